Background: an optimization exercise with open tools, aiming at a short achievable clock period and few clock cycles. Do not read the settings as production practice.
RTL that was checked went through simulation tests only; none was proved equivalent to the original.
Runs are listed by start time; runs that overlapped did not see each other's results, and the first one shown may already differ from the original design.
Not every run is shown, and edits may drop behaviour that the tests do not exercise.
The RTL of runs 5 to 7, 13, 16 to 18, 20 to 22 and 24 to 27 was laid out without a check of its function.
No activity file was given, so power comes from the tool's default toggle rates.

==> design/flow/design.v <==
module main(clk, rst, mem_rdata, mem_addr, mem_wdata, mem_we);
	input clk, rst;
	input [15:0] mem_rdata;       
	output [7:0] mem_addr;
	output [7:0] mem_wdata;
	output mem_we;
	wire PCWrite, IRWrite, S, AdrSrc, MemWrite, RegSrc1, ExtenderShift, RegWrite;
	wire [1:0] RegSrc0, ALUSrcA, ALUSrcB, ResultSrc, ImmSrc;
	wire [3:0] ALUControl;
	wire [3:0] FLAGS;
	wire [15:0] Instr;
	wire [2:0] IMM_VAL_7;
	wire [7:0] IMM_VAL_1;
	assign ImmSrc = Instr[15:14];
	assign IMM_VAL_7 = 7;
	assign IMM_VAL_1 = 1;
	assign mem_we = MemWrite;
	controller CTRL(
		.clk(clk),
		.rst(rst),
		.FLAGS(FLAGS),
		.Instr(Instr),
		.PCWrite(PCWrite),
		.IRWrite(IRWrite),
		.S(S),
		.AdrSrc(AdrSrc),
		.MemWrite(MemWrite),
		.RegSrc1(RegSrc1),
		.ExtenderShift(ExtenderShift),
		.RegWrite(RegWrite),
		.RegSrc0(RegSrc0),
		.ALUSrcA(ALUSrcA),
		.ALUSrcB(ALUSrcB),
		.ResultSrc(ResultSrc),
		.ALUControl(ALUControl)
	);
	datapath DUT(
		AdrSrc,
		PCWrite,
		MemWrite,
		IRWrite,
		RegSrc1,
		ExtenderShift,
		RegWrite,
		clk,
		rst,
		S,
		ALUControl,
		ALUSrcA,
		ALUSrcB,
		IMM_VAL_1,
		IMM_VAL_7,
		ImmSrc,
		RegSrc0,
		ResultSrc,
		mem_rdata,
		FLAGS,
		Instr,
		mem_addr,
		mem_wdata
	);
endmodule
module controller(clk, rst, FLAGS, Instr, PCWrite, IRWrite, S, AdrSrc, MemWrite, RegSrc1, ExtenderShift, RegWrite, RegSrc0, ALUSrcA, ALUSrcB, ResultSrc, ALUControl);
	input clk, rst;
	input [3:0] FLAGS;
	input [15:0] Instr;
	reg [4:0] current_state, next_state;
	output reg PCWrite, IRWrite, S, AdrSrc, MemWrite, RegSrc1, ExtenderShift, RegWrite;
	output reg [1:0] RegSrc0, ALUSrcA, ALUSrcB, ResultSrc;
	output reg [3:0] ALUControl;
	wire [1:0] OP, CMD_00, B_type, B_flag;
	wire [2:0] CMD_01;
	wire logic_op;
	assign OP = Instr[15:14];
	assign CMD_00 = Instr[13:12];  
	assign CMD_01 = Instr[13:11];  
	assign B_type = Instr[13:12];
	assign B_flag = Instr[11:10];
	assign logic_op = (CMD_01 == 3'b000 | CMD_01 == 3'b001 | CMD_01 == 3'b010);
	parameter Fetch = 0;
	parameter Decode = 1;
	parameter MemAdr = 2;
	parameter MemRead = 3;
	parameter MemWB = 4;
	parameter MemW = 5;
	parameter ExecuteR = 6;
	parameter ExecuteI = 7;
	parameter ALUWB = 8;
	parameter Branch = 9;
	parameter BL = 10;
	parameter BI_MemAdr = 11;
	parameter BI_MemRead = 12;
	parameter BI_WritePC = 13;
	parameter BranchWithCondition = 14;
	always @(posedge clk)
	begin: STATE_MEMORY
		if (rst)
			current_state <= Fetch;
		else
			current_state <= next_state;
	end
	always @(*)
	begin: REGSRC_LOGIC
		RegSrc0 = 0;
		RegSrc1 = 0;
		ExtenderShift = 0;
		case (OP)
			2'b00: begin  
				if (Instr[11] == 1) begin
					RegSrc0 = 2;  
					ExtenderShift = 1;
				end
			end
			2'b01: begin  
				if (!logic_op) begin  
					RegSrc0 = 2;  
					ExtenderShift = 1;
				end
			end
			2'b10: begin  
				RegSrc1 = 1;  
			end
			2'b11: begin  
				RegSrc1 = 1;  
			end
		endcase
	end
	always @(*)
	begin: WRITE_CONTROLLER
		IRWrite = 0;
		PCWrite = 0;
		MemWrite = 0;
		RegWrite = 0;
		S = 0;
		case (current_state)
			Fetch: begin
				IRWrite = 1;
				PCWrite = 1;
			end
			Decode: begin
				PCWrite = 1;
				if (OP == 2'b11 && B_type == 2'b01)  
					RegWrite = 1;
			end
			ExecuteR: S = 1;
			ExecuteI: S = 1;
			ALUWB: RegWrite = 1;
			MemW: MemWrite = 1;
			MemWB: RegWrite = 1;
			Branch: PCWrite = 1;
			BL: PCWrite = 1;
			BI_WritePC: PCWrite = 1;
			BranchWithCondition: begin
				case (B_flag)
					2'b00: PCWrite = (FLAGS[2] == 1);  
					2'b01: PCWrite = (FLAGS[2] == 0);  
					2'b10: PCWrite = (FLAGS[1] == 1);  
					2'b11: PCWrite = (FLAGS[1] == 0);  
				endcase
			end
			default: ;
		endcase
	end
	always @(*)
	begin: OUTPUT_LOGIC
		AdrSrc = 0;
		ALUSrcA = 2'b01;
		ALUSrcB = 2'b10;
		ALUControl = 4'b0000;
		ResultSrc = 2'b10;
		case (current_state)
			Fetch: ;  
			Decode: ;  
			ExecuteR: begin 
				ALUSrcA = 0;  
				ALUSrcB = 2'b00;  
				if (OP == 2'b00) begin  
					if (CMD_00 == 2'b01)
						ALUControl = 4'b0001;  
					if (CMD_00 == 2'b10)
						ALUControl = 4'b0001;  
				end
				if (OP == 2'b01) begin  
					if (CMD_01 == 3'b000)  
						ALUControl = 4'b0100;
					if (CMD_01 == 3'b001)  
						ALUControl = 4'b0101;
					if (CMD_01 == 3'b010)  
						ALUControl = 4'b0110;
				end
			end
			ExecuteI: begin
				ALUSrcB = 2'b01;  
				ALUSrcA = 0;  
				if (OP == 2'b00) begin 
					if (CMD_00 == 2'b11)  
						ALUSrcA = 2'b10;  
					if (CMD_00 == 2'b01)
						ALUControl = 4'b0001;  
					if (CMD_00 == 2'b10)
						ALUControl = 4'b0001;  
				end
				if (OP == 2'b01) begin  
					if (CMD_01 == 3'b011)  
						ALUControl = 4'b1000;
					if (CMD_01 == 3'b100)  
						ALUControl = 4'b1001;
					if (CMD_01 == 3'b101)  
						ALUControl = 4'b1010;
					if (CMD_01 == 3'b110)  
						ALUControl = 4'b1011;
					if (CMD_01 == 3'b111)  
						ALUControl = 4'b1100;
				end
			end	
			ALUWB: ResultSrc = 2'b00;
			MemAdr: begin
				if (Instr[12] == 0)  
					ALUSrcA = 2'b00;	 
				else  
					ALUSrcA = 2'b10;	 
				ALUSrcB = 2'b01;
			end
			MemRead: begin
				ResultSrc = 2'b00;
				AdrSrc = 1;
			end
			MemW: begin
				ResultSrc = 2'b00;
				AdrSrc = 1;
			end
			MemWB: ResultSrc = 2'b01;
			Branch, BL, BI_MemAdr, BranchWithCondition: begin
				ALUSrcA = 2'b10;  
				ALUSrcB = 2'b01;  
			end
			BI_MemRead: begin
				ResultSrc = 2'b00;
				AdrSrc = 1;
			end
			BI_WritePC: ResultSrc = 2'b01;
			default: ;
		endcase
	end
	always @(*)
	begin: NEXT_STATE_LOGIC
		next_state = Fetch;
		case (current_state)
			Fetch: next_state = Decode;
			Decode: begin
				case (OP)
					2'b00: next_state = Instr[11] ? ExecuteI : ExecuteR;  
					2'b01: next_state = logic_op ? ExecuteR : ExecuteI;   
					2'b10: next_state = MemAdr;                           
					2'b11: begin  
						case (B_type)
							2'b00: next_state = Branch;
							2'b01: next_state = BL;
							2'b10: next_state = BI_MemAdr;
							2'b11: next_state = BranchWithCondition;
						endcase
					end
				endcase
			end
			ExecuteR, ExecuteI: begin
				if (OP == 2'b00 && CMD_00 == 2'b10)  
					next_state = Fetch;
				else
					next_state = ALUWB;
			end
			MemAdr: next_state = Instr[13] ? MemRead : MemW;
			MemRead: next_state = MemWB;
			BI_MemAdr: next_state = BI_MemRead;
			BI_MemRead: next_state = BI_WritePC;
			default: next_state = Fetch;
		endcase
	end
endmodule
module datapath(
	AdrSrc,
	PcWrite,
	MemWrite,
	IRWrite,
	RegSrc1,
	ExtenderShift,
	RegWrite,
	clk,
	rst,
	S,
	ALUControl,
	ALUSrcA,
	ALUSrcB,
	IMM_VAL_1,
	IMM_VAL_7,
	ImmSrc,
	RegSrc0,
	ResultSrc,
	M,
	FLAGS,
	Instr,
	MemAddr,
	WrittenData
);
input wire	AdrSrc;
input wire	PcWrite;
input wire	MemWrite;
input wire	IRWrite;
input wire	RegSrc1;
input wire	ExtenderShift;
input wire	RegWrite;
input wire	clk;
input wire	rst;
input wire	S;
input wire	[3:0] ALUControl;
input wire	[1:0] ALUSrcA;
input wire	[1:0] ALUSrcB;
input wire	[7:0] IMM_VAL_1;
input wire	[2:0] IMM_VAL_7;
input wire	[1:0] ImmSrc;
input wire	[1:0] RegSrc0;
input wire	[1:0] ResultSrc;
input wire	[15:0] M;
output wire	[3:0] FLAGS;
output wire	[15:0] Instr;
output wire	[7:0] MemAddr;
output wire	[7:0] WrittenData;
wire	[3:0] F;
wire	[3:3] FL;
wire	[15:0] Instr_ALTERA_SYNTHESIZED;
wire	[7:0] SYNTHESIZED_WIRE_0;
wire	[7:0] SYNTHESIZED_WIRE_1;
wire	[7:0] SYNTHESIZED_WIRE_27;
wire	[7:0] SYNTHESIZED_WIRE_3;
wire	[7:0] SYNTHESIZED_WIRE_4;
wire	[7:0] SYNTHESIZED_WIRE_28;
wire	[7:0] SYNTHESIZED_WIRE_29;
wire	[2:0] SYNTHESIZED_WIRE_8;
wire	[2:0] SYNTHESIZED_WIRE_9;
wire	[7:0] SYNTHESIZED_WIRE_12;
wire	[7:0] SYNTHESIZED_WIRE_30;
wire	[7:0] SYNTHESIZED_WIRE_31;
wire	[7:0] SYNTHESIZED_WIRE_16;
wire	[7:0] SYNTHESIZED_WIRE_32;
wire	[7:0] SYNTHESIZED_WIRE_18;
wire	[7:0] SYNTHESIZED_WIRE_22;
wire	[0:7] SYNTHESIZED_WIRE_24;
wire	[0:7] SYNTHESIZED_WIRE_25;
wire	[0:2] SYNTHESIZED_WIRE_26;
assign	WrittenData = SYNTHESIZED_WIRE_32;
assign	SYNTHESIZED_WIRE_24 = 0;
assign	SYNTHESIZED_WIRE_25 = 0;
assign	SYNTHESIZED_WIRE_26 = 0;
alu_with_shifter #(.W(8))	b2v_inst(
	.A(SYNTHESIZED_WIRE_0),
	.B(SYNTHESIZED_WIRE_1),
	.control(ALUControl),
	.N(F[3]),
	.Z(F[2]),
	.CO(F[1]),
	.OVF(F[0]),
	.out(SYNTHESIZED_WIRE_28));
mux_2x1 #(.W(3))	b2v_inst10(
	.sel(RegSrc1),
	.in0(Instr_ALTERA_SYNTHESIZED[2:0]),
	.in1(Instr_ALTERA_SYNTHESIZED[10:8]),
	.out(SYNTHESIZED_WIRE_9));
reg_w_rst_en #(.W(8))	b2v_inst12(
	.clk(clk),
	.rst(rst),
	.en(PcWrite),
	.inp(SYNTHESIZED_WIRE_27),
	.out(SYNTHESIZED_WIRE_29));
reg_w_rst_en #(.W(4))	b2v_inst13(
	.clk(clk),
	.rst(rst),
	.en(S),
	.inp(F),
	.out(FLAGS));
reg_w_res #(.W(8))	b2v_inst14(
	.clk(clk),
	.rst(rst),
	.inp(SYNTHESIZED_WIRE_3),
	.out(SYNTHESIZED_WIRE_22));
reg_w_res #(.W(8))	b2v_inst15(
	.clk(clk),
	.rst(rst),
	.inp(SYNTHESIZED_WIRE_4),
	.out(SYNTHESIZED_WIRE_32));
reg_w_res #(.W(8))	b2v_inst16(
	.clk(clk),
	.rst(rst),
	.inp(SYNTHESIZED_WIRE_28),
	.out(SYNTHESIZED_WIRE_12));
reg_w_res #(.W(8))	b2v_inst18(
	.clk(clk),
	.rst(rst),
	.inp(M[7:0]),
	.out(SYNTHESIZED_WIRE_30));
mux_2x1 #(.W(8))	b2v_inst19(
	.sel(AdrSrc),
	.in0(SYNTHESIZED_WIRE_29),
	.in1(SYNTHESIZED_WIRE_27),
	.out(SYNTHESIZED_WIRE_16));
reg_file_8	b2v_inst2(
	.clk(clk),
	.rst(rst),
	.WE3(RegWrite),
	.A1(SYNTHESIZED_WIRE_8),
	.A2(SYNTHESIZED_WIRE_9),
	.A3(Instr_ALTERA_SYNTHESIZED[10:8]),
	.R7_in(SYNTHESIZED_WIRE_27),
	.WD3(SYNTHESIZED_WIRE_27),
	.RD1(SYNTHESIZED_WIRE_3),
	.RD2(SYNTHESIZED_WIRE_4));
reg_w_rst_en #(.W(16))	b2v_inst20(
	.clk(clk),
	.rst(rst),
	.en(IRWrite),
	.inp(M),
	.out(Instr_ALTERA_SYNTHESIZED));
mux_4x1 #(.W(8))	b2v_inst22(
	.in0(SYNTHESIZED_WIRE_12),
	.in1(SYNTHESIZED_WIRE_30),
	.in2(SYNTHESIZED_WIRE_28),
	.in3(SYNTHESIZED_WIRE_31),
	.sel(ResultSrc),
	.out(SYNTHESIZED_WIRE_27));
assign	MemAddr = SYNTHESIZED_WIRE_16;
extend	b2v_inst4(
	.ImmSrc(ImmSrc),
	.inp(Instr_ALTERA_SYNTHESIZED[11:0]),
	.out(SYNTHESIZED_WIRE_18));
left_shifter	b2v_inst5(
	.en(ExtenderShift),
	.inp(SYNTHESIZED_WIRE_18),
	.rot(Instr_ALTERA_SYNTHESIZED[7:5]),
	.out(SYNTHESIZED_WIRE_31));
mux_4x1 #(.W(8))	b2v_inst7(
	.in0(SYNTHESIZED_WIRE_32),
	.in1(SYNTHESIZED_WIRE_31),
	.in2(IMM_VAL_1),
	.in3(SYNTHESIZED_WIRE_30),
	.sel(ALUSrcB),
	.out(SYNTHESIZED_WIRE_1));
mux_4x1 #(.W(8))	b2v_inst8(
	.in0(SYNTHESIZED_WIRE_22),
	.in1(SYNTHESIZED_WIRE_29),
	.in2(SYNTHESIZED_WIRE_24),
	.in3(SYNTHESIZED_WIRE_25),
	.sel(ALUSrcA),
	.out(SYNTHESIZED_WIRE_0));
mux_4x1 #(.W(3))	b2v_inst9(
	.in0(Instr_ALTERA_SYNTHESIZED[7:5]),
	.in1(IMM_VAL_7),
	.in2(Instr_ALTERA_SYNTHESIZED[10:8]),
	.in3(SYNTHESIZED_WIRE_26),
	.sel(RegSrc0),
	.out(SYNTHESIZED_WIRE_8));
assign	Instr = Instr_ALTERA_SYNTHESIZED;
endmodule
module dec_3x8(inp, out);
	input [2:0] inp;
	output [7:0] out;
	assign out[7] = (inp[2]) & (inp[1]) & (inp[0]);
	assign out[6] = (inp[2]) & (inp[1]) & (~inp[0]);
	assign out[5] = (inp[2]) & (~inp[1]) & (inp[0]);
	assign out[4] = (inp[2]) & (~inp[1]) & (~inp[0]);
	assign out[3] = (~inp[2]) & (inp[1]) & (inp[0]);
	assign out[2] = (~inp[2]) & (inp[1]) & (~inp[0]);
	assign out[1] = (~inp[2]) & (~inp[1]) & (inp[0]);
	assign out[0] = (~inp[2]) & (~inp[1]) & (~inp[0]);
endmodule
module mux_2x1 #(parameter W=8)(in0, in1, sel, out);
	input [W-1:0] in0, in1;
	input sel;
	output reg [W-1:0] out;
	always @(in0, in1, sel)
		case(sel)
			1'b0: out = in0;
			1'b1: out = in1;
		endcase
endmodule
module mux_4x1 #(parameter W=8)(in0, in1, in2, in3, sel, out);
	input [W-1:0] in0, in1, in2, in3;
	input [1:0] sel;
	output reg [W-1:0] out;
	always @(in0, in1, in2, in3, sel)
		case(sel)
			2'b00: out = in0;
			2'b01: out = in1;
			2'b10: out = in2;
			2'b11: out = in3;
		endcase
endmodule
module mux_8x1 #(parameter W=8)(in0, in1, in2, in3, in4, in5, in6, in7, sel, out);
	input [W-1:0] in0, in1, in2, in3, in4, in5, in6, in7;
	input [2:0] sel;
	wire [W-1:0] middle_out0, middle_out1;
	output [W-1:0] out;
	mux_4x1 #(W) mux1 (in0, in1, in2, in3, sel[1:0], middle_out0);
	mux_4x1 #(W) mux2 (in4, in5, in6, in7, sel[1:0], middle_out1);
	mux_2x1 #(W) mux3 (middle_out0, middle_out1, sel[2], out);
endmodule
module reg_w_res #(parameter W=8) (clk, rst, inp, out);
	input clk, rst;
	input [W-1:0] inp;
	output reg [W-1:0] out;
	always @(posedge clk)
	begin
		if (rst) begin
			out <= 0;
		end else begin
			out <= inp;
		end
	end
endmodule
module reg_w_rst_en #(parameter W=8) (clk, rst, en, inp, out);
	input clk, rst, en;
	input [W-1:0] inp;
	output reg [W-1:0] out;
	always @(posedge clk)
	begin
		if (rst) begin
			out <= 0;
		end else if (en) begin
			out <= inp;
		end
	end
endmodule
module bit_8_reg_w_rst_en #(parameter D=0) (clk, rst, en, inp, out);
	input clk, rst, en;
	input [7:0] inp;
	output reg [7:0] out;
	always @(posedge clk)
	begin
		if (rst) begin
			out <= D;
		end else if (en) begin
			out <= inp;
		end
	end
endmodule
module reg_file_8(clk, rst, A1, A2, A3, WD3, R7_in, RD1, RD2, WE3);
	input clk, rst, WE3;
	input[2:0] A1, A2, A3;
	input[7:0] WD3, R7_in;
	output [7:0] RD1, RD2;
	wire [7:0] R_OUT[7:0];
	wire [7:0] DEC_WR_OUT, WRITE_SELECT;
	dec_3x8 dec_write_en(.inp(A3), .out(DEC_WR_OUT));
	assign WRITE_SELECT[0] = DEC_WR_OUT[0] & WE3;
	assign WRITE_SELECT[1] = DEC_WR_OUT[1] & WE3;
	assign WRITE_SELECT[2] = DEC_WR_OUT[2] & WE3;
	assign WRITE_SELECT[3] = DEC_WR_OUT[3] & WE3;
	assign WRITE_SELECT[4] = DEC_WR_OUT[4] & WE3;
	assign WRITE_SELECT[5] = DEC_WR_OUT[5] & WE3;
	assign WRITE_SELECT[6] = DEC_WR_OUT[6] & WE3;
	assign WRITE_SELECT[7] = DEC_WR_OUT[7] & WE3;
	bit_8_reg_w_rst_en #(0) R0(.clk(clk), .rst(rst), .en(WRITE_SELECT[0]), .inp(WD3), .out(R_OUT[0]));
	bit_8_reg_w_rst_en #(1) R1(.clk(clk), .rst(rst), .en(WRITE_SELECT[1]), .inp(WD3), .out(R_OUT[1]));
	bit_8_reg_w_rst_en #(2) R2(.clk(clk), .rst(rst), .en(WRITE_SELECT[2]), .inp(WD3), .out(R_OUT[2]));
	bit_8_reg_w_rst_en #(3) R3(.clk(clk), .rst(rst), .en(WRITE_SELECT[3]), .inp(WD3), .out(R_OUT[3]));
	bit_8_reg_w_rst_en #(4) R4(.clk(clk), .rst(rst), .en(WRITE_SELECT[4]), .inp(WD3), .out(R_OUT[4]));
	bit_8_reg_w_rst_en #(5) R5(.clk(clk), .rst(rst), .en(WRITE_SELECT[5]), .inp(WD3), .out(R_OUT[5]));
	bit_8_reg_w_rst_en #(6) R6(.clk(clk), .rst(rst), .en(WRITE_SELECT[6]), .inp(WD3), .out(R_OUT[6]));
	bit_8_reg_w_rst_en #(0) R7(.clk(clk), .rst(rst), .en(WRITE_SELECT[7]), .inp(R7_in), .out(R_OUT[7]));
	mux_8x1 #(8) mux_A1(R_OUT[0], R_OUT[1], R_OUT[2], R_OUT[3],
								 R_OUT[4], R_OUT[5], R_OUT[6], R_OUT[7],
								 A1, RD1);
	mux_8x1 #(8) mux_A2(R_OUT[0], R_OUT[1], R_OUT[2], R_OUT[3],
								 R_OUT[4], R_OUT[5], R_OUT[6], R_OUT[7],
								 A2, RD2);
endmodule
module extend(inp, out, ImmSrc);
	input [11:0] inp;
	input [1:0] ImmSrc;
	output reg [7:0] out;
	always @(inp, ImmSrc)
	begin
		case (ImmSrc)
			2'b10: out = {2'b0, inp[11], inp[4:0]};  
			2'b11: out = {2'b0, inp[5:0]};           
			default: out = {3'b0, inp[4:0]};         
		endcase
	end
endmodule
module left_shifter(inp, rot, en, out);
	input [7:0] inp;
	input [2:0] rot;
	input en;
	output reg [7:0] out;
	always @(*)
	begin
	if (en)
	begin
		out = inp << rot;
	end
	else
		out = inp;
	end
endmodule
module alu_with_shifter #(parameter W=8)(A, B, out, control, N, Z, CO, OVF);
	input [W-1:0] A, B;
	input [3:0] control;
	output reg N,Z,CO,OVF;
	output reg [W-1:0] out;
	reg [2*W-1:0] A_A;
	always @(*)
	begin
		CO = 0;
		OVF = 0;
		out = 0;
		A_A = 0;
		case(control)
		4'b0000:	begin  
					{CO, out} = A + B;
					OVF = (A[W-1] ~^ B[W-1]) & (A[W-1] ^ out[W-1]);
					end
		4'b0001:	begin  
					{CO, out} = A - B;
					OVF = (A[W-1] ^ out[W-1]) & (A[W-1] ^ B[W-1]);
					end
		4'b0010:	begin  
					{CO, out} = B - A;
					OVF = (B[W-1] ^ out[W-1]) & (A[W-1] ^ B[W-1]);
					end
		4'b0011:	out = A & (~B);
		4'b0100:	out = A & B;   
		4'b0101:	out = A | B;   
		4'b0110:	out = A ^ B;   
		4'b0111:	out = A ~^ B;
		4'b1000: begin  
					A_A = {A,A};
					A_A = A_A << B;
					out = A_A[2*W-1:W];
					end
		4'b1001: begin  
					A_A = {A,A};
					A_A = A_A >> B;
					out = A_A[W-1:0];
					end
		4'b1010: out = A << B;    
		4'b1011: out = A >> B;    
		4'b1100: out = A >>> B;   
		default: out = 0;
		endcase
		N = out[W-1];
		Z = (out == 0);
	end
endmodule
==> design/flow/run.sh <==
#!/bin/bash
# synth_recipe.tcl (not shown) runs the flow's synth.tcl, then flattens the netlist and writes it again
# the make line also repeats each setting of config.mk as NAME=value (left out here)
make -C /OpenROAD-flow-scripts/flow DESIGN_CONFIG=/design/flow/config.mk WORK_HOME=/design/flow/orfs CLKGATE_MAP_FILE= SYNTH_SCRIPT=/design/flow/synth_recipe.tcl finish
==> design/flow/config.mk <==
export PLATFORM = sky130hd
export DESIGN_NAME = main
export DESIGN_NICKNAME = main
export VERILOG_FILES = /design/flow/design.v
export SDC_FILE = /design/flow/constraint.sdc
export NUM_CORES = 4
export LEC_CHECK = 0
export CAP_MARGIN = 20
export CORE_MARGIN = 2
export CORE_UTILIZATION = 40
export SLEW_MARGIN = 20
==> design/flow/constraint.sdc <==
create_clock -name core_clock -period 5.5 [get_ports {clk}]
set_input_delay 1.1000 -clock core_clock [delete_from_list [all_inputs] [get_ports {clk}]]
set_output_delay 1.1000 -clock core_clock [all_outputs]
set_load 0.01 [all_outputs]
==> results_dict.tcl, run 1 <==
set metrics [dict create \
    r2r_start "DUT.b2v_inst20.out[12]" \
    numClockSinks 126 \
    h-tree-depth 4 \
    crit_chain "and3b_2 -> a21o_1 -> mux2_4 -> a21oi_4 -> ha_1 -> nand2b_4 -> a221oi_2 -> o21ai_1 -> and4_1 -> o31ai_4 -> o311ai_4 -> a311oi_2 -> o211ai_1 -> nor2b_4 -> a221oi_4 -> mux2i_1 -> buf_2" \
    die_height_um 154 \
    ys_ff_latch 126 \
    seqPwrFrac_pct 24.3 \
    synth_edf_count 0 \
    syn_avg_cell_area_um2 7.29 \
    synth_area_leader_cell "dfxtp_1" \
    cts_made_buffers 17 \
    dieArea_um2 23800 \
    ys_top_cells_by_count "nand2_1 (193), dfxtp_1 (126), nor2_1 (107)" \
    r2r-end "DUT.b2v_inst2.R3.out[3]" \
    slew_violations 0 \
    worstSetupPathType "register to primary output" \
    fin_ws_ns 0.0637 \
    min_delay_path_depth 2 \
    p_clk_share_pct 22.6 \
    p_comb_share_pct 53.1 \
    ff2ff_setup_slack_ns 0.22 \
    min_path_type "register to register" \
    clockBufferDepth 2 \
    p_sw_share_pct 42.5 \
    synthesis.area_um2 9040 \
    grt.total_usage_pct 29.5 \
    maxCapViolations 0 \
    wl_per_cell_um 21.4 \
    synth_top_area_share_pct 27.9 \
    initialDrtViolationCount 1038 \
    regArea_um2 2540 \
    hpwl_um 26500 \
    worst_slew_pin_slew_ns 1.11 \
    final_layout_size_suffix_gt1_share_pct 20.9 \
    synth_area_leaders "dfxtp_1 (28%), nand2_1 (8.0%), a21oi_1 (5.4%)" \
    overflow 0 \
    synth_top_flop_cell "dfxtp_1" \
    cp_slowest_stage_delay_ns 0.34 \
    fin_util_pct 51.5 \
    crit_slowest_cell "dfxtp_2" \
    rsz0062_at_grt "yes" \
    power.net_switching_mw 2.03 \
    largest-register "DUT.b2v_inst20.out" \
    min_to "DUT.b2v_inst20.out[12]" \
    grt_pass1_vias 9578 \
    first_pass_iters 7 \
    synth-seq-area-share_pct 27.9 \
    power.density_nw_per_um2 413 \
    wirelength_um 35900 \
    hold_violations 0 \
    row_count 55 \
    cts.clk_slew.worst_paths_ns 0.06 \
    crit_family "compound AO/OA/AOI/OAI gates" \
    die_w_um 154 \
    clockRootBuffer "clkbuf_16" \
    finalSetupViolCount 0 \
    async_flop_share_pct 0 \
    cts_tree "yes" \
    io_pins 35 \
    gp_congestion 1.00 \
    grt_pass1_wl_um 55100 \
    vias 10162 \
    finalCritPeriodShare_pct 98.8 \
    fill_cells 2188 \
    finClkSkew_ns 0.00785 \
    post-place-ws_ns -0.125 \
    cp.required_ns 4.40 \
    start_kind "register" \
    drc 0 \
    design.core.area_um2 22400 \
    reg2reg_depth 32 \
    worstHoldStart "DUT.b2v_inst20.out[12]" \
    antenna_found_initial 0 \
    worstSkewPairLatency_ns 0.42 \
    crit_fanout 4 \
    final_nets 1435 \
    p_int_mw 2.75 \
    peakVddDrop_uv 206 \
    status "finished clean" \
    viasPerCell 6.06 \
    initial_core_util_pct 40.3 \
    grt_max_degree 53 \
    synth.distinct_cells 85 \
    yosys.cell_count.top_type "nand2_1" \
    max_freq_mhz 184 \
    portBuffers 34 \
    period_needed_ns 5.44 \
    power_leakage_nw 4.46 \
    end_kind "primary output" \
    multi_input_area_um2 6260 \
    largest_reg_flops 16 \
    cp_data_arrival_time_ns 4.34 \
    syn_inst 1240 \
    postRouteAntennaNets 0 \
    syn2layout_area_growth_pct 27.8 \
    antennaDiodeCount 0 \
    path_buf_inv 1 \
    ys_warn_count 20 \
    slew-limit-headroom_pct 26.1 \
]
[area by class of cell]
type                            count  area share, %
Multi-Input combinational cell    982           54.2
Sequential cell                   126           22.0
Timing Repair Buffer              212           14.5
Clock buffer                       18           3.80
Tap cell                          285           3.08
Inverter                           40           1.30
Clock inverter                     14           1.15
[cells by family after synthesis]
group	after synthesis	synth area share (%)
AOI/OAI and AO/OA	425	31.8
adders and majority gates	38	5.51
xor gates and xnor gates	5	0.484
and+or+nand+nor	480	24.7
DFF	126	27.9
buffers and inverters	132	5.77
muxes	34	3.94
[power by group through the flow]
stage                     sequential (mW)  clock, mW  combinational (mW)
after floorplan                      1.11          0                1.31
after global placement               1.17          0                2.18
after detailed placement             1.17          0                2.18
after CTS                            1.15       1.09                2.35
after global routing                 1.17       1.13                2.72
final                                1.16       1.08                2.54
[repair_timing]
item,in CTS,in global routing
pin swaps,7,19
hold buffers,0,0
setup buffers,15,9
endpoints found under the setup margin,4,14
gates resized for setup,31,46
[worst reg2reg max path: cells and delay by family, from the launching register on]
| family | cells | cell delay, ns |
|---|---|---|
| buffers and inverters | 18 | 1.90 |
| adder cells (fa/ha/maj) | 1 | 0.16 |
| flip-flops | 1 | 0.32 |
| AND/OR/NAND/NOR | 3 | 0.90 |
| AO/OA/AOI/OAI | 10 | 1.85 |
[cell usage in the layout (no fill, tap or decap), drive strengths merged, types with 10 or more instances in the layout]
| cell type | n |
|---|---|
| a211oi | 53 |
| a21o | 10 |
| a21oi | 98 |
| a221oi | 12 |
| a311oi | 16 |
| a31oi | 22 |
| a32o | 11 |
| and3 | 15 |
| buf | 182 |
| clkbuf | 19 |
| clkdlybuf4s50 | 29 |
| dfxtp | 126 |
| ha | 35 |
| inv | 44 |
| mux2 | 10 |
| mux2i | 24 |
| nand2 | 193 |
| nand2b | 18 |
| nand3 | 44 |
| nor2 | 107 |
| nor2b | 21 |
| nor3 | 29 |
| o211ai | 32 |
| o21a | 10 |
| o21ai | 87 |
| o22ai | 10 |
[per-stage QoR]
| step | instance area (µm²) | TNS (ns) | instances | hold slack, ns | power [mW] |
|---|---|---|---|---|---|
| after global routing | 11600 | -0.140 | 1677 | 0.482 | 5.02 |
| after floorplan | 9060 | 0 | 1240 | 0.440 | 2.42 |
| final | 11600 | 0 | 1677 | 0.464 | 4.78 |
| after CTS | 11300 | -0.0208 | 1669 | 0.475 | 4.60 |
| after detailed placement | 10600 | -0.215 | 1622 | 0.466 | 3.35 |
| after global placement | 10600 | -0.0103 | 1621 | 0.469 | 3.34 |
[how the worst max path moves through the flow]
stage | start | to | slack, ns | cells after the start
finish | DUT.b2v_inst20.out[15] | mem_addr[5] | 0.06 | 17
global placement | CTRL.current_state[0] | mem_addr[2] | -0.01 | 18
global route | DUT.b2v_inst20.out[15] | mem_addr[5] | -0.09 | 17
floorplan | DUT.b2v_inst20.out[12] | mem_addr[5] | 0.05 | 20
CTS | DUT.b2v_inst20.out[12] | mem_addr[5] | -0.02 | 18
detailed placement | DUT.b2v_inst20.out[14] | mem_addr[2] | -0.12 | 20
[routing by layer]
metal	vias to the layer above	GRT usage, %	wire length [µm]
li1	4844	-	-
met1	4756	36.3	14800
met2	453	48.8	16700
met3	109	5.35	2300
met4	0	16.3	2070
met5	-	0	0
Testbench counts, summed over its fixed seeds: cycles 248,895.
==> run 2: changes to the inputs <==
==> design/flow/design.v (replaced) <==
module main(clk, rst, mem_rdata, mem_addr, mem_wdata, mem_we);
	input clk, rst;
	input [15:0] mem_rdata;       
	output [7:0] mem_addr;
	output [7:0] mem_wdata;
	output mem_we;
	reg k_fetch, k_ld, k_st, k_bip;    
	reg [7:0] addr_q, wdata_q;
	reg we_q;
	reg [7:0] fpc;                     
	reg fpc_bip;                       
	reg [7:0] sfa;                     
	reg [2:0] ld_rd;
	reg [63:0] rf;
	reg [7:0] res_q;                   
	reg fz, fc;
	reg v;
	reg e_wr, e_setf, e_arith, e_sub, e_and, e_or, e_xor, e_shf, e_passb;
	reg e_ld, e_st, e_bc, e_pred;
	reg [1:0] e_cc;
	reg [2:0] e_rd;
	reg [7:0] e_alt;
	reg [7:0] opA, opB, opS;
	reg fwdA, fwdB, fwdS;
	reg [2:0] iA, iB, iS;
	reg uA, uB, uS;
	reg [2:0] ramt;
	reg [7:0] smask;
	assign mem_addr = addr_q;
	assign mem_wdata = wdata_q;
	assign mem_we = we_q;
	wire exec = v & k_fetch;
	wire [7:0] A = fwdA ? res_q : opA;
	wire [7:0] B = fwdB ? (e_sub ? ~res_q : res_q) : opB;
	wire [7:0] S = fwdS ? res_q : opS;
	wire [8:0] sum = {1'b0, A} + {1'b0, B} + {8'b0, e_sub};
	wire [7:0] pg = A ^ B;
	wire [7:0] cz = {A[6:0] | B[6:0], e_sub};
	wire z_add = &(~(pg ^ cz));
	wire [7:0] rot1 = ramt[0] ? {A[6:0], A[7]} : A;
	wire [7:0] rot2 = ramt[1] ? {rot1[5:0], rot1[7:6]} : rot1;
	wire [7:0] rot4 = ramt[2] ? {rot2[3:0], rot2[7:4]} : rot2;
	wire [7:0] r_oth = ({8{e_and}} & (A & B)) | ({8{e_or}} & (A | B)) | ({8{e_xor}} & (A ^ B)) |
	                   ({8{e_shf}} & rot4 & smask) | ({8{e_passb}} & B);
	wire [7:0] result = e_arith ? sum[7:0] : r_oth;
	wire z_new = e_arith ? z_add : ~|r_oth;
	wire c_new = e_arith & (sum[8] ^ e_sub);
	reg taken_e;
	always @(*)
		case (e_cc)
			2'b00: taken_e = fz;
			2'b01: taken_e = ~fz;
			2'b10: taken_e = fc;
			default: taken_e = ~fc;
		endcase
	wire mispred = exec & e_bc & (taken_e ^ e_pred);
	wire e_mem = exec & (e_ld | e_st);
	wire [15:0] I = mem_rdata;
	wire d_alu0 = (I[15:14] == 2'b00);
	wire d_alu1 = (I[15:14] == 2'b01);
	wire d_mem  = (I[15:14] == 2'b10);
	wire d_br   = (I[15:14] == 2'b11);
	wire d_imm  = I[11];
	wire d_mov  = d_alu0 & (I[13:12] == 2'b11) & d_imm;
	wire d_sub  = d_alu0 & (I[13:12] == 2'b01 || I[13:12] == 2'b10);
	wire d_cmp  = d_alu0 & (I[13:12] == 2'b10);
	wire d_logic = d_alu1 & (I[13:11] <= 3'd2);
	wire d_shift = d_alu1 & (I[13:11] >= 3'd3);
	wire d_b    = d_br & (I[13:12] == 2'b00);
	wire d_bl   = d_br & (I[13:12] == 2'b01);
	wire d_bi   = d_br & (I[13:12] == 2'b10);
	wire d_bc   = d_br & (I[13:12] == 2'b11);
	wire [7:0] fa = addr_q;
	wire [7:0] fa2 = {addr_q[7:1] + 7'd1, addr_q[0]};
	wire [7:0] target = {2'b00, I[5:0]};
	wire d_back = (target <= fa);               
	wire d_taken = d_b | d_bl | d_bi | (d_bc & d_back);
	wire [7:0] succ = d_taken ? target : fa2;
	wire [7:0] ext = {3'b000, I[4:0]} << I[7:5];
	wire [7:0] rRn = rf[I[7:5]*8 +: 8];
	wire [7:0] rRd = rf[I[10:8]*8 +: 8];
	wire [7:0] rRm = rf[I[2:0]*8 +: 8];
	wire selA_rd = (d_alu0 & d_imm) | d_shift;
	wire selA_0  = d_mem & I[12];
	wire [2:0] d_iA = selA_rd ? I[10:8] : I[7:5];
	wire d_uA = (d_alu0 & ~d_mov) | d_alu1 | (d_mem & ~I[12]);
	wire d_uB = (d_alu0 & ~d_imm) | d_logic;
	wire d_uS = d_mem & ~I[13];
	wire [7:0] d_opA = selA_0 ? 8'd0 : (selA_rd ? rRd : rRn);
	wire [7:0] d_opB0 = d_mem ? {2'b00, I[11], I[4:0]} :
	                    d_br  ? fa2 :
	                    (d_alu0 & d_imm) ? ext : rRm;
	wire [7:0] d_opB = d_sub ? ~d_opB0 : d_opB0;
	wire d_right = (I[13:11] == 3'b100) | (I[13:11] == 3'b110) | (I[13:11] == 3'b111);
	wire d_rotop = (I[13:11] == 3'b011) | (I[13:11] == 3'b100);
	wire [2:0] d_ramt = d_right ? (3'd0 - ext[2:0]) : ext[2:0];
	wire d_zero = d_rotop ? (ext[7:4] != 4'd0) : (ext[7:3] != 5'd0);
	wire d_full = d_rotop & ~ext[3] & (ext[7:4] == 4'd0);
	wire [7:0] d_mask = d_zero ? 8'h00 : d_full ? 8'hFF :
	                    d_right ? (8'hFF >> ext[2:0]) : (8'hFF << ext[2:0]);
	wire fwd_en = exec & e_wr;
	wire smc = (addr_q == sfa) | (addr_q == sfa + 8'd1);
	wire [7:0] ld_data = mem_rdata[7:0];
	wire rf_we_e = exec & e_wr;
	wire rf_we_l = k_ld;
	wire [2:0] rf_wa = k_ld ? ld_rd : e_rd;
	wire [7:0] rf_wd = k_ld ? ld_data : result;
	integer i;
	always @(posedge clk) begin
		if (rst) begin
			k_fetch <= 1'b1; k_ld <= 1'b0; k_st <= 1'b0; k_bip <= 1'b0;
			addr_q <= 8'd0;
			we_q <= 1'b0;
			v <= 1'b0;
			fpc_bip <= 1'b0;
			fz <= 1'b0; fc <= 1'b0;
			rf <= {8'd0, 8'd6, 8'd5, 8'd4, 8'd3, 8'd2, 8'd1, 8'd0};
		end else begin
			if (rf_we_e | rf_we_l) begin
				for (i = 0; i < 8; i = i + 1)
					if (rf_wa == i) rf[i*8 +: 8] <= rf_wd;
				res_q <= rf_wd;
			end
			if (exec & e_setf) begin
				fz <= z_new;
				fc <= c_new;
			end
			we_q <= 1'b0;
			if (k_fetch) begin
				if (mispred) begin
					addr_q <= e_alt;
					v <= 1'b0;
					k_fetch <= 1'b1; k_ld <= 1'b0; k_st <= 1'b0; k_bip <= 1'b0;
				end else begin
					v <= ~(d_b | d_bi);
					e_wr <= (d_alu0 & ~d_cmp) | d_alu1 | d_bl;
					e_setf <= d_alu0 | d_alu1;
					e_arith <= (d_alu0 & ~d_mov) | d_mem;
					e_sub <= d_sub;
					e_and <= d_alu1 & (I[13:11] == 3'b000);
					e_or  <= d_alu1 & (I[13:11] == 3'b001);
					e_xor <= d_alu1 & (I[13:11] == 3'b010);
					e_shf <= d_shift;
					e_passb <= d_mov | d_bl;
					e_ld <= d_mem & I[13];
					e_st <= d_mem & ~I[13];
					e_bc <= d_bc;
					e_pred <= d_back;
					e_cc <= I[11:10];
					e_rd <= I[10:8];
					e_alt <= d_back ? fa2 : target;
					opA <= d_opA;
					opB <= d_opB;
					opS <= rRd;
					iA <= d_iA; iB <= I[2:0]; iS <= I[10:8];
					uA <= d_uA; uB <= d_uB; uS <= d_uS;
					fwdA <= fwd_en & d_uA & (e_rd == d_iA);
					fwdB <= fwd_en & d_uB & (e_rd == I[2:0]);
					fwdS <= fwd_en & d_uS & (e_rd == I[10:8]);
					ramt <= d_ramt;
					smask <= d_mask;
					if (e_mem) begin
						addr_q <= sum[7:0];
						we_q <= e_st;
						wdata_q <= S;
						ld_rd <= e_rd;
						fpc <= succ;
						fpc_bip <= d_bi;
						sfa <= fa;
						k_fetch <= 1'b0; k_ld <= e_ld; k_st <= e_st; k_bip <= 1'b0;
					end else begin
						addr_q <= succ;
						k_fetch <= ~d_bi; k_ld <= 1'b0; k_st <= 1'b0; k_bip <= d_bi;
					end
				end
			end else if (k_bip) begin
				addr_q <= ld_data;
				k_fetch <= 1'b1; k_ld <= 1'b0; k_st <= 1'b0; k_bip <= 1'b0;
			end else begin
				if (k_ld) begin
					fwdA <= uA & (iA == ld_rd);
					fwdB <= uB & (iB == ld_rd);
					fwdS <= uS & (iS == ld_rd);
				end
				if (k_st & smc) begin
					v <= 1'b0;
					addr_q <= sfa;
					k_fetch <= 1'b1; k_ld <= 1'b0; k_st <= 1'b0; k_bip <= 1'b0;
				end else begin
					addr_q <= fpc;
					k_fetch <= ~fpc_bip; k_ld <= 1'b0; k_st <= 1'b0; k_bip <= fpc_bip;
				end
			end
		end
	end
endmodule
==> run 2 against run 1 <==
  * Still clean on timing, DRC and antenna
  * Via count is 8.5% lower
  * Non-clock buffer count is 160 lower
  * Worst hold slack better by 0.0070 ns
  * Clock skew is 0.016 ns higher
  * Design area is 14% higher
  * Combinational power is 48% lower
  * Utilization is 6.8 points lower
  * Sequential cell count is 60 higher
  * Sequential power is 59% higher
  * Die area is 31% higher
  * Largest power group is now registers
==> results_dict.tcl, run 2 <==
set metrics [dict create \
    synth_top_area_share_pct 26.7 \
    final_common_cell "edfxtp_1" \
    largest_reg_flops 64 \
    die_w_um 177 \
    synth_top_flop_cell "edfxtp_1" \
    hold_slack_ns 0.471 \
    dpl_cell_area_um2 12500 \
    fin_area_um2 13200 \
    grt_pass1_vias 9055 \
    p_comb_share_pct 29.1 \
    power.net_switching_mw 1.60 \
    ctsHoldBuffers 0 \
    vias 9297 \
    wirelength_um 35500 \
    ys_top_cells_by_count "edfxtp_1 (106), nor2_1 (100), nand2_1 (90)" \
    post-place-ws_ns 1.24 \
    row_count 63 \
    synth_edf_count 106 \
    final_layout_size_suffix_gt1_share_pct 14.1 \
    cp.required_ns 5.68 \
    syn_avg_cell_area_um2 10.1 \
    yosys.cell_count.top_type "edfxtp_1" \
    synth_area_leader_cell "edfxtp_1" \
    worstSkewPairLatency_ns 0.45 \
    clockRootBuffer "clkbuf_16" \
    worstSetupPathType "register to register" \
    grt_pass1_wl_um 54900 \
    syn2layout_area_growth_pct 10.6 \
    design.core.area_um2 29500 \
    gp_congestion 0.884 \
    synthesis.area_um2 11900 \
    status "finished clean" \
    ys_warn_count 1 \
    initialDrtViolationCount 1144 \
    slew-limit-headroom_pct 24.9 \
    cts_made_buffers 17 \
    period_needed_ns 3.89 \
    clockBufferDepth 2 \
    peakVddDrop_uv 263 \
    viasPerCell 5.95 \
    tns_ns 0 \
    hpwl_um 25400 \
    cp_data_arrival_time_ns 4.08 \
    antennaDiodeCount 0 \
    h-tree-depth 4 \
    post_cts_resized 0 \
    slew_violations 0 \
    io_pins 35 \
    synth-seq-area-share_pct 40.2 \
    min_path_type "register to register" \
    postRouteAntennaNets 0 \
    final_nets 1213 \
    hold_violations 0 \
    overflow 0 \
    p_int_mw 2.95 \
    ys_ff_latch 186 \
    wl_per_cell_um 22.7 \
    drc 0 \
    p_total_mw 4.54 \
    power_leakage_nw 4.81 \
    dieArea_um2 31200 \
    p_sw_share_pct 35.1 \
    power.density_nw_per_um2 345 \
    max_freq_mhz 257 \
    cts.clk_slew.worst_paths_ns 0.08 \
    fin_ws_ns 1.61 \
    finalCritPeriodShare_pct 70.7 \
    p_clk_share_pct 30.3 \
    portBuffers 34 \
    worst_slew_pin_slew_ns 1.12 \
    first_pass_iters 5 \
    grt_max_degree 50 \
    finClkSkew_ns 0.0234 \
    final_cell_mix "edfxtp_1 (106), nor2_1 (98), nand2_1 (90)" \
    antenna_found_initial 0 \
    largest-register "rf" \
    grt.total_usage_pct 23.3 \
    post-cts-setup-buffers 0 \
    crit_fanout 11 \
    syn_inst 1178 \
    async_flop_share_pct 0 \
    synth_area_leaders "edfxtp_1 (27%), dfxtp_1 (13%), mux4_2 (10%)" \
    rsz0062_at_grt "no" \
    maxCapViolations 0 \
    start_kind "register" \
    initial_core_util_pct 40.4 \
    finalSetupViolCount 0 \
    die_height_um 177 \
    end_kind "register" \
    seqPwrFrac_pct 40.6 \
    synth.distinct_cells 78 \
    numClockSinks 186 \
    cts_tree "yes" \
]
-- run 2: cell count changes after synthesis, moves of 14 or more --
| cell | before | now |
|---|---|---|
| o211ai_1 | 31 | 10 |
| xor2_1 | 1 | 31 |
| nor2b_1 | 21 | 7 |
| mux4_2 | 0 | 54 |
| edfxtp_1 | 0 | 106 |
| mux2i_1 | 24 | 40 |
| nand2_1 | 193 | 90 |
| a21oi_1 | 97 | 73 |
| xnor2_1 | 4 | 30 |
| a211oi_1 | 53 | 32 |
| o21ai_0 | 81 | 66 |
| dfxtp_1 | 126 | 80 |
| inv_1 | 36 | 61 |
| mux2_2 | 9 | 44 |
-- run 2: critical path, stage by stage (launching register included) --
cell and delay, ns:
edfxtp_1 0.77, xnor2_1 0.19, a21oi_1 0.17, fa_1 0.48, fa_1 0.44, a21o_1 0.18, a21oi_1 0.21, o21ai_0 0.18
a211o_1 0.29, o221a_2 0.14, mux2i_2 0.52, inv_1 0.08
-- run 2: final timing paths --
kind / from / to / slack (ns) / depth (start not counted)
setup / recovery: e_sub / res_q[6] / 1.61 / 11
hold / removal: fz / fz / 0.47 / 2
setup reg to reg: e_sub / res_q[6] / 1.61 / 11
hold reg to reg: fz / fz / 0.47 / 2
-- run 2: power groups by stage --
| stage | logic, mW | clock network, mW | registers, mW |
|---|---|---|---|
| CTS | 1.31 | 1.39 | 1.84 |
| global placement | 1.29 | 0 | 1.87 |
| detailed placement | 1.30 | 0 | 1.87 |
| global route | 1.43 | 1.45 | 1.86 |
| floorplan | 0.951 | 0 | 1.77 |
| finish | 1.32 | 1.38 | 1.84 |
-- run 2: kinds of logic (layout without fill, tap and decap cells) --
group	after synthesis	in the layout	share of synthesized area, %
AND/OR/NAND/NOR	311	311	11.9
AO/OA/AOI/OAI	290	290	16.1
flip-flops	186	186	40.2
buffers and inverters	152	147	5.09
multiplexers	143	143	18.5
XOR/XNOR	61	61	4.49
adder cells (fa/ha/maj)	35	35	3.80
-- run 2: final cells by class --
cell class              count  area, µm²
multi-input cells         840       6540
repair buffers             52        460
inverters                  63        236
clock inverters            15        248
well taps                 390        488
fillers                  2829      16300
flip-flops and latches    186       4780
clock buffers              17        425
-- run 2: metrics by stage --
| stage | std cells | util [%] |
|---|---|---|
| 2_1_floorplan | 1178 | - |
| 3_3_place_gp | 1531 | 42.4 |
| 3_5_place_dp | 1531 | 42.4 |
| 4_1_cts | 1563 | 44.7 |
| 5_1_grt | 1563 | 44.7 |
| 6_report | 1563 | 44.7 |
-- run 2: metal layers --
| metal | wire, µm | up-vias | global-route usage (%) | part of all wire [%] |
|---|---|---|---|---|
| met4 | 606 | 0 | 6.75 | 1.7 |
| met5 | 0 | - | 0 | 0 |
| met3 | 2260 | 41 | 3.23 | 6.3 |
| met2 | 17000 | 369 | 37.4 | 48 |
| li1 | - | 4348 | - | - |
| met1 | 15700 | 4539 | 32.8 | 44 |
Testbench counts for the RTL of run 2, summed over its fixed seeds: cycles 89,804.
==> run 3: changes to the inputs <==
--- a/design/flow/config.mk
+++ b/design/flow/config.mk
@@ -6,6 +6,10 @@
 export NUM_CORES = 4
 export LEC_CHECK = 0
+export ABC_CLOCK_PERIOD_IN_PS = 1800
 export CAP_MARGIN = 20
 export CORE_MARGIN = 2
 export CORE_UTILIZATION = 40
+export GPL_TIMING_DRIVEN = 1
+export SETUP_SLACK_MARGIN = 3.6
 export SLEW_MARGIN = 20
+export TNS_END_PERCENT = 100
==> run 3 against run 2 <==
  * Synthesized cell count unchanged
  * Non-clock buffer count increased by 197
  * Via count increased by 18%
  * Critical path depth increased by 2
  * Area after synthesis unchanged
  * First-iteration DRC count increased by 7.3%
  * Utilization increased by 14 points
  * Worst hold slack improved by 0.010 ns
  * Critical path type unchanged
  * Highest routed layer unchanged
==> results_dict.tcl, run 3 <==
set metrics [dict create \
    ys_top_cells_by_count "edfxtp_1 (106), nor2_1 (100), nand2_1 (90)" \
    io_pins 35 \
    min_path_type "register to register" \
    cts_tree "yes" \
    crit_slowest_cell "edfxtp_1" \
    cts.clk_slew.worst_paths_ns 0.09 \
    synth_top_flop_cell "edfxtp_1" \
    dpl.cell_count 1533 \
    viasPerCell 6.24 \
    hold_violations 0 \
    top_usage_layer "met2" \
    ctsHoldBuffers 0 \
    tns_ns 0 \
    worstSetupPathType "register to register" \
    cp_slowest_stage_delay_ns 0.43 \
    grt.total_usage_pct 27.2 \
    end_kind "register" \
    wl_per_cell_um 25.3 \
    first_pass_iters 6 \
    clockRootBuffer "clkbuf_16" \
    gp_congestion 0.884 \
    slew-limit-headroom_pct 36.8 \
    synth_top_area_share_pct 26.7 \
    grt_pass1_wl_um 63300 \
    regArea_um2 4820 \
    synthesis.area_um2 11900 \
    drc 0 \
    fin_ws_ns 2.40 \
    synth_edf_count 106 \
    initial_core_util_pct 40.4 \
    antenna_found_initial 2 \
    power.net_switching_mw 2.03 \
    status "finished clean" \
    die_height_um 177 \
    wirelength_um 44600 \
    largest-register "rf" \
    power_leakage_nw 6.46 \
    finalCritPeriodShare_pct 56.3 \
    dpl_cell_area_um2 12900 \
    p_comb_share_pct 44.2 \
    period_needed_ns 3.10 \
    p_sw_share_pct 36.8 \
    multi_input_area_um2 8240 \
    grt_use_met2_pct 44.6 \
    synth-seq-area-share_pct 40.2 \
    async_flop_share_pct 0 \
    cp.required_ns 5.80 \
    syn_avg_cell_area_um2 10.1 \
    grt_max_degree 30 \
    h-tree-depth 4 \
    p_clk_share_pct 22.9 \
    synth.distinct_cells 78 \
    portBuffers 34 \
    clockBufferDepth 2 \
    crit_fanout 8 \
    postRouteAntennaNets 0 \
    largest_reg_flops 64 \
    max_freq_mhz 323 \
    die_w_um 177 \
    path_buf_inv 3 \
    worst_slew_pin_slew_ns 0.946 \
    worstSkewPairLatency_ns 0.44 \
    ys_ff_latch 186 \
    seqPwrFrac_pct 32.8 \
    numClockSinks 186 \
    finClkSkew_ns 0.0196 \
    vias 11002 \
    rsz0062_at_grt "yes" \
    synth_area_leaders "edfxtp_1 (27%), dfxtp_1 (13%), mux4_2 (10%)" \
    post-place-ws_ns 1.11 \
    final_layout_size_suffix_gt1_share_pct 47.0 \
    cts_made_buffers 17 \
    overflow 0 \
    layout.cells.non_filler 1764 \
    fill_cells 2330 \
    hpwl_um 25300 \
    grt_use_met3_pct 3.75 \
    syn2layout_area_growth_pct 45.6 \
    final_nets 1412 \
    final_cell_mix "buf_4 (127), edfxtp_1 (106), nand2_1 (81)" \
    peakVddDrop_uv 188 \
    maxCapViolations 0 \
    finalSetupViolCount 0 \
    crit_chain "buf_12 -> mux2i_4 -> inv_2 -> fa_2 -> fa_2 -> a21o_1 -> a21oi_2 -> o21ai_2 -> a211o_1 -> o221a_4 -> mux2i_4 -> buf_6 -> a211oi_1" \
    fin_area_um2 17300 \
    final_common_cell "buf_4" \
    crit_family "compound AO/OA/AOI/OAI gates" \
    row_count 63 \
    grt_pass1_vias 10610 \
    synth_area_leader_cell "edfxtp_1" \
    slew_violations 0 \
    design.core.area_um2 29500 \
    p_int_mw 3.49 \
    syn_inst 1178 \
    initialDrtViolationCount 1227 \
    yosys.cell_count.top_type "edfxtp_1" \
    power.density_nw_per_um2 318 \
    dieArea_um2 31200 \
    start_kind "register" \
    cp_data_arrival_time_ns 3.39 \
    ys_warn_count 1 \
    grt_use_met1_pct 34.9 \
]
run 3: cell counts after synthesis:
Identical to the previous run, type by type.
run 3: layer usage:
metal  routed length (µm)  part of all wire [%]
met5                    0                     0
met4                 2640                   5.9
met3                 3520                   7.9
met2                21500                    48
met1                16900                    38
run 3: stage by stage:
step	hold WS [ns]	util, %	power (mW)
2_1_floorplan	0.424	-	2.87
3_3_place_gp	0.462	43.8	3.25
3_5_place_dp	0.469	43.8	3.26
4_1_cts	0.481	55.1	5.18
5_1_grt	0.514	58.8	5.71
6_report	0.481	58.8	5.52
run 3: power groups by stage:
stage / sequential (mW) / combinational (mW) / clock (mW)
final: 1.81 / 2.44 / 1.27
after global routing: 1.83 / 2.55 / 1.33
after CTS: 1.80 / 2.11 / 1.27
after detailed placement: 1.87 / 1.39 / 0
after global placement: 1.87 / 1.38 / 0
after floorplan: 1.77 / 1.10 / 0
run 3: area by class of cell:
class                   instances  area share [%]
flip-flops and latches        186            27.8
repair buffers                249            16.8
multi-input cells             842            47.5
well taps                     390            2.81
clock inverters                15            1.02
diodes                          2          0.0289
clock buffers                  17            2.45
inverters                      63            1.57
run 3: timing repair:
item                       in CTS  in global routing
setup buffers                 128                 47
resized for setup             426                135
setup endpoints to repair     278                263
cloned                         17                  5
pin swaps                      67                 56
run 3: logic make-up after synthesis:
family                     after synthesis  share of synthesized area, %
AOI/OAI and AO/OA                      290                          16.1
adders and majority gates               35                          3.80
and+or+nand+nor                        311                          11.9
DFF                                    186                          40.2
muxes                                  143                          18.5
buffers and inverters                  152                          5.09
xor gates and xnor gates                61                          4.49
run 3: path summary, 6_finish.rpt:
check                           startpoint  endpoint  slack [ns]  cells past startpoint
worst max-delay path                  fwdA    rf[46]        2.40                     13
worst min-delay path               fpc_bip   fpc_bip        0.48                      2
worst max register to register        fwdA    rf[46]        2.40                     13
worst min register to register     fpc_bip   fpc_bip        0.48                      2
run 3: worst register-to-register path: stages, from the launching register on:
cell,delay (ns)
edfxtp_1,0.43
buf_12,0.16
mux2i_4,0.21
inv_2,0.07
fa_2,0.38
fa_2,0.37
a21o_1,0.19
a21oi_2,0.17
o21ai_2,0.09
a211o_1,0.29
o221a_4,0.15
mux2i_4,0.17
buf_6,0.18
a211oi_1,0.08
==> run 4: changes to the inputs <==
--- a/design/flow/design.v
+++ b/design/flow/design.v
@@ -22,5 +22,6 @@
 	reg [7:0] e_alt;
 	reg [7:0] opA, opB, opS;
-	reg fwdA, fwdB, fwdS;
+	reg fwdA, fwdBp, fwdBn, fwdS;
+	reg [5:0] e_off;
 	reg [2:0] iA, iB, iS;
 	reg uA, uB, uS;
@@ -32,7 +33,13 @@
 	wire exec = v & k_fetch;
 	wire [7:0] A = fwdA ? res_q : opA;
-	wire [7:0] B = fwdB ? (e_sub ? ~res_q : res_q) : opB;
+	wire [7:0] B = ({8{fwdBp}} & res_q) | ({8{fwdBn}} & ~res_q) | ({8{~(fwdBp | fwdBn)}} & opB);
 	wire [7:0] S = fwdS ? res_q : opS;
-	wire [8:0] sum = {1'b0, A} + {1'b0, B} + {8'b0, e_sub};
+	wire [8:0] sum;
+	wire co;
+	cla8 alu_add(.a(A), .b(B), .cin(e_sub), .s(sum[7:0]), .co(co));
+	assign sum[8] = co;
+	wire [7:0] mar;
+	wire mar_co;
+	cla8 adr_add(.a(A), .b({2'b00, e_off}), .cin(1'b0), .s(mar), .co(mar_co));
 	wire [7:0] pg = A ^ B;
 	wire [7:0] cz = {A[6:0] | B[6:0], e_sub};
@@ -156,10 +163,12 @@
 					uA <= d_uA; uB <= d_uB; uS <= d_uS;
 					fwdA <= fwd_en & d_uA & (e_rd == d_iA);
-					fwdB <= fwd_en & d_uB & (e_rd == I[2:0]);
+					fwdBp <= fwd_en & d_uB & ~d_sub & (e_rd == I[2:0]);
+					fwdBn <= fwd_en & d_uB & d_sub & (e_rd == I[2:0]);
+					e_off <= {I[11], I[4:0]};
 					fwdS <= fwd_en & d_uS & (e_rd == I[10:8]);
 					ramt <= d_ramt;
 					smask <= d_mask;
 					if (e_mem) begin
-						addr_q <= sum[7:0];
+						addr_q <= mar;
 						we_q <= e_st;
 						wdata_q <= S;
@@ -180,5 +189,6 @@
 				if (k_ld) begin
 					fwdA <= uA & (iA == ld_rd);
-					fwdB <= uB & (iB == ld_rd);
+					fwdBp <= uB & ~e_sub & (iB == ld_rd);
+					fwdBn <= uB & e_sub & (iB == ld_rd);
 					fwdS <= uS & (iS == ld_rd);
 				end
@@ -195,2 +205,42 @@
 	end
 endmodule
+module cla8(a, b, cin, s, co);
+	input [7:0] a, b;
+	input cin;
+	output [7:0] s;
+	output co;
+	wire [7:0] p = a ^ b;
+	wire [7:0] g = {a[7:1] & b[7:1], (a[0] & b[0]) | (p[0] & cin)};
+	wire [7:0] g1, p1;
+	assign g1[0] = g[0];
+	assign p1[0] = 1'b0;
+	genvar i;
+	generate
+		for (i = 1; i < 8; i = i + 1) begin : l1
+			assign g1[i] = g[i] | (p[i] & g[i-1]);
+			assign p1[i] = p[i] & p[i-1];
+		end
+	endgenerate
+	wire [7:0] g2, p2;
+	assign g2[0] = g1[0];
+	assign p2[0] = 1'b0;
+	assign g2[1] = g1[1] | (p1[1] & g1[0]);
+	assign p2[1] = 1'b0;
+	generate
+		for (i = 2; i < 8; i = i + 1) begin : l2
+			assign g2[i] = g1[i] | (p1[i] & g1[i-2]);
+			assign p2[i] = p1[i] & p1[i-2];
+		end
+	endgenerate
+	wire [7:0] g3;
+	generate
+		for (i = 0; i < 4; i = i + 1) begin : l3a
+			assign g3[i] = g2[i];
+		end
+		for (i = 4; i < 8; i = i + 1) begin : l3b
+			assign g3[i] = g2[i] | (p2[i] & g2[i-4]);
+		end
+	endgenerate
+	assign s = p ^ {g3[6:0], cin};
+	assign co = g3[7];
+endmodule
==> run 4 against run 3 <==
  * Via count down 2.8%
  * Maximum frequency down 0.89%
  * Wire length down 3.6%
  * Clock skew down 0.010 ns
  * Sequential share of layout area up 1.2 points
  * Total power about the same
  * Final cell count down 1.3%
  * Critical path depth unchanged
  * Register-to-register slack worse by 0.03 ns
  * First-iteration DRC count up 3.1%
  * Critical path type unchanged
  * Critical endpoint is now rf[6]
  * Highest routed layer unchanged
==> results_dict.tcl, run 4 <==
set metrics [dict create \
    status "finished clean" \
    synth-seq-area-share_pct 40.1 \
    finClkSkew_ns 0.00955 \
    power.density_nw_per_um2 325 \
    power_leakage_nw 6.30 \
    min_path_type "register to register" \
    io_pins 35 \
    synth_area_leader_cell "edfxtp_1" \
    antenna_found_initial 0 \
    async_flop_share_pct 0 \
    synth_edf_count 109 \
    syn_avg_cell_area_um2 10.3 \
    die_w_um 178 \
    portBuffers 34 \
    syn2layout_area_growth_pct 39.8 \
    fill_cells 2427 \
    ys_warn_count 1 \
    peakVddDrop_uv 224 \
    gp_congestion 0.883 \
    cp_slowest_stage_delay_ns 0.43 \
    worstSetupPathType "register to register" \
    grt_pass1_wl_um 63300 \
    h-tree-depth 4 \
    cts_made_buffers 17 \
    wirelength_um 43000 \
    finalCritPeriodShare_pct 56.8 \
    worstHoldStart "fz" \
    yosys.cell_count.top_type "edfxtp_1" \
    ys_ff_latch 189 \
    top_usage_layer "met2" \
    rsz0062_at_grt "yes" \
    synth.distinct_cells 69 \
    cts_tree "yes" \
    crit_fanout 8 \
    cp.required_ns 5.84 \
    final_nets 1398 \
    maxCapViolations 0 \
    synthSimpleGateAreaFrac_pct 11.8 \
    synth_compound_area_share_pct 15.1 \
    synth_top_flop_cell "edfxtp_1" \
    vias 10694 \
    max_freq_mhz 320 \
    cts.clk_slew.worst_paths_ns 0.07 \
    design.core.area_um2 29800 \
    final_layout_size_suffix_gt1_share_pct 44.2 \
    numClockSinks 189 \
    worst_slew_pin_slew_ns 1.01 \
    syn_inst 1184 \
    largest_reg_flops 64 \
    drc 0 \
    ctsHoldBuffers 0 \
    synth_top_family_by_area "multiplexers" \
    ys_top_cells_by_count "edfxtp_1 (109), nand2_1 (88), nor2_1 (82)" \
    crit_slowest_cell "fa_2" \
    r2r_start "fwdA" \
    wl_per_cell_um 24.7 \
    crit_chain "buf_12 -> mux2i_4 -> inv_2 -> fa_2 -> fa_2 -> a31oi_4 -> o21bai_2 -> a41oi_2 -> xor2_1 -> and2_4 -> o32ai_4 -> buf_12 -> a21o_1" \
    finalSetupViolCount 0 \
    synthXorXnorAreaFrac_pct 4.33 \
    hold_violations 0 \
    end_kind "register" \
    period_needed_ns 3.12 \
    row_count 63 \
    synthesis.area_um2 12100 \
    initialDrtViolationCount 1265 \
    die_height_um 178 \
    grt_pass1_vias 10265 \
    hpwl_um 26200 \
    cp_data_arrival_time_ns 3.46 \
    dieArea_um2 31800 \
    viasPerCell 6.14 \
    fin_util_pct 56.9 \
    antennaDiodeCount 0 \
    crit_start "fwdA" \
    synth_area_leaders "edfxtp_1 (27%), dfxtp_1 (13%), mux4_2 (11%)" \
    final_cell_mix "buf_4 (114), edfxtp_1 (109), nand2_1 (77)" \
    postRouteAntennaNets 0 \
    slew_violations 0 \
    initial_core_util_pct 40.7 \
    grt_use_met3_pct 3.96 \
    final_common_cell "buf_4" \
    grt_max_degree 46 \
    synthMuxAreaShare_pct 19.2 \
    overflow 0 \
    first_pass_iters 7 \
    synth_top_area_share_pct 27.0 \
    clockRootBuffer "clkbuf_16" \
    post_synth_fa_ha_maj_area_fraction_pct 4.51 \
    start_kind "register" \
    worstSkewPairLatency_ns 0.44 \
    grt.total_usage_pct 27.0 \
    slew-limit-headroom_pct 32.3 \
    largest-register "rf" \
    tns_ns 0 \
    grt_use_met2_pct 43.8 \
    clockBufferDepth 2 \
    grt_use_met1_pct 36.2 \
]
==> run 4: cell types whose count changed after synthesis, sizes merged, moves of 6 or more <==
cell,delta
nor2,-18
mux2i,+15
mux2,-11
a211oi,-10
clkbuf,+8
o21ai,+8
xor2,-8
nor3b,+7
o31a,-7
xnor2,+7
buf,-6
ha,+6
o21a,-6
==> run 4: metrics by stage <==
| step | cell area [µm²] | setup slack, ns | total power [mW] | std cells | hold WS [ns] |
|---|---|---|---|---|---|
| after global placement | 13200 | 1.32 | 3.34 | 1540 | 0.453 |
| after CTS | 16300 | 2.46 | 5.23 | 1712 | 0.464 |
| final | 17000 | 2.38 | 5.52 | 1741 | 0.472 |
| after floorplan | 13000 | 2.32 | 2.93 | 1184 | 0.424 |
| after global routing | 17000 | 2.30 | 5.72 | 1741 | 0.487 |
| after detailed placement | 13200 | 1.29 | 3.36 | 1541 | 0.454 |
==> run 4: logic make-up (layout without fill, tap and decap cells) <==
group           count (synthesis)  after routing
compound gates                286            288
xor+xnor                       60             60
fa+ha+maj                      42             42
buf+inv                       154            318
flops                         189            189
mux                           152            152
simple gates                  301            302
==> run 4: cell type report <==
cell class                      instances  area (µm²)  share of cell area, %
Clock inverter                          9        73.8                  0.435
Timing Repair Buffer                  223        2350                   13.9
Clock buffer                           23         510                   3.01
Multi-Input combinational cell        844        8360                   49.3
Sequential cell                       189        4910                   28.9
Inverter                               63         275                   1.62
Tap cell                              390         488                   2.88
==> run 4: where the power goes <==
group	switching, mW	leakage (nW)	internal (mW)
clock network	0.565	0.290	0.666
registers	0.157	1.71	1.70
logic	1.26	4.30	1.16
total	1.99	6.30	3.53
==> run 4: timing repair <==
item,in CTS,in global routing
gates cloned,11,1
setup buffers,128,28
setup endpoints to repair,280,270
pin swaps,84,52
gates resized for setup,427,94
hold endpoints to repair,0,0
==> run 4: layer usage <==
layer	wire length (µm)	vias to the layer above
met5	0	-
met4	1930	0
met3	3170	119
met2	20400	522
met1	17500	5303
li1	-	4750
==> run 4: worst paths after layout <==
| path | end | slack [ns] | depth (start not counted) |
|---|---|---|---|
| hold reg to reg | fz | 0.47 | 2 |
| hold / removal | fz | 0.47 | 2 |
| setup / recovery | rf[6] | 2.38 | 13 |
| setup reg to reg | rf[6] | 2.38 | 13 |
==> run 4: worst max-delay path: cells and delay by family (launching register included) <==
family                     cells  cell delay [ns]
adders and majority gates      2             0.81
AOI/OAI and AO/OA              5             0.71
buffers and inverters          3             0.44
DFF                            1             0.38
muxes                          1             0.30
and+or+nand+nor                1             0.20
xor gates and xnor gates       1             0.17
Testbench counts for the RTL of run 4, summed over its fixed seeds: cycles 89,804.
==> run 5: changes to the inputs <==
--- a/design/flow/design.v
+++ b/design/flow/design.v
@@ -5,15 +5,19 @@
 	output [7:0] mem_wdata;
 	output mem_we;
-	reg k_fetch, k_ld, k_st, k_bip;    
+	reg k_fetch, k_ld, k_st, k_bip;
 	reg [7:0] addr_q, wdata_q;
 	reg we_q;
 	reg [7:0] fpc;                     
 	reg fpc_bip;                       
-	reg [7:0] sfa;                     
 	reg [2:0] ld_rd;
 	reg [63:0] rf;
 	reg [7:0] res_q;                   
 	reg fz, fc;
+	reg dv;
+	reg [15:0] ir;
+	reg [7:0] d_fa;
+	reg d_pred;
 	reg v;
+	reg [7:0] e_fa;
 	reg e_wr, e_setf, e_arith, e_sub, e_and, e_or, e_xor, e_shf, e_passb;
 	reg e_ld, e_st, e_bc, e_pred;
@@ -21,7 +25,7 @@
 	reg [2:0] e_rd;
 	reg [7:0] e_alt;
+	reg [5:0] e_off;
 	reg [7:0] opA, opB, opS;
 	reg fwdA, fwdBp, fwdBn, fwdS;
-	reg [5:0] e_off;
 	reg [2:0] iA, iB, iS;
 	reg uA, uB, uS;
@@ -31,5 +35,6 @@
 	assign mem_wdata = wdata_q;
 	assign mem_we = we_q;
-	wire exec = v & k_fetch;
+	wire adv = ~(k_ld | k_st);
+	wire exec = v & adv;
 	wire [7:0] A = fwdA ? res_q : opA;
 	wire [7:0] B = ({8{fwdBp}} & res_q) | ({8{fwdBn}} & ~res_q) | ({8{~(fwdBp | fwdBn)}} & opB);
@@ -63,5 +68,5 @@
 	wire mispred = exec & e_bc & (taken_e ^ e_pred);
 	wire e_mem = exec & (e_ld | e_st);
-	wire [15:0] I = mem_rdata;
+	wire [15:0] I = ir;
 	wire d_alu0 = (I[15:14] == 2'b00);
 	wire d_alu1 = (I[15:14] == 2'b01);
@@ -74,14 +79,9 @@
 	wire d_logic = d_alu1 & (I[13:11] <= 3'd2);
 	wire d_shift = d_alu1 & (I[13:11] >= 3'd3);
-	wire d_b    = d_br & (I[13:12] == 2'b00);
 	wire d_bl   = d_br & (I[13:12] == 2'b01);
-	wire d_bi   = d_br & (I[13:12] == 2'b10);
 	wire d_bc   = d_br & (I[13:12] == 2'b11);
-	wire [7:0] fa = addr_q;
-	wire [7:0] fa2 = {addr_q[7:1] + 7'd1, addr_q[0]};
-	wire [7:0] target = {2'b00, I[5:0]};
-	wire d_back = (target <= fa);               
-	wire d_taken = d_b | d_bl | d_bi | (d_bc & d_back);
-	wire [7:0] succ = d_taken ? target : fa2;
+	wire d_st   = d_mem & ~I[13];
+	wire [7:0] d_fa2 = {d_fa[7:1] + 7'd1, d_fa[0]};
+	wire [7:0] d_target = {2'b00, I[5:0]};
 	wire [7:0] ext = {3'b000, I[4:0]} << I[7:5];
 	wire [7:0] rRn = rf[I[7:5]*8 +: 8];
@@ -93,8 +93,8 @@
 	wire d_uA = (d_alu0 & ~d_mov) | d_alu1 | (d_mem & ~I[12]);
 	wire d_uB = (d_alu0 & ~d_imm) | d_logic;
-	wire d_uS = d_mem & ~I[13];
+	wire d_uS = d_st;
 	wire [7:0] d_opA = selA_0 ? 8'd0 : (selA_rd ? rRd : rRn);
 	wire [7:0] d_opB0 = d_mem ? {2'b00, I[11], I[4:0]} :
-	                    d_br  ? fa2 :
+	                    d_br  ? d_fa2 :
 	                    (d_alu0 & d_imm) ? ext : rRm;
 	wire [7:0] d_opB = d_sub ? ~d_opB0 : d_opB0;
@@ -107,8 +107,30 @@
 	                    d_right ? (8'hFF >> ext[2:0]) : (8'hFF << ext[2:0]);
 	wire fwd_en = exec & e_wr;
-	wire smc = (addr_q == sfa) | (addr_q == sfa + 8'd1);
+	wire [15:0] M = mem_rdata;
+	wire f_br = (M[15:14] == 2'b11);
+	wire f_bi = f_br & (M[13:12] == 2'b10);
+	wire f_bc = f_br & (M[13:12] == 2'b11);
+	wire [7:0] fa2 = {addr_q[7:1] + 7'd1, addr_q[0]};
+	wire f_back = (addr_q[7:6] != 2'b00) | (M[5:0] <= addr_q[5:0]);
+	wire f_taken = f_br & ~f_bi & (~f_bc | f_back);
+	reg [7:0] own_a;
+	reg own_bip;
+	always @(*) begin
+		if (k_fetch) begin
+			own_a = f_taken | f_bi ? {2'b00, M[5:0]} : fa2;
+			own_bip = f_bi;
+		end else if (k_bip) begin
+			own_a = M[7:0];
+			own_bip = 1'b0;
+		end else begin
+			own_a = fpc;
+			own_bip = fpc_bip;
+		end
+	end
+	wire next_e_st = adv ? (dv & (ir[15:13] == 3'b100)) : (v & e_st);
+	wire hitE = v & ((addr_q == e_fa) | (addr_q == e_fa + 8'd1));
+	wire hitD = dv & ((addr_q == d_fa) | (addr_q == d_fa + 8'd1));
 	wire [7:0] ld_data = mem_rdata[7:0];
-	wire rf_we_e = exec & e_wr;
-	wire rf_we_l = k_ld;
+	wire rf_we = (exec & e_wr) | k_ld;
 	wire [2:0] rf_wa = k_ld ? ld_rd : e_rd;
 	wire [7:0] rf_wd = k_ld ? ld_data : result;
@@ -120,9 +142,10 @@
 			we_q <= 1'b0;
 			v <= 1'b0;
+			dv <= 1'b0;
 			fpc_bip <= 1'b0;
 			fz <= 1'b0; fc <= 1'b0;
 			rf <= {8'd0, 8'd6, 8'd5, 8'd4, 8'd3, 8'd2, 8'd1, 8'd0};
 		end else begin
-			if (rf_we_e | rf_we_l) begin
+			if (rf_we) begin
 				for (i = 0; i < 8; i = i + 1)
 					if (rf_wa == i) rf[i*8 +: 8] <= rf_wd;
@@ -134,56 +157,58 @@
 			end
 			we_q <= 1'b0;
-			if (k_fetch) begin
+			if (adv) begin
+				v <= dv & ~mispred;
+				e_fa <= d_fa;
+				e_wr <= (d_alu0 & ~d_cmp) | d_alu1 | d_bl;
+				e_setf <= d_alu0 | d_alu1;
+				e_arith <= (d_alu0 & ~d_mov) | d_mem;
+				e_sub <= d_sub;
+				e_and <= d_alu1 & (I[13:11] == 3'b000);
+				e_or  <= d_alu1 & (I[13:11] == 3'b001);
+				e_xor <= d_alu1 & (I[13:11] == 3'b010);
+				e_shf <= d_shift;
+				e_passb <= d_mov | d_bl;
+				e_ld <= d_mem & I[13];
+				e_st <= d_st;
+				e_bc <= d_bc;
+				e_pred <= d_pred;
+				e_cc <= I[11:10];
+				e_rd <= I[10:8];
+				e_alt <= d_pred ? d_fa2 : d_target;
+				e_off <= {I[11], I[4:0]};
+				opA <= d_opA;
+				opB <= d_opB;
+				opS <= rRd;
+				iA <= d_iA; iB <= I[2:0]; iS <= I[10:8];
+				uA <= d_uA; uB <= d_uB; uS <= d_uS;
+				fwdA <= fwd_en & d_uA & (e_rd == d_iA);
+				fwdBp <= fwd_en & d_uB & ~d_sub & (e_rd == I[2:0]);
+				fwdBn <= fwd_en & d_uB & d_sub & (e_rd == I[2:0]);
+				fwdS <= fwd_en & d_uS & (e_rd == I[10:8]);
+				ramt <= d_ramt;
+				smask <= d_mask;
+				dv <= k_fetch & ~mispred;
+				ir <= M;
+				d_fa <= addr_q;
+				d_pred <= f_bc & f_back;
 				if (mispred) begin
 					addr_q <= e_alt;
-					v <= 1'b0;
 					k_fetch <= 1'b1; k_ld <= 1'b0; k_st <= 1'b0; k_bip <= 1'b0;
+				end else if (e_mem) begin
+					addr_q <= mar;
+					we_q <= e_st;
+					wdata_q <= S;
+					ld_rd <= e_rd;
+					fpc <= own_a;
+					fpc_bip <= own_bip;
+					k_fetch <= 1'b0; k_ld <= e_ld; k_st <= e_st; k_bip <= 1'b0;
+				end else if (own_bip & next_e_st) begin
+					fpc <= own_a;
+					fpc_bip <= 1'b1;
+					k_fetch <= 1'b0; k_ld <= 1'b0; k_st <= 1'b0; k_bip <= 1'b0;
 				end else begin
-					v <= ~(d_b | d_bi);
-					e_wr <= (d_alu0 & ~d_cmp) | d_alu1 | d_bl;
-					e_setf <= d_alu0 | d_alu1;
-					e_arith <= (d_alu0 & ~d_mov) | d_mem;
-					e_sub <= d_sub;
-					e_and <= d_alu1 & (I[13:11] == 3'b000);
-					e_or  <= d_alu1 & (I[13:11] == 3'b001);
-					e_xor <= d_alu1 & (I[13:11] == 3'b010);
-					e_shf <= d_shift;
-					e_passb <= d_mov | d_bl;
-					e_ld <= d_mem & I[13];
-					e_st <= d_mem & ~I[13];
-					e_bc <= d_bc;
-					e_pred <= d_back;
-					e_cc <= I[11:10];
-					e_rd <= I[10:8];
-					e_alt <= d_back ? fa2 : target;
-					opA <= d_opA;
-					opB <= d_opB;
-					opS <= rRd;
-					iA <= d_iA; iB <= I[2:0]; iS <= I[10:8];
-					uA <= d_uA; uB <= d_uB; uS <= d_uS;
-					fwdA <= fwd_en & d_uA & (e_rd == d_iA);
-					fwdBp <= fwd_en & d_uB & ~d_sub & (e_rd == I[2:0]);
-					fwdBn <= fwd_en & d_uB & d_sub & (e_rd == I[2:0]);
-					e_off <= {I[11], I[4:0]};
-					fwdS <= fwd_en & d_uS & (e_rd == I[10:8]);
-					ramt <= d_ramt;
-					smask <= d_mask;
-					if (e_mem) begin
-						addr_q <= mar;
-						we_q <= e_st;
-						wdata_q <= S;
-						ld_rd <= e_rd;
-						fpc <= succ;
-						fpc_bip <= d_bi;
-						sfa <= fa;
-						k_fetch <= 1'b0; k_ld <= e_ld; k_st <= e_st; k_bip <= 1'b0;
-					end else begin
-						addr_q <= succ;
-						k_fetch <= ~d_bi; k_ld <= 1'b0; k_st <= 1'b0; k_bip <= d_bi;
-					end
+					addr_q <= own_a;
+					k_fetch <= ~own_bip; k_ld <= 1'b0; k_st <= 1'b0; k_bip <= own_bip;
 				end
-			end else if (k_bip) begin
-				addr_q <= ld_data;
-				k_fetch <= 1'b1; k_ld <= 1'b0; k_st <= 1'b0; k_bip <= 1'b0;
 			end else begin
 				if (k_ld) begin
@@ -193,8 +218,11 @@
 					fwdS <= uS & (iS == ld_rd);
 				end
-				if (k_st & smc) begin
-					v <= 1'b0;
-					addr_q <= sfa;
+				if (k_st & (hitE | hitD)) begin
+					v <= v & ~hitE;
+					dv <= 1'b0;
+					addr_q <= hitE ? e_fa : d_fa;
 					k_fetch <= 1'b1; k_ld <= 1'b0; k_st <= 1'b0; k_bip <= 1'b0;
+				end else if (fpc_bip & next_e_st) begin
+					k_fetch <= 1'b0; k_ld <= 1'b0; k_st <= 1'b0; k_bip <= 1'b0;
 				end else begin
 					addr_q <= fpc;
==> run 5 against run 4 <==
  * Still clean on timing, DRC and antenna
  * Sequential share of layout area is 0.77 points higher
  * First-iteration DRC count rose by 11%
  * Maximum frequency fell by 4.7%
  * Setup slack worse by 0.15 ns
  * Clock power up 28%
  * Critical path type unchanged
  * Critical endpoint is now rf[63]
  * Highest routed layer is now met5
==> results_dict.tcl, run 5 <==
set metrics [dict create \
    numClockSinks 215 \
    layout.cells.non_filler 1959 \
    cp_data_arrival_time_ns 3.69 \
    ctsHoldBuffers 0 \
    yosys.cell_count.top_type "edfxtp_1" \
    postRouteAntennaNets 0 \
    synth_top_area_share_pct 29.7 \
    tns_ns 0 \
    p_sw_share_pct 32.1 \
    viasPerCell 6.20 \
    p_int_mw 3.54 \
    crit_start "fwdBn" \
    worst_slew_pin_slew_ns 0.815 \
    period_needed_ns 3.28 \
    h-tree-depth 1 \
    overflow 0 \
    maxCapViolations 0 \
    first_pass_iters 6 \
    syn2layout_area_growth_pct 41.2 \
    hpwl_um 29700 \
    initial_core_util_pct 40.5 \
    io_pins 35 \
    drc 0 \
    path_buf_inv 3 \
    worstSkewPairLatency_ns 0.54 \
    final_layout_size_suffix_gt1_share_pct 44.3 \
    min_path_type "register to register" \
    design.core.area_um2 33400 \
    cts_tree "yes" \
    p_clk_share_pct 30.1 \
    finalSetupViolCount 0 \
    synth_area_leaders "edfxtp_1 (30%), dfxtp_1 (12%), mux4_2 (9.3%)" \
    dieArea_um2 35400 \
    syn_avg_cell_area_um2 10.5 \
    grt.total_usage_pct 26.3 \
    top_regs "rf (64), ir (16)" \
    start_kind "register" \
    crit_fanout 8 \
    synth-seq-area-share_pct 41.7 \
    hold_violations 0 \
    max_freq_mhz 305 \
    slew_violations 0 \
    wirelength_um 49300 \
    ys_ff_latch 215 \
    row_count 67 \
    power.density_nw_per_um2 272 \
    initialDrtViolationCount 1398 \
    synthesis.area_um2 13600 \
    cp_slowest_stage_delay_ns 0.46 \
    finalCritPeriodShare_pct 59.6 \
    end_kind "register" \
    finClkSkew_ns 0.0253 \
    grt_max_degree 80 \
    syn_inst 1289 \
    largest-register "rf" \
    async_flop_share_pct 0 \
    antennaDiodeCount 0 \
    gp_congestion 0.879 \
    clockBufferDepth 3 \
    synth_edf_count 134 \
    power.net_switching_mw 1.67 \
    seqPwrFrac_pct 37.7 \
    rsz0062_at_grt "yes" \
    final_cell_mix "buf_4 (152), edfxtp_1 (134), nand2_1 (84), nor2_1 (84), mux2i_1 (73)" \
    wl_per_cell_um 25.2 \
    status "finished clean" \
    crit_chain "buf_6 -> a211oi_2 -> a21o_1 -> inv_2 -> fa_2 -> buf_4 -> a21o_1 -> a21oi_2 -> o21ba_4 -> o21ai_2 -> a21o_1 -> a311oi_4 -> a211o_4 -> mux2i_1" \
    die_height_um 188 \
    grt_pass1_wl_um 71000 \
    portBuffers 34 \
    final_nets 1554 \
    synth.distinct_cells 79 \
    power_leakage_nw 7.15 \
    crit_family "compound AO/OA/AOI/OAI gates" \
    p_comb_share_pct 32.2 \
    cp.required_ns 5.91 \
    cts.clk_slew.worst_paths_ns 0.06 \
    synth_area_leader_cell "edfxtp_1" \
    clockRootBuffer "clkbuf_16" \
    synth_top_flop_cell "edfxtp_1" \
    dpl.cell_count 1698 \
    ys_warn_count 1 \
    antenna_found_initial 1 \
    crit_slowest_cell "edfxtp_1" \
    peakVddDrop_uv 230 \
    crit_path_frequent_cell "a21o_1" \
    worstHoldStart "rf[6]" \
    r2r_start "fwdBn" \
    final_common_cell "buf_4" \
    ys_top_cells_by_count "edfxtp_1 (134), nand2_1 (96), nor2_1 (95)" \
    worstSetupPathType "register to register" \
    cts_made_buffers 24 \
    slew-limit-headroom_pct 45.6 \
    grt_pass1_vias 11286 \
    vias 12149 \
    largest_reg_flops 64 \
    die_w_um 188 \
]
-- run 5: worst paths after layout --
check | endpoint | depth (start not counted) | slack (ns)
max | rf[63] | 14 | 2.22
min reg2reg | rf[6] | 2 | 0.48
max reg2reg | rf[63] | 14 | 2.22
min | rf[6] | 2 | 0.48
-- run 5: area by class of cell --
cell class	count	area [µm²]
Sequential cell	215	5680
Fill cell	2683	14300
Timing Repair Buffer	265	2600
Clock buffer	28	616
Clock inverter	16	139
Tap cell	448	561
Multi-Input combinational cell	930	9310
Inverter	57	225
-- run 5: power by group through the flow --
stage	clock (mW)	combinational (mW)	sequential, mW
floorplan	0	0.770	1.92
global placement	0	0.973	2.02
detailed placement	0	0.980	2.03
CTS	1.58	1.43	1.96
global route	1.64	1.75	1.97
finish	1.57	1.68	1.97
-- run 5: kinds of logic (layout without fill, tap and decap cells) --
group,count (synthesis),in the layout,share of synthesized area (%)
compound gates,297,298,14.7
xor+xnor,76,76,4.91
buf+inv,146,366,4.20
fa+ha+maj,43,43,4.14
simple gates,331,332,11.6
mux,181,181,18.8
flops,215,215,41.7
-- run 5: metal layers --
metal  share of wire, %  up-vias  track usage (%)
li1                   -     5253                -
met1                 40     6062             36.7
met2                 46      673             41.6
met3                9.5      159             4.12
met4                4.3        2             9.27
met5              0.022        -                0
-- run 5: timing repair --
item                       in CTS  in global routing
buffers inserted              150                 56
gates cloned                    7                  4
setup endpoints to repair     278                186
pin swaps                      80                 79
resized for setup             409                130
-- run 5: through the flow --
step           util, %  hold slack, ns  setup WS [ns]  power (mW)  instance area (µm²)
3_3_place_gp      43.8           0.463           1.03        3.00                14700
3_5_place_dp      43.8           0.477          0.955        3.01                14700
6_report          57.2           0.483           2.22        5.21                19100
5_1_grt           57.2           0.518           2.11        5.37                19100
4_1_cts           53.8           0.485           2.34        4.97                18000
2_1_floorplan        -           0.421           2.03        2.69                14100
-- run 5: worst register-to-register path: stages (launching register included) --
cell	delay, ns
edfxtp_1	0.46
buf_6	0.16
a211oi_2	0.16
a21o_1	0.16
inv_2	0.06
fa_2	0.36
buf_4	0.15
a21o_1	0.17
a21oi_2	0.23
o21ba_4	0.18
o21ai_2	0.07
a21o_1	0.19
a311oi_4	0.45
a211o_4	0.26
mux2i_1	0.10
==> run 6: changes to the inputs <==
--- a/design/flow/design.v
+++ b/design/flow/design.v
@@ -12,5 +12,4 @@
 	reg [2:0] ld_rd;
 	reg [63:0] rf;
-	reg [7:0] res_q;                   
 	reg fz, fc;
 	reg dv;
@@ -27,5 +26,4 @@
 	reg [5:0] e_off;
 	reg [7:0] opA, opB, opS;
-	reg fwdA, fwdBp, fwdBn, fwdS;
 	reg [2:0] iA, iB, iS;
 	reg uA, uB, uS;
@@ -37,7 +35,7 @@
 	wire adv = ~(k_ld | k_st);
 	wire exec = v & adv;
-	wire [7:0] A = fwdA ? res_q : opA;
-	wire [7:0] B = ({8{fwdBp}} & res_q) | ({8{fwdBn}} & ~res_q) | ({8{~(fwdBp | fwdBn)}} & opB);
-	wire [7:0] S = fwdS ? res_q : opS;
+	wire [7:0] A = opA;
+	wire [7:0] B = opB;
+	wire [7:0] S = opS;
 	wire [8:0] sum;
 	wire co;
@@ -94,9 +92,16 @@
 	wire d_uB = (d_alu0 & ~d_imm) | d_logic;
 	wire d_uS = d_st;
-	wire [7:0] d_opA = selA_0 ? 8'd0 : (selA_rd ? rRd : rRn);
+	wire fwd_en = exec & e_wr;
+	wire bpA = fwd_en & (e_rd == d_iA);
+	wire bpB = fwd_en & (e_rd == I[2:0]);
+	wire bpS = fwd_en & (e_rd == I[10:8]);
+	wire [7:0] vA = bpA ? result : (selA_rd ? rRd : rRn);
+	wire [7:0] vB = bpB ? result : rRm;
+	wire [7:0] d_opA = selA_0 ? 8'd0 : vA;
 	wire [7:0] d_opB0 = d_mem ? {2'b00, I[11], I[4:0]} :
 	                    d_br  ? d_fa2 :
-	                    (d_alu0 & d_imm) ? ext : rRm;
+	                    (d_alu0 & d_imm) ? ext : vB;
 	wire [7:0] d_opB = d_sub ? ~d_opB0 : d_opB0;
+	wire [7:0] d_opS = bpS ? result : rRd;
 	wire d_right = (I[13:11] == 3'b100) | (I[13:11] == 3'b110) | (I[13:11] == 3'b111);
 	wire d_rotop = (I[13:11] == 3'b011) | (I[13:11] == 3'b100);
@@ -106,5 +111,4 @@
 	wire [7:0] d_mask = d_zero ? 8'h00 : d_full ? 8'hFF :
 	                    d_right ? (8'hFF >> ext[2:0]) : (8'hFF << ext[2:0]);
-	wire fwd_en = exec & e_wr;
 	wire [15:0] M = mem_rdata;
 	wire f_br = (M[15:14] == 2'b11);
@@ -112,6 +116,6 @@
 	wire f_bc = f_br & (M[13:12] == 2'b11);
 	wire [7:0] fa2 = {addr_q[7:1] + 7'd1, addr_q[0]};
-	wire f_back = (addr_q[7:6] != 2'b00) | (M[5:0] <= addr_q[5:0]);
-	wire f_taken = f_br & ~f_bi & (~f_bc | f_back);
+	wire f_pbne = f_bc & (M[11:10] == 2'b01);
+	wire f_taken = f_br & ~f_bi & (~f_bc | f_pbne);
 	reg [7:0] own_a;
 	reg own_bip;
@@ -150,5 +154,4 @@
 				for (i = 0; i < 8; i = i + 1)
 					if (rf_wa == i) rf[i*8 +: 8] <= rf_wd;
-				res_q <= rf_wd;
 			end
 			if (exec & e_setf) begin
@@ -179,11 +182,7 @@
 				opA <= d_opA;
 				opB <= d_opB;
-				opS <= rRd;
+				opS <= d_opS;
 				iA <= d_iA; iB <= I[2:0]; iS <= I[10:8];
 				uA <= d_uA; uB <= d_uB; uS <= d_uS;
-				fwdA <= fwd_en & d_uA & (e_rd == d_iA);
-				fwdBp <= fwd_en & d_uB & ~d_sub & (e_rd == I[2:0]);
-				fwdBn <= fwd_en & d_uB & d_sub & (e_rd == I[2:0]);
-				fwdS <= fwd_en & d_uS & (e_rd == I[10:8]);
 				ramt <= d_ramt;
 				smask <= d_mask;
@@ -191,5 +190,5 @@
 				ir <= M;
 				d_fa <= addr_q;
-				d_pred <= f_bc & f_back;
+				d_pred <= f_pbne;
 				if (mispred) begin
 					addr_q <= e_alt;
@@ -213,8 +212,7 @@
 			end else begin
 				if (k_ld) begin
-					fwdA <= uA & (iA == ld_rd);
-					fwdBp <= uB & ~e_sub & (iB == ld_rd);
-					fwdBn <= uB & e_sub & (iB == ld_rd);
-					fwdS <= uS & (iS == ld_rd);
+					if (uA & (iA == ld_rd)) opA <= ld_data;
+					if (uB & (iB == ld_rd)) opB <= e_sub ? ~ld_data : ld_data;
+					if (uS & (iS == ld_rd)) opS <= ld_data;
 				end
 				if (k_st & (hitE | hitD)) begin
==> run 6 against run 5 <==
  * Final cell count is 1.5% lower
  * Critical endpoint is now opB[7]
  * Synthesized cell count is 2.5% higher
  * Clock skew is 0.013 ns lower
  * Combinational power is 14% lower
  * Non-clock buffer count is 50 lower
  * Critical path type unchanged
  * Design area is 8.1% lower
==> results_dict.tcl, run 6 <==
set metrics [dict create \
    initialDrtViolationCount 1169 \
    peakVddDrop_uv 231 \
    final_layout_size_suffix_gt1_share_pct 37.0 \
    slew_violations 0 \
    first_pass_iters 7 \
    row_count 66 \
    synth_area_leaders "edfxtp_1 (27%), dfxtp_1 (12%), mux4_2 (9.4%)" \
    synth-seq-area-share_pct 39.5 \
    cts_made_buffers 24 \
    crit_family "compound AO/OA/AOI/OAI gates" \
    reg2reg_depth 9 \
    p_total_mw 4.95 \
    synth_edf_count 122 \
    cp_slowest_stage_delay_ns 0.54 \
    synth.distinct_cells 86 \
    layout.cells.non_filler 1929 \
    overflow 0 \
    drc 0 \
    worstSkewPairLatency_ns 0.53 \
    crit_chain "inv_1 -> ha_1 -> a211o_1 -> a2111o_1 -> a21o_1 -> a311o_1 -> a21oi_2 -> xor2_1 -> a21oi_1" \
    finalCritPeriodShare_pct 54.1 \
    clockRootBuffer "clkbuf_16" \
    design.core.area_um2 32700 \
    r2r_start "opA[2]" \
    crit_fanout 7 \
    min_path_type "register to register" \
    power_leakage_nw 6.66 \
    synthesis.area_um2 13400 \
    die_height_um 187 \
    status "finished clean" \
    finalSetupViolCount 0 \
    worst_slew_pin_slew_ns 1.07 \
    antenna_found_initial 0 \
    ff2ff_setup_slack_ns 2.52 \
    end_kind "register" \
    antennaDiodeCount 0 \
    synth_top_area_share_pct 27.4 \
    tns_ns 0 \
    rsz0062_at_grt "yes" \
    wl_per_cell_um 23.1 \
    largest_reg_flops 64 \
    maxCapViolations 0 \
    initial_core_util_pct 40.9 \
    grt_pass1_wl_um 67000 \
    power.density_nw_per_um2 281 \
    crit_slowest_cell "edfxtp_1" \
    syn2layout_area_growth_pct 31.5 \
    io_pins 35 \
    period_needed_ns 2.98 \
    gp_congestion 0.946 \
    die_w_um 187 \
    h-tree-depth 1 \
    ys_ff_latch 203 \
    min_to "wdata_q[0]" \
    final_cell_mix "buf_4 (133), edfxtp_1 (122), nand2_1 (103)" \
    final_common_cell "buf_4" \
    top_regs "rf (64), ir (16)" \
    largest-register "rf" \
    finClkSkew_ns 0.0121 \
    portBuffers 34 \
    path_buf_inv 1 \
    vias 11590 \
    crit_start "opA[2]" \
    viasPerCell 6.01 \
    dieArea_um2 34900 \
    hpwl_um 28700 \
    syn_inst 1321 \
    slew-limit-headroom_pct 28.4 \
    cts_tree "yes" \
    synth_top_flop_cell "edfxtp_1" \
    grt_pass1_vias 11211 \
    grt_max_degree 58 \
    syn_avg_cell_area_um2 10.1 \
    grt.total_usage_pct 24.8 \
    ys_warn_count 1 \
    numClockSinks 203 \
    ctsHoldBuffers 0 \
    ys_top_cells_by_count "edfxtp_1 (122), nand2_1 (122), nor2_1 (105)" \
    clockBufferDepth 3 \
    wirelength_um 44500 \
    cp.required_ns 5.77 \
    max_freq_mhz 336 \
    hold_violations 0 \
    async_flop_share_pct 0 \
    worstHoldStart "opS[0]" \
    final_nets 1524 \
    worstSetupPathType "register to register" \
    postRouteAntennaNets 0 \
    min_delay_path_depth 0 \
    dpl.cell_count 1719 \
    synth_area_leader_cell "edfxtp_1" \
    start_kind "register" \
    cp_data_arrival_time_ns 3.25 \
    r2r-end "opB[7]" \
    cts.clk_slew.worst_paths_ns 0.06 \
]
run 6: changes by cell type after synthesis, moves of 7 or more:
cell and delta:
nor2_1 +10, nand2_1 +26, a211oi_1 -10, inv_1 -8, nor2b_1 +9, a311oi_1 -7, edfxtp_1 -12, or4_1 +7
mux2_2 -9, o21ai_1 +9
run 6: cell families (layout without fill, tap and decap cells):
logic type | Yosys count | after routing | synth area share [%]
mux | 168 | 168 | 18.0
flops | 203 | 203 | 39.5
buf+inv | 141 | 306 | 4.41
xor+xnor | 83 | 83 | 5.49
simple gates | 378 | 379 | 13.5
compound gates | 311 | 311 | 15.5
fa+ha+maj | 37 | 37 | 3.63
run 6: where the power goes:
group	switching (mW)	total (mW)	internal [mW]
Sequential	0.133	1.86	1.73
Combinational	0.766	1.44	0.675
Clock	0.663	1.64	0.982
run 6: worst max path at each step:
stage | endpoint | slack (ns) | cells past startpoint
2_1_floorplan | opA[1] | 2.62 | 10
3_3_place_gp | addr_q[0] | 1.79 | 8
3_5_place_dp | addr_q[0] | 1.95 | 9
4_1_cts | opB[7] | 2.54 | 9
5_1_grt | rf[32] | 2.44 | 12
6_report | opB[7] | 2.52 | 9
run 6: repair_timing:
item	in CTS	in global routing
gates resized for setup	272	94
pin swaps	59	63
buffers inserted	144	20
gates cloned	2	0
setup endpoints to repair	268	182
run 6: metrics by stage:
| step | util (%) | cell area [µm²] | worst slack [ns] | hold WS (ns) |
|---|---|---|---|---|
| 2_1_floorplan | - | 14000 | 2.62 | 0.400 |
| 3_3_place_gp | 44.0 | 14400 | 1.79 | 0.407 |
| 3_5_place_dp | 44.0 | 14400 | 1.95 | 0.413 |
| 4_1_cts | 52.0 | 17000 | 2.54 | 0.423 |
| 5_1_grt | 53.8 | 17600 | 2.44 | 0.426 |
| 6_report | 53.8 | 17600 | 2.52 | 0.419 |
run 6: per-layer routing:
layer  track usage (%)  part of all wire [%]
met1              33.0                    41
met4              10.3                   4.7
met3              3.40                   7.6
met5                 0                     0
met2              40.5                    47
run 6: cell type report:
class                      count  area, µm²
clock buffer                  32        696
clock inverter                12        120
fill                        2852      15100
inverter                      47        191
multi-input combinational    978       8770
sequential                   203       5330
tap                          442        553
timing repair buffer         215       1930
==> run 7: changes to the inputs <==
--- a/design/flow/design.v
+++ b/design/flow/design.v
@@ -13,4 +13,7 @@
 	reg [63:0] rf;
 	reg fz, fc;
+	reg [7:0] res_q;                   
+	reg [2:0] res_wa;
+	reg res_we;
 	reg dv;
 	reg [15:0] ir;
@@ -45,7 +48,6 @@
 	wire mar_co;
 	cla8 adr_add(.a(A), .b({2'b00, e_off}), .cin(1'b0), .s(mar), .co(mar_co));
-	wire [7:0] pg = A ^ B;
 	wire [7:0] cz = {A[6:0] | B[6:0], e_sub};
-	wire z_add = &(~(pg ^ cz));
+	wire z_add = &(~((A ^ cz) ^ B));
 	wire [7:0] rot1 = ramt[0] ? {A[6:0], A[7]} : A;
 	wire [7:0] rot2 = ramt[1] ? {rot1[5:0], rot1[7:6]} : rot1;
@@ -83,7 +85,7 @@
 	wire [7:0] d_target = {2'b00, I[5:0]};
 	wire [7:0] ext = {3'b000, I[4:0]} << I[7:5];
-	wire [7:0] rRn = rf[I[7:5]*8 +: 8];
-	wire [7:0] rRd = rf[I[10:8]*8 +: 8];
-	wire [7:0] rRm = rf[I[2:0]*8 +: 8];
+	wire [7:0] rRn = (res_we & (res_wa == I[7:5])) ? res_q : rf[I[7:5]*8 +: 8];
+	wire [7:0] rRd = (res_we & (res_wa == I[10:8])) ? res_q : rf[I[10:8]*8 +: 8];
+	wire [7:0] rRm = (res_we & (res_wa == I[2:0])) ? res_q : rf[I[2:0]*8 +: 8];
 	wire selA_rd = (d_alu0 & d_imm) | d_shift;
 	wire selA_0  = d_mem & I[12];
@@ -136,7 +138,16 @@
 	wire hitD = dv & ((addr_q == d_fa) | (addr_q == d_fa + 8'd1));
 	wire [7:0] ld_data = mem_rdata[7:0];
-	wire rf_we = (exec & e_wr) | k_ld;
-	wire [2:0] rf_wa = k_ld ? ld_rd : e_rd;
-	wire [7:0] rf_wd = k_ld ? ld_data : result;
+	wire hit_any = k_st & (hitE | hitD);
+	wire [7:0] oth_a = mispred ? e_alt :
+	                   e_mem ? mar :
+	                   hit_any ? (hitE ? e_fa : d_fa) :
+	                   k_fetch ? fa2 : fpc;
+	wire f_jump = f_br & ~(M[13] & M[12] & ~f_pbne);    
+	wire no_ovr = ~mispred & ~e_mem;
+	wire useM6 = k_fetch & no_ovr & f_jump;
+	wire useM8 = k_bip & no_ovr;
+	wire [7:0] addr_nx;
+	assign addr_nx[5:0] = (useM6 | useM8) ? M[5:0] : oth_a[5:0];
+	assign addr_nx[7:6] = useM8 ? M[7:6] : useM6 ? 2'b00 : oth_a[7:6];
 	integer i;
 	always @(posedge clk) begin
@@ -148,11 +159,16 @@
 			dv <= 1'b0;
 			fpc_bip <= 1'b0;
+			res_we <= 1'b0;
 			fz <= 1'b0; fc <= 1'b0;
 			rf <= {8'd0, 8'd6, 8'd5, 8'd4, 8'd3, 8'd2, 8'd1, 8'd0};
 		end else begin
-			if (rf_we) begin
+			if (res_we) begin
 				for (i = 0; i < 8; i = i + 1)
-					if (rf_wa == i) rf[i*8 +: 8] <= rf_wd;
-			end
+					if (res_wa == i) rf[i*8 +: 8] <= res_q;
+			end
+			res_we <= (exec & e_wr) | k_ld;
+			res_wa <= k_ld ? ld_rd : e_rd;
+			res_q <= k_ld ? ld_data : result;
+			addr_q <= addr_nx;
 			if (exec & e_setf) begin
 				fz <= z_new;
@@ -192,8 +208,6 @@
 				d_pred <= f_pbne;
 				if (mispred) begin
-					addr_q <= e_alt;
 					k_fetch <= 1'b1; k_ld <= 1'b0; k_st <= 1'b0; k_bip <= 1'b0;
 				end else if (e_mem) begin
-					addr_q <= mar;
 					we_q <= e_st;
 					wdata_q <= S;
@@ -207,5 +221,4 @@
 					k_fetch <= 1'b0; k_ld <= 1'b0; k_st <= 1'b0; k_bip <= 1'b0;
 				end else begin
-					addr_q <= own_a;
 					k_fetch <= ~own_bip; k_ld <= 1'b0; k_st <= 1'b0; k_bip <= own_bip;
 				end
@@ -219,10 +232,8 @@
 					v <= v & ~hitE;
 					dv <= 1'b0;
-					addr_q <= hitE ? e_fa : d_fa;
 					k_fetch <= 1'b1; k_ld <= 1'b0; k_st <= 1'b0; k_bip <= 1'b0;
 				end else if (fpc_bip & next_e_st) begin
 					k_fetch <= 1'b0; k_ld <= 1'b0; k_st <= 1'b0; k_bip <= 1'b0;
 				end else begin
-					addr_q <= fpc;
 					k_fetch <= ~fpc_bip; k_ld <= 1'b0; k_st <= 1'b0; k_bip <= fpc_bip;
 				end
@@ -236,37 +247,35 @@
 	output [7:0] s;
 	output co;
-	wire [7:0] p = a ^ b;
-	wire [7:0] g = {a[7:1] & b[7:1], (a[0] & b[0]) | (p[0] & cin)};
-	wire [7:0] g1, p1;
-	assign g1[0] = g[0];
-	assign p1[0] = 1'b0;
+	wire [7:0] g0 = a & b;
+	wire [7:0] t0 = a | b;
+	wire [7:0] g1, t1, g2, t2, g3, t3;
 	genvar i;
 	generate
-		for (i = 1; i < 8; i = i + 1) begin : l1
-			assign g1[i] = g[i] | (p[i] & g[i-1]);
-			assign p1[i] = p[i] & p[i-1];
+		for (i = 0; i < 8; i = i + 1) begin : pre
+			if (i >= 1) begin : l1
+				assign g1[i] = g0[i] | (t0[i] & g0[i-1]);
+				assign t1[i] = t0[i] & t0[i-1];
+			end else begin : l1z
+				assign g1[i] = g0[i];
+				assign t1[i] = t0[i];
+			end
+			if (i >= 2) begin : l2
+				assign g2[i] = g1[i] | (t1[i] & g1[i-2]);
+				assign t2[i] = t1[i] & t1[i-2];
+			end else begin : l2z
+				assign g2[i] = g1[i];
+				assign t2[i] = t1[i];
+			end
+			if (i >= 4) begin : l3
+				assign g3[i] = g2[i] | (t2[i] & g2[i-4]);
+				assign t3[i] = t2[i] & t2[i-4];
+			end else begin : l3z
+				assign g3[i] = g2[i];
+				assign t3[i] = t2[i];
+			end
 		end
 	endgenerate
-	wire [7:0] g2, p2;
-	assign g2[0] = g1[0];
-	assign p2[0] = 1'b0;
-	assign g2[1] = g1[1] | (p1[1] & g1[0]);
-	assign p2[1] = 1'b0;
-	generate
-		for (i = 2; i < 8; i = i + 1) begin : l2
-			assign g2[i] = g1[i] | (p1[i] & g1[i-2]);
-			assign p2[i] = p1[i] & p1[i-2];
-		end
-	endgenerate
-	wire [7:0] g3;
-	generate
-		for (i = 0; i < 4; i = i + 1) begin : l3a
-			assign g3[i] = g2[i];
-		end
-		for (i = 4; i < 8; i = i + 1) begin : l3b
-			assign g3[i] = g2[i] | (p2[i] & g2[i-4]);
-		end
-	endgenerate
-	assign s = p ^ {g3[6:0], cin};
-	assign co = g3[7];
+	wire [8:0] c = {g3 | (t3 & {8{cin}}), cin};
+	assign s = (a ^ c[7:0]) ^ b;
+	assign co = c[8];
 endmodule
==> run 7 against run 6 <==
  * Maximum frequency grew 1.3%
  * Via count up 6.3%
  * Wire length increased by 11%
  * Critical path depth rose by 3
  * Clock power barely moved
  * Register-to-register slack gained 0.04 ns
  * Non-clock buffer count up 34
  * Final cell count rose by 6.0%
  * Critical endpoint is now opA[6]
==> results_dict.tcl, run 7 <==
set metrics [dict create \
    status "finished clean" \
    io_pins 35 \
    synth_top_area_share_pct 29.1 \
    ctsHoldBuffers 0 \
    postRouteAntennaNets 0 \
    wirelength_um 49200 \
    finClkSkew_ns 0.0241 \
    synth.distinct_cells 84 \
    die_height_um 189 \
    initial_core_util_pct 40.8 \
    synth_top_family_by_area "multiplexers" \
    end_kind "register" \
    synth_edf_count 133 \
    period_needed_ns 2.94 \
    cts_made_buffers 25 \
    wl_per_cell_um 24.1 \
    max_freq_mhz 340 \
    path_buf_inv 3 \
    post-place-ws_ns 2.12 \
    synth_area_leaders "edfxtp_1 (29%), dfxtp_1 (12%), mux4_2 (9.2%)" \
    finalSetupViolCount 0 \
    syn2layout_area_growth_pct 34.4 \
    synth_area_leader_cell "edfxtp_1" \
    async_flop_share_pct 0 \
    first_pass_iters 5 \
    initialDrtViolationCount 1186 \
    slew-limit-headroom_pct 21.9 \
    synthesis.area_um2 13700 \
    rsz0062_at_grt "yes" \
    dieArea_um2 35900 \
    power_leakage_nw 6.91 \
    ys_ff_latch 215 \
    fin_ws_ns 2.56 \
    crit_family "multiplexers" \
    antennaDiodeCount 0 \
    vias 12318 \
    crit_path_frequent_cell "buf_6" \
    start_kind "register" \
    final_layout_size_suffix_gt1_share_pct 36.0 \
    synthXorXnorAreaFrac_pct 6.44 \
    worstSetupPathType "register to register" \
    largest_reg_flops 64 \
    antenna_found_initial 1 \
    finalCritPeriodShare_pct 53.4 \
    final_cell_mix "nand2_1 (210), buf_4 (144), edfxtp_1 (133)" \
    post_synth_fa_ha_maj_area_fraction_pct 3.30 \
    syn_avg_cell_area_um2 9.85 \
    peakVddDrop_uv 261 \
    cts_tree "yes" \
    gp_congestion 0.937 \
    grt.total_usage_pct 26.9 \
    cp_data_arrival_time_ns 3.18 \
    tns_ns 0 \
    row_count 67 \
    h-tree-depth 1 \
    synthMuxAreaShare_pct 17.0 \
    ys_top_cells_by_count "nand2_1 (215), edfxtp_1 (133), a21oi_1 (95)" \
    drc 0 \
    crit_fanout 6 \
    synth_compound_area_share_pct 13.4 \
    worst_slew_pin_slew_ns 1.16 \
    design.core.area_um2 33700 \
    crit_slowest_cell "edfxtp_1" \
    top_regs "rf (64), ir (16)" \
    cts.clk_slew.worst_paths_ns 0.06 \
    synthSimpleGateAreaFrac_pct 14.7 \
    hold_violations 0 \
    grt_pass1_vias 11801 \
    power.density_nw_per_um2 277 \
    hold_slack_ns 0.415 \
    die_w_um 189 \
    cp_slowest_stage_delay_ns 0.41 \
    largest-register "rf" \
    clockBufferDepth 3 \
    hpwl_um 30900 \
    synth_top_flop_cell "edfxtp_1" \
    grt_pass1_wl_um 73400 \
    viasPerCell 6.03 \
    overflow 0 \
    synth-seq-area-share_pct 41.0 \
    portBuffers 34 \
    slew_violations 0 \
    cp.required_ns 5.74 \
    min_path_type "register to register" \
    ys_warn_count 1 \
    worstSkewPairLatency_ns 0.54 \
    maxCapViolations 0 \
    yosys.cell_count.top_type "nand2_1" \
    clockRootBuffer "clkbuf_16" \
    final_nets 1626 \
    syn_inst 1395 \
    numClockSinks 215 \
    crit_chain "inv_2 -> ha_4 -> o21a_1 -> nor2_2 -> o31ai_2 -> buf_6 -> mux2_4 -> xor2_2 -> nor4_4 -> buf_6 -> mux2i_1 -> o21ai_1" \
    final_common_cell "nand2_1" \
    grt_max_degree 80 \
]
run 7: layout make-up:
type                    instances  area (µm²)
repair buffers                249        2340
clock buffers                  34         689
repair inverters                2        18.8
well taps                     448         561
multi-input cells            1037        8870
fillers                      2930       15200
clock inverters                12         116
flip-flops and latches        215        5670
inverters                      47         205
run 7: cell families (layout without fill, tap and decap cells):
group	count (synthesis)	count (layout)
AOI/OAI and AO/OA	298	299
xor gates and xnor gates	101	101
adders and majority gates	36	36
buffers and inverters	145	344
DFF	215	215
muxes	159	159
and+or+nand+nor	441	442
run 7: worst paths after layout:
path	from	endpoint	slack, ns	cells past startpoint
worst min-delay path	opS[2]	wdata_q[2]	0.42	0
worst max register to register	ir[13]	opA[6]	2.56	12
worst min register to register	opS[2]	wdata_q[2]	0.42	0
worst max-delay path	ir[13]	opA[6]	2.56	12
run 7: per-stage QoR:
step / util [%] / power (mW) / instances / instance area, µm²
floorplan: - / 2.68 / 1395 / 14300
global placement: 43.7 / 2.97 / 1799 / 14700
detailed placement: 43.7 / 2.99 / 1799 / 14700
CTS: 52.8 / 4.95 / 2003 / 17800
global route: 54.8 / 5.29 / 2044 / 18500
finish: 54.8 / 5.11 / 2044 / 18500
run 7: what timing repair did:
item | in CTS | in global routing
setup endpoints to repair | 239 | 149
gates cloned | 9 | 0
hold endpoints to repair | 0 | 0
gates resized for setup | 333 | 78
pin swaps | 91 | 54
buffers inserted | 149 | 41
run 7: layer usage:
layer	global-route usage [%]	vias up	share of wire, %	wire, µm
li1	-	5491	-	-
met1	36.0	6052	40	19900
met2	42.9	632	46	22900
met3	4.21	143	7.9	3890
met4	12.7	0	5.2	2560
met5	0	-	0	0
run 7: power breakdown:
| group | internal, mW | switching (mW) |
|---|---|---|
| combinational | 0.683 | 0.765 |
| sequential | 1.85 | 0.160 |
| clock | 0.971 | 0.682 |
| total | 3.50 | 1.61 |
==> run 8: changes to the inputs <==
--- a/design/flow/design.v
+++ b/design/flow/design.v
@@ -6,9 +6,13 @@
 	output mem_we;
 	reg k_fetch, k_ld, k_st, k_bip;
-	reg [7:0] addr_q, wdata_q;
+	reg [7:0] a_oth, a_m;
+	reg a_selm;
+	reg [7:0] wdata_q;
 	reg we_q;
-	reg [7:0] fpc;                     
+	reg [7:0] fpc_oth, fpc_m;
+	reg fpc_selm;
 	reg fpc_bip;                       
 	reg [2:0] ld_rd;
+	reg hitE_q, hitD_q;                
 	reg [63:0] rf;
 	reg fz, fc;
@@ -20,4 +24,5 @@
 	reg [7:0] d_fa;
 	reg d_pred;
+	reg mE_n, mE_d, mE_m, mR_n, mR_d, mR_m;
 	reg v;
 	reg [7:0] e_fa;
@@ -33,5 +38,7 @@
 	reg [2:0] ramt;
 	reg [7:0] smask;
-	assign mem_addr = addr_q;
+	wire [7:0] addr = a_selm ? a_m : a_oth;
+	wire [7:0] fpc = fpc_selm ? fpc_m : fpc_oth;
+	assign mem_addr = addr;
 	assign mem_wdata = wdata_q;
 	assign mem_we = we_q;
@@ -82,10 +89,14 @@
 	wire d_bc   = d_br & (I[13:12] == 2'b11);
 	wire d_st   = d_mem & ~I[13];
+	wire d_wr   = (d_alu0 & ~d_cmp) | d_alu1 | d_bl;
 	wire [7:0] d_fa2 = {d_fa[7:1] + 7'd1, d_fa[0]};
 	wire [7:0] d_target = {2'b00, I[5:0]};
 	wire [7:0] ext = {3'b000, I[4:0]} << I[7:5];
-	wire [7:0] rRn = (res_we & (res_wa == I[7:5])) ? res_q : rf[I[7:5]*8 +: 8];
-	wire [7:0] rRd = (res_we & (res_wa == I[10:8])) ? res_q : rf[I[10:8]*8 +: 8];
-	wire [7:0] rRm = (res_we & (res_wa == I[2:0])) ? res_q : rf[I[2:0]*8 +: 8];
+	wire [7:0] rRn = mR_n ? res_q : rf[I[7:5]*8 +: 8];
+	wire [7:0] rRd = mR_d ? res_q : rf[I[10:8]*8 +: 8];
+	wire [7:0] rRm = mR_m ? res_q : rf[I[2:0]*8 +: 8];
+	wire [7:0] vRn = (exec & mE_n) ? result : rRn;
+	wire [7:0] vRd = (exec & mE_d) ? result : rRd;
+	wire [7:0] vRm = (exec & mE_m) ? result : rRm;
 	wire selA_rd = (d_alu0 & d_imm) | d_shift;
 	wire selA_0  = d_mem & I[12];
@@ -94,16 +105,10 @@
 	wire d_uB = (d_alu0 & ~d_imm) | d_logic;
 	wire d_uS = d_st;
-	wire fwd_en = exec & e_wr;
-	wire bpA = fwd_en & (e_rd == d_iA);
-	wire bpB = fwd_en & (e_rd == I[2:0]);
-	wire bpS = fwd_en & (e_rd == I[10:8]);
-	wire [7:0] vA = bpA ? result : (selA_rd ? rRd : rRn);
-	wire [7:0] vB = bpB ? result : rRm;
-	wire [7:0] d_opA = selA_0 ? 8'd0 : vA;
+	wire [7:0] d_opA = selA_0 ? 8'd0 : (selA_rd ? vRd : vRn);
 	wire [7:0] d_opB0 = d_mem ? {2'b00, I[11], I[4:0]} :
 	                    d_br  ? d_fa2 :
-	                    (d_alu0 & d_imm) ? ext : vB;
+	                    (d_alu0 & d_imm) ? ext : vRm;
 	wire [7:0] d_opB = d_sub ? ~d_opB0 : d_opB0;
-	wire [7:0] d_opS = bpS ? result : rRd;
+	wire [7:0] d_opS = vRd;
 	wire d_right = (I[13:11] == 3'b100) | (I[13:11] == 3'b110) | (I[13:11] == 3'b111);
 	wire d_rotop = (I[13:11] == 3'b011) | (I[13:11] == 3'b100);
@@ -117,42 +122,22 @@
 	wire f_bi = f_br & (M[13:12] == 2'b10);
 	wire f_bc = f_br & (M[13:12] == 2'b11);
-	wire [7:0] fa2 = {addr_q[7:1] + 7'd1, addr_q[0]};
 	wire f_pbne = f_bc & (M[11:10] == 2'b01);
-	wire f_taken = f_br & ~f_bi & (~f_bc | f_pbne);
-	reg [7:0] own_a;
-	reg own_bip;
-	always @(*) begin
-		if (k_fetch) begin
-			own_a = f_taken | f_bi ? {2'b00, M[5:0]} : fa2;
-			own_bip = f_bi;
-		end else if (k_bip) begin
-			own_a = M[7:0];
-			own_bip = 1'b0;
-		end else begin
-			own_a = fpc;
-			own_bip = fpc_bip;
-		end
-	end
+	wire f_jump = f_br & ~(M[13] & M[12] & ~f_pbne);    
+	wire [7:0] fa2 = {addr[7:1] + 7'd1, addr[0]};
+	wire [7:0] m_a = {M[7:6] & {2{k_bip}}, M[5:0]};
+	wire own_selm = (k_fetch & f_jump) | k_bip;
+	wire [7:0] own_oth = k_fetch ? fa2 : fpc;
+	wire own_bip = k_fetch ? f_bi : (~k_bip & fpc_bip);
 	wire next_e_st = adv ? (dv & (ir[15:13] == 3'b100)) : (v & e_st);
-	wire hitE = v & ((addr_q == e_fa) | (addr_q == e_fa + 8'd1));
-	wire hitD = dv & ((addr_q == d_fa) | (addr_q == d_fa + 8'd1));
+	wire hitE = v & hitE_q;
+	wire hitD = dv & hitD_q;
+	wire hit_any = k_st & (hitE | hitD);
 	wire [7:0] ld_data = mem_rdata[7:0];
-	wire hit_any = k_st & (hitE | hitD);
-	wire [7:0] oth_a = mispred ? e_alt :
-	                   e_mem ? mar :
-	                   hit_any ? (hitE ? e_fa : d_fa) :
-	                   k_fetch ? fa2 : fpc;
-	wire f_jump = f_br & ~(M[13] & M[12] & ~f_pbne);    
-	wire no_ovr = ~mispred & ~e_mem;
-	wire useM6 = k_fetch & no_ovr & f_jump;
-	wire useM8 = k_bip & no_ovr;
-	wire [7:0] addr_nx;
-	assign addr_nx[5:0] = (useM6 | useM8) ? M[5:0] : oth_a[5:0];
-	assign addr_nx[7:6] = useM8 ? M[7:6] : useM6 ? 2'b00 : oth_a[7:6];
 	integer i;
 	always @(posedge clk) begin
 		if (rst) begin
 			k_fetch <= 1'b1; k_ld <= 1'b0; k_st <= 1'b0; k_bip <= 1'b0;
-			addr_q <= 8'd0;
+			a_oth <= 8'd0;
+			a_selm <= 1'b0;
 			we_q <= 1'b0;
 			v <= 1'b0;
@@ -170,5 +155,4 @@
 			res_wa <= k_ld ? ld_rd : e_rd;
 			res_q <= k_ld ? ld_data : result;
-			addr_q <= addr_nx;
 			if (exec & e_setf) begin
 				fz <= z_new;
@@ -176,8 +160,9 @@
 			end
 			we_q <= 1'b0;
+			a_m <= m_a;
 			if (adv) begin
 				v <= dv & ~mispred;
 				e_fa <= d_fa;
-				e_wr <= (d_alu0 & ~d_cmp) | d_alu1 | d_bl;
+				e_wr <= d_wr;
 				e_setf <= d_alu0 | d_alu1;
 				e_arith <= (d_alu0 & ~d_mov) | d_mem;
@@ -205,23 +190,46 @@
 				dv <= k_fetch & ~mispred;
 				ir <= M;
-				d_fa <= addr_q;
+				d_fa <= addr;
 				d_pred <= f_pbne;
+				mE_n <= d_wr & (I[10:8] == M[7:5]);
+				mE_d <= d_wr & (I[10:8] == M[10:8]);
+				mE_m <= d_wr & (I[10:8] == M[2:0]);
+				mR_n <= exec & e_wr & (e_rd == M[7:5]);
+				mR_d <= exec & e_wr & (e_rd == M[10:8]);
+				mR_m <= exec & e_wr & (e_rd == M[2:0]);
+				hitE_q <= (mar == d_fa) | (mar == d_fa + 8'd1);
+				hitD_q <= (mar == addr) | (mar == addr + 8'd1);
 				if (mispred) begin
+					a_oth <= e_alt;
+					a_selm <= 1'b0;
 					k_fetch <= 1'b1; k_ld <= 1'b0; k_st <= 1'b0; k_bip <= 1'b0;
 				end else if (e_mem) begin
+					a_oth <= mar;
+					a_selm <= 1'b0;
 					we_q <= e_st;
 					wdata_q <= S;
 					ld_rd <= e_rd;
-					fpc <= own_a;
+					fpc_oth <= own_oth;
+					fpc_m <= m_a;
+					fpc_selm <= own_selm;
 					fpc_bip <= own_bip;
 					k_fetch <= 1'b0; k_ld <= e_ld; k_st <= e_st; k_bip <= 1'b0;
-				end else if (own_bip & next_e_st) begin
-					fpc <= own_a;
-					fpc_bip <= 1'b1;
-					k_fetch <= 1'b0; k_ld <= 1'b0; k_st <= 1'b0; k_bip <= 1'b0;
 				end else begin
-					k_fetch <= ~own_bip; k_ld <= 1'b0; k_st <= 1'b0; k_bip <= own_bip;
+					a_oth <= own_oth;
+					a_selm <= own_selm;
+					if (own_bip & next_e_st) begin
+						fpc_oth <= own_oth;
+						fpc_m <= m_a;
+						fpc_selm <= own_selm;
+						fpc_bip <= 1'b1;
+						k_fetch <= 1'b0; k_ld <= 1'b0; k_st <= 1'b0; k_bip <= 1'b0;
+					end else begin
+						k_fetch <= ~own_bip; k_ld <= 1'b0; k_st <= 1'b0; k_bip <= own_bip;
+					end
 				end
 			end else begin
+				mR_n <= k_ld & (ld_rd == ir[7:5]);
+				mR_d <= k_ld & (ld_rd == ir[10:8]);
+				mR_m <= k_ld & (ld_rd == ir[2:0]);
 				if (k_ld) begin
 					if (uA & (iA == ld_rd)) opA <= ld_data;
@@ -229,12 +237,17 @@
 					if (uS & (iS == ld_rd)) opS <= ld_data;
 				end
-				if (k_st & (hitE | hitD)) begin
+				a_selm <= 1'b0;
+				if (hit_any) begin
 					v <= v & ~hitE;
 					dv <= 1'b0;
+					a_oth <= hitE ? e_fa : d_fa;
 					k_fetch <= 1'b1; k_ld <= 1'b0; k_st <= 1'b0; k_bip <= 1'b0;
-				end else if (fpc_bip & next_e_st) begin
-					k_fetch <= 1'b0; k_ld <= 1'b0; k_st <= 1'b0; k_bip <= 1'b0;
 				end else begin
-					k_fetch <= ~fpc_bip; k_ld <= 1'b0; k_st <= 1'b0; k_bip <= fpc_bip;
+					a_oth <= fpc;
+					if (fpc_bip & next_e_st) begin
+						k_fetch <= 1'b0; k_ld <= 1'b0; k_st <= 1'b0; k_bip <= 1'b0;
+					end else begin
+						k_fetch <= ~fpc_bip; k_ld <= 1'b0; k_st <= 1'b0; k_bip <= fpc_bip;
+					end
 				end
 			end
==> run 8 against run 7 <==
  * Design area up 5.4%
  * Synthesized cell count up 5.2%
  * Setup slack better by 0.069 ns
  * Final cell count up 3.4%
  * First-iteration DRC count down 4.0%
  * Sequential share of layout area up 2.3 points
  * Critical endpoint is now opB[5]
  * Largest power group unchanged
==> results_dict.tcl, run 8 <==
set metrics [dict create \
    clockRootBuffer "clkbuf_16" \
    finalSetupViolCount 0 \
    start_kind "register" \
    final_cell_mix "nand2_1 (203), edfxtp_1 (158), buf_4 (120)" \
    async_flop_share_pct 0 \
    overflow 0 \
    clockBufferDepth 3 \
    drc 0 \
    largest-register "rf" \
    final_layout_size_suffix_gt1_share_pct 35.4 \
    cp.required_ns 5.79 \
    top_regs "rf (64), ir (16)" \
    h-tree-depth 1 \
    cts_tree "yes" \
    synth_area_leaders "edfxtp_1 (32%), dfxtp_1 (11%), mux4_2 (8.9%)" \
    hpwl_um 32000 \
    row_count 70 \
    finClkSkew_ns 0.0169 \
    syn2layout_area_growth_pct 32.0 \
    wirelength_um 51400 \
    post-place-ws_ns 2.30 \
    grt_max_degree 61 \
    gp_congestion 0.929 \
    end_kind "register" \
    vias 12725 \
    period_needed_ns 2.87 \
    dieArea_um2 38400 \
    grt.total_usage_pct 26.1 \
    worstSkewPairLatency_ns 0.56 \
    wl_per_cell_um 24.3 \
    viasPerCell 6.02 \
    synth-seq-area-share_pct 43.4 \
    fin_area_um2 19500 \
    die_w_um 196 \
    synth_top_flop_cell "edfxtp_1" \
    synthesis.area_um2 14700 \
    slew_violations 0 \
    syn_avg_cell_area_um2 10.0 \
    rsz0062_at_grt "yes" \
    synth.distinct_cells 77 \
    synth_edf_count 158 \
    cts_made_buffers 28 \
    ys_top_cells_by_count "nand2_1 (214), edfxtp_1 (158), a21oi_1 (121)" \
    fin_ws_ns 2.63 \
    yosys.cell_count.top_type "nand2_1" \
    initialDrtViolationCount 1139 \
    grt_pass1_vias 12223 \
    status "finished clean" \
    ys_ff_latch 241 \
    cts.clk_slew.worst_paths_ns 0.06 \
    ys_warn_count 1 \
    power_leakage_nw 7.13 \
    fill_cells 3096 \
    peakVddDrop_uv 284 \
    synth_top_area_share_pct 32.2 \
    worstSetupPathType "register to register" \
    final_nets 1672 \
    dpl_cell_area_um2 15800 \
    slew-limit-headroom_pct 27.1 \
    largest_reg_flops 64 \
    syn_inst 1468 \
    final_common_cell "nand2_1" \
    portBuffers 34 \
    synth_area_leader_cell "edfxtp_1" \
    postRouteAntennaNets 0 \
    finalCritPeriodShare_pct 52.2 \
    fin_util_pct 53.4 \
    hold_violations 0 \
    cp_data_arrival_time_ns 3.16 \
    tns_ns 0 \
    initial_core_util_pct 40.5 \
    die_height_um 196 \
    crit_fanout 4 \
    worst_slew_pin_slew_ns 1.09 \
    io_pins 35 \
    numClockSinks 241 \
    first_pass_iters 7 \
    ctsHoldBuffers 0 \
    antennaDiodeCount 0 \
    power.density_nw_per_um2 304 \
    design.core.area_um2 36400 \
    maxCapViolations 0 \
    max_freq_mhz 349 \
    grt_pass1_wl_um 75700 \
    min_path_type "register to register" \
    antenna_found_initial 0 \
]
==> run 8: metal layers <==
layer	part of all wire (%)	GRT usage, %
met1	39	33.4
met2	47	42.9
met3	7.8	3.85
met4	6.5	13.7
met5	0	0
==> run 8: power by group <==
part	total [mW]	internal [mW]	switching [mW]
combinational	1.78	0.854	0.928
clock	1.87	1.07	0.792
sequential	2.27	2.09	0.179
total	5.91	4.02	1.90
==> run 8: stage by stage <==
stage                     power (mW)  cells  hold WS (ns)
after floorplan                 3.13   1468         0.400
final                           5.91   2113         0.429
after detailed placement        3.48   1880         0.416
after global placement          3.47   1880         0.412
after global routing            6.12   2113         0.447
after CTS                       5.70   2071         0.431
==> run 8: worst paths after layout <==
| path | start | end | slack [ns] | cells after the start |
|---|---|---|---|---|
| worst max-delay path | opA[0] | opB[5] | 2.63 | 12 |
| worst min-delay path | opS[3] | wdata_q[3] | 0.43 | 0 |
| worst max register to register | opA[0] | opB[5] | 2.63 | 12 |
| worst min register to register | opS[3] | wdata_q[3] | 0.43 | 0 |
==> run 8: cells by family (layout without fill, tap and decap cells) <==
family	Yosys count	after routing	synth area share, %
DFF	241	241	43.4
buffers and inverters	157	330	4.20
xor gates and xnor gates	113	113	6.91
and+or+nand+nor	462	466	13.9
AOI/OAI and AO/OA	302	302	12.7
adders and majority gates	31	31	2.73
muxes	162	162	16.2
==> run 8: cell type report <==
cell class	count	area [µm²]	area share (%)
Inverter	49	199	1.02
Clock buffer	33	751	3.86
Multi-Input combinational cell	1074	9120	46.9
Timing Repair Buffer	229	2210	11.4
Tap cell	468	586	3.01
Sequential cell	241	6420	33.0
Clock inverter	19	169	0.868
==> run 8: worst max-delay path, cell delays in order (launching register included) <==
cell,delay [ns]
edfxtp_1,0.43
inv_1,0.07
ha_2,0.17
nand2b_4,0.15
a2111o_1,0.49
buf_6,0.16
a31oi_2,0.13
xnor2_1,0.17
mux2i_2,0.10
buf_4,0.20
a311o_1,0.29
mux2i_1,0.15
a22oi_1,0.08
==> run 8: repair_timing <==
| action | CTS | global route |
|---|---|---|
| cloned | 4 | 2 |
| resized for setup | 265 | 131 |
| setup endpoints to repair | 302 | 139 |
| pin swaps | 75 | 57 |
| setup buffers | 135 | 40 |
Testbench counts for the RTL of run 8, summed over its fixed seeds: cycles 92,371.
==> run 9: changes to the inputs <==
--- a/design/flow/design.v
+++ b/design/flow/design.v
@@ -14,5 +14,6 @@
 	reg fpc_bip;                       
 	reg [2:0] ld_rd;
-	reg hitE_q, hitD_q;                
+	reg smc_q;                         
+	reg [7:0] smc_a;                   
 	reg [63:0] rf;
 	reg fz, fc;
@@ -44,5 +45,5 @@
 	assign mem_we = we_q;
 	wire adv = ~(k_ld | k_st);
-	wire exec = v & adv;
+	wire exec = v & adv & ~smc_q;
 	wire [7:0] A = opA;
 	wire [7:0] B = opB;
@@ -124,5 +125,15 @@
 	wire f_pbne = f_bc & (M[11:10] == 2'b01);
 	wire f_jump = f_br & ~(M[13] & M[12] & ~f_pbne);    
-	wire [7:0] fa2 = {addr[7:1] + 7'd1, addr[0]};
+	function [7:0] inc8;
+		input [7:0] x;
+		integer k;
+		begin
+			for (k = 0; k < 8; k = k + 1)
+				inc8[k] = x[k] ^ ((x & ((8'd1 << k) - 8'd1)) == ((8'd1 << k) - 8'd1));
+		end
+	endfunction
+	wire [7:0] a_oth2 = {inc8({1'b0, a_oth[7:1]}), a_oth[0]};
+	wire [7:0] a_m2 = {inc8({1'b0, a_m[7:1]}), a_m[0]};
+	wire [7:0] fa2 = a_selm ? a_m2 : a_oth2;
 	wire [7:0] m_a = {M[7:6] & {2{k_bip}}, M[5:0]};
 	wire own_selm = (k_fetch & f_jump) | k_bip;
@@ -130,7 +141,6 @@
 	wire own_bip = k_fetch ? f_bi : (~k_bip & fpc_bip);
 	wire next_e_st = adv ? (dv & (ir[15:13] == 3'b100)) : (v & e_st);
-	wire hitE = v & hitE_q;
-	wire hitD = dv & hitD_q;
-	wire hit_any = k_st & (hitE | hitD);
+	wire hitE = v & ((a_oth == e_fa) | (a_oth == inc8(e_fa)));
+	wire hitD = dv & ((a_oth == d_fa) | (a_oth == inc8(d_fa)));
 	wire [7:0] ld_data = mem_rdata[7:0];
 	integer i;
@@ -140,4 +150,5 @@
 			a_oth <= 8'd0;
 			a_selm <= 1'b0;
+			smc_q <= 1'b0;
 			we_q <= 1'b0;
 			v <= 1'b0;
@@ -147,4 +158,7 @@
 			fz <= 1'b0; fc <= 1'b0;
 			rf <= {8'd0, 8'd6, 8'd5, 8'd4, 8'd3, 8'd2, 8'd1, 8'd0};
+			opA <= 8'd0; opB <= 8'd0; opS <= 8'd0;
+			e_arith <= 1'b0; e_sub <= 1'b0; e_and <= 1'b0; e_or <= 1'b0; e_xor <= 1'b0; e_shf <= 1'b0; e_passb <= 1'b0;
+			ramt <= 3'd0; smask <= 8'd0;
 		end else begin
 			if (res_we) begin
@@ -162,4 +176,5 @@
 			a_m <= m_a;
 			if (adv) begin
+				smc_q <= 1'b0;
 				v <= dv & ~mispred;
 				e_fa <= d_fa;
@@ -198,7 +213,15 @@
 				mR_d <= exec & e_wr & (e_rd == M[10:8]);
 				mR_m <= exec & e_wr & (e_rd == M[2:0]);
-				hitE_q <= (mar == d_fa) | (mar == d_fa + 8'd1);
-				hitD_q <= (mar == addr) | (mar == addr + 8'd1);
-				if (mispred) begin
+				fpc_oth <= own_oth;
+				fpc_m <= m_a;
+				fpc_selm <= own_selm;
+				fpc_bip <= own_bip;
+				if (smc_q) begin
+					v <= 1'b0;
+					dv <= 1'b0;
+					a_oth <= smc_a;
+					a_selm <= 1'b0;
+					k_fetch <= 1'b1; k_ld <= 1'b0; k_st <= 1'b0; k_bip <= 1'b0;
+				end else if (mispred) begin
 					a_oth <= e_alt;
 					a_selm <= 1'b0;
@@ -210,8 +233,4 @@
 					wdata_q <= S;
 					ld_rd <= e_rd;
-					fpc_oth <= own_oth;
-					fpc_m <= m_a;
-					fpc_selm <= own_selm;
-					fpc_bip <= own_bip;
 					k_fetch <= 1'b0; k_ld <= e_ld; k_st <= e_st; k_bip <= 1'b0;
 				end else begin
@@ -219,8 +238,4 @@
 					a_selm <= own_selm;
 					if (own_bip & next_e_st) begin
-						fpc_oth <= own_oth;
-						fpc_m <= m_a;
-						fpc_selm <= own_selm;
-						fpc_bip <= 1'b1;
 						k_fetch <= 1'b0; k_ld <= 1'b0; k_st <= 1'b0; k_bip <= 1'b0;
 					end else begin
@@ -238,16 +253,11 @@
 				end
 				a_selm <= 1'b0;
-				if (hit_any) begin
-					v <= v & ~hitE;
-					dv <= 1'b0;
-					a_oth <= hitE ? e_fa : d_fa;
-					k_fetch <= 1'b1; k_ld <= 1'b0; k_st <= 1'b0; k_bip <= 1'b0;
+				smc_q <= k_st & (hitE | hitD);
+				smc_a <= v ? e_fa : d_fa;       
+				a_oth <= fpc;
+				if (fpc_bip & next_e_st) begin
+					k_fetch <= 1'b0; k_ld <= 1'b0; k_st <= 1'b0; k_bip <= 1'b0;
 				end else begin
-					a_oth <= fpc;
-					if (fpc_bip & next_e_st) begin
-						k_fetch <= 1'b0; k_ld <= 1'b0; k_st <= 1'b0; k_bip <= 1'b0;
-					end else begin
-						k_fetch <= ~fpc_bip; k_ld <= 1'b0; k_st <= 1'b0; k_bip <= fpc_bip;
-					end
+					k_fetch <= ~fpc_bip; k_ld <= 1'b0; k_st <= 1'b0; k_bip <= fpc_bip;
 				end
 			end
==> run 9 against run 8 <==
  * Still clean on timing, DRC and antenna
  * Die area increased by 0.45%
  * Area after synthesis up 0.46%
  * Design area down 1.6%
  * Clock power down 3%
  * Combinational power shrank 27%
  * Via count up 2.1%
  * Register-to-register slack better by 0.15 ns
  * Critical path depth down 1
  * Highest routed layer unchanged
==> results_dict.tcl, run 9 <==
set metrics [dict create \
    status "finished clean" \
    h-tree-depth 1 \
    crit_path_frequent_cell "maj3_2" \
    slew-limit-headroom_pct 31.1 \
    period_needed_ns 2.72 \
    min_to "wdata_q[7]" \
    gp_congestion 0.932 \
    cp.required_ns 5.89 \
    fin_ws_ns 2.78 \
    synth.distinct_cells 73 \
    numClockSinks 242 \
    wl_per_cell_um 24.3 \
    synth_area_leader_cell "edfxtp_1" \
    grt_pass1_vias 12390 \
    r2r-end "a_oth[6]" \
    min_delay_path_depth 0 \
    slew_violations 0 \
    hpwl_um 32400 \
    crit_family "adder cells" \
    final_nets 1698 \
    synthesis.area_um2 14800 \
    synth_area_leaders "edfxtp_1 (24%), dfxtp_1 (17%), mux4_2 (8.2%)" \
    ys_warn_count 1 \
    rsz0062_at_grt "yes" \
    portBuffers 34 \
    p_total_mw 5.34 \
    async_flop_share_pct 0 \
    final_cell_mix "nand2_1 (216), buf_4 (122), edfxtp_1 (116)" \
    syn2layout_area_growth_pct 29.3 \
    worstSetupPathType "register to register" \
    initial_core_util_pct 40.6 \
    wirelength_um 51700 \
    min_path_type "register to register" \
    worstSkewPairLatency_ns 0.56 \
    final_layout_size_suffix_gt1_share_pct 34.1 \
    initialDrtViolationCount 1325 \
    post-place-ws_ns 2.00 \
    drc 0 \
    yosys.cell_count.top_type "nand2_1" \
    dieArea_um2 38600 \
    first_pass_iters 7 \
    die_height_um 196 \
    tns_ns 0 \
    design.core.area_um2 36500 \
    power_leakage_nw 7.14 \
    crit_chain "ha_2 -> inv_2 -> fa_2 -> inv_2 -> maj3_2 -> maj3_2 -> maj3_2 -> maj3_2 -> xnor2_2 -> o21ai_1 -> o2bb2ai_1" \
    antenna_found_initial 1 \
    io_pins 35 \
    cp_data_arrival_time_ns 3.11 \
    grt.total_usage_pct 25.8 \
    crit_fanout 2 \
    grt_max_degree 83 \
    postRouteAntennaNets 0 \
    clockBufferDepth 3 \
    worstHoldStart "opS[7]" \
    crit_slowest_cell "edfxtp_1" \
    viasPerCell 6.10 \
    ff2ff_setup_slack_ns 2.78 \
    final_common_cell "nand2_1" \
    ys_ff_latch 242 \
    top_regs "rf (64), ir (10)" \
    r2r_start "iB[0]" \
    power.density_nw_per_um2 279 \
    worst_slew_pin_slew_ns 1.03 \
    peakVddDrop_uv 254 \
    fin_area_um2 19200 \
    finalCritPeriodShare_pct 49.4 \
    synth-seq-area-share_pct 40.5 \
    syn_avg_cell_area_um2 9.82 \
    largest-register "rf" \
    syn_inst 1508 \
    overflow 0 \
    synth_top_flop_cell "dfxtp_1" \
    start_kind "register" \
    dpl_cell_area_um2 15600 \
    max_freq_mhz 368 \
    vias 12993 \
    cts_tree "yes" \
    synth_edf_count 116 \
    die_w_um 196 \
    maxCapViolations 0 \
    ys_top_cells_by_count "nand2_1 (222), dfxtp_1 (126), edfxtp_1 (116)" \
    path_buf_inv 2 \
    finClkSkew_ns 0.0292 \
    finalSetupViolCount 0 \
    fin_util_pct 52.4 \
    clockRootBuffer "clkbuf_16" \
    end_kind "register" \
    reg2reg_depth 11 \
    synth_top_area_share_pct 23.5 \
    hold_violations 0 \
    largest_reg_flops 64 \
    cts_made_buffers 28 \
    cts.clk_slew.worst_paths_ns 0.06 \
    row_count 70 \
    cp_slowest_stage_delay_ns 0.41 \
    grt_pass1_wl_um 76100 \
]
[run 9: changes by cell type after synthesis, sizes merged, moves of 11 or more]
cell	before	now
a21oi	121	106
clkbuf	79	90
a211oi	10	28
xnor2	70	57
nor2	107	89
dfxtp	83	126
o211ai	17	5
xor2	42	62
mux2i	74	85
edfxtp	158	116
[run 9: stage by stage]
step	hold slack, ns	cells
2_1_floorplan	0.401	1508
3_3_place_gp	0.418	1913
3_5_place_dp	0.422	1913
4_1_cts	0.438	2082
5_1_grt	0.438	2131
6_report	0.436	2131
[run 9: worst reg2reg max path: stages, from the launching register on]
cell	delay, ns
edfxtp_1	0.41
ha_2	0.22
inv_2	0.05
fa_2	0.20
inv_2	0.04
maj3_2	0.29
maj3_2	0.33
maj3_2	0.30
maj3_2	0.33
xnor2_2	0.18
o21ai_1	0.08
o2bb2ai_1	0.13
[run 9: routing by layer]
| metal | part of all wire [%] | global-route usage (%) | vias to the layer above |
|---|---|---|---|
| met3 | 8.0 | 3.92 | 149 |
| met5 | 0 | 0 | - |
| met1 | 41 | 34.6 | 6410 |
| met2 | 47 | 41.7 | 683 |
| met4 | 4.6 | 11.2 | 0 |
| li1 | - | - | 5751 |
[run 9: logic make-up after synthesis]
logic type	after synthesis	share of synthesized area (%)
DFF	242	40.5
and+or+nand+nor	451	13.6
AOI/OAI and AO/OA	308	12.8
buffers and inverters	158	4.17
muxes	182	17.8
xor gates and xnor gates	119	7.04
adders and majority gates	48	4.05
[run 9: power by group]
part | leakage, nW | total, mW | switching [mW] | internal [mW]
sequential | 2.18 | 2.23 | 0.194 | 2.03
clock | 0.421 | 1.81 | 0.792 | 1.02
combinational | 4.54 | 1.30 | 0.687 | 0.613
[run 9: worst max-delay path by stage]
stage,from,endpoint,cells past startpoint
3_3_place_gp,k_ld,opA[4],11
3_5_place_dp,rst,wdata_q[7],6
5_1_grt,iB[0],a_oth[6],11
2_1_floorplan,rst,opA[7],7
6_report,iB[0],a_oth[6],11
4_1_cts,iB[0],a_oth[6],11
[run 9: final cells by class]
| type | count | area (µm²) |
|---|---|---|
| clock buffers | 36 | 752 |
| diodes | 1 | 2.50 |
| well taps | 468 | 586 |
| multi-input cells | 1111 | 9350 |
| fillers | 3074 | 17400 |
| clock inverters | 16 | 124 |
| inverters | 42 | 178 |
| repair buffers | 214 | 2070 |
| repair inverters | 1 | 7.51 |
| flip-flops and latches | 242 | 6080 |
[run 9: repair_timing]
| action | CTS | global route |
|---|---|---|
| pin swaps | 70 | 68 |
| gates resized for setup | 326 | 100 |
| endpoints found under the setup margin | 192 | 166 |
| cloned | 7 | 2 |
| hold buffers | 0 | 0 |
| buffers inserted | 110 | 46 |
Testbench counts for the RTL of run 9, summed over its fixed seeds: cycles 92,371.
==> run 10: changes to the inputs <==
--- a/design/flow/design.v
+++ b/design/flow/design.v
@@ -53,7 +53,5 @@
 	cla8 alu_add(.a(A), .b(B), .cin(e_sub), .s(sum[7:0]), .co(co));
 	assign sum[8] = co;
-	wire [7:0] mar;
-	wire mar_co;
-	cla8 adr_add(.a(A), .b({2'b00, e_off}), .cin(1'b0), .s(mar), .co(mar_co));
+	wire [7:0] mar = sum[7:0];
 	wire [7:0] cz = {A[6:0] | B[6:0], e_sub};
 	wire z_add = &(~((A ^ cz) ^ B));
==> run 10 against run 9 <==
  * Count of clock-buffer cells in the layout down 3
  * Non-clock buffer count up 10
  * Setup slack better by 0.019 ns
  * Combinational power up 8%
  * Highest routed layer unchanged
  * Clock power up 8%
  * Critical path depth down 7
==> results_dict.tcl, run 10 <==
set metrics [dict create \
    status "finished clean" \
    finalCritPeriodShare_pct 49.1 \
    cts_made_buffers 26 \
    first_pass_iters 7 \
    gp_congestion 0.948 \
    ys_ff_latch 240 \
    grt_use_met1_pct 36.9 \
    cp_data_arrival_time_ns 1.60 \
    antenna_found_initial 0 \
    overflow 0 \
    wirelength_um 53400 \
    slew_violations 0 \
    initialDrtViolationCount 1410 \
    postRouteAntennaNets 0 \
    grt_max_degree 84 \
    worstSkewPairLatency_ns 0.58 \
    synth_area_leader_cell "edfxtp_1" \
    die_height_um 197 \
    crit_fanout 6 \
    initial_core_util_pct 40.6 \
    period_needed_ns 2.70 \
    clockRootBuffer "clkbuf_16" \
    min_to "wdata_q[3]" \
    r2r-end "d_fa[0]" \
    io_pins 35 \
    synth-seq-area-share_pct 40.0 \
    synth_edf_count 114 \
    h-tree-depth 1 \
    synth_top_area_share_pct 23.0 \
    crit_family "buffers and inverters" \
    antennaDiodeCount 0 \
    end_kind "primary output" \
    cts.clk_slew.worst_paths_ns 0.06 \
    die_w_um 197 \
    syn_avg_cell_area_um2 9.77 \
    rsz0062_at_grt "yes" \
    post-place-ws_ns 2.13 \
    synthesis.area_um2 14900 \
    worstHoldStart "opS[3]" \
    start_kind "register" \
    final_nets 1717 \
    power_leakage_nw 7.26 \
    crit_path_frequent_cell "buf_12" \
    yosys.cell_count.top_type "nand2_1" \
    top_regs "rf (64), ir (10)" \
    power.density_nw_per_um2 284 \
    hold_violations 0 \
    largest-register "rf" \
    row_count 70 \
    fin_ws_ns 2.80 \
    grt.total_usage_pct 27.1 \
    reg2reg_depth 17 \
    portBuffers 34 \
    worstSetupPathType "register to primary output" \
    numClockSinks 240 \
    fill_cells 3162 \
    vias 13203 \
    maxCapViolations 0 \
    cp_slowest_stage_delay_ns 0.35 \
    wl_per_cell_um 24.9 \
    finClkSkew_ns 0.0234 \
    ctsHoldBuffers 0 \
    grt_pass1_wl_um 79700 \
    largest_reg_flops 64 \
    async_flop_share_pct 0 \
    peakVddDrop_uv 243 \
    min_path_type "register to register" \
    dieArea_um2 38700 \
    drc 0 \
    design.core.area_um2 36600 \
    synth_top_flop_cell "dfxtp_1" \
    crit_slowest_cell "dfxtp_4" \
    cts_tree "yes" \
    finalSetupViolCount 0 \
    syn2layout_area_growth_pct 31.7 \
    crit_start "a_selm" \
    min_delay_path_depth 0 \
    ff2ff_setup_slack_ns 2.86 \
    cp.required_ns 4.40 \
    final_common_cell "nand2_1" \
    slew-limit-headroom_pct 35.7 \
    grt_pass1_vias 12659 \
    ys_warn_count 1 \
    r2r_start "a_selm" \
    grt_use_met3_pct 4.43 \
    worst_slew_pin_slew_ns 0.962 \
    syn_inst 1522 \
    synth_area_leaders "edfxtp_1 (23%), dfxtp_1 (17%), mux4_2 (8.0%)" \
    clockBufferDepth 3 \
    tns_ns 0 \
    path_buf_inv 3 \
    grt_use_met2_pct 43.2 \
    max_freq_mhz 370 \
    final_layout_size_suffix_gt1_share_pct 35.3 \
    top_usage_layer "met2" \
    viasPerCell 6.14 \
    crit_chain "buf_12 -> buf_12 -> mux2_4 -> buf_6" \
    ys_top_cells_by_count "nand2_1 (217), dfxtp_1 (126), a21oi_1 (121)" \
    synth.distinct_cells 80 \
    hpwl_um 32800 \
    final_cell_mix "nand2_1 (208), buf_4 (129), edfxtp_1 (114)" \
]
==> run 10: cell count changes after synthesis, moves of 6 or more <==
cell and delta:
a221oi_1 -8, nand4_1 -8, a21oi_1 +15, and3_1 +6, xnor2_1 -12, inv_1 +7, nand2b_1 +6
==> run 10: how the worst max path moves through the flow <==
stage,cells past startpoint,slack (ns),endpoint
2_1_floorplan,5,2.78,opB[5]
3_3_place_gp,7,2.17,a_oth[5]
3_5_place_dp,7,2.13,a_oth[5]
4_1_cts,3,2.89,mem_addr[6]
5_1_grt,4,2.78,mem_addr[4]
6_report,4,2.80,mem_addr[6]
==> run 10: cell type report <==
| type | instances | area [µm²] | area share, % |
|---|---|---|---|
| Inverter | 50 | 234 | 1.19 |
| Sequential cell | 240 | 6030 | 30.8 |
| Tap cell | 468 | 586 | 2.99 |
| Clock inverter | 15 | 191 | 0.978 |
| Multi-Input combinational cell | 1114 | 9540 | 48.7 |
| Timing Repair inverter | 5 | 40.0 | 0.204 |
| Timing Repair Buffer | 224 | 2200 | 11.2 |
| Clock buffer | 33 | 761 | 3.88 |
==> run 10: kinds of logic (layout without fill, tap and decap cells) <==
| kind of cell | count (synthesis) | in the layout | synth area share [%] |
|---|---|---|---|
| AOI/OAI and AO/OA | 341 | 342 | 14.7 |
| DFF | 240 | 240 | 40.0 |
| muxes | 180 | 180 | 17.7 |
| buffers and inverters | 170 | 327 | 4.64 |
| adders and majority gates | 38 | 38 | 3.25 |
| xor gates and xnor gates | 102 | 102 | 6.01 |
| and+or+nand+nor | 451 | 452 | 13.8 |
==> run 10: power breakdown <==
part / leakage [nW] / internal [mW] / switching (mW) / total, mW
sequential: 2.16 / 2.02 / 0.191 / 2.21
clock: 0.467 / 1.17 / 0.788 / 1.96
combinational: 4.63 / 0.661 / 0.743 / 1.40
==> run 10: routing by layer <==
metal | part of all wire (%) | vias to the layer above
met5 | 0 | -
met4 | 4.7 | 0
met3 | 8.3 | 174
met2 | 46 | 679
met1 | 41 | 6498
li1 | - | 5852
==> run 10: stage by stage <==
| step | total power [mW] | cell area, µm² | hold slack, ns | cells | utilization [%] |
|---|---|---|---|---|---|
| after floorplan | 2.90 | 15400 | 0.404 | 1522 | - |
| after global placement | 3.19 | 15800 | 0.415 | 1925 | 43.2 |
| after detailed placement | 3.20 | 15800 | 0.425 | 1925 | 43.2 |
| after CTS | 5.43 | 18900 | 0.440 | 2114 | 51.6 |
| after global routing | 5.75 | 19600 | 0.457 | 2149 | 53.5 |
| final | 5.57 | 19600 | 0.441 | 2149 | 53.5 |
==> run 10: what timing repair did <==
item / in CTS / in global routing
setup buffers: 130 / 34
gates resized for setup: 325 / 94
cloned: 11 / 1
endpoints found under the setup margin: 181 / 106
pin swaps: 77 / 68
Testbench counts for the RTL of run 10, summed over its fixed seeds: cycles 92,371.
==> run 11: changes to the inputs <==
--- a/design/flow/design.v
+++ b/design/flow/design.v
@@ -39,5 +39,6 @@
 	reg [2:0] ramt;
 	reg [7:0] smask;
-	wire [7:0] addr = a_selm ? a_m : a_oth;
+	reg [7:0] am_o, ao_o;
+	wire [7:0] addr = am_o | ao_o;
 	wire [7:0] fpc = fpc_selm ? fpc_m : fpc_oth;
 	assign mem_addr = addr;
@@ -142,10 +143,20 @@
 	wire hitD = dv & ((a_oth == d_fa) | (a_oth == inc8(d_fa)));
 	wire [7:0] ld_data = mem_rdata[7:0];
+	wire [7:0] n_oth = rst ? 8'd0 :
+	                   ~adv ? fpc :
+	                   smc_q ? smc_a :
+	                   mispred ? e_alt :
+	                   e_mem ? mar : own_oth;
+	wire n_selm = ~rst & adv & ~smc_q & ~mispred & ~e_mem & own_selm;
+	always @(posedge clk) begin
+		a_oth <= n_oth;
+		a_selm <= n_selm;
+		ao_o <= n_selm ? 8'd0 : n_oth;
+		am_o <= n_selm ? m_a : 8'd0;
+	end
 	integer i;
 	always @(posedge clk) begin
 		if (rst) begin
 			k_fetch <= 1'b1; k_ld <= 1'b0; k_st <= 1'b0; k_bip <= 1'b0;
-			a_oth <= 8'd0;
-			a_selm <= 1'b0;
 			smc_q <= 1'b0;
 			we_q <= 1'b0;
@@ -218,14 +229,8 @@
 					v <= 1'b0;
 					dv <= 1'b0;
-					a_oth <= smc_a;
-					a_selm <= 1'b0;
 					k_fetch <= 1'b1; k_ld <= 1'b0; k_st <= 1'b0; k_bip <= 1'b0;
 				end else if (mispred) begin
-					a_oth <= e_alt;
-					a_selm <= 1'b0;
 					k_fetch <= 1'b1; k_ld <= 1'b0; k_st <= 1'b0; k_bip <= 1'b0;
 				end else if (e_mem) begin
-					a_oth <= mar;
-					a_selm <= 1'b0;
 					we_q <= e_st;
 					wdata_q <= S;
@@ -233,6 +238,4 @@
 					k_fetch <= 1'b0; k_ld <= e_ld; k_st <= e_st; k_bip <= 1'b0;
 				end else begin
-					a_oth <= own_oth;
-					a_selm <= own_selm;
 					if (own_bip & next_e_st) begin
 						k_fetch <= 1'b0; k_ld <= 1'b0; k_st <= 1'b0; k_bip <= 1'b0;
@@ -250,8 +253,6 @@
 					if (uS & (iS == ld_rd)) opS <= ld_data;
 				end
-				a_selm <= 1'b0;
 				smc_q <= k_st & (hitE | hitD);
 				smc_a <= v ? e_fa : d_fa;       
-				a_oth <= fpc;
 				if (fpc_bip & next_e_st) begin
 					k_fetch <= 1'b0; k_ld <= 1'b0; k_st <= 1'b0; k_bip <= 1'b0;
==> run 11 against run 10 <==
  * Via count shrank 0.21%
  * Final cell count up 3.1%
  * Combinational power shrank 5%
  * Global-route usage down 0.58 points
  * Non-clock buffer count down 27
  * Sequential share of layout area up 1.7 points
  * Utilization is 1.1 points lower
  * Worst hold slack got worse by 0.014 ns
  * Die area is 1.4% higher
  * Critical path type is now register to register
  * Critical endpoint is now opA[5]
  * Largest power group unchanged
==> results_dict.tcl, run 11 <==
set metrics [dict create \
    synthesis.area_um2 15100 \
    reg2reg_depth 11 \
    slew_violations 0 \
    grt_pass1_wl_um 78500 \
    status "finished clean" \
    syn_inst 1561 \
    finalSetupViolCount 0 \
    synth_edf_count 114 \
    worst_setup_path_endpoint "opA[5]" \
    final_layout_size_suffix_gt1_share_pct 33.6 \
    synth.distinct_cells 74 \
    first_pass_iters 7 \
    cp_data_arrival_time_ns 3.01 \
    start_kind "register" \
    top_regs "rf (64), ir (10)" \
    power.density_nw_per_um2 298 \
    crit_start "opA[4]" \
    drc 0 \
    worstSetupPathType "register to register" \
    maxCapViolations 0 \
    end_kind "register" \
    design.core.area_um2 37400 \
    synth_top_area_share_pct 22.7 \
    antennaDiodeCount 0 \
    cts_made_buffers 29 \
    period_needed_ns 2.54 \
    die_w_um 198 \
    crit_chain "inv_4 -> ha_4 -> buf_6 -> or3_4 -> a211oi_4 -> o311a_1 -> a211oi_4 -> buf_6 -> mux2_4 -> a22oi_2 -> o21ai_1" \
    max_freq_mhz 394 \
    dieArea_um2 39300 \
    wirelength_um 52700 \
    yosys.cell_count.top_type "nand2_1" \
    syn2layout_area_growth_pct 29.9 \
    synth_top_flop_cell "dfxtp_1" \
    ff2ff_setup_slack_ns 2.96 \
    fill_cells 3279 \
    min_path_type "register to register" \
    worstSkewPairLatency_ns 0.59 \
    overflow 0 \
    largest-register "rf" \
    largest_reg_flops 64 \
    rsz0062_at_grt "yes" \
    crit_slowest_cell "dfxtp_4" \
    crit_fanout 4 \
    viasPerCell 5.95 \
    synth_area_leader_cell "edfxtp_1" \
    cts.clk_slew.worst_paths_ns 0.07 \
    hold_violations 0 \
    clockRootBuffer "clkbuf_16" \
    clockBufferDepth 3 \
    cp_slowest_stage_delay_ns 0.42 \
    ys_warn_count 1 \
    io_pins 35 \
    final_common_cell "nand2_1" \
    cts_tree "yes" \
    portBuffers 34 \
    wl_per_cell_um 23.8 \
    initial_core_util_pct 40.3 \
    die_height_um 198 \
    vias 13175 \
    async_flop_share_pct 0 \
    synth-seq-area-share_pct 41.6 \
    finalCritPeriodShare_pct 46.2 \
    worst_slew_pin_slew_ns 0.930 \
    r2r-end "opA[5]" \
    grt_pass1_vias 12660 \
    finClkSkew_ns 0.0219 \
    slew-limit-headroom_pct 38.0 \
    grt_max_degree 65 \
    postRouteAntennaNets 0 \
    final_cell_mix "nand2_1 (227), buf_4 (115), edfxtp_1 (114)" \
    grt.total_usage_pct 26.5 \
    initialDrtViolationCount 1476 \
    hpwl_um 33900 \
    r2r_start "opA[4]" \
    gp_congestion 0.947 \
    numClockSinks 256 \
    h-tree-depth 1 \
    row_count 71 \
    ys_top_cells_by_count "nand2_1 (234), dfxtp_1 (142), edfxtp_1 (114)" \
    tns_ns 0 \
    power_leakage_nw 7.13 \
    cp.required_ns 5.97 \
    final_nets 1737 \
    synth_area_leaders "edfxtp_1 (23%), dfxtp_1 (19%), mux4_2 (8.1%)" \
    antenna_found_initial 0 \
    dpl.cell_count 2018 \
    peakVddDrop_uv 323 \
    ys_ff_latch 256 \
    layout.cells.non_filler 2215 \
    syn_avg_cell_area_um2 9.66 \
]
-- run 11: cell types whose count changed after synthesis, sizes merged, moves of 11 or more --
cell | previous run | this run
dfxtp | 126 | 142
clkbuf | 91 | 79
o21ai | 79 | 94
nand2 | 217 | 234
or2 | 3 | 14
-- run 11: timing repair --
action / 4_1_cts / 5_1_grt
hold buffers: 0 / 0
cloned: 4 / 0
setup endpoints to repair: 206 / 113
buffers inserted: 91 / 48
pin swaps: 69 / 86
resized for setup: 297 / 126
-- run 11: area by class of cell --
cell class | instances | area, µm² | share of cell area, %
repair inverters | 2 | 16.3 | 0.0830
multi-input cells | 1154 | 9500 | 48.5
flip-flops and latches | 256 | 6360 | 32.5
clock inverters | 18 | 283 | 1.44
repair buffers | 197 | 1810 | 9.23
well taps | 511 | 639 | 3.26
inverters | 41 | 189 | 0.964
clock buffers | 36 | 792 | 4.04
-- run 11: per-layer routing --
layer	share of wire (%)	track usage, %	vias up
met5	0	0	-
met4	4.6	10.5	0
met3	8.3	4.72	154
met2	46	43.2	657
met1	41	35.1	6438
li1	-	-	5926
-- run 11: where the power goes --
| part | leakage [nW] | switching (mW) | internal (mW) |
|---|---|---|---|
| Clock | 0.522 | 0.841 | 1.35 |
| Combinational | 4.31 | 0.716 | 0.610 |
| Sequential | 2.29 | 0.184 | 2.14 |
-- run 11: worst min-delay path by stage --
stage            from         end  slack [ns]  cells past startpoint
2_1_floorplan  opS[0]  wdata_q[0]        0.41                      0
3_3_place_gp   opS[0]  wdata_q[0]        0.41                      0
3_5_place_dp   opS[7]  wdata_q[7]        0.42                      0
4_1_cts        opS[7]  wdata_q[7]        0.43                      0
5_1_grt        opS[7]  wdata_q[7]        0.44                      0
6_report       opS[7]  wdata_q[7]        0.43                      0
-- run 11: per-stage QoR --
step	power, mW	setup slack [ns]	util (%)	cell area, µm²	hold WS, ns
after floorplan	2.99	2.47	-	15500	0.408
after global placement	3.29	1.95	43.1	16100	0.415
after detailed placement	3.30	1.91	43.1	16100	0.417
after CTS	5.68	2.95	49.9	18700	0.432
after global routing	6.03	2.89	52.4	19600	0.436
final	5.84	2.96	52.4	19600	0.427
-- run 11: worst max-delay path, delay by kind of cell (launching register included) --
| kind | cells | cell delay, ns |
|---|---|---|
| compound gates | 5 | 0.85 |
| fa+ha+maj | 1 | 0.16 |
| buf+inv | 3 | 0.32 |
| flops | 1 | 0.42 |
| mux | 1 | 0.29 |
| simple gates | 1 | 0.37 |
-- run 11: kinds of logic (layout without fill, tap and decap cells) --
group                    after synthesis  in the layout  share of synthesized area, %
AND/OR/NAND/NOR                      519            519                          16.0
adder cells (fa/ha/maj)               38             38                          3.20
multiplexers                         159            159                          15.6
buffers and inverters                151            294                          3.98
AO/OA/AOI/OAI                        336            336                          13.8
flip-flops                           256            256                          41.6
XOR/XNOR                             102            102                          5.93
Testbench counts for the RTL of run 11, summed over its fixed seeds: cycles 92,371.
==> run 12: changes to the inputs <==
--- a/design/flow/design.v
+++ b/design/flow/design.v
@@ -105,10 +105,18 @@
 	wire d_uB = (d_alu0 & ~d_imm) | d_logic;
 	wire d_uS = d_st;
-	wire [7:0] d_opA = selA_0 ? 8'd0 : (selA_rd ? vRd : vRn);
-	wire [7:0] d_opB0 = d_mem ? {2'b00, I[11], I[4:0]} :
-	                    d_br  ? d_fa2 :
-	                    (d_alu0 & d_imm) ? ext : vRm;
-	wire [7:0] d_opB = d_sub ? ~d_opB0 : d_opB0;
-	wire [7:0] d_opS = vRd;
+	wire bpA = exec & (selA_rd ? mE_d : mE_n) & ~selA_0;
+	wire bpB = exec & mE_m & ~d_mem & ~d_br & ~(d_alu0 & d_imm);
+	wire bpS = exec & mE_d;
+	wire [7:0] rA = selA_rd ? rRd : rRn;
+	wire [7:0] oB0 = d_mem ? {2'b00, I[11], I[4:0]} :
+	                 d_br  ? d_fa2 :
+	                 (d_alu0 & d_imm) ? ext : rRm;
+	wire [7:0] oB = d_sub ? ~oB0 : oB0;
+	wire [7:0] d_opA = ({8{bpA & e_arith}} & sum[7:0]) | ({8{bpA & ~e_arith}} & r_oth) |
+	                   ({8{~bpA & ~selA_0}} & rA);
+	wire [7:0] d_opB = ({8{bpB & e_arith & ~d_sub}} & sum[7:0]) | ({8{bpB & e_arith & d_sub}} & ~sum[7:0]) |
+	                   ({8{bpB & ~e_arith & ~d_sub}} & r_oth) | ({8{bpB & ~e_arith & d_sub}} & ~r_oth) |
+	                   ({8{~bpB}} & oB);
+	wire [7:0] d_opS = ({8{bpS & e_arith}} & sum[7:0]) | ({8{bpS & ~e_arith}} & r_oth) | ({8{~bpS}} & rRd);
 	wire d_right = (I[13:11] == 3'b100) | (I[13:11] == 3'b110) | (I[13:11] == 3'b111);
 	wire d_rotop = (I[13:11] == 3'b011) | (I[13:11] == 3'b100);
==> run 12 against run 11 <==
  * Clock power is 11% lower
  * Still clean on timing, DRC and antenna
  * Largest cell class unchanged
  * Register-to-register slack better by 0.17 ns
  * Non-clock buffer count is 35 higher
  * Setup slack better by 0.17 ns
  * Total power is 4.6% lower
  * Die area is 3.4% higher
  * Worst hold slack better by 0.017 ns
  * Design area is 6.0% higher
  * Sequential power hardly changed
  * Critical path type is now register to primary output
==> results_dict.tcl, run 12 <==
set metrics [dict create \
    status "finished clean" \
    grt_pass1_vias 13589 \
    syn_avg_cell_area_um2 9.79 \
    crit_slowest_cell "dfxtp_1" \
    drc 0 \
    grt.total_usage_pct 27.5 \
    min_delay_path_depth 0 \
    min_path_type "register to register" \
    dpl.cell_count 2048 \
    finClkSkew_ns 0.0137 \
    gp_congestion 0.989 \
    end_kind "primary output" \
    synthesis.area_um2 15600 \
    cp.required_ns 4.40 \
    postRouteAntennaNets 0 \
    row_count 72 \
    final_nets 1807 \
    final_common_cell "nand2_1" \
    reg2reg_depth 6 \
    cp_data_arrival_time_ns 1.27 \
    final_layout_size_suffix_gt1_share_pct 38.2 \
    numClockSinks 256 \
    design.core.area_um2 38600 \
    die_w_um 201 \
    worst_slew_pin_slew_ns 0.952 \
    syn2layout_area_growth_pct 33.2 \
    period_needed_ns 2.37 \
    fin_ws_ns 3.13 \
    initialDrtViolationCount 1730 \
    layout.cells.non_filler 2292 \
    slew-limit-headroom_pct 36.5 \
    fill_cells 3384 \
    start_kind "register" \
    ys_top_cells_by_count "nand2_1 (219), dfxtp_1 (142), edfxtp_1 (114)" \
    dieArea_um2 40600 \
    ctsHoldBuffers 0 \
    maxCapViolations 0 \
    antennaDiodeCount 0 \
    antenna_found_initial 0 \
    syn_inst 1594 \
    portBuffers 34 \
    wl_per_cell_um 25.7 \
    largest_reg_flops 64 \
    fin_area_um2 20800 \
    cp_slowest_stage_delay_ns 0.30 \
    dpl_cell_area_um2 16400 \
    viasPerCell 6.15 \
    slew_violations 0 \
    p_total_mw 5.58 \
    grt_max_degree 82 \
    tns_ns 0 \
    min_to "wdata_q[2]" \
    finalSetupViolCount 0 \
    die_height_um 201 \
    max_freq_mhz 422 \
    cts_made_buffers 29 \
    peakVddDrop_uv 231 \
    crit_chain "or2_4 -> buf_6" \
    synth_area_leader_cell "edfxtp_1" \
    synth_edf_count 114 \
    ff2ff_setup_slack_ns 3.13 \
    initial_core_util_pct 40.5 \
    hold_violations 0 \
    finalCritPeriodShare_pct 43.1 \
    power_leakage_nw 7.63 \
    r2r_start "ir[7]" \
    first_pass_iters 5 \
    io_pins 35 \
    crit_fanout 2 \
    synth_top_flop_cell "dfxtp_1" \
    wirelength_um 59000 \
    worstHoldStart "opS[2]" \
    r2r-end "opB[6]" \
    post-place-ws_ns 2.02 \
    ys_ff_latch 256 \
    power.density_nw_per_um2 268 \
    synth_top_area_share_pct 21.9 \
    ys_warn_count 1 \
    clockBufferDepth 3 \
    cts.clk_slew.worst_paths_ns 0.06 \
    vias 14090 \
    synth_area_leaders "edfxtp_1 (22%), dfxtp_1 (18%), mux4_2 (7.1%)" \
    worstSetupPathType "register to primary output" \
    largest-register "rf" \
    final_cell_mix "nand2_1 (208), buf_4 (124), edfxtp_1 (114)" \
    hold_slack_ns 0.443 \
    yosys.cell_count.top_type "nand2_1" \
    rsz0062_at_grt "yes" \
    fin_util_pct 53.9 \
    synth-seq-area-share_pct 40.2 \
    clockRootBuffer "clkbuf_16" \
    hpwl_um 36300 \
    overflow 0 \
    async_flop_share_pct 0 \
    h-tree-depth 1 \
    synth.distinct_cells 96 \
    grt_pass1_wl_um 85300 \
    cts_tree "yes" \
    top_regs "rf (64), ir (10)" \
    worstSkewPairLatency_ns 0.59 \
]
==> run 12: where the power goes <==
part / internal (mW) / switching, mW / leakage, nW / total [mW]
clock network: 1.11 / 0.839 / 0.469 / 1.95
logic: 0.602 / 0.717 / 4.86 / 1.32
registers: 2.13 / 0.182 / 2.29 / 2.31
==> run 12: cell families after synthesis <==
kind of cell / synth area share [%]
fa+ha+maj: 3.10
compound gates: 14.8
mux: 15.8
buf+inv: 4.65
simple gates: 15.7
xor+xnor: 5.73
flops: 40.2
==> run 12: what timing repair did <==
item | 4_1_cts | 5_1_grt
setup buffers | 123 | 54
pin swaps | 86 | 85
gates cloned | 8 | 5
resized for setup | 417 | 170
endpoints found under the setup margin | 219 | 156
==> run 12: cell type report <==
type	instances	area, µm²	area share, %
sequential	256	6350	30.6
timing repair inverter	5	43.8	0.211
timing repair buffer	232	2240	10.8
clock buffer	42	836	4.02
inverter	48	246	1.19
clock inverter	12	103	0.494
multi-input combinational	1179	10300	49.6
tap	518	648	3.12
==> run 12: worst max path at each step <==
| stage | startpoint | end | slack (ns) | cells past startpoint |
|---|---|---|---|---|
| 6_report | ao_o[6] | mem_addr[6] | 3.13 | 2 |
| 5_1_grt | d_fa[1] | smc_q | 3.10 | 10 |
| 4_1_cts | ao_o[6] | mem_addr[6] | 3.13 | 2 |
| 3_5_place_dp | rst | ao_o[5] | 2.02 | 8 |
| 3_3_place_gp | rst | ao_o[5] | 2.06 | 8 |
| 2_1_floorplan | rst | ao_o[5] | 3.31 | 7 |
==> run 12: routing by layer <==
metal,vias up,wire length (µm),track usage (%)
met2,809,26900,44.8
li1,6153,-,-
met4,0,3750,13.2
met3,217,4860,4.66
met1,6911,23400,35.6
met5,-,0,0
==> run 12: critical path, delay by kind of cell (launching register included) <==
kind / cells / cell delay (ns)
flip-flops: 1 / 0.30
AND/OR/NAND/NOR: 1 / 0.27
buffers and inverters: 1 / 0.13
Testbench counts for the RTL of run 12, summed over its fixed seeds: cycles 92,371.
==> run 13: changes to the inputs <==
--- a/design/flow/design.v
+++ b/design/flow/design.v
@@ -175,4 +175,12 @@
 			fz <= 1'b0; fc <= 1'b0;
 			rf <= {8'd0, 8'd6, 8'd5, 8'd4, 8'd3, 8'd2, 8'd1, 8'd0};
+			wdata_q <= 8'd0; fpc_oth <= 8'd0; fpc_m <= 8'd0; fpc_selm <= 1'b0;
+			ld_rd <= 3'd0; smc_a <= 8'd0; res_q <= 8'd0; res_wa <= 3'd0;
+			ir <= 16'd0; d_fa <= 8'd0; d_pred <= 1'b0;
+			mE_n <= 1'b0; mE_d <= 1'b0; mE_m <= 1'b0; mR_n <= 1'b0; mR_d <= 1'b0; mR_m <= 1'b0;
+			e_fa <= 8'd0; e_wr <= 1'b0; e_setf <= 1'b0; e_ld <= 1'b0; e_st <= 1'b0; e_bc <= 1'b0;
+			e_pred <= 1'b0; e_cc <= 2'd0; e_rd <= 3'd0; e_alt <= 8'd0;
+			iA <= 3'd0; iB <= 3'd0; iS <= 3'd0; uA <= 1'b0; uB <= 1'b0; uS <= 1'b0;
+			a_m <= 8'd0;
 			opA <= 8'd0; opB <= 8'd0; opS <= 8'd0;
 			e_arith <= 1'b0; e_sub <= 1'b0; e_and <= 1'b0; e_or <= 1'b0; e_xor <= 1'b0; e_shf <= 1'b0; e_passb <= 1'b0;
==> run 13 against run 12 <==
  * Sequential power shrank 12%
  * Still clean
  * Non-clock buffer count shrank 28
  * Combinational power shrank 32%
  * Critical path type is now register to register
  * First-iteration DRC count shrank 11%
==> results_dict.tcl, run 13 <==
set metrics [dict create \
    synthesis.area_um2 15500 \
    min_to "e_wr" \
    synth_area_leader_cell "dfxtp_1" \
    top_regs "rf (64), ir (10)" \
    power.net_switching_mw 1.46 \
    rsz0062_at_grt "yes" \
    dpl.cell_count 2266 \
    slew-limit-headroom_pct 38.2 \
    antenna_found_initial 0 \
    ys_ff_latch 256 \
    gp_congestion 0.930 \
    clockBufferDepth 3 \
    synth-seq-area-share_pct 33.1 \
    multi_input_area_um2 11100 \
    grt_pass1_wl_um 86900 \
    syn2layout_area_growth_pct 31.2 \
    synth_top_area_share_pct 33.1 \
    worstSkewPairLatency_ns 0.59 \
    hpwl_um 36500 \
    peakVddDrop_uv 244 \
    cp_data_arrival_time_ns 2.87 \
    postRouteAntennaNets 0 \
    maxCapViolations 0 \
    p_comb_share_pct 17.7 \
    finalCritPeriodShare_pct 44.3 \
    crit_start "fpc_m[5]" \
    grt.total_usage_pct 27.9 \
    cts_made_buffers 28 \
    min_delay_path_depth 1 \
    dpl_cell_area_um2 16300 \
    clockRootBuffer "clkbuf_16" \
    numClockSinks 256 \
    synth.distinct_cells 83 \
    slew_violations 0 \
    final_layout_size_suffix_gt1_share_pct 32.8 \
    finalSetupViolCount 0 \
    seqPwrFrac_pct 40.2 \
    final_nets 1983 \
    die_w_um 201 \
    ys_top_cells_by_count "nand2_1 (302), dfxtp_1 (256), a21oi_1 (161)" \
    status "finished clean" \
    start_kind "register" \
    p_total_mw 5.07 \
    cp.required_ns 5.94 \
    post_synth_fa_ha_maj_area_fraction_pct 3.18 \
    worstHoldStart "e_wr" \
    wl_per_cell_um 23.8 \
    power.density_nw_per_um2 250 \
    synth_area_leaders "dfxtp_1 (33%), nand2_1 (7.3%), mux4_2 (6.8%)" \
    vias 14919 \
    final_cell_mix "nand2_1 (296), dfxtp_1 (192), a21oi_1 (144)" \
    synthMuxAreaShare_pct 15.3 \
    overflow 0 \
    worstSetupPathType "register to register" \
    ys_warn_count 1 \
    async_flop_share_pct 0 \
    final_common_cell "nand2_1" \
    drc 0 \
    reg2reg_depth 8 \
    synth_top_flop_cell "dfxtp_1" \
    syn_avg_cell_area_um2 8.38 \
    synthSimpleGateAreaFrac_pct 20.3 \
    first_pass_iters 6 \
    ff2ff_setup_slack_ns 3.06 \
    wirelength_um 58600 \
    p_clk_share_pct 42.1 \
    synthXorXnorAreaFrac_pct 6.11 \
    regArea_um2 5280 \
    portBuffers 34 \
    hold_violations 0 \
    largest_reg_flops 64 \
    finClkSkew_ns 0.0247 \
    ctsHoldBuffers 0 \
    cts.clk_slew.worst_paths_ns 0.07 \
    grt_pass1_vias 14079 \
    dieArea_um2 40300 \
    yosys.cell_count.top_type "nand2_1" \
    worst_slew_pin_slew_ns 0.927 \
    io_pins 35 \
    design.core.area_um2 38500 \
    die_height_um 201 \
    p_int_mw 3.61 \
    p_sw_share_pct 28.8 \
    synth_compound_area_share_pct 16.6 \
    grt_max_degree 95 \
    synth_top_family_by_area "simple AND/OR/NAND/NOR gates" \
    fill_cells 3411 \
    h-tree-depth 1 \
    hold_slack_ns 0.451 \
    syn_inst 1848 \
    largest-register "rf" \
    min_path_type "register to register" \
    post-place-ws_ns 2.24 \
    synth_edf_count 0 \
    viasPerCell 6.05 \
    initial_core_util_pct 40.2 \
    power_leakage_nw 7.28 \
    max_freq_mhz 411 \
    cts_tree "yes" \
    period_needed_ns 2.44 \
    fin_area_um2 20300 \
    r2r-end "opB[7]" \
    end_kind "register" \
    antennaDiodeCount 0 \
    layout.cells.non_filler 2467 \
    initialDrtViolationCount 1536 \
    fin_util_pct 52.8 \
    tns_ns 0 \
    fin_ws_ns 3.06 \
    r2r_start "fpc_m[5]" \
    crit_fanout 14 \
    row_count 72 \
]
## run 13: cell count changes in the layout (fill, tap and decap cells not counted), sizes merged, moves of 19 or more
cell | previous run | this run
nand2 | 219 | 302
xnor2 | 51 | 72
buf | 213 | 186
dfxtp | 142 | 256
nor2 | 101 | 149
nor3 | 20 | 40
nor2b | 15 | 34
a21oi | 103 | 161
edfxtp | 114 | 0
## run 13: cells by family after synthesis
logic type,after synthesis
flops,256
simple gates,682
mux,162
fa+ha+maj,39
xor+xnor,108
compound gates,405
buf+inv,196
## run 13: final cells by class
class	instances	area share (%)
clock buffers	35	3.78
clock inverters	17	1.32
inverters	38	0.782
multi-input cells	1399	54.8
flip-flops and latches	256	26.0
well taps	518	3.19
repair buffers	204	10.1
## run 13: power by group through the flow
stage	logic (mW)	clock network, mW	registers (mW)
2_1_floorplan	0.501	0	2.00
3_3_place_gp	0.599	0	2.09
3_5_place_dp	0.605	0	2.09
4_1_cts	0.800	2.14	2.04
5_1_grt	0.945	2.21	2.05
6_report	0.898	2.13	2.04
## run 13: timing repair
action	4_1_cts	5_1_grt
gates cloned	7	2
pin swaps	89	80
endpoints found under the hold margin	0	0
buffers inserted	107	33
endpoints found under the setup margin	245	120
resized for setup	420	132
## run 13: worst max path at each step
| stage | slack [ns] | cells after the start | end |
|---|---|---|---|
| floorplan | 3.19 | 6 | e_xor |
| global placement | 2.25 | 7 | ao_o[3] |
| detailed placement | 2.24 | 7 | ao_o[0] |
| CTS | 3.09 | 6 | opB[7] |
| global route | 3.02 | 8 | opB[7] |
| finish | 3.06 | 8 | opB[7] |
## run 13: critical path: stages, from the launching register on
cell      delay (ns)
dfxtp_4         0.37
buf_12          0.17
mux2_2          0.39
a21oi_2         0.21
nor2b_1         0.09
o311a_4         0.32
a221o_1         0.31
a311oi_1        0.29
a221oi_1        0.13
## run 13: metal layers
layer,routed length [µm],up-vias,track usage (%)
li1,-,6705,-
met1,24100,7245,37.8
met2,26200,796,43.1
met3,5380,173,4.89
met4,2920,0,13.2
met5,0,-,0
==> run 14: changes to the inputs <==
--- a/design/flow/design.v
+++ b/design/flow/design.v
@@ -175,12 +175,4 @@
 			fz <= 1'b0; fc <= 1'b0;
 			rf <= {8'd0, 8'd6, 8'd5, 8'd4, 8'd3, 8'd2, 8'd1, 8'd0};
-			wdata_q <= 8'd0; fpc_oth <= 8'd0; fpc_m <= 8'd0; fpc_selm <= 1'b0;
-			ld_rd <= 3'd0; smc_a <= 8'd0; res_q <= 8'd0; res_wa <= 3'd0;
-			ir <= 16'd0; d_fa <= 8'd0; d_pred <= 1'b0;
-			mE_n <= 1'b0; mE_d <= 1'b0; mE_m <= 1'b0; mR_n <= 1'b0; mR_d <= 1'b0; mR_m <= 1'b0;
-			e_fa <= 8'd0; e_wr <= 1'b0; e_setf <= 1'b0; e_ld <= 1'b0; e_st <= 1'b0; e_bc <= 1'b0;
-			e_pred <= 1'b0; e_cc <= 2'd0; e_rd <= 3'd0; e_alt <= 8'd0;
-			iA <= 3'd0; iB <= 3'd0; iS <= 3'd0; uA <= 1'b0; uB <= 1'b0; uS <= 1'b0;
-			a_m <= 8'd0;
 			opA <= 8'd0; opB <= 8'd0; opS <= 8'd0;
 			e_arith <= 1'b0; e_sub <= 1'b0; e_and <= 1'b0; e_or <= 1'b0; e_xor <= 1'b0; e_shf <= 1'b0; e_passb <= 1'b0;
--- a/design/flow/config.mk
+++ b/design/flow/config.mk
@@ -9,6 +9,7 @@
 export CAP_MARGIN = 20
 export CORE_MARGIN = 2
-export CORE_UTILIZATION = 40
+export CORE_UTILIZATION = 25
 export GPL_TIMING_DRIVEN = 1
+export PLACE_DENSITY = 0.5
 export SETUP_SLACK_MARGIN = 3.6
 export SLEW_MARGIN = 20
==> run 14 against run 13 <==
  * Still clean on timing, DRC and antenna
  * Final cell count is 7.9% higher
  * Clock skew is 0.0061 ns lower
  * Total power is 13% higher
  * Non-clock buffer count is 81 higher
  * Setup slack better by 0.040 ns
  * Critical path type is now register to primary output
  * Largest power group is now registers
  * Highest routed layer is now met5
==> results_dict.tcl, run 14 <==
set metrics [dict create \
    initial_core_util_pct 25.3 \
    grt_max_degree 84 \
    h-tree-depth 1 \
    async_flop_share_pct 0 \
    initialDrtViolationCount 1533 \
    clockRootBuffer "clkbuf_16" \
    hold_violations 0 \
    die_w_um 254 \
    synth_edf_count 114 \
    min_delay_path_depth 0 \
    design.core.area_um2 61700 \
    synth_area_leader_cell "edfxtp_1" \
    wirelength_um 61200 \
    min_path_type "register to register" \
    worst_slew_pin_slew_ns 1.03 \
    reg2reg_depth 10 \
    cp_slowest_stage_delay_ns 0.51 \
    final_cell_mix "nand2_1 (204), buf_4 (158), edfxtp_1 (114)" \
    viasPerCell 5.27 \
    die_height_um 254 \
    dieArea_um2 64400 \
    r2r-end "opB[3]" \
    slew-limit-headroom_pct 31.1 \
    cp_data_arrival_time_ns 1.30 \
    ff2ff_setup_slack_ns 3.18 \
    largest-register "rf" \
    final_nets 1860 \
    status "finished clean" \
    synth.distinct_cells 96 \
    ys_warn_count 1 \
    antennaDiodeCount 0 \
    drc 0 \
    fill_cells 6169 \
    hpwl_um 37900 \
    max_freq_mhz 417 \
    period_needed_ns 2.40 \
    top_regs "rf (64), ir (10)" \
    grt_pass1_vias 13420 \
    start_kind "register" \
    final_common_cell "nand2_1" \
    worstSkewPairLatency_ns 0.58 \
    crit_family "flip-flops" \
    grt.total_usage_pct 18.2 \
    overflow 0 \
    syn2layout_area_growth_pct 40.7 \
    syn_avg_cell_area_um2 9.79 \
    ys_ff_latch 256 \
    numClockSinks 256 \
    cts_made_buffers 29 \
    finClkSkew_ns 0.0186 \
    rsz0062_at_grt "yes" \
    finalCritPeriodShare_pct 43.6 \
    finalSetupViolCount 0 \
    power_leakage_nw 8.00 \
    antenna_found_initial 4 \
    ctsHoldBuffers 0 \
    largest_reg_flops 64 \
    peakVddDrop_uv 216 \
    maxCapViolations 0 \
    ys_top_cells_by_count "nand2_1 (219), dfxtp_1 (142), edfxtp_1 (114)" \
    crit_chain "buf_2" \
    cp.required_ns 4.40 \
    synth_top_area_share_pct 21.9 \
    first_pass_iters 6 \
    r2r_start "fpc_m[0]" \
    cp.depth 1 \
    min_to "wdata_q[7]" \
    yosys.cell_count.top_type "nand2_1" \
    clockBufferDepth 3 \
    syn_inst 1594 \
    synth-seq-area-share_pct 40.2 \
    portBuffers 34 \
    gp_congestion 0.926 \
    end_kind "primary output" \
    grt_pass1_wl_um 88400 \
    synth_area_leaders "edfxtp_1 (22%), dfxtp_1 (18%), mux4_2 (7.1%)" \
    cts_tree "yes" \
    final_layout_size_suffix_gt1_share_pct 41.1 \
    cts.clk_slew.worst_paths_ns 0.07 \
    tns_ns 0 \
    power.density_nw_per_um2 261 \
    fin_util_pct 35.6 \
    row_count 91 \
    io_pins 35 \
    postRouteAntennaNets 0 \
    crit_slowest_cell "edfxtp_1" \
    slew_violations 0 \
    synthesis.area_um2 15600 \
    wl_per_cell_um 23.0 \
    crit_fanout 1 \
    hold_slack_ns 0.428 \
    vias 14042 \
    worstHoldStart "opS[7]" \
    worstSetupPathType "register to primary output" \
    path_buf_inv 1 \
    synth_top_flop_cell "dfxtp_1" \
]
run 14: cell count changes after synthesis, moves of 21 or more:
cell and delta:
xnor2_1 -21, edfxtp_1 +114, nor2_1 -48, nand2_1 -83, a21oi_1 -59, dfxtp_1 -114
clkbuf_1 -42
run 14: logic make-up (layout without fill, tap and decap cells):
kind of cell	after synthesis	in the layout	synth area share [%]
AOI/OAI and AO/OA	348	348	14.8
xor gates and xnor gates	102	102	5.73
adders and majority gates	38	38	3.10
buffers and inverters	161	391	4.65
DFF	256	256	40.2
muxes	172	172	15.8
and+or+nand+nor	517	519	15.7
run 14: metal layers:
metal	wire length, µm	global-route usage, %
met2	28200	29.5
met3	4840	2.89
met1	25500	24.5
met5	38	0
met4	2660	6.72
run 14: area by class of cell:
class / instances / area, µm² / area share (%)
Timing Repair Buffer: 285 / 2770 / 12.6
Clock inverter: 10 / 91.3 / 0.416
Sequential cell: 256 / 6350 / 28.9
Multi-Input combinational cell: 1179 / 10500 / 47.8
Inverter: 48 / 243 / 1.11
Timing Repair inverter: 5 / 46.3 / 0.211
Clock buffer: 43 / 903 / 4.12
Tap cell: 837 / 1050 / 4.77
run 14: repair_timing:
action,CTS,global route
endpoints found under the hold margin,0,0
pin swaps,113,107
setup buffers,141,84
resized for setup,421,218
setup endpoints to repair,215,149
cloned,11,4
run 14: through the flow:
| stage | instances | cell area [µm²] | power (mW) | worst slack [ns] |
|---|---|---|---|---|
| 5_1_grt | 2663 | 21900 | 5.92 | 3.09 |
| 3_3_place_gp | 2370 | 16800 | 3.22 | 1.94 |
| 4_1_cts | 2575 | 20300 | 5.53 | 3.09 |
| 6_report | 2663 | 21900 | 5.73 | 3.10 |
| 2_1_floorplan | 1594 | 15900 | 2.91 | 3.31 |
| 3_5_place_dp | 2370 | 16800 | 3.23 | 1.92 |
run 14: worst max-delay path by stage:
stage               startpoint      endpoint  slack (ns)
finish              wdata_q[6]  mem_wdata[6]        3.10
global route           ao_o[5]   mem_addr[5]        3.09
CTS                 wdata_q[6]  mem_wdata[6]        3.09
detailed placement         rst       ao_o[5]        1.92
global placement           rst       ao_o[5]        1.94
floorplan                  rst       ao_o[5]        3.31
run 14: power by group:
group | switching (mW) | leakage (nW) | internal, mW
logic | 0.736 | 5.22 | 0.650
clock network | 0.851 | 0.495 | 1.18
registers | 0.174 | 2.29 | 2.13
total | 1.76 | 8.00 | 3.97
Testbench counts for the RTL of run 14, summed over its fixed seeds: cycles 92,371.
==> run 15: changes to the inputs <==
--- a/design/flow/design.v
+++ b/design/flow/design.v
@@ -23,4 +23,5 @@
 	reg dv;
 	reg [15:0] ir;
+	reg [7:0] ext_q;                   
 	reg [7:0] d_fa;
 	reg d_pred;
@@ -92,5 +93,5 @@
 	wire [7:0] d_fa2 = {d_fa[7:1] + 7'd1, d_fa[0]};
 	wire [7:0] d_target = {2'b00, I[5:0]};
-	wire [7:0] ext = {3'b000, I[4:0]} << I[7:5];
+	wire [7:0] ext = ext_q;
 	wire [7:0] rRn = mR_n ? res_q : rf[I[7:5]*8 +: 8];
 	wire [7:0] rRd = mR_d ? res_q : rf[I[10:8]*8 +: 8];
@@ -222,4 +223,5 @@
 				dv <= k_fetch & ~mispred;
 				ir <= M;
+				ext_q <= {3'b000, M[4:0]} << M[7:5];
 				d_fa <= addr;
 				d_pred <= f_pbne;
--- a/design/flow/config.mk
+++ b/design/flow/config.mk
@@ -9,7 +9,6 @@
 export CAP_MARGIN = 20
 export CORE_MARGIN = 2
-export CORE_UTILIZATION = 25
+export CORE_UTILIZATION = 40
 export GPL_TIMING_DRIVEN = 1
-export PLACE_DENSITY = 0.5
 export SETUP_SLACK_MARGIN = 3.6
 export SLEW_MARGIN = 20
==> run 15 against run 14 <==
  * Synthesized cell count rose by 0.44%
  * Total power is 1.6% higher
  * Sequential power grew 4%
  * Die area decreased by 36%
  * Worst hold slack better by 0.0033 ns
  * Combinational power hardly changed
  * Largest cell class unchanged
  * Largest power group unchanged
  * Highest routed layer unchanged
==> results_dict.tcl, run 15 <==
set metrics [dict create \
    async_flop_share_pct 0 \
    min_to "wdata_q[3]" \
    synth.distinct_cells 91 \
    cp.required_ns 4.40 \
    wl_per_cell_um 25.1 \
    ff2ff_setup_slack_ns 3.18 \
    r2r_start "fpc_m[0]" \
    dpl.cell_count 2060 \
    ys_warn_count 1 \
    min_path_type "register to register" \
    syn2layout_area_growth_pct 34.4 \
    largest-register "rf" \
    final_cell_mix "nand2_1 (223), buf_4 (144), edfxtp_1 (122)" \
    ys_top_cells_by_count "nand2_1 (236), dfxtp_1 (142), edfxtp_1 (122)" \
    syn_inst 1601 \
    postRouteAntennaNets 0 \
    crit_fanout 2 \
    grt_max_degree 80 \
    synth-seq-area-share_pct 41.3 \
    portBuffers 34 \
    start_kind "register" \
    hold_slack_ns 0.432 \
    syn_avg_cell_area_um2 9.84 \
    cts_made_buffers 29 \
    slew_violations 0 \
    period_needed_ns 2.36 \
    cp_data_arrival_time_ns 1.26 \
    hpwl_um 36000 \
    h-tree-depth 1 \
    tns_ns 0 \
    numClockSinks 264 \
    synth_area_leader_cell "edfxtp_1" \
    final_nets 1826 \
    wirelength_um 58000 \
    clockBufferDepth 3 \
    synthesis.area_um2 15800 \
    viasPerCell 6.11 \
    finalSetupViolCount 0 \
    synth_top_area_share_pct 23.3 \
    vias 14129 \
    synth_edf_count 122 \
    design.core.area_um2 38700 \
    largest_reg_flops 64 \
    dieArea_um2 41000 \
    grt_pass1_wl_um 85600 \
    layout.cells.non_filler 2312 \
    r2r-end "opB[6]" \
    yosys.cell_count.top_type "nand2_1" \
    gp_congestion 0.938 \
    grt.total_usage_pct 27.5 \
    final_layout_size_suffix_gt1_share_pct 37.3 \
    rsz0062_at_grt "yes" \
    hold_violations 0 \
    maxCapViolations 0 \
    ys_ff_latch 264 \
    worstSetupPathType "register to primary output" \
    antenna_found_initial 3 \
    fill_cells 3289 \
    row_count 72 \
    worstHoldStart "opS[3]" \
    cp_slowest_stage_delay_ns 0.32 \
    worstSkewPairLatency_ns 0.58 \
    min_delay_path_depth 0 \
    die_w_um 202 \
    power_leakage_nw 7.76 \
    final_common_cell "nand2_1" \
    end_kind "primary output" \
    max_freq_mhz 424 \
    status "finished clean" \
    peakVddDrop_uv 219 \
    initial_core_util_pct 40.7 \
    die_height_um 202 \
    crit_slowest_cell "dfxtp_2" \
    overflow 0 \
    slew-limit-headroom_pct 36.2 \
    synth_area_leaders "edfxtp_1 (23%), dfxtp_1 (18%), mux4_2 (8.0%)" \
    ctsHoldBuffers 0 \
    clockRootBuffer "clkbuf_16" \
    crit_chain "or2_4 -> buf_6" \
    first_pass_iters 5 \
    p_total_mw 5.82 \
    drc 0 \
    worst_slew_pin_slew_ns 0.954 \
    initialDrtViolationCount 1481 \
    cts_tree "yes" \
    grt_pass1_vias 13793 \
    finClkSkew_ns 0.0128 \
    top_regs "rf (64), ir (10)" \
    reg2reg_depth 8 \
    power.density_nw_per_um2 275 \
    synth_top_flop_cell "dfxtp_1" \
    io_pins 35 \
    finalCritPeriodShare_pct 42.9 \
    cts.clk_slew.worst_paths_ns 0.06 \
]
==> run 15: per-layer routing <==
| layer | track usage, % | routed length [µm] |
|---|---|---|
| met1 | 35.1 | 22500 |
| met2 | 44.7 | 27000 |
| met3 | 5.03 | 5160 |
| met4 | 14.0 | 3390 |
| met5 | 0 | 7 |
==> run 15: repair_timing <==
item / 4_1_cts / 5_1_grt
cloned: 9 / 1
setup buffers: 145 / 42
pin swaps: 104 / 66
endpoints found under the setup margin: 222 / 151
resized for setup: 415 / 108
==> run 15: cell type report <==
class | instances | area [µm²] | share of cell area (%)
Multi-Input combinational cell | 1175 | 10200 | 48.4
Sequential cell | 264 | 6600 | 31.2
Timing Repair Buffer | 249 | 2410 | 11.4
Clock buffer | 37 | 807 | 3.81
Tap cell | 518 | 648 | 3.06
Inverter | 47 | 239 | 1.13
Clock inverter | 17 | 171 | 0.810
Timing Repair inverter | 4 | 53.8 | 0.254
Antenna cell | 1 | 2.50 | 0.0118
==> run 15: logic make-up (layout without fill, tap and decap cells) <==
kind of cell / count (synthesis) / in the layout / synth area share (%)
AO/OA/AOI/OAI: 338 / 338 / 14.3
XOR/XNOR: 96 / 96 / 5.34
adder cells (fa/ha/maj): 38 / 38 / 3.07
buffers and inverters: 164 / 354 / 4.42
flip-flops: 264 / 264 / 41.3
multiplexers: 174 / 174 / 15.8
other: 0 / 1 / 0
AND/OR/NAND/NOR: 527 / 529 / 15.8
==> run 15: how the worst max path moves through the flow <==
stage,slack (ns),cells past startpoint,end,startpoint
after floorplan,3.22,5,ld_rd[0],rst
after global placement,2.32,5,ext_q[7],mem_rdata[5]
after detailed placement,2.30,5,ext_q[7],mem_rdata[5]
after CTS,3.14,2,mem_addr[6],ao_o[6]
after global routing,3.12,2,mem_addr[6],ao_o[6]
final,3.14,2,mem_addr[6],ao_o[6]
==> run 15: worst max-delay path, delay by kind of cell (launching register included) <==
kind / cells / cell delay [ns]
flip-flops: 1 / 0.32
AND/OR/NAND/NOR: 1 / 0.24
buffers and inverters: 1 / 0.12
==> run 15: power by group <==
| group | switching [mW] | leakage, nW | internal (mW) |
|---|---|---|---|
| combinational | 0.739 | 4.91 | 0.666 |
| clock | 0.847 | 0.478 | 1.18 |
| sequential | 0.183 | 2.37 | 2.20 |
==> run 15: per-stage QoR <==
stage,util (%),setup WS [ns],instance area [µm²]
CTS,52.6,3.14,20400
detailed placement,43.3,2.30,16800
global route,54.7,3.12,21200
global placement,43.3,2.32,16800
finish,54.7,3.14,21200
floorplan,-,3.22,16300
Testbench counts for the RTL of run 15, summed over its fixed seeds: cycles 92,371.
==> run 16: changes to the inputs <==
--- a/design/flow/design.v
+++ b/design/flow/design.v
@@ -43,5 +43,6 @@
 	wire [7:0] addr = am_o | ao_o;
 	wire [7:0] fpc = fpc_selm ? fpc_m : fpc_oth;
-	assign mem_addr = addr;
+	reg [7:0] addr_o;                  
+	assign mem_addr = addr_o;
 	assign mem_wdata = wdata_q;
 	assign mem_we = we_q;
@@ -163,4 +164,6 @@
 		ao_o <= n_selm ? 8'd0 : n_oth;
 		am_o <= n_selm ? m_a : 8'd0;
+		addr_o <= n_selm ? m_a : n_oth;
+		wdata_q <= S;
 	end
 	integer i;
@@ -244,5 +247,4 @@
 				end else if (e_mem) begin
 					we_q <= e_st;
-					wdata_q <= S;
 					ld_rd <= e_rd;
 					k_fetch <= 1'b0; k_ld <= e_ld; k_st <= e_st; k_bip <= 1'b0;
==> run 16 against run 15 <==
  * Clock skew decreased by 0.00076 ns
  * Final cell count decreased by 2.2%
  * Via count decreased by 3.4%
  * Worst hold slack got worse by 0.087 ns
  * Total power increased by 1.6%
  * Setup slack got worse by 0.026 ns
  * Non-clock buffer count decreased by 19
  * Sequential power increased by 3%
  * Sequential cell count increased by 8
  * Die area decreased by 2.3%
  * Global-route usage decreased by 1.2 points
  * Largest cell class unchanged
  * Largest power group unchanged
  * Highest routed layer is now met4
==> results_dict.tcl, run 16 <==
set metrics [dict create \
    p_total_mw 5.91 \
    yosys.cell_count.top_type "nand2_1" \
    post-place-ws_ns 2.32 \
    hold_slack_ns 0.344 \
    start_kind "register" \
    synth_area_leader_cell "edfxtp_1" \
    peakVddDrop_uv 259 \
    syn_inst 1570 \
    period_needed_ns 2.38 \
    hold_violations 0 \
    largest-register "rf" \
    clockRootBuffer "clkbuf_16" \
    largest_reg_flops 64 \
    final_layout_size_suffix_gt1_share_pct 36.3 \
    hpwl_um 35000 \
    finalSetupViolCount 0 \
    synth-seq-area-share_pct 42.8 \
    worst_slew_pin_slew_ns 0.942 \
    initialDrtViolationCount 1476 \
    drc 0 \
    viasPerCell 6.03 \
    synth.distinct_cells 82 \
    io_pins 35 \
    initial_core_util_pct 40.7 \
    power_leakage_nw 7.65 \
    maxCapViolations 0 \
    synth_edf_count 114 \
    grt_max_degree 53 \
    min_path_type "register to register" \
    multi_input_area_um2 9640 \
    regArea_um2 6690 \
    cts.clk_slew.worst_paths_ns 0.06 \
    fin_ws_ns 3.12 \
    top_regs "rf (64), ir (10)" \
    fill_cells 3248 \
    ys_top_cells_by_count "nand2_1 (228), dfxtp_1 (158), a21oi_1 (123)" \
    cp.required_ns 5.97 \
    synth_area_leaders "edfxtp_1 (22%), dfxtp_1 (21%), mux4_2 (7.2%)" \
    gp_congestion 0.925 \
    tns_ns 0 \
    finalCritPeriodShare_pct 43.4 \
    synthesis.area_um2 15400 \
    ctsHoldBuffers 0 \
    cts_made_buffers 30 \
    worstSkewPairLatency_ns 0.59 \
    async_flop_share_pct 0 \
    first_pass_iters 6 \
    grt.total_usage_pct 26.3 \
    portBuffers 34 \
    wirelength_um 55200 \
    final_cell_mix "nand2_1 (216), buf_4 (127), dfxtp_1 (117)" \
    grt_pass1_wl_um 81000 \
    postRouteAntennaNets 0 \
    power.density_nw_per_um2 288 \
    antennaDiodeCount 0 \
    wl_per_cell_um 24.4 \
    end_kind "register" \
    design.core.area_um2 37800 \
    synth_top_area_share_pct 22.3 \
    slew_violations 0 \
    rsz0062_at_grt "yes" \
    clockBufferDepth 3 \
    grt_pass1_vias 12890 \
    slew-limit-headroom_pct 37.0 \
    overflow 0 \
    final_nets 1783 \
    crit_fanout 3 \
    cts_tree "yes" \
    syn_avg_cell_area_um2 9.80 \
    die_height_um 200 \
    row_count 71 \
    status "finished clean" \
    numClockSinks 272 \
    dieArea_um2 40000 \
    ys_ff_latch 272 \
    die_w_um 200 \
    synth_top_flop_cell "dfxtp_1" \
    cp_data_arrival_time_ns 2.85 \
    antenna_found_initial 0 \
    finClkSkew_ns 0.0120 \
    vias 13643 \
    ys_warn_count 1 \
    max_freq_mhz 419 \
    syn2layout_area_growth_pct 33.5 \
    h-tree-depth 1 \
    final_common_cell "nand2_1" \
    worstSetupPathType "register to register" \
]
-- run 16: cell count changes after synthesis, sizes merged, moves of 7 or more --
cell	change
a211oi	+8
a21oi	+20
a31oi	-13
and2	-7
and3	+7
buf	-7
dfxtp	+16
edfxtp	-8
mux2i	-7
nand2	-7
nor2	+7
o22ai	+8
xor2	+9
-- run 16: stage by stage --
stage               utilization [%]  area, µm²  cells
finish                         54.4      20500   2262
global route                   54.4      20500   2262
CTS                            52.1      19700   2219
detailed placement             43.3      16300   2030
global placement               43.3      16300   2030
floorplan                         -      15800   1570
-- run 16: kinds of logic after synthesis --
family	Yosys count	share of synthesized area, %
fa+ha+maj	38	3.14
mux	158	14.7
flops	272	42.8
xor+xnor	110	6.26
compound gates	340	14.0
simple gates	500	15.0
buf+inv	152	4.02
-- run 16: final timing paths --
kind                 to  slack [ns]   start  cells past startpoint
max              opB[4]        3.12  opA[3]                      9
min          wdata_q[1]        0.34  opS[1]                      0
max reg2reg      opB[4]        3.12  opA[3]                      9
min reg2reg  wdata_q[1]        0.34  opS[1]                      0
-- run 16: critical path: stages, from the launching register on --
cell and delay (ns):
dfxtp_4 0.38, buf_6 0.12, buf_6 0.11, mux4_2 0.46, a32o_2 0.29, or3_4 0.35, o31ai_4 0.10, a2bb2oi_2 0.22
xor2_1 0.16, o22ai_1 0.09
-- run 16: final cells by class --
cell class / instances / area share [%]
timing repair buffer: 230 / 11.3
inverter: 46 / 0.956
tap: 511 / 3.11
multi-input combinational: 1147 / 46.9
sequential: 272 / 32.5
clock inverter: 13 / 0.615
clock buffer: 43 / 4.56
-- run 16: metal layers --
metal  global-route usage, %  vias to the layer above  wire length [µm]
li1                        -                     6027                 -
met1                    35.3                     6739             22600
met2                    42.6                      727             26000
met3                    4.38                      150              4530
met4                    9.94                        0              2100
met5                       0                        -                 0
-- run 16: what timing repair did --
item,CTS,global route
cloned,4,0
pin swaps,88,63
setup buffers,129,43
endpoints found under the setup margin,226,132
gates resized for setup,377,123
-- run 16: where the power goes --
part,switching (mW),total (mW),leakage [nW],internal (mW)
clock network,0.877,2.16,0.528,1.28
registers,0.186,2.45,2.43,2.26
logic,0.692,1.31,4.68,0.615
total,1.75,5.91,7.65,4.16
==> run 17: changes to the inputs <==
--- a/design/flow/design.v
+++ b/design/flow/design.v
@@ -38,5 +38,5 @@
 	reg [2:0] iA, iB, iS;
 	reg uA, uB, uS;
-	reg [2:0] ramt;
+	reg [7:0] rsel;
 	reg [7:0] smask;
 	reg [7:0] am_o, ao_o;
@@ -59,7 +59,12 @@
 	wire [7:0] cz = {A[6:0] | B[6:0], e_sub};
 	wire z_add = &(~((A ^ cz) ^ B));
-	wire [7:0] rot1 = ramt[0] ? {A[6:0], A[7]} : A;
-	wire [7:0] rot2 = ramt[1] ? {rot1[5:0], rot1[7:6]} : rot1;
-	wire [7:0] rot4 = ramt[2] ? {rot2[3:0], rot2[7:4]} : rot2;
+	reg [7:0] rot4;
+	integer ri, rj;
+	always @(*)
+		for (ri = 0; ri < 8; ri = ri + 1) begin
+			rot4[ri] = 1'b0;
+			for (rj = 0; rj < 8; rj = rj + 1)
+				rot4[ri] = rot4[ri] | (rsel[rj] & A[(ri - rj + 8) % 8]);
+		end
 	wire [7:0] r_oth = ({8{e_and}} & (A & B)) | ({8{e_or}} & (A | B)) | ({8{e_xor}} & (A ^ B)) |
 	                   ({8{e_shf}} & rot4 & smask) | ({8{e_passb}} & B);
@@ -181,5 +186,5 @@
 			opA <= 8'd0; opB <= 8'd0; opS <= 8'd0;
 			e_arith <= 1'b0; e_sub <= 1'b0; e_and <= 1'b0; e_or <= 1'b0; e_xor <= 1'b0; e_shf <= 1'b0; e_passb <= 1'b0;
-			ramt <= 3'd0; smask <= 8'd0;
+			rsel <= 8'd0; smask <= 8'd0;
 		end else begin
 			if (res_we) begin
@@ -222,5 +227,5 @@
 				iA <= d_iA; iB <= I[2:0]; iS <= I[10:8];
 				uA <= d_uA; uB <= d_uB; uS <= d_uS;
-				ramt <= d_ramt;
+				rsel <= 8'd1 << d_ramt;
 				smask <= d_mask;
 				dv <= k_fetch & ~mispred;
==> run 17 against run 16 <==
  * Total power is 1.0% higher
  * Largest power group unchanged
  * Wire length increased by 3.1%
  * Area after synthesis is 2.6% higher
  * Still clean
  * First-iteration DRC count grew 3.7%
  * Count of clock-buffer cells in the layout is 2 lower
==> results_dict.tcl, run 17 <==
set metrics [dict create \
    status "finished clean" \
    cp.required_ns 5.99 \
    syn_avg_cell_area_um2 9.61 \
    cp.depth 8 \
    design.core.area_um2 38800 \
    synth_area_leaders "edfxtp_1 (22%), dfxtp_1 (21%), nand2_1 (5.5%)" \
    slew-limit-headroom_pct 44.7 \
    syn2layout_area_growth_pct 35.3 \
    power_leakage_nw 7.91 \
    ff2ff_setup_slack_ns 3.08 \
    first_pass_iters 6 \
    reg2reg_depth 8 \
    row_count 72 \
    slew_violations 0 \
    antenna_found_initial 0 \
    rsz0062_at_grt "yes" \
    gp_congestion 0.891 \
    path_buf_inv 1 \
    synth_top_area_share_pct 21.7 \
    worstSkewPairLatency_ns 0.61 \
    yosys.cell_count.top_type "nand2_1" \
    ctsHoldBuffers 0 \
    worst_setup_path_endpoint "opB[7]" \
    syn_inst 1643 \
    synthesis.area_um2 15800 \
    finalCritPeriodShare_pct 44.1 \
    p_int_mw 4.15 \
    crit_slowest_cell "mux4_2" \
    wirelength_um 56900 \
    grt.total_usage_pct 26.5 \
    ys_top_cells_by_count "nand2_1 (230), dfxtp_1 (163), a21oi_1 (119)" \
    initialDrtViolationCount 1530 \
    clockRootBuffer "clkbuf_16" \
    drc 0 \
    postRouteAntennaNets 0 \
    period_needed_ns 2.42 \
    synth_area_leader_cell "edfxtp_1" \
    r2r_start "ir[0]" \
    p_sw_share_pct 30.5 \
    hold_violations 0 \
    cts.clk_slew.worst_paths_ns 0.07 \
    finClkSkew_ns 0.0333 \
    p_total_mw 5.97 \
    min_path_type "register to register" \
    grt_pass1_wl_um 83700 \
    wl_per_cell_um 24.3 \
    h-tree-depth 1 \
    async_flop_share_pct 0 \
    clockBufferDepth 3 \
    start_kind "register" \
    ys_ff_latch 277 \
    cts_made_buffers 31 \
    maxCapViolations 0 \
    synth_edf_count 114 \
    die_height_um 203 \
    fin_area_um2 21400 \
    grt_pass1_vias 13561 \
    seqPwrFrac_pct 41.6 \
    final_cell_mix "nand2_1 (214), buf_4 (132), dfxtp_1 (125)" \
    hold_slack_ns 0.351 \
    crit_fanout 8 \
    power.density_nw_per_um2 280 \
    p_comb_share_pct 23.0 \
    dieArea_um2 41100 \
    worstSetupPathType "register to register" \
    largest_reg_flops 64 \
    synth-seq-area-share_pct 42.4 \
    tns_ns 0 \
    viasPerCell 6.08 \
    power.net_switching_mw 1.82 \
    finalSetupViolCount 0 \
    hpwl_um 34400 \
    end_kind "register" \
    final_nets 1862 \
    ys_warn_count 1 \
    final_layout_size_suffix_gt1_share_pct 35.9 \
    portBuffers 34 \
    dpl_cell_area_um2 16700 \
    grt_max_degree 58 \
    final_common_cell "nand2_1" \
    max_freq_mhz 413 \
    initial_core_util_pct 40.7 \
    crit_start "ir[0]" \
    r2r-end "opB[7]" \
    cts_tree "yes" \
    p_clk_share_pct 35.4 \
    crit_chain "buf_12 -> mux4_2 -> mux2i_2 -> a2111oi_1 -> a311oi_1 -> mux2i_1 -> a41oi_1 -> o31ai_1" \
    numClockSinks 277 \
    cp_slowest_stage_delay_ns 0.52 \
    io_pins 35 \
    die_w_um 203 \
    synth_top_flop_cell "dfxtp_1" \
    overflow 0 \
    crit_family "multiplexers" \
    worst_slew_pin_slew_ns 0.827 \
    peakVddDrop_uv 238 \
    largest-register "rf" \
    antennaDiodeCount 0 \
    vias 14273 \
    top_regs "rf (64), ir (16)" \
    cp_data_arrival_time_ns 2.92 \
    synth.distinct_cells 85 \
]
[run 17: cell types whose count changed after synthesis, sizes merged, moves of 6 or more]
cell	delta
o211ai	-6
mux2i	-18
and3	-7
a31oi	+12
o21ai	-7
a22oi	+31
clkbuf	+19
nor2	+9
nand3	+10
nand2b	+7
[run 17: through the flow]
step           util, %  setup WS, ns  std cells
6_report          55.0          3.08       2346
5_1_grt           55.0          3.01       2346
4_1_cts           51.8          3.12       2279
3_5_place_dp      42.9          1.81       2086
3_3_place_gp      42.9          1.85       2084
2_1_floorplan        -          3.09       1643
[run 17: cell families after synthesis]
| family | after synthesis | synth area share, % |
|---|---|---|
| compound gates | 376 | 15.4 |
| xor+xnor | 107 | 6.02 |
| fa+ha+maj | 40 | 3.22 |
| buf+inv | 172 | 4.43 |
| flops | 277 | 42.4 |
| mux | 133 | 12.7 |
| simple gates | 538 | 15.9 |
[run 17: how the worst min path moves through the flow]
stage                       from          to  slack, ns  depth (start not counted)
after floorplan           opS[0]  wdata_q[0]       0.33                          0
final                     opS[6]  wdata_q[6]       0.35                          0
after global placement    opS[6]  wdata_q[6]       0.34                          0
after detailed placement  opS[6]  wdata_q[6]       0.34                          0
after CTS                 opS[3]  wdata_q[3]       0.35                          0
after global routing      opS[3]  wdata_q[3]       0.35                          0
[run 17: what timing repair did]
| item | 4_1_cts | 5_1_grt |
|---|---|---|
| pin swaps | 104 | 90 |
| setup endpoints to repair | 271 | 180 |
| gates resized for setup | 394 | 163 |
| gates cloned | 12 | 4 |
| buffers inserted | 124 | 63 |
[run 17: worst reg2reg max path, delay by kind of cell, from the launching register on]
| kind | cells | cell delay [ns] |
|---|---|---|
| mux | 3 | 0.86 |
| flops | 1 | 0.45 |
| compound gates | 4 | 0.81 |
| buf+inv | 1 | 0.18 |
[run 17: area by class of cell]
type / instances / area [µm²]
Sequential cell: 277 / 6780
Multi-Input combinational cell: 1199 / 10000
Inverter: 45 / 251
Clock inverter: 16 / 163
Timing Repair inverter: 4 / 78.8
Fill cell: 3210 / 17500
Clock buffer: 41 / 865
Timing Repair Buffer: 246 / 2560
Tap cell: 518 / 648
[run 17: power by group through the flow]
stage	Clock, mW	Combinational, mW	Sequential, mW
floorplan	0	0.702	2.41
global placement	0	0.846	2.54
detailed placement	0	0.858	2.54
CTS	2.13	1.19	2.48
global route	2.21	1.44	2.50
finish	2.12	1.37	2.48
[run 17: metal layers]
| metal | vias up | track usage, % | wire, µm |
|---|---|---|---|
| met5 | - | 0 | 0 |
| met1 | 6965 | 34.6 | 22100 |
| met4 | 0 | 11.7 | 3350 |
| met2 | 750 | 43.5 | 26700 |
| met3 | 216 | 4.06 | 4760 |
| li1 | 6342 | - | - |
==> run 18: changes to the inputs <==
--- a/design/flow/design.v
+++ b/design/flow/design.v
@@ -23,4 +23,6 @@
 	reg dv;
 	reg [15:0] ir;
+	reg [7:0] d_fa2_q;                 
+	reg [7:0] oh_n, oh_d, oh_m;        
 	reg [7:0] ext_q;                   
 	reg [7:0] d_fa;
@@ -97,10 +99,20 @@
 	wire d_st   = d_mem & ~I[13];
 	wire d_wr   = (d_alu0 & ~d_cmp) | d_alu1 | d_bl;
-	wire [7:0] d_fa2 = {d_fa[7:1] + 7'd1, d_fa[0]};
+	wire [7:0] d_fa2 = d_fa2_q;
 	wire [7:0] d_target = {2'b00, I[5:0]};
 	wire [7:0] ext = ext_q;
-	wire [7:0] rRn = mR_n ? res_q : rf[I[7:5]*8 +: 8];
-	wire [7:0] rRd = mR_d ? res_q : rf[I[10:8]*8 +: 8];
-	wire [7:0] rRm = mR_m ? res_q : rf[I[2:0]*8 +: 8];
+	function [7:0] rf_read;
+		input [7:0] oh;
+		input [63:0] r;
+		integer k;
+		begin
+			rf_read = 8'd0;
+			for (k = 0; k < 8; k = k + 1)
+				rf_read = rf_read | ({8{oh[k]}} & r[k*8 +: 8]);
+		end
+	endfunction
+	wire [7:0] rRn = mR_n ? res_q : rf_read(oh_n, rf);
+	wire [7:0] rRd = mR_d ? res_q : rf_read(oh_d, rf);
+	wire [7:0] rRm = mR_m ? res_q : rf_read(oh_m, rf);
 	wire [7:0] vRn = (exec & mE_n) ? result : rRn;
 	wire [7:0] vRd = (exec & mE_d) ? result : rRd;
@@ -184,4 +196,6 @@
 			fz <= 1'b0; fc <= 1'b0;
 			rf <= {8'd0, 8'd6, 8'd5, 8'd4, 8'd3, 8'd2, 8'd1, 8'd0};
+			ir <= 16'd0; d_fa <= 8'd0; d_fa2_q <= 8'd0; ext_q <= 8'd0;
+			oh_n <= 8'd0; oh_d <= 8'd0; oh_m <= 8'd0;
 			opA <= 8'd0; opB <= 8'd0; opS <= 8'd0;
 			e_arith <= 1'b0; e_sub <= 1'b0; e_and <= 1'b0; e_or <= 1'b0; e_xor <= 1'b0; e_shf <= 1'b0; e_passb <= 1'b0;
@@ -231,4 +245,8 @@
 				dv <= k_fetch & ~mispred;
 				ir <= M;
+				d_fa2_q <= fa2;
+				oh_n <= 8'd1 << M[7:5];
+				oh_d <= 8'd1 << M[10:8];
+				oh_m <= 8'd1 << M[2:0];
 				ext_q <= {3'b000, M[4:0]} << M[7:5];
 				d_fa <= addr;
==> run 18 against run 17 <==
  * Sequential power grew 12%
  * Die area grew 8.0%
  * Largest power group unchanged
  * Clock skew is 0.017 ns lower
  * Via count up 14%
  * Largest cell class unchanged
  * Synthesized cell count grew 18%
  * Non-clock buffer count shrank 15
==> results_dict.tcl, run 18 <==
set metrics [dict create \
    status "finished clean" \
    max_freq_mhz 425 \
    synth_top_flop_cell "dfxtp_1" \
    grt_max_degree 73 \
    syn2layout_area_growth_pct 31.0 \
    worstSkewPairLatency_ns 0.54 \
    post-place-ws_ns 2.05 \
    power_leakage_nw 8.29 \
    finalCritPeriodShare_pct 42.8 \
    synth_top_family_by_area "compound AO/OA/AOI/OAI gates" \
    grt.total_usage_pct 29.3 \
    worstHoldStart "opS[1]" \
    synthesis.area_um2 17100 \
    min_path_type "register to register" \
    worst_slew_pin_slew_ns 0.798 \
    dpl.cell_count 2353 \
    fin_area_um2 22400 \
    final_common_cell "nand2_1" \
    wl_per_cell_um 25.3 \
    async_flop_share_pct 0 \
    end_kind "register" \
    dieArea_um2 44400 \
    slew-limit-headroom_pct 46.4 \
    initial_core_util_pct 40.6 \
    antenna_found_initial 0 \
    grt_pass1_wl_um 99000 \
    crit_chain "inv_4 -> ha_4 -> nor2b_4 -> a211o_1 -> o211ai_1 -> mux2i_4 -> buf_6 -> a311o_1 -> a31oi_1" \
    yosys.cell_count.top_type "nand2_1" \
    rsz0062_at_grt "yes" \
    slew_violations 0 \
    overflow 0 \
    synth_area_leaders "dfxtp_1 (27%), edfxtp_1 (15%), nand2_1 (5.9%)" \
    cts_tree "yes" \
    maxCapViolations 0 \
    synth.distinct_cells 95 \
    dpl_cell_area_um2 18000 \
    ys_ff_latch 315 \
    ys_top_cells_by_count "nand2_1 (267), dfxtp_1 (227), a21oi_1 (153)" \
    start_kind "register" \
    fin_ws_ns 3.15 \
    final_cell_mix "nand2_1 (254), dfxtp_1 (184), a21oi_1 (146)" \
    post_synth_fa_ha_maj_area_fraction_pct 2.90 \
    peakVddDrop_uv 215 \
    portBuffers 34 \
    finalSetupViolCount 0 \
    die_height_um 211 \
    synth_top_area_share_pct 26.6 \
    r2r_start "opA[1]" \
    crit_fanout 4 \
    cp_slowest_stage_delay_ns 0.40 \
    fin_util_pct 53.2 \
    largest-register "rf" \
    ctsHoldBuffers 0 \
    synthXorXnorAreaFrac_pct 5.51 \
    ys_warn_count 1 \
    postRouteAntennaNets 0 \
    synthSimpleGateAreaFrac_pct 17.5 \
    wirelength_um 65900 \
    initialDrtViolationCount 1833 \
    hold_violations 0 \
    crit_slowest_cell "dfxtp_4" \
    io_pins 35 \
    numClockSinks 315 \
    viasPerCell 6.25 \
    hpwl_um 40100 \
    syn_inst 1931 \
    cts_made_buffers 36 \
    die_w_um 211 \
    power.density_nw_per_um2 296 \
    synth-seq-area-share_pct 42.1 \
    cp_data_arrival_time_ns 2.77 \
    cp.required_ns 5.91 \
    h-tree-depth 2 \
    design.core.area_um2 42000 \
    clockBufferDepth 3 \
    drc 0 \
    grt_pass1_vias 15667 \
    period_needed_ns 2.35 \
    final_layout_size_suffix_gt1_share_pct 29.0 \
    synth_compound_area_share_pct 20.2 \
    gp_congestion 0.979 \
    top_regs "rf (64), ir (16)" \
    synthMuxAreaShare_pct 6.63 \
    tns_ns 0 \
    vias 16276 \
    largest_reg_flops 64 \
    crit_start "opA[1]" \
    clockRootBuffer "clkbuf_16" \
    layout.cells.non_filler 2605 \
    worstSetupPathType "register to register" \
    syn_avg_cell_area_um2 8.85 \
    finClkSkew_ns 0.0158 \
    p_total_mw 6.62 \
    final_nets 2094 \
    synth_edf_count 88 \
    synth_area_leader_cell "dfxtp_1" \
    cts.clk_slew.worst_paths_ns 0.06 \
    hold_slack_ns 0.350 \
    row_count 75 \
    first_pass_iters 6 \
]
==> run 18: cell families after synthesis <==
kind of cell | Yosys count
xor+xnor | 105
mux | 108
simple gates | 634
flops | 315
fa+ha+maj | 39
compound gates | 509
buf+inv | 221
==> run 18: metal layers <==
layer | part of all wire (%) | global-route usage (%) | vias to the layer above
met5 | 0 | 0.111 | -
met4 | 5.3 | 13.7 | 0
met3 | 8.4 | 5.20 | 238
met2 | 46 | 48.1 | 940
met1 | 40 | 37.4 | 7879
li1 | - | - | 7219
==> run 18: worst max-delay path: cells and delay by family, from the launching register on <==
kind,cells,cell delay [ns]
mux,1,0.40
buf+inv,2,0.21
fa+ha+maj,1,0.16
flops,1,0.40
simple gates,1,0.14
compound gates,4,0.92
==> run 18: final timing paths <==
path,endpoint,slack [ns],cells past startpoint
worst max-delay path,addr_o[7],3.15,9
worst min-delay path,wdata_q[1],0.35,0
worst max register to register,addr_o[7],3.15,9
worst min register to register,wdata_q[1],0.35,0
==> run 18: area by class of cell <==
type	count	area, µm²
repair inverters	5	43.8
diodes	1	2.50
inverters	50	259
fillers	3711	19700
repair buffers	231	2400
well taps	539	674
clock buffers	56	1110
multi-input cells	1398	10500
flip-flops and latches	315	7300
clock inverters	10	113
==> run 18: repair_timing <==
action / CTS / global route
endpoints found under the setup margin: 304 / 148
gates cloned: 17 / 0
setup buffers: 139 / 29
resized for setup: 383 / 94
endpoints found under the hold margin: 0 / 0
pin swaps: 91 / 45
==> run 18: where the power goes <==
group	internal [mW]	switching (mW)
logic	0.631	0.739
clock network	1.49	0.997
registers	2.56	0.211
==> run 19: changes to the inputs <==
--- a/design/flow/design.v
+++ b/design/flow/design.v
@@ -170,16 +170,22 @@
 	wire hitD = dv & ((a_oth == d_fa) | (a_oth == inc8(d_fa)));
 	wire [7:0] ld_data = mem_rdata[7:0];
-	wire [7:0] n_oth = rst ? 8'd0 :
-	                   ~adv ? fpc :
-	                   smc_q ? smc_a :
-	                   mispred ? e_alt :
-	                   e_mem ? mar : own_oth;
-	wire n_selm = ~rst & adv & ~smc_q & ~mispred & ~e_mem & own_selm;
+	wire [7:0] n_oth_e = ~adv ? fpc :
+	                     smc_q ? smc_a :
+	                     mispred ? e_alt : own_oth;
+	wire n_selm = adv & ~smc_q & ~mispred & ~e_mem & own_selm;
 	always @(posedge clk) begin
-		a_oth <= n_oth;
-		a_selm <= n_selm;
-		ao_o <= n_selm ? 8'd0 : n_oth;
-		am_o <= n_selm ? m_a : 8'd0;
-		addr_o <= n_selm ? m_a : n_oth;
+		if (rst) begin
+			a_oth <= 8'd0;
+			a_selm <= 1'b0;
+			ao_o <= 8'd0;
+			am_o <= 8'd0;
+			addr_o <= 8'd0;
+		end else begin
+			a_oth <= e_mem ? mar : n_oth_e;
+			a_selm <= n_selm;
+			ao_o <= e_mem ? mar : (n_selm ? 8'd0 : n_oth_e);
+			am_o <= n_selm ? m_a : 8'd0;
+			addr_o <= e_mem ? mar : (n_selm ? m_a : n_oth_e);
+		end
 		wdata_q <= S;
 	end
==> run 19 against run 18 <==
  * Global-route usage down 1.4 points
  * Register-to-register slack improved by 0.08 ns
  * Total power shrank 0.34%
  * Critical endpoint is now smc_q
  * Via count fell by 0.78%
  * Maximum frequency is 3.5% higher
  * First-iteration DRC count grew 17%
  * Critical path depth is 1 lower
  * Clock power down 4%
  * Area after synthesis fell by 2.1%
==> results_dict.tcl, run 19 <==
set metrics [dict create \
    ys_warn_count 1 \
    die_height_um 208 \
    async_flop_share_pct 0 \
    worstHoldStart "opS[2]" \
    clockBufferDepth 3 \
    largest_reg_flops 64 \
    cts_made_buffers 36 \
    synth_area_leaders "dfxtp_1 (27%), edfxtp_1 (16%), a22oi_1 (5.7%)" \
    wl_per_cell_um 25.0 \
    die_w_um 208 \
    start_kind "register" \
    r2r-end "smc_q" \
    hpwl_um 39100 \
    r2r_start "e_fa[0]" \
    initial_core_util_pct 40.8 \
    top_regs "rf (64), ir (16)" \
    final_cell_mix "nand2_1 (237), dfxtp_1 (171), a21oi_1 (145)" \
    crit_slowest_cell "edfxtp_1" \
    cts_tree "yes" \
    syn_inst 1896 \
    path_buf_inv 0 \
    min_to "wdata_q[2]" \
    crit_chain "ha_2 -> and3_4 -> ha_4 -> xor2_1 -> or4_1 -> a2111oi_2 -> o21ai_1 -> a21oi_1" \
    numClockSinks 315 \
    period_needed_ns 2.27 \
    grt_max_degree 91 \
    worstSetupPathType "register to register" \
    wirelength_um 64700 \
    finalSetupViolCount 0 \
    ff2ff_setup_slack_ns 3.23 \
    grt_pass1_vias 14923 \
    power.density_nw_per_um2 292 \
    fin_util_pct 55.2 \
    antennaDiodeCount 0 \
    cp_data_arrival_time_ns 2.78 \
    synth.distinct_cells 77 \
    postRouteAntennaNets 0 \
    dpl.cell_count 2315 \
    slew-limit-headroom_pct 53.8 \
    portBuffers 34 \
    crit_family "simple AND/OR/NAND/NOR gates" \
    drc 0 \
    tns_ns 0 \
    initialDrtViolationCount 2152 \
    power_leakage_nw 8.14 \
    row_count 74 \
    io_pins 35 \
    finClkSkew_ns 0.0433 \
    antenna_found_initial 0 \
    clockRootBuffer "clkbuf_16" \
    cp_slowest_stage_delay_ns 0.44 \
    largest-register "rf" \
    ys_ff_latch 315 \
    finalCritPeriodShare_pct 41.3 \
    grt_pass1_wl_um 93800 \
    h-tree-depth 2 \
    vias 16149 \
    rsz0062_at_grt "yes" \
    dieArea_um2 43500 \
    max_freq_mhz 440 \
    grt.total_usage_pct 27.9 \
    first_pass_iters 6 \
    overflow 0 \
    gp_congestion 0.922 \
    final_layout_size_suffix_gt1_share_pct 32.8 \
    synth_top_area_share_pct 27.2 \
    yosys.cell_count.top_type "nand2_1" \
    ys_top_cells_by_count "nand2_1 (248), dfxtp_1 (227), a21oi_1 (167)" \
    synth-seq-area-share_pct 43.0 \
    syn_avg_cell_area_um2 8.82 \
    synth_edf_count 88 \
    viasPerCell 6.25 \
    final_nets 2079 \
    synth_top_flop_cell "dfxtp_1" \
    fill_cells 3440 \
    crit_fanout 3 \
    worst_slew_pin_slew_ns 0.692 \
    hold_violations 0 \
    layout.cells.non_filler 2582 \
    final_common_cell "nand2_1" \
    min_path_type "register to register" \
    cts.clk_slew.worst_paths_ns 0.07 \
    maxCapViolations 0 \
    synthesis.area_um2 16700 \
    min_delay_path_depth 0 \
    worstSkewPairLatency_ns 0.59 \
    syn2layout_area_growth_pct 35.3 \
    synth_area_leader_cell "dfxtp_1" \
    p_total_mw 6.60 \
    reg2reg_depth 8 \
    end_kind "register" \
    cp.required_ns 6.01 \
    slew_violations 0 \
    design.core.area_um2 41000 \
    status "finished clean" \
    peakVddDrop_uv 277 \
]
## run 19: cell families (layout without fill, tap and decap cells)
family                   after synthesis  count (layout)  synth area share, %
multiplexers                         100             100                 6.25
AO/OA/AOI/OAI                        491             491                 19.5
buffers and inverters                212             360                 5.00
XOR/XNOR                             114             114                 6.01
AND/OR/NAND/NOR                      625             631                 17.3
flip-flops                           315             315                 43.0
adder cells (fa/ha/maj)               39              39                 2.96
## run 19: routing by layer
layer | global-route usage (%) | routed length, µm | up-vias
met2 | 46.1 | 30400 | 943
met1 | 36.0 | 25200 | 7839
met4 | 12.5 | 3590 | 0
met5 | 0 | 0 | -
li1 | - | - | 7130
met3 | 4.20 | 5440 | 237
## run 19: final cells by class
type	instances	area [µm²]	share of cell area, %
Multi-Input combinational cell	1375	10600	47.0
Sequential cell	315	7330	32.4
Timing Repair Buffer	246	2570	11.4
Clock buffer	48	1020	4.49
Tap cell	532	666	2.94
Inverter	44	218	0.962
Clock inverter	18	164	0.724
Timing Repair inverter	4	31.3	0.138
## run 19: timing repair
action	4_1_cts	5_1_grt
pin swaps	94	94
resized for setup	480	180
setup endpoints to repair	273	174
buffers inserted	124	57
cloned	13	7
hold buffers	0	0
## run 19: worst max-delay path by stage
| stage | cells after the start | start | to | slack, ns |
|---|---|---|---|---|
| floorplan | 7 | rst | opA[4] | 2.64 |
| global placement | 8 | mem_rdata[10] | addr_o[5] | 2.00 |
| detailed placement | 8 | mem_rdata[10] | addr_o[5] | 1.98 |
| CTS | 8 | e_fa[0] | smc_q | 3.22 |
| global route | 11 | opB[0] | res_q[7] | 3.15 |
| finish | 8 | e_fa[0] | smc_q | 3.23 |
## run 19: power breakdown
group	switching, mW	total, mW	internal [mW]	leakage [nW]
combinational	0.760	1.43	0.670	4.81
clock	1.05	2.38	1.33	0.572
sequential	0.229	2.79	2.56	2.76
## run 19: metrics by stage
step           cell area (µm²)  worst slack, ns  hold WS (ns)
2_1_floorplan            17200             2.64         0.326
3_3_place_gp             17500             2.00         0.349
3_5_place_dp             17500             1.98         0.347
4_1_cts                  21200             3.22         0.355
5_1_grt                  22600             3.15         0.359
6_report                 22600             3.23         0.354
Testbench counts for the RTL of run 19, summed over its fixed seeds: cycles 92,371.
==> run 20: changes to the inputs <==
--- a/design/flow/design.v
+++ b/design/flow/design.v
@@ -23,4 +23,5 @@
 	reg dv;
 	reg [15:0] ir;
+	reg [7:0] d_fa1, e_fa1;             
 	reg [7:0] d_fa2_q;                 
 	reg [7:0] oh_n, oh_d, oh_m;        
@@ -167,6 +168,6 @@
 	wire own_bip = k_fetch ? f_bi : (~k_bip & fpc_bip);
 	wire next_e_st = adv ? (dv & (ir[15:13] == 3'b100)) : (v & e_st);
-	wire hitE = v & ((a_oth == e_fa) | (a_oth == inc8(e_fa)));
-	wire hitD = dv & ((a_oth == d_fa) | (a_oth == inc8(d_fa)));
+	wire hitE = v & ((a_oth == e_fa) | (a_oth == e_fa1));
+	wire hitD = dv & ((a_oth == d_fa) | (a_oth == d_fa1));
 	wire [7:0] ld_data = mem_rdata[7:0];
 	wire [7:0] n_oth_e = ~adv ? fpc :
@@ -202,4 +203,5 @@
 			fz <= 1'b0; fc <= 1'b0;
 			rf <= {8'd0, 8'd6, 8'd5, 8'd4, 8'd3, 8'd2, 8'd1, 8'd0};
+			res_q <= 8'd0; res_wa <= 3'd0; e_fa <= 8'd0; e_fa1 <= 8'd0; d_fa1 <= 8'd0;
 			ir <= 16'd0; d_fa <= 8'd0; d_fa2_q <= 8'd0; ext_q <= 8'd0;
 			oh_n <= 8'd0; oh_d <= 8'd0; oh_m <= 8'd0;
@@ -225,4 +227,5 @@
 				v <= dv & ~mispred;
 				e_fa <= d_fa;
+				e_fa1 <= d_fa1;
 				e_wr <= d_wr;
 				e_setf <= d_alu0 | d_alu1;
@@ -252,4 +255,5 @@
 				ir <= M;
 				d_fa2_q <= fa2;
+				d_fa1 <= a_selm ? inc8(a_m) : inc8(a_oth);
 				oh_n <= 8'd1 << M[7:5];
 				oh_d <= 8'd1 << M[10:8];
==> run 20 against run 19 <==
  * Sequential share of layout area fell by 0.33 points
  * Count of clock-buffer cells in the layout rose by 9
  * Synthesized cell count rose by 8.3%
  * Sequential power rose by 5%
  * Worst hold slack got worse by 0.0033 ns
  * Clock skew fell by 0.018 ns
  * Utilization fell by 2.2 points
  * Highest routed layer unchanged
  * Largest power group unchanged
  * Non-clock buffer count fell by 2
  * Largest cell class unchanged
==> results_dict.tcl, run 20 <==
set metrics [dict create \
    status "finished clean" \
    synth_top_area_share_pct 29.6 \
    yosys.cell_count.top_type "nand2_1" \
    grt.total_usage_pct 28.6 \
    vias 17232 \
    clockBufferDepth 3 \
    worstSkewPairLatency_ns 0.58 \
    io_pins 35 \
    dieArea_um2 46000 \
    cts.clk_slew.worst_paths_ns 0.06 \
    fin_area_um2 23300 \
    max_freq_mhz 436 \
    clockRootBuffer "clkbuf_16" \
    fill_cells 3881 \
    h-tree-depth 2 \
    cp.required_ns 5.95 \
    peakVddDrop_uv 217 \
    postRouteAntennaNets 0 \
    slew-limit-headroom_pct 45.7 \
    power.density_nw_per_um2 307 \
    overflow 0 \
    ys_top_cells_by_count "nand2_1 (292), dfxtp_1 (262), a21oi_1 (175)" \
    gp_congestion 0.944 \
    async_flop_share_pct 0 \
    hold_violations 0 \
    slew_violations 0 \
    largest_reg_flops 64 \
    finalCritPeriodShare_pct 41.7 \
    finalSetupViolCount 0 \
    antennaDiodeCount 0 \
    ctsHoldBuffers 0 \
    synth-seq-area-share_pct 41.3 \
    final_nets 2211 \
    fin_ws_ns 3.21 \
    ys_ff_latch 331 \
    period_needed_ns 2.29 \
    final_common_cell "nand2_1" \
    die_w_um 214 \
    initialDrtViolationCount 2239 \
    final_cell_mix "nand2_1 (279), dfxtp_1 (201), a21oi_1 (157)" \
    end_kind "register" \
    numClockSinks 331 \
    post-place-ws_ns 2.24 \
    cts_made_buffers 38 \
    ys_warn_count 1 \
    antenna_found_initial 0 \
    wirelength_um 69500 \
    synth_edf_count 69 \
    syn_inst 2053 \
    grt_pass1_wl_um 102000 \
    cp_data_arrival_time_ns 2.74 \
    top_regs "rf (64), ir (16)" \
    regArea_um2 7460 \
    syn2layout_area_growth_pct 31.5 \
    r2r_start "ir[13]" \
    maxCapViolations 0 \
    viasPerCell 6.21 \
    synth_area_leaders "dfxtp_1 (30%), edfxtp_1 (12%), nand2_1 (6.2%)" \
    worstSetupPathType "register to register" \
    design.core.area_um2 43900 \
    rsz0062_at_grt "yes" \
    grt_pass1_vias 16303 \
    synth.distinct_cells 88 \
    synth_area_leader_cell "dfxtp_1" \
    synth_top_flop_cell "dfxtp_1" \
    worst_slew_pin_slew_ns 0.814 \
    start_kind "register" \
    synthesis.area_um2 17700 \
    worstHoldStart "opS[3]" \
    power_leakage_nw 8.32 \
    crit_fanout 7 \
    crit_start "ir[13]" \
    tns_ns 0 \
    grt_max_degree 84 \
    p_total_mw 7.15 \
    die_height_um 214 \
    initial_core_util_pct 40.3 \
    finClkSkew_ns 0.0258 \
    first_pass_iters 7 \
    row_count 77 \
    min_path_type "register to register" \
    largest-register "rf" \
    portBuffers 34 \
    drc 0 \
    dpl_cell_area_um2 18500 \
    multi_input_area_um2 11000 \
    final_layout_size_suffix_gt1_share_pct 28.4 \
    cts_tree "yes" \
    hpwl_um 42700 \
    wl_per_cell_um 25.0 \
    syn_avg_cell_area_um2 8.63 \
]
-- run 20: changes by cell type after synthesis, moves of 9 or more --
cell / before / now
nand2_1: 248 / 292
dfxtp_1: 227 / 262
xnor2_1: 57 / 78
buf_2: 17 / 36
edfxtp_1: 88 / 69
xor2_1: 56 / 39
o21ai_0: 47 / 61
mux2_2: 36 / 26
a311oi_1: 3 / 12
mux2i_1: 64 / 73
-- run 20: stage by stage --
step,hold WS [ns],instances,util (%)
after floorplan,0.326,2053,-
after global placement,0.354,2514,42.0
after detailed placement,0.352,2514,42.1
after CTS,0.355,2729,50.5
after global routing,0.363,2776,53.0
final,0.351,2776,53.0
-- run 20: worst max-delay path, cell delays in order (launching register included) --
cell        delay (ns)
dfxtp_4           0.39
clkinvlp_4        0.12
ha_4              0.17
or3b_4            0.36
a22oi_2           0.26
or2_4             0.22
a311oi_4          0.09
buf_6             0.17
buf_6             0.11
a221o_1           0.28
-- run 20: worst paths after layout --
path | endpoint | slack [ns] | depth (start not counted)
setup / recovery | opA[0] | 3.21 | 9
hold / removal | wdata_q[3] | 0.35 | 0
setup reg to reg | opA[0] | 3.21 | 9
hold reg to reg | wdata_q[3] | 0.35 | 0
-- run 20: logic make-up after synthesis --
| group | share of synthesized area, % |
|---|---|
| AO/OA/AOI/OAI | 20.3 |
| XOR/XNOR | 6.12 |
| adder cells (fa/ha/maj) | 2.80 |
| buffers and inverters | 5.28 |
| flip-flops | 41.3 |
| multiplexers | 5.86 |
| AND/OR/NAND/NOR | 18.3 |
-- run 20: what timing repair did --
action	in CTS	in global routing
buffers inserted	138	43
hold endpoints to repair	0	0
resized for setup	409	156
pin swaps	90	65
cloned	7	4
endpoints found under the setup margin	255	134
-- run 20: routing by layer --
layer	global-route usage, %	part of all wire (%)	vias up
met5	0	0	-
li1	-	-	7597
met3	4.62	8.5	253
met4	14.0	5.6	0
met2	46.7	46	1044
met1	36.8	40	8338
-- run 20: power breakdown --
| group | switching (mW) | internal [mW] | total, mW |
|---|---|---|---|
| registers | 0.262 | 2.67 | 2.93 |
| clock network | 1.10 | 1.53 | 2.63 |
| logic | 0.850 | 0.740 | 1.59 |
| total | 2.21 | 4.94 | 7.15 |
-- run 20: area by class of cell --
type,instances,share of cell area [%]
timing repair buffer,244,11.1
multi-input combinational,1496,47.1
inverter,43,0.994
sequential,331,32.0
clock inverter,13,0.575
clock buffer,57,5.01
tap,592,3.18
==> run 21: changes to the inputs <==
--- a/design/flow/config.mk
+++ b/design/flow/config.mk
@@ -11,5 +11,5 @@
 export CORE_UTILIZATION = 40
 export GPL_TIMING_DRIVEN = 1
-export SETUP_SLACK_MARGIN = 3.6
+export SETUP_SLACK_MARGIN = 3.3
 export SLEW_MARGIN = 20
 export TNS_END_PERCENT = 100
==> run 21 against run 20 <==
  * Still clean
  * Sequential share of layout area grew 2.4 points
  * Final cell count decreased by 2.5%
  * Count of clock-buffer cells in the layout unchanged
  * Utilization shrank 4.0 points
  * Via count fell by 4.3%
  * Synthesized cell count stayed put
  * Maximum frequency grew 1.9%
  * Combinational power fell by 18%
  * Sequential cell count unchanged
  * Non-clock buffer count shrank 70
  * Critical path type unchanged
==> results_dict.tcl, run 21 <==
set metrics [dict create \
    finalCritPeriodShare_pct 40.9 \
    crit_fanout 6 \
    reg2reg_depth 9 \
    cts_made_buffers 39 \
    drc 0 \
    post_synth_fa_ha_maj_area_fraction_pct 2.80 \
    portBuffers 34 \
    largest_reg_flops 64 \
    wirelength_um 65800 \
    initialDrtViolationCount 1953 \
    r2r-end "opA[4]" \
    peakVddDrop_uv 211 \
    viasPerCell 6.10 \
    tns_ns 0 \
    synthesis.area_um2 17700 \
    synthXorXnorAreaFrac_pct 6.12 \
    gp_congestion 0.940 \
    crit_family "compound AO/OA/AOI/OAI gates" \
    hpwl_um 42100 \
    power_leakage_nw 7.64 \
    worst_slew_pin_slew_ns 0.971 \
    ys_warn_count 1 \
    syn_avg_cell_area_um2 8.63 \
    row_count 77 \
    synth_top_flop_cell "dfxtp_1" \
    finalSetupViolCount 0 \
    met3_length_um 5000 \
    top_layer_used "met4" \
    cts.clk_slew.worst_paths_ns 0.06 \
    top_regs "rf (64), ir (16)" \
    period_needed_ns 2.25 \
    final_cell_mix "nand2_1 (287), dfxtp_1 (229), a21oi_1 (171)" \
    clockRootBuffer "clkbuf_16" \
    largest-register "rf" \
    synth-seq-area-share_pct 41.3 \
    slew_violations 0 \
    slew-limit-headroom_pct 34.8 \
    grt.total_usage_pct 27.3 \
    ys_top_cells_by_count "nand2_1 (292), dfxtp_1 (262), a21oi_1 (175)" \
    cp_slowest_stage_delay_ns 0.52 \
    io_pins 35 \
    status "finished clean" \
    cp_data_arrival_time_ns 2.69 \
    synthMuxAreaShare_pct 5.86 \
    cts_tree "yes" \
    synthSimpleGateAreaFrac_pct 18.3 \
    die_w_um 214 \
    wl_per_cell_um 24.3 \
    synth_compound_area_share_pct 20.3 \
    min_delay_path_depth 0 \
    p_total_mw 6.96 \
    grt_pass1_wl_um 97200 \
    final_nets 2142 \
    antenna_found_initial 0 \
    start_kind "register" \
    syn2layout_area_growth_pct 21.4 \
    postRouteAntennaNets 0 \
    synth_top_area_share_pct 29.6 \
    synth_edf_count 69 \
    async_flop_share_pct 0 \
    r2r_start "opA[2]" \
    die_height_um 214 \
    rsz0062_at_grt "yes" \
    synth_top_family_by_area "compound AO/OA/AOI/OAI gates" \
    first_pass_iters 8 \
    grt_pass1_vias 15648 \
    final_common_cell "nand2_1" \
    crit_slowest_cell "o31ai_2" \
    finClkSkew_ns 0.0174 \
    ys_ff_latch 331 \
    maxCapViolations 0 \
    min_path_type "register to register" \
    min_to "wdata_q[3]" \
    hold_violations 0 \
    antennaDiodeCount 0 \
    h-tree-depth 2 \
    initial_core_util_pct 40.3 \
    final_layout_size_suffix_gt1_share_pct 19.1 \
    end_kind "register" \
    yosys.cell_count.top_type "nand2_1" \
    worstSetupPathType "register to register" \
    path_buf_inv 3 \
    fill_cells 4117 \
    cp.required_ns 5.94 \
    worstSkewPairLatency_ns 0.56 \
    worstHoldStart "opS[3]" \
    grt_max_degree 75 \
    syn_inst 2053 \
    synth.distinct_cells 88 \
    synth_area_leaders "dfxtp_1 (30%), edfxtp_1 (12%), nand2_1 (6.2%)" \
    ff2ff_setup_slack_ns 3.25 \
    ctsHoldBuffers 0 \
    power.density_nw_per_um2 323 \
    dieArea_um2 46000 \
    overflow 0 \
    design.core.area_um2 43900 \
    numClockSinks 331 \
    cp.depth 9 \
    synth_area_leader_cell "dfxtp_1" \
    wl_met1_um 27100 \
    clockBufferDepth 3 \
    vias 16497 \
    crit_chain "inv_1 -> ha_4 -> nand2b_1 -> a21oi_1 -> o31ai_2 -> a31oi_4 -> buf_4 -> buf_12 -> a221o_1" \
    max_freq_mhz 444 \
    met2_length_um 30400 \
]
run 21: cell counts after synthesis:
Identical to the previous run, type by type.
run 21: layer usage:
metal | GRT usage, % | vias up
li1 | - | 7475
met1 | 35.6 | 7953
met3 | 3.80 | 183
met5 | 0 | -
met4 | 12.4 | 0
met2 | 44.9 | 886
run 21: logic make-up (layout without fill, tap and decap cells):
family / after synthesis / count (layout)
AOI/OAI and AO/OA: 538 / 538
xor gates and xnor gates: 120 / 120
adders and majority gates: 39 / 39
buffers and inverters: 229 / 289
DFF: 331 / 331
muxes: 100 / 100
and+or+nand+nor: 696 / 697
run 21: area by class of cell:
type | instances | area (µm²) | share of cell area, %
multi-input combinational | 1494 | 10100 | 47.0
sequential | 331 | 7410 | 34.5
timing repair buffer | 174 | 1650 | 7.65
clock buffer | 57 | 1150 | 5.33
tap | 592 | 741 | 3.44
inverter | 43 | 233 | 1.08
clock inverter | 13 | 195 | 0.908
timing repair inverter | 2 | 18.8 | 0.0873
run 21: where the power goes:
group	internal [mW]	leakage [nW]	total, mW	switching, mW
clock network	1.68	0.657	2.74	1.06
registers	2.66	2.84	2.91	0.244
logic	0.577	4.15	1.31	0.736
run 21: how the worst max path moves through the flow:
stage / from / end / slack, ns
after detailed placement: rst / opB[5] / 2.05
final: opA[2] / opA[4] / 3.25
after CTS: v / opA[4] / 3.24
after global placement: rst / opB[2] / 2.10
after floorplan: rst / opA[4] / 3.26
after global routing: k_ld / opB[1] / 3.21
run 21: per-stage QoR:
stage | area (µm²) | hold slack [ns] | std cells | utilization (%) | worst slack, ns
finish | 21500 | 0.362 | 2706 | 49.0 | 3.25
global route | 21500 | 0.370 | 2706 | 49.0 | 3.21
CTS | 20600 | 0.363 | 2651 | 46.9 | 3.24
detailed placement | 18300 | 0.354 | 2518 | 41.6 | 2.05
global placement | 18300 | 0.355 | 2518 | 41.6 | 2.10
floorplan | 17800 | 0.326 | 2053 | - | 3.26
run 21: repair_timing:
action | CTS | global route
endpoints found under the setup margin | 218 | 75
hold endpoints to repair | 0 | 0
pin swaps | 27 | 39
gates resized for setup | 212 | 109
cloned | 3 | 5
buffers inserted | 60 | 50
==> run 22: changes to the inputs <==
--- a/design/flow/config.mk
+++ b/design/flow/config.mk
@@ -11,5 +11,5 @@
 export CORE_UTILIZATION = 40
 export GPL_TIMING_DRIVEN = 1
-export SETUP_SLACK_MARGIN = 3.3
+export SETUP_SLACK_MARGIN = 4.2
 export SLEW_MARGIN = 20
 export TNS_END_PERCENT = 100
==> run 22 against run 21 <==
  * Still clean
  * Area after synthesis unchanged
  * Combinational power increased by 66%
  * Clock power about the same
  * Critical endpoint is now opA[0]
  * Sequential power increased by 2%
  * Synthesized cell count unchanged
  * Global-route usage increased by 6.2 points
  * Final cell count increased by 8.9%
==> results_dict.tcl, run 22 <==
set metrics [dict create \
    final_cell_mix "nand2_1 (226), dfxtp_1 (194), buf_4 (191)" \
    top_regs "rf (64), ir (16)" \
    largest-register "rf" \
    grt.total_usage_pct 33.5 \
    cp.required_ns 5.97 \
    async_flop_share_pct 0 \
    wl_per_cell_um 30.7 \
    start_kind "register" \
    h-tree-depth 2 \
    finClkSkew_ns 0.0353 \
    hold_violations 0 \
    power_leakage_nw 10.1 \
    maxCapViolations 0 \
    min_path_type "register to register" \
    rsz0062_at_grt "yes" \
    die_height_um 214 \
    syn2layout_area_growth_pct 53.5 \
    syn_avg_cell_area_um2 8.63 \
    power.density_nw_per_um2 289 \
    cts_tree "yes" \
    cts.clk_slew.worst_paths_ns 0.06 \
    first_pass_iters 14 \
    clockBufferDepth 3 \
    design.core.area_um2 43900 \
    clockRootBuffer "clkbuf_16" \
    ys_ff_latch 331 \
    post-place-ws_ns 2.21 \
    crit_slowest_cell "a22oi_2" \
    grt_max_degree 53 \
    largest_reg_flops 64 \
    synth_area_leader_cell "dfxtp_1" \
    hpwl_um 43000 \
    syn_inst 2053 \
    status "finished clean" \
    end_kind "register" \
    cts_made_buffers 39 \
    finalCritPeriodShare_pct 46.3 \
    max_freq_mhz 393 \
    synth_area_leaders "dfxtp_1 (30%), edfxtp_1 (12%), nand2_1 (6.2%)" \
    gp_congestion 0.929 \
    final_layout_size_suffix_gt1_share_pct 43.1 \
    vias 19829 \
    viasPerCell 6.73 \
    finalSetupViolCount 0 \
    hold_slack_ns 0.357 \
    grt_pass1_vias 18087 \
    postRouteAntennaNets 0 \
    fin_ws_ns 2.95 \
    die_w_um 214 \
    synth_edf_count 69 \
    synth.distinct_cells 88 \
    cp_data_arrival_time_ns 3.01 \
    drc 0 \
    slew_violations 0 \
    wirelength_um 90400 \
    worst_slew_pin_slew_ns 0.825 \
    yosys.cell_count.top_type "nand2_1" \
    synth-seq-area-share_pct 41.3 \
    crit_fanout 6 \
    tns_ns 0 \
    peakVddDrop_uv 243 \
    worstSkewPairLatency_ns 0.60 \
    fill_cells 3190 \
    ys_top_cells_by_count "nand2_1 (292), dfxtp_1 (262), a21oi_1 (175)" \
    row_count 77 \
    numClockSinks 331 \
    multi_input_area_um2 12500 \
    portBuffers 34 \
    initial_core_util_pct 40.3 \
    synth_top_area_share_pct 29.6 \
    ys_warn_count 1 \
    ctsHoldBuffers 0 \
    crit_chain "inv_6 -> ha_4 -> or3b_4 -> a22oi_2 -> or2_4 -> buf_6 -> buf_12 -> mux2i_1 -> a221o_1" \
    regArea_um2 7490 \
    grt_pass1_wl_um 116000 \
    cp_slowest_stage_delay_ns 0.45 \
    synthesis.area_um2 17700 \
    final_nets 2381 \
    period_needed_ns 2.55 \
    io_pins 35 \
    antenna_found_initial 3 \
    slew-limit-headroom_pct 45.0 \
    initialDrtViolationCount 2954 \
    final_common_cell "nand2_1" \
    dieArea_um2 46000 \
    worstSetupPathType "register to register" \
    overflow 0 \
    synth_top_flop_cell "dfxtp_1" \
]
## run 22: cell counts after synthesis
Identical to the previous run, type by type.
## run 22: path summary, 6_finish.rpt
kind               start          to  slack, ns  cells after the start
setup / recovery  ir[13]      opA[0]       2.95                      9
hold / removal    opS[1]  wdata_q[1]       0.36                      0
setup reg to reg  ir[13]      opA[0]       2.95                      9
hold reg to reg   opS[1]  wdata_q[1]       0.36                      0
## run 22: cell families (layout without fill, tap and decap cells)
family / Yosys count / in the layout / share of synthesized area, %
flops: 331 / 331 / 41.3
compound gates: 538 / 538 / 20.3
buf+inv: 229 / 521 / 5.28
xor+xnor: 120 / 120 / 6.12
other cells: 0 / 2 / 0
fa+ha+maj: 39 / 39 / 2.80
simple gates: 696 / 704 / 18.3
mux: 100 / 100 / 5.86
## run 22: repair_timing
item	4_1_cts	5_1_grt
setup buffers	224	88
gates cloned	39	11
resized for setup	730	301
pin swaps	169	162
setup endpoints to repair	389	336
## run 22: report_power, final
| part | total (mW) | internal (mW) | leakage [nW] | switching (mW) |
|---|---|---|---|---|
| clock | 2.73 | 1.58 | 0.631 | 1.15 |
| sequential | 2.96 | 2.67 | 2.85 | 0.296 |
| combinational | 2.17 | 1.03 | 6.66 | 1.14 |
| total | 7.86 | 5.28 | 10.1 | 2.58 |
## run 22: worst max-delay path, delay by kind of cell (launching register included)
kind,cells,cell delay (ns)
AOI/OAI and AO/OA,2,0.81
and+or+nand+nor,2,0.65
DFF,1,0.39
buffers and inverters,3,0.26
adders and majority gates,1,0.16
muxes,1,0.12
## run 22: area by class of cell
| type | instances | share of cell area (%) |
|---|---|---|
| timing repair inverter | 9 | 0.506 |
| clock buffer | 51 | 3.87 |
| multi-input combinational | 1501 | 45.9 |
| tap | 592 | 2.73 |
| sequential | 331 | 27.6 |
| timing repair buffer | 399 | 17.7 |
| clock inverter | 19 | 0.842 |
| antenna | 2 | 0.0184 |
| inverter | 43 | 0.888 |
## run 22: stage by stage
| step | cell area [µm²] | power (mW) | utilization (%) | cells |
|---|---|---|---|---|
| after floorplan | 18800 | 3.70 | - | 2053 |
| after global placement | 18700 | 4.02 | 42.7 | 2513 |
| after detailed placement | 18700 | 4.03 | 42.7 | 2513 |
| after CTS | 25000 | 7.31 | 56.9 | 2846 |
| after global routing | 27200 | 8.00 | 61.9 | 2945 |
| final | 27200 | 7.86 | 61.9 | 2947 |
## run 22: layer usage
metal	up-vias	global-route usage, %	wire, µm
met1	9417	39.6	30600
li1	7977	-	-
met4	2	24.4	9180
met3	668	9.12	11800
met2	1765	52.3	38800
met5	-	0.417	12
==> run 23: changes to the inputs <==
--- a/design/flow/design.v
+++ b/design/flow/design.v
@@ -30,4 +30,5 @@
 	reg d_pred;
 	reg mE_n, mE_d, mE_m, mR_n, mR_d, mR_m;
+	reg q_selA_rd, q_selA_0, q_sub, q_mem, q_br, q_aimm, q_bA, q_bB;
 	reg v;
 	reg [7:0] e_fa;
@@ -119,22 +120,22 @@
 	wire [7:0] vRd = (exec & mE_d) ? result : rRd;
 	wire [7:0] vRm = (exec & mE_m) ? result : rRm;
-	wire selA_rd = (d_alu0 & d_imm) | d_shift;
-	wire selA_0  = d_mem & I[12];
+	wire selA_rd = q_selA_rd;
+	wire selA_0  = q_selA_0;
 	wire [2:0] d_iA = selA_rd ? I[10:8] : I[7:5];
 	wire d_uA = (d_alu0 & ~d_mov) | d_alu1 | (d_mem & ~I[12]);
 	wire d_uB = (d_alu0 & ~d_imm) | d_logic;
 	wire d_uS = d_st;
-	wire bpA = exec & (selA_rd ? mE_d : mE_n) & ~selA_0;
-	wire bpB = exec & mE_m & ~d_mem & ~d_br & ~(d_alu0 & d_imm);
+	wire bpA = exec & q_bA;
+	wire bpB = exec & q_bB;
 	wire bpS = exec & mE_d;
 	wire [7:0] rA = selA_rd ? rRd : rRn;
-	wire [7:0] oB0 = d_mem ? {2'b00, I[11], I[4:0]} :
-	                 d_br  ? d_fa2 :
-	                 (d_alu0 & d_imm) ? ext : rRm;
-	wire [7:0] oB = d_sub ? ~oB0 : oB0;
+	wire [7:0] oB0 = q_mem ? {2'b00, I[11], I[4:0]} :
+	                 q_br  ? d_fa2 :
+	                 q_aimm ? ext : rRm;
+	wire [7:0] oB = q_sub ? ~oB0 : oB0;
 	wire [7:0] d_opA = ({8{bpA & e_arith}} & sum[7:0]) | ({8{bpA & ~e_arith}} & r_oth) |
 	                   ({8{~bpA & ~selA_0}} & rA);
-	wire [7:0] d_opB = ({8{bpB & e_arith & ~d_sub}} & sum[7:0]) | ({8{bpB & e_arith & d_sub}} & ~sum[7:0]) |
-	                   ({8{bpB & ~e_arith & ~d_sub}} & r_oth) | ({8{bpB & ~e_arith & d_sub}} & ~r_oth) |
+	wire [7:0] d_opB = ({8{bpB & e_arith & ~q_sub}} & sum[7:0]) | ({8{bpB & e_arith & q_sub}} & ~sum[7:0]) |
+	                   ({8{bpB & ~e_arith & ~q_sub}} & r_oth) | ({8{bpB & ~e_arith & q_sub}} & ~r_oth) |
 	                   ({8{~bpB}} & oB);
 	wire [7:0] d_opS = ({8{bpS & e_arith}} & sum[7:0]) | ({8{bpS & ~e_arith}} & r_oth) | ({8{~bpS}} & rRd);
@@ -163,4 +164,7 @@
 	wire [7:0] a_m2 = {inc8({1'b0, a_m[7:1]}), a_m[0]};
 	wire [7:0] fa2 = a_selm ? a_m2 : a_oth2;
+	wire f_aimm = (M[15:14] == 2'b00) & M[11];
+	wire f_selA_rd = f_aimm | ((M[15:14] == 2'b01) & (M[13:11] >= 3'd3));
+	wire f_selA_0 = (M[15:14] == 2'b10) & M[12];
 	wire [7:0] m_a = {M[7:6] & {2{k_bip}}, M[5:0]};
 	wire own_selm = (k_fetch & f_jump) | k_bip;
@@ -204,4 +208,6 @@
 			rf <= {8'd0, 8'd6, 8'd5, 8'd4, 8'd3, 8'd2, 8'd1, 8'd0};
 			res_q <= 8'd0; res_wa <= 3'd0; e_fa <= 8'd0; e_fa1 <= 8'd0; d_fa1 <= 8'd0;
+			q_selA_rd <= 1'b0; q_selA_0 <= 1'b0; q_sub <= 1'b0; q_mem <= 1'b0; q_br <= 1'b0;
+			q_aimm <= 1'b0; q_bA <= 1'b0; q_bB <= 1'b0;
 			ir <= 16'd0; d_fa <= 8'd0; d_fa2_q <= 8'd0; ext_q <= 8'd0;
 			oh_n <= 8'd0; oh_d <= 8'd0; oh_m <= 8'd0;
@@ -262,4 +268,12 @@
 				d_fa <= addr;
 				d_pred <= f_pbne;
+				q_selA_rd <= f_selA_rd;
+				q_selA_0 <= f_selA_0;
+				q_sub <= (M[15:14] == 2'b00) & (M[13:12] == 2'b01 || M[13:12] == 2'b10);
+				q_mem <= (M[15:14] == 2'b10);
+				q_br <= (M[15:14] == 2'b11);
+				q_aimm <= f_aimm;
+				q_bA <= d_wr & (I[10:8] == (f_selA_rd ? M[10:8] : M[7:5])) & ~f_selA_0;
+				q_bB <= d_wr & (I[10:8] == M[2:0]) & ~M[15] & ~f_aimm;
 				mE_n <= d_wr & (I[10:8] == M[7:5]);
 				mE_d <= d_wr & (I[10:8] == M[10:8]);
--- a/design/flow/config.mk
+++ b/design/flow/config.mk
@@ -11,5 +11,5 @@
 export CORE_UTILIZATION = 40
 export GPL_TIMING_DRIVEN = 1
-export SETUP_SLACK_MARGIN = 4.2
+export SETUP_SLACK_MARGIN = 3.6
 export SLEW_MARGIN = 20
 export TNS_END_PERCENT = 100
==> run 23 against run 22 <==
  * Clock skew is 0.011 ns lower
  * Largest power group unchanged
  * Global-route usage is 5.1 points lower
  * Sequential power hardly changed
  * Die area is 0.47% higher
  * Sequential share of layout area is 5.2 points higher
  * Worst hold slack worse by 0.0023 ns
==> results_dict.tcl, run 23 <==
set metrics [dict create \
    synth_area_leader_cell "dfxtp_1" \
    cp_data_arrival_time_ns 2.74 \
    worstSkewPairLatency_ns 0.59 \
    slew_violations 0 \
    finalCritPeriodShare_pct 41.0 \
    synth_area_leaders "dfxtp_1 (30%), edfxtp_1 (11%), nand2_1 (6.0%)" \
    initial_core_util_pct 40.4 \
    dieArea_um2 46200 \
    p_clk_share_pct 37.3 \
    post_synth_fa_ha_maj_area_fraction_pct 2.99 \
    synth_compound_area_share_pct 20.4 \
    layout.cells.non_filler 2733 \
    final_cell_mix "nand2_1 (279), dfxtp_1 (231), a21oi_1 (158)" \
    hold_slack_ns 0.354 \
    ys_warn_count 1 \
    final_common_cell "nand2_1" \
    synthesis.area_um2 17800 \
    async_flop_share_pct 0 \
    tns_ns 0 \
    synth_top_flop_cell "dfxtp_1" \
    max_freq_mhz 444 \
    worstSetupPathType "register to register" \
    status "finished clean" \
    die_height_um 215 \
    finClkSkew_ns 0.0241 \
    largest_reg_flops 64 \
    grt.total_usage_pct 28.3 \
    hold_violations 0 \
    synthSimpleGateAreaFrac_pct 17.9 \
    cts.clk_slew.worst_paths_ns 0.06 \
    period_needed_ns 2.25 \
    die_w_um 215 \
    gp_congestion 0.932 \
    dpl.cell_count 2513 \
    top_regs "rf (64), ir (16)" \
    numClockSinks 337 \
    clockBufferDepth 3 \
    cp.required_ns 5.99 \
    io_pins 35 \
    ff2ff_setup_slack_ns 3.25 \
    slew-limit-headroom_pct 24.7 \
    r2r_start "opA[0]" \
    vias 16846 \
    synthMuxAreaShare_pct 6.05 \
    start_kind "register" \
    power.net_switching_mw 2.13 \
    synthXorXnorAreaFrac_pct 5.88 \
    crit_fanout 3 \
    overflow 0 \
    min_path_type "register to register" \
    finalSetupViolCount 0 \
    p_sw_share_pct 30.8 \
    post-place-ws_ns 2.02 \
    h-tree-depth 2 \
    antenna_found_initial 0 \
    power_leakage_nw 8.26 \
    worst_slew_pin_slew_ns 1.12 \
    seqPwrFrac_pct 42.6 \
    synth_top_family_by_area "compound AO/OA/AOI/OAI gates" \
    fin_util_pct 52.1 \
    row_count 77 \
    peakVddDrop_uv 262 \
    worstHoldStart "opS[0]" \
    grt_pass1_vias 16200 \
    final_nets 2173 \
    p_comb_share_pct 20.1 \
    r2r-end "opS[4]" \
    p_total_mw 6.91 \
    ys_top_cells_by_count "nand2_1 (286), dfxtp_1 (270), a21oi_1 (170)" \
    fin_ws_ns 3.25 \
    synth_top_area_share_pct 30.4 \
    synth-seq-area-share_pct 41.7 \
    synth.distinct_cells 83 \
    portBuffers 34 \
    power.density_nw_per_um2 301 \
    wirelength_um 68000 \
    maxCapViolations 0 \
    reg2reg_depth 9 \
    syn2layout_area_growth_pct 28.8 \
    drc 0 \
    synth_edf_count 67 \
    end_kind "register" \
    ctsHoldBuffers 0 \
    viasPerCell 6.16 \
    min_to "wdata_q[0]" \
    dpl_cell_area_um2 18600 \
    cts_made_buffers 39 \
    min_delay_path_depth 0 \
    p_int_mw 4.78 \
    fin_area_um2 22900 \
    final_layout_size_suffix_gt1_share_pct 25.3 \
    initialDrtViolationCount 1795 \
    hpwl_um 42600 \
    antennaDiodeCount 0 \
    wl_per_cell_um 24.9 \
    ys_ff_latch 337 \
    syn_avg_cell_area_um2 8.68 \
    first_pass_iters 8 \
    rsz0062_at_grt "yes" \
    cts_tree "yes" \
    clockRootBuffer "clkbuf_16" \
    grt_pass1_wl_um 101000 \
    yosys.cell_count.top_type "nand2_1" \
    design.core.area_um2 44000 \
    postRouteAntennaNets 0 \
    largest-register "rf" \
    syn_inst 2050 \
    grt_max_degree 69 \
]
run 23: cell count changes after synthesis, sizes merged, moves of 8 or more:
cell    delta
clkbuf    +19
o21ai     -17
a22oi     +16
a221oi    +17
dfxtp      +8
buf       -18
run 23: final cells by class:
class                           count  area, µm²
Tap cell                          592        741
Timing Repair inverter              1       8.76
Clock buffer                       54       1120
Clock inverter                     15        158
Fill cell                        3878      21100
Timing Repair Buffer              204       2220
Sequential cell                   337       7510
Multi-Input combinational cell   1484      10900
Inverter                           46        214
run 23: worst max-delay path by stage:
stage / from / end / slack, ns / cells after the start
detailed placement: mem_rdata[10] / ao_o[1] / 2.02 / 7
floorplan: rst / opA[0] / 2.63 / 7
CTS: opA[0] / opS[4] / 3.26 / 9
global placement: mem_rdata[10] / ao_o[1] / 2.06 / 7
finish: opA[0] / opS[4] / 3.25 / 9
global route: a_m[1] / a_oth[6] / 3.15 / 9
run 23: logic make-up (layout without fill, tap and decap cells):
| group | after synthesis | in the layout |
|---|---|---|
| and+or+nand+nor | 684 | 688 |
| AOI/OAI and AO/OA | 535 | 535 |
| DFF | 337 | 337 |
| buffers and inverters | 233 | 320 |
| xor gates and xnor gates | 115 | 115 |
| muxes | 104 | 104 |
| adders and majority gates | 42 | 42 |
run 23: routing by layer:
layer,vias up,track usage [%],share of wire (%)
met3,245,5.32,7.9
met2,875,47.0,47
li1,7533,-,-
met1,8193,35.1,40
met5,-,0,0
met4,0,14.7,6.0
run 23: what timing repair did:
action,CTS,global route
setup buffers,115,24
pin swaps,111,64
setup endpoints to repair,317,183
cloned,11,1
endpoints found under the hold margin,0,0
gates resized for setup,432,87
run 23: power groups by stage:
stage                     Clock, mW  Sequential, mW  Combinational, mW
after floorplan                   0            2.83              0.765
after global placement            0            2.99              0.939
after detailed placement          0            2.99              0.953
after CTS                      2.59            2.93               1.28
after global routing           2.71            2.96               1.47
final                          2.58            2.94               1.39
run 23: worst max-delay path: stages, from the launching register on:
cell       delay, ns
dfxtp_4         0.39
inv_4           0.04
ha_4            0.15
nand2b_4        0.13
a221o_2         0.39
a21o_1          0.23
a221oi_4        0.36
buf_6           0.17
a21oi_4         0.08
a2111oi_4       0.19
Testbench counts for the RTL of run 23, summed over its fixed seeds: cycles 92,371.
==> run 24: changes to the inputs <==
--- a/design/flow/design.v
+++ b/design/flow/design.v
@@ -151,5 +151,5 @@
 	wire f_bi = f_br & (M[13:12] == 2'b10);
 	wire f_bc = f_br & (M[13:12] == 2'b11);
-	wire f_pbne = f_bc & (M[11:10] == 2'b01);
+	wire f_pbne = f_bc & M[10];                         
 	wire f_jump = f_br & ~(M[13] & M[12] & ~f_pbne);    
 	function [7:0] inc8;
==> run 24 against run 23 <==
  * Via count shrank 4.2%
  * Global-route usage decreased by 1.7 points
  * Wire length decreased by 5.6%
  * Highest routed layer unchanged
  * Sequential power is essentially flat
  * First-iteration DRC count down 0.22%
  * Critical path type unchanged
  * Clock power increased by 8.9%
  * Synthesized cell count is 0.59% lower
  * Clock skew increased by 0.0044 ns
==> results_dict.tcl, run 24 <==
set metrics [dict create \
    synth_top_area_share_pct 30.7 \
    postRouteAntennaNets 0 \
    ys_ff_latch 337 \
    power_leakage_nw 7.93 \
    synth_area_leaders "dfxtp_1 (31%), edfxtp_1 (11%), nand2_1 (6.5%)" \
    cts_made_buffers 39 \
    viasPerCell 6.01 \
    hold_violations 0 \
    hold_slack_ns 0.348 \
    start_kind "register" \
    slew-limit-headroom_pct 50.0 \
    synth_edf_count 67 \
    rsz0062_at_grt "yes" \
    numClockSinks 337 \
    syn_avg_cell_area_um2 8.65 \
    io_pins 35 \
    p_total_mw 7.02 \
    r2r_start "opA[0]" \
    design.core.area_um2 43300 \
    min_path_type "register to register" \
    fin_area_um2 22000 \
    top_regs "rf (64), ir (16)" \
    wl_per_cell_um 23.9 \
    final_common_cell "nand2_1" \
    largest_reg_flops 64 \
    die_w_um 214 \
    clockRootBuffer "clkbuf_16" \
    power.net_switching_mw 2.04 \
    layout.cells.non_filler 2684 \
    p_clk_share_pct 39.9 \
    period_needed_ns 2.40 \
    p_sw_share_pct 29.0 \
    crit_fanout 4 \
    seqPwrFrac_pct 42.1 \
    largest-register "rf" \
    syn2layout_area_growth_pct 25.1 \
    synth_area_leader_cell "dfxtp_1" \
    syn_inst 2038 \
    crit_chain "inv_4 -> ha_4 -> nand2b_4 -> a2111o_1 -> and2_4 -> o41ai_4 -> xor2_2 -> a222oi_1 -> buf_4 -> o21bai_1" \
    vias 16142 \
    grt_pass1_vias 15314 \
    h-tree-depth 2 \
    power.density_nw_per_um2 319 \
    yosys.cell_count.top_type "nand2_1" \
    synth.distinct_cells 79 \
    final_layout_size_suffix_gt1_share_pct 23.7 \
    finClkSkew_ns 0.0285 \
    worstSetupPathType "register to register" \
    ys_warn_count 1 \
    first_pass_iters 7 \
    ys_top_cells_by_count "nand2_1 (304), dfxtp_1 (270), a21oi_1 (174)" \
    final_cell_mix "nand2_1 (297), dfxtp_1 (221), a21oi_1 (161)" \
    fill_cells 3910 \
    grt_pass1_wl_um 95000 \
    tns_ns 0 \
    async_flop_share_pct 0 \
    drc 0 \
    dpl_cell_area_um2 18400 \
    maxCapViolations 0 \
    final_nets 2129 \
    crit_start "opA[0]" \
    grt_max_degree 82 \
    worstHoldStart "opS[0]" \
    synthesis.area_um2 17600 \
    synth_top_flop_cell "dfxtp_1" \
    end_kind "register" \
    slew_violations 0 \
    clockBufferDepth 3 \
    dpl.cell_count 2496 \
    dieArea_um2 45800 \
    worst_slew_pin_slew_ns 0.750 \
    gp_congestion 0.956 \
    hpwl_um 40900 \
    cp_slowest_stage_delay_ns 0.39 \
    regArea_um2 7530 \
    grt.total_usage_pct 26.7 \
    multi_input_area_um2 10400 \
    die_height_um 214 \
    peakVddDrop_uv 214 \
    p_comb_share_pct 18.0 \
    synth-seq-area-share_pct 42.1 \
    row_count 76 \
    cp_data_arrival_time_ns 2.85 \
    cts_tree "yes" \
    initialDrtViolationCount 1791 \
    portBuffers 34 \
    overflow 0 \
    worstSkewPairLatency_ns 0.57 \
    antennaDiodeCount 0 \
    finalSetupViolCount 0 \
    initial_core_util_pct 40.7 \
    max_freq_mhz 417 \
    cts.clk_slew.worst_paths_ns 0.06 \
    wirelength_um 64200 \
    crit_slowest_cell "dfxtp_4" \
    antenna_found_initial 1 \
    status "finished clean" \
    finalCritPeriodShare_pct 43.6 \
    p_int_mw 4.98 \
    cp.required_ns 5.95 \
]
run 24: worst paths after layout:
check	cells after the start	to	slack, ns
setup / recovery	10	addr_o[7]	3.10
hold / removal	0	wdata_q[0]	0.35
setup reg to reg	10	addr_o[7]	3.10
hold reg to reg	0	wdata_q[0]	0.35
run 24: routing by layer:
metal | track usage [%] | share of wire, % | up-vias
met5 | 0 | 0 | -
met4 | 13.4 | 5.0 | 0
met3 | 4.79 | 7.7 | 206
met2 | 44.1 | 47 | 770
met1 | 33.4 | 40 | 7769
li1 | - | - | 7397
run 24: cell families after synthesis:
logic type,share of synthesized area (%)
AO/OA/AOI/OAI,19.8
XOR/XNOR,5.95
adder cells (fa/ha/maj),3.02
buffers and inverters,4.99
flip-flops,42.1
multiplexers,6.41
AND/OR/NAND/NOR,17.8
run 24: timing repair:
action                                  CTS  global route
hold buffers                              0             0
hold endpoints to repair                  0             0
pin swaps                                58            36
endpoints found under the setup margin  306           160
setup buffers                            76            32
resized for setup                       346            92
cloned                                    5             4
run 24: area by class of cell:
type	count	area share, %
timing repair inverter	1	0.0397
multi-input combinational	1475	47.0
clock buffer	49	4.93
inverter	45	1.00
tap	585	3.32
sequential	337	34.2
clock inverter	22	1.34
timing repair buffer	170	8.17
run 24: critical path: cells and delay by family, from the launching register on:
kind            cells  cell delay, ns
compound gates      4            1.05
simple gates        2            0.32
buf+inv             2            0.22
fa+ha+maj           1            0.15
xor+xnor            1            0.18
flops               1            0.39
run 24: through the flow:
stage	utilization (%)	setup WS (ns)
2_1_floorplan	-	2.91
3_3_place_gp	42.6	2.08
3_5_place_dp	42.6	2.05
4_1_cts	49.4	3.03
5_1_grt	51.0	2.99
6_report	51.0	3.10
run 24: power by group through the flow:
stage	Sequential [mW]	Clock (mW)	Combinational, mW
floorplan	2.84	0	0.769
detailed placement	3.01	0	0.937
CTS	2.95	2.84	1.14
finish	2.96	2.81	1.26
global placement	3.01	0	0.922
global route	2.97	2.95	1.34
==> run 25: changes to the inputs <==
--- a/design/flow/design.v
+++ b/design/flow/design.v
@@ -60,5 +60,7 @@
 	cla8 alu_add(.a(A), .b(B), .cin(e_sub), .s(sum[7:0]), .co(co));
 	assign sum[8] = co;
-	wire [7:0] mar = sum[7:0];
+	wire [7:0] mar;
+	wire mar_co;
+	cla8 adr_add(.a(A), .b(B), .cin(1'b0), .s(mar), .co(mar_co));
 	wire [7:0] cz = {A[6:0] | B[6:0], e_sub};
 	wire z_add = &(~((A ^ cz) ^ B));
==> run 25 against run 24 <==
  * Area after synthesis rose by 0.28%
  * Worst hold slack improved by 0.0063 ns
  * Critical endpoint is now opS[5]
  * Still clean on timing, DRC and antenna
  * Combinational power fell by 7%
  * Clock power fell by 12%
  * Wire length rose by 10%
  * Design area rose by 2.6%
  * Highest routed layer is now met5
  * Setup slack got worse by 0.053 ns
==> results_dict.tcl, run 25 <==
set metrics [dict create \
    tns_ns 0 \
    dpl.cell_count 2527 \
    finalSetupViolCount 0 \
    min_path_type "register to register" \
    row_count 77 \
    worst_slew_pin_slew_ns 1.08 \
    drc 0 \
    antenna_found_initial 2 \
    slew_violations 0 \
    fin_util_pct 51.5 \
    h-tree-depth 2 \
    syn_inst 2068 \
    max_freq_mhz 408 \
    peakVddDrop_uv 208 \
    overflow 0 \
    clockRootBuffer "clkbuf_16" \
    r2r_start "opB[0]" \
    synth_edf_count 67 \
    crit_fanout 5 \
    maxCapViolations 0 \
    cp_data_arrival_time_ns 2.88 \
    power.density_nw_per_um2 290 \
    ys_top_cells_by_count "nand2_1 (308), dfxtp_1 (270), a21oi_1 (174)" \
    synth_area_leaders "dfxtp_1 (31%), edfxtp_1 (11%), nand2_1 (6.5%)" \
    postRouteAntennaNets 0 \
    ys_ff_latch 337 \
    power_leakage_nw 8.14 \
    die_w_um 214 \
    worstSkewPairLatency_ns 0.58 \
    wirelength_um 70700 \
    async_flop_share_pct 0 \
    ctsHoldBuffers 0 \
    cp.required_ns 5.93 \
    grt.total_usage_pct 28.6 \
    synth.distinct_cells 79 \
    largest-register "rf" \
    largest_reg_flops 64 \
    yosys.cell_count.top_type "nand2_1" \
    grt_max_degree 72 \
    layout.cells.non_filler 2759 \
    top_regs "rf (64), ir (16)" \
    hpwl_um 42500 \
    syn_avg_cell_area_um2 8.55 \
    end_kind "register" \
    final_layout_size_suffix_gt1_share_pct 26.1 \
    dieArea_um2 45900 \
    worstHoldStart "opS[7]" \
    cts.clk_slew.worst_paths_ns 0.07 \
    min_delay_path_depth 0 \
    hold_violations 0 \
    fin_area_um2 22600 \
    status "finished clean" \
    initialDrtViolationCount 2367 \
    design.core.area_um2 43900 \
    rsz0062_at_grt "yes" \
    wl_per_cell_um 25.6 \
    numClockSinks 337 \
    synthesis.area_um2 17700 \
    reg2reg_depth 9 \
    dpl_cell_area_um2 18500 \
    first_pass_iters 7 \
    hold_slack_ns 0.355 \
    synth_top_flop_cell "dfxtp_1" \
    syn2layout_area_growth_pct 27.9 \
    synth_top_area_share_pct 30.6 \
    r2r-end "opS[5]" \
    vias 16988 \
    p_total_mw 6.55 \
    slew-limit-headroom_pct 27.8 \
    viasPerCell 6.16 \
    portBuffers 34 \
    final_cell_mix "nand2_1 (296), dfxtp_1 (220), a21oi_1 (154)" \
    ff2ff_setup_slack_ns 3.05 \
    initial_core_util_pct 40.2 \
    post-place-ws_ns 2.03 \
    die_height_um 214 \
    period_needed_ns 2.45 \
    cts_made_buffers 38 \
    finClkSkew_ns 0.0306 \
    clockBufferDepth 3 \
    final_common_cell "nand2_1" \
    final_nets 2198 \
    synth_area_leader_cell "dfxtp_1" \
    fin_ws_ns 3.05 \
    io_pins 35 \
    min_to "wdata_q[7]" \
    cts_tree "yes" \
    grt_pass1_vias 16037 \
    antennaDiodeCount 0 \
    start_kind "register" \
    finalCritPeriodShare_pct 44.6 \
    synth-seq-area-share_pct 42.0 \
    grt_pass1_wl_um 101000 \
    gp_congestion 0.943 \
    ys_warn_count 1 \
    worstSetupPathType "register to register" \
]
[run 25: cell count changes after synthesis, sizes merged, moves of 5 or more]
cell    before  now
nand4       42   36
nor3        53   66
nand3       45   34
o211ai      12   20
inv         43   50
a41oi        9   14
mux2        36   25
nor2       143  157
a22oi      135  123
o21ai       52   62
xor2        40   46
nor4         8   14
[run 25: metal layers]
| layer | vias to the layer above | track usage, % | wire, µm |
|---|---|---|---|
| met1 | 8094 | 36.1 | 27400 |
| met5 | - | 0 | 17 |
| li1 | 7576 | - | - |
| met3 | 313 | 4.71 | 6040 |
| met2 | 1003 | 45.9 | 32100 |
| met4 | 2 | 17.4 | 5140 |
[run 25: cell type report]
class,instances,area [µm²]
clock inverter,20,148
tap,592,741
fill,3924,21300
timing repair buffer,212,2250
timing repair inverter,2,13.8
inverter,52,246
multi-input combinational,1494,10600
clock buffer,50,1050
sequential,337,7540
[run 25: critical path, stage by stage (launching register included)]
cell,delay [ns]
dfxtp_4,0.41
inv_2,0.06
ha_4,0.16
or4b_4,0.54
a311o_1,0.33
xor2_2,0.25
a21oi_2,0.12
buf_4,0.18
a211oi_4,0.20
nor4_1,0.06
[run 25: what timing repair did]
item	in CTS	in global routing
endpoints found under the hold margin	0	0
resized for setup	371	146
buffers inserted	88	58
gates cloned	9	7
endpoints found under the setup margin	323	126
pin swaps	56	60
[run 25: kinds of logic (layout without fill, tap and decap cells)]
group | Yosys count | in the layout | synth area share, %
AOI/OAI and AO/OA | 533 | 533 | 20.0
xor gates and xnor gates | 121 | 121 | 6.00
adders and majority gates | 43 | 43 | 3.13
buffers and inverters | 240 | 336 | 5.23
DFF | 337 | 337 | 42.0
muxes | 100 | 100 | 5.84
and+or+nand+nor | 694 | 697 | 17.8
[run 25: how the worst max path moves through the flow]
stage,start,end,slack [ns],depth (start not counted)
6_report,opB[0],opS[5],3.05,9
3_3_place_gp,rst,e_xor,2.09,6
3_5_place_dp,rst,e_xor,2.03,6
2_1_floorplan,rst,opB[5],2.98,6
4_1_cts,opB[1],opS[5],3.04,9
5_1_grt,opA[0],opB[6],3.00,11
[run 25: report_power, final]
part	leakage, nW	internal, mW	switching (mW)
logic	4.68	0.522	0.646
registers	2.89	2.68	0.235
clock network	0.569	1.36	1.11
total	8.14	4.56	1.99
==> run 26: changes to the inputs <==
--- a/design/flow/config.mk
+++ b/design/flow/config.mk
@@ -13,3 +13,5 @@
 export SETUP_SLACK_MARGIN = 3.6
 export SLEW_MARGIN = 20
+export SYNTH_HIERARCHICAL = 1
+export SYNTH_MINIMUM_KEEP_SIZE = 0
 export TNS_END_PERCENT = 100
==> run 26 against run 25 <==
  * Synthesized cell count is 1.6% higher
  * Sequential power grew 2%
  * Global-route usage fell by 1.6 points
  * Area after synthesis grew 2.6%
  * Non-clock buffer count shrank 14
  * Setup slack improved by 0.029 ns
  * Register-to-register slack better by 0.03 ns
  * Utilization fell by 1.2 points
  * Combinational power increased by 21%
  * Design area increased by 0.16%
  * Critical path type unchanged
  * Largest cell class unchanged
  * Highest routed layer is now met4
==> results_dict.tcl, run 26 <==
set metrics [dict create \
    h-tree-depth 2 \
    end_kind "register" \
    first_pass_iters 6 \
    hpwl_um 41300 \
    cts.clk_slew.worst_paths_ns 0.06 \
    worst_slew_pin_slew_ns 0.991 \
    numClockSinks 337 \
    antennaDiodeCount 0 \
    viasPerCell 5.98 \
    start_kind "register" \
    vias 16648 \
    grt_pass1_wl_um 98500 \
    power.density_nw_per_um2 312 \
    path_buf_inv 1 \
    die_w_um 217 \
    syn_inst 2101 \
    fin_util_pct 50.2 \
    largest-register "rf" \
    row_count 78 \
    hold_violations 0 \
    final_cell_mix "nand2_1 (286), dfxtp_1 (224), a21oi_1 (165)" \
    die_height_um 217 \
    finClkSkew_ns 0.0223 \
    slew-limit-headroom_pct 33.4 \
    grt_pass1_vias 16185 \
    gp_congestion 0.916 \
    final_layout_size_suffix_gt1_share_pct 23.4 \
    crit_slowest_cell "nor4_4" \
    slew_violations 0 \
    synthesis.area_um2 18100 \
    worstSkewPairLatency_ns 0.59 \
    cts_tree "yes" \
    finalSetupViolCount 0 \
    antenna_found_initial 0 \
    syn2layout_area_growth_pct 24.8 \
    peakVddDrop_uv 212 \
    grt.total_usage_pct 27.0 \
    top_regs "rf (64), ir (16)" \
    io_pins 35 \
    cp_data_arrival_time_ns 2.90 \
    syn_avg_cell_area_um2 8.64 \
    overflow 0 \
    power_leakage_nw 8.21 \
    cp.required_ns 5.98 \
    dieArea_um2 47100 \
    portBuffers 34 \
    period_needed_ns 2.42 \
    crit_chain "maj3_2 -> o21ai_4 -> a21oi_4 -> a31o_1 -> nor4_4 -> inv_1 -> a21oi_2 -> a211oi_1 -> a2111oi_1" \
    rsz0062_at_grt "yes" \
    cts_made_buffers 39 \
    initialDrtViolationCount 1991 \
    drc 0 \
    crit_fanout 5 \
    largest_reg_flops 64 \
    ctsHoldBuffers 0 \
    maxCapViolations 0 \
    grt_max_degree 96 \
    status "finished clean" \
    crit_family "compound AO/OA/AOI/OAI gates" \
    cp_slowest_stage_delay_ns 0.39 \
    tns_ns 0 \
    wl_per_cell_um 23.4 \
    finalCritPeriodShare_pct 44.0 \
    min_path_type "register to register" \
    fin_ws_ns 3.08 \
    final_common_cell "nand2_1" \
    postRouteAntennaNets 0 \
    final_nets 2216 \
    design.core.area_um2 45100 \
    max_freq_mhz 413 \
    clockRootBuffer "clkbuf_16" \
    ys_warn_count 7 \
    clockBufferDepth 3 \
    wirelength_um 65100 \
    post-place-ws_ns 2.25 \
    fill_cells 4149 \
    initial_core_util_pct 40.2 \
    worstSetupPathType "register to register" \
]
==> run 26: per-stage QoR <==
step           instance area, µm²  power, mW  cells  hold WS, ns
2_1_floorplan               18600       3.72   2102        0.331
3_3_place_gp                19000       4.06   2573        0.347
3_5_place_dp                19000       4.08   2573        0.351
4_1_cts                     22000       6.98   2750        0.359
5_1_grt                     22600       7.33   2786        0.364
6_report                    22600       7.06   2786        0.351
==> run 26: power breakdown <==
part	switching (mW)	leakage, nW	internal, mW
clock	1.13	0.658	1.54
sequential	0.259	2.89	2.71
combinational	0.769	4.66	0.645
==> run 26: cell type report <==
| type | count | area (µm²) | share of cell area [%] |
|---|---|---|---|
| Multi-Input combinational cell | 1520 | 10900 | 48.2 |
| Sequential cell | 337 | 7530 | 33.3 |
| Timing Repair Buffer | 198 | 1880 | 8.29 |
| Clock buffer | 55 | 1120 | 4.93 |
| Tap cell | 600 | 751 | 3.31 |
| Inverter | 59 | 245 | 1.08 |
| Clock inverter | 17 | 213 | 0.939 |
==> run 26: what timing repair did <==
| item | 4_1_cts | 5_1_grt |
|---|---|---|
| cloned | 5 | 1 |
| setup endpoints to repair | 299 | 174 |
| resized for setup | 327 | 99 |
| setup buffers | 100 | 35 |
| hold endpoints to repair | 0 | 0 |
| pin swaps | 74 | 55 |
==> run 26: final timing paths <==
kind	start	to	slack (ns)	depth (start not counted)
min	opS[3]	wdata_q[3]	0.35	0
min reg2reg	opS[3]	wdata_q[3]	0.35	0
max reg2reg	opA[0]	opS[7]	3.08	9
max	opA[0]	opS[7]	3.08	9
==> run 26: worst reg2reg max path, stage by stage, from the launching register on <==
cell       delay (ns)
dfxtp_4          0.36
maj3_2           0.35
o21ai_4          0.20
a21oi_4          0.11
a31o_1           0.21
nor4_4           0.39
inv_1            0.10
a21oi_2          0.18
a211oi_1         0.10
a2111oi_1        0.31
==> run 26: routing by layer <==
layer / part of all wire (%) / GRT usage, % / wire length, µm / vias up
li1: - / - / - / 7664
met1: 41 / 33.5 / 26800 / 8126
met3: 5.6 / 3.77 / 3670 / 183
met5: 0 / 0 / 0 / -
met2: 49 / 46.6 / 31600 / 675
met4: 4.5 / 11.8 / 2910 / 0
==> run 27: changes to the inputs <==
--- a/design/flow/design.v
+++ b/design/flow/design.v
@@ -60,7 +60,5 @@
 	cla8 alu_add(.a(A), .b(B), .cin(e_sub), .s(sum[7:0]), .co(co));
 	assign sum[8] = co;
-	wire [7:0] mar;
-	wire mar_co;
-	cla8 adr_add(.a(A), .b(B), .cin(1'b0), .s(mar), .co(mar_co));
+	wire [7:0] mar = sum[7:0];
 	wire [7:0] cz = {A[6:0] | B[6:0], e_sub};
 	wire z_add = &(~((A ^ cz) ^ B));
==> run 27 against run 26 <==
  * Setup slack got worse by 0.11 ns
  * Clock power decreased by 7%
  * Sequential cell count unchanged
  * Largest cell class unchanged
  * Wire length decreased by 2.8%
  * Still clean
  * Sequential power decreased by 2%
  * Die area decreased by 2.4%
  * Global-route usage decreased by 0.74 points
  * Register-to-register slack got worse by 0.11 ns
  * First-iteration DRC count decreased by 17%
==> results_dict.tcl, run 27 <==
set metrics [dict create \
    ys_ff_latch 337 \
    dieArea_um2 46000 \
    r2r_start "opA[3]" \
    first_pass_iters 6 \
    wl_per_cell_um 23.3 \
    finClkSkew_ns 0.0164 \
    p_int_mw 4.66 \
    async_flop_share_pct 0 \
    fill_cells 4057 \
    crit_fanout 6 \
    overflow 0 \
    largest-register "rf" \
    start_kind "register" \
    slew-limit-headroom_pct 35.5 \
    ys_top_cells_by_count "nand2_1 (294), dfxtp_1 (270), a21oi_1 (175)" \
    peakVddDrop_uv 206 \
    hpwl_um 40800 \
    cp.depth 10 \
    crit_family "compound AO/OA/AOI/OAI gates" \
    viasPerCell 6.02 \
    multi_input_area_um2 10700 \
    min_path_type "register to register" \
    p_clk_share_pct 37.9 \
    cp_slowest_stage_delay_ns 0.45 \
    grt_max_degree 91 \
    fin_area_um2 22200 \
    cp_data_arrival_time_ns 2.97 \
    p_sw_share_pct 28.8 \
    worstSkewPairLatency_ns 0.57 \
    antennaDiodeCount 0 \
    gp_congestion 0.932 \
    ff2ff_setup_slack_ns 2.97 \
    postRouteAntennaNets 0 \
    top_regs "rf (64), ir (16)" \
    cp.required_ns 5.94 \
    grt_pass1_vias 15220 \
    ys_warn_count 7 \
    cts_tree "yes" \
    finalSetupViolCount 0 \
    power.net_switching_mw 1.89 \
    worst_setup_path_endpoint "opS[7]" \
    grt.total_usage_pct 26.3 \
    initialDrtViolationCount 1660 \
    seqPwrFrac_pct 44.4 \
    dpl_cell_area_um2 18600 \
    worst_slew_pin_slew_ns 0.963 \
    largest_reg_flops 64 \
    status "finished clean" \
    period_needed_ns 2.53 \
    crit_slowest_cell "a211oi_4" \
    cts_made_buffers 37 \
    numClockSinks 337 \
    grt_pass1_wl_um 94000 \
    power.density_nw_per_um2 295 \
    clockRootBuffer "clkbuf_16" \
    die_w_um 214 \
    final_cell_mix "nand2_1 (290), dfxtp_1 (225), a21oi_1 (163)" \
    slew_violations 0 \
    synth_edf_count 67 \
    power_leakage_nw 7.89 \
    yosys.cell_count.top_type "nand2_1" \
    final_nets 2160 \
    syn2layout_area_growth_pct 25.3 \
    reg2reg_depth 10 \
    worstSetupPathType "register to register" \
    syn_inst 2059 \
    regArea_um2 7520 \
    initial_core_util_pct 40.3 \
    synth-seq-area-share_pct 41.9 \
    synthesis.area_um2 17700 \
    max_freq_mhz 395 \
    drc 0 \
    final_common_cell "nand2_1" \
    path_buf_inv 0 \
    syn_avg_cell_area_um2 8.60 \
    die_height_um 214 \
    end_kind "register" \
    vias 16368 \
    p_comb_share_pct 17.6 \
    final_layout_size_suffix_gt1_share_pct 23.1 \
    design.core.area_um2 43900 \
    synth_area_leaders "dfxtp_1 (31%), edfxtp_1 (11%), a22oi_1 (6.2%)" \
    rsz0062_at_grt "yes" \
    r2r-end "opS[7]" \
    hold_slack_ns 0.342 \
    crit_chain "nor2_4 -> or3_4 -> a21oi_4 -> a31o_1 -> nor4_4 -> and2_4 -> a211oi_4 -> nor2_1 -> o21ai_2 -> a31oi_1" \
    finalCritPeriodShare_pct 46.0 \
    io_pins 35 \
    synth.distinct_cells 85 \
    tns_ns 0 \
    synth_top_flop_cell "dfxtp_1" \
    antenna_found_initial 1 \
    synth_area_leader_cell "dfxtp_1" \
    portBuffers 34 \
    synth_top_area_share_pct 30.5 \
    wirelength_um 63200 \
    fin_util_pct 50.5 \
    row_count 77 \
    hold_violations 0 \
    cts.clk_slew.worst_paths_ns 0.06 \
    crit_start "opA[3]" \
    clockBufferDepth 3 \
    h-tree-depth 2 \
    maxCapViolations 0 \
]
-- run 27: cell families (layout without fill, tap and decap cells) --
group                    count (synthesis)  in the layout  share of synthesized area, %
flip-flops                             337            337                          41.9
multiplexers                            98             98                          5.69
adder cells (fa/ha/maj)                 44             44                          3.13
buffers and inverters                  217            284                          4.80
AO/OA/AOI/OAI                          561            561                          20.8
AND/OR/NAND/NOR                        681            682                          17.7
XOR/XNOR                               121            121                          5.99
-- run 27: cell type report --
cell class                 count  area share [%]
clock buffer                  55            4.95
clock inverter                11           0.401
inverter                      42            1.11
multi-input combinational   1506            48.2
sequential                   337            33.9
tap                          592            3.34
timing repair buffer         175            8.02
timing repair inverter         1          0.0733
-- run 27: worst min path at each step --
| stage | from | slack [ns] | to | cells past startpoint |
|---|---|---|---|---|
| CTS | opS[5] | 0.34 | wdata_q[5] | 0 |
| floorplan | opS[0] | 0.33 | wdata_q[0] | 0 |
| detailed placement | opS[5] | 0.34 | wdata_q[5] | 0 |
| global placement | opS[3] | 0.34 | wdata_q[3] | 0 |
| finish | opS[5] | 0.34 | wdata_q[5] | 0 |
| global route | opS[1] | 0.36 | wdata_q[1] | 0 |
-- run 27: per-stage QoR --
stage / worst slack [ns] / total power [mW] / cells
final: 2.97 / 6.55 / 2719
after global routing: 2.94 / 6.77 / 2719
after CTS: 3.02 / 6.46 / 2676
after detailed placement: 2.03 / 3.79 / 2530
after global placement: 2.07 / 3.77 / 2530
after floorplan: 3.01 / 3.49 / 2059
-- run 27: Yosys stat by module (local to each module, per instance) --
module,cells inside,flip-flops and latches
cla8,55,0
main,2004,337
-- run 27: what timing repair did --
item | CTS | global route
setup endpoints to repair | 338 | 192
gates resized for setup | 340 | 117
setup buffers | 75 | 41
pin swaps | 61 | 64
hold buffers | 0 | 0
gates cloned | 5 | 2
-- run 27: worst reg2reg max path: stages, from the launching register on --
cell      delay [ns]
dfxtp_4         0.38
nor2_4          0.05
or3_4           0.37
a21oi_4         0.27
a31o_1          0.24
nor4_4          0.07
and2_4          0.18
a211oi_4        0.45
nor2_1          0.12
o21ai_2         0.17
a31oi_1         0.10
-- run 27: power by group through the flow --
stage	logic (mW)	registers (mW)	clock network, mW
after floorplan	0.677	2.82	0
after global placement	0.808	2.97	0
after detailed placement	0.818	2.97	0
after CTS	1.05	2.90	2.51
after global routing	1.23	2.93	2.60
final	1.16	2.91	2.48
-- run 27: per-layer routing --
layer	global-route usage, %	routed length, µm	up-vias
met1	33.9	25800	7882
met2	43.4	29700	792
met3	3.33	4200	216
met4	13.0	3460	0
met5	0	0	-
li1	-	-	7478
==> run 28: changes to the inputs <==
--- a/design/flow/design.v
+++ b/design/flow/design.v
@@ -153,4 +153,14 @@
 	wire f_pbne = f_bc & M[10];                         
 	wire f_jump = f_br & ~(M[13] & M[12] & ~f_pbne);    
+	function all_ones;
+		input [7:0] x;
+		input integer n;
+		integer j;
+		begin
+			all_ones = 1'b1;
+			for (j = n - 1; j >= 0; j = j - 1)
+				all_ones = all_ones & x[j];
+		end
+	endfunction
 	function [7:0] inc8;
 		input [7:0] x;
@@ -158,5 +168,5 @@
 		begin
 			for (k = 0; k < 8; k = k + 1)
-				inc8[k] = x[k] ^ ((x & ((8'd1 << k) - 8'd1)) == ((8'd1 << k) - 8'd1));
+				inc8[k] = all_ones(x, k) ? ~x[k] : x[k];
 		end
 	endfunction
--- a/design/flow/config.mk
+++ b/design/flow/config.mk
@@ -13,5 +13,3 @@
 export SETUP_SLACK_MARGIN = 3.6
 export SLEW_MARGIN = 20
-export SYNTH_HIERARCHICAL = 1
-export SYNTH_MINIMUM_KEEP_SIZE = 0
 export TNS_END_PERCENT = 100
==> run 28 against run 27 <==
  * Still clean
  * Sequential power grew 2%
  * Area after synthesis shrank 0.23%
  * Count of clock-buffer cells in the layout grew 2
==> results_dict.tcl, run 28 <==
set metrics [dict create \
    cp_slowest_stage_delay_ns 0.40 \
    hold_violations 0 \
    wl_per_cell_um 23.6 \
    slew-limit-headroom_pct 37.0 \
    largest_reg_flops 64 \
    synth_edf_count 67 \
    maxCapViolations 0 \
    final_common_cell "nand2_1" \
    fill_cells 3931 \
    die_height_um 214 \
    peakVddDrop_uv 213 \
    grt_max_degree 97 \
    cts_tree "yes" \
    min_path_type "register to register" \
    ys_warn_count 1 \
    clockRootBuffer "clkbuf_16" \
    rsz0062_at_grt "yes" \
    p_total_mw 7.04 \
    synth_top_area_share_pct 30.6 \
    power_leakage_nw 7.80 \
    synthesis.area_um2 17700 \
    crit_family "compound AO/OA/AOI/OAI gates" \
    clockBufferDepth 3 \
    numClockSinks 337 \
    crit_chain "inv_2 -> ha_4 -> nor3b_4 -> o31ai_4 -> a31oi_4 -> xnor2_2 -> buf_6 -> o311ai_4 -> xnor2_1 -> o22ai_1" \
    hold_slack_ns 0.357 \
    post_synth_fa_ha_maj_area_fraction_pct 2.45 \
    finalSetupViolCount 0 \
    grt_pass1_wl_um 95600 \
    hpwl_um 40700 \
    worst_slew_pin_slew_ns 0.943 \
    die_w_um 214 \
    ys_top_cells_by_count "nand2_1 (300), dfxtp_1 (270), a21oi_1 (188)" \
    row_count 76 \
    finalCritPeriodShare_pct 40.9 \
    fin_ws_ns 3.25 \
    path_buf_inv 2 \
    async_flop_share_pct 0 \
    max_freq_mhz 445 \
    cp.required_ns 5.92 \
    post-place-ws_ns 2.23 \
    grt_pass1_vias 15446 \
    wirelength_um 63900 \
    cp.depth 10 \
    cp_data_arrival_time_ns 2.67 \
    start_kind "register" \
    worstHoldStart "opS[6]" \
    syn_inst 2047 \
    initial_core_util_pct 40.7 \
    synth_area_leaders "dfxtp_1 (31%), edfxtp_1 (11%), nand2_1 (6.4%)" \
    syn_avg_cell_area_um2 8.63 \
    h-tree-depth 2 \
    synth_top_flop_cell "dfxtp_1" \
    vias 16333 \
    finClkSkew_ns 0.0325 \
    design.core.area_um2 43400 \
    gp_congestion 0.939 \
    synth.distinct_cells 86 \
    synth_area_leader_cell "dfxtp_1" \
    power.density_nw_per_um2 315 \
    yosys.cell_count.top_type "nand2_1" \
    antennaDiodeCount 0 \
    overflow 0 \
    end_kind "register" \
    syn2layout_area_growth_pct 26.4 \
    ys_ff_latch 337 \
    grt.total_usage_pct 26.6 \
    worstSkewPairLatency_ns 0.57 \
    final_layout_size_suffix_gt1_share_pct 25.9 \
    portBuffers 34 \
    reg2reg_depth 10 \
    first_pass_iters 8 \
    drc 0 \
    crit_slowest_cell "o31ai_4" \
    status "finished clean" \
    cts_made_buffers 39 \
    synthSimpleGateAreaFrac_pct 17.6 \
    synthXorXnorAreaFrac_pct 6.44 \
    min_delay_path_depth 0 \
    r2r_start "opA[1]" \
    largest-register "rf" \
    final_cell_mix "nand2_1 (295), dfxtp_1 (204), a21oi_1 (169)" \
    ff2ff_setup_slack_ns 3.25 \
    cts.clk_slew.worst_paths_ns 0.06 \
    io_pins 35 \
    top_regs "rf (64), ir (16)" \
    final_nets 2147 \
    worstSetupPathType "register to register" \
    synth_compound_area_share_pct 20.1 \
    crit_start "opA[1]" \
    synthMuxAreaShare_pct 6.08 \
    postRouteAntennaNets 0 \
    crit_fanout 5 \
    antenna_found_initial 0 \
    dieArea_um2 45900 \
    viasPerCell 6.03 \
    initialDrtViolationCount 1863 \
    synth_top_family_by_area "compound AO/OA/AOI/OAI gates" \
    period_needed_ns 2.25 \
    tns_ns 0 \
    slew_violations 0 \
    ctsHoldBuffers 0 \
    fin_util_pct 51.5 \
    synth-seq-area-share_pct 42.0 \
]
run 28: changes by cell type after synthesis, moves of 12 or more:
cell      before  now
o21ai_0       68   45
a31oi_1       28   14
and2_1        28   16
buf_2         13   25
nand3_1       47   34
a21oi_1      175  188
a221oi_1       6   20
a22oi_1      147  134
inv_1         38   50
run 28: layer usage:
| metal | up-vias | track usage [%] | share of wire, % |
|---|---|---|---|
| met5 | - | 0 | 0 |
| met4 | 0 | 12.3 | 5.0 |
| met3 | 204 | 3.67 | 6.9 |
| met2 | 808 | 44.4 | 48 |
| met1 | 7918 | 34.1 | 41 |
| li1 | 7403 | - | - |
run 28: logic make-up after synthesis:
group / Yosys count
and+or+nand+nor: 671
AOI/OAI and AO/OA: 533
DFF: 337
buffers and inverters: 239
xor gates and xnor gates: 129
muxes: 104
adders and majority gates: 34
run 28: per-stage QoR:
step | cell area (µm²) | std cells
after global routing | 22300 | 2709
after detailed placement | 18300 | 2494
after global placement | 18300 | 2492
after floorplan | 18000 | 2047
final | 22300 | 2709
after CTS | 21600 | 2677
run 28: what timing repair did:
action | 4_1_cts | 5_1_grt
endpoints found under the setup margin | 278 | 98
resized for setup | 420 | 114
pin swaps | 83 | 51
gates cloned | 7 | 0
setup buffers | 106 | 32
run 28: final timing paths:
path / to
setup / recovery: opB[7]
hold / removal: wdata_q[6]
setup reg to reg: opB[7]
hold reg to reg: wdata_q[6]
run 28: worst reg2reg max path: cells and delay by family (launching register included):
| kind | cells | cell delay, ns |
|---|---|---|
| DFF | 1 | 0.37 |
| xor gates and xnor gates | 2 | 0.35 |
| AOI/OAI and AO/OA | 4 | 0.93 |
| and+or+nand+nor | 1 | 0.06 |
| adders and majority gates | 1 | 0.18 |
| buffers and inverters | 2 | 0.22 |
run 28: cell type report:
type                    instances  area [µm²]  area share [%]
flip-flops and latches        337        7570            33.9
multi-input cells            1474       10600            47.6
well taps                     585         732            3.28
inverters                      50         220           0.986
repair inverters                3        22.5           0.101
repair buffers                190        1830            8.22
clock buffers                  57        1130            5.08
clock inverters                13         178           0.796
run 28: power breakdown:
group	internal [mW]	total, mW	switching (mW)
logic	0.642	1.38	0.743
clock network	1.62	2.68	1.06
registers	2.71	2.97	0.260
Testbench counts for the RTL of run 28, summed over its fixed seeds: cycles 91,487.
==> run 29: changes to the inputs <==
--- a/design/flow/config.mk
+++ b/design/flow/config.mk
@@ -9,5 +9,5 @@
 export CAP_MARGIN = 20
 export CORE_MARGIN = 2
-export CORE_UTILIZATION = 40
+export CORE_UTILIZATION = 30
 export GPL_TIMING_DRIVEN = 1
 export SETUP_SLACK_MARGIN = 3.6
==> run 29 against run 28 <==
  * Still clean on timing, DRC and antenna
  * Register-to-register slack worse by 0.02 ns
  * Utilization is 12 points lower
  * Clock skew is 0.011 ns lower
  * Worst hold slack better by 0.0084 ns
  * Combinational power is 4% higher
  * Total power is 0.25% higher
  * Synthesized cell count stayed put
  * Die area is 33% higher
  * Largest power group unchanged
==> results_dict.tcl, run 29 <==
set metrics [dict create \
    row_count 88 \
    crit_slowest_cell "dfxtp_4" \
    power_leakage_nw 7.95 \
    overflow 0 \
    syn_inst 2047 \
    grt_pass1_vias 15844 \
    status "finished clean" \
    wl_per_cell_um 23.0 \
    grt.total_usage_pct 21.3 \
    viasPerCell 5.69 \
    synth.distinct_cells 86 \
    synth_top_area_share_pct 30.6 \
    cts_made_buffers 38 \
    cts.clk_slew.worst_paths_ns 0.06 \
    syn_avg_cell_area_um2 8.63 \
    maxCapViolations 0 \
    largest_reg_flops 64 \
    worstSkewPairLatency_ns 0.55 \
    tns_ns 0 \
    synth_area_leaders "dfxtp_1 (31%), edfxtp_1 (11%), nand2_1 (6.4%)" \
    start_kind "register" \
    peakVddDrop_uv 260 \
    drc 0 \
    worst_slew_pin_slew_ns 0.950 \
    crit_chain "inv_4 -> ha_4 -> nor3b_4 -> buf_6 -> nor3_4 -> xnor2_2 -> mux2i_4 -> a21oi_2 -> xor2_1 -> a21oi_1" \
    finalSetupViolCount 0 \
    cts_tree "yes" \
    design.core.area_um2 57900 \
    ys_warn_count 1 \
    final_common_cell "nand2_1" \
    synthesis.area_um2 17700 \
    period_needed_ns 2.27 \
    syn2layout_area_growth_pct 29.1 \
    gp_congestion 0.922 \
    cp_slowest_stage_delay_ns 0.41 \
    dpl_cell_area_um2 18600 \
    io_pins 35 \
    yosys.cell_count.top_type "nand2_1" \
    final_nets 2175 \
    slew-limit-headroom_pct 36.6 \
    crit_fanout 4 \
    vias 16592 \
    worstSetupPathType "register to register" \
    ctsHoldBuffers 0 \
    portBuffers 34 \
    synth_edf_count 67 \
    min_path_type "register to register" \
    end_kind "register" \
    synth-seq-area-share_pct 42.0 \
    wirelength_um 67200 \
    antenna_found_initial 1 \
    initial_core_util_pct 30.5 \
    rsz0062_at_grt "yes" \
    top_regs "rf (64), ir (16)" \
    path_buf_inv 2 \
    h-tree-depth 2 \
    finalCritPeriodShare_pct 41.3 \
    grt_pass1_wl_um 98800 \
    cp_data_arrival_time_ns 2.70 \
    clockRootBuffer "clkbuf_16" \
    cp.required_ns 5.93 \
    first_pass_iters 8 \
    hold_violations 0 \
    ys_ff_latch 337 \
    postRouteAntennaNets 0 \
    hpwl_um 40900 \
    max_freq_mhz 440 \
    slew_violations 0 \
    synth_top_flop_cell "dfxtp_1" \
    fin_area_um2 22800 \
    final_layout_size_suffix_gt1_share_pct 25.8 \
    clockBufferDepth 3 \
    largest-register "rf" \
    power.density_nw_per_um2 309 \
    die_w_um 247 \
    ys_top_cells_by_count "nand2_1 (300), dfxtp_1 (270), a21oi_1 (188)" \
    async_flop_share_pct 0 \
    initialDrtViolationCount 1682 \
    grt_max_degree 88 \
    final_cell_mix "nand2_1 (293), dfxtp_1 (208), a21oi_1 (169)" \
    dieArea_um2 60800 \
    finClkSkew_ns 0.0218 \
    die_height_um 247 \
    synth_area_leader_cell "dfxtp_1" \
    numClockSinks 337 \
    crit_family "XOR/XNOR gates" \
]
## run 29: cell counts after synthesis
No cell type changed its count.
## run 29: where the power goes
part | internal, mW | switching, mW
Clock | 1.57 | 1.08
Combinational | 0.666 | 0.763
Sequential | 2.71 | 0.263
## run 29: path summary, 6_finish.rpt
check	slack (ns)	startpoint	endpoint	cells after the start
setup / recovery	3.23	opA[0]	opB[2]	10
hold / removal	0.37	opS[6]	wdata_q[6]	0
hold reg to reg	0.37	opS[6]	wdata_q[6]	0
setup reg to reg	3.23	opA[0]	opB[2]	10
## run 29: final cells by class
cell class	instances	area, µm²
timing repair inverter	3	22.5
antenna	1	2.50
inverter	50	230
clock inverter	16	194
timing repair buffer	216	2190
clock buffer	52	1080
fill	5651	35100
tap	765	957
multi-input combinational	1477	10600
sequential	337	7570
## run 29: what timing repair did
action / CTS / global route
pin swaps: 76 / 40
setup endpoints to repair: 309 / 192
gates resized for setup: 419 / 113
buffers inserted: 121 / 38
cloned: 12 / 1
## run 29: per-layer routing
metal  vias up  GRT usage [%]  wire, µm
li1       7476              -         -
met1      8003           27.0     27200
met2       902           35.0     31200
met3       211           3.57      5450
met4         0           10.1      3350
met5         -              0         0
## run 29: cell families after synthesis
family | Yosys count | synth area share [%]
AO/OA/AOI/OAI | 533 | 20.1
XOR/XNOR | 129 | 6.44
adder cells (fa/ha/maj) | 34 | 2.45
buffers and inverters | 239 | 5.39
flip-flops | 337 | 42.0
multiplexers | 104 | 6.08
AND/OR/NAND/NOR | 671 | 17.6
## run 29: stage by stage
step           util (%)  hold WS (ns)  power (mW)  cells  setup slack [ns]
5_1_grt            39.4         0.378        7.28   2916              3.15
2_1_floorplan         -         0.330        3.65   2047              3.00
3_3_place_gp       32.0         0.371        3.98   2676              2.18
6_report           39.4         0.365        7.05   2917              3.23
3_5_place_dp       32.0         0.366        4.00   2676              2.12
4_1_cts            38.1         0.374        6.93   2877              3.31
==> run 30: changes to the inputs <==
--- a/design/flow/config.mk
+++ b/design/flow/config.mk
@@ -9,5 +9,5 @@
 export CAP_MARGIN = 20
 export CORE_MARGIN = 2
-export CORE_UTILIZATION = 30
+export CORE_UTILIZATION = 55
 export GPL_TIMING_DRIVEN = 1
 export SETUP_SLACK_MARGIN = 3.6
==> run 30 against run 29 <==
  * Area after synthesis is the same
  * Clock skew shrank 0.00068 ns
  * Sequential cell count is the same
  * Global-route usage grew 16 points
==> results_dict.tcl, run 30 <==
set metrics [dict create \
    status "finished clean" \
    synth.distinct_cells 86 \
    crit_slowest_cell "dfxtp_4" \
    synth_edf_count 67 \
    rsz0062_at_grt "yes" \
    vias 16608 \
    worstSetupPathType "register to register" \
    tns_ns 0 \
    hpwl_um 40800 \
    async_flop_share_pct 0 \
    die_height_um 183 \
    synth_area_leaders "dfxtp_1 (31%), edfxtp_1 (11%), nand2_1 (6.4%)" \
    slew_violations 0 \
    cp_slowest_stage_delay_ns 0.36 \
    initialDrtViolationCount 2133 \
    wl_per_cell_um 25.7 \
    cp_data_arrival_time_ns 2.59 \
    cts_made_buffers 38 \
    viasPerCell 6.56 \
    ys_ff_latch 337 \
    numClockSinks 337 \
    final_common_cell "nand2_1" \
    portBuffers 34 \
    dpl_cell_area_um2 18100 \
    ys_warn_count 1 \
    cts_tree "yes" \
    design.core.area_um2 31600 \
    finalCritPeriodShare_pct 39.8 \
    io_pins 35 \
    postRouteAntennaNets 0 \
    met3_length_um 6170 \
    synth_top_area_share_pct 30.6 \
    syn2layout_area_growth_pct 25.3 \
    largest_reg_flops 64 \
    row_count 65 \
    largest-register "rf" \
    synth_top_flop_cell "dfxtp_1" \
    wirelength_um 65100 \
    finClkSkew_ns 0.0211 \
    met2_length_um 29700 \
    clockRootBuffer "clkbuf_16" \
    crit_chain "ha_2 -> nor2b_2 -> o31ai_4 -> a31oi_4 -> xnor2_2 -> buf_6 -> o311ai_4 -> xnor2_1 -> o22ai_1" \
    syn_inst 2047 \
    final_cell_mix "nand2_1 (292), dfxtp_1 (207), a21oi_1 (166)" \
    peakVddDrop_uv 244 \
    cp.required_ns 5.90 \
    cts.clk_slew.worst_paths_ns 0.06 \
    hold_violations 0 \
    worst_slew_pin_slew_ns 0.958 \
    start_kind "register" \
    synth_area_leader_cell "dfxtp_1" \
    first_pass_iters 8 \
    max_freq_mhz 457 \
    antennaDiodeCount 0 \
    top_layer_used "met4" \
    fin_area_um2 22100 \
    grt_pass1_vias 15359 \
    final_nets 2152 \
    overflow 0 \
    final_layout_size_suffix_gt1_share_pct 26.4 \
    finalSetupViolCount 0 \
    drc 0 \
    synth-seq-area-share_pct 42.0 \
    dieArea_um2 33600 \
    synthesis.area_um2 17700 \
    dpl.cell_count 2310 \
    top_regs "rf (64), ir (16)" \
    gp_congestion 0.959 \
    yosys.cell_count.top_type "nand2_1" \
    slew-limit-headroom_pct 36.0 \
    layout.cells.non_filler 2531 \
    grt_max_degree 83 \
    min_path_type "register to register" \
    antenna_found_initial 0 \
    initial_core_util_pct 56.0 \
    crit_fanout 5 \
    maxCapViolations 0 \
    grt_pass1_wl_um 96400 \
    period_needed_ns 2.19 \
    syn_avg_cell_area_um2 8.63 \
    power.density_nw_per_um2 316 \
    end_kind "register" \
    worstSkewPairLatency_ns 0.53 \
    wl_met1_um 25900 \
    die_w_um 183 \
    power_leakage_nw 7.85 \
    grt.total_usage_pct 37.7 \
    clockBufferDepth 3 \
    ys_top_cells_by_count "nand2_1 (300), dfxtp_1 (270), a21oi_1 (188)" \
    h-tree-depth 2 \
]
## run 30: worst max-delay path: cells and delay by family (launching register included)
| kind | cells | cell delay [ns] |
|---|---|---|
| adders and majority gates | 1 | 0.21 |
| AOI/OAI and AO/OA | 4 | 0.83 |
| buffers and inverters | 1 | 0.15 |
| DFF | 1 | 0.36 |
| and+or+nand+nor | 1 | 0.19 |
| xor gates and xnor gates | 2 | 0.32 |
## run 30: final timing paths
check | start | to | slack, ns | cells past startpoint
hold reg to reg | opS[5] | wdata_q[5] | 0.34 | 0
hold / removal | opS[5] | wdata_q[5] | 0.34 | 0
setup / recovery | opA[0] | opB[7] | 3.31 | 9
setup reg to reg | opA[0] | opB[7] | 3.31 | 9
## run 30: final cells by class
class | instances | area [µm²]
timing repair inverter | 4 | 31.3
fill | 2438 | 9430
tap | 402 | 503
timing repair buffer | 196 | 1910
clock inverter | 17 | 176
inverter | 50 | 228
multi-input combinational | 1473 | 10600
clock buffer | 52 | 1120
sequential | 337 | 7570
## run 30: where the power goes
part,internal [mW],total (mW),switching (mW)
sequential,2.71,2.97,0.266
combinational,0.627,1.38,0.751
clock,1.57,2.64,1.07
## run 30: logic make-up after synthesis
family                   count (synthesis)  synth area share, %
AO/OA/AOI/OAI                          533                 20.1
XOR/XNOR                               129                 6.44
AND/OR/NAND/NOR                        671                 17.6
buffers and inverters                  239                 5.39
flip-flops                             337                 42.0
adder cells (fa/ha/maj)                 34                 2.45
multiplexers                           104                 6.08
## run 30: metrics by stage
step           hold slack [ns]  utilization [%]  power (mW)  setup WS [ns]
2_1_floorplan            0.330                -        3.65           3.00
3_3_place_gp             0.342             57.3        3.97           2.11
3_5_place_dp             0.340             57.3        3.99           2.08
4_1_cts                  0.344             67.3        6.82           3.35
5_1_grt                  0.351             70.1        7.20           3.24
6_report                 0.344             70.1        6.99           3.31
## run 30: what timing repair did
action / CTS / global route
hold buffers: 0 / 0
endpoints found under the setup margin: 331 / 141
setup buffers: 92 / 48
cloned: 9 / 2
pin swaps: 76 / 55
resized for setup: 417 / 116
## run 30: layer usage
metal | vias up | track usage [%]
li1 | 7432 | -
met1 | 7924 | 51.1
met2 | 999 | 60.0
met3 | 253 | 5.70
met4 | 0 | 16.5
met5 | - | 0
==> run 31: changes to the inputs <==
--- a/design/flow/config.mk
+++ b/design/flow/config.mk
@@ -9,5 +9,5 @@
 export CAP_MARGIN = 20
 export CORE_MARGIN = 2
-export CORE_UTILIZATION = 55
+export CORE_UTILIZATION = 70
 export GPL_TIMING_DRIVEN = 1
 export SETUP_SLACK_MARGIN = 3.6
==> run 31 against run 30 <==
  * The run now fails in global routing
  * Area after synthesis unchanged
  * Synthesized cell count unchanged
==> results_dict.tcl, run 31 <==
set metrics [dict create \
    status "did not finish" \
    lastStage "global routing" \
    toolErrorMsg "[ERROR GRT-0232] Routing congestion too high. Check the congestion heatmap in the GUI." \
    numClockSinks 337 \
    dpl.cell_count 2240 \
    overflow 60 \
    synth_edf_count 67 \
    clockBufferDepth 3 \
    initial_core_util_pct 70.7 \
    synth.distinct_cells 86 \
    ys_ff_latch 337 \
    row_count 58 \
    antenna_found_initial 20 \
    synth_top_flop_cell "dfxtp_1" \
    worst_endpoint "opB[6]$_SDFFE_PP0P_/D" \
    async_flop_share_pct 0 \
    synth_top_area_share_pct 30.6 \
    synth_area_leaders "dfxtp_1 (31%), edfxtp_1 (11%), nand2_1 (6.4%)" \
    grt.total_usage_pct 85.1 \
    die_height_um 163 \
    ys_warn_count 1 \
    ctsHoldBuffers 0 \
    synth-seq-area-share_pct 42.0 \
    endpoint_type "sequential cell input" \
    cts_made_buffers 37 \
    synth_area_leader_cell "dfxtp_1" \
    gp_congestion 1.00 \
    die_w_um 163 \
    hpwl_um 38700 \
    synthesis.area_um2 17700 \
    ys_top_cells_by_count "nand2_1 (300), dfxtp_1 (270), a21oi_1 (188)" \
    io_pins 35 \
    syn_inst 2047 \
    syn_avg_cell_area_um2 8.63 \
    portBuffers 34 \
    clockRootBuffer "clkbuf_16" \
    yosys.cell_count.top_type "nand2_1" \
    h-tree-depth 2 \
    grt_max_degree 98 \
]
run 31: cell counts after synthesis:
No cell type changed its count.
run 31: cells by family after synthesis:
family                   Yosys count  share of synthesized area (%)
multiplexers                     104                           6.08
adder cells (fa/ha/maj)           34                           2.45
AO/OA/AOI/OAI                    533                           20.1
AND/OR/NAND/NOR                  671                           17.6
XOR/XNOR                         129                           6.44
buffers and inverters            239                           5.39
flip-flops                       337                           42.0
run 31: power by group through the flow:
stage / clock [mW] / sequential (mW) / combinational (mW)
after floorplan: 0 / 2.84 / 0.804
after global placement: 0 / 3.01 / 0.927
after detailed placement: 0 / 3.02 / 0.951
after CTS: 2.43 / 2.96 / 1.28
run 31: metrics by stage:
step | instance area (µm²) | setup slack [ns]
2_1_floorplan | 18000 | 3.00
3_3_place_gp | 18000 | 2.22
3_5_place_dp | 18000 | 2.20
4_1_cts | 21400 | 3.35
run 31: worst max path at each step:
stage	slack, ns	end	depth (start not counted)
detailed placement	2.20	ext_q[4]	6
global placement	2.22	ext_q[7]	6
CTS	3.35	opB[3]	11
floorplan	3.00	d_pred	5
run 31: per-layer routing:
layer | overflow | GRT usage [%]
met1 | 5 | 85.5
met2 | 19 | 94.2
met3 | 3 | 76.1
met4 | 31 | 83.5
met5 | 2 | 64.4
run 31: timing repair:
action,CTS
pin swaps,75
gates resized for setup,414
hold endpoints to repair,0
endpoints found under the setup margin,299
gates cloned,10
buffers inserted,124
==> run 32: changes to the inputs <==
--- a/design/flow/config.mk
+++ b/design/flow/config.mk
@@ -9,5 +9,5 @@
 export CAP_MARGIN = 20
 export CORE_MARGIN = 2
-export CORE_UTILIZATION = 70
+export CORE_UTILIZATION = 62
 export GPL_TIMING_DRIVEN = 1
 export SETUP_SLACK_MARGIN = 3.6
==> run 32 against run 31 <==
  * Now clean on timing, DRC and antenna
  * Area after synthesis unchanged
  * Synthesized cell count unchanged
==> results_dict.tcl, run 32 <==
set metrics [dict create \
    row_count 61 \
    final_nets 2177 \
    synth_top_area_share_pct 30.6 \
    final_cell_mix "nand2_1 (288), dfxtp_1 (212), a21oi_1 (169)" \
    layout.cells.non_filler 2531 \
    ctsHoldBuffers 0 \
    syn_inst 2047 \
    maxCapViolations 0 \
    grt.total_usage_pct 41.7 \
    drc 0 \
    numClockSinks 337 \
    peakVddDrop_uv 271 \
    design.core.area_um2 27900 \
    clockRootBuffer "clkbuf_16" \
    clockBufferDepth 3 \
    first_pass_iters 12 \
    hpwl_um 39800 \
    wirelength_um 70400 \
    status "finished clean" \
    portBuffers 34 \
    dieArea_um2 29900 \
    cts_made_buffers 37 \
    io_pins 35 \
    synth_edf_count 67 \
    die_w_um 173 \
    ys_ff_latch 337 \
    rsz0062_at_grt "yes" \
    slew-limit-headroom_pct 34.0 \
    grt_pass1_vias 15996 \
    async_flop_share_pct 0 \
    cts.clk_slew.worst_paths_ns 0.06 \
    final_common_cell "nand2_1" \
    power_leakage_nw 7.97 \
    cts_tree "yes" \
    period_needed_ns 2.46 \
    h-tree-depth 2 \
    end_kind "register" \
    synthesis.area_um2 17700 \
    power.density_nw_per_um2 312 \
    synth_top_flop_cell "dfxtp_1" \
    synth.distinct_cells 86 \
    tns_ns 0 \
    syn_avg_cell_area_um2 8.63 \
    syn2layout_area_growth_pct 26.8 \
    die_height_um 173 \
    hold_violations 0 \
    finalCritPeriodShare_pct 44.7 \
    yosys.cell_count.top_type "nand2_1" \
    vias 17957 \
    antenna_found_initial 5 \
    worstSkewPairLatency_ns 0.55 \
    worstSetupPathType "register to register" \
    crit_fanout 3 \
    postRouteAntennaNets 0 \
    synth_area_leaders "dfxtp_1 (31%), edfxtp_1 (11%), nand2_1 (6.4%)" \
    synth-seq-area-share_pct 42.0 \
    initialDrtViolationCount 3156 \
    min_path_type "register to register" \
    initial_core_util_pct 63.2 \
    overflow 0 \
    top_regs "rf (64), ir (16)" \
    finClkSkew_ns 0.0262 \
    final_layout_size_suffix_gt1_share_pct 26.3 \
    slew_violations 0 \
    largest_reg_flops 64 \
    grt_max_degree 83 \
    dpl.cell_count 2287 \
    gp_congestion 0.944 \
    max_freq_mhz 407 \
    cp.required_ns 5.87 \
    finalSetupViolCount 0 \
    grt_pass1_wl_um 96900 \
    wl_per_cell_um 27.8 \
    largest-register "rf" \
    synth_area_leader_cell "dfxtp_1" \
    ys_top_cells_by_count "nand2_1 (300), dfxtp_1 (270), a21oi_1 (188)" \
    cp_data_arrival_time_ns 2.83 \
    start_kind "register" \
    ys_warn_count 1 \
    viasPerCell 7.09 \
    worst_slew_pin_slew_ns 0.986 \
]
run 32: cell counts after synthesis:
Identical to the previous run, type by type.
run 32: final timing paths:
check,startpoint,endpoint,slack (ns),cells past startpoint
worst min-delay path,opS[6],wdata_q[6],0.35,0
worst min register to register,opS[6],wdata_q[6],0.35,0
worst max-delay path,opA[1],opA[1],3.04,11
worst max register to register,opA[1],opA[1],3.04,11
run 32: layout make-up:
| cell class | count | area (µm²) |
|---|---|---|
| diodes | 1 | 2.50 |
| clock buffers | 51 | 1040 |
| clock inverters | 15 | 145 |
| fillers | 1694 | 5540 |
| inverters | 50 | 230 |
| multi-input cells | 1476 | 10700 |
| flip-flops and latches | 337 | 7550 |
| well taps | 378 | 473 |
| repair buffers | 220 | 2260 |
| repair inverters | 3 | 22.5 |
run 32: report_power, final:
group	total, mW	leakage, nW	internal, mW	switching, mW
logic	1.50	4.51	0.675	0.828
registers	2.99	2.89	2.71	0.284
clock network	2.48	0.573	1.43	1.05
run 32: kinds of logic (layout without fill, tap and decap cells):
group	Yosys count	after routing	share of synthesized area, %
adders and majority gates	34	34	2.45
muxes	104	104	6.08
other	0	1	0
AOI/OAI and AO/OA	533	534	20.1
and+or+nand+nor	671	675	17.6
DFF	337	337	42.0
buffers and inverters	239	339	5.39
xor gates and xnor gates	129	129	6.44
run 32: layer usage:
layer	vias up	wire length, µm	track usage [%]
met4	6	6140	24.6
li1	7496	-	-
met2	1595	30300	65.1
met5	-	34	0
met1	8378	25000	54.6
met3	482	8880	7.15
run 32: what timing repair did:
action | CTS | global route
endpoints found under the setup margin | 330 | 190
hold endpoints to repair | 0 | 0
pin swaps | 69 | 70
buffers inserted | 105 | 56
gates resized for setup | 397 | 138
gates cloned | 12 | 3
run 32: worst max-delay path, cell delays in order, from the launching register on:
cell and delay [ns]:
dfxtp_4 0.40, inv_4 0.05, ha_4 0.18, buf_6 0.12, buf_6 0.11, buf_6 0.12, o211ai_1 0.27, a31oi_2 0.10
mux2_4 0.35, nor2_1 0.10, a21oi_1 0.08, o22ai_1 0.41
run 32: stage by stage:
step | total power [mW] | cell area, µm² | util [%] | setup slack [ns] | hold slack [ns]
2_1_floorplan | 3.65 | 18000 | - | 3.00 | 0.330
3_3_place_gp | 3.95 | 18000 | 64.6 | 2.19 | 0.343
3_5_place_dp | 3.98 | 18100 | 64.6 | 2.16 | 0.342
4_1_cts | 6.66 | 21300 | 76.2 | 3.28 | 0.357
5_1_grt | 7.12 | 22400 | 80.2 | 3.07 | 0.360
6_report | 6.98 | 22400 | 80.2 | 3.04 | 0.354
==> run 33: changes to the inputs <==
--- a/design/flow/config.mk
+++ b/design/flow/config.mk
@@ -9,5 +9,5 @@
 export CAP_MARGIN = 20
 export CORE_MARGIN = 2
-export CORE_UTILIZATION = 62
+export CORE_UTILIZATION = 48
 export GPL_TIMING_DRIVEN = 1
 export SETUP_SLACK_MARGIN = 3.6
==> run 33 against run 32 <==
  * Sequential share of layout area is 0.51 points lower
  * Largest power group unchanged
  * Total power is 3.8% higher
  * Area after synthesis stayed put
==> results_dict.tcl, run 33 <==
set metrics [dict create \
    syn_inst 2047 \
    ctsHoldBuffers 0 \
    wirelength_um 65300 \
    finClkSkew_ns 0.0258 \
    async_flop_share_pct 0 \
    cp.required_ns 5.94 \
    synth_area_leader_cell "dfxtp_1" \
    antennaDiodeCount 0 \
    finalSetupViolCount 0 \
    vias 16668 \
    die_w_um 196 \
    final_cell_mix "nand2_1 (293), dfxtp_1 (213), a21oi_1 (167)" \
    io_pins 35 \
    h-tree-depth 2 \
    yosys.cell_count.top_type "nand2_1" \
    start_kind "register" \
    power_leakage_nw 8.11 \
    antenna_found_initial 0 \
    drc 0 \
    syn_avg_cell_area_um2 8.63 \
    min_path_type "register to register" \
    dpl.cell_count 2378 \
    final_common_cell "nand2_1" \
    finalCritPeriodShare_pct 41.4 \
    final_layout_size_suffix_gt1_share_pct 27.5 \
    worstSkewPairLatency_ns 0.59 \
    rsz0062_at_grt "yes" \
    first_pass_iters 8 \
    synth_top_flop_cell "dfxtp_1" \
    hpwl_um 40700 \
    grt_pass1_wl_um 96600 \
    synth_top_area_share_pct 30.6 \
    ys_ff_latch 337 \
    synth_area_leaders "dfxtp_1 (31%), edfxtp_1 (11%), nand2_1 (6.4%)" \
    synth-seq-area-share_pct 42.0 \
    max_freq_mhz 440 \
    portBuffers 34 \
    gp_congestion 0.935 \
    wl_per_cell_um 24.7 \
    cts_made_buffers 38 \
    crit_fanout 5 \
    cp_data_arrival_time_ns 2.72 \
    slew-limit-headroom_pct 23.4 \
    period_needed_ns 2.27 \
    dieArea_um2 38300 \
    multi_input_area_um2 10700 \
    initial_core_util_pct 48.5 \
    tns_ns 0 \
    viasPerCell 6.32 \
    power.density_nw_per_um2 318 \
    cp_slowest_stage_delay_ns 0.37 \
    crit_slowest_cell "o31ai_4" \
    largest_reg_flops 64 \
    crit_chain "inv_2 -> ha_4 -> nor2b_4 -> o31ai_4 -> a31oi_4 -> xnor2_4 -> buf_12 -> o311ai_4 -> xnor2_2 -> o22ai_1" \
    design.core.area_um2 36400 \
    worstSetupPathType "register to register" \
    largest-register "rf" \
    end_kind "register" \
    grt_max_degree 201 \
    clockRootBuffer "clkbuf_16" \
    maxCapViolations 0 \
    grt_pass1_vias 15691 \
    regArea_um2 7550 \
    row_count 70 \
    layout.cells.non_filler 2639 \
    grt.total_usage_pct 32.9 \
    die_height_um 196 \
    synth_edf_count 67 \
    synth.distinct_cells 86 \
    ys_warn_count 1 \
    syn2layout_area_growth_pct 28.9 \
    postRouteAntennaNets 0 \
    peakVddDrop_uv 196 \
    overflow 0 \
    synthesis.area_um2 17700 \
    cts.clk_slew.worst_paths_ns 0.06 \
    initialDrtViolationCount 1748 \
    status "finished clean" \
    cts_tree "yes" \
    clockBufferDepth 3 \
    final_nets 2194 \
    slew_violations 0 \
    top_regs "rf (64), ir (16)" \
    numClockSinks 337 \
    fill_cells 2968 \
    hold_violations 0 \
    worst_slew_pin_slew_ns 1.15 \
    ys_top_cells_by_count "nand2_1 (300), dfxtp_1 (270), a21oi_1 (188)" \
]
run 33: cell counts after synthesis:
No cell type changed its count.
run 33: area by class of cell:
cell class                      instances  area share (%)
Multi-Input combinational cell       1475            47.0
Sequential cell                       337            33.2
Timing Repair Buffer                  237            10.1
Clock buffer                           51            4.88
Tap cell                              468            2.57
Clock inverter                         18            1.21
Inverter                               50           0.984
Timing Repair inverter                  3          0.0990
run 33: stage by stage:
step                      total power [mW]  cell area (µm²)  hold slack [ns]  utilization (%)  setup WS (ns)
final                                 7.25            22800            0.341             62.5           3.23
after global routing                  7.48            22800            0.346             62.5           3.12
after CTS                             7.08            21700            0.344             59.4           3.31
after detailed placement              3.99            18200            0.352             49.9           2.27
after global placement                3.98            18200            0.354             49.9           2.29
after floorplan                       3.65            18000            0.330                -           3.00
run 33: critical path, delay by kind of cell, from the launching register on:
family / cells / cell delay, ns
compound gates: 4 / 0.94
flops: 1 / 0.36
xor+xnor: 2 / 0.35
buf+inv: 2 / 0.24
fa+ha+maj: 1 / 0.19
simple gates: 1 / 0.06
run 33: repair_timing:
action / in CTS / in global routing
gates cloned: 8 / 2
setup endpoints to repair: 279 / 116
gates resized for setup: 419 / 116
setup buffers: 118 / 64
pin swaps: 89 / 59
run 33: layer usage:
layer / track usage [%] / vias up / wire [µm]
met4: 15.9 / 0 / 3870
li1: - / 7525 / -
met2: 54.1 / 888 / 30500
met5: 0 / - / 0
met3: 5.04 / 218 / 5220
met1: 42.4 / 8037 / 25700
run 33: power breakdown:
part | internal (mW) | leakage, nW | switching, mW
logic | 0.699 | 4.54 | 0.780
clock network | 1.68 | 0.677 | 1.13
registers | 2.71 | 2.89 | 0.258
total | 5.08 | 8.11 | 2.16
run 33: path summary, 6_finish.rpt:
kind | from | end | slack (ns) | cells after the start
worst min-delay path | opS[7] | wdata_q[7] | 0.34 | 0
worst max-delay path | opB[1] | opB[7] | 3.23 | 10
worst min register to register | opS[7] | wdata_q[7] | 0.34 | 0
worst max register to register | opB[1] | opB[7] | 3.23 | 10
run 33: kinds of logic (layout without fill, tap and decap cells):
kind of cell	count (synthesis)	in the layout	synth area share (%)
buf+inv	239	359	5.39
flops	337	337	42.0
xor+xnor	129	129	6.44
compound gates	533	533	20.1
mux	104	104	6.08
fa+ha+maj	34	34	2.45
simple gates	671	675	17.6

separate check: timing with driven ports:
In the flow no input, the clock included, has a driving cell. The finished layouts below were timed again as built, in two steps.
Step 1: set_driving_cell puts a clkbuf_16 on clk and a buf_2 on each other input, an assumption about the parent block.
Step 2, shift: input delay + t, output delay - t, t = (earliest + latest rising clock arrival at the registers) / 2. This alone moves slack from input paths to output paths.
a / b / c = ideal / step 1 / step 2; a / b = the first two.
run	t (ns)	slack for setup (ns)	clock arrival spread, ns	worst register clock-pin slew, ns	cell pins on the clock port's net
run 1	0.459	0.064 / 0.024 / 0.223	0.008 / 0.007	0.06 / 0.06	1
run 2	0.487	1.609 / 1.609 / 1.143	0.023 / 0.023	0.08 / 0.08	1
run 3	0.486	2.405 / 2.405 / 2.197	0.019 / 0.020	0.09 / 0.09	1
run 4	0.485	2.377 / 2.377 / 2.052	0.009 / 0.010	0.07 / 0.07	1
run 5	0.581	2.223 / 2.223 / 2.009	0.027 / 0.027	0.06 / 0.06	1
run 6	0.575	2.524 / 2.524 / 2.524	0.013 / 0.013	0.06 / 0.06	1
run 7	0.575	2.562 / 2.562 / 2.562	0.025 / 0.025	0.06 / 0.06	1
run 8	0.608	2.631 / 2.631 / 2.631	0.018 / 0.018	0.07 / 0.07	1
run 9	0.606	2.781 / 2.781 / 2.781	0.029 / 0.030	0.07 / 0.07	1
run 10	0.617	2.800 / 2.748 / 2.780	0.023 / 0.024	0.07 / 0.07	1
run 11	0.632	2.962 / 2.962 / 2.776	0.023 / 0.022	0.07 / 0.07	1
run 12	0.635	3.129 / 3.077 / 2.669	0.015 / 0.015	0.07 / 0.07	1
run 13	0.635	3.065 / 3.058 / 2.773	0.024 / 0.025	0.07 / 0.07	1
run 14	0.633	3.105 / 3.043 / 2.770	0.019 / 0.019	0.07 / 0.07	1
run 15	0.627	3.141 / 3.086 / 2.906	0.013 / 0.013	0.07 / 0.07	1
run 16	0.639	3.115 / 3.115 / 2.798	0.013 / 0.013	0.07 / 0.07	1
run 17	0.653	3.076 / 3.076 / 2.449	0.035 / 0.034	0.07 / 0.07	1
run 18	0.589	3.147 / 3.147 / 2.718	0.018 / 0.017	0.07 / 0.07	1
run 19	0.617	3.226 / 3.205 / 2.824	0.044 / 0.043	0.07 / 0.07	1
run 20	0.623	3.207 / 3.207 / 2.617	0.028 / 0.029	0.07 / 0.07	1
run 21	0.611	3.250 / 3.250 / 2.668	0.018 / 0.017	0.07 / 0.07	1
run 22	0.647	2.953 / 2.953 / 2.769	0.037 / 0.037	0.07 / 0.07	1
run 23	0.635	3.246 / 3.226 / 2.756	0.027 / 0.028	0.06 / 0.06	1
run 24	0.610	3.102 / 3.102 / 2.837	0.032 / 0.032	0.07 / 0.07	1
run 25	0.628	3.049 / 3.049 / 2.683	0.031 / 0.032	0.07 / 0.07	1
run 26	0.627	3.078 / 3.078 / 2.801	0.023 / 0.023	0.06 / 0.06	1
run 27	0.611	2.967 / 2.967 / 2.693	0.022 / 0.023	0.07 / 0.07	1
run 28	0.607	3.251 / 3.251 / 2.934	0.033 / 0.033	0.07 / 0.07	1
run 29	0.602	3.229 / 3.229 / 2.908	0.024 / 0.024	0.07 / 0.07	1
run 30	0.577	3.312 / 3.312 / 2.981	0.021 / 0.021	0.07 / 0.07	1
run 32	0.585	3.041 / 3.041 / 2.820	0.027 / 0.027	0.07 / 0.07	1
run 33	0.624	3.225 / 3.225 / 2.863	0.026 / 0.026	0.07 / 0.07	1
After both steps setup and hold are still met in every run listed. The setup slack of run 17, which loses most, moves by 0.000 ns with the drivers and by -0.627 ns with both steps.
